Background: an optimization exercise with open tools, aiming at small area, a short achievable clock period and few clock cycles. Do not read the settings as production practice. Where RTL was checked, it was by simulation tests only, not by an equivalence proof against the original. Runs are listed by start time; runs that overlapped did not see each other's results, and the first one shown may already differ from the original design. The series may have gaps, and a smaller design here may also do less where the tests do not look. No functional check of the RTL was part of runs 2 to 7, 9 to 11, 18, 21 to 24, 26, 27, 30, 31 and 36. No driver is modelled on the clock port, so clocking that relies on it looks cheaper here than on a real chip. Power is estimated from default activity; no workload was simulated.

==> design/flow/design.v <==
`default_nettype none
module alu (
    input  logic signed [11:0] a, b,
    input  logic [3:0] opcode,
    output logic [11:0] result,
    output logic zero_flag, positive_flag
);
    parameter [11:0] NOP = 12'b101100010001;  
    parameter [3:0] HALT   = 4'b0000;  
    parameter [3:0] LOAD   = 4'b0001;  
    parameter [3:0] STOREL = 4'b0110;  
    parameter [3:0] STOREU = 4'b0111;  
    parameter [3:0] ADD    = 4'b1000;  
    parameter [3:0] SUB    = 4'b1001;  
    parameter [3:0] AND    = 4'b1010;  
    parameter [3:0] OR     = 4'b1011;  
    parameter [3:0] XOR    = 4'b1100;  
    parameter [3:0] SL     = 4'b1101;  
    parameter [3:0] SRL    = 4'b1110;  
    parameter [3:0] SRA    = 4'b1111;  
    parameter [3:0] NOT    = 4'b0101;  
    parameter [3:0] LI     = 4'b0100;  
    parameter [3:0] JUMP   = 4'b0010;  
    parameter [3:0] BRANCH = 4'b0011;  
    always_comb begin
        case (opcode)
            4'b1000: result = a + b;  
            4'b1001: result = b - a;  
            4'b1010: result = a & b;  
            4'b1011: result = a | b;  
            4'b1100: result = a ^ b;  
            4'b1101: result = a << b;     
            4'b1110: result = a >> b;     
            4'b1111: result = a >>> b;    
            4'b0101: result = ~b;  
            4'b0011: result = a + b;  
            4'b0010: result = a + b;  
            default: result = 12'b0;   
        endcase
        zero_flag = (result == 12'b0);
        positive_flag = (result[11] == 1'b0) & ~zero_flag;  
    end
endmodule
`default_nettype wire
`default_nettype none
module branch_jump (
    input  logic [9:0] pc_plus_1, alu_result,
    input  logic branch_op, jump_op, prev_zero_flag, prev_positive_flag, 
    input logic branch_type,  
    output logic [9:0] next_pc, 
    output logic take_branch
);
    always_comb begin
        take_branch = 1'b0;
        next_pc = alu_result;
        if (branch_op) begin
            if (branch_type & prev_positive_flag) begin 
                take_branch = 1'b1;
            end else if (~branch_type & prev_zero_flag) begin 
                take_branch = 1'b1;
            end
        end else if (jump_op) begin 
            take_branch = 1'b1;
        end
    end
endmodule
`default_nettype wire
`default_nettype none
module control (
    input  logic [9:0] pc,
    input  logic [9:0] mem_address,
    input logic [5:0] mem_write_data,  
    input logic mem_store,  
    input logic mem_load,  
    input logic mem_store_commit,  
    input logic [11:0] instruction_ex_stage,
    input logic [11:0] instruction_c_stage,
    input logic [11:0] mem_result,  
    output logic pc_enable,
    output logic FE_reg_enable,
    output logic FE_reg_clear,
    output logic EC_reg_enable,
    output logic EC_reg_clear,
    output logic write_commit,  
    output logic mem_read_write,  
    output logic [9:0] mem_bus_out  
);
    parameter [3:0] HALT   = 4'b0000;  
    always_comb begin
        pc_enable = 1;
        FE_reg_enable = 0;
        FE_reg_clear = 0;
        EC_reg_enable = 0;
        EC_reg_clear = 0;
        write_commit = 0;
        mem_read_write = 1;  
        mem_bus_out = '0;
        if (mem_store_commit) begin
            mem_read_write = 0;
            mem_bus_out[5:0] = mem_write_data[5:0];
            if (instruction_c_stage[8] == 1) begin
                mem_bus_out[6] = 1;
            end
            write_commit = 1;
            pc_enable = 0;
            FE_reg_enable = 0;
            EC_reg_enable = 0;
            EC_reg_clear = 1;
        end
        else if (mem_store | mem_load) begin 
            mem_read_write = ~mem_store; 
            mem_bus_out = mem_address;
            write_commit = 0;
            pc_enable = 0;
            FE_reg_enable = 0;
            FE_reg_clear = 1; 
            EC_reg_enable = 1;
        end
        else if (instruction_ex_stage[11:9] == 3'b001) begin
            pc_enable = 0;
            FE_reg_enable = 0;
            write_commit = 0;
            FE_reg_clear = 1; 
            EC_reg_enable = 1;
        end
        else begin
            if (mem_result[11:8] == HALT) begin
                pc_enable = 0;
            end else begin
                pc_enable = 1;
            end
            FE_reg_enable = 1;
            EC_reg_enable = 1;
            mem_read_write = 1;
            mem_bus_out = pc;
        end
        if (instruction_c_stage[11:8] == HALT) begin
            mem_read_write = 1;
            write_commit = 1;
        end
    end
endmodule
`default_nettype wire
`default_nettype none
module decode (
    input  logic [11:0] instruction,
    output logic flag_write_enable,
    output logic jump_op,
    output logic branch_op,
    output logic load_imm,
    output logic reg_write_enable,
    output logic mem_load,
    output logic mem_store,
    output logic mem_store_upper
);
    parameter [11:0] NOP = 12'b101100010001;  
    parameter [3:0] HALT   = 4'b0000;  
    parameter [3:0] LOAD   = 4'b0001;  
    parameter [3:0] STOREL = 4'b0110;  
    parameter [3:0] STOREU = 4'b0111;  
    parameter [3:0] ADD    = 4'b1000;  
    parameter [3:0] SUB    = 4'b1001;  
    parameter [3:0] AND    = 4'b1010;  
    parameter [3:0] OR     = 4'b1011;  
    parameter [3:0] XOR    = 4'b1100;  
    parameter [3:0] SL     = 4'b1101;  
    parameter [3:0] SRL    = 4'b1110;  
    parameter [3:0] SRA    = 4'b1111;  
    parameter [3:0] NOT    = 4'b0101;  
    parameter [3:0] LI     = 4'b0100;  
    parameter [3:0] JUMP   = 4'b0010;  
    parameter [3:0] BRANCH = 4'b0011;  
    logic [3:0] opcode;
    assign opcode = instruction[11:8];
    assign flag_write_enable = (opcode[3] | opcode == NOT) & instruction != NOP;
    assign jump_op = opcode == JUMP;
    assign branch_op = opcode == BRANCH;
    assign load_imm = opcode == LI;
    assign reg_write_enable = (opcode == LOAD) | (opcode == LI) | opcode[3] | (opcode == NOT);
    assign mem_load = (opcode == LOAD);
    assign mem_store = (opcode == STOREL) | (opcode == STOREU);
    assign mem_store_upper = opcode[0];
endmodule
`default_nettype wire
`default_nettype none
module ec_pipe_reg (
    input  logic clk,
    input  logic rst,
    input  logic write_enable_EC,
    input  logic clear_EC,
    input  logic mem_store_EC_in,
    input  logic reg_write_en_EC_in,
    input  logic [3:0] reg_write_addr_EC_in,
    input  logic [11:0] execute_result_EC_in,
    input  logic [11:0] instruction_EC_in,
    input  logic [9:0] pc_plus_1_EC_in,
    output  logic mem_store_EC_out,
    output  logic reg_write_en_EC_out,
    output  logic [3:0] reg_write_addr_EC_out,
    output  logic [11:0] execute_result_EC_out,
    output  logic [11:0] instruction_EC_out,
    output  logic [9:0] pc_plus_1_EC_out
);
    parameter [11:0] NOP = 12'b101100010001;  
    logic [3:0] opcode_EC_in, opcode_EC_out;
    assign opcode_EC_in = instruction_EC_in[11:8];
    assign opcode_EC_out = instruction_EC_out[11:8];
    always_ff @(posedge clk or posedge rst) begin
        if (rst) begin
            mem_store_EC_out <= 1'b0;
            reg_write_en_EC_out <= 1'b0;
            reg_write_addr_EC_out <= 4'b0;
            execute_result_EC_out <= 12'b0;
            instruction_EC_out <= NOP;
            pc_plus_1_EC_out <= '0;
        end else begin 
            if (clear_EC) begin
                mem_store_EC_out <= 1'b0;
                reg_write_en_EC_out <= 1'b0;
                reg_write_addr_EC_out <= 4'b0;
                execute_result_EC_out <= 12'b0;
                instruction_EC_out <= NOP;
                pc_plus_1_EC_out <= '0;
            end else if (write_enable_EC) begin
                mem_store_EC_out <= mem_store_EC_in;
                reg_write_en_EC_out <= reg_write_en_EC_in;
                reg_write_addr_EC_out <= reg_write_addr_EC_in;
                execute_result_EC_out <= execute_result_EC_in;
                instruction_EC_out <= instruction_EC_in;
                pc_plus_1_EC_out <= pc_plus_1_EC_in;
            end
        end
    end
endmodule
`default_nettype wire
`default_nettype none
module execute (
    input  logic [11:0] instruction_FE_out,
    input  logic [9:0] pc_plus_1_FE_out,
    input logic [11:0] mem_result,
    input logic current_p_flag, current_z_flag,
    input logic reg_write_en,
    input logic [3:0] reg_write_addr,
    input logic [11:0] reg_write_data,
    input logic clk,
    input logic rst,
    output logic [11:0] execute_result,
    output logic [3:0] reg_write_addr_EC_in,
    output logic reg_write_en_EC_in,
    output logic [9:0] next_pc,
    output logic take_branch,
    output logic flag_write_enable,
    output logic new_p_flag, new_z_flag,
    output logic mem_store,
    output logic mem_load,
    output logic [9:0] Rs
);
    logic jump_op, branch_op, load_imm, mem_store_upper;
    decode decode_mod (
        .instruction(instruction_FE_out),
        .flag_write_enable(flag_write_enable),
        .jump_op(jump_op),
        .branch_op(branch_op),
        .load_imm(load_imm),
        .reg_write_enable(reg_write_en_EC_in),
        .mem_load(mem_load),
        .mem_store(mem_store), 
        .mem_store_upper(mem_store_upper)
    );
    logic [11:0] data_out_rs, data_out_rd;
    register_file i_reg_file(
        .clk(clk),
        .rst(rst),
        .rd_reg_addr(instruction_FE_out[7:4]),
        .rs_reg_addr(instruction_FE_out[3:0]),    
        .reg_write_addr(reg_write_addr),
        .reg_write_data(reg_write_data),   
        .reg_write_en(reg_write_en),
        .data_out_rs(data_out_rs),
        .data_out_rd(data_out_rd)
    );
    logic [11:0] alu_input_a, alu_input_b;
    assign alu_input_b = (jump_op | branch_op) ? {{2{pc_plus_1_FE_out[9]}}, pc_plus_1_FE_out} : data_out_rs;
    assign alu_input_a = (branch_op) ? {{5{instruction_FE_out[6]}}, instruction_FE_out[6:0]} : data_out_rd;
    logic [11:0] ALU_out;
    alu alu_mod (
        .a(alu_input_a),
        .b(alu_input_b),
        .opcode(instruction_FE_out[11:8]),
        .result(ALU_out),
        .zero_flag(new_z_flag),
        .positive_flag(new_p_flag)
    );
    branch_jump bj_logic (
        .pc_plus_1(pc_plus_1_FE_out), 
        .alu_result(ALU_out[9:0]),
        .branch_op(branch_op), 
        .jump_op(jump_op), 
        .prev_zero_flag(current_z_flag), 
        .prev_positive_flag(current_p_flag), 
        .branch_type(instruction_FE_out[7]),  
        .next_pc(next_pc), 
        .take_branch(take_branch)
    );
    logic [11:0] ex_res_1, ex_res_2, mem_store_data;
    assign mem_store_data = (mem_store_upper) ? {6'b0, data_out_rd[11:6]} : {6'b0, data_out_rd[5:0]};
    assign ex_res_1 = (mem_store) ? mem_store_data : ALU_out;
    assign ex_res_2 = (mem_load) ? mem_result : ex_res_1;
    assign execute_result = (load_imm) ? {8'b0, instruction_FE_out[3:0]} : ex_res_2;
    assign reg_write_addr_EC_in = instruction_FE_out[7:4];
    assign Rs = data_out_rs[9:0];
endmodule
`default_nettype wire
`default_nettype none
module fe_pipe_reg (
    input  logic clk,
    input  logic rst,
    input  logic write_enable_FE,
    input  logic clear_FE,
    input  logic [11:0] instruction_FE_in,
    input  logic [9:0] pc_plus_1_FE_in,
    output logic [11:0] instruction_FE_out,
    output logic [9:0] pc_plus_1_FE_out
);
    parameter [11:0] NOP = 12'b101100010001;  
    logic [3:0] opcode_FE_in, opcode_FE_out;
    assign opcode_FE_in = instruction_FE_in[11:8];
    assign opcode_FE_out = instruction_FE_out[11:8];
    always_ff @(posedge clk or posedge rst) begin
        if (rst) begin
            instruction_FE_out <= NOP;
            pc_plus_1_FE_out <= '0;
        end
        else begin 
            if (clear_FE) begin
                instruction_FE_out <= NOP;
                pc_plus_1_FE_out <= '0;
            end else if (write_enable_FE) begin
                instruction_FE_out <= instruction_FE_in;
                pc_plus_1_FE_out <= pc_plus_1_FE_in;
            end
        end
    end
endmodule
`default_nettype wire
`default_nettype none
module fetch (
    input  logic clk,
    input  logic rst,
    input  logic pc_enable,
    input  logic [9:0] next_pc,
    input  logic [11:0] instruction_from_mem,
    input logic take_branch,
    output logic [9:0] pc_out, pc_plus_1_out
);
    assign pc_plus_1_out = pc_out + 1'b1;
    logic [9:0] next_pc_internal;
    assign next_pc_internal = take_branch ? next_pc : (pc_enable ? pc_plus_1_out : pc_out);  
    always_ff @(posedge clk or posedge rst) begin
        if (rst) begin
            pc_out <= '0;
        end else  begin
            pc_out <= next_pc_internal;
        end
    end
endmodule
`default_nettype wire
`default_nettype none
module flags_register (
    input  logic clk,
    input  logic rst,
    input  logic z_in, p_in,
    input logic flag_write_enable,
    output logic z_out, p_out   
);
    logic z_reg, p_reg;
    always_ff @(posedge clk or posedge rst) begin
        if (rst) begin
            z_reg <= 1'b0;   
            p_reg <= 1'b0;   
        end else if (flag_write_enable) begin
            z_reg <= z_in;   
            p_reg <= p_in;   
        end
    end
    assign z_out = z_reg;
    assign p_out = p_reg;
endmodule
`default_nettype wire
`default_nettype none
module register_file (
    input  logic clk,
    input  logic rst,
    input  logic [3:0] rd_reg_addr, rs_reg_addr,     
    input  logic [3:0] reg_write_addr,
    input  logic [11:0] reg_write_data,   
    input  logic reg_write_en,
    output logic [11:0] data_out_rs,
    output logic [11:0] data_out_rd
);
    logic [11:0] registers [15:0];  
    always_comb begin
        if (reg_write_en && reg_write_addr == rs_reg_addr) begin
            data_out_rs = reg_write_data;
        end else begin
            data_out_rs = registers[rs_reg_addr];
        end
        if (reg_write_en && reg_write_addr == rd_reg_addr) begin
            data_out_rd = reg_write_data;
        end else begin
            data_out_rd = registers[rd_reg_addr];
        end
    end
    always_ff @(posedge clk or posedge rst) begin
        if (rst) begin
            for (int i = 0; i < 16; i++) begin
                registers[i] <= 12'b0;
            end
        end else if (reg_write_en) begin
            registers[reg_write_addr] <= reg_write_data;
        end
    end
endmodule
`default_nettype wire
`default_nettype none
module my_chip (
    input logic [11:0] io_in,  
    output logic [11:0] io_out,  
    input logic clock, 
    input logic reset  
);
    logic clk; 
    logic rst; 
    logic [11:0] mem_result;
    logic [9:0] addr_data;
    logic read_write;
    logic write_commit;
    assign clk = clock;
    assign rst = reset;
    assign mem_result = io_in;
    assign io_out = {read_write, write_commit, addr_data};
    logic pc_enable;
    logic FE_reg_enable;
    logic FE_reg_clear;
    logic EC_reg_enable;
    logic EC_reg_clear;
    control i_control (
        .pc(pc),
        .mem_address(Rs),
        .mem_write_data(execute_result_EC_out[5:0]),
        .mem_store(mem_store),
        .mem_load(mem_load),
        .mem_store_commit(mem_store_EC_out),
        .instruction_ex_stage(instruction_FE_out),
        .instruction_c_stage(instruction_EC_out),
        .mem_result(mem_result),
        .pc_enable(pc_enable),
        .FE_reg_enable(FE_reg_enable),
        .FE_reg_clear(FE_reg_clear),
        .EC_reg_enable(EC_reg_enable),
        .EC_reg_clear(EC_reg_clear),
        .write_commit(write_commit),
        .mem_read_write(read_write),
        .mem_bus_out(addr_data)
    );
    logic [9:0] pc, pc_plus_1_out;
    fetch i_fetch (
        .clk(clk),
        .rst(rst),
        .pc_enable(pc_enable),
        .next_pc(next_pc),  
        .instruction_from_mem(mem_result),
        .take_branch(take_branch),
        .pc_out(pc),
        .pc_plus_1_out(pc_plus_1_out)
    );
    logic [11:0] instruction_FE_out;
    logic [9:0] pc_plus_1_FE_out;
    fe_pipe_reg i_fe_pipe_reg (
        .clk(clk),
        .rst(rst),
        .write_enable_FE(FE_reg_enable),
        .clear_FE(FE_reg_clear),
        .instruction_FE_in(mem_result),
        .pc_plus_1_FE_in(pc_plus_1_out),
        .instruction_FE_out(instruction_FE_out),
        .pc_plus_1_FE_out(pc_plus_1_FE_out)
    );
    logic [11:0] execute_result;
    logic [3:0] reg_write_addr_EC_in;
    logic reg_write_en_EC_in;
    logic mem_store_EC_in;
    logic [9:0] next_pc;
    logic take_branch;
    logic flag_write_enable;
    logic new_p_flag, new_z_flag;
    logic mem_store;
    logic mem_load;
    logic [9:0] Rs;
    execute i_execute (
        .instruction_FE_out(instruction_FE_out),
        .pc_plus_1_FE_out(pc_plus_1_FE_out),
        .mem_result(mem_result),
        .current_p_flag(current_p_flag),
        .current_z_flag(current_z_flag),
        .reg_write_en(reg_write_en_EC_out),
        .reg_write_addr(reg_write_addr_EC_out),
        .reg_write_data(execute_result_EC_out),
        .clk(clk),
        .rst(rst),
        .execute_result(execute_result),
        .reg_write_addr_EC_in(reg_write_addr_EC_in),
        .reg_write_en_EC_in(reg_write_en_EC_in),
        .next_pc(next_pc),
        .take_branch(take_branch),
        .flag_write_enable(flag_write_enable),
        .new_p_flag(new_p_flag),
        .new_z_flag(new_z_flag),
        .mem_store(mem_store),
        .mem_load(mem_load),
        .Rs(Rs)
    );
    logic current_z_flag, current_p_flag;
    flags_register i_flags_register (
        .clk(clk),
        .rst(rst),
        .z_in(new_z_flag),
        .p_in(new_p_flag),
        .flag_write_enable(flag_write_enable),
        .z_out(current_z_flag),
        .p_out(current_p_flag)
    );
    logic mem_store_EC_out;
    logic reg_write_en_EC_out;
    logic [3:0] reg_write_addr_EC_out;
    logic [11:0] execute_result_EC_out;
    logic [11:0] instruction_EC_out;
    logic [9:0] pc_plus_1_EC_out;
    ec_pipe_reg i_ec_pipe_reg (
        .clk(clk),
        .rst(rst),
        .write_enable_EC(EC_reg_enable),
        .clear_EC(EC_reg_clear),
        .mem_store_EC_in(mem_store),
        .reg_write_en_EC_in(reg_write_en_EC_in),
        .reg_write_addr_EC_in(reg_write_addr_EC_in),
        .execute_result_EC_in(execute_result),
        .instruction_EC_in(instruction_FE_out),
        .pc_plus_1_EC_in(pc_plus_1_FE_out),
        .mem_store_EC_out(mem_store_EC_out),
        .reg_write_en_EC_out(reg_write_en_EC_out),
        .reg_write_addr_EC_out(reg_write_addr_EC_out),
        .execute_result_EC_out(execute_result_EC_out),
        .instruction_EC_out(instruction_EC_out),
        .pc_plus_1_EC_out(pc_plus_1_EC_out)
    );
endmodule
`default_nettype wire
==> design/flow/run.sh <==
#!/bin/bash
# synth_recipe.tcl (not shown) runs the flow's synth.tcl, then flattens the netlist and writes it again
# the make line also repeats each setting of config.mk as NAME=value (left out here)
make -C /OpenROAD-flow-scripts/flow DESIGN_CONFIG=/design/flow/config.mk WORK_HOME=/design/flow/orfs CLKGATE_MAP_FILE= SYNTH_SCRIPT=/design/flow/synth_recipe.tcl finish
==> design/flow/config.mk <==
export PLATFORM = sky130hd
export DESIGN_NAME = my_chip
export DESIGN_NICKNAME = my_chip
export VERILOG_FILES = /design/flow/design.v
export SDC_FILE = /design/flow/constraint.sdc
export NUM_CORES = 4
export LEC_CHECK = 0
export CAP_MARGIN = 20
export CORE_MARGIN = 2
export CORE_UTILIZATION = 40
export SLEW_MARGIN = 20
==> design/flow/constraint.sdc <==
create_clock -name core_clock -period 8.0 [get_ports {clock}]
set_input_delay 1.6000 -clock core_clock [delete_from_list [all_inputs] [get_ports {clock}]]
set_output_delay 1.6000 -clock core_clock [all_outputs]
set_load 0.01 [all_outputs]
==> impl_metrics.prom, run 1 <==
# TYPE chip_impl_metric gauge
chip_impl_info{name="status",value="timing/DRC/antenna clean"} 1
chip_impl_metric{name="grt.overflow.total",unit=""} 0
chip_impl_metric{name="async_flop_share",unit="%"} 100
chip_impl_metric{name="synth_edf_count",unit=""} 0
chip_impl_metric{name="drt_first_pass_iters",unit=""} 5
chip_impl_metric{name="setup_viol_count_final",unit=""} 0
chip_impl_metric{name="placement_rows",unit=""} 76
chip_impl_metric{name="floorplan.io_pins",unit=""} 26
chip_impl_metric{name="first_global_vias",unit=""} 15490
chip_impl_metric{name="clkSinkCount",unit=""} 248
chip_impl_metric{name="cts_buffers",unit=""} 26
chip_impl_metric{name="achievable-frequency",unit="MHz"} 140
chip_impl_info{name="crit_path_cell_trace",value="nor2b_1 > a22oi_1 > o221ai_1 > a211oi_1 > o31ai_2 > nor2_1 > a31oi_1 > xnor2_1 > ha_1 > or3_1 > a211oi_1 > o31a_1 > xnor2_1 > a22oi_1 > nand3_1 > a21o_1 > nor3b_1 > nor3b_1 > nand4_1 > nor4_2 > a21oi_1"} 1
chip_impl_metric{name="place.detailed.hpwl",unit="mm"} 54.1
chip_impl_metric{name="syn_area",unit="sq um"} 17500
chip_impl_info{name="cpMaxStageDelayCell",value="dfrtp_2"} 1
chip_impl_metric{name="core_area",unit="sq um"} 43100
chip_impl_metric{name="flow.area_growth_from_synthesis",unit="%"} 9.70
chip_impl_metric{name="initial_core_util",unit="%"} 40.6
chip_impl_metric{name="drtIter0Drc",unit=""} 2225
chip_impl_metric{name="route.detailed.wl_per_inst",unit="um"} 30.6
chip_impl_metric{name="holdPathStages",unit=""} 1
chip_impl_metric{name="cts_resized",unit=""} 0
chip_impl_metric{name="area_enclosed_by_the_die_boundary",unit="sq um"} 45400
chip_impl_metric{name="place.gp.congestion",unit=""} 1.04
chip_impl_metric{name="total_number_of_nets_in_the_final_design",unit=""} 1880
chip_impl_info{name="yosys_most_used_dff",value="dfrtp_1"} 1
chip_impl_metric{name="cts.htree.levels",unit=""} 1
chip_impl_info{name="end_kind",value="flip-flop"} 1
chip_impl_metric{name="via_count",unit=""} 16311
chip_impl_metric{name="worst_ep_required_time",unit="ps"} 8470
chip_impl_info{name="critPathKind",value="reg2reg"} 1
chip_impl_metric{name="post_drt_via_cell_ratio",unit=""} 6.70
chip_impl_metric{name="remaining_drc_errors",unit=""} 0
chip_impl_metric{name="critical-path-max-stage-delay",unit="ps"} 1010
chip_impl_metric{name="synth_warnings",unit=""} 9
chip_impl_metric{name="final_min_period_over_clock_period",unit="%"} 89.1
chip_impl_metric{name="timing_max_transition_violations_final",unit=""} 0
chip_impl_metric{name="slew_headroom",unit="%"} 19.6
chip_impl_metric{name="synthesis.instances",unit=""} 1877
chip_impl_info{name="clock_tree_from_tritoncts",value="done"} 1
chip_impl_metric{name="largest_register_ff_count",unit=""} 192
chip_impl_metric{name="timing.final.hold_violations",unit=""} 0
chip_impl_metric{name="part_of_the_yosys_area_used_for_sequential_elements",unit="%"} 35.6
chip_impl_metric{name="setup_fix_buffers_added_after_clock_tree_synthesis",unit=""} 0
chip_impl_metric{name="setup_total_negative_slack",unit="ps"} 0
chip_impl_metric{name="num_antenna_cells",unit=""} 0
chip_impl_metric{name="post_route_cells_drive_above_1_share",unit="%"} 20.8
chip_impl_metric{name="maximum_number_of_pins_on_one_net_before_global_route_repair",unit=""} 145
chip_impl_metric{name="timing.clock.skew",unit="ps"} 45.5
chip_impl_metric{name="worst-endpoint-arrival",unit="ps"} 7590
chip_impl_metric{name="antenna_found_initial",unit=""} 0
chip_impl_metric{name="die_w",unit="um"} 213
chip_impl_metric{name="drv_cap",unit=""} 0
chip_impl_metric{name="yosysUniqueCellTypes",unit=""} 92
chip_impl_metric{name="cts.hold.buffers_added",unit=""} 0
chip_impl_metric{name="whs",unit="ps"} 504
chip_impl_metric{name="synth.net_count",unit=""} 1928
chip_impl_info{name="hp-class",value="reg2reg"} 1
chip_impl_info{name="top_register",value="i_execute.i_reg_file.registers"} 1
chip_impl_metric{name="timing_worst_slew_pin_value",unit="ps"} 1210
chip_impl_metric{name="worstRegToRegCells",unit=""} 21
chip_impl_metric{name="post_synth.cell_area_avg",unit="sq um"} 9.31
chip_impl_metric{name="critPathMaxFanout",unit=""} 44
chip_impl_metric{name="global_route_usage_over_all_layers",unit="%"} 33.0
chip_impl_metric{name="cts.clk_slew.worst_paths",unit="ps"} 70
chip_impl_info{name="clockRootBuffer",value="clkbuf_16"} 1
chip_impl_metric{name="io_buffers",unit=""} 25
chip_impl_metric{name="synth-seq-cells",unit=""} 248
chip_impl_metric{name="global_route_wire_length_before_repair",unit="mm"} 109
chip_impl_info{name="start_kind",value="flip-flop"} 1
chip_impl_info{name="layout_top_registers",value="i_execute.i_reg_file.registers: 192 flops, i_ec_pipe_reg.execute_result_EC_out: 12 flops, i_fe_pipe_reg.instruction_FE_out: 12 flops"} 1
chip_impl_metric{name="cts-root-to-sink-buffers",unit=""} 3
chip_impl_metric{name="clk-insertion-delay-late",unit="ps"} 590
chip_impl_metric{name="chipHeight",unit="um"} 213
chip_impl_info{name="setup_repair_after_global_routing_missed_its_margin",value="false"} 1
chip_impl_metric{name="final_critical_delay_including_setup_and_external_delays",unit="ps"} 7120
chip_impl_metric{name="post_route_antenna_net_violation_count",unit=""} 0
chip_impl_metric{name="totalWireLength",unit="mm"} 74.5
[critical path: cells and delay by family (launching register included)]
kind | cells | cell delay [ps]
simple gates | 8 | 2650
compound gates | 10 | 2870
xor+xnor | 2 | 200
flops | 1 | 1010
fa+ha+maj | 1 | 220
[synth_stat cells (all sizes together) (25+ instances only)]
master	count	area (sq um)
buf	67	399
a21oi	111	556
mux2	202	2280
nor2	130	493
a22oi	47	353
ha	36	450
dfrtp	240	6010
a31oi	35	225
nor3	35	175
and3	31	194
nand2	127	477
a221oi	25	255
mux2i	81	811
inv	46	173
xnor2	27	236
nor2b	27	169
o21ai	87	435
clkbuf	94	353
o22ai	30	188
nand3	47	240
[final cells by class]
| type | instances | area [sq um] |
|---|---|---|
| clock inverter | 14 | 214 |
| multi-input combinational | 1417 | 10300 |
| clock buffer | 33 | 737 |
| inverter | 51 | 195 |
| fill | 4194 | 23900 |
| tap | 585 | 732 |
| sequential | 248 | 6220 |
| timing repair buffer | 85 | 726 |
[logic make-up after synthesis]
group | after synthesis | synth area share [%]
mux | 285 | 17.9
simple gates | 540 | 15.8
xor+xnor | 37 | 1.85
flops | 248 | 35.6
buf+inv | 212 | 5.40
compound gates | 518 | 20.7
fa+ha+maj | 37 | 2.69
[through the flow]
stage | instances | setup WS, ps | util (%) | area [sq um]
2_1_floorplan | 1877 | 2740 | - | 17500
3_3_place_gp | 2386 | 1360 | 42.2 | 18200
3_5_place_dp | 2386 | 1130 | 42.3 | 18200
4_1_cts | 2433 | 1100 | 44.5 | 19200
5_1_grt | 2433 | 421 | 44.5 | 19200
6_report | 2433 | 876 | 44.5 | 19200
[per-layer routing]
layer / part of all wire, % / track usage [%] / routed length [um] / up-vias
li1: - / - / - / 6910
met1: 43 / 48.4 / 32300 / 8071
met2: 40 / 45.9 / 30100 / 1144
met3: 12 / 9.77 / 9140 / 186
met4: 3.9 / 11.0 / 2880 / 0
met5: 0 / 0 / 0 / -
[path summary, 6_finish.rpt]
check | end | slack (ps) | from
max | i_flags_register.p_reg | 880 | i_fe_pipe_reg.instruction_FE_out[6]
max in group asynchronous | i_fe_pipe_reg.instruction_FE_out[1] | 4990 | reset
min in group asynchronous | i_execute.i_reg_file.registers[8][0] | 1510 | reset
min | i_flags_register.z_reg | 500 | i_flags_register.z_reg
min reg2reg | i_flags_register.z_reg | 500 | i_flags_register.z_reg
max reg2reg | i_flags_register.p_reg | 880 | i_fe_pipe_reg.instruction_FE_out[6]
[placed cells by master, fill, tap and decap left out, drive strengths merged, types with 13 or more instances in the layout]
cell type / n
a22oi: 47
ha: 36
o21ai: 87
and3: 31
and2: 13
o22ai: 30
nor3: 35
clkbuf: 33
nand4: 14
clkdlybuf4s50: 25
or2: 20
nor2: 130
a221oi: 25
a22o: 22
inv: 46
nand2b: 24
mux2: 202
nand3b: 21
mux2i: 81
buf: 60
xnor2: 27
dfrtp: 240
a211oi: 20
a31oi: 35
nand2: 127
nor2b: 27
nand3: 47
a21oi: 111
o221ai: 14
clkinv: 13
Testbench counts, summed over its fixed seeds: cycles 156,036.
Power of run 1 is not shown: default switching activity piles up to over one toggle a cycle in this logic, so the estimate is an artifact.
==> inputs of run 2 (changes only) <==
==> design/flow/design.v (replaced) <==
`default_nettype none
module my_chip (
    input  logic [11:0] io_in,
    output logic [11:0] io_out,
    input  logic clock,
    input  logic reset
);
    localparam [11:0] NOP = 12'hB11;
    logic [9:0]  pc;         
    logic [11:0] ir;         
    logic        st_ph;      
    logic        zf, pf;     
    logic [11:0] rf [0:15];  
    wire [3:0] op = ir[11:8];
    wire [3:0] rd = ir[7:4];
    wire [3:0] rs = ir[3:0];
    wire [11:0] a = rf[rd];
    wire [11:0] b = rf[rs];
    wire is_halt  = (op == 4'b0000);
    wire is_load  = (op == 4'b0001);
    wire is_jump  = (op == 4'b0010);
    wire is_br    = (op == 4'b0011);
    wire is_store = (op[3:1] == 3'b011);
    wire big = |b[11:4] | (b[3:0] >= 4'd12);
    logic [11:0] shl, shr;
    always_comb begin
        shl = a << b[3:0];
        shr = $signed({op[0] & a[11], a}) >>> b[3:0];
        if (big) begin
            shl = 12'b0;
            shr = {12{op[0] & a[11]}};
        end
    end
    logic [11:0] res;
    always_comb begin
        case (op)
            4'b1000: res = a + b;
            4'b1001: res = b - a;
            4'b1010: res = a & b;
            4'b1011: res = a | b;
            4'b1100: res = a ^ b;
            4'b1101: res = shl;
            4'b1110: res = shr;
            4'b1111: res = shr;
            4'b0101: res = ~b;
            default: res = {8'b0, rs};  
        endcase
    end
    wire rf_we = op[3] | (op[3:1] == 3'b010) | is_load;  
    wire [11:0] rf_wd = is_load ? io_in : res;
    wire fl_we = (op[3] | (op == 4'b0101)) & (ir != NOP);
    wire res_z = (res == 12'b0);
    wire br_taken = is_br & (ir[7] ? pf : zf);
    wire [9:0] br_tgt = pc + {{3{ir[6]}}, ir[6:0]};
    wire [9:0] jp_tgt = pc + a[9:0];
    wire [9:0] faddr = is_jump ? jp_tgt : (br_taken ? br_tgt : pc);
    always_comb begin
        if (is_halt)
            io_out = {2'b11, 10'b0};
        else if (is_load)
            io_out = {2'b10, b[9:0]};
        else if (is_store)
            io_out = st_ph ? {2'b01, 3'b0, op[0], (op[0] ? a[11:6] : a[5:0])}
                           : {2'b00, b[9:0]};
        else
            io_out = {2'b10, faddr};
    end
    wire fetching = ~(is_halt | is_load | is_store);
    always_ff @(posedge clock or posedge reset) begin
        if (reset) begin
            pc    <= 10'b0;
            ir    <= NOP;
            st_ph <= 1'b0;
            zf    <= 1'b0;
            pf    <= 1'b0;
        end else begin
            if (fl_we) begin
                zf <= res_z;
                pf <= ~res[11] & ~res_z;
            end
            if (fetching) begin
                ir <= io_in;
                pc <= faddr + 10'd1;
            end else if (is_load | (is_store & st_ph)) begin
                ir <= NOP;
            end
            if (is_store) st_ph <= ~st_ph;
        end
    end
    always_ff @(posedge clock or posedge reset) begin
        if (reset) begin
            for (int i = 0; i < 16; i++) rf[i] <= 12'b0;
        end else if (rf_we) begin
            rf[rd] <= rf_wd;
        end
    end
endmodule
`default_nettype wire
==> impl_metrics.prom, run 2 <==
# TYPE chip_impl_metric gauge
chip_impl_info{name="start_kind",value="flip-flop"} 1
chip_impl_info{name="hp-class",value="reg2reg"} 1
chip_impl_metric{name="largest_register_ff_count",unit=""} 192
chip_impl_metric{name="cts_buffers",unit=""} 26
chip_impl_metric{name="timing.clock.skew",unit="ps"} 23.1
chip_impl_metric{name="flow.area_growth_from_synthesis",unit="%"} 11.0
chip_impl_info{name="layout_top_registers",value="rf: 192 flops, ir: 12 flops, pc: 10 flops"} 1
chip_impl_info{name="r2r-start",value="ir[5]"} 1
chip_impl_metric{name="yosysUniqueCellTypes",unit=""} 91
chip_impl_info{name="critPathCapture",value="io_out[6]"} 1
chip_impl_info{name="first_element_of_the_critical_path",value="ir[4]"} 1
chip_impl_metric{name="regToRegSetupSlack",unit="ps"} 1290
chip_impl_metric{name="floorplan.io_pins",unit=""} 26
chip_impl_metric{name="syn_area",unit="sq um"} 15900
chip_impl_info{name="setup_repair_after_global_routing_missed_its_margin",value="false"} 1
chip_impl_metric{name="global_route_wire_length_before_repair",unit="mm"} 104
chip_impl_info{name="worst_r2r_endpoint",value="pf"} 1
chip_impl_metric{name="via_count",unit=""} 15911
chip_impl_metric{name="maximum_number_of_pins_on_one_net_before_global_route_repair",unit=""} 116
chip_impl_metric{name="drt_first_pass_iters",unit=""} 6
chip_impl_info{name="clockRootBuffer",value="clkbuf_16"} 1
chip_impl_metric{name="drv_cap",unit=""} 0
chip_impl_metric{name="synth_warnings",unit=""} 2
chip_impl_metric{name="core_area",unit="sq um"} 38900
chip_impl_metric{name="remaining_drc_errors",unit=""} 0
chip_impl_metric{name="total_number_of_nets_in_the_final_design",unit=""} 1958
chip_impl_metric{name="cts_resized",unit=""} 0
chip_impl_metric{name="worst_ep_required_time",unit="ps"} 6400
chip_impl_metric{name="worstRegToRegCells",unit=""} 20
chip_impl_metric{name="synth-seq-cells",unit=""} 217
chip_impl_metric{name="route.detailed.wl_per_inst",unit="um"} 28.8
chip_impl_info{name="end_kind",value="output port"} 1
chip_impl_metric{name="final_min_period_over_clock_period",unit="%"} 94.3
chip_impl_metric{name="part_of_the_yosys_area_used_for_sequential_elements",unit="%"} 34.2
chip_impl_metric{name="cts.hold.buffers_added",unit=""} 0
chip_impl_info{name="synth.area.top_cells",value="dfrtp_1, o21ai_0, nand2_1"} 1
chip_impl_metric{name="clk-insertion-delay-late",unit="ps"} 570
chip_impl_metric{name="async_flop_share",unit="%"} 100
chip_impl_metric{name="setup_fix_buffers_added_after_clock_tree_synthesis",unit=""} 0
chip_impl_metric{name="synthesis.instances",unit=""} 1916
chip_impl_metric{name="place.detailed.hpwl",unit="mm"} 51.3
chip_impl_metric{name="placement_rows",unit=""} 72
chip_impl_metric{name="post_route_antenna_net_violation_count",unit=""} 0
chip_impl_metric{name="antenna_found_initial",unit=""} 1
chip_impl_metric{name="layout.core_utilization",unit="%"} 45.3
chip_impl_metric{name="num_antenna_cells",unit=""} 0
chip_impl_metric{name="cts-root-to-sink-buffers",unit=""} 3
chip_impl_info{name="post-synth-top-count-cell",value="nand2_1"} 1
chip_impl_metric{name="chipHeight",unit="um"} 203
chip_impl_metric{name="critPathMaxFanout",unit=""} 32
chip_impl_metric{name="post_route_cells_drive_above_1_share",unit="%"} 10.5
chip_impl_metric{name="grt.overflow.total",unit=""} 0
chip_impl_info{name="critPathKind",value="reg2out"} 1
chip_impl_metric{name="final_critical_delay_including_setup_and_external_delays",unit="ps"} 7550
chip_impl_metric{name="synth.net_count",unit=""} 1988
chip_impl_metric{name="worst-endpoint-arrival",unit="ps"} 5950
chip_impl_metric{name="post-synth-top-area-fraction",unit="%"} 33.4
chip_impl_metric{name="timing_max_transition_violations_final",unit=""} 0
chip_impl_metric{name="cts.htree.levels",unit=""} 1
chip_impl_metric{name="timing.final.hold_violations",unit=""} 0
chip_impl_metric{name="setup_total_negative_slack",unit="ps"} 0
chip_impl_info{name="worstHoldStart",value="pc[9]"} 1
chip_impl_metric{name="place.gp.congestion",unit=""} 1.05
chip_impl_metric{name="achievable-frequency",unit="MHz"} 133
chip_impl_info{name="synth_commonest_cells",value="nand2_1, o21ai_0, dfrtp_1, nor2_1, clkbuf_1"} 1
chip_impl_metric{name="io_buffers",unit=""} 25
chip_impl_metric{name="clkSinkCount",unit=""} 217
chip_impl_info{name="mostFrequentLayoutCell",value="nand2_1"} 1
chip_impl_metric{name="setup_viol_count_final",unit=""} 0
chip_impl_metric{name="post_drt_via_cell_ratio",unit=""} 6.56
chip_impl_info{name="status",value="timing/DRC/antenna clean"} 1
chip_impl_info{name="yosys_most_used_dff",value="dfrtp_1"} 1
chip_impl_metric{name="cts.clk_slew.worst_paths",unit="ps"} 60
chip_impl_metric{name="timing_worst_slew_pin_value",unit="ps"} 1240
chip_impl_metric{name="global_route_usage_over_all_layers",unit="%"} 33.7
chip_impl_info{name="clock_tree_from_tritoncts",value="done"} 1
chip_impl_metric{name="totalWireLength",unit="mm"} 69.9
chip_impl_metric{name="drtIter0Drc",unit=""} 2066
chip_impl_metric{name="die_w",unit="um"} 203
chip_impl_metric{name="synth_edf_count",unit=""} 0
chip_impl_metric{name="initial_core_util",unit="%"} 40.8
chip_impl_metric{name="area_enclosed_by_the_die_boundary",unit="sq um"} 41300
chip_impl_metric{name="first_global_vias",unit=""} 15094
chip_impl_info{name="mostFrequentLayoutCells",value="nand2_1, o21ai_0, dfrtp_1"} 1
chip_impl_metric{name="post_synth.cell_area_avg",unit="sq um"} 8.29
chip_impl_info{name="synthDominantAreaCellType",value="dfrtp_1"} 1
chip_impl_info{name="top_register",value="rf"} 1
chip_impl_metric{name="slew_headroom",unit="%"} 17.1
[run 2: cells by family (layout without fill, tap and decap cells)]
family          count (synthesis)  in the layout  synth area share [%]
mux                            94             94                  6.13
simple gates                  647            647                  19.9
flops                         217            217                  34.2
compound gates                650            650                  26.8
xor+xnor                       44             44                  2.43
fa+ha+maj                      58             58                  4.71
buf+inv                       206            196                  5.80
[run 2: how the worst min path moves through the flow]
stage,slack (ps),endpoint,cells past startpoint
detailed placement,490,zf,2
finish,510,pc[9],2
floorplan,460,rf[4][11],2
global placement,480,zf,2
global route,530,zf,2
CTS,510,pc[9],2
[run 2: critical path: stages (launching register included)]
cell,delay (ps)
dfstp_2,900
buf_4,430
nand3b_1,170
a21oi_1,80
o32ai_1,350
a31oi_1,330
ha_1,320
fa_1,440
a21o_1,210
a21oi_1,230
o21bai_1,100
a21oi_1,260
xnor2_1,150
nor2_1,50
a21oi_1,360
nor2_1,110
a211oi_1,280
clkdlybuf4s50_1,610
[run 2: cell type report]
type	instances	area [sq um]
fillers	3911	21300
multi-input cells	1493	9540
flip-flops and latches	217	5440
repair buffers	100	813
clock buffers	31	701
well taps	518	648
clock inverters	17	283
inverters	48	188
[run 2: stage by stage]
stage / hold slack, ps / std cells / setup WS [ps] / cell area, sq um
2_1_floorplan: 456 / 1916 / 472 / 15900
3_3_place_gp: 478 / 2376 / 1180 / 16600
3_5_place_dp: 486 / 2376 / 1160 / 16600
4_1_cts: 512 / 2424 / 542 / 17600
5_1_grt: 529 / 2424 / 81.3 / 17600
6_report: 505 / 2424 / 454 / 17600
[run 2: routing by layer]
layer | vias up | part of all wire (%) | wire, um | track usage (%)
met5 | - | 0.090 | 63 | 0.833
met4 | 4 | 6.0 | 4180 | 16.3
met3 | 227 | 11 | 7470 | 7.94
met2 | 993 | 41 | 28900 | 49.1
met1 | 7716 | 42 | 29300 | 46.9
li1 | 6971 | - | - | -
Power of run 2 is left out for the same reason.
==> inputs of run 3 (changes only) <==
--- a/design/flow/design.v
+++ b/design/flow/design.v
@@ -55,3 +55,3 @@
     wire [9:0] jp_tgt = pc + a[9:0];
-    wire [9:0] faddr = is_jump ? jp_tgt : (br_taken ? br_tgt : pc);
+    wire [9:0] faddr = br_taken ? br_tgt : pc;
     always_comb begin
@@ -67,3 +67,3 @@
     end
-    wire fetching = ~(is_halt | is_load | is_store);
+    wire fetching = ~(is_halt | is_load | is_store | is_jump);
     always_ff @(posedge clock or posedge reset) begin
@@ -83,2 +83,5 @@
                 pc <= faddr + 10'd1;
+            end else if (is_jump) begin
+                ir <= NOP;
+                pc <= jp_tgt;
             end else if (is_load | (is_store & st_ph)) begin
--- a/design/flow/config.mk
+++ b/design/flow/config.mk
@@ -10,2 +10,3 @@
 export CORE_UTILIZATION = 40
+export SETUP_SLACK_MARGIN = 3
 export SLEW_MARGIN = 20
==> impl_metrics.prom, run 3 <==
# TYPE chip_impl_metric gauge
chip_impl_metric{name="setup_total_negative_slack",unit="ps"} 0
chip_impl_metric{name="clkSinkCount",unit=""} 217
chip_impl_metric{name="clk-insertion-delay-late",unit="ps"} 570
chip_impl_metric{name="grt_use_met2",unit="%"} 50.6
chip_impl_metric{name="cts-root-to-sink-buffers",unit=""} 3
chip_impl_metric{name="place_inst",unit=""} 2358
chip_impl_info{name="mostFrequentLayoutCells",value="nand2_1, o21ai_0, dfrtp_1"} 1
chip_impl_metric{name="post-synth-top-area-fraction",unit="%"} 33.4
chip_impl_metric{name="remaining_drc_errors",unit=""} 0
chip_impl_info{name="end_kind",value="flip-flop"} 1
chip_impl_metric{name="global_route_wire_length_before_repair",unit="mm"} 108
chip_impl_metric{name="timing_worst_slew_pin_value",unit="ps"} 1020
chip_impl_metric{name="slew_headroom",unit="%"} 31.7
chip_impl_metric{name="gr_util_met1",unit="%"} 48.2
chip_impl_metric{name="post_synth.cell_area_avg",unit="sq um"} 8.37
chip_impl_metric{name="timing_max_transition_violations_final",unit=""} 0
chip_impl_metric{name="part_of_the_yosys_area_used_for_sequential_elements",unit="%"} 34.2
chip_impl_info{name="hp-class",value="reg2reg"} 1
chip_impl_metric{name="synthesis.instances",unit=""} 1897
chip_impl_info{name="first_element_of_the_critical_path",value="ir[4]"} 1
chip_impl_info{name="critPathCapture",value="pf"} 1
chip_impl_info{name="synth_commonest_cells",value="nand2_1, o21ai_0, dfrtp_1, nor2_1, a21oi_1"} 1
chip_impl_metric{name="stdcell_area",unit="sq um"} 20000
chip_impl_metric{name="post_route_cells_drive_above_1_share",unit="%"} 23.8
chip_impl_info{name="yosys_most_used_dff",value="dfrtp_1"} 1
chip_impl_metric{name="async_flop_share",unit="%"} 100
chip_impl_metric{name="place.detailed.hpwl",unit="mm"} 49.3
chip_impl_metric{name="die_w",unit="um"} 203
chip_impl_info{name="synth.area.top_cells",value="dfrtp_1, o21ai_0, nand2_1"} 1
chip_impl_metric{name="final_critical_delay_including_setup_and_external_delays",unit="ps"} 5210
chip_impl_metric{name="grt.met3_usage",unit="%"} 11.2
chip_impl_info{name="synthDominantAreaCellType",value="dfrtp_1"} 1
chip_impl_metric{name="place.gp.congestion",unit=""} 0.997
chip_impl_metric{name="synth_warnings",unit=""} 2
chip_impl_metric{name="worst-endpoint-arrival",unit="ps"} 5630
chip_impl_metric{name="timing.final.hold_violations",unit=""} 0
chip_impl_metric{name="floorplan.io_pins",unit=""} 26
chip_impl_metric{name="post_route_antenna_net_violation_count",unit=""} 0
chip_impl_info{name="top_register",value="rf"} 1
chip_impl_info{name="layout_top_registers",value="rf: 192 flops, ir: 12 flops, pc: 10 flops"} 1
chip_impl_metric{name="route.detailed.wl_per_inst",unit="um"} 29.6
chip_impl_metric{name="cts.hold.buffers_added",unit=""} 0
chip_impl_info{name="start_kind",value="flip-flop"} 1
chip_impl_info{name="clockRootBuffer",value="clkbuf_16"} 1
chip_impl_metric{name="placement_rows",unit=""} 72
chip_impl_metric{name="fill_cells",unit=""} 3662
chip_impl_metric{name="cts_buffers",unit=""} 26
chip_impl_metric{name="cts.htree.levels",unit=""} 1
chip_impl_metric{name="flow.area_growth_from_synthesis",unit="%"} 25.6
chip_impl_metric{name="antenna_found_initial",unit=""} 1
chip_impl_metric{name="critPathMaxFanout",unit=""} 10
chip_impl_info{name="clock_tree_from_tritoncts",value="done"} 1
chip_impl_metric{name="cts.clk_slew.worst_paths",unit="ps"} 60
chip_impl_metric{name="total_number_of_nets_in_the_final_design",unit=""} 2076
chip_impl_metric{name="post_drt_via_cell_ratio",unit=""} 6.67
chip_impl_metric{name="drt_first_pass_iters",unit=""} 6
chip_impl_metric{name="yosysUniqueCellTypes",unit=""} 97
chip_impl_info{name="r2r-start",value="ir[4]"} 1
chip_impl_metric{name="regToRegSetupSlack",unit="ps"} 2790
chip_impl_info{name="worst_r2r_endpoint",value="pf"} 1
chip_impl_metric{name="totalWireLength",unit="mm"} 75.3
chip_impl_metric{name="timing.clock.skew",unit="ps"} 26.0
chip_impl_metric{name="placement.cell_area",unit="sq um"} 16700
chip_impl_info{name="critPathKind",value="reg2reg"} 1
chip_impl_info{name="setup_repair_after_global_routing_missed_its_margin",value="true"} 1
chip_impl_metric{name="finalNonFillerCells",unit=""} 2543
chip_impl_metric{name="synth_edf_count",unit=""} 0
chip_impl_metric{name="whs",unit="ps"} 487
chip_impl_metric{name="via_count",unit=""} 16969
chip_impl_metric{name="worst_ep_required_time",unit="ps"} 8420
chip_impl_metric{name="synth-seq-cells",unit=""} 217
chip_impl_info{name="grt_most_used_layer",value="met2"} 1
chip_impl_metric{name="grt.overflow.total",unit=""} 0
chip_impl_metric{name="area_enclosed_by_the_die_boundary",unit="sq um"} 41300
chip_impl_metric{name="drtIter0Drc",unit=""} 2570
chip_impl_metric{name="chipHeight",unit="um"} 203
chip_impl_metric{name="initial_core_util",unit="%"} 40.8
chip_impl_metric{name="achievable-frequency",unit="MHz"} 192
chip_impl_metric{name="syn_area",unit="sq um"} 15900
chip_impl_metric{name="setup_viol_count_final",unit=""} 0
chip_impl_info{name="post-synth-top-count-cell",value="nand2_1"} 1
chip_impl_metric{name="largest_register_ff_count",unit=""} 192
chip_impl_metric{name="io_buffers",unit=""} 25
chip_impl_metric{name="first_global_vias",unit=""} 16059
chip_impl_info{name="status",value="timing/DRC/antenna clean"} 1
chip_impl_metric{name="core_area",unit="sq um"} 38900
chip_impl_metric{name="worstRegToRegCells",unit=""} 23
chip_impl_metric{name="maximum_number_of_pins_on_one_net_before_global_route_repair",unit=""} 69
chip_impl_info{name="worstHoldStart",value="pf"} 1
chip_impl_metric{name="drv_cap",unit=""} 0
chip_impl_metric{name="final_min_period_over_clock_period",unit="%"} 65.2
chip_impl_metric{name="global_route_usage_over_all_layers",unit="%"} 35.2
chip_impl_info{name="mostFrequentLayoutCell",value="nand2_1"} 1
chip_impl_metric{name="synth.net_count",unit=""} 1969
-- run 3: cell types whose count changed in the layout (fill, tap and decap cells not counted), sizes merged, moves of 9 or more --
cell,previous run,this run
buf,75,202
a22oi,43,31
clkbuf,31,40
clkdlybuf4s50,25,15
a31oi,29,19
nand2,292,281
-- run 3: worst min-delay path by stage --
| stage | endpoint | cells after the start |
|---|---|---|
| global route | pf | 2 |
| CTS | pf | 2 |
| finish | pf | 2 |
| global placement | pf | 2 |
| floorplan | pf | 2 |
| detailed placement | pf | 2 |
-- run 3: critical path, stage by stage, from the launching register on --
cell and delay (ps):
dfstp_4 630, buf_12 140, buf_4 140, clkinv_4 130
a21o_1 180, a32o_2 270, nor3b_4 340, nor2_4 90
inv_2 120, ha_4 180, nor2_4 50, xnor2_2 170
ha_1 330, nor2b_4 140, o21ai_2 170, a21oi_2 90
o21ai_2 150, nor2b_4 170, xnor2_2 70, a221o_1 340
or4b_4 540, nor4_4 280, and3_4 240, o31ai_1 70
-- run 3: kinds of logic (layout without fill, tap and decap cells) --
| group | Yosys count | in the layout | share of synthesized area (%) |
|---|---|---|---|
| flip-flops | 217 | 217 | 34.2 |
| AND/OR/NAND/NOR | 650 | 650 | 20.0 |
| other | 0 | 1 | 0 |
| XOR/XNOR | 43 | 43 | 2.37 |
| adder cells (fa/ha/maj) | 58 | 58 | 4.71 |
| buffers and inverters | 198 | 324 | 5.40 |
| AO/OA/AOI/OAI | 623 | 624 | 25.5 |
| multiplexers | 108 | 108 | 7.74 |
-- run 3: cell type report --
class	count	area (sq um)	share of cell area (%)
clock buffer	35	776	3.89
clock inverter	13	165	0.828
inverter	49	220	1.10
multi-input combinational	1483	10500	52.4
tap	518	648	3.25
timing repair buffer	227	2210	11.1
sequential	217	5470	27.4
antenna	1	2.50	0.0125
-- run 3: timing repair --
item,4_1_cts,5_1_grt
setup buffers,63,61
setup endpoints to repair,205,151
pin swaps,31,76
gates resized for setup,178,145
cloned,6,6
-- run 3: through the flow --
| stage | utilization (%) | setup slack, ps |
|---|---|---|
| 6_report | 51.3 | 2790 |
| 5_1_grt | 51.3 | 2640 |
| 4_1_cts | 48.7 | 2760 |
| 3_5_place_dp | 42.9 | 1600 |
| 3_3_place_gp | 42.8 | 1820 |
| 2_1_floorplan | - | 3030 |
-- run 3: layer usage --
metal	vias to the layer above	routed length [um]
met5	-	14
met4	2	4140
met3	287	10200
met2	1247	31100
met1	8244	29900
li1	7189	-
Power of run 3 is left out for the same reason.
==> inputs of run 4 (changes only) <==
--- a/design/flow/config.mk
+++ b/design/flow/config.mk
@@ -10,3 +10,3 @@
 export CORE_UTILIZATION = 40
-export SETUP_SLACK_MARGIN = 3
+export SETUP_SLACK_MARGIN = 4.5
 export SLEW_MARGIN = 20
==> impl_metrics.prom, run 4 <==
# TYPE chip_impl_metric gauge
chip_impl_metric{name="flow.area_growth_from_synthesis",unit="%"} 40.1
chip_impl_metric{name="drv_cap",unit=""} 0
chip_impl_metric{name="worst_ep_required_time",unit="ps"} 8430
chip_impl_metric{name="slew_headroom",unit="%"} 18.4
chip_impl_metric{name="place.gp.congestion",unit=""} 1.05
chip_impl_metric{name="synth-seq-cells",unit=""} 217
chip_impl_metric{name="global_route_wire_length_before_repair",unit="mm"} 115
chip_impl_metric{name="area_enclosed_by_the_die_boundary",unit="sq um"} 41300
chip_impl_info{name="clockRootBuffer",value="clkbuf_16"} 1
chip_impl_metric{name="regToRegSetupSlack",unit="ps"} 2870
chip_impl_info{name="top_register",value="rf"} 1
chip_impl_metric{name="maximum_number_of_pins_on_one_net_before_global_route_repair",unit=""} 127
chip_impl_metric{name="clkSinkCount",unit=""} 217
chip_impl_metric{name="timing_worst_slew_pin_value",unit="ps"} 1220
chip_impl_metric{name="timing_max_transition_violations_final",unit=""} 0
chip_impl_metric{name="global_route_usage_over_all_layers",unit="%"} 37.6
chip_impl_info{name="yosys_most_used_dff",value="dfrtp_1"} 1
chip_impl_metric{name="cts.htree.levels",unit=""} 1
chip_impl_metric{name="cts-root-to-sink-buffers",unit=""} 3
chip_impl_metric{name="post_synth.cell_area_avg",unit="sq um"} 8.37
chip_impl_metric{name="worst-endpoint-arrival",unit="ps"} 5560
chip_impl_metric{name="part_of_the_yosys_area_used_for_sequential_elements",unit="%"} 34.2
chip_impl_metric{name="total_number_of_nets_in_the_final_design",unit=""} 2183
chip_impl_info{name="setup_repair_after_global_routing_missed_its_margin",value="true"} 1
chip_impl_metric{name="synth_edf_count",unit=""} 0
chip_impl_metric{name="final_critical_delay_including_setup_and_external_delays",unit="ps"} 5130
chip_impl_info{name="status",value="timing/DRC/antenna clean"} 1
chip_impl_metric{name="initial_core_util",unit="%"} 40.8
chip_impl_metric{name="core_area",unit="sq um"} 38900
chip_impl_info{name="clock_tree_from_tritoncts",value="done"} 1
chip_impl_metric{name="yosysUniqueCellTypes",unit=""} 97
chip_impl_metric{name="clk-insertion-delay-late",unit="ps"} 560
chip_impl_metric{name="setup_viol_count_final",unit=""} 0
chip_impl_info{name="synth_commonest_cells",value="nand2_1, o21ai_0, dfrtp_1, nor2_1, a21oi_1"} 1
chip_impl_metric{name="floorplan.io_pins",unit=""} 26
chip_impl_metric{name="post_drt_via_cell_ratio",unit=""} 6.76
chip_impl_info{name="mostFrequentLayoutCell",value="nand2_1"} 1
chip_impl_metric{name="antenna_found_initial",unit=""} 0
chip_impl_metric{name="timing.clock.skew",unit="ps"} 22.8
chip_impl_info{name="synthDominantAreaCellType",value="dfrtp_1"} 1
chip_impl_metric{name="timing.final.hold_violations",unit=""} 0
chip_impl_metric{name="first_global_vias",unit=""} 17014
chip_impl_metric{name="post-synth-top-area-fraction",unit="%"} 33.4
chip_impl_metric{name="grt.met3_usage",unit="%"} 12.9
chip_impl_metric{name="cts.clk_slew.worst_paths",unit="ps"} 60
chip_impl_metric{name="post_route_cells_drive_above_1_share",unit="%"} 35.6
chip_impl_metric{name="place.detailed.hpwl",unit="mm"} 49.4
chip_impl_metric{name="post-place-ws",unit="ps"} 1970
chip_impl_info{name="mostFrequentLayoutCells",value="nand2_1, dfrtp_1, buf_4"} 1
chip_impl_metric{name="grt_use_met2",unit="%"} 54.3
chip_impl_info{name="post-synth-top-count-cell",value="nand2_1"} 1
chip_impl_info{name="start_kind",value="flip-flop"} 1
chip_impl_info{name="cpMaxStageDelayCell",value="or4b_4"} 1
chip_impl_metric{name="largest_register_ff_count",unit=""} 192
chip_impl_info{name="crit_path_frequent_cell",value="buf_4"} 1
chip_impl_metric{name="grt.overflow.total",unit=""} 0
chip_impl_info{name="layout_top_registers",value="rf: 192 flops, ir: 12 flops, pc: 10 flops"} 1
chip_impl_info{name="hp-class",value="reg2reg"} 1
chip_impl_metric{name="via_count",unit=""} 17896
chip_impl_metric{name="post_route_antenna_net_violation_count",unit=""} 0
chip_impl_info{name="grt_most_used_layer",value="met2"} 1
chip_impl_metric{name="fill_cells",unit=""} 3426
chip_impl_metric{name="synth.net_count",unit=""} 1969
chip_impl_metric{name="syn_area",unit="sq um"} 15900
chip_impl_info{name="critPathKind",value="reg2reg"} 1
chip_impl_metric{name="placement_rows",unit=""} 72
chip_impl_info{name="synth.area.top_cells",value="dfrtp_1, o21ai_0, nand2_1"} 1
chip_impl_metric{name="critPathMaxFanout",unit=""} 9
chip_impl_metric{name="setup_total_negative_slack",unit="ps"} 0
chip_impl_metric{name="die_w",unit="um"} 203
chip_impl_metric{name="synthesis.instances",unit=""} 1897
chip_impl_metric{name="route.detailed.wl_per_inst",unit="um"} 30.1
chip_impl_metric{name="io_buffers",unit=""} 25
chip_impl_info{name="crit_path_cell_trace",value="buf_12 > buf_12 > buf_4 > or3_1 > a21oi_2 > nor4_4 > o21ai_4 > buf_4 > xnor2_1 > ha_1 > buf_4 > buf_4 > o21ai_2 > a21boi_2 > o21ai_2 > nor2b_4 > xnor2_1 > a221o_1 > or4b_4 > nor4_2 > and3_1 > o31ai_1"} 1
chip_impl_metric{name="remaining_drc_errors",unit=""} 0
chip_impl_metric{name="finalWorstSetupSlack",unit="ps"} 2870
chip_impl_metric{name="final_min_period_over_clock_period",unit="%"} 64.2
chip_impl_metric{name="gr_util_met1",unit="%"} 50.1
chip_impl_metric{name="totalWireLength",unit="mm"} 79.7
chip_impl_metric{name="synth_warnings",unit=""} 2
chip_impl_metric{name="async_flop_share",unit="%"} 100
chip_impl_metric{name="chipHeight",unit="um"} 203
chip_impl_metric{name="cts_buffers",unit=""} 26
chip_impl_metric{name="drtIter0Drc",unit=""} 2797
chip_impl_info{name="end_kind",value="flip-flop"} 1
chip_impl_metric{name="drt_first_pass_iters",unit=""} 8
chip_impl_metric{name="achievable-frequency",unit="MHz"} 195
chip_impl_metric{name="critical-path-max-stage-delay",unit="ps"} 510
run 4: worst max-delay path, delay by kind of cell (launching register included):
family                     cells  cell delay [ps]
xor gates and xnor gates       2              230
and+or+nand+nor                6             1650
adders and majority gates      1              270
buffers and inverters          6              930
DFF                            1              490
AOI/OAI and AO/OA              7             1400
run 4: area by class of cell:
type                            count  area [sq um]  area share (%)
Clock buffer                       35           766            3.44
Multi-Input combinational cell   1486         11600            52.0
Sequential cell                   217          5480            24.6
Antenna cell                        1          2.50          0.0112
Clock inverter                     10           138           0.619
Tap cell                          518           648            2.91
Timing Repair inverter              1          8.76          0.0394
Inverter                           49           248            1.11
Timing Repair Buffer              330          3400            15.3
run 4: metal layers:
metal | up-vias | share of wire [%]
li1 | 7438 | -
met1 | 8626 | 39
met2 | 1416 | 41
met3 | 416 | 14
met4 | 0 | 6.8
met5 | - | 0
run 4: path summary, 6_finish.rpt:
check,startpoint,to,depth (start not counted)
setup / recovery,ir[4],pf,22
hold / removal,rf[4][8],rf[4][8],2
setup reg to reg,ir[4],pf,22
hold reg to reg,rf[4][8],rf[4][8],2
max in group asynchronous,reset,ir[2],3
min in group asynchronous,reset,rf[14][10],2
run 4: metrics by stage:
step / util (%) / hold WS, ps / cells / instance area [sq um]
final: 57.2 / 513 / 2647 / 22200
after global routing: 57.2 / 532 / 2646 / 22200
after CTS: 55.0 / 510 / 2601 / 21400
after detailed placement: 43.6 / 496 / 2342 / 17000
after global placement: 43.5 / 479 / 2342 / 16900
after floorplan: - / 460 / 1897 / 16500
run 4: cells by family (layout without fill, tap and decap cells):
logic type               after synthesis  in the layout  synth area share, %
AND/OR/NAND/NOR                      650            650                 20.0
buffers and inverters                198            425                 5.40
adder cells (fa/ha/maj)               58             58                 4.71
multiplexers                         108            108                 7.74
flip-flops                           217            217                 34.2
XOR/XNOR                              43             43                 2.37
other                                  0              1                    0
AO/OA/AOI/OAI                        623            627                 25.5
run 4: repair_timing:
item                                    in CTS  in global routing
hold buffers                                 0                  0
setup buffers                              198                 43
cloned                                      16                  2
endpoints found under the setup margin     214                214
pin swaps                                  131                 96
gates resized for setup                    447                130
Power of run 4 is left out for the same reason.
==> inputs of run 5 (changes only) <==
==> design/flow/design.v (replaced) <==
`default_nettype none
module my_chip (
    input  logic [11:0] io_in,
    output logic [11:0] io_out,
    input  logic clock,
    input  logic reset
);
    localparam [11:0] BUBBLE = 12'h300;  
    logic [11:0] cmd;         
    logic [9:0]  npc;         
    logic [11:0] xi;          
    logic [11:0] xa, xb;      
    logic        zf, pf;      
    logic [11:0] rf [0:15];   
    assign io_out = cmd;
    wire [3:0] xop = xi[11:8];
    wire [3:0] xrd = xi[7:4];
    wire x_load  = (xop == 4'b0001);
    wire x_jump  = (xop == 4'b0010);
    wire x_store = (xop[3:1] == 3'b011);
    wire x_halt  = (xop == 4'b0000);
    wire x_we    = xop[3] | (xop[3:1] == 3'b010);           
    wire x_fwe   = (xop[3] | (xop == 4'b0101)) & (xi != 12'hB11);
    wire big = |xb[11:4] | (xb[3:0] >= 4'd12);
    logic [11:0] shl, shr;
    always_comb begin
        shl = xa << xb[3:0];
        shr = $signed({xop[0] & xa[11], xa}) >>> xb[3:0];
        if (big) begin
            shl = 12'b0;
            shr = {12{xop[0] & xa[11]}};
        end
    end
    logic [11:0] res;
    always_comb begin
        case (xop)
            4'b1000: res = xa + xb;
            4'b1001: res = xb - xa;
            4'b1010: res = xa & xb;
            4'b1011: res = xa | xb;
            4'b1100: res = xa ^ xb;
            4'b1101: res = shl;
            4'b1110: res = shr;
            4'b1111: res = shr;
            4'b0101: res = ~xb;
            default: res = {8'b0, xi[3:0]};  
        endcase
    end
    wire res_z = (res == 12'b0);
    wire res_p = ~res[11] & ~res_z;
    wire zn = x_fwe ? res_z : zf;
    wire pn = x_fwe ? res_p : pf;
    wire fetch = cmd[11] & ~cmd[10] & ~x_load & ~x_jump;
    wire [3:0] iop = io_in[11:8];
    wire [3:0] ird = io_in[7:4];
    wire [3:0] irs = io_in[3:0];
    wire i_load  = (iop == 4'b0001);
    wire i_store = (iop[3:1] == 3'b011);
    wire i_halt  = (iop == 4'b0000);
    wire i_jump  = (iop == 4'b0010);
    wire i_br    = (iop == 4'b0011);
    wire [11:0] ra = (x_we && xrd == ird) ? res : rf[ird];
    wire [11:0] rb = (x_we && xrd == irs) ? res : rf[irs];
    wire br_taken = i_br & (io_in[7] ? pn : zn);
    wire [9:0] off = {{3{io_in[6]}}, io_in[6:0]};
    wire [9:0] br_t  = npc + off;
    wire [9:0] br_t1 = npc + off + 10'd1;
    wire [9:0] jp_t  = npc + xa[9:0];
    wire [9:0] jp_t1 = npc + xa[9:0] + 10'd1;
    wire [9:0] npc1  = npc + 10'd1;
    logic [11:0] cmd_n;
    logic [9:0]  npc_n;
    logic [11:0] xi_n;
    always_comb begin
        cmd_n = cmd;
        npc_n = npc;
        xi_n  = BUBBLE;
        if (fetch) begin
            xi_n = io_in;
            if (i_load)       cmd_n = {2'b10, rb[9:0]};
            else if (i_store) cmd_n = {2'b00, rb[9:0]};
            else if (i_halt)  cmd_n = {2'b11, 10'b0};
            else if (i_jump)  cmd_n = {2'b10, npc};
            else if (br_taken) begin
                cmd_n = {2'b10, br_t};
                npc_n = br_t1;
            end else begin
                cmd_n = {2'b10, npc};
                npc_n = npc1;
            end
        end else if (x_halt) begin
            xi_n = xi;
        end else if (x_store & ~cmd[10]) begin
            cmd_n = {2'b01, 3'b000, xop[0], (xop[0] ? xa[11:6] : xa[5:0])};
        end else if (x_jump) begin
            cmd_n = {2'b10, jp_t};
            npc_n = jp_t1;
        end else begin  
            cmd_n = {2'b10, npc};
            npc_n = npc1;
        end
    end
    always_ff @(posedge clock or posedge reset) begin
        if (reset) begin
            cmd <= {2'b10, 10'd0};
            npc <= 10'd1;
            xi  <= BUBBLE;
            zf  <= 1'b0;
            pf  <= 1'b0;
        end else begin
            cmd <= cmd_n;
            npc <= npc_n;
            xi  <= xi_n;
            zf  <= zn;
            pf  <= pn;
        end
    end
    always_ff @(posedge clock) begin
        xa <= ra;
        xb <= rb;
    end
    wire rf_we = x_we | x_load;
    wire [11:0] rf_wd = x_load ? io_in : res;
    always_ff @(posedge clock or posedge reset) begin
        if (reset) begin
            for (int i = 0; i < 16; i++) rf[i] <= 12'b0;
        end else if (rf_we) begin
            rf[xrd] <= rf_wd;
        end
    end
endmodule
`default_nettype wire
--- a/design/flow/config.mk
+++ b/design/flow/config.mk
@@ -10,3 +10,3 @@
 export CORE_UTILIZATION = 40
-export SETUP_SLACK_MARGIN = 4.5
+export SETUP_SLACK_MARGIN = 3
 export SLEW_MARGIN = 20
==> impl_metrics.prom, run 5 <==
# TYPE chip_impl_metric gauge
chip_impl_metric{name="report.power.total",unit="mW"} 8.70
chip_impl_metric{name="power.switching",unit="mW"} 4.24
chip_impl_metric{name="slew_headroom",unit="%"} 20.9
chip_impl_metric{name="chipHeight",unit="um"} 208
chip_impl_info{name="status",value="timing/DRC/antenna clean"} 1
chip_impl_metric{name="finalWorstSetupSlack",unit="ps"} 3180
chip_impl_info{name="setup_repair_after_global_routing_missed_its_margin",value="false"} 1
chip_impl_metric{name="setup_viol_count_final",unit=""} 0
chip_impl_metric{name="static-leakage-power",unit="nW"} 7.59
chip_impl_metric{name="cts_buffers",unit=""} 28
chip_impl_metric{name="num_antenna_cells",unit=""} 0
chip_impl_metric{name="placement_rows",unit=""} 74
chip_impl_metric{name="synthMuxAreaShare",unit="%"} 5.21
chip_impl_metric{name="place.gp.congestion",unit=""} 0.952
chip_impl_metric{name="p_clk_share",unit="%"} 15.8
chip_impl_metric{name="post-synth-top-area-fraction",unit="%"} 33.8
chip_impl_metric{name="total_number_of_nets_in_the_final_design",unit=""} 1987
chip_impl_info{name="r2r-start",value="xa[4]"} 1
chip_impl_metric{name="initial_core_util",unit="%"} 40.6
chip_impl_metric{name="synth_edf_count",unit=""} 0
chip_impl_metric{name="global_route_wire_length_before_repair",unit="mm"} 98.6
chip_impl_metric{name="cts.htree.levels",unit=""} 1
chip_impl_metric{name="seq_power_share",unit="%"} 31.7
chip_impl_metric{name="timing.clock.skew",unit="ps"} 53.9
chip_impl_info{name="start_kind",value="flip-flop"} 1
chip_impl_metric{name="route.detailed.wl_per_inst",unit="um"} 26.8
chip_impl_info{name="top_register",value="rf"} 1
chip_impl_metric{name="async_flop_share",unit="%"} 90.5
chip_impl_metric{name="synth-seq-cells",unit=""} 252
chip_impl_metric{name="timing.final.hold_violations",unit=""} 0
chip_impl_metric{name="remaining_drc_errors",unit=""} 0
chip_impl_metric{name="final_min_period_over_clock_period",unit="%"} 60.2
chip_impl_metric{name="timing_max_transition_violations_final",unit=""} 0
chip_impl_metric{name="synth-adder-area-share",unit="%"} 4.66
chip_impl_metric{name="via_count",unit=""} 16418
chip_impl_info{name="synth.area.top_cells",value="dfrtp_1, o21ai_0, nand2_1"} 1
chip_impl_metric{name="grt.overflow.total",unit=""} 0
chip_impl_metric{name="floorplan.io_pins",unit=""} 26
chip_impl_metric{name="syn_area",unit="sq um"} 16600
chip_impl_metric{name="synthesis.instances",unit=""} 1953
chip_impl_info{name="worstHoldStart",value="zf"} 1
chip_impl_metric{name="drt_first_pass_iters",unit=""} 6
chip_impl_metric{name="place_inst",unit=""} 2406
chip_impl_info{name="critPathKind",value="reg2reg"} 1
chip_impl_metric{name="clkSinkCount",unit=""} 252
chip_impl_metric{name="synth_warnings",unit=""} 2
chip_impl_info{name="combinational_family_with_the_most_area_after_synthesis",value="compound AO/OA/AOI/OAI gates"} 1
chip_impl_metric{name="post_route_cells_drive_above_1_share",unit="%"} 10.9
chip_impl_info{name="mostFrequentLayoutCell",value="nand2_1"} 1
chip_impl_info{name="clockRootBuffer",value="clkbuf_16"} 1
chip_impl_metric{name="cts-root-to-sink-buffers",unit=""} 3
chip_impl_metric{name="worst-endpoint-arrival",unit="ps"} 5250
chip_impl_metric{name="ir_drop",unit="mV"} 0.201
chip_impl_metric{name="intPower",unit="mW"} 4.45
chip_impl_info{name="first_element_of_the_critical_path",value="xa[4]"} 1
chip_impl_metric{name="part_of_the_yosys_area_used_for_sequential_elements",unit="%"} 37.3
chip_impl_metric{name="drtIter0Drc",unit=""} 2182
chip_impl_metric{name="setup_total_negative_slack",unit="ps"} 0
chip_impl_metric{name="netSwitchingFraction",unit="%"} 48.8
chip_impl_metric{name="antenna_found_initial",unit=""} 0
chip_impl_metric{name="clk-insertion-delay-late",unit="ps"} 590
chip_impl_metric{name="worst_ep_required_time",unit="ps"} 8430
chip_impl_metric{name="place.detailed.hpwl",unit="mm"} 42.6
chip_impl_info{name="post-synth-top-count-cell",value="nand2_1"} 1
chip_impl_metric{name="core_area",unit="sq um"} 40900
chip_impl_metric{name="flow.area_growth_from_synthesis",unit="%"} 11.8
chip_impl_metric{name="yosysUniqueCellTypes",unit=""} 88
chip_impl_metric{name="post_drt_via_cell_ratio",unit=""} 6.66
chip_impl_metric{name="first_global_vias",unit=""} 15556
chip_impl_metric{name="timing_worst_slew_pin_value",unit="ps"} 1190
chip_impl_metric{name="cts.hold.buffers_added",unit=""} 0
chip_impl_metric{name="simple_gate_portion_of_the_synthesized_area",unit="%"} 17.7
chip_impl_metric{name="power_density",unit="nW/um^2"} 469
chip_impl_metric{name="synth-compound-area-share",unit="%"} 27.0
chip_impl_info{name="hp-class",value="reg2reg"} 1
chip_impl_metric{name="drv_cap",unit=""} 0
chip_impl_info{name="synth_commonest_cells",value="nand2_1, o21ai_0, dfrtp_1, a22oi_1, clkbuf_1"} 1
chip_impl_metric{name="post_route_antenna_net_violation_count",unit=""} 0
chip_impl_metric{name="p_comb_share",unit="%"} 52.6
chip_impl_metric{name="cts.clk_slew.worst_paths",unit="ps"} 60
chip_impl_metric{name="die_w",unit="um"} 208
chip_impl_metric{name="synth.net_count",unit=""} 2027
chip_impl_metric{name="totalWireLength",unit="mm"} 66.0
chip_impl_metric{name="fill_cells",unit=""} 3995
chip_impl_metric{name="synthXorXnorAreaFrac",unit="%"} 3.38
chip_impl_metric{name="final_critical_delay_including_setup_and_external_delays",unit="ps"} 4820
chip_impl_metric{name="post-place-ws",unit="ps"} 2340
chip_impl_metric{name="post_synth.cell_area_avg",unit="sq um"} 8.50
chip_impl_metric{name="largest_register_ff_count",unit=""} 192
chip_impl_metric{name="global_route_usage_over_all_layers",unit="%"} 29.5
chip_impl_info{name="end_kind",value="flip-flop"} 1
chip_impl_info{name="mostFrequentLayoutCells",value="nand2_1, o21ai_0, dfrtp_1"} 1
chip_impl_metric{name="critPathMaxFanout",unit=""} 17
chip_impl_metric{name="area_enclosed_by_the_die_boundary",unit="sq um"} 43200
chip_impl_info{name="yosys_most_used_dff",value="dfrtp_1"} 1
chip_impl_info{name="synthDominantAreaCellType",value="dfrtp_1"} 1
chip_impl_metric{name="io_buffers",unit=""} 25
chip_impl_metric{name="maximum_number_of_pins_on_one_net_before_global_route_repair",unit=""} 74
chip_impl_metric{name="finalNonFillerCells",unit=""} 2466
chip_impl_metric{name="achievable-frequency",unit="MHz"} 207
chip_impl_info{name="clock_tree_from_tritoncts",value="done"} 1
## run 5: cell types whose count changed after synthesis, moves of 20 or more
cell and delta:
a22oi_1 +113, buf_2 -42, clkbuf_1 +50, dfxtp_1 +24, mux2_2 -21, mux2i_1 -43, nand2_1 +27, nand4_1 +30
nor2b_1 -22, o21ai_1 -20, o22ai_1 +23
## run 5: layout make-up
type                            count  area, sq um  share of cell area, %
Multi-Input combinational cell   1507         9830                   53.0
Sequential cell                   252         6210                   33.4
Clock buffer                       39          792                   4.27
Timing Repair Buffer               83          716                   3.86
Tap cell                          532          666                   3.59
Clock inverter                     12          190                   1.02
Inverter                           41          158                  0.849
## run 5: worst max-delay path: stages, from the launching register on
cell and delay, ps:
dfxtp_1 570, inv_1 280, nand3_1 120, or3_1 380, o21ai_0 220, xnor2_1 170
ha_1 330, a41oi_1 200, o21ai_0 130, a221oi_1 360, xor2_1 220, o211ai_2 190
a2111oi_4 390, nand4_4 240, a31oi_4 390, a211oi_1 140, o32a_1 370
## run 5: layer usage
| metal | track usage [%] | up-vias | wire length (um) |
|---|---|---|---|
| met5 | 0.445 | - | 0 |
| met4 | 12.0 | 0 | 3070 |
| met3 | 7.23 | 233 | 7470 |
| met2 | 45.8 | 1082 | 29000 |
| met1 | 39.6 | 7956 | 26500 |
| li1 | - | 7147 | - |
## run 5: stage by stage
step / cell area, sq um / hold WS (ps) / utilization, %
after global routing: 18600 / 531 / 45.3
final: 18600 / 493 / 45.3
after detailed placement: 17400 / 469 / 42.5
after CTS: 18400 / 486 / 45.0
after global placement: 17400 / 464 / 42.4
after floorplan: 16600 / 450 / -
## run 5: power groups by stage
stage / combinational (mW) / sequential [mW] / clock, mW
2_1_floorplan: 3.33 / 2.33 / 0
3_3_place_gp: 4.31 / 2.71 / 0
3_5_place_dp: 4.39 / 2.73 / 0
4_1_cts: 4.42 / 2.72 / 1.38
5_1_grt: 4.99 / 2.81 / 1.44
6_report: 4.57 / 2.75 / 1.37
## run 5: path summary, 6_finish.rpt
path,to,slack [ps],cells after the start
max,npc[5],3180,16
min,zf,490,2
max reg2reg,npc[5],3180,16
min reg2reg,zf,490,2
max in group asynchronous,xi[10],5180,4
min in group asynchronous,rf[14][3],1590,3
## run 5: logic make-up after synthesis
| group | after synthesis |
|---|---|
| adder cells (fa/ha/maj) | 60 |
| AND/OR/NAND/NOR | 631 |
| XOR/XNOR | 64 |
| multiplexers | 57 |
| buffers and inverters | 196 |
| AO/OA/AOI/OAI | 693 |
| flip-flops | 252 |
## run 5: timing repair
item | in CTS | in global routing
setup endpoints to repair | 36 | 20
pin swaps | 0 | 3
resized for setup | 10 | 10
cloned | 0 | 2
setup buffers | 0 | 7
==> inputs of run 6 (changes only) <==
--- a/design/flow/design.v
+++ b/design/flow/design.v
@@ -9,3 +9,3 @@
     logic [11:0] cmd;         
-    logic [9:0]  npc;         
+    logic [9:0]  rpc;         
     logic [11:0] xi;          
@@ -15,2 +15,4 @@
     assign io_out = cmd;
+    logic x_add, x_sub, x_and, x_or, x_xor, x_shl, x_shr, x_not, x_li;
+    logic x_we, x_fwe;
     wire [3:0] xop = xi[11:8];
@@ -21,4 +23,2 @@
     wire x_halt  = (xop == 4'b0000);
-    wire x_we    = xop[3] | (xop[3:1] == 3'b010);           
-    wire x_fwe   = (xop[3] | (xop == 4'b0101)) & (xi != 12'hB11);
     wire big = |xb[11:4] | (xb[3:0] >= 4'd12);
@@ -33,18 +33,23 @@
     end
-    logic [11:0] res;
-    always_comb begin
-        case (xop)
-            4'b1000: res = xa + xb;
-            4'b1001: res = xb - xa;
-            4'b1010: res = xa & xb;
-            4'b1011: res = xa | xb;
-            4'b1100: res = xa ^ xb;
-            4'b1101: res = shl;
-            4'b1110: res = shr;
-            4'b1111: res = shr;
-            4'b0101: res = ~xb;
-            default: res = {8'b0, xi[3:0]};  
-        endcase
-    end
-    wire res_z = (res == 12'b0);
+    wire [11:0] sum  = xa + xb;
+    wire [11:0] diff = xb - xa;
+    wire [11:0] res = ({12{x_add}} & sum)
+                    | ({12{x_sub}} & diff)
+                    | ({12{x_and}} & (xa & xb))
+                    | ({12{x_or}}  & (xa | xb))
+                    | ({12{x_xor}} & (xa ^ xb))
+                    | ({12{x_shl}} & shl)
+                    | ({12{x_shr}} & shr)
+                    | ({12{x_not}} & ~xb)
+                    | ({12{x_li}}  & {8'b0, xi[3:0]});
+    wire [11:0] ab_x = xa ^ xb;
+    wire z_add = (ab_x == {xa[10:0] | xb[10:0], 1'b0});
+    wire z_eq  = (ab_x == 12'b0);               
+    wire z_and = ((xa & xb) == 12'b0);
+    wire z_or  = ((xa | xb) == 12'b0);
+    wire z_not = (xb == 12'hFFF);
+    wire z_shl = (shl == 12'b0);
+    wire z_shr = (shr == 12'b0);
+    wire res_z = (x_add & z_add) | ((x_sub | x_xor) & z_eq) | (x_and & z_and)
+               | (x_or & z_or) | (x_not & z_not) | (x_shl & z_shl) | (x_shr & z_shr);
     wire res_p = ~res[11] & ~res_z;
@@ -64,10 +69,13 @@
     wire br_taken = i_br & (io_in[7] ? pn : zn);
-    wire [9:0] off = {{3{io_in[6]}}, io_in[6:0]};
-    wire [9:0] br_t  = npc + off;
-    wire [9:0] br_t1 = npc + off + 10'd1;
-    wire [9:0] jp_t  = npc + xa[9:0];
-    wire [9:0] jp_t1 = npc + xa[9:0] + 10'd1;
-    wire [9:0] npc1  = npc + 10'd1;
+    wire [9:0] fa  = cmd[9:0];
+    wire [9:0] fa1 = fa + 10'd1;
+    wire [7:0] lo = {1'b0, fa[6:0]} + {1'b0, io_in[6:0]} + 8'd1;
+    wire [2:0] hi_p = fa[9:7] + 3'd1;
+    wire [2:0] hi_m = fa[9:7] - 3'd1;
+    wire [2:0] hi = lo[7] ? (io_in[6] ? fa[9:7] : hi_p)
+                          : (io_in[6] ? hi_m : fa[9:7]);
+    wire [9:0] br_t = {hi, lo[6:0]};
+    wire [9:0] jp_t = rpc + xa[9:0];
     logic [11:0] cmd_n;
-    logic [9:0]  npc_n;
+    logic [9:0]  rpc_n;
     logic [11:0] xi_n;
@@ -75,3 +83,3 @@
         cmd_n = cmd;
-        npc_n = npc;
+        rpc_n = rpc;
         xi_n  = BUBBLE;
@@ -79,2 +87,3 @@
             xi_n = io_in;
+            rpc_n = fa1;
             if (i_load)       cmd_n = {2'b10, rb[9:0]};
@@ -82,10 +91,5 @@
             else if (i_halt)  cmd_n = {2'b11, 10'b0};
-            else if (i_jump)  cmd_n = {2'b10, npc};
-            else if (br_taken) begin
-                cmd_n = {2'b10, br_t};
-                npc_n = br_t1;
-            end else begin
-                cmd_n = {2'b10, npc};
-                npc_n = npc1;
-            end
+            else if (i_jump)  cmd_n = {2'b10, fa1};
+            else if (br_taken) cmd_n = {2'b10, br_t};
+            else               cmd_n = {2'b10, fa1};
         end else if (x_halt) begin
@@ -96,6 +100,4 @@
             cmd_n = {2'b10, jp_t};
-            npc_n = jp_t1;
         end else begin  
-            cmd_n = {2'b10, npc};
-            npc_n = npc1;
+            cmd_n = {2'b10, rpc};
         end
@@ -105,3 +107,3 @@
             cmd <= {2'b10, 10'd0};
-            npc <= 10'd1;
+            rpc <= 10'd0;
             xi  <= BUBBLE;
@@ -111,3 +113,3 @@
             cmd <= cmd_n;
-            npc <= npc_n;
+            rpc <= rpc_n;
             xi  <= xi_n;
@@ -120,2 +122,20 @@
         xb <= rb;
+    end
+    wire [3:0] nop_ = xi_n[11:8];
+    always_ff @(posedge clock or posedge reset) begin
+        if (reset) begin
+            {x_add, x_sub, x_and, x_or, x_xor, x_shl, x_shr, x_not, x_li, x_we, x_fwe} <= '0;
+        end else begin
+            x_add <= (nop_ == 4'b1000);
+            x_sub <= (nop_ == 4'b1001);
+            x_and <= (nop_ == 4'b1010);
+            x_or  <= (nop_ == 4'b1011);
+            x_xor <= (nop_ == 4'b1100);
+            x_shl <= (nop_ == 4'b1101);
+            x_shr <= (nop_[3:1] == 3'b111);
+            x_not <= (nop_ == 4'b0101);
+            x_li  <= (nop_ == 4'b0100);
+            x_we  <= nop_[3] | (nop_[3:1] == 3'b010);
+            x_fwe <= (nop_[3] | (nop_ == 4'b0101)) & (xi_n != 12'hB11);
+        end
     end
--- a/design/flow/config.mk
+++ b/design/flow/config.mk
@@ -10,3 +10,3 @@
 export CORE_UTILIZATION = 40
-export SETUP_SLACK_MARGIN = 3
+export SETUP_SLACK_MARGIN = 3.5
 export SLEW_MARGIN = 20
==> impl_metrics.prom, run 6 <==
# TYPE chip_impl_metric gauge
chip_impl_info{name="status",value="timing/DRC/antenna clean"} 1
chip_impl_metric{name="yosysUniqueCellTypes",unit=""} 89
chip_impl_metric{name="post_route_antenna_net_violation_count",unit=""} 0
chip_impl_info{name="critical-path-top-delay-family",value="buffers and inverters"} 1
chip_impl_info{name="synth.area.top_cells",value="dfrtp_1, o21ai_0, nand2_1"} 1
chip_impl_metric{name="post_drt_via_cell_ratio",unit=""} 6.58
chip_impl_metric{name="place_inst",unit=""} 2418
chip_impl_metric{name="post-place-ws",unit="ps"} 2980
chip_impl_metric{name="drtIter0Drc",unit=""} 2121
chip_impl_info{name="crit_path_cell_trace",value="clkdlybuf4s50_1 > inv_1 > nor4b_2 > buf_4 > a22oi_1 > nand4_1 > o22ai_1 > mux2_2 > o31a_1 > o211a_1 > a221oi_2"} 1
chip_impl_info{name="clock_tree_from_tritoncts",value="done"} 1
chip_impl_metric{name="cts_buffers",unit=""} 30
chip_impl_metric{name="ir_drop",unit="mV"} 0.227
chip_impl_metric{name="area_enclosed_by_the_die_boundary",unit="sq um"} 43600
chip_impl_metric{name="clkSinkCount",unit=""} 263
chip_impl_metric{name="worst-path-buf-inv",unit=""} 3
chip_impl_metric{name="cts.hold.buffers_added",unit=""} 0
chip_impl_metric{name="place.gp.congestion",unit=""} 0.975
chip_impl_metric{name="flow.area_growth_from_synthesis",unit="%"} 12.3
chip_impl_metric{name="achievable-frequency",unit="MHz"} 227
chip_impl_info{name="yosys_most_used_dff",value="dfrtp_1"} 1
chip_impl_metric{name="synthesis.instances",unit=""} 1955
chip_impl_metric{name="setup_total_negative_slack",unit="ps"} 0
chip_impl_metric{name="gr_util_met1",unit="%"} 39.7
chip_impl_metric{name="chipHeight",unit="um"} 209
chip_impl_info{name="grt_most_used_layer",value="met2"} 1
chip_impl_metric{name="remaining_drc_errors",unit=""} 0
chip_impl_metric{name="drt_first_pass_iters",unit=""} 7
chip_impl_metric{name="place.detailed.hpwl",unit="mm"} 45.9
chip_impl_metric{name="finalNonFillerCells",unit=""} 2475
chip_impl_metric{name="worst_ep_required_time",unit="ps"} 8480
chip_impl_metric{name="clk-insertion-delay-late",unit="ps"} 600
chip_impl_info{name="start_kind",value="input port"} 1
chip_impl_info{name="setup_repair_after_global_routing_missed_its_margin",value="false"} 1
chip_impl_metric{name="cts.htree.levels",unit=""} 1
chip_impl_metric{name="report.power.total",unit="mW"} 8.27
chip_impl_metric{name="initial_core_util",unit="%"} 40.3
chip_impl_metric{name="cts-root-to-sink-buffers",unit=""} 3
chip_impl_metric{name="worst-endpoint-arrival",unit="ps"} 4890
chip_impl_metric{name="part_of_the_yosys_area_used_for_sequential_elements",unit="%"} 38.5
chip_impl_metric{name="async_flop_share",unit="%"} 90.9
chip_impl_metric{name="timing_max_transition_violations_final",unit=""} 0
chip_impl_metric{name="route.detailed.wl_per_inst",unit="um"} 27.2
chip_impl_metric{name="syn_area",unit="sq um"} 16800
chip_impl_metric{name="post-synth-top-area-fraction",unit="%"} 35.2
chip_impl_metric{name="core_area",unit="sq um"} 41700
chip_impl_metric{name="first_global_vias",unit=""} 15744
chip_impl_metric{name="synth.net_count",unit=""} 2026
chip_impl_metric{name="fill_cells",unit=""} 4127
chip_impl_info{name="end_kind",value="flip-flop"} 1
chip_impl_metric{name="post_route_cells_drive_above_1_share",unit="%"} 10.3
chip_impl_info{name="hp-class",value="reg2reg"} 1
chip_impl_metric{name="post_synth.cell_area_avg",unit="sq um"} 8.58
chip_impl_metric{name="finalWorstSetupSlack",unit="ps"} 3590
chip_impl_metric{name="timing.clock.skew",unit="ps"} 30.6
chip_impl_metric{name="synth_edf_count",unit=""} 0
chip_impl_info{name="top_register",value="rf"} 1
chip_impl_metric{name="grt.met3_usage",unit="%"} 5.97
chip_impl_metric{name="floorplan.io_pins",unit=""} 26
chip_impl_metric{name="grt_use_met2",unit="%"} 48.7
chip_impl_info{name="cpMaxStageDelayCell",value="clkdlybuf4s50_1"} 1
chip_impl_info{name="post-synth-top-count-cell",value="nand2_1"} 1
chip_impl_info{name="clockRootBuffer",value="clkbuf_16"} 1
chip_impl_metric{name="drv_cap",unit=""} 0
chip_impl_info{name="mostFrequentLayoutCells",value="nand2_1, o21ai_0, dfrtp_1"} 1
chip_impl_metric{name="grt.overflow.total",unit=""} 0
chip_impl_metric{name="setup_viol_count_final",unit=""} 0
chip_impl_metric{name="global_route_wire_length_before_repair",unit="mm"} 101
chip_impl_metric{name="power_density",unit="nW/um^2"} 439
chip_impl_metric{name="timing_worst_slew_pin_value",unit="ps"} 1280
chip_impl_metric{name="final_critical_delay_including_setup_and_external_delays",unit="ps"} 4410
chip_impl_metric{name="global_route_usage_over_all_layers",unit="%"} 30.6
chip_impl_metric{name="total_number_of_nets_in_the_final_design",unit=""} 1985
chip_impl_metric{name="via_count",unit=""} 16294
chip_impl_metric{name="totalWireLength",unit="mm"} 67.4
chip_impl_metric{name="die_w",unit="um"} 209
chip_impl_info{name="synthDominantAreaCellType",value="dfrtp_1"} 1
chip_impl_metric{name="slew_headroom",unit="%"} 13.8
chip_impl_metric{name="critPathMaxFanout",unit=""} 16
chip_impl_metric{name="cts.clk_slew.worst_paths",unit="ps"} 60
chip_impl_metric{name="io_buffers",unit=""} 25
chip_impl_info{name="synth_commonest_cells",value="nand2_1, o21ai_0, dfrtp_1, clkbuf_1, a22oi_1"} 1
chip_impl_metric{name="antenna_found_initial",unit=""} 0
chip_impl_metric{name="maximum_number_of_pins_on_one_net_before_global_route_repair",unit=""} 179
chip_impl_info{name="critPathKind",value="in2reg"} 1
chip_impl_metric{name="num_antenna_cells",unit=""} 0
chip_impl_metric{name="largest_register_ff_count",unit=""} 192
chip_impl_metric{name="final_min_period_over_clock_period",unit="%"} 55.1
chip_impl_metric{name="critical-path-max-stage-delay",unit="ps"} 910
chip_impl_info{name="mostFrequentLayoutCell",value="nand2_1"} 1
chip_impl_metric{name="layout.core_utilization",unit="%"} 45.2
chip_impl_metric{name="placement_rows",unit=""} 75
chip_impl_metric{name="synth_warnings",unit=""} 2
chip_impl_metric{name="timing.final.hold_violations",unit=""} 0
chip_impl_metric{name="synth-seq-cells",unit=""} 263
chip_impl_metric{name="static-leakage-power",unit="nW"} 7.76
run 6: cell count changes after synthesis, moves of 6 or more:
| cell | delta |
|---|---|
| a21oi_1 | -23 |
| a221oi_1 | +10 |
| a22oi_1 | -13 |
| a31oi_1 | -7 |
| and3_1 | -7 |
| dfrtp_1 | +12 |
| inv_1 | +22 |
| nand3_1 | -6 |
| nor2_1 | -27 |
| nor4_1 | +9 |
| o211ai_1 | +9 |
| o21a_1 | +6 |
| o21ai_0 | +16 |
| xor2_1 | -10 |
run 6: metal layers:
metal	vias to the layer above	wire length [um]
met2	958	30400
met3	280	6200
met5	-	0
met4	0	3940
li1	7182	-
met1	7874	26900
run 6: logic make-up (layout without fill, tap and decap cells):
logic type	after synthesis	after routing	share of synthesized area [%]
adders and majority gates	57	57	4.47
DFF	263	263	38.5
and+or+nand+nor	608	608	17.2
muxes	55	55	4.82
xor gates and xnor gates	49	49	2.56
buffers and inverters	219	200	5.10
AOI/OAI and AO/OA	704	704	27.3
run 6: final timing paths:
check | from | endpoint | slack, ps | depth (start not counted)
worst max-delay path | io_in[1] | cmd[4] | 3590 | 11
worst min-delay path | rf[4][9] | rf[4][9] | 510 | 2
worst max register to register | xb[3] | cmd[3] | 3760 | 12
worst min register to register | rf[4][9] | rf[4][9] | 510 | 2
max in group asynchronous | reset | rf[13][5] | 4940 | 5
min in group asynchronous | reset | rf[2][0] | 1610 | 3
run 6: report_power, final:
part	switching, mW	internal (mW)
sequential	0.821	1.94
clock	0.596	0.899
combinational	2.50	1.51
total	3.92	4.35
run 6: worst reg2reg max path, cell delays in order (launching register included):
cell      delay [ps]
dfxtp_1          310
buf_4            240
clkinv_1         350
ha_1             590
o21ai_0          230
o21ai_1          370
a311oi_1         150
a211oi_1         430
a41oi_1          220
and3_1           360
nor3_4           370
mux2_2           380
a21oi_1          160
run 6: what timing repair did:
action                     CTS  global route
cloned                       0             0
setup endpoints to repair    6             9
buffers inserted             0             1
resized for setup            3            15
hold endpoints to repair     0             0
run 6: cell type report:
class	count	area, sq um	area share [%]
Clock buffer	36	823	4.37
Clock inverter	18	267	1.41
Inverter	63	244	1.29
Multi-Input combinational cell	1473	9630	51.1
Sequential cell	263	6470	34.3
Tap cell	539	674	3.58
Timing Repair Buffer	83	737	3.91
run 6: stage by stage:
stage	area [sq um]	hold WS, ps
floorplan	16800	467
global placement	17600	491
detailed placement	17700	498
CTS	18700	514
global route	18800	535
finish	18800	512
==> inputs of run 7 (changes only) <==
--- a/design/flow/design.v
+++ b/design/flow/design.v
@@ -71,8 +71,33 @@
     wire [9:0] fa1 = fa + 10'd1;
-    wire [7:0] lo = {1'b0, fa[6:0]} + {1'b0, io_in[6:0]} + 8'd1;
-    wire [2:0] hi_p = fa[9:7] + 3'd1;
-    wire [2:0] hi_m = fa[9:7] - 3'd1;
-    wire [2:0] hi = lo[7] ? (io_in[6] ? fa[9:7] : hi_p)
-                          : (io_in[6] ? hi_m : fa[9:7]);
-    wire [9:0] br_t = {hi, lo[6:0]};
+    wire [6:0] bg = fa1[6:0] & io_in[6:0];
+    wire [6:0] bp = fa1[6:0] ^ io_in[6:0];
+    wire [6:0] g1, p1, g2, p2, g3;
+    genvar k;
+    generate
+        for (k = 0; k < 7; k++) begin : pfx
+            if (k % 2 == 1) begin
+                assign g1[k] = bg[k] | (bp[k] & bg[k-1]);
+                assign p1[k] = bp[k] & bp[k-1];
+            end else begin
+                assign g1[k] = bg[k];
+                assign p1[k] = bp[k];
+            end
+            if (k % 4 >= 2) begin
+                assign g2[k] = g1[k] | (p1[k] & g1[(k/4)*4+1]);
+                assign p2[k] = p1[k] & p1[(k/4)*4+1];
+            end else begin
+                assign g2[k] = g1[k];
+                assign p2[k] = p1[k];
+            end
+            if (k >= 4) assign g3[k] = g2[k] | (p2[k] & g2[3]);
+            else        assign g3[k] = g2[k];
+        end
+    endgenerate
+    wire [6:0] lo = bp ^ {g3[5:0], 1'b0};
+    wire c7 = g3[6];
+    wire [2:0] hi_p = fa1[9:7] + 3'd1;
+    wire [2:0] hi_m = fa1[9:7] - 3'd1;
+    wire [2:0] hi = c7 ? (io_in[6] ? fa1[9:7] : hi_p)
+                       : (io_in[6] ? hi_m : fa1[9:7]);
+    wire [9:0] br_t = {hi, lo};
     wire [9:0] jp_t = rpc + xa[9:0];
--- a/design/flow/config.mk
+++ b/design/flow/config.mk
@@ -10,3 +10,3 @@
 export CORE_UTILIZATION = 40
-export SETUP_SLACK_MARGIN = 3.5
+export SETUP_SLACK_MARGIN = 4.0
 export SLEW_MARGIN = 20
==> impl_metrics.prom, run 7 <==
# TYPE chip_impl_metric gauge
chip_impl_info{name="status",value="timing/DRC/antenna clean"} 1
chip_impl_metric{name="power_density",unit="nW/um^2"} 415
chip_impl_metric{name="post_drt_via_cell_ratio",unit=""} 6.51
chip_impl_metric{name="synth_warnings",unit=""} 2
chip_impl_metric{name="remaining_drc_errors",unit=""} 0
chip_impl_info{name="mostFrequentLayoutCells",value="nand2_1, o21ai_0, dfrtp_1"} 1
chip_impl_metric{name="timing_max_transition_violations_final",unit=""} 0
chip_impl_info{name="synth_commonest_cells",value="nand2_1, o21ai_0, dfrtp_1, a22oi_1, clkbuf_1"} 1
chip_impl_metric{name="async_flop_share",unit="%"} 90.9
chip_impl_metric{name="area_enclosed_by_the_die_boundary",unit="sq um"} 42800
chip_impl_info{name="synthDominantAreaCellType",value="dfrtp_1"} 1
chip_impl_info{name="first_element_of_the_critical_path",value="io_in[6]"} 1
chip_impl_metric{name="timing.clock.skew",unit="ps"} 29.9
chip_impl_metric{name="cts.htree.levels",unit=""} 1
chip_impl_metric{name="final_min_period_over_clock_period",unit="%"} 49.6
chip_impl_metric{name="setup_viol_count_final",unit=""} 0
chip_impl_metric{name="timing.final.hold_violations",unit=""} 0
chip_impl_metric{name="post_synth.cell_area_avg",unit="sq um"} 8.53
chip_impl_metric{name="part_of_the_yosys_area_used_for_sequential_elements",unit="%"} 39.3
chip_impl_info{name="r2r-start",value="xa[1]"} 1
chip_impl_metric{name="timing_worst_slew_pin_value",unit="ps"} 1130
chip_impl_info{name="post-synth-top-count-cell",value="nand2_1"} 1
chip_impl_metric{name="chipHeight",unit="um"} 207
chip_impl_metric{name="io_buffers",unit=""} 25
chip_impl_metric{name="antenna_found_initial",unit=""} 0
chip_impl_metric{name="setup_total_negative_slack",unit="ps"} 0
chip_impl_metric{name="num_antenna_cells",unit=""} 0
chip_impl_metric{name="whs",unit="ps"} 492
chip_impl_info{name="critical-path-top-delay-family",value="simple AND/OR/NAND/NOR gates"} 1
chip_impl_info{name="start_kind",value="input port"} 1
chip_impl_metric{name="critical-path-max-stage-delay",unit="ps"} 980
chip_impl_metric{name="syn_area",unit="sq um"} 16500
chip_impl_metric{name="cts_buffers",unit=""} 29
chip_impl_metric{name="worstRegToRegCells",unit=""} 12
chip_impl_info{name="worstHoldStart",value="pf"} 1
chip_impl_metric{name="critPathMaxFanout",unit=""} 15
chip_impl_metric{name="worst_ep_required_time",unit="ps"} 8460
chip_impl_metric{name="multiInputGateArea",unit="sq um"} 9390
chip_impl_metric{name="grt.overflow.total",unit=""} 0
chip_impl_info{name="mostFrequentLayoutCell",value="nand2_1"} 1
chip_impl_metric{name="slew_headroom",unit="%"} 24.4
chip_impl_info{name="clockRootBuffer",value="clkbuf_16"} 1
chip_impl_metric{name="worst-endpoint-arrival",unit="ps"} 4420
chip_impl_metric{name="die_w",unit="um"} 207
chip_impl_metric{name="global_route_wire_length_before_repair",unit="mm"} 97.8
chip_impl_metric{name="clk-insertion-delay-late",unit="ps"} 590
chip_impl_metric{name="flow.area_growth_from_synthesis",unit="%"} 12.6
chip_impl_metric{name="ir_drop",unit="mV"} 0.213
chip_impl_metric{name="first_global_vias",unit=""} 15432
chip_impl_metric{name="post_route_antenna_net_violation_count",unit=""} 0
chip_impl_info{name="setup_repair_after_global_routing_missed_its_margin",value="true"} 1
chip_impl_metric{name="core_area",unit="sq um"} 40700
chip_impl_metric{name="cts.hold.buffers_added",unit=""} 0
chip_impl_metric{name="total_number_of_nets_in_the_final_design",unit=""} 1975
chip_impl_metric{name="via_count",unit=""} 15993
chip_impl_metric{name="cts-root-to-sink-buffers",unit=""} 3
chip_impl_metric{name="final_critical_delay_including_setup_and_external_delays",unit="ps"} 3970
chip_impl_info{name="crit_path_cell_trace",value="clkdlybuf4s50_1 > nand2_1 > nor2_4 > a22o_1 > a221oi_1 > nand3_1 > o22ai_1 > mux2i_1"} 1
chip_impl_metric{name="report.power.total",unit="mW"} 7.70
chip_impl_metric{name="largest_register_ff_count",unit=""} 192
chip_impl_metric{name="worst-path-buf-inv",unit=""} 1
chip_impl_metric{name="yosysUniqueCellTypes",unit=""} 87
chip_impl_metric{name="global_route_usage_over_all_layers",unit="%"} 30.6
chip_impl_metric{name="totalWireLength",unit="mm"} 65.2
chip_impl_metric{name="maximum_number_of_pins_on_one_net_before_global_route_repair",unit=""} 79
chip_impl_info{name="cpMaxStageDelayCell",value="clkdlybuf4s50_1"} 1
chip_impl_metric{name="fill_cells",unit=""} 3968
chip_impl_metric{name="drv_cap",unit=""} 0
chip_impl_metric{name="drt_first_pass_iters",unit=""} 7
chip_impl_metric{name="place.detailed.hpwl",unit="mm"} 43.4
chip_impl_metric{name="synth.net_count",unit=""} 2003
chip_impl_metric{name="cts.clk_slew.worst_paths",unit="ps"} 60
chip_impl_metric{name="clkSinkCount",unit=""} 263
chip_impl_metric{name="post-synth-top-area-fraction",unit="%"} 35.9
chip_impl_metric{name="regToRegSetupSlack",unit="ps"} 4080
chip_impl_info{name="critPathKind",value="in2reg"} 1
chip_impl_info{name="yosys_most_used_dff",value="dfrtp_1"} 1
chip_impl_info{name="top_register",value="rf"} 1
chip_impl_metric{name="synth_edf_count",unit=""} 0
chip_impl_metric{name="floorplan.io_pins",unit=""} 26
chip_impl_info{name="end_kind",value="flip-flop"} 1
chip_impl_info{name="worst_r2r_endpoint",value="cmd[0]"} 1
chip_impl_info{name="synth.area.top_cells",value="dfrtp_1, o21ai_0, nand2_1"} 1
chip_impl_metric{name="synth-seq-cells",unit=""} 263
chip_impl_metric{name="achievable-frequency",unit="MHz"} 252
chip_impl_metric{name="post_route_cells_drive_above_1_share",unit="%"} 11.1
chip_impl_metric{name="initial_core_util",unit="%"} 40.4
chip_impl_metric{name="place.gp.congestion",unit=""} 1.02
chip_impl_metric{name="layout.core_utilization",unit="%"} 45.5
chip_impl_info{name="hp-class",value="reg2reg"} 1
chip_impl_info{name="clock_tree_from_tritoncts",value="done"} 1
chip_impl_metric{name="static-leakage-power",unit="nW"} 7.76
chip_impl_metric{name="holdPathStages",unit=""} 2
chip_impl_metric{name="synthesis.instances",unit=""} 1930
chip_impl_metric{name="placement_rows",unit=""} 74
chip_impl_metric{name="route.detailed.wl_per_inst",unit="um"} 26.5
chip_impl_metric{name="drtIter0Drc",unit=""} 2291
chip_impl_metric{name="area_taken_by_flip_flops_and_latches",unit="sq um"} 6480
chip_impl_info{name="min_to",value="pf"} 1
[run 7: repair_timing]
action | 4_1_cts | 5_1_grt
buffers inserted | 1 | 0
gates resized for setup | 29 | 31
pin swaps | 0 | 1
gates cloned | 0 | 1
endpoints found under the setup margin | 112 | 100
[run 7: report_power, final]
group / internal, mW / switching (mW) / leakage (nW)
Combinational: 1.36 / 2.20 / 4.14
Sequential: 1.94 / 0.782 / 3.13
Clock: 0.833 / 0.582 / 0.485
Total: 4.14 / 3.56 / 7.76
[run 7: routing by layer]
metal / track usage (%) / routed length, um / share of wire, % / vias to the layer above
met2: 48.7 / 28800 / 44 / 1011
li1: - / - / - / 7049
met4: 15.1 / 3930 / 6.0 / 0
met3: 5.84 / 6630 / 10 / 279
met1: 39.8 / 25800 / 40 / 7654
met5: 0 / 0 / 0 / -
[run 7: area by class of cell]
cell class | count | area share [%]
clock buffer | 43 | 4.75
tap | 532 | 3.59
multi-input combinational | 1455 | 50.7
sequential | 263 | 34.9
timing repair buffer | 81 | 3.75
inverter | 72 | 1.52
clock inverter | 11 | 0.749
[run 7: worst max path at each step]
stage,end,slack (ps),depth (start not counted)
6_report,xa[2],4030,8
5_1_grt,cmd[0],3970,12
4_1_cts,rf[12][6],3960,15
3_5_place_dp,cmd[8],2990,13
3_3_place_gp,cmd[5],3120,10
2_1_floorplan,cmd[0],3270,1
[run 7: through the flow]
| step | cells | setup slack, ps | area (sq um) |
|---|---|---|---|
| 6_report | 2457 | 4030 | 18500 |
| 5_1_grt | 2457 | 3970 | 18500 |
| 4_1_cts | 2455 | 3960 | 18400 |
| 3_5_place_dp | 2400 | 2990 | 17300 |
| 3_3_place_gp | 2400 | 3120 | 17300 |
| 2_1_floorplan | 1930 | 3270 | 16500 |
[run 7: cell families after synthesis]
logic type | share of synthesized area (%)
XOR/XNOR | 1.97
multiplexers | 5.10
AO/OA/AOI/OAI | 26.8
AND/OR/NAND/NOR | 17.0
buffers and inverters | 5.10
adder cells (fa/ha/maj) | 4.76
flip-flops | 39.3
[run 7: worst min-delay path, delay by kind of cell, from the launching register on]
family,cells,cell delay (ps)
and+or+nand+nor,1,60
AOI/OAI and AO/OA,1,70
DFF,1,320
==> inputs of run 8 (changes only) <==
--- a/design/flow/design.v
+++ b/design/flow/design.v
@@ -25,5 +25,6 @@
     logic [11:0] shl, shr;
+    wire [23:0] shr_w = {{12{xop[0] & xa[11]}}, xa} >> xb[3:0];
     always_comb begin
         shl = xa << xb[3:0];
-        shr = $signed({xop[0] & xa[11], xa}) >>> xb[3:0];
+        shr = shr_w[11:0];
         if (big) begin
@@ -71,33 +72,8 @@
     wire [9:0] fa1 = fa + 10'd1;
-    wire [6:0] bg = fa1[6:0] & io_in[6:0];
-    wire [6:0] bp = fa1[6:0] ^ io_in[6:0];
-    wire [6:0] g1, p1, g2, p2, g3;
-    genvar k;
-    generate
-        for (k = 0; k < 7; k++) begin : pfx
-            if (k % 2 == 1) begin
-                assign g1[k] = bg[k] | (bp[k] & bg[k-1]);
-                assign p1[k] = bp[k] & bp[k-1];
-            end else begin
-                assign g1[k] = bg[k];
-                assign p1[k] = bp[k];
-            end
-            if (k % 4 >= 2) begin
-                assign g2[k] = g1[k] | (p1[k] & g1[(k/4)*4+1]);
-                assign p2[k] = p1[k] & p1[(k/4)*4+1];
-            end else begin
-                assign g2[k] = g1[k];
-                assign p2[k] = p1[k];
-            end
-            if (k >= 4) assign g3[k] = g2[k] | (p2[k] & g2[3]);
-            else        assign g3[k] = g2[k];
-        end
-    endgenerate
-    wire [6:0] lo = bp ^ {g3[5:0], 1'b0};
-    wire c7 = g3[6];
-    wire [2:0] hi_p = fa1[9:7] + 3'd1;
-    wire [2:0] hi_m = fa1[9:7] - 3'd1;
-    wire [2:0] hi = c7 ? (io_in[6] ? fa1[9:7] : hi_p)
-                       : (io_in[6] ? hi_m : fa1[9:7]);
-    wire [9:0] br_t = {hi, lo};
+    wire [7:0] lo = {1'b0, fa[6:0]} + {1'b0, io_in[6:0]} + 8'd1;
+    wire [2:0] hi_p = fa[9:7] + 3'd1;
+    wire [2:0] hi_m = fa[9:7] - 3'd1;
+    wire [2:0] hi = lo[7] ? (io_in[6] ? fa[9:7] : hi_p)
+                          : (io_in[6] ? hi_m : fa[9:7]);
+    wire [9:0] br_t = {hi, lo[6:0]};
     wire [9:0] jp_t = rpc + xa[9:0];
--- a/design/flow/config.mk
+++ b/design/flow/config.mk
@@ -10,3 +10,3 @@
 export CORE_UTILIZATION = 40
-export SETUP_SLACK_MARGIN = 4.0
+export SETUP_SLACK_MARGIN = 3.5
 export SLEW_MARGIN = 20
==> impl_metrics.prom, run 8 <==
# TYPE chip_impl_metric gauge
chip_impl_info{name="status",value="timing/DRC/antenna clean"} 1
chip_impl_metric{name="synthMuxAreaShare",unit="%"} 5.97
chip_impl_info{name="end_kind",value="flip-flop"} 1
chip_impl_metric{name="timing.clock.skew",unit="ps"} 79.2
chip_impl_info{name="post-synth-top-count-cell",value="nand2_1"} 1
chip_impl_metric{name="synth.net_count",unit=""} 1995
chip_impl_metric{name="drt_first_pass_iters",unit=""} 6
chip_impl_info{name="combinational_family_with_the_most_area_after_synthesis",value="compound AO/OA/AOI/OAI gates"} 1
chip_impl_metric{name="total_number_of_nets_in_the_final_design",unit=""} 1960
chip_impl_metric{name="yosysUniqueCellTypes",unit=""} 80
chip_impl_info{name="mostFrequentLayoutCell",value="nand2_1"} 1
chip_impl_info{name="synth_commonest_cells",value="nand2_1, o21ai_0, dfrtp_1, clkbuf_1, a22oi_1"} 1
chip_impl_metric{name="ir_drop",unit="mV"} 0.238
chip_impl_metric{name="syn_area",unit="sq um"} 16600
chip_impl_metric{name="cts_buffers",unit=""} 28
chip_impl_metric{name="timing_max_transition_violations_final",unit=""} 0
chip_impl_info{name="yosys_most_used_dff",value="dfrtp_1"} 1
chip_impl_metric{name="setup_viol_count_final",unit=""} 0
chip_impl_metric{name="timing_worst_slew_pin_value",unit="ps"} 1220
chip_impl_metric{name="slew_headroom",unit="%"} 18.7
chip_impl_metric{name="placement.cell_area",unit="sq um"} 17500
chip_impl_metric{name="remaining_drc_errors",unit=""} 0
chip_impl_metric{name="worst_ep_required_time",unit="ps"} 8400
chip_impl_metric{name="post_synth.cell_area_avg",unit="sq um"} 8.61
chip_impl_metric{name="regToRegSetupSlack",unit="ps"} 3720
chip_impl_info{name="setup_repair_after_global_routing_missed_its_margin",value="true"} 1
chip_impl_metric{name="totalWireLength",unit="mm"} 63.6
chip_impl_metric{name="post_route_antenna_net_violation_count",unit=""} 0
chip_impl_info{name="cpMaxStageDelayCell",value="clkdlybuf4s50_1"} 1
chip_impl_metric{name="cts-root-to-sink-buffers",unit=""} 3
chip_impl_metric{name="post_route_cells_drive_above_1_share",unit="%"} 10.4
chip_impl_metric{name="drv_cap",unit=""} 0
chip_impl_info{name="top_register",value="rf"} 1
chip_impl_metric{name="initial_core_util",unit="%"} 40.6
chip_impl_metric{name="grt.overflow.total",unit=""} 0
chip_impl_metric{name="cts.clk_slew.worst_paths",unit="ps"} 60
chip_impl_info{name="start_kind",value="input port"} 1
chip_impl_metric{name="stdcell_area",unit="sq um"} 18500
chip_impl_metric{name="chipHeight",unit="um"} 208
chip_impl_metric{name="num_antenna_cells",unit=""} 0
chip_impl_metric{name="report.power.total",unit="mW"} 7.42
chip_impl_metric{name="post-place-ws",unit="ps"} 2690
chip_impl_metric{name="wl_met1",unit="mm"} 25.8
chip_impl_info{name="synth.area.top_cells",value="dfrtp_1, o21ai_0, nand2_1"} 1
chip_impl_metric{name="worstRegToRegCells",unit=""} 12
chip_impl_metric{name="floorplan.io_pins",unit=""} 26
chip_impl_info{name="critPathKind",value="in2reg"} 1
chip_impl_info{name="clockRootBuffer",value="clkbuf_16"} 1
chip_impl_metric{name="critical-path-max-stage-delay",unit="ps"} 690
chip_impl_info{name="highest_metal_used",value="met4"} 1
chip_impl_metric{name="post-synth-top-area-fraction",unit="%"} 35.6
chip_impl_metric{name="first_global_vias",unit=""} 15074
chip_impl_metric{name="layout.core_utilization",unit="%"} 45.3
chip_impl_metric{name="power_density",unit="nW/um^2"} 402
chip_impl_metric{name="synth_edf_count",unit=""} 0
chip_impl_metric{name="place.gp.congestion",unit=""} 0.959
chip_impl_info{name="r2r-start",value="xa[4]"} 1
chip_impl_metric{name="setup_total_negative_slack",unit="ps"} 0
chip_impl_metric{name="final_critical_delay_including_setup_and_external_delays",unit="ps"} 4280
chip_impl_metric{name="place.detailed.hpwl",unit="mm"} 42.2
chip_impl_metric{name="die_w",unit="um"} 208
chip_impl_info{name="clock_tree_from_tritoncts",value="done"} 1
chip_impl_info{name="worst_r2r_endpoint",value="cmd[8]"} 1
chip_impl_metric{name="area_enclosed_by_the_die_boundary",unit="sq um"} 43100
chip_impl_metric{name="critPathMaxFanout",unit=""} 11
chip_impl_metric{name="timing.final.hold_violations",unit=""} 0
chip_impl_metric{name="met3WireLength",unit="mm"} 6.47
chip_impl_info{name="first_element_of_the_critical_path",value="io_in[4]"} 1
chip_impl_metric{name="global_route_usage_over_all_layers",unit="%"} 28.9
chip_impl_metric{name="fill_cells",unit=""} 3966
chip_impl_info{name="crit_path_cell_trace",value="clkdlybuf4s50_1 > ha_1 > o21ai_0 > a21oi_1 > nor4_1 > nor3_1 > inv_1 > fa_1 > xnor2_1 > xnor2_1 > nor3_1 > a21oi_1 > a31oi_1"} 1
chip_impl_metric{name="clk-insertion-delay-late",unit="ps"} 610
chip_impl_metric{name="whs",unit="ps"} 494
chip_impl_metric{name="clkSinkCount",unit=""} 263
chip_impl_metric{name="io_buffers",unit=""} 25
chip_impl_metric{name="finalWorstSetupSlack",unit="ps"} 3720
chip_impl_metric{name="synth-seq-cells",unit=""} 263
chip_impl_metric{name="synthesis.instances",unit=""} 1924
chip_impl_metric{name="finalNonFillerCells",unit=""} 2442
chip_impl_metric{name="part_of_the_yosys_area_used_for_sequential_elements",unit="%"} 39.0
chip_impl_metric{name="via_count",unit=""} 15908
chip_impl_metric{name="global_route_wire_length_before_repair",unit="mm"} 96.1
chip_impl_info{name="mostFrequentLayoutCells",value="nand2_1, o21ai_0, dfrtp_1"} 1
chip_impl_metric{name="drtIter0Drc",unit=""} 2255
chip_impl_metric{name="cts.htree.levels",unit=""} 1
chip_impl_metric{name="cts.hold.buffers_added",unit=""} 0
chip_impl_metric{name="final_min_period_over_clock_period",unit="%"} 53.5
chip_impl_metric{name="place_inst",unit=""} 2384
chip_impl_info{name="hp-class",value="reg2reg"} 1
chip_impl_metric{name="maximum_number_of_pins_on_one_net_before_global_route_repair",unit=""} 186
chip_impl_metric{name="route.detailed.wl_per_inst",unit="um"} 26.1
chip_impl_metric{name="post_drt_via_cell_ratio",unit=""} 6.51
chip_impl_metric{name="synth-adder-area-share",unit="%"} 4.53
chip_impl_info{name="synthDominantAreaCellType",value="dfrtp_1"} 1
chip_impl_metric{name="synthXorXnorAreaFrac",unit="%"} 2.64
chip_impl_metric{name="simple_gate_portion_of_the_synthesized_area",unit="%"} 17.2
chip_impl_metric{name="worst-endpoint-arrival",unit="ps"} 4680
chip_impl_metric{name="placement_rows",unit=""} 74
chip_impl_metric{name="routed-wl-met2",unit="mm"} 27.8
chip_impl_metric{name="achievable-frequency",unit="MHz"} 234
chip_impl_metric{name="static-leakage-power",unit="nW"} 7.65
chip_impl_metric{name="core_area",unit="sq um"} 40800
chip_impl_info{name="critPathCapture",value="cmd[9]"} 1
chip_impl_metric{name="largest_register_ff_count",unit=""} 192
chip_impl_metric{name="antenna_found_initial",unit=""} 0
chip_impl_metric{name="synth-compound-area-share",unit="%"} 25.6
chip_impl_metric{name="flow.area_growth_from_synthesis",unit="%"} 11.5
chip_impl_metric{name="synth_warnings",unit=""} 2
chip_impl_metric{name="async_flop_share",unit="%"} 90.9
[run 8: worst min path at each step]
| stage | startpoint | end | slack (ps) | cells after the start |
|---|---|---|---|---|
| floorplan | zf | zf | 470 | 1 |
| global placement | zf | zf | 470 | 1 |
| detailed placement | zf | zf | 480 | 1 |
| CTS | zf | zf | 490 | 1 |
| global route | zf | zf | 520 | 1 |
| finish | zf | zf | 490 | 1 |
[run 8: layer usage]
layer,global-route usage (%),vias up
li1,-,7009
met2,44.3,987
met1,39.1,7660
met5,0,-
met3,6.02,252
met4,13.7,0
[run 8: where the power goes]
group	internal [mW]	switching, mW	total [mW]
Combinational	1.39	2.08	3.46
Clock	0.704	0.557	1.26
Sequential	1.93	0.770	2.70
Total	4.02	3.40	7.42
[run 8: layout make-up]
type                    instances  area (sq um)  area share (%)
clock buffers                  43           817            4.42
clock inverters                 8          70.1           0.379
inverters                      57           228            1.23
multi-input cells            1451          9450            51.1
flip-flops and latches        263          6470            35.0
well taps                     532           666            3.60
repair buffers                 88           786            4.25
[run 8: cell families (layout without fill, tap and decap cells)]
kind of cell,count (synthesis),count (layout)
AOI/OAI and AO/OA,654,654
adders and majority gates,57,57
xor gates and xnor gates,50,50
muxes,71,71
and+or+nand+nor,619,619
buffers and inverters,210,196
DFF,263,263
[run 8: repair_timing]
action | CTS | global route
buffers inserted | 5 | 0
pin swaps | 1 | 0
cloned | 0 | 0
endpoints found under the hold margin | 0 | 0
setup endpoints to repair | 10 | 10
gates resized for setup | 6 | 8
[run 8: critical path, delay by kind of cell]
| family | cells | cell delay [ps] |
|---|---|---|
| adder cells (fa/ha/maj) | 2 | 880 |
| AO/OA/AOI/OAI | 4 | 550 |
| XOR/XNOR | 2 | 310 |
| AND/OR/NAND/NOR | 3 | 540 |
| buffers and inverters | 2 | 790 |
Testbench counts for the RTL of run 8, summed over its fixed seeds: cycles 144,292.
==> inputs of run 9 (changes only) <==
--- a/design/flow/design.v
+++ b/design/flow/design.v
@@ -25,6 +25,5 @@
     logic [11:0] shl, shr;
-    wire [23:0] shr_w = {{12{xop[0] & xa[11]}}, xa} >> xb[3:0];
     always_comb begin
         shl = xa << xb[3:0];
-        shr = shr_w[11:0];
+        shr = $signed({xop[0] & xa[11], xa}) >>> xb[3:0];
         if (big) begin
@@ -72,8 +71,33 @@
     wire [9:0] fa1 = fa + 10'd1;
-    wire [7:0] lo = {1'b0, fa[6:0]} + {1'b0, io_in[6:0]} + 8'd1;
-    wire [2:0] hi_p = fa[9:7] + 3'd1;
-    wire [2:0] hi_m = fa[9:7] - 3'd1;
-    wire [2:0] hi = lo[7] ? (io_in[6] ? fa[9:7] : hi_p)
-                          : (io_in[6] ? hi_m : fa[9:7]);
-    wire [9:0] br_t = {hi, lo[6:0]};
+    wire [6:0] bg = fa1[6:0] & io_in[6:0];
+    wire [6:0] bp = fa1[6:0] ^ io_in[6:0];
+    wire [6:0] g1, p1, g2, p2, g3;
+    genvar k;
+    generate
+        for (k = 0; k < 7; k++) begin : pfx
+            if (k % 2 == 1) begin
+                assign g1[k] = bg[k] | (bp[k] & bg[k-1]);
+                assign p1[k] = bp[k] & bp[k-1];
+            end else begin
+                assign g1[k] = bg[k];
+                assign p1[k] = bp[k];
+            end
+            if (k % 4 >= 2) begin
+                assign g2[k] = g1[k] | (p1[k] & g1[(k/4)*4+1]);
+                assign p2[k] = p1[k] & p1[(k/4)*4+1];
+            end else begin
+                assign g2[k] = g1[k];
+                assign p2[k] = p1[k];
+            end
+            if (k >= 4) assign g3[k] = g2[k] | (p2[k] & g2[3]);
+            else        assign g3[k] = g2[k];
+        end
+    endgenerate
+    wire [6:0] lo = bp ^ {g3[5:0], 1'b0};
+    wire c7 = g3[6];
+    wire [2:0] hi_p = fa1[9:7] + 3'd1;
+    wire [2:0] hi_m = fa1[9:7] - 3'd1;
+    wire [2:0] hi = c7 ? (io_in[6] ? fa1[9:7] : hi_p)
+                       : (io_in[6] ? hi_m : fa1[9:7]);
+    wire [9:0] br_t = {hi, lo};
     wire [9:0] jp_t = rpc + xa[9:0];
--- a/design/flow/config.mk
+++ b/design/flow/config.mk
@@ -10,3 +10,3 @@
 export CORE_UTILIZATION = 40
-export SETUP_SLACK_MARGIN = 3.5
+export SETUP_SLACK_MARGIN = 4.5
 export SLEW_MARGIN = 20
==> impl_metrics.prom, run 9 <==
# TYPE chip_impl_metric gauge
chip_impl_metric{name="fill_cells",unit=""} 3908
chip_impl_metric{name="drv_cap",unit=""} 0
chip_impl_metric{name="drt_first_pass_iters",unit=""} 12
chip_impl_metric{name="layout.core_utilization",unit="%"} 48.1
chip_impl_metric{name="die_w",unit="um"} 207
chip_impl_metric{name="finalNonFillerCells",unit=""} 2526
chip_impl_metric{name="worst-path-buf-inv",unit=""} 1
chip_impl_metric{name="multiInputGateArea",unit="sq um"} 9700
chip_impl_metric{name="chipHeight",unit="um"} 207
chip_impl_metric{name="static-leakage-power",unit="nW"} 8.25
chip_impl_metric{name="timing_worst_slew_pin_value",unit="ps"} 1220
chip_impl_metric{name="synthesis.instances",unit=""} 1930
chip_impl_metric{name="flow.area_growth_from_synthesis",unit="%"} 19.2
chip_impl_metric{name="placement.cell_area",unit="sq um"} 17400
chip_impl_metric{name="timing_max_transition_violations_final",unit=""} 0
chip_impl_info{name="mostFrequentLayoutCells",value="nand2_1, o21ai_0, dfrtp_1"} 1
chip_impl_metric{name="global_route_wire_length_before_repair",unit="mm"} 103
chip_impl_metric{name="clkSinkCount",unit=""} 263
chip_impl_info{name="top_register",value="rf"} 1
chip_impl_metric{name="critical-path-max-stage-delay",unit="ps"} 950
chip_impl_metric{name="slew_headroom",unit="%"} 18.4
chip_impl_metric{name="global_route_usage_over_all_layers",unit="%"} 32.3
chip_impl_metric{name="floorplan.io_pins",unit=""} 26
chip_impl_info{name="synthDominantAreaCellType",value="dfrtp_1"} 1
chip_impl_metric{name="grt.overflow.total",unit=""} 0
chip_impl_info{name="mostFrequentLayoutCell",value="nand2_1"} 1
chip_impl_info{name="yosys_most_used_dff",value="dfrtp_1"} 1
chip_impl_metric{name="post_synth.cell_area_avg",unit="sq um"} 8.53
chip_impl_metric{name="post_drt_via_cell_ratio",unit=""} 6.53
chip_impl_metric{name="first_global_vias",unit=""} 15804
chip_impl_metric{name="area_taken_by_flip_flops_and_latches",unit="sq um"} 6510
chip_impl_metric{name="cts.hold.buffers_added",unit=""} 0
chip_impl_metric{name="setup_total_negative_slack",unit="ps"} 0
chip_impl_metric{name="via_count",unit=""} 16492
chip_impl_metric{name="initial_core_util",unit="%"} 40.4
chip_impl_metric{name="post-place-ws",unit="ps"} 3060
chip_impl_metric{name="synth.net_count",unit=""} 2003
chip_impl_info{name="worstHoldStart",value="pf"} 1
chip_impl_info{name="setup_repair_after_global_routing_missed_its_margin",value="true"} 1
chip_impl_metric{name="totalWireLength",unit="mm"} 68.9
chip_impl_metric{name="critPathMaxFanout",unit=""} 12
chip_impl_metric{name="drtIter0Drc",unit=""} 2510
chip_impl_metric{name="final_min_period_over_clock_period",unit="%"} 44.6
chip_impl_info{name="critical-path-top-delay-family",value="simple AND/OR/NAND/NOR gates"} 1
chip_impl_metric{name="async_flop_share",unit="%"} 90.9
chip_impl_metric{name="synth_warnings",unit=""} 2
chip_impl_info{name="synth_commonest_cells",value="nand2_1, o21ai_0, dfrtp_1, a22oi_1, clkbuf_1"} 1
chip_impl_metric{name="place.detailed.hpwl",unit="mm"} 44.4
chip_impl_metric{name="antenna_found_initial",unit=""} 3
chip_impl_metric{name="total_number_of_nets_in_the_final_design",unit=""} 2043
chip_impl_metric{name="largest_register_ff_count",unit=""} 192
chip_impl_metric{name="synth-seq-cells",unit=""} 263
chip_impl_metric{name="power_density",unit="nW/um^2"} 434
chip_impl_info{name="first_element_of_the_critical_path",value="io_in[3]"} 1
chip_impl_metric{name="synth_edf_count",unit=""} 0
chip_impl_metric{name="setup_viol_count_final",unit=""} 0
chip_impl_metric{name="core_area",unit="sq um"} 40700
chip_impl_metric{name="ir_drop",unit="mV"} 0.227
chip_impl_info{name="status",value="timing/DRC/antenna clean"} 1
chip_impl_metric{name="worst-endpoint-arrival",unit="ps"} 4020
chip_impl_metric{name="cts.htree.levels",unit=""} 1
chip_impl_metric{name="post_route_antenna_net_violation_count",unit=""} 0
chip_impl_metric{name="stdcell_area",unit="sq um"} 19600
chip_impl_info{name="start_kind",value="input port"} 1
chip_impl_metric{name="whs",unit="ps"} 503
chip_impl_info{name="r2r-start",value="xa[1]"} 1
chip_impl_metric{name="report.power.total",unit="mW"} 8.52
chip_impl_metric{name="post_route_cells_drive_above_1_share",unit="%"} 16.9
chip_impl_metric{name="placement_rows",unit=""} 74
chip_impl_info{name="synth.area.top_cells",value="dfrtp_1, o21ai_0, nand2_1"} 1
chip_impl_info{name="critPathKind",value="in2reg"} 1
chip_impl_info{name="clock_tree_from_tritoncts",value="done"} 1
chip_impl_metric{name="io_buffers",unit=""} 25
chip_impl_metric{name="clk-insertion-delay-late",unit="ps"} 590
chip_impl_metric{name="cts-root-to-sink-buffers",unit=""} 3
chip_impl_info{name="post-synth-top-count-cell",value="nand2_1"} 1
chip_impl_metric{name="yosysUniqueCellTypes",unit=""} 87
chip_impl_metric{name="route.detailed.wl_per_inst",unit="um"} 27.3
chip_impl_metric{name="timing.final.hold_violations",unit=""} 0
chip_impl_metric{name="place.gp.congestion",unit=""} 0.960
chip_impl_metric{name="area_enclosed_by_the_die_boundary",unit="sq um"} 42800
chip_impl_info{name="crit_path_cell_trace",value="clkdlybuf4s18_2 > or4_1 > o22a_1 > mux2_2 > a221oi_1 > o21ai_1"} 1
chip_impl_metric{name="maximum_number_of_pins_on_one_net_before_global_route_repair",unit=""} 174
chip_impl_metric{name="worst_ep_required_time",unit="ps"} 8440
chip_impl_metric{name="part_of_the_yosys_area_used_for_sequential_elements",unit="%"} 39.3
chip_impl_metric{name="syn_area",unit="sq um"} 16500
chip_impl_metric{name="cts.clk_slew.worst_paths",unit="ps"} 60
chip_impl_metric{name="remaining_drc_errors",unit=""} 0
chip_impl_metric{name="final_critical_delay_including_setup_and_external_delays",unit="ps"} 3570
chip_impl_metric{name="finalWorstSetupSlack",unit="ps"} 4430
chip_impl_info{name="cpMaxStageDelayCell",value="or4_1"} 1
chip_impl_metric{name="cts_buffers",unit=""} 29
chip_impl_metric{name="achievable-frequency",unit="MHz"} 280
chip_impl_metric{name="place_inst",unit=""} 2404
chip_impl_metric{name="post-synth-top-area-fraction",unit="%"} 35.9
chip_impl_info{name="hp-class",value="reg2reg"} 1
chip_impl_info{name="clockRootBuffer",value="clkbuf_16"} 1
chip_impl_info{name="end_kind",value="flip-flop"} 1
chip_impl_metric{name="timing.clock.skew",unit="ps"} 21.9
-- run 9: cell count changes after synthesis, sizes merged, moves of 13 or more --
cell,previous run,this run
a21oi,56,82
a221oi,43,30
a22o,38,23
a22oi,114,135
clkbuf,135,122
inv,55,70
nand2,323,301
-- run 9: cells by family after synthesis --
| logic type | share of synthesized area, % |
|---|---|
| muxes | 5.10 |
| and+or+nand+nor | 17.0 |
| adders and majority gates | 4.76 |
| xor gates and xnor gates | 1.97 |
| AOI/OAI and AO/OA | 26.8 |
| DFF | 39.3 |
| buffers and inverters | 5.10 |
-- run 9: layout make-up --
cell class,instances,area share [%]
clock inverters,14,1.23
multi-input cells,1455,49.5
repair buffers,149,7.07
well taps,532,3.39
diodes,1,0.0128
flip-flops and latches,263,33.2
inverters,72,1.59
clock buffers,40,4.06
-- run 9: metal layers --
layer	vias to the layer above	global-route usage, %	share of wire (%)
li1	7186	-	-
met4	4	17.5	6.9
met1	7870	41.0	39
met3	323	7.49	9.6
met2	1109	51.1	45
met5	-	0	0.048
-- run 9: timing repair --
action                                  in CTS  in global routing
setup buffers                               51                 11
endpoints found under the setup margin     196                128
gates resized for setup                    108                 62
pin swaps                                   14                 12
cloned                                       3                  2
-- run 9: worst reg2reg max path, delay by kind of cell (launching register included) --
| family | cells | cell delay [ps] |
|---|---|---|
| muxes | 1 | 120 |
| DFF | 1 | 360 |
| and+or+nand+nor | 4 | 1400 |
| AOI/OAI and AO/OA | 5 | 1010 |
| buffers and inverters | 2 | 210 |
| adders and majority gates | 1 | 280 |
-- run 9: worst paths after layout --
check,depth (start not counted),end,slack (ps)
min in group asynchronous,3,rf[6][2],1620
hold reg to reg,2,pf,500
setup reg to reg,13,cmd[2],4490
max in group asynchronous,4,rf[15][9],4960
setup / recovery,6,cmd[7],4430
hold / removal,2,pf,500
-- run 9: where the power goes --
part           internal, mW  switching (mW)  total, mW
Sequential             1.96           0.765       2.72
Clock                 0.894           0.570       1.46
Combinational          1.81            2.53       4.34
==> inputs of run 10 (changes only) <==
--- a/design/flow/design.v
+++ b/design/flow/design.v
@@ -14,4 +14,5 @@
     logic [11:0] rf [0:15];   
+    logic [15:0] rv;          
     assign io_out = cmd;
-    logic x_add, x_sub, x_and, x_or, x_xor, x_shl, x_shr, x_not, x_li;
+    logic x_add, x_sub, x_and, x_or, x_xor, x_shl, x_shr, x_sra, x_not, x_li;
     logic x_we, x_fwe;
@@ -23,16 +24,18 @@
     wire x_halt  = (xop == 4'b0000);
+    logic [11:0] xa_rev, sh_in, sh_out, sh_rev;
+    always_comb begin
+        for (int i = 0; i < 12; i++) xa_rev[i] = xa[11 - i];
+    end
+    assign sh_in = x_shl ? xa_rev : xa;
+    wire sh_fill = x_sra & xa[11];
     wire big = |xb[11:4] | (xb[3:0] >= 4'd12);
-    logic [11:0] shl, shr;
+    wire [23:0] sh_w = {{12{sh_fill}}, sh_in} >> xb[3:0];
     always_comb begin
-        shl = xa << xb[3:0];
-        shr = $signed({xop[0] & xa[11], xa}) >>> xb[3:0];
-        if (big) begin
-            shl = 12'b0;
-            shr = {12{xop[0] & xa[11]}};
-        end
+        sh_out = sh_w[11:0];
+        if (big) sh_out = {12{sh_fill}};
+        for (int i = 0; i < 12; i++) sh_rev[i] = sh_out[11 - i];
     end
-    wire [11:0] sum  = xa + xb;
-    wire [11:0] diff = xb - xa;
-    wire [11:0] res = ({12{x_add}} & sum)
-                    | ({12{x_sub}} & diff)
+    wire [11:0] add_a = xa ^ {12{x_sub}};
+    wire [11:0] sum = add_a + xb + {11'b0, x_sub};
+    wire [11:0] res = ({12{x_add | x_sub}} & sum)
                     | ({12{x_and}} & (xa & xb))
@@ -40,4 +43,4 @@
                     | ({12{x_xor}} & (xa ^ xb))
-                    | ({12{x_shl}} & shl)
-                    | ({12{x_shr}} & shr)
+                    | ({12{x_shl}} & sh_rev)
+                    | ({12{x_shr}} & sh_out)
                     | ({12{x_not}} & ~xb)
@@ -45,11 +48,10 @@
     wire [11:0] ab_x = xa ^ xb;
-    wire z_add = (ab_x == {xa[10:0] | xb[10:0], 1'b0});
-    wire z_eq  = (ab_x == 12'b0);               
+    wire z_as  = ((add_a ^ xb) == {add_a[10:0] | xb[10:0], x_sub});
     wire z_and = ((xa & xb) == 12'b0);
     wire z_or  = ((xa | xb) == 12'b0);
+    wire z_xor = (ab_x == 12'b0);
     wire z_not = (xb == 12'hFFF);
-    wire z_shl = (shl == 12'b0);
-    wire z_shr = (shr == 12'b0);
-    wire res_z = (x_add & z_add) | ((x_sub | x_xor) & z_eq) | (x_and & z_and)
-               | (x_or & z_or) | (x_not & z_not) | (x_shl & z_shl) | (x_shr & z_shr);
+    wire z_sh  = (sh_out == 12'b0);
+    wire res_z = ((x_add | x_sub) & z_as) | (x_xor & z_xor) | (x_and & z_and)
+               | (x_or & z_or) | (x_not & z_not) | ((x_shl | x_shr) & z_sh);
     wire res_p = ~res[11] & ~res_z;
@@ -66,4 +68,13 @@
     wire i_br    = (iop == 4'b0011);
-    wire [11:0] ra = (x_we && xrd == ird) ? res : rf[ird];
-    wire [11:0] rb = (x_we && xrd == irs) ? res : rf[irs];
+    logic [11:0] rf_a, rf_b;
+    always_comb begin
+        rf_a = 12'b0;
+        rf_b = 12'b0;
+        for (int i = 0; i < 16; i++) begin
+            rf_a = rf_a | (rf[i] & {12{rv[i] & (ird == i)}});
+            rf_b = rf_b | (rf[i] & {12{rv[i] & (irs == i)}});
+        end
+    end
+    wire [11:0] ra = (x_we && xrd == ird) ? res : rf_a;
+    wire [11:0] rb = (x_we && xrd == irs) ? res : rf_b;
     wire br_taken = i_br & (io_in[7] ? pn : zn);
@@ -151,3 +162,3 @@
         if (reset) begin
-            {x_add, x_sub, x_and, x_or, x_xor, x_shl, x_shr, x_not, x_li, x_we, x_fwe} <= '0;
+            {x_add, x_sub, x_and, x_or, x_xor, x_shl, x_shr, x_sra, x_not, x_li, x_we, x_fwe} <= '0;
         end else begin
@@ -160,2 +171,3 @@
             x_shr <= (nop_[3:1] == 3'b111);
+            x_sra <= (nop_ == 4'b1111);
             x_not <= (nop_ == 4'b0101);
@@ -168,8 +180,8 @@
     wire [11:0] rf_wd = x_load ? io_in : res;
+    always_ff @(posedge clock) begin
+        if (rf_we) rf[xrd] <= rf_wd;
+    end
     always_ff @(posedge clock or posedge reset) begin
-        if (reset) begin
-            for (int i = 0; i < 16; i++) rf[i] <= 12'b0;
-        end else if (rf_we) begin
-            rf[xrd] <= rf_wd;
-        end
+        if (reset) rv <= 16'b0;
+        else if (rf_we) rv[xrd] <= 1'b1;
     end
==> impl_metrics.prom, run 10 <==
# TYPE chip_impl_metric gauge
chip_impl_info{name="status",value="timing/DRC/antenna clean"} 1
chip_impl_metric{name="setup_viol_count_final",unit=""} 0
chip_impl_info{name="r2r-start",value="x_shl"} 1
chip_impl_metric{name="slew_headroom",unit="%"} 37.9
chip_impl_metric{name="floorplan.io_pins",unit=""} 26
chip_impl_metric{name="via_count",unit=""} 13530
chip_impl_metric{name="worstRegToRegCells",unit=""} 12
chip_impl_info{name="critPathCapture",value="cmd[8]"} 1
chip_impl_info{name="setup_repair_after_global_routing_missed_its_margin",value="true"} 1
chip_impl_metric{name="final_min_period_over_clock_period",unit="%"} 46.0
chip_impl_metric{name="post_synth.cell_area_avg",unit="sq um"} 10.8
chip_impl_info{name="top_register",value="rf"} 1
chip_impl_metric{name="cts.clk_slew.worst_paths",unit="ps"} 70
chip_impl_info{name="cpMaxStageDelayCell",value="mux4_2"} 1
chip_impl_metric{name="critical-path-max-stage-delay",unit="ps"} 530
chip_impl_metric{name="cts.hold.buffers_added",unit=""} 0
chip_impl_metric{name="post_drt_via_cell_ratio",unit=""} 6.65
chip_impl_metric{name="place.detailed.hpwl",unit="mm"} 39.3
chip_impl_metric{name="synth_edf_count",unit=""} 192
chip_impl_metric{name="critPathMaxFanout",unit=""} 6
chip_impl_metric{name="cts.htree.levels",unit=""} 1
chip_impl_metric{name="timing.clock.skew",unit="ps"} 11.9
chip_impl_metric{name="ir_drop",unit="mV"} 0.217
chip_impl_metric{name="drtIter0Drc",unit=""} 2344
chip_impl_metric{name="place.gp.congestion",unit=""} 0.965
chip_impl_info{name="clockRootBuffer",value="clkbuf_16"} 1
chip_impl_metric{name="num_antenna_cells",unit=""} 0
chip_impl_metric{name="clk-insertion-delay-late",unit="ps"} 570
chip_impl_metric{name="totalWireLength",unit="mm"} 60.3
chip_impl_metric{name="placement.cell_area",unit="sq um"} 16600
chip_impl_metric{name="setup_total_negative_slack",unit="ps"} 0
chip_impl_metric{name="core_area",unit="sq um"} 38700
chip_impl_info{name="start_kind",value="flip-flop"} 1
chip_impl_metric{name="total_number_of_nets_in_the_final_design",unit=""} 1580
chip_impl_metric{name="flow.area_growth_from_synthesis",unit="%"} 19.0
chip_impl_metric{name="static-leakage-power",unit="nW"} 6.92
chip_impl_info{name="clock_tree_from_tritoncts",value="done"} 1
chip_impl_metric{name="initial_core_util",unit="%"} 40.6
chip_impl_metric{name="part_of_the_yosys_area_used_for_sequential_elements",unit="%"} 49.9
chip_impl_metric{name="achievable-frequency",unit="MHz"} 272
chip_impl_metric{name="area_enclosed_by_the_die_boundary",unit="sq um"} 40900
chip_impl_metric{name="cts_buffers",unit=""} 29
chip_impl_metric{name="timing_max_transition_violations_final",unit=""} 0
chip_impl_metric{name="post-synth-top-area-fraction",unit="%"} 36.6
chip_impl_info{name="synth.area.top_cells",value="edfxtp_1, dfrtp_1, ha_1"} 1
chip_impl_info{name="synth_commonest_cells",value="edfxtp_1, a22oi_1, nand2_1, nor2_1, a21oi_1"} 1
chip_impl_metric{name="post_route_cells_drive_above_1_share",unit="%"} 20.1
chip_impl_metric{name="synthesis.instances",unit=""} 1452
chip_impl_metric{name="async_flop_share",unit="%"} 22.9
chip_impl_metric{name="timing.final.hold_violations",unit=""} 0
chip_impl_metric{name="clkSinkCount",unit=""} 280
chip_impl_metric{name="syn_area",unit="sq um"} 15700
chip_impl_metric{name="first_global_vias",unit=""} 13043
chip_impl_metric{name="maximum_number_of_pins_on_one_net_before_global_route_repair",unit=""} 65
chip_impl_info{name="crit_path_cell_trace",value="clkbuf_16 > mux4_2 > mux2i_4 > nand4_1 > or4_4 > o311ai_4 > a31oi_2 > or2_1 > a221o_2 > mux2i_2 > a211oi_2 > a211o_1"} 1
chip_impl_metric{name="synth-seq-cells",unit=""} 280
chip_impl_metric{name="cts-root-to-sink-buffers",unit=""} 3
chip_impl_metric{name="global_route_wire_length_before_repair",unit="mm"} 87.8
chip_impl_info{name="yosys_most_used_dff",value="edfxtp_1"} 1
chip_impl_metric{name="timing_worst_slew_pin_value",unit="ps"} 929
chip_impl_metric{name="yosysUniqueCellTypes",unit=""} 71
chip_impl_metric{name="remaining_drc_errors",unit=""} 0
chip_impl_metric{name="antenna_found_initial",unit=""} 0
chip_impl_info{name="hp-class",value="reg2reg"} 1
chip_impl_metric{name="global_route_usage_over_all_layers",unit="%"} 28.8
chip_impl_metric{name="fill_cells",unit=""} 3465
chip_impl_info{name="first_element_of_the_critical_path",value="x_shl"} 1
chip_impl_metric{name="whs",unit="ps"} 492
chip_impl_info{name="critPathKind",value="reg2reg"} 1
chip_impl_metric{name="regToRegSetupSlack",unit="ps"} 4320
chip_impl_metric{name="largest_register_ff_count",unit=""} 192
chip_impl_metric{name="route.detailed.wl_per_inst",unit="um"} 29.6
chip_impl_metric{name="placement_rows",unit=""} 72
chip_impl_metric{name="worst_ep_required_time",unit="ps"} 8460
chip_impl_metric{name="die_w",unit="um"} 202
chip_impl_metric{name="post_route_antenna_net_violation_count",unit=""} 0
chip_impl_metric{name="drt_first_pass_iters",unit=""} 10
chip_impl_metric{name="synth_warnings",unit=""} 1
chip_impl_metric{name="drv_cap",unit=""} 0
chip_impl_metric{name="stdcell_area",unit="sq um"} 18700
chip_impl_metric{name="synth.net_count",unit=""} 1538
chip_impl_metric{name="power_density",unit="nW/um^2"} 364
chip_impl_metric{name="chipHeight",unit="um"} 202
chip_impl_info{name="layout_top_registers",value="rf: 192 flops, rv: 16 flops"} 1
chip_impl_metric{name="final_critical_delay_including_setup_and_external_delays",unit="ps"} 3680
chip_impl_info{name="end_kind",value="flip-flop"} 1
chip_impl_metric{name="grt.overflow.total",unit=""} 0
chip_impl_info{name="worst_r2r_endpoint",value="cmd[8]"} 1
chip_impl_info{name="mostFrequentLayoutCell",value="edfxtp_1"} 1
chip_impl_info{name="synthDominantAreaCellType",value="edfxtp_1"} 1
chip_impl_info{name="mostFrequentLayoutCells",value="edfxtp_1, a22oi_1, nand2_1"} 1
chip_impl_info{name="post-synth-top-count-cell",value="edfxtp_1"} 1
chip_impl_metric{name="worst-endpoint-arrival",unit="ps"} 4140
chip_impl_metric{name="io_buffers",unit=""} 25
==> run 10: cell type report <==
type	count	area [sq um]	share of cell area [%]
clock buffers	36	783	4.18
clock inverters	18	213	1.14
inverters	70	267	1.42
multi-input cells	1021	8030	42.9
flip-flops and latches	280	7890	42.1
well taps	518	648	3.46
repair buffers	92	895	4.78
==> run 10: cells by family after synthesis <==
group,count (synthesis),share of synthesized area [%]
compound gates,445,20.5
simple gates,396,12.2
flops,280,49.9
buf+inv,152,3.83
fa+ha+maj,72,5.96
xor+xnor,63,3.51
mux,44,4.13
==> run 10: per-stage QoR <==
step	utilization, %	cells	setup WS, ps	power (mW)
2_1_floorplan	-	1452	4360	3.95
3_3_place_gp	42.9	1944	3300	4.86
3_5_place_dp	43.0	1945	3230	4.90
4_1_cts	47.6	2029	4380	6.64
5_1_grt	48.3	2035	4200	7.13
6_report	48.3	2035	4320	6.82
==> run 10: worst min path at each step <==
stage,slack (ps),start,cells after the start,endpoint
3_3_place_gp,460,pf,2,pf
5_1_grt,520,pf,2,pf
3_5_place_dp,470,pf,2,pf
2_1_floorplan,430,rv[5],1,rv[5]
4_1_cts,490,pf,2,pf
6_report,490,pf,2,pf
==> run 10: timing repair <==
item,in CTS,in global routing
gates resized for setup,156,58
gates cloned,3,1
setup endpoints to repair,279,218
pin swaps,21,8
setup buffers,27,5
endpoints found under the hold margin,0,0
==> run 10: worst max-delay path, delay by kind of cell (launching register included) <==
family	cells	cell delay, ps
muxes	3	970
buffers and inverters	1	160
DFF	1	420
AOI/OAI and AO/OA	5	1110
and+or+nand+nor	3	900
==> run 10: power by group <==
group	internal [mW]	switching [mW]	total (mW)	leakage (nW)
Sequential	2.02	0.447	2.47	2.76
Combinational	1.16	1.77	2.94	3.69
Clock	0.828	0.586	1.41	0.484
Total	4.01	2.81	6.82	6.92
==> run 10: per-layer routing <==
layer  share of wire, %  vias to the layer above  GRT usage [%]
met1                 39                     6553           38.8
met5                  0                        -          0.476
met4                5.7                        0           11.7
li1                   -                     5714              -
met2                 44                      987           45.2
met3                 11                      276           6.35
==> inputs of run 11 (changes only) <==
--- a/design/flow/config.mk
+++ b/design/flow/config.mk
@@ -7,2 +7,3 @@
 export LEC_CHECK = 0
+export ABC_AREA = 1
 export CAP_MARGIN = 20
==> impl_metrics.prom, run 11 <==
# TYPE chip_impl_metric gauge
chip_impl_metric{name="setup_viol_count_final",unit=""} 0
chip_impl_metric{name="synth_edf_count",unit=""} 192
chip_impl_info{name="end_kind",value="flip-flop"} 1
chip_impl_info{name="yosys_most_used_dff",value="edfxtp_1"} 1
chip_impl_metric{name="place.detailed.hpwl",unit="mm"} 48.0
chip_impl_metric{name="largest_register_ff_count",unit=""} 192
chip_impl_metric{name="setup_total_negative_slack",unit="ps"} 0
chip_impl_metric{name="simple_gate_portion_of_the_synthesized_area",unit="%"} 22.1
chip_impl_metric{name="synthMuxAreaShare",unit="%"} 0
chip_impl_metric{name="ir_drop",unit="mV"} 0.275
chip_impl_metric{name="grt.overflow.total",unit=""} 0
chip_impl_metric{name="worst-endpoint-arrival",unit="ps"} 3660
chip_impl_metric{name="wl_met1",unit="mm"} 26.1
chip_impl_metric{name="initial_core_util",unit="%"} 40.6
chip_impl_metric{name="whs",unit="ps"} 523
chip_impl_metric{name="async_flop_share",unit="%"} 22.9
chip_impl_metric{name="syn_area",unit="sq um"} 16200
chip_impl_metric{name="num_antenna_cells",unit=""} 0
chip_impl_metric{name="seq_power_share",unit="%"} 34.2
chip_impl_metric{name="regToRegSetupSlack",unit="ps"} 4490
chip_impl_metric{name="cts.htree.levels",unit=""} 2
chip_impl_info{name="clock_tree_from_tritoncts",value="done"} 1
chip_impl_metric{name="timing.final.hold_violations",unit=""} 0
chip_impl_metric{name="post-synth-top-area-fraction",unit="%"} 35.6
chip_impl_metric{name="final_critical_delay_including_setup_and_external_delays",unit="ps"} 3510
chip_impl_info{name="status",value="timing/DRC/antenna clean"} 1
chip_impl_metric{name="die_w",unit="um"} 205
chip_impl_metric{name="power.switching",unit="mW"} 2.92
chip_impl_metric{name="final_min_period_over_clock_period",unit="%"} 43.8
chip_impl_metric{name="power_density",unit="nW/um^2"} 346
chip_impl_info{name="clockRootBuffer",value="clkbuf_16"} 1
chip_impl_metric{name="yosysUniqueCellTypes",unit=""} 58
chip_impl_metric{name="post_drt_via_cell_ratio",unit=""} 5.94
chip_impl_metric{name="timing_worst_slew_pin_value",unit="ps"} 1270
chip_impl_metric{name="p_clk_share",unit="%"} 23.1
chip_impl_metric{name="synth-seq-cells",unit=""} 280
chip_impl_metric{name="worst_ep_required_time",unit="ps"} 8150
chip_impl_metric{name="clk-insertion-delay-late",unit="ps"} 560
chip_impl_metric{name="io_buffers",unit=""} 25
chip_impl_metric{name="post_route_cells_drive_above_1_share",unit="%"} 16.2
chip_impl_info{name="critPathKind",value="reg2reg"} 1
chip_impl_metric{name="placement.cell_area",unit="sq um"} 17300
chip_impl_info{name="highest_metal_used",value="met4"} 1
chip_impl_metric{name="post_synth.cell_area_avg",unit="sq um"} 8.66
chip_impl_metric{name="place.gp.congestion",unit=""} 1.02
chip_impl_metric{name="synthesis.instances",unit=""} 1873
chip_impl_metric{name="maximum_number_of_pins_on_one_net_before_global_route_repair",unit=""} 65
chip_impl_metric{name="drt_first_pass_iters",unit=""} 6
chip_impl_metric{name="netSwitchingFraction",unit="%"} 43.0
chip_impl_info{name="mostFrequentLayoutCell",value="nand2_1"} 1
chip_impl_metric{name="global_route_wire_length_before_repair",unit="mm"} 95.3
chip_impl_metric{name="routed-wl-met2",unit="mm"} 30.1
chip_impl_metric{name="synth-compound-area-share",unit="%"} 14.4
chip_impl_metric{name="synthXorXnorAreaFrac",unit="%"} 1.78
chip_impl_metric{name="stdcell_area",unit="sq um"} 19600
chip_impl_metric{name="fill_cells",unit=""} 3771
chip_impl_metric{name="core_area",unit="sq um"} 39900
chip_impl_info{name="start_kind",value="flip-flop"} 1
chip_impl_metric{name="floorplan.io_pins",unit=""} 26
chip_impl_metric{name="part_of_the_yosys_area_used_for_sequential_elements",unit="%"} 48.4
chip_impl_metric{name="chipHeight",unit="um"} 205
chip_impl_metric{name="cts.clk_slew.worst_paths",unit="ps"} 60
chip_impl_metric{name="timing_max_transition_violations_final",unit=""} 0
chip_impl_metric{name="achievable-frequency",unit="MHz"} 285
chip_impl_metric{name="static-leakage-power",unit="nW"} 8.02
chip_impl_metric{name="remaining_drc_errors",unit=""} 0
chip_impl_metric{name="cts-root-to-sink-buffers",unit=""} 3
chip_impl_info{name="hp-class",value="reg2reg"} 1
chip_impl_metric{name="synth.net_count",unit=""} 1959
chip_impl_metric{name="met3WireLength",unit="mm"} 5.41
chip_impl_info{name="synth.area.top_cells",value="edfxtp_1, nand2_1, dfrtp_1"} 1
chip_impl_metric{name="intPower",unit="mW"} 3.86
chip_impl_metric{name="placement_rows",unit=""} 73
chip_impl_info{name="post-synth-top-count-cell",value="nand2_1"} 1
chip_impl_info{name="combinational_family_with_the_most_area_after_synthesis",value="simple AND/OR/NAND/NOR gates"} 1
chip_impl_metric{name="first_global_vias",unit=""} 14590
chip_impl_metric{name="critPathMaxFanout",unit=""} 18
chip_impl_metric{name="p_comb_share",unit="%"} 42.7
chip_impl_metric{name="clkSinkCount",unit=""} 280
chip_impl_metric{name="synth-adder-area-share",unit="%"} 5.79
chip_impl_metric{name="drtIter0Drc",unit=""} 1811
chip_impl_metric{name="cts_buffers",unit=""} 34
chip_impl_info{name="mostFrequentLayoutCells",value="nand2_1, inv_1, edfxtp_1"} 1
chip_impl_metric{name="timing.clock.skew",unit="ps"} 36.4
chip_impl_info{name="synthDominantAreaCellType",value="edfxtp_1"} 1
chip_impl_info{name="top_register",value="rf"} 1
chip_impl_metric{name="area_enclosed_by_the_die_boundary",unit="sq um"} 42200
chip_impl_info{name="setup_repair_after_global_routing_missed_its_margin",value="true"} 1
chip_impl_metric{name="synth_warnings",unit=""} 1
chip_impl_metric{name="post_route_antenna_net_violation_count",unit=""} 0
chip_impl_metric{name="route.detailed.wl_per_inst",unit="um"} 25.9
chip_impl_metric{name="drv_cap",unit=""} 0
chip_impl_metric{name="antenna_found_initial",unit=""} 0
chip_impl_info{name="synth_commonest_cells",value="nand2_1, inv_1, edfxtp_1, nor2_1, nand3_1"} 1
chip_impl_metric{name="slew_headroom",unit="%"} 15.2
chip_impl_metric{name="global_route_usage_over_all_layers",unit="%"} 31.0
chip_impl_info{name="layout_top_registers",value="rf: 192 flops, rv: 16 flops"} 1
chip_impl_metric{name="totalWireLength",unit="mm"} 65.3
chip_impl_metric{name="flow.area_growth_from_synthesis",unit="%"} 20.7
chip_impl_metric{name="total_number_of_nets_in_the_final_design",unit=""} 2060
chip_impl_metric{name="via_count",unit=""} 14986
[run 11: logic make-up (layout without fill, tap and decap cells)]
group           Yosys count  count (layout)
simple gates            818             819
compound gates          361             363
xor+xnor                 33              33
fa+ha+maj                72              72
flops                   280             280
buf+inv                 309             431
[run 11: worst max-delay path: stages, from the launching register on]
cell and delay (ps):
dfstp_2 650, inv_1 140, nor3_1 290, buf_4 300, inv_1 520, o21ai_2 1190
[run 11: final timing paths]
kind | startpoint | end | cells past startpoint
setup reg to reg | xi[8] | rf[9][7] | 5
hold / removal | rv[14] | rv[14] | 2
max in group asynchronous | reset | x_sub | 3
setup / recovery | xi[8] | rf[9][7] | 5
hold reg to reg | rv[14] | rv[14] | 2
min in group asynchronous | reset | rv[7] | 3
[run 11: final cells by class]
cell class	count	area, sq um	area share [%]
Multi-Input combinational cell	1287	8000	40.9
Sequential cell	280	7880	40.3
Inverter	267	1040	5.29
Clock buffer	42	911	4.65
Timing Repair Buffer	104	875	4.47
Tap cell	525	657	3.36
Clock inverter	18	210	1.07
[run 11: timing repair]
action / in CTS / in global routing
endpoints found under the setup margin: 158 / 111
pin swaps: 17 / 25
resized for setup: 108 / 101
gates cloned: 1 / 2
hold buffers: 0 / 0
endpoints found under the hold margin: 0 / 0
buffers inserted: 27 / 10
[run 11: metrics by stage]
stage	power (mW)	instances	util (%)	setup WS [ps]
floorplan	3.81	1873	-	4450
global placement	4.82	2422	43.3	2860
detailed placement	4.84	2423	43.3	2840
CTS	6.53	2511	47.6	4480
global route	7.13	2523	49.0	4390
finish	6.77	2523	49.0	4490
[run 11: per-layer routing]
layer | vias to the layer above | global-route usage, %
met2 | 811 | 51.1
met3 | 204 | 5.00
li1 | 6720 | -
met1 | 7251 | 39.9
met4 | 0 | 14.7
met5 | - | 0
[run 11: power by group through the flow]
stage / clock network [mW] / registers, mW / logic, mW
global placement: 0 / 2.31 / 2.51
finish: 1.57 / 2.32 / 2.89
detailed placement: 0 / 2.31 / 2.53
global route: 1.65 / 2.33 / 3.16
floorplan: 0 / 2.16 / 1.65
CTS: 1.59 / 2.29 / 2.65
==> inputs of run 12 (changes only) <==
--- a/design/flow/design.v
+++ b/design/flow/design.v
@@ -14,3 +14,2 @@
     logic [11:0] rf [0:15];   
-    logic [15:0] rv;          
     assign io_out = cmd;
@@ -68,13 +67,4 @@
     wire i_br    = (iop == 4'b0011);
-    logic [11:0] rf_a, rf_b;
-    always_comb begin
-        rf_a = 12'b0;
-        rf_b = 12'b0;
-        for (int i = 0; i < 16; i++) begin
-            rf_a = rf_a | (rf[i] & {12{rv[i] & (ird == i)}});
-            rf_b = rf_b | (rf[i] & {12{rv[i] & (irs == i)}});
-        end
-    end
-    wire [11:0] ra = (x_we && xrd == ird) ? res : rf_a;
-    wire [11:0] rb = (x_we && xrd == irs) ? res : rf_b;
+    wire [11:0] ra = (x_we && xrd == ird) ? res : rf[ird];
+    wire [11:0] rb = (x_we && xrd == irs) ? res : rf[irs];
     wire br_taken = i_br & (io_in[7] ? pn : zn);
@@ -180,8 +170,8 @@
     wire [11:0] rf_wd = x_load ? io_in : res;
-    always_ff @(posedge clock) begin
-        if (rf_we) rf[xrd] <= rf_wd;
-    end
     always_ff @(posedge clock or posedge reset) begin
-        if (reset) rv <= 16'b0;
-        else if (rf_we) rv[xrd] <= 1'b1;
+        if (reset) begin
+            for (int i = 0; i < 16; i++) rf[i] <= 12'b0;
+        end else if (rf_we) begin
+            rf[xrd] <= rf_wd;
+        end
     end
==> impl_metrics.prom, run 12 <==
# TYPE chip_impl_metric gauge
chip_impl_metric{name="antenna_found_initial",unit=""} 1
chip_impl_metric{name="worst_ep_required_time",unit="ps"} 8410
chip_impl_metric{name="global_route_wire_length_before_repair",unit="mm"} 105
chip_impl_metric{name="finalWorstSetupSlack",unit="ps"} 4530
chip_impl_info{name="post-synth-top-count-cell",value="nand2_1"} 1
chip_impl_metric{name="first_global_vias",unit=""} 16106
chip_impl_metric{name="fill_cells",unit=""} 4158
chip_impl_metric{name="setup_total_negative_slack",unit="ps"} 0
chip_impl_info{name="cpMaxStageDelayCell",value="nand2_1"} 1
chip_impl_info{name="worstHoldStart",value="rf[15][10]"} 1
chip_impl_info{name="top_register",value="rf"} 1
chip_impl_metric{name="synth_warnings",unit=""} 2
chip_impl_metric{name="seq_power_share",unit="%"} 33.3
chip_impl_metric{name="area_enclosed_by_the_die_boundary",unit="sq um"} 42900
chip_impl_metric{name="via_count",unit=""} 16636
chip_impl_metric{name="route.detailed.wl_per_inst",unit="um"} 24.9
chip_impl_metric{name="timing.clock.skew",unit="ps"} 14.6
chip_impl_info{name="clockRootBuffer",value="clkbuf_16"} 1
chip_impl_metric{name="placement_rows",unit=""} 74
chip_impl_metric{name="p_comb_share",unit="%"} 48.0
chip_impl_info{name="start_kind",value="flip-flop"} 1
chip_impl_info{name="synth_commonest_cells",value="nand2_1, o21ai_0, inv_1, dfrtp_1, nor2_1"} 1
chip_impl_metric{name="flow.area_growth_from_synthesis",unit="%"} 16.3
chip_impl_metric{name="remaining_drc_errors",unit=""} 0
chip_impl_metric{name="async_flop_share",unit="%"} 90.9
chip_impl_info{name="clock_tree_from_tritoncts",value="done"} 1
chip_impl_metric{name="cts_buffers",unit=""} 31
chip_impl_metric{name="worstRegToRegCells",unit=""} 8
chip_impl_metric{name="drt_first_pass_iters",unit=""} 8
chip_impl_metric{name="drtIter0Drc",unit=""} 1829
chip_impl_metric{name="post_synth.cell_area_avg",unit="sq um"} 7.41
chip_impl_metric{name="initial_core_util",unit="%"} 40.5
chip_impl_metric{name="post_route_antenna_net_violation_count",unit=""} 0
chip_impl_metric{name="layout.core_utilization",unit="%"} 47.1
chip_impl_metric{name="placement.cell_area",unit="sq um"} 17300
chip_impl_info{name="hp-class",value="reg2reg"} 1
chip_impl_metric{name="largest_register_ff_count",unit=""} 192
chip_impl_metric{name="achievable-frequency",unit="MHz"} 289
chip_impl_metric{name="worst-path-buf-inv",unit=""} 2
chip_impl_metric{name="p_clk_share",unit="%"} 18.7
chip_impl_metric{name="regToRegSetupSlack",unit="ps"} 4530
chip_impl_metric{name="part_of_the_yosys_area_used_for_sequential_elements",unit="%"} 39.4
chip_impl_metric{name="place.detailed.hpwl",unit="mm"} 52.4
chip_impl_metric{name="worst-endpoint-arrival",unit="ps"} 3880
chip_impl_metric{name="place_inst",unit=""} 2721
chip_impl_metric{name="setup_viol_count_final",unit=""} 0
chip_impl_metric{name="global_route_usage_over_all_layers",unit="%"} 32.2
chip_impl_metric{name="cts.clk_slew.worst_paths",unit="ps"} 60
chip_impl_info{name="worst_r2r_endpoint",value="rf[14][11]"} 1
chip_impl_info{name="synthDominantAreaCellType",value="dfrtp_1"} 1
chip_impl_info{name="status",value="timing/DRC/antenna clean"} 1
chip_impl_metric{name="critical-path-max-stage-delay",unit="ps"} 790
chip_impl_metric{name="stdcell_area",unit="sq um"} 19200
chip_impl_metric{name="total_number_of_nets_in_the_final_design",unit=""} 2345
chip_impl_metric{name="maximum_number_of_pins_on_one_net_before_global_route_repair",unit=""} 131
chip_impl_metric{name="timing_max_transition_violations_final",unit=""} 0
chip_impl_metric{name="critPathMaxFanout",unit=""} 24
chip_impl_info{name="crit_path_frequent_cell",value="nand2_1"} 1
chip_impl_info{name="mostFrequentLayoutCell",value="nand2_1"} 1
chip_impl_metric{name="timing_worst_slew_pin_value",unit="ps"} 1080
chip_impl_metric{name="io_buffers",unit=""} 25
chip_impl_metric{name="cts-root-to-sink-buffers",unit=""} 3
chip_impl_metric{name="clk-insertion-delay-late",unit="ps"} 580
chip_impl_info{name="synth.area.top_cells",value="dfrtp_1, nand2_1, o21ai_0"} 1
chip_impl_info{name="min_to",value="rf[15][10]"} 1
chip_impl_metric{name="netSwitchingFraction",unit="%"} 48.6
chip_impl_metric{name="post_route_cells_drive_above_1_share",unit="%"} 12.5
chip_impl_metric{name="synthesis.instances",unit=""} 2225
chip_impl_metric{name="final_min_period_over_clock_period",unit="%"} 43.3
chip_impl_metric{name="finalNonFillerCells",unit=""} 2819
chip_impl_metric{name="static-leakage-power",unit="nW"} 8.92
chip_impl_metric{name="holdPathStages",unit=""} 2
chip_impl_metric{name="synth-seq-cells",unit=""} 264
chip_impl_metric{name="cts.htree.levels",unit=""} 1
chip_impl_metric{name="timing.final.hold_violations",unit=""} 0
chip_impl_info{name="yosys_most_used_dff",value="dfrtp_1"} 1
chip_impl_metric{name="place.gp.congestion",unit=""} 1.05
chip_impl_info{name="crit_path_cell_trace",value="inv_1 > nor3_2 > buf_4 > nor2_1 > nor3_1 > nand2_1 > nand2_1 > o21ai_0"} 1
chip_impl_info{name="setup_repair_after_global_routing_missed_its_margin",value="true"} 1
chip_impl_metric{name="power_density",unit="nW/um^2"} 431
chip_impl_info{name="end_kind",value="flip-flop"} 1
chip_impl_info{name="critPathKind",value="reg2reg"} 1
chip_impl_metric{name="core_area",unit="sq um"} 40700
chip_impl_metric{name="totalWireLength",unit="mm"} 70.2
chip_impl_info{name="r2r-start",value="xi[8]"} 1
chip_impl_metric{name="final_critical_delay_including_setup_and_external_delays",unit="ps"} 3470
chip_impl_metric{name="yosysUniqueCellTypes",unit=""} 62
chip_impl_metric{name="report.power.total",unit="mW"} 8.27
chip_impl_info{name="critical-path-top-delay-family",value="simple AND/OR/NAND/NOR gates"} 1
chip_impl_metric{name="power.switching",unit="mW"} 4.02
chip_impl_metric{name="synth.net_count",unit=""} 2307
chip_impl_metric{name="floorplan.io_pins",unit=""} 26
chip_impl_metric{name="post-place-ws",unit="ps"} 2690
chip_impl_metric{name="num_antenna_cells",unit=""} 0
chip_impl_metric{name="drv_cap",unit=""} 0
chip_impl_metric{name="syn_area",unit="sq um"} 16500
chip_impl_metric{name="grt.overflow.total",unit=""} 0
chip_impl_metric{name="clkSinkCount",unit=""} 264
chip_impl_metric{name="chipHeight",unit="um"} 207
chip_impl_metric{name="slew_headroom",unit="%"} 28.3
chip_impl_metric{name="synth_edf_count",unit=""} 0
chip_impl_info{name="mostFrequentLayoutCells",value="nand2_1, o21ai_0, dfrtp_1"} 1
chip_impl_metric{name="ir_drop",unit="mV"} 0.204
chip_impl_metric{name="post_drt_via_cell_ratio",unit=""} 5.90
chip_impl_metric{name="whs",unit="ps"} 486
chip_impl_metric{name="post-synth-top-area-fraction",unit="%"} 36.0
chip_impl_metric{name="intPower",unit="mW"} 4.25
chip_impl_metric{name="die_w",unit="um"} 207
## run 12: cell count changes in the layout (fill, tap and decap cells not counted), moves of 18 or more
cell | before | now
o21ai_0 | 90 | 247
nor2_1 | 150 | 115
nor2_4 | 2 | 21
edfxtp_1 | 192 | 0
nand2_1 | 406 | 572
o21ai_1 | 7 | 71
dfrtp_1 | 59 | 236
a221oi_1 | 28 | 46
o22ai_1 | 36 | 55
## run 12: logic make-up after synthesis
group                      count (synthesis)  synth area share [%]
xor gates and xnor gates                  35                  1.86
AOI/OAI and AO/OA                        572                  20.9
and+or+nand+nor                          935                  24.2
buffers and inverters                    351                  8.26
DFF                                      264                  39.4
adders and majority gates                 68                  5.39
## run 12: worst reg2reg max path, cell delays in order (launching register included)
cell and delay (ps):
dfstp_2 650, inv_1 150, nor3_2 210, buf_4 320, nor2_1 140, nor3_1 700, nand2_1 790, nand2_1 250
o21ai_0 110
## run 12: repair_timing
item / in CTS / in global routing
hold buffers: 0 / 0
setup endpoints to repair: 179 / 146
buffers inserted: 18 / 22
cloned: 0 / 1
gates resized for setup: 100 / 59
pin swaps: 7 / 12
## run 12: power by group through the flow
stage / clock network [mW] / registers [mW] / logic, mW
2_1_floorplan: 0 / 2.35 / 2.50
3_3_place_gp: 0 / 2.71 / 3.66
3_5_place_dp: 0 / 2.71 / 3.71
4_1_cts: 1.57 / 2.71 / 3.80
5_1_grt: 1.62 / 2.79 / 4.40
6_report: 1.54 / 2.76 / 3.97
## run 12: layer usage
metal	up-vias	part of all wire, %	global-route usage, %
li1	7628	-	-
met1	8032	41	41.4
met2	756	46	52.4
met3	218	6.4	4.67
met4	2	6.2	17.0
met5	-	0.024	0
## run 12: how the worst max path moves through the flow
stage | start | end | slack [ps] | cells after the start
2_1_floorplan | reset | cmd[0] | 3250 | 1
3_5_place_dp | io_in[0] | cmd[9] | 2690 | 11
3_3_place_gp | io_in[0] | cmd[9] | 2360 | 11
6_report | xi[8] | rf[14][11] | 4530 | 8
4_1_cts | io_in[7] | xa[0] | 4520 | 11
5_1_grt | xi[8] | rf[14][9] | 4350 | 7
## run 12: layout make-up
| class | count | area [sq um] | share of cell area, % |
|---|---|---|---|
| repair buffers | 93 | 821 | 4.28 |
| repair inverters | 1 | 5.00 | 0.0261 |
| inverters | 262 | 1010 | 5.28 |
| flip-flops and latches | 264 | 6500 | 33.9 |
| multi-input cells | 1610 | 9060 | 47.2 |
| clock inverters | 18 | 255 | 1.33 |
| clock buffers | 39 | 856 | 4.46 |
| well taps | 532 | 666 | 3.47 |
Testbench counts for the RTL of run 12, summed over its fixed seeds: cycles 144,292.
==> inputs of run 13 (changes only) <==
--- a/design/flow/config.mk
+++ b/design/flow/config.mk
@@ -11,2 +11,4 @@
 export CORE_UTILIZATION = 40
+export CTS_BUF_LIST = sky130_fd_sc_hd__clkbuf_4 sky130_fd_sc_hd__clkbuf_8
+export CTS_CLUSTER_SIZE = 25
 export SETUP_SLACK_MARGIN = 4.5
==> impl_metrics.prom, run 13 <==
# TYPE chip_impl_metric gauge
chip_impl_info{name="first_element_of_the_critical_path",value="xi[8]"} 1
chip_impl_info{name="hp-class",value="reg2reg"} 1
chip_impl_info{name="combinational_family_with_the_most_area_after_synthesis",value="simple AND/OR/NAND/NOR gates"} 1
chip_impl_metric{name="static-leakage-power",unit="nW"} 8.80
chip_impl_metric{name="part_of_the_yosys_area_used_for_sequential_elements",unit="%"} 39.4
chip_impl_metric{name="synth_warnings",unit=""} 2
chip_impl_metric{name="io_buffers",unit=""} 25
chip_impl_metric{name="antenna_found_initial",unit=""} 0
chip_impl_metric{name="cts_buffers",unit=""} 46
chip_impl_metric{name="power_density",unit="nW/um^2"} 427
chip_impl_metric{name="critPathMaxFanout",unit=""} 24
chip_impl_metric{name="cts-root-to-sink-buffers",unit=""} 3
chip_impl_metric{name="chipHeight",unit="um"} 207
chip_impl_metric{name="total_number_of_nets_in_the_final_design",unit=""} 2344
chip_impl_metric{name="post_drt_via_cell_ratio",unit=""} 5.90
chip_impl_metric{name="worst_ep_required_time",unit="ps"} 8470
chip_impl_metric{name="place.gp.congestion",unit=""} 1.05
chip_impl_metric{name="post_synth.cell_area_avg",unit="sq um"} 7.41
chip_impl_metric{name="clk-insertion-delay-late",unit="ps"} 650
chip_impl_info{name="mostFrequentLayoutCell",value="nand2_1"} 1
chip_impl_metric{name="post_route_antenna_net_violation_count",unit=""} 0
chip_impl_metric{name="totalWireLength",unit="mm"} 70.0
chip_impl_info{name="setup_repair_after_global_routing_missed_its_margin",value="true"} 1
chip_impl_info{name="r2r-start",value="xi[8]"} 1
chip_impl_metric{name="initial_core_util",unit="%"} 40.5
chip_impl_info{name="synth_commonest_cells",value="nand2_1, o21ai_0, inv_1, dfrtp_1, nor2_1"} 1
chip_impl_metric{name="route.detailed.wl_per_inst",unit="um"} 24.7
chip_impl_metric{name="setup_viol_count_final",unit=""} 0
chip_impl_metric{name="synthesis.instances",unit=""} 2225
chip_impl_metric{name="post_route_cells_drive_above_1_share",unit="%"} 12.2
chip_impl_metric{name="floorplan.io_pins",unit=""} 26
chip_impl_metric{name="drv_cap",unit=""} 0
chip_impl_metric{name="synthXorXnorAreaFrac",unit="%"} 1.86
chip_impl_metric{name="drtIter0Drc",unit=""} 1727
chip_impl_metric{name="maximum_number_of_pins_on_one_net_before_global_route_repair",unit=""} 131
chip_impl_metric{name="worst-endpoint-arrival",unit="ps"} 4020
chip_impl_info{name="worstHoldStart",value="rf[3][3]"} 1
chip_impl_metric{name="num_antenna_cells",unit=""} 0
chip_impl_metric{name="cts.htree.levels",unit=""} 2
chip_impl_metric{name="synth-seq-cells",unit=""} 264
chip_impl_metric{name="synth-compound-area-share",unit="%"} 20.9
chip_impl_metric{name="achievable-frequency",unit="MHz"} 282
chip_impl_metric{name="fill_cells",unit=""} 4228
chip_impl_metric{name="timing.clock.skew",unit="ps"} 53.5
chip_impl_metric{name="largest_register_ff_count",unit=""} 192
chip_impl_info{name="start_kind",value="flip-flop"} 1
chip_impl_info{name="clockRootBuffer",value="clkbuf_8"} 1
chip_impl_metric{name="global_route_usage_over_all_layers",unit="%"} 32.3
chip_impl_metric{name="timing.final.hold_violations",unit=""} 0
chip_impl_metric{name="synth.net_count",unit=""} 2307
chip_impl_metric{name="area_enclosed_by_the_die_boundary",unit="sq um"} 42900
chip_impl_metric{name="post-synth-top-area-fraction",unit="%"} 36.0
chip_impl_metric{name="remaining_drc_errors",unit=""} 0
chip_impl_info{name="clock_tree_from_tritoncts",value="done"} 1
chip_impl_info{name="synthDominantAreaCellType",value="dfrtp_1"} 1
chip_impl_info{name="yosys_most_used_dff",value="dfrtp_1"} 1
chip_impl_info{name="status",value="timing/DRC/antenna clean"} 1
chip_impl_metric{name="flow.area_growth_from_synthesis",unit="%"} 14.2
chip_impl_metric{name="core_area",unit="sq um"} 40700
chip_impl_metric{name="timing_worst_slew_pin_value",unit="ps"} 1060
chip_impl_metric{name="first_global_vias",unit=""} 16297
chip_impl_info{name="post-synth-top-count-cell",value="nand2_1"} 1
chip_impl_info{name="synth.area.top_cells",value="dfrtp_1, nand2_1, o21ai_0"} 1
chip_impl_metric{name="cts.clk_slew.worst_paths",unit="ps"} 60
chip_impl_metric{name="yosysUniqueCellTypes",unit=""} 62
chip_impl_metric{name="placement_rows",unit=""} 74
chip_impl_metric{name="timing_max_transition_violations_final",unit=""} 0
chip_impl_metric{name="drt_first_pass_iters",unit=""} 8
chip_impl_metric{name="final_critical_delay_including_setup_and_external_delays",unit="ps"} 3550
chip_impl_metric{name="synth_edf_count",unit=""} 0
chip_impl_metric{name="syn_area",unit="sq um"} 16500
chip_impl_metric{name="synthMuxAreaShare",unit="%"} 0
chip_impl_metric{name="synth-adder-area-share",unit="%"} 5.39
chip_impl_metric{name="ir_drop",unit="mV"} 0.174
chip_impl_metric{name="die_w",unit="um"} 207
chip_impl_info{name="end_kind",value="flip-flop"} 1
chip_impl_metric{name="slew_headroom",unit="%"} 29.6
chip_impl_metric{name="setup_total_negative_slack",unit="ps"} 0
chip_impl_metric{name="clkSinkCount",unit=""} 264
chip_impl_metric{name="async_flop_share",unit="%"} 90.9
chip_impl_metric{name="simple_gate_portion_of_the_synthesized_area",unit="%"} 24.2
chip_impl_metric{name="place.detailed.hpwl",unit="mm"} 52.4
chip_impl_metric{name="via_count",unit=""} 16711
chip_impl_info{name="mostFrequentLayoutCells",value="nand2_1, o21ai_0, dfrtp_1"} 1
chip_impl_metric{name="report.power.total",unit="mW"} 8.03
chip_impl_metric{name="global_route_wire_length_before_repair",unit="mm"} 105
chip_impl_metric{name="grt.overflow.total",unit=""} 0
chip_impl_info{name="top_register",value="rf"} 1
chip_impl_info{name="critPathKind",value="reg2reg"} 1
chip_impl_metric{name="final_min_period_over_clock_period",unit="%"} 44.4
[run 13: cell counts after synthesis]
Identical to the previous run, type by type.
[run 13: final cells by class]
class	instances	area, sq um	area share, %
Clock buffer	75	926	4.92
Clock inverter	10	67.6	0.359
Inverter	262	1010	5.37
Multi-Input combinational cell	1610	8960	47.6
Sequential cell	264	6500	34.5
Tap cell	532	666	3.53
Timing Repair Buffer	78	704	3.74
[run 13: kinds of logic after synthesis]
kind of cell / count (synthesis)
AND/OR/NAND/NOR: 935
adder cells (fa/ha/maj): 68
buffers and inverters: 351
XOR/XNOR: 35
AO/OA/AOI/OAI: 572
flip-flops: 264
[run 13: what timing repair did]
| action | CTS | global route |
|---|---|---|
| buffers inserted | 16 | 9 |
| endpoints found under the setup margin | 179 | 138 |
| hold endpoints to repair | 0 | 0 |
| pin swaps | 8 | 2 |
| gates resized for setup | 84 | 42 |
| hold buffers | 0 | 0 |
[run 13: stage by stage]
stage	utilization, %	hold WS [ps]	std cells	area [sq um]	setup WS, ps
finish	46.2	485	2831	18800	4450
global route	46.2	496	2831	18800	4360
CTS	45.8	490	2822	18600	4520
detailed placement	42.4	475	2721	17300	2690
global placement	42.4	470	2721	17300	2360
floorplan	-	453	2225	16500	3250
[run 13: path summary, 6_finish.rpt]
check	endpoint	slack, ps	cells past startpoint
setup / recovery	rf[6][9]	4450	8
hold reg to reg	rf[3][3]	490	2
max in group asynchronous	x_sub	4970	3
hold / removal	rf[3][3]	490	2
setup reg to reg	rf[6][9]	4450	8
min in group asynchronous	rf[8][10]	1510	2
[run 13: where the power goes]
group          internal (mW)  switching, mW
registers               1.96          0.789
clock network          0.738          0.600
logic                   1.33           2.62
[run 13: per-layer routing]
layer  GRT usage [%]  wire [um]  vias up
met5               0          0        -
li1                -          -     7633
met2            51.8      31700      768
met3            4.53       4720      246
met1            41.4      28700     8064
met4            19.9       4910        0
[run 13: worst max-delay path, cell delays in order (launching register included)]
cell     delay (ps)
dfstp_2         650
inv_1           150
nor3_2          210
buf_4           310
nor2_1          130
nor3_1          710
nand2_1         830
nand2_1         240
o21ai_0         110
==> inputs of run 14 (changes only) <==
==> design/flow/flow/run.sh (new file) <==
#!/bin/bash
set -euo pipefail
bash standard.sh synth > synth.log 2>&1
bash standard.sh BUFFER_PORTS_ARGS="-buffer_cell sky130_fd_sc_hd__buf_2" finish > layout.log 2>&1
==> design/flow/standard.sh (new file) <==
#!/bin/bash
# synth_recipe.tcl (not shown) runs the flow's synth.tcl, then flattens the netlist and writes it again
# the make line also repeats each setting of config.mk as NAME=value (left out here)
make -C /OpenROAD-flow-scripts/flow DESIGN_CONFIG=/design/flow/config.mk WORK_HOME=/design/flow/orfs CLKGATE_MAP_FILE= SYNTH_SCRIPT=/design/flow/synth_recipe.tcl "${@:-finish}"
--- a/design/flow/config.mk
+++ b/design/flow/config.mk
@@ -11,4 +11,2 @@
 export CORE_UTILIZATION = 40
-export CTS_BUF_LIST = sky130_fd_sc_hd__clkbuf_4 sky130_fd_sc_hd__clkbuf_8
-export CTS_CLUSTER_SIZE = 25
 export SETUP_SLACK_MARGIN = 4.5
removed: design/flow/run.sh
==> impl_metrics.prom, run 14 <==
# TYPE chip_impl_metric gauge
chip_impl_metric{name="largest_register_ff_count",unit=""} 192
chip_impl_metric{name="cts.hold.buffers_added",unit=""} 0
chip_impl_info{name="worstHoldStart",value="rf[1][1]"} 1
chip_impl_metric{name="worst_ep_required_time",unit="ps"} 8440
chip_impl_info{name="hp-class",value="reg2reg"} 1
chip_impl_info{name="r2r-start",value="xi[8]"} 1
chip_impl_metric{name="initial_core_util",unit="%"} 40.5
chip_impl_info{name="mostFrequentLayoutCells",value="nand2_1, o21ai_0, dfrtp_1"} 1
chip_impl_info{name="yosys_most_used_dff",value="dfrtp_1"} 1
chip_impl_metric{name="post_synth.cell_area_avg",unit="sq um"} 7.41
chip_impl_info{name="critical-path-top-delay-family",value="compound AO/OA/AOI/OAI gates"} 1
chip_impl_metric{name="syn_area",unit="sq um"} 16500
chip_impl_metric{name="clkSinkCount",unit=""} 264
chip_impl_metric{name="power.switching",unit="mW"} 3.99
chip_impl_metric{name="drtIter0Drc",unit=""} 1844
chip_impl_info{name="post-synth-top-count-cell",value="nand2_1"} 1
chip_impl_metric{name="placement_rows",unit=""} 74
chip_impl_info{name="synthDominantAreaCellType",value="dfrtp_1"} 1
chip_impl_metric{name="timing_worst_slew_pin_value",unit="ps"} 1070
chip_impl_metric{name="intPower",unit="mW"} 4.02
chip_impl_metric{name="via_count",unit=""} 16697
chip_impl_metric{name="whs",unit="ps"} 486
chip_impl_metric{name="core_area",unit="sq um"} 40700
chip_impl_metric{name="totalWireLength",unit="mm"} 70.7
chip_impl_info{name="crit_path_cell_trace",value="buf_2 > inv_1 > nor2_4 > nand2_1 > o22ai_1 > a221oi_1 > a31o_2 > o21ai_0 > o21ai_0 > inv_1 > nand2_1 > a21oi_2"} 1
chip_impl_metric{name="finalNonFillerCells",unit=""} 2810
chip_impl_metric{name="yosysUniqueCellTypes",unit=""} 62
chip_impl_metric{name="num_antenna_cells",unit=""} 0
chip_impl_metric{name="critical-path-max-stage-delay",unit="ps"} 400
chip_impl_metric{name="worst-endpoint-arrival",unit="ps"} 3930
chip_impl_info{name="setup_repair_after_global_routing_missed_its_margin",value="true"} 1
chip_impl_metric{name="synthesis.instances",unit=""} 2225
chip_impl_metric{name="critPathMaxFanout",unit=""} 8
chip_impl_metric{name="grt.overflow.total",unit=""} 0
chip_impl_metric{name="die_w",unit="um"} 207
chip_impl_metric{name="worst-path-buf-inv",unit=""} 3
chip_impl_metric{name="layout.core_utilization",unit="%"} 46.1
chip_impl_metric{name="cts-root-to-sink-buffers",unit=""} 3
chip_impl_metric{name="holdPathStages",unit=""} 2
chip_impl_metric{name="timing_max_transition_violations_final",unit=""} 0
chip_impl_metric{name="worstRegToRegCells",unit=""} 7
chip_impl_info{name="start_kind",value="input port"} 1
chip_impl_metric{name="drt_first_pass_iters",unit=""} 6
chip_impl_metric{name="setup_viol_count_final",unit=""} 0
chip_impl_metric{name="crit_cells",unit=""} 12
chip_impl_info{name="status",value="timing/DRC/antenna clean"} 1
chip_impl_metric{name="synth.net_count",unit=""} 2307
chip_impl_info{name="top_register",value="rf"} 1
chip_impl_metric{name="antenna_found_initial",unit=""} 1
chip_impl_metric{name="io_buffers",unit=""} 25
chip_impl_metric{name="power_density",unit="nW/um^2"} 426
chip_impl_metric{name="cts.clk_slew.worst_paths",unit="ps"} 60
chip_impl_metric{name="remaining_drc_errors",unit=""} 0
chip_impl_metric{name="post_route_cells_drive_above_1_share",unit="%"} 12.7
chip_impl_metric{name="timing.clock.skew",unit="ps"} 39.1
chip_impl_metric{name="static-leakage-power",unit="nW"} 8.79
chip_impl_metric{name="drv_cap",unit=""} 0
chip_impl_metric{name="global_route_wire_length_before_repair",unit="mm"} 104
chip_impl_metric{name="global_route_usage_over_all_layers",unit="%"} 32.0
chip_impl_metric{name="netSwitchingFraction",unit="%"} 49.8
chip_impl_metric{name="post_route_antenna_net_violation_count",unit=""} 0
chip_impl_metric{name="setup_total_negative_slack",unit="ps"} 0
chip_impl_metric{name="post-synth-top-area-fraction",unit="%"} 36.0
chip_impl_metric{name="slew_headroom",unit="%"} 27.8
chip_impl_metric{name="clk-insertion-delay-late",unit="ps"} 600
chip_impl_info{name="critPathKind",value="in2reg"} 1
chip_impl_metric{name="synth_warnings",unit=""} 2
chip_impl_metric{name="total_number_of_nets_in_the_final_design",unit=""} 2340
chip_impl_metric{name="place.gp.congestion",unit=""} 1.04
chip_impl_info{name="clock_tree_from_tritoncts",value="done"} 1
chip_impl_info{name="end_kind",value="flip-flop"} 1
chip_impl_metric{name="place.detailed.hpwl",unit="mm"} 52.2
chip_impl_info{name="synth.area.top_cells",value="dfrtp_1, nand2_1, o21ai_0"} 1
chip_impl_info{name="synth_commonest_cells",value="nand2_1, o21ai_0, inv_1, dfrtp_1, nor2_1"} 1
chip_impl_info{name="cpMaxStageDelayCell",value="a221oi_1"} 1
chip_impl_metric{name="route.detailed.wl_per_inst",unit="um"} 25.2
chip_impl_metric{name="place_inst",unit=""} 2724
chip_impl_metric{name="seq_power_share",unit="%"} 34.1
chip_impl_info{name="mostFrequentLayoutCell",value="nand2_1"} 1
chip_impl_metric{name="synth_edf_count",unit=""} 0
chip_impl_metric{name="final_critical_delay_including_setup_and_external_delays",unit="ps"} 3480
chip_impl_metric{name="post_drt_via_cell_ratio",unit=""} 5.94
chip_impl_metric{name="area_enclosed_by_the_die_boundary",unit="sq um"} 42900
chip_impl_metric{name="floorplan.io_pins",unit=""} 26
chip_impl_metric{name="p_clk_share",unit="%"} 17.0
chip_impl_info{name="first_element_of_the_critical_path",value="io_in[3]"} 1
chip_impl_metric{name="maximum_number_of_pins_on_one_net_before_global_route_repair",unit=""} 136
chip_impl_metric{name="synth-seq-cells",unit=""} 264
chip_impl_metric{name="cts_buffers",unit=""} 30
chip_impl_metric{name="cts.htree.levels",unit=""} 1
chip_impl_metric{name="flow.area_growth_from_synthesis",unit="%"} 14.0
chip_impl_metric{name="timing.final.hold_violations",unit=""} 0
chip_impl_metric{name="chipHeight",unit="um"} 207
chip_impl_metric{name="p_comb_share",unit="%"} 48.9
chip_impl_info{name="clockRootBuffer",value="clkbuf_16"} 1
chip_impl_metric{name="final_min_period_over_clock_period",unit="%"} 43.5
chip_impl_metric{name="ir_drop",unit="mV"} 0.214
chip_impl_metric{name="achievable-frequency",unit="MHz"} 287
chip_impl_metric{name="async_flop_share",unit="%"} 90.9
chip_impl_metric{name="report.power.total",unit="mW"} 8.01
chip_impl_metric{name="first_global_vias",unit=""} 16041
chip_impl_metric{name="part_of_the_yosys_area_used_for_sequential_elements",unit="%"} 39.4
==> run 14: cell counts after synthesis <==
No cell type changed its count.
==> run 14: what timing repair did <==
item	CTS	global route
resized for setup	36	85
cloned	0	1
endpoints found under the setup margin	134	187
setup buffers	7	26
pin swaps	4	7
==> run 14: final timing paths <==
| kind | slack (ps) | endpoint |
|---|---|---|
| min in group asynchronous | 1150 | rf[14][4] |
| max in group asynchronous | 5290 | x_shl |
| worst min register to register | 490 | rf[1][1] |
| worst max register to register | 4600 | rf[3][1] |
| worst min-delay path | 490 | rf[1][1] |
| worst max-delay path | 4520 | cmd[5] |
==> run 14: kinds of logic after synthesis <==
group / Yosys count / share of synthesized area (%)
xor gates and xnor gates: 35 / 1.86
DFF: 264 / 39.4
adders and majority gates: 68 / 5.39
buffers and inverters: 351 / 8.26
AOI/OAI and AO/OA: 572 / 20.9
and+or+nand+nor: 935 / 24.2
==> run 14: layer usage <==
metal  part of all wire [%]  track usage, %
met4                    6.9            19.3
met2                     45            51.0
met5                  0.023               0
met3                    6.7            4.64
met1                     41            41.2
==> run 14: cell type report <==
type	instances	area, sq um
clock inverter	13	125
clock buffer	39	835
timing repair buffer	89	649
sequential	264	6510
multi-input combinational	1611	8990
inverter	262	1020
fill	4169	21900
tap	532	666
==> run 14: tightest hold or removal path: stages, from the launching register on <==
cell     delay [ps]
dfrtp_1         340
nand2_1          50
o21ai_0          60
==> run 14: per-stage QoR <==
stage                     worst slack, ps  area, sq um
after CTS                            4400        18300
after global routing                 4290        18800
after floorplan                      3250        16500
after global placement               2840        17200
after detailed placement             3190        17200
final                                4520        18800
==> run 14: power groups by stage <==
stage / clock [mW] / combinational (mW) / sequential, mW
2_1_floorplan: 0 / 2.50 / 2.35
3_3_place_gp: 0 / 3.62 / 2.69
3_5_place_dp: 0 / 3.66 / 2.70
4_1_cts: 1.39 / 3.72 / 2.69
5_1_grt: 1.44 / 4.31 / 2.77
6_report: 1.36 / 3.91 / 2.73
==> inputs of run 15 (changes only) <==
--- a/design/flow/config.mk
+++ b/design/flow/config.mk
@@ -11,3 +11,5 @@
 export CORE_UTILIZATION = 40
-export SETUP_SLACK_MARGIN = 4.5
+export CTS_BUF_LIST = sky130_fd_sc_hd__clkbuf_4 sky130_fd_sc_hd__clkbuf_8
+export CTS_CLUSTER_SIZE = 25
+export SETUP_SLACK_MARGIN = 5.0
 export SLEW_MARGIN = 20
==> impl_metrics.prom, run 15 <==
# TYPE chip_impl_metric gauge
chip_impl_metric{name="timing_worst_slew_pin_value",unit="ps"} 933
chip_impl_metric{name="placement_rows",unit=""} 74
chip_impl_info{name="synthDominantAreaCellType",value="dfrtp_1"} 1
chip_impl_metric{name="grt.overflow.total",unit=""} 0
chip_impl_metric{name="static-leakage-power",unit="nW"} 9.64
chip_impl_metric{name="regToRegSetupSlack",unit="ps"} 4760
chip_impl_metric{name="synth.net_count",unit=""} 2307
chip_impl_metric{name="clkSinkCount",unit=""} 264
chip_impl_info{name="r2r-start",value="x_sub"} 1
chip_impl_info{name="end_kind",value="flip-flop"} 1
chip_impl_metric{name="maximum_number_of_pins_on_one_net_before_global_route_repair",unit=""} 111
chip_impl_metric{name="post_synth.cell_area_avg",unit="sq um"} 7.41
chip_impl_metric{name="remaining_drc_errors",unit=""} 0
chip_impl_metric{name="post_route_cells_drive_above_1_share",unit="%"} 24.6
chip_impl_metric{name="cts-root-to-sink-buffers",unit=""} 3
chip_impl_info{name="mostFrequentLayoutCells",value="nand2_1, dfrtp_1, inv_1"} 1
chip_impl_metric{name="totalWireLength",unit="mm"} 75.5
chip_impl_info{name="post-synth-top-count-cell",value="nand2_1"} 1
chip_impl_metric{name="global_route_wire_length_before_repair",unit="mm"} 110
chip_impl_metric{name="via_count",unit=""} 17467
chip_impl_metric{name="synthMuxAreaShare",unit="%"} 0
chip_impl_metric{name="timing_max_transition_violations_final",unit=""} 0
chip_impl_metric{name="synthesis.instances",unit=""} 2225
chip_impl_metric{name="synth-adder-area-share",unit="%"} 5.39
chip_impl_info{name="start_kind",value="flip-flop"} 1
chip_impl_metric{name="achievable-frequency",unit="MHz"} 309
chip_impl_metric{name="part_of_the_yosys_area_used_for_sequential_elements",unit="%"} 39.4
chip_impl_metric{name="num_antenna_cells",unit=""} 0
chip_impl_metric{name="floorplan.io_pins",unit=""} 26
chip_impl_metric{name="critPathMaxFanout",unit=""} 8
chip_impl_metric{name="timing.final.hold_violations",unit=""} 0
chip_impl_info{name="clock_tree_from_tritoncts",value="done"} 1
chip_impl_metric{name="place.detailed.hpwl",unit="mm"} 53.8
chip_impl_metric{name="syn_area",unit="sq um"} 16500
chip_impl_metric{name="synthXorXnorAreaFrac",unit="%"} 1.86
chip_impl_info{name="top_register",value="rf"} 1
chip_impl_metric{name="drtIter0Drc",unit=""} 1919
chip_impl_metric{name="synth_warnings",unit=""} 2
chip_impl_metric{name="whs",unit="ps"} 487
chip_impl_info{name="synth_commonest_cells",value="nand2_1, o21ai_0, inv_1, dfrtp_1, nor2_1"} 1
chip_impl_metric{name="final_min_period_over_clock_period",unit="%"} 40.5
chip_impl_metric{name="yosysUniqueCellTypes",unit=""} 62
chip_impl_info{name="critPathCapture",value="cmd[7]"} 1
chip_impl_metric{name="worst-endpoint-arrival",unit="ps"} 3740
chip_impl_info{name="setup_repair_after_global_routing_missed_its_margin",value="true"} 1
chip_impl_metric{name="worst_ep_required_time",unit="ps"} 8500
chip_impl_metric{name="core_area",unit="sq um"} 40700
chip_impl_metric{name="route.detailed.wl_per_inst",unit="um"} 25.8
chip_impl_metric{name="slew_headroom",unit="%"} 37.7
chip_impl_metric{name="place.gp.congestion",unit=""} 1.05
chip_impl_info{name="hp-class",value="reg2reg"} 1
chip_impl_metric{name="final_critical_delay_including_setup_and_external_delays",unit="ps"} 3240
chip_impl_metric{name="drt_first_pass_iters",unit=""} 6
chip_impl_metric{name="die_w",unit="um"} 207
chip_impl_metric{name="ir_drop",unit="mV"} 0.222
chip_impl_metric{name="post_drt_via_cell_ratio",unit=""} 5.96
chip_impl_metric{name="async_flop_share",unit="%"} 90.9
chip_impl_info{name="yosys_most_used_dff",value="dfrtp_1"} 1
chip_impl_metric{name="power_density",unit="nW/um^2"} 441
chip_impl_info{name="worst_r2r_endpoint",value="cmd[7]"} 1
chip_impl_info{name="combinational_family_with_the_most_area_after_synthesis",value="simple AND/OR/NAND/NOR gates"} 1
chip_impl_info{name="mostFrequentLayoutCell",value="nand2_1"} 1
chip_impl_metric{name="largest_register_ff_count",unit=""} 192
chip_impl_metric{name="cts_buffers",unit=""} 47
chip_impl_info{name="clockRootBuffer",value="clkbuf_8"} 1
chip_impl_metric{name="drv_cap",unit=""} 0
chip_impl_metric{name="global_route_usage_over_all_layers",unit="%"} 34.0
chip_impl_metric{name="synth_edf_count",unit=""} 0
chip_impl_metric{name="post-synth-top-area-fraction",unit="%"} 36.0
chip_impl_metric{name="area_enclosed_by_the_die_boundary",unit="sq um"} 42900
chip_impl_metric{name="simple_gate_portion_of_the_synthesized_area",unit="%"} 24.2
chip_impl_metric{name="total_number_of_nets_in_the_final_design",unit=""} 2442
chip_impl_metric{name="io_buffers",unit=""} 25
chip_impl_metric{name="first_global_vias",unit=""} 16815
chip_impl_metric{name="initial_core_util",unit="%"} 40.5
chip_impl_info{name="status",value="timing/DRC/antenna clean"} 1
chip_impl_metric{name="flow.area_growth_from_synthesis",unit="%"} 26.8
chip_impl_info{name="synth.area.top_cells",value="dfrtp_1, nand2_1, o21ai_0"} 1
chip_impl_metric{name="antenna_found_initial",unit=""} 1
chip_impl_metric{name="clk-insertion-delay-late",unit="ps"} 630
chip_impl_metric{name="timing.clock.skew",unit="ps"} 29.3
chip_impl_metric{name="chipHeight",unit="um"} 207
chip_impl_metric{name="post_route_antenna_net_violation_count",unit=""} 0
chip_impl_metric{name="worstRegToRegCells",unit=""} 20
chip_impl_metric{name="cts.clk_slew.worst_paths",unit="ps"} 60
chip_impl_metric{name="synth-seq-cells",unit=""} 264
chip_impl_metric{name="setup_viol_count_final",unit=""} 0
chip_impl_info{name="critPathKind",value="reg2reg"} 1
chip_impl_metric{name="synth-compound-area-share",unit="%"} 20.9
chip_impl_info{name="first_element_of_the_critical_path",value="x_sub"} 1
chip_impl_metric{name="cts.hold.buffers_added",unit=""} 0
chip_impl_metric{name="cts.htree.levels",unit=""} 2
chip_impl_metric{name="setup_total_negative_slack",unit="ps"} 0
## run 15: cell counts after synthesis
Identical to the previous run, type by type.
## run 15: layer usage
metal / routed length (um) / GRT usage, %
met5: 18 / 0
met4: 4790 / 19.1
met3: 5310 / 5.46
met2: 34700 / 54.7
met1: 30700 / 43.8
## run 15: worst min path at each step
stage | endpoint | from | slack (ps) | cells past startpoint
3_5_place_dp | rf[3][8] | rf[3][8] | 480 | 2
3_3_place_gp | rf[1][9] | rf[1][9] | 470 | 2
2_1_floorplan | rf[0][7] | rf[0][7] | 450 | 2
5_1_grt | rf[10][10] | rf[10][10] | 510 | 2
4_1_cts | rf[3][8] | rf[3][8] | 490 | 2
6_report | rf[13][8] | rf[13][8] | 490 | 2
## run 15: timing repair
item,4_1_cts,5_1_grt
resized for setup,264,165
setup buffers,83,29
endpoints found under the hold margin,0,0
pin swaps,66,52
cloned,5,3
endpoints found under the setup margin,240,195
## run 15: logic make-up after synthesis
logic type / after synthesis
and+or+nand+nor: 935
DFF: 264
buffers and inverters: 351
AOI/OAI and AO/OA: 572
xor gates and xnor gates: 35
adders and majority gates: 68
## run 15: area by class of cell
type / count / area, sq um
tap: 532 / 666
inverter: 262 / 1050
clock inverter: 8 / 71.3
fill: 3978 / 19800
sequential: 264 / 6510
timing repair buffer: 173 / 1670
clock buffer: 79 / 943
multi-input combinational: 1612 / 9990
## run 15: critical path, stage by stage, from the launching register on
cell      delay (ps)
dfrtp_4          500
buf_12           170
buf_12           140
xnor2_4          210
ha_4             250
a21oi_4          130
nor2_2            50
a211oi_2         170
and3_4           240
nand2_2           50
nand2_2           70
nor2_2            50
nor2_4           210
nand3_4          120
nand3_4          170
buf_4            160
nand4_1           80
nand3_1           90
nand2_1           80
nand2_1           90
a21oi_2           50
## run 15: power by group
group          internal [mW]  switching [mW]
logic                   1.94            3.13
clock network          0.775           0.588
registers               1.96           0.812
total                   4.68            4.53
## run 15: metrics by stage
stage	instances	util (%)	power [mW]	instance area (sq um)	setup slack [ps]
after floorplan	2225	-	4.89	16600	3250
after global placement	2723	42.4	6.43	17300	3170
after detailed placement	2723	42.4	6.48	17300	3250
after CTS	2898	49.3	8.63	20100	4890
after global routing	2930	51.3	9.70	20900	4660
final	2930	51.3	9.21	20900	4760
==> inputs of run 16 (changes only) <==
==> design/flow/run.sh (new file) <==
#!/bin/bash
# synth_recipe.tcl (not shown) runs the flow's synth.tcl, then flattens the netlist and writes it again
# the make line also repeats each setting of config.mk as NAME=value (left out here)
make -C /OpenROAD-flow-scripts/flow DESIGN_CONFIG=/design/flow/config.mk WORK_HOME=/design/flow/orfs CLKGATE_MAP_FILE= SYNTH_SCRIPT=/design/flow/synth_recipe.tcl finish
removed: design/flow/flow/run.sh
removed: design/flow/standard.sh
==> impl_metrics.prom, run 16 <==
# TYPE chip_impl_metric gauge
chip_impl_metric{name="finalNonFillerCells",unit=""} 2942
chip_impl_metric{name="p_comb_share",unit="%"} 57.7
chip_impl_metric{name="place.gp.congestion",unit=""} 1.06
chip_impl_metric{name="area_enclosed_by_the_die_boundary",unit="sq um"} 42900
chip_impl_info{name="hp-class",value="reg2reg"} 1
chip_impl_metric{name="clk-insertion-delay-late",unit="ps"} 640
chip_impl_info{name="synth_commonest_cells",value="nand2_1, o21ai_0, inv_1, dfrtp_1, nor2_1"} 1
chip_impl_info{name="synth.area.top_cells",value="dfrtp_1, nand2_1, o21ai_0"} 1
chip_impl_metric{name="power_density",unit="nW/um^2"} 448
chip_impl_metric{name="slew_headroom",unit="%"} 51.4
chip_impl_metric{name="timing_worst_slew_pin_value",unit="ps"} 725
chip_impl_metric{name="setup_viol_count_final",unit=""} 0
chip_impl_metric{name="async_flop_share",unit="%"} 90.9
chip_impl_metric{name="clkSinkCount",unit=""} 264
chip_impl_metric{name="part_of_the_yosys_area_used_for_sequential_elements",unit="%"} 39.4
chip_impl_metric{name="synth.net_count",unit=""} 2307
chip_impl_metric{name="final_min_period_over_clock_period",unit="%"} 41.6
chip_impl_metric{name="layout.core_utilization",unit="%"} 53.5
chip_impl_metric{name="placement_rows",unit=""} 74
chip_impl_metric{name="drtIter0Drc",unit=""} 1718
chip_impl_metric{name="synth_edf_count",unit=""} 0
chip_impl_info{name="status",value="timing/DRC/antenna clean"} 1
chip_impl_metric{name="global_route_wire_length_before_repair",unit="mm"} 110
chip_impl_metric{name="cts.hold.buffers_added",unit=""} 0
chip_impl_metric{name="cts_buffers",unit=""} 45
chip_impl_metric{name="total_number_of_nets_in_the_final_design",unit=""} 2456
chip_impl_metric{name="first_global_vias",unit=""} 16724
chip_impl_metric{name="netSwitchingFraction",unit="%"} 49.7
chip_impl_metric{name="maximum_number_of_pins_on_one_net_before_global_route_repair",unit=""} 129
chip_impl_metric{name="initial_core_util",unit="%"} 40.5
chip_impl_metric{name="num_antenna_cells",unit=""} 0
chip_impl_metric{name="post_synth.cell_area_avg",unit="sq um"} 7.41
chip_impl_metric{name="post_route_antenna_net_violation_count",unit=""} 0
chip_impl_metric{name="critPathMaxFanout",unit=""} 8
chip_impl_metric{name="timing.final.hold_violations",unit=""} 0
chip_impl_metric{name="totalWireLength",unit="mm"} 77.3
chip_impl_metric{name="achievable-frequency",unit="MHz"} 300
chip_impl_info{name="clockRootBuffer",value="clkbuf_8"} 1
chip_impl_metric{name="post-synth-top-area-fraction",unit="%"} 36.0
chip_impl_metric{name="intPower",unit="mW"} 4.92
chip_impl_info{name="start_kind",value="flip-flop"} 1
chip_impl_metric{name="power.switching",unit="mW"} 4.85
chip_impl_metric{name="cts-root-to-sink-buffers",unit=""} 3
chip_impl_metric{name="yosysUniqueCellTypes",unit=""} 62
chip_impl_metric{name="core_area",unit="sq um"} 40700
chip_impl_info{name="setup_repair_after_global_routing_missed_its_margin",value="true"} 1
chip_impl_info{name="r2r-start",value="x_sub"} 1
chip_impl_info{name="mostFrequentLayoutCell",value="nand2_1"} 1
chip_impl_info{name="top_register",value="rf"} 1
chip_impl_metric{name="synth-seq-cells",unit=""} 264
chip_impl_info{name="end_kind",value="flip-flop"} 1
chip_impl_metric{name="synthesis.instances",unit=""} 2225
chip_impl_metric{name="drt_first_pass_iters",unit=""} 6
chip_impl_metric{name="seq_power_share",unit="%"} 28.5
chip_impl_metric{name="setup_total_negative_slack",unit="ps"} 0
chip_impl_metric{name="via_count",unit=""} 17683
chip_impl_metric{name="worst-endpoint-arrival",unit="ps"} 3820
chip_impl_info{name="worstHoldStart",value="rf[8][6]"} 1
chip_impl_metric{name="io_buffers",unit=""} 25
chip_impl_metric{name="syn_area",unit="sq um"} 16500
chip_impl_info{name="first_element_of_the_critical_path",value="x_sub"} 1
chip_impl_metric{name="drv_cap",unit=""} 0
chip_impl_metric{name="synth_warnings",unit=""} 2
chip_impl_metric{name="floorplan.io_pins",unit=""} 26
chip_impl_metric{name="ir_drop",unit="mV"} 0.194
chip_impl_metric{name="timing.clock.skew",unit="ps"} 35.0
chip_impl_metric{name="grt.overflow.total",unit=""} 0
chip_impl_metric{name="post_drt_via_cell_ratio",unit=""} 6.01
chip_impl_info{name="yosys_most_used_dff",value="dfrtp_1"} 1
chip_impl_metric{name="flow.area_growth_from_synthesis",unit="%"} 32.2
chip_impl_metric{name="cts.clk_slew.worst_paths",unit="ps"} 60
chip_impl_metric{name="post_route_cells_drive_above_1_share",unit="%"} 28.8
chip_impl_metric{name="place.detailed.hpwl",unit="mm"} 53.1
chip_impl_metric{name="worst_ep_required_time",unit="ps"} 8490
chip_impl_info{name="clock_tree_from_tritoncts",value="done"} 1
chip_impl_metric{name="die_w",unit="um"} 207
chip_impl_metric{name="route.detailed.wl_per_inst",unit="um"} 26.3
chip_impl_metric{name="timing_max_transition_violations_final",unit=""} 0
chip_impl_metric{name="global_route_usage_over_all_layers",unit="%"} 33.9
chip_impl_metric{name="antenna_found_initial",unit=""} 0
chip_impl_info{name="mostFrequentLayoutCells",value="nand2_1, dfrtp_1, inv_1"} 1
chip_impl_metric{name="final_critical_delay_including_setup_and_external_delays",unit="ps"} 3330
chip_impl_info{name="critPathKind",value="reg2reg"} 1
chip_impl_metric{name="static-leakage-power",unit="nW"} 9.99
chip_impl_metric{name="p_clk_share",unit="%"} 13.8
chip_impl_metric{name="largest_register_ff_count",unit=""} 192
chip_impl_info{name="post-synth-top-count-cell",value="nand2_1"} 1
chip_impl_metric{name="place_inst",unit=""} 2718
chip_impl_metric{name="cts.htree.levels",unit=""} 2
chip_impl_metric{name="chipHeight",unit="um"} 207
chip_impl_info{name="synthDominantAreaCellType",value="dfrtp_1"} 1
chip_impl_metric{name="remaining_drc_errors",unit=""} 0
run 16: cell count changes in the layout (fill, tap and decap cells not counted), sizes merged:
cell           delta
buf               -8
bufinv            -1
clkbuf            +8
clkdlybuf4s15     +1
clkdlybuf4s50     +5
clkinv            -3
dlygate4sd2      +11
nor2              -1
run 16: through the flow:
stage               setup slack, ps  hold WS [ps]  power [mW]  instance area (sq um)
floorplan                      3250           453        4.89                  16600
global placement               2590           468        6.45                  17400
detailed placement             2620           473        6.49                  17400
CTS                            4750           486        8.67                  20400
global route                   4630           507        10.3                  21800
finish                         4670           481        9.77                  21800
run 16: area by class of cell:
cell class | instances | area, sq um
Clock inverter | 4 | 25.0
Sequential cell | 264 | 6520
Inverter | 262 | 1040
Tap cell | 532 | 666
Fill cell | 3826 | 18900
Clock buffer | 79 | 975
Timing Repair Buffer | 190 | 1950
Multi-Input combinational cell | 1611 | 10600
run 16: path summary, 6_finish.rpt:
| path | end | slack [ps] | cells past startpoint |
|---|---|---|---|
| max | rf[6][6] | 4670 | 16 |
| min | rf[8][6] | 480 | 2 |
| max reg2reg | rf[6][6] | 4670 | 16 |
| min reg2reg | rf[8][6] | 480 | 2 |
| max in group asynchronous | x_sub | 5450 | 4 |
| min in group asynchronous | rf[11][0] | 1300 | 2 |
run 16: routing by layer:
layer / global-route usage (%) / share of wire [%] / routed length [um] / up-vias
li1: - / - / - / 7909
met1: 44.2 / 40 / 31100 / 8562
met2: 54.0 / 45 / 34500 / 900
met3: 4.67 / 7.3 / 5630 / 312
met4: 19.6 / 7.8 / 6060 / 0
met5: 0 / 0 / 0 / -
run 16: worst max-delay path, cell delays in order, from the launching register on:
cell and delay (ps):
dfrtp_4 580, buf_12 170, xnor2_4 170, inv_2 80, fa_2 380, nand3_2 90
nand2_2 70, buf_6 120, buf_6 120, nand2_4 70, nand2_4 50, a21oi_4 170
xor2_2 250, o221ai_4 220, o21ai_4 320, clkbuf_16 250, o21ai_0 80
run 16: cells by family after synthesis:
| group | share of synthesized area [%] |
|---|---|
| DFF | 39.4 |
| xor gates and xnor gates | 1.86 |
| AOI/OAI and AO/OA | 20.9 |
| buffers and inverters | 8.26 |
| and+or+nand+nor | 24.2 |
| adders and majority gates | 5.39 |
run 16: repair_timing:
action                                  in CTS  in global routing
pin swaps                                  103                 63
resized for setup                          360                289
buffers inserted                            97                 32
endpoints found under the setup margin     313                221
gates cloned                                 3                  8
run 16: power groups by stage:
stage | Combinational (mW) | Clock [mW] | Sequential (mW)
3_3_place_gp | 3.72 | 0 | 2.72
5_1_grt | 6.01 | 1.43 | 2.82
2_1_floorplan | 2.54 | 0 | 2.35
6_report | 5.64 | 1.35 | 2.78
4_1_cts | 4.57 | 1.37 | 2.73
3_5_place_dp | 3.77 | 0 | 2.72
==> inputs of run 17 (changes only) <==
==> design/flow/flow/run.sh (new file) <==
#!/bin/bash
set -euo pipefail
bash standard.sh synth > synth.log 2>&1
bash standard.sh BUFFER_PORTS_ARGS="-buffer_cell sky130_fd_sc_hd__buf_2" finish > layout.log 2>&1
==> design/flow/standard.sh (new file) <==
#!/bin/bash
# synth_recipe.tcl (not shown) runs the flow's synth.tcl, then flattens the netlist and writes it again
# the make line also repeats each setting of config.mk as NAME=value (left out here)
make -C /OpenROAD-flow-scripts/flow DESIGN_CONFIG=/design/flow/config.mk WORK_HOME=/design/flow/orfs CLKGATE_MAP_FILE= SYNTH_SCRIPT=/design/flow/synth_recipe.tcl "${@:-finish}"
--- a/design/flow/config.mk
+++ b/design/flow/config.mk
@@ -15 +15,2 @@
 export SLEW_MARGIN = 20
+export TNS_END_PERCENT = 0
removed: design/flow/run.sh
==> impl_metrics.prom, run 17 <==
# TYPE chip_impl_metric gauge
chip_impl_info{name="status",value="timing/DRC/antenna clean"} 1
chip_impl_info{name="yosys_most_used_dff",value="dfrtp_1"} 1
chip_impl_info{name="setup_repair_after_global_routing_missed_its_margin",value="true"} 1
chip_impl_metric{name="intPower",unit="mW"} 4.30
chip_impl_metric{name="achievable-frequency",unit="MHz"} 306
chip_impl_info{name="post-synth-top-count-cell",value="nand2_1"} 1
chip_impl_metric{name="setup_total_negative_slack",unit="ps"} 0
chip_impl_metric{name="critPathMaxFanout",unit=""} 9
chip_impl_metric{name="floorplan.io_pins",unit=""} 26
chip_impl_metric{name="p_clk_share",unit="%"} 16.6
chip_impl_info{name="end_kind",value="flip-flop"} 1
chip_impl_metric{name="maximum_number_of_pins_on_one_net_before_global_route_repair",unit=""} 136
chip_impl_metric{name="remaining_drc_errors",unit=""} 0
chip_impl_metric{name="cts_buffers",unit=""} 48
chip_impl_metric{name="num_antenna_cells",unit=""} 0
chip_impl_metric{name="p_comb_share",unit="%"} 50.9
chip_impl_metric{name="grt_use_met2",unit="%"} 53.1
chip_impl_metric{name="grt.met3_usage",unit="%"} 5.29
chip_impl_metric{name="post_route_antenna_net_violation_count",unit=""} 0
chip_impl_metric{name="place.gp.congestion",unit=""} 1.04
chip_impl_info{name="cpMaxStageDelayCell",value="nor3_1"} 1
chip_impl_metric{name="synth_edf_count",unit=""} 0
chip_impl_metric{name="synthesis.instances",unit=""} 2225
chip_impl_metric{name="ir_drop",unit="mV"} 0.205
chip_impl_metric{name="post-synth-top-area-fraction",unit="%"} 36.0
chip_impl_info{name="synth_commonest_cells",value="nand2_1, o21ai_0, inv_1, dfrtp_1, nor2_1"} 1
chip_impl_metric{name="place.detailed.hpwl",unit="mm"} 52.2
chip_impl_metric{name="first_global_vias",unit=""} 16724
chip_impl_metric{name="critical-path-max-stage-delay",unit="ps"} 610
chip_impl_metric{name="clkSinkCount",unit=""} 264
chip_impl_metric{name="power.switching",unit="mW"} 4.19
chip_impl_metric{name="static-leakage-power",unit="nW"} 9.13
chip_impl_metric{name="flow.area_growth_from_synthesis",unit="%"} 19.3
chip_impl_info{name="worst_r2r_endpoint",value="rf[7][10]"} 1
chip_impl_metric{name="netSwitchingFraction",unit="%"} 49.3
chip_impl_metric{name="drt_first_pass_iters",unit=""} 7
chip_impl_metric{name="whs",unit="ps"} 487
chip_impl_metric{name="final_min_period_over_clock_period",unit="%"} 40.9
chip_impl_info{name="synthDominantAreaCellType",value="dfrtp_1"} 1
chip_impl_info{name="critical-path-top-delay-family",value="buffers and inverters"} 1
chip_impl_metric{name="area_enclosed_by_the_die_boundary",unit="sq um"} 42900
chip_impl_metric{name="report.power.total",unit="mW"} 8.49
chip_impl_metric{name="cts-root-to-sink-buffers",unit=""} 3
chip_impl_metric{name="seq_power_share",unit="%"} 32.4
chip_impl_metric{name="die_w",unit="um"} 207
chip_impl_metric{name="worst-endpoint-arrival",unit="ps"} 3690
chip_impl_info{name="crit_path_frequent_cell",value="inv_1"} 1
chip_impl_info{name="mostFrequentLayoutCell",value="nand2_1"} 1
chip_impl_metric{name="route.detailed.wl_per_inst",unit="um"} 25.2
chip_impl_info{name="critPathCapture",value="xa[6]"} 1
chip_impl_metric{name="global_route_wire_length_before_repair",unit="mm"} 108
chip_impl_metric{name="multiInputGateArea",unit="sq um"} 9460
chip_impl_metric{name="synth_warnings",unit=""} 2
chip_impl_metric{name="gr_util_met1",unit="%"} 41.8
chip_impl_metric{name="async_flop_share",unit="%"} 90.9
chip_impl_metric{name="place_inst",unit=""} 2724
chip_impl_info{name="synth.area.top_cells",value="dfrtp_1, nand2_1, o21ai_0"} 1
chip_impl_metric{name="drtIter0Drc",unit=""} 1749
chip_impl_metric{name="regToRegSetupSlack",unit="ps"} 4760
chip_impl_metric{name="cts.htree.levels",unit=""} 2
chip_impl_metric{name="synth-seq-cells",unit=""} 264
chip_impl_metric{name="total_number_of_nets_in_the_final_design",unit=""} 2385
chip_impl_metric{name="antenna_found_initial",unit=""} 2
chip_impl_metric{name="syn_area",unit="sq um"} 16500
chip_impl_metric{name="chipHeight",unit="um"} 207
chip_impl_metric{name="area_taken_by_flip_flops_and_latches",unit="sq um"} 6510
chip_impl_metric{name="timing.final.hold_violations",unit=""} 0
chip_impl_info{name="critPathKind",value="in2reg"} 1
chip_impl_info{name="clock_tree_from_tritoncts",value="done"} 1
chip_impl_info{name="start_kind",value="input port"} 1
chip_impl_metric{name="post_route_cells_drive_above_1_share",unit="%"} 18.3
chip_impl_info{name="top_register",value="rf"} 1
chip_impl_metric{name="synth.net_count",unit=""} 2307
chip_impl_metric{name="worst-path-buf-inv",unit=""} 4
chip_impl_metric{name="yosysUniqueCellTypes",unit=""} 62
chip_impl_metric{name="crit_cells",unit=""} 9
chip_impl_metric{name="fill_cells",unit=""} 4087
chip_impl_metric{name="worst_ep_required_time",unit="ps"} 8420
chip_impl_metric{name="finalNonFillerCells",unit=""} 2872
chip_impl_metric{name="post_synth.cell_area_avg",unit="sq um"} 7.41
chip_impl_metric{name="core_area",unit="sq um"} 40700
chip_impl_metric{name="drv_cap",unit=""} 0
chip_impl_metric{name="timing_max_transition_violations_final",unit=""} 0
chip_impl_metric{name="clk-insertion-delay-late",unit="ps"} 650
chip_impl_metric{name="cts.hold.buffers_added",unit=""} 0
chip_impl_metric{name="part_of_the_yosys_area_used_for_sequential_elements",unit="%"} 39.4
chip_impl_info{name="hp-class",value="reg2reg"} 1
chip_impl_metric{name="slew_headroom",unit="%"} 37.2
chip_impl_info{name="first_element_of_the_critical_path",value="io_in[6]"} 1
chip_impl_metric{name="placement_rows",unit=""} 74
chip_impl_info{name="mostFrequentLayoutCells",value="nand2_1, dfrtp_1, o21ai_0"} 1
chip_impl_metric{name="timing.clock.skew",unit="ps"} 69.0
chip_impl_metric{name="timing_worst_slew_pin_value",unit="ps"} 941
chip_impl_info{name="crit_path_cell_trace",value="buf_2 > clkinv_1 > nor2_1 > inv_1 > nor2_4 > inv_1 > o22ai_1 > nor3_1 > a41oi_1"} 1
chip_impl_metric{name="cts.clk_slew.worst_paths",unit="ps"} 60
chip_impl_metric{name="final_critical_delay_including_setup_and_external_delays",unit="ps"} 3270
chip_impl_metric{name="global_route_usage_over_all_layers",unit="%"} 33.3
chip_impl_info{name="r2r-start",value="x_sub"} 1
chip_impl_metric{name="via_count",unit=""} 17015
chip_impl_metric{name="grt.overflow.total",unit=""} 0
chip_impl_metric{name="largest_register_ff_count",unit=""} 192
chip_impl_metric{name="io_buffers",unit=""} 25
chip_impl_info{name="grt_most_used_layer",value="met2"} 1
chip_impl_metric{name="totalWireLength",unit="mm"} 72.5
chip_impl_metric{name="worstRegToRegCells",unit=""} 17
chip_impl_metric{name="setup_viol_count_final",unit=""} 0
chip_impl_metric{name="initial_core_util",unit="%"} 40.5
chip_impl_metric{name="post_drt_via_cell_ratio",unit=""} 5.92
chip_impl_info{name="clockRootBuffer",value="clkbuf_8"} 1
chip_impl_metric{name="power_density",unit="nW/um^2"} 432
==> run 17: how the worst min path moves through the flow <==
stage	to	cells after the start	from	slack [ps]
2_1_floorplan	rf[0][7]	2	rf[0][7]	450
3_3_place_gp	rf[5][3]	2	rf[5][3]	470
3_5_place_dp	rf[3][3]	2	rf[3][3]	480
4_1_cts	rf[3][3]	2	rf[3][3]	490
5_1_grt	rf[2][2]	2	rf[2][2]	510
6_report	rf[15][11]	2	rf[15][11]	490
==> run 17: tightest hold or removal path, stage by stage, from the launching register on <==
cell and delay (ps):
dfrtp_1 340, nand2_1 60, o21ai_0 60
==> run 17: final cells by class <==
type	count	area share, %
inverter	262	5.28
multi-input combinational	1614	48.1
clock inverter	15	0.731
timing repair buffer	113	4.78
clock buffer	72	4.66
tap	532	3.38
sequential	264	33.1
==> run 17: metal layers <==
metal,share of wire [%],up-vias
li1,-,7722
met1,40,8165
met2,45,842
met3,7.2,282
met4,7.7,4
met5,0.033,-
==> run 17: power by group through the flow <==
stage / sequential (mW) / clock (mW) / combinational [mW]
2_1_floorplan: 2.35 / 0 / 2.50
3_5_place_dp: 2.70 / 0 / 3.66
6_report: 2.76 / 1.41 / 4.32
3_3_place_gp: 2.69 / 0 / 3.62
4_1_cts: 2.71 / 1.44 / 4.15
5_1_grt: 2.79 / 1.50 / 4.73
==> run 17: cells by family after synthesis <==
| family | after synthesis | share of synthesized area (%) |
|---|---|---|
| fa+ha+maj | 68 | 5.39 |
| buf+inv | 351 | 8.26 |
| simple gates | 935 | 24.2 |
| xor+xnor | 35 | 1.86 |
| compound gates | 572 | 20.9 |
| flops | 264 | 39.4 |
==> run 17: stage by stage <==
stage               area (sq um)  setup WS (ps)  util, %
finish                     19700           4730     48.3
global route               19700           4640     48.3
CTS                        19500           4880     47.9
detailed placement         17200           3190     42.1
global placement           17200           2840     42.1
floorplan                  16500           3250        -
==> run 17: timing repair <==
action | CTS | global route
endpoints found under the setup margin | 238 | 226
gates resized for setup | 219 | 27
setup buffers | 52 | 4
cloned | 5 | 0
pin swaps | 45 | 15
==> inputs of run 18 (changes only) <==
--- a/design/flow/design.v
+++ b/design/flow/design.v
@@ -14,2 +14,3 @@
     logic [11:0] rf [0:15];   
+    logic [15:0] rv;          
     assign io_out = cmd;
@@ -67,4 +68,13 @@
     wire i_br    = (iop == 4'b0011);
-    wire [11:0] ra = (x_we && xrd == ird) ? res : rf[ird];
-    wire [11:0] rb = (x_we && xrd == irs) ? res : rf[irs];
+    logic [11:0] rf_a, rf_b;
+    always_comb begin
+        rf_a = 12'b0;
+        rf_b = 12'b0;
+        for (int i = 0; i < 16; i++) begin
+            rf_a = rf_a | (rf[i] & {12{rv[i] & (ird == i)}});
+            rf_b = rf_b | (rf[i] & {12{rv[i] & (irs == i)}});
+        end
+    end
+    wire [11:0] ra = (x_we && xrd == ird) ? res : rf_a;
+    wire [11:0] rb = (x_we && xrd == irs) ? res : rf_b;
     wire br_taken = i_br & (io_in[7] ? pn : zn);
@@ -170,8 +180,8 @@
     wire [11:0] rf_wd = x_load ? io_in : res;
+    always_ff @(posedge clock) begin
+        if (rf_we) rf[xrd] <= rf_wd;
+    end
     always_ff @(posedge clock or posedge reset) begin
-        if (reset) begin
-            for (int i = 0; i < 16; i++) rf[i] <= 12'b0;
-        end else if (rf_we) begin
-            rf[xrd] <= rf_wd;
-        end
+        if (reset) rv <= 16'b0;
+        else if (rf_we) rv[xrd] <= 1'b1;
     end
==> design/flow/run.sh (new file) <==
#!/bin/bash
# synth_recipe.tcl (not shown) runs the flow's synth.tcl, then flattens the netlist and writes it again
# the make line also repeats each setting of config.mk as NAME=value (left out here)
make -C /OpenROAD-flow-scripts/flow DESIGN_CONFIG=/design/flow/config.mk WORK_HOME=/design/flow/orfs CLKGATE_MAP_FILE= SYNTH_SCRIPT=/design/flow/synth_recipe.tcl finish
removed: design/flow/flow/run.sh
removed: design/flow/standard.sh
==> impl_metrics.prom, run 18 <==
# TYPE chip_impl_metric gauge
chip_impl_info{name="status",value="timing/DRC/antenna clean"} 1
chip_impl_metric{name="timing_worst_slew_pin_value",unit="ps"} 1090
chip_impl_metric{name="remaining_drc_errors",unit=""} 0
chip_impl_metric{name="setup_total_negative_slack",unit="ps"} 0
chip_impl_metric{name="part_of_the_yosys_area_used_for_sequential_elements",unit="%"} 48.4
chip_impl_metric{name="syn_area",unit="sq um"} 16200
chip_impl_metric{name="place.detailed.hpwl",unit="mm"} 50.2
chip_impl_info{name="start_kind",value="input port"} 1
chip_impl_info{name="critPathKind",value="in2reg"} 1
chip_impl_info{name="critical-path-top-delay-family",value="compound AO/OA/AOI/OAI gates"} 1
chip_impl_metric{name="async_flop_share",unit="%"} 22.9
chip_impl_metric{name="synth_edf_count",unit=""} 192
chip_impl_metric{name="final_min_period_over_clock_period",unit="%"} 42.8
chip_impl_metric{name="post_drt_via_cell_ratio",unit=""} 5.99
chip_impl_metric{name="regToRegSetupSlack",unit="ps"} 4600
chip_impl_metric{name="post_route_cells_drive_above_1_share",unit="%"} 17.3
chip_impl_metric{name="global_route_wire_length_before_repair",unit="mm"} 99.1
chip_impl_metric{name="timing.clock.skew",unit="ps"} 26.3
chip_impl_metric{name="power_density",unit="nW/um^2"} 349
chip_impl_metric{name="timing.final.hold_violations",unit=""} 0
chip_impl_info{name="mostFrequentLayoutCells",value="nand2_1, inv_1, edfxtp_1"} 1
chip_impl_metric{name="placement.cell_area",unit="sq um"} 17300
chip_impl_metric{name="achievable-frequency",unit="MHz"} 292
chip_impl_metric{name="synth-seq-cells",unit=""} 280
chip_impl_metric{name="post_route_antenna_net_violation_count",unit=""} 0
chip_impl_metric{name="cts-root-to-sink-buffers",unit=""} 3
chip_impl_metric{name="worst-endpoint-arrival",unit="ps"} 3900
chip_impl_metric{name="fill_cells",unit=""} 3851
chip_impl_info{name="layout_top_registers",value="rf: 192 flops, rv: 16 flops"} 1
chip_impl_metric{name="drtIter0Drc",unit=""} 2014
chip_impl_metric{name="setup_viol_count_final",unit=""} 0
chip_impl_info{name="top_register",value="rf"} 1
chip_impl_metric{name="placement_rows",unit=""} 73
chip_impl_metric{name="initial_core_util",unit="%"} 40.6
chip_impl_info{name="mostFrequentLayoutCell",value="nand2_1"} 1
chip_impl_metric{name="route.detailed.wl_per_inst",unit="um"} 26.7
chip_impl_metric{name="global_route_usage_over_all_layers",unit="%"} 32.6
chip_impl_metric{name="flow.area_growth_from_synthesis",unit="%"} 19.8
chip_impl_metric{name="worst-path-buf-inv",unit=""} 3
chip_impl_metric{name="ir_drop",unit="mV"} 0.161
chip_impl_metric{name="die_w",unit="um"} 205
chip_impl_metric{name="total_number_of_nets_in_the_final_design",unit=""} 2085
chip_impl_metric{name="slew_headroom",unit="%"} 27.6
chip_impl_metric{name="place.gp.congestion",unit=""} 1.05
chip_impl_metric{name="via_count",unit=""} 15349
chip_impl_metric{name="cts_buffers",unit=""} 48
chip_impl_metric{name="final_critical_delay_including_setup_and_external_delays",unit="ps"} 3420
chip_impl_metric{name="drv_cap",unit=""} 0
chip_impl_metric{name="first_global_vias",unit=""} 14685
chip_impl_metric{name="synthesis.instances",unit=""} 1873
chip_impl_info{name="clockRootBuffer",value="clkbuf_8"} 1
chip_impl_metric{name="maximum_number_of_pins_on_one_net_before_global_route_repair",unit=""} 65
chip_impl_info{name="crit_path_cell_trace",value="clkdlybuf4s15_1 > nand2_1 > nor3_1 > buf_4 > inv_1 > o22ai_1 > a211oi_1 > o2111ai_1 > o21ai_1 > o21ai_0"} 1
chip_impl_info{name="synthDominantAreaCellType",value="edfxtp_1"} 1
chip_impl_info{name="cpMaxStageDelayCell",value="a211oi_1"} 1
chip_impl_metric{name="totalWireLength",unit="mm"} 68.4
chip_impl_metric{name="area_enclosed_by_the_die_boundary",unit="sq um"} 42200
chip_impl_metric{name="clkSinkCount",unit=""} 280
chip_impl_info{name="hp-class",value="reg2reg"} 1
chip_impl_info{name="synth.area.top_cells",value="edfxtp_1, nand2_1, dfrtp_1"} 1
chip_impl_metric{name="whs",unit="ps"} 514
chip_impl_metric{name="synth_warnings",unit=""} 1
chip_impl_metric{name="synth.net_count",unit=""} 1959
chip_impl_metric{name="io_buffers",unit=""} 25
chip_impl_metric{name="clk-insertion-delay-late",unit="ps"} 640
chip_impl_metric{name="chipHeight",unit="um"} 205
chip_impl_metric{name="cts.hold.buffers_added",unit=""} 0
chip_impl_metric{name="cts.htree.levels",unit=""} 2
chip_impl_info{name="clock_tree_from_tritoncts",value="done"} 1
chip_impl_info{name="synth_commonest_cells",value="nand2_1, inv_1, edfxtp_1, nor2_1, nand3_1"} 1
chip_impl_metric{name="largest_register_ff_count",unit=""} 192
chip_impl_metric{name="antenna_found_initial",unit=""} 0
chip_impl_info{name="post-synth-top-count-cell",value="nand2_1"} 1
chip_impl_metric{name="critPathMaxFanout",unit=""} 9
chip_impl_metric{name="core_area",unit="sq um"} 39900
chip_impl_info{name="setup_repair_after_global_routing_missed_its_margin",value="true"} 1
chip_impl_metric{name="critical-path-max-stage-delay",unit="ps"} 400
chip_impl_metric{name="post_synth.cell_area_avg",unit="sq um"} 8.66
chip_impl_metric{name="drt_first_pass_iters",unit=""} 8
chip_impl_metric{name="cts.clk_slew.worst_paths",unit="ps"} 70
chip_impl_info{name="end_kind",value="flip-flop"} 1
chip_impl_metric{name="timing_max_transition_violations_final",unit=""} 0
chip_impl_metric{name="static-leakage-power",unit="nW"} 8.02
chip_impl_metric{name="stdcell_area",unit="sq um"} 19400
chip_impl_metric{name="yosysUniqueCellTypes",unit=""} 58
chip_impl_metric{name="floorplan.io_pins",unit=""} 26
chip_impl_metric{name="worst_ep_required_time",unit="ps"} 8480
chip_impl_info{name="yosys_most_used_dff",value="edfxtp_1"} 1
chip_impl_metric{name="grt.overflow.total",unit=""} 0
chip_impl_metric{name="post-synth-top-area-fraction",unit="%"} 35.6
## run 18: cell types whose count changed after synthesis, moves of 18 or more
| cell | delta |
|---|---|
| nand2_1 | -171 |
| dfrtp_1 | -176 |
| o21ai_1 | -67 |
| nor2_1 | +27 |
| nand3_1 | +19 |
| nor3_1 | +24 |
| a221oi_1 | -21 |
| edfxtp_1 | +192 |
| o22ai_1 | -18 |
| clkbuf_1 | -39 |
| o21ai_0 | -141 |
## run 18: per-stage QoR
stage	cells	utilization, %	worst slack (ps)	total power, mW
CTS	2542	47.8	4630	6.55
detailed placement	2422	43.3	2940	4.90
floorplan	1873	-	4520	3.82
finish	2563	48.7	4580	6.78
global route	2562	48.7	4490	7.11
global placement	2422	43.3	2650	4.89
## run 18: power by group
group,internal (mW),switching (mW)
Clock,0.844,0.606
Sequential,1.99,0.330
Combinational,0.980,2.03
## run 18: timing repair
| item | CTS | global route |
|---|---|---|
| pin swaps | 27 | 29 |
| buffers inserted | 30 | 18 |
| resized for setup | 127 | 46 |
| endpoints found under the setup margin | 324 | 321 |
| gates cloned | 2 | 1 |
## run 18: worst min-delay path: cells and delay by family (launching register included)
family	cells	cell delay, ps
flip-flops	1	320
AO/OA/AOI/OAI	1	80
buffers and inverters	1	70
## run 18: kinds of logic after synthesis
| logic type | Yosys count | synth area share [%] |
|---|---|---|
| adder cells (fa/ha/maj) | 72 | 5.79 |
| buffers and inverters | 309 | 7.51 |
| flip-flops | 280 | 48.4 |
| AND/OR/NAND/NOR | 818 | 22.1 |
| AO/OA/AOI/OAI | 361 | 14.4 |
| XOR/XNOR | 33 | 1.78 |
## run 18: per-layer routing
layer / wire (um) / track usage (%) / up-vias
met3: 5940 / 6.24 / 229
met1: 26600 / 40.7 / 7427
met5: 0 / 0 / -
li1: - / - / 6769
met4: 4440 / 18.0 / 0
met2: 31400 / 53.0 / 924
## run 18: cell type report
| cell class | instances | area, sq um | share of cell area (%) |
|---|---|---|---|
| diodes | 1 | 2.50 | 0.0129 |
| clock buffers | 76 | 902 | 4.64 |
| clock inverters | 12 | 163 | 0.837 |
| inverters | 267 | 1040 | 5.34 |
| multi-input cells | 1287 | 7830 | 40.3 |
| flip-flops and latches | 280 | 7880 | 40.6 |
| well taps | 525 | 657 | 3.38 |
| repair buffers | 115 | 956 | 4.92 |
## run 18: final timing paths
kind                              to  startpoint  cells after the start
max                           xa[11]    io_in[4]                     10
min                            rv[2]       rv[2]                      2
max reg2reg                rf[11][9]       x_sub                     15
min reg2reg                    rv[2]       rv[2]                      2
max in group asynchronous      x_shl       reset                      3
min in group asynchronous     rv[14]       reset                      3
==> inputs of run 19 (changes only) <==
--- a/design/flow/design.v
+++ b/design/flow/design.v
@@ -14,3 +14,2 @@
     logic [11:0] rf [0:15];   
-    logic [15:0] rv;          
     assign io_out = cmd;
@@ -68,13 +67,4 @@
     wire i_br    = (iop == 4'b0011);
-    logic [11:0] rf_a, rf_b;
-    always_comb begin
-        rf_a = 12'b0;
-        rf_b = 12'b0;
-        for (int i = 0; i < 16; i++) begin
-            rf_a = rf_a | (rf[i] & {12{rv[i] & (ird == i)}});
-            rf_b = rf_b | (rf[i] & {12{rv[i] & (irs == i)}});
-        end
-    end
-    wire [11:0] ra = (x_we && xrd == ird) ? res : rf_a;
-    wire [11:0] rb = (x_we && xrd == irs) ? res : rf_b;
+    wire [11:0] ra = (x_we && xrd == ird) ? res : rf[ird];
+    wire [11:0] rb = (x_we && xrd == irs) ? res : rf[irs];
     wire br_taken = i_br & (io_in[7] ? pn : zn);
@@ -180,8 +170,8 @@
     wire [11:0] rf_wd = x_load ? io_in : res;
-    always_ff @(posedge clock) begin
-        if (rf_we) rf[xrd] <= rf_wd;
-    end
     always_ff @(posedge clock or posedge reset) begin
-        if (reset) rv <= 16'b0;
-        else if (rf_we) rv[xrd] <= 1'b1;
+        if (reset) begin
+            for (int i = 0; i < 16; i++) rf[i] <= 12'b0;
+        end else if (rf_we) begin
+            rf[xrd] <= rf_wd;
+        end
     end
==> impl_metrics.prom, run 19 <==
# TYPE chip_impl_metric gauge
chip_impl_metric{name="cts-root-to-sink-buffers",unit=""} 3
chip_impl_metric{name="syn_area",unit="sq um"} 16500
chip_impl_metric{name="async_flop_share",unit="%"} 90.9
chip_impl_metric{name="post-place-ws",unit="ps"} 2690
chip_impl_metric{name="maximum_number_of_pins_on_one_net_before_global_route_repair",unit=""} 131
chip_impl_metric{name="yosysUniqueCellTypes",unit=""} 62
chip_impl_metric{name="power_density",unit="nW/um^2"} 427
chip_impl_metric{name="placement.cell_area",unit="sq um"} 17300
chip_impl_metric{name="global_route_usage_over_all_layers",unit="%"} 32.7
chip_impl_metric{name="cts.hold.buffers_added",unit=""} 0
chip_impl_metric{name="final_min_period_over_clock_period",unit="%"} 40.3
chip_impl_metric{name="drt_first_pass_iters",unit=""} 8
chip_impl_metric{name="fill_cells",unit=""} 4145
chip_impl_metric{name="cts.clk_slew.worst_paths",unit="ps"} 60
chip_impl_metric{name="finalWorstSetupSlack",unit="ps"} 4770
chip_impl_metric{name="timing.final.hold_violations",unit=""} 0
chip_impl_metric{name="part_of_the_yosys_area_used_for_sequential_elements",unit="%"} 39.4
chip_impl_info{name="end_kind",value="flip-flop"} 1
chip_impl_metric{name="global_route_wire_length_before_repair",unit="mm"} 106
chip_impl_metric{name="critical-path-max-stage-delay",unit="ps"} 460
chip_impl_metric{name="post-synth-top-area-fraction",unit="%"} 36.0
chip_impl_metric{name="whs",unit="ps"} 486
chip_impl_metric{name="drv_cap",unit=""} 0
chip_impl_metric{name="synth_edf_count",unit=""} 0
chip_impl_info{name="hp-class",value="reg2reg"} 1
chip_impl_metric{name="drtIter0Drc",unit=""} 1825
chip_impl_metric{name="floorplan.io_pins",unit=""} 26
chip_impl_metric{name="remaining_drc_errors",unit=""} 0
chip_impl_info{name="synthDominantAreaCellType",value="dfrtp_1"} 1
chip_impl_info{name="yosys_most_used_dff",value="dfrtp_1"} 1
chip_impl_metric{name="post_drt_via_cell_ratio",unit=""} 5.92
chip_impl_info{name="setup_repair_after_global_routing_missed_its_margin",value="true"} 1
chip_impl_metric{name="io_buffers",unit=""} 25
chip_impl_metric{name="first_global_vias",unit=""} 16504
chip_impl_metric{name="final_critical_delay_including_setup_and_external_delays",unit="ps"} 3230
chip_impl_metric{name="worstRegToRegCells",unit=""} 18
chip_impl_metric{name="static-leakage-power",unit="nW"} 9.09
chip_impl_metric{name="synth-seq-cells",unit=""} 264
chip_impl_metric{name="setup_viol_count_final",unit=""} 0
chip_impl_metric{name="antenna_found_initial",unit=""} 0
chip_impl_info{name="mostFrequentLayoutCells",value="nand2_1, o21ai_0, dfrtp_1"} 1
chip_impl_metric{name="holdPathStages",unit=""} 2
chip_impl_metric{name="worst_ep_required_time",unit="ps"} 8530
chip_impl_metric{name="achievable-frequency",unit="MHz"} 310
chip_impl_metric{name="clkSinkCount",unit=""} 264
chip_impl_info{name="clock_tree_from_tritoncts",value="done"} 1
chip_impl_metric{name="totalWireLength",unit="mm"} 71.8
chip_impl_info{name="cpMaxStageDelayCell",value="a2111oi_4"} 1
chip_impl_metric{name="route.detailed.wl_per_inst",unit="um"} 25.1
chip_impl_metric{name="placement_rows",unit=""} 74
chip_impl_metric{name="post_route_cells_drive_above_1_share",unit="%"} 17.5
chip_impl_metric{name="initial_core_util",unit="%"} 40.5
chip_impl_metric{name="ir_drop",unit="mV"} 0.175
chip_impl_metric{name="place.gp.congestion",unit=""} 1.05
chip_impl_info{name="start_kind",value="input port"} 1
chip_impl_info{name="status",value="timing/DRC/antenna clean"} 1
chip_impl_info{name="synth_commonest_cells",value="nand2_1, o21ai_0, inv_1, dfrtp_1, nor2_1"} 1
chip_impl_metric{name="flow.area_growth_from_synthesis",unit="%"} 19.3
chip_impl_metric{name="cts.htree.levels",unit=""} 2
chip_impl_metric{name="slew_headroom",unit="%"} 37.0
chip_impl_metric{name="post_route_antenna_net_violation_count",unit=""} 0
chip_impl_info{name="mostFrequentLayoutCell",value="nand2_1"} 1
chip_impl_metric{name="place.detailed.hpwl",unit="mm"} 52.4
chip_impl_metric{name="synthesis.instances",unit=""} 2225
chip_impl_metric{name="synth.net_count",unit=""} 2307
chip_impl_metric{name="clk-insertion-delay-late",unit="ps"} 650
chip_impl_info{name="crit_path_cell_trace",value="buf_4 > nand2_2 > nor2_4 > inv_2 > buf_4 > o21ai_0 > a2111oi_4 > nand3_1 > a21boi_2 > a21oi_1 > nand2_1 > a21oi_2"} 1
chip_impl_metric{name="timing_max_transition_violations_final",unit=""} 0
chip_impl_metric{name="die_w",unit="um"} 207
chip_impl_metric{name="critPathMaxFanout",unit=""} 7
chip_impl_metric{name="cts_buffers",unit=""} 46
chip_impl_info{name="clockRootBuffer",value="clkbuf_8"} 1
chip_impl_metric{name="chipHeight",unit="um"} 207
chip_impl_metric{name="largest_register_ff_count",unit=""} 192
chip_impl_info{name="crit_path_frequent_cell",value="buf_4"} 1
chip_impl_metric{name="grt.overflow.total",unit=""} 0
chip_impl_metric{name="via_count",unit=""} 16956
chip_impl_info{name="top_register",value="rf"} 1
chip_impl_metric{name="total_number_of_nets_in_the_final_design",unit=""} 2377
chip_impl_metric{name="area_enclosed_by_the_die_boundary",unit="sq um"} 42900
chip_impl_info{name="post-synth-top-count-cell",value="nand2_1"} 1
chip_impl_metric{name="report.power.total",unit="mW"} 8.40
chip_impl_metric{name="worst-endpoint-arrival",unit="ps"} 3750
chip_impl_metric{name="num_antenna_cells",unit=""} 0
chip_impl_info{name="synth.area.top_cells",value="dfrtp_1, nand2_1, o21ai_0"} 1
chip_impl_metric{name="post_synth.cell_area_avg",unit="sq um"} 7.41
chip_impl_metric{name="core_area",unit="sq um"} 40700
chip_impl_metric{name="synth_warnings",unit=""} 2
chip_impl_metric{name="timing_worst_slew_pin_value",unit="ps"} 943
chip_impl_info{name="critPathKind",value="in2reg"} 1
chip_impl_metric{name="stdcell_area",unit="sq um"} 19700
chip_impl_metric{name="timing.clock.skew",unit="ps"} 52.6
chip_impl_metric{name="setup_total_negative_slack",unit="ps"} 0
## run 19: changes by cell type after synthesis, moves of 13 or more
cell | before | now
o21ai_1 | 2 | 69
o21ai_0 | 110 | 251
a21oi_1 | 61 | 48
a221oi_1 | 32 | 53
nand2_1 | 413 | 584
nor3_1 | 43 | 19
edfxtp_1 | 192 | 0
a22oi_1 | 18 | 2
o22ai_1 | 39 | 57
nor2_1 | 160 | 133
nand3_1 | 125 | 106
clkbuf_1 | 26 | 65
dfrtp_1 | 61 | 237
## run 19: repair_timing
action                     in CTS  in global routing
gates cloned                    0                  2
setup endpoints to repair     307                335
setup buffers                  33                 23
resized for setup             166                124
pin swaps                      14                 23
## run 19: path summary, 6_finish.rpt
path / from / endpoint / slack (ps)
hold / removal: rf[3][3] / rf[3][3] / 490
max in group asynchronous: reset / rf[0][8] / 5250
setup reg to reg: x_sub / cmd[8] / 4800
setup / recovery: io_in[2] / cmd[9] / 4770
hold reg to reg: rf[3][3] / rf[3][3] / 490
min in group asynchronous: reset / rf[8][10] / 1510
## run 19: per-layer routing
layer / global-route usage [%] / wire (um) / up-vias
met1: 41.7 / 29000 / 8126
met5: 0 / 0 / -
li1: - / - / 7718
met2: 52.4 / 32700 / 848
met3: 4.78 / 4820 / 264
met4: 20.7 / 5290 / 0
## run 19: power breakdown
part	internal [mW]	switching, mW
clock network	0.738	0.602
registers	1.96	0.804
logic	1.51	2.78
## run 19: stage by stage
step / utilization [%] / std cells
floorplan: - / 2225
global placement: 42.4 / 2721
detailed placement: 42.4 / 2721
CTS: 46.6 / 2839
global route: 48.3 / 2864
finish: 48.3 / 2864
## run 19: area by class of cell
class	instances	area [sq um]	share of cell area, %
clock buffer	75	926	4.71
clock inverter	10	67.6	0.344
inverter	262	1030	5.23
multi-input combinational	1611	9470	48.1
sequential	264	6510	33.1
tap	532	666	3.38
timing repair buffer	110	1000	5.08
## run 19: kinds of logic (layout without fill, tap and decap cells)
| group | Yosys count | after routing | synth area share, % |
|---|---|---|---|
| adder cells (fa/ha/maj) | 68 | 68 | 5.39 |
| AND/OR/NAND/NOR | 935 | 936 | 24.2 |
| AO/OA/AOI/OAI | 572 | 572 | 20.9 |
| buffers and inverters | 351 | 457 | 8.26 |
| XOR/XNOR | 35 | 35 | 1.86 |
| flip-flops | 264 | 264 | 39.4 |
## run 19: critical path: cells and delay by family
family                 cells  cell delay (ps)
buffers and inverters      3              430
and+or+nand+nor            4              630
AOI/OAI and AO/OA          5             1080
Testbench counts for the RTL of run 19, summed over its fixed seeds: cycles 144,292.
==> inputs of run 20 (changes only) <==
--- a/design/flow/config.mk
+++ b/design/flow/config.mk
@@ -10,3 +10,3 @@
 export CORE_MARGIN = 2
-export CORE_UTILIZATION = 40
+export CORE_UTILIZATION = 60
 export CTS_BUF_LIST = sky130_fd_sc_hd__clkbuf_4 sky130_fd_sc_hd__clkbuf_8
==> impl_metrics.prom, run 20 <==
# TYPE chip_impl_metric gauge
chip_impl_metric{name="largest_register_ff_count",unit=""} 192
chip_impl_metric{name="layout.core_utilization",unit="%"} 72.5
chip_impl_info{name="mostFrequentLayoutCell",value="nand2_1"} 1
chip_impl_metric{name="post-synth-top-area-fraction",unit="%"} 36.0
chip_impl_metric{name="syn_area",unit="sq um"} 16500
chip_impl_metric{name="synth_warnings",unit=""} 2
chip_impl_metric{name="simple_gate_portion_of_the_synthesized_area",unit="%"} 24.2
chip_impl_metric{name="holdPathStages",unit=""} 2
chip_impl_metric{name="global_route_usage_over_all_layers",unit="%"} 46.6
chip_impl_info{name="synth_commonest_cells",value="nand2_1, o21ai_0, inv_1, dfrtp_1, nor2_1"} 1
chip_impl_info{name="post-synth-top-count-cell",value="nand2_1"} 1
chip_impl_info{name="hp-class",value="reg2reg"} 1
chip_impl_metric{name="place.gp.congestion",unit=""} 1.05
chip_impl_metric{name="drtIter0Drc",unit=""} 2412
chip_impl_metric{name="placement_rows",unit=""} 60
chip_impl_metric{name="slew_headroom",unit="%"} 29.6
chip_impl_metric{name="worst_ep_required_time",unit="ps"} 8450
chip_impl_metric{name="setup_viol_count_final",unit=""} 0
chip_impl_metric{name="part_of_the_yosys_area_used_for_sequential_elements",unit="%"} 39.4
chip_impl_metric{name="synth-seq-cells",unit=""} 264
chip_impl_metric{name="area_enclosed_by_the_die_boundary",unit="sq um"} 28800
chip_impl_metric{name="synth-adder-area-share",unit="%"} 5.39
chip_impl_metric{name="drt_first_pass_iters",unit=""} 9
chip_impl_metric{name="antenna_found_initial",unit=""} 0
chip_impl_metric{name="cts_buffers",unit=""} 44
chip_impl_metric{name="cts.clk_slew.worst_paths",unit="ps"} 70
chip_impl_info{name="status",value="timing/DRC/antenna clean"} 1
chip_impl_metric{name="synthesis.instances",unit=""} 2225
chip_impl_metric{name="route.detailed.wl_per_inst",unit="um"} 25.7
chip_impl_metric{name="io_buffers",unit=""} 25
chip_impl_info{name="mostFrequentLayoutCells",value="nand2_1, o21ai_0, dfrtp_1"} 1
chip_impl_metric{name="post_synth.cell_area_avg",unit="sq um"} 7.41
chip_impl_metric{name="die_w",unit="um"} 170
chip_impl_metric{name="synthMuxAreaShare",unit="%"} 0
chip_impl_metric{name="cts-root-to-sink-buffers",unit=""} 3
chip_impl_metric{name="total_number_of_nets_in_the_final_design",unit=""} 2380
chip_impl_metric{name="synth_edf_count",unit=""} 0
chip_impl_metric{name="cts.htree.levels",unit=""} 2
chip_impl_metric{name="timing.final.hold_violations",unit=""} 0
chip_impl_metric{name="final_critical_delay_including_setup_and_external_delays",unit="ps"} 3370
chip_impl_metric{name="cts.hold.buffers_added",unit=""} 0
chip_impl_metric{name="static-leakage-power",unit="nW"} 9.15
chip_impl_info{name="start_kind",value="flip-flop"} 1
chip_impl_metric{name="synth-compound-area-share",unit="%"} 20.9
chip_impl_info{name="top_register",value="rf"} 1
chip_impl_metric{name="first_global_vias",unit=""} 16670
chip_impl_metric{name="post_route_cells_drive_above_1_share",unit="%"} 17.9
chip_impl_metric{name="maximum_number_of_pins_on_one_net_before_global_route_repair",unit=""} 142
chip_impl_info{name="clock_tree_from_tritoncts",value="done"} 1
chip_impl_metric{name="synth.net_count",unit=""} 2307
chip_impl_info{name="end_kind",value="flip-flop"} 1
chip_impl_metric{name="worstRegToRegCells",unit=""} 8
chip_impl_metric{name="flow.area_growth_from_synthesis",unit="%"} 18.4
chip_impl_metric{name="synthXorXnorAreaFrac",unit="%"} 1.86
chip_impl_metric{name="timing_max_transition_violations_final",unit=""} 0
chip_impl_metric{name="num_antenna_cells",unit=""} 0
chip_impl_metric{name="drv_cap",unit=""} 0
chip_impl_metric{name="yosysUniqueCellTypes",unit=""} 62
chip_impl_metric{name="global_route_wire_length_before_repair",unit="mm"} 100
chip_impl_metric{name="totalWireLength",unit="mm"} 68.6
chip_impl_metric{name="achievable-frequency",unit="MHz"} 296
chip_impl_metric{name="critPathMaxFanout",unit=""} 24
chip_impl_metric{name="timing.clock.skew",unit="ps"} 62.4
chip_impl_metric{name="initial_core_util",unit="%"} 61.2
chip_impl_metric{name="clk-insertion-delay-late",unit="ps"} 630
chip_impl_info{name="setup_repair_after_global_routing_missed_its_margin",value="true"} 1
chip_impl_metric{name="place.detailed.hpwl",unit="mm"} 47.4
chip_impl_metric{name="floorplan.io_pins",unit=""} 26
chip_impl_metric{name="report.power.total",unit="mW"} 8.42
chip_impl_metric{name="worst-endpoint-arrival",unit="ps"} 3820
chip_impl_metric{name="chipHeight",unit="um"} 170
chip_impl_info{name="combinational_family_with_the_most_area_after_synthesis",value="simple AND/OR/NAND/NOR gates"} 1
chip_impl_metric{name="power_density",unit="nW/um^2"} 431
chip_impl_metric{name="async_flop_share",unit="%"} 90.9
chip_impl_metric{name="whs",unit="ps"} 487
chip_impl_metric{name="remaining_drc_errors",unit=""} 0
chip_impl_metric{name="setup_total_negative_slack",unit="ps"} 0
chip_impl_info{name="yosys_most_used_dff",value="dfrtp_1"} 1
chip_impl_metric{name="core_area",unit="sq um"} 27000
chip_impl_metric{name="post_drt_via_cell_ratio",unit=""} 6.74
chip_impl_metric{name="ir_drop",unit="mV"} 0.288
chip_impl_metric{name="post_route_antenna_net_violation_count",unit=""} 0
chip_impl_metric{name="via_count",unit=""} 18014
chip_impl_metric{name="clkSinkCount",unit=""} 264
chip_impl_info{name="synth.area.top_cells",value="dfrtp_1, nand2_1, o21ai_0"} 1
chip_impl_metric{name="grt.overflow.total",unit=""} 0
chip_impl_info{name="synthDominantAreaCellType",value="dfrtp_1"} 1
chip_impl_metric{name="final_min_period_over_clock_period",unit="%"} 42.2
chip_impl_info{name="critPathKind",value="reg2reg"} 1
chip_impl_info{name="clockRootBuffer",value="clkbuf_8"} 1
chip_impl_metric{name="timing_worst_slew_pin_value",unit="ps"} 1050
-- run 20: cell counts after synthesis --
Identical to the previous run, type by type.
-- run 20: worst max-delay path: stages (launching register included) --
cell and delay [ps]:
dfstp_2 650, inv_1 140, nor3_2 230, buf_6 270
nor2_1 170, nor3_2 820, nand2_2 630, nand2_1 170
o21ai_0 100
-- run 20: layer usage --
layer	track usage [%]	part of all wire (%)	vias up
li1	-	-	7708
met1	57.2	35	8377
met2	71.4	44	1469
met3	11.1	11	460
met4	35.1	9.9	0
met5	0.696	0	-
-- run 20: kinds of logic after synthesis --
logic type	count (synthesis)
simple gates	935
fa+ha+maj	68
compound gates	572
buf+inv	351
xor+xnor	35
flops	264
-- run 20: power breakdown --
part / leakage, nW / internal [mW] / total (mW) / switching [mW]
registers: 3.05 / 1.96 / 2.76 / 0.796
logic: 5.56 / 1.48 / 4.27 / 2.79
clock network: 0.535 / 0.788 / 1.39 / 0.603
-- run 20: path summary, 6_finish.rpt --
check	start	to	slack, ps
setup / recovery	xi[8]	rf[14][0]	4630
hold / removal	rf[3][4]	rf[3][4]	490
setup reg to reg	xi[8]	rf[14][0]	4630
hold reg to reg	rf[3][4]	rf[3][4]	490
max in group asynchronous	reset	cmd[5]	5180
min in group asynchronous	reset	rf[8][4]	1420
-- run 20: layout make-up --
class                      instances  area [sq um]
multi-input combinational       1612          9450
fill                            2031          7420
sequential                       264          6510
timing repair buffer             114          1100
inverter                         262          1020
clock buffer                      68           855
tap                              341           427
clock inverter                    13           166
-- run 20: metrics by stage --
step / cells / area [sq um] / setup WS (ps)
floorplan: 2225 / 16500 / 3250
finish: 2674 / 19500 / 4630
detailed placement: 2521 / 17000 / 2920
CTS: 2629 / 18700 / 4760
global placement: 2521 / 17000 / 2840
global route: 2674 / 19500 / 4430
-- run 20: what timing repair did --
item / 4_1_cts / 5_1_grt
buffers inserted: 27 / 43
endpoints found under the setup margin: 246 / 313
cloned: 0 / 2
pin swaps: 17 / 33
gates resized for setup: 183 / 109
==> inputs of run 21 (changes only) <==
--- a/design/flow/design.v
+++ b/design/flow/design.v
@@ -67,39 +67,26 @@
     wire i_br    = (iop == 4'b0011);
-    wire [11:0] ra = (x_we && xrd == ird) ? res : rf[ird];
-    wire [11:0] rb = (x_we && xrd == irs) ? res : rf[irs];
-    wire br_taken = i_br & (io_in[7] ? pn : zn);
+    wire byp_a = x_we & (xrd == ird);
+    wire byp_b = x_we & (xrd == irs);
+    logic [11:0] ra, rb;
+    always_comb begin
+        ra = res & {12{byp_a}};
+        rb = res & {12{byp_b}};
+        for (int i = 0; i < 16; i++) begin
+            ra = ra | (rf[i] & {12{~byp_a & (ird == i)}});
+            rb = rb | (rf[i] & {12{~byp_b & (irs == i)}});
+        end
+    end
+    wire cond = io_in[7] ? pn : zn;
     wire [9:0] fa  = cmd[9:0];
     wire [9:0] fa1 = fa + 10'd1;
-    wire [6:0] bg = fa1[6:0] & io_in[6:0];
-    wire [6:0] bp = fa1[6:0] ^ io_in[6:0];
-    wire [6:0] g1, p1, g2, p2, g3;
-    genvar k;
-    generate
-        for (k = 0; k < 7; k++) begin : pfx
-            if (k % 2 == 1) begin
-                assign g1[k] = bg[k] | (bp[k] & bg[k-1]);
-                assign p1[k] = bp[k] & bp[k-1];
-            end else begin
-                assign g1[k] = bg[k];
-                assign p1[k] = bp[k];
-            end
-            if (k % 4 >= 2) begin
-                assign g2[k] = g1[k] | (p1[k] & g1[(k/4)*4+1]);
-                assign p2[k] = p1[k] & p1[(k/4)*4+1];
-            end else begin
-                assign g2[k] = g1[k];
-                assign p2[k] = p1[k];
-            end
-            if (k >= 4) assign g3[k] = g2[k] | (p2[k] & g2[3]);
-            else        assign g3[k] = g2[k];
-        end
-    endgenerate
-    wire [6:0] lo = bp ^ {g3[5:0], 1'b0};
-    wire c7 = g3[6];
-    wire [2:0] hi_p = fa1[9:7] + 3'd1;
-    wire [2:0] hi_m = fa1[9:7] - 3'd1;
-    wire [2:0] hi = c7 ? (io_in[6] ? fa1[9:7] : hi_p)
-                       : (io_in[6] ? hi_m : fa1[9:7]);
-    wire [9:0] br_t = {hi, lo};
+    wire [9:0] br_t = fa1 + {{3{io_in[6]}}, io_in[6:0]};
     wire [9:0] jp_t = rpc + xa[9:0];
+    wire f_ldst  = fetch & (i_load | i_store);
+    wire f_br    = fetch & i_br;
+    wire f_seq   = fetch & ~i_load & ~i_store & ~i_halt & ~i_br;
+    wire n_hold  = ~fetch & x_halt;
+    wire n_sdata = ~fetch & x_store & ~cmd[10];
+    wire n_jump  = ~fetch & x_jump;
+    wire n_rpc   = ~fetch & ~x_halt & ~(x_store & ~cmd[10]) & ~x_jump;
+    wire [9:0] sdata = {3'b000, xop[0], (xop[0] ? xa[11:6] : xa[5:0])};
     logic [11:0] cmd_n;
@@ -108,23 +95,13 @@
     always_comb begin
-        cmd_n = cmd;
-        rpc_n = rpc;
-        xi_n  = BUBBLE;
-        if (fetch) begin
-            xi_n = io_in;
-            rpc_n = fa1;
-            if (i_load)       cmd_n = {2'b10, rb[9:0]};
-            else if (i_store) cmd_n = {2'b00, rb[9:0]};
-            else if (i_halt)  cmd_n = {2'b11, 10'b0};
-            else if (i_jump)  cmd_n = {2'b10, fa1};
-            else if (br_taken) cmd_n = {2'b10, br_t};
-            else               cmd_n = {2'b10, fa1};
-        end else if (x_halt) begin
-            xi_n = xi;
-        end else if (x_store & ~cmd[10]) begin
-            cmd_n = {2'b01, 3'b000, xop[0], (xop[0] ? xa[11:6] : xa[5:0])};
-        end else if (x_jump) begin
-            cmd_n = {2'b10, jp_t};
-        end else begin  
-            cmd_n = {2'b10, rpc};
-        end
+        cmd_n[9:0] = ({10{f_ldst}} & rb[9:0])
+                   | ({10{f_seq | (f_br & ~cond)}} & fa1)
+                   | ({10{f_br & cond}} & br_t)
+                   | ({10{n_hold}} & cmd[9:0])
+                   | ({10{n_sdata}} & sdata)
+                   | ({10{n_jump}} & jp_t)
+                   | ({10{n_rpc}} & rpc);
+        cmd_n[11] = (fetch & ~i_store) | (~fetch & ~n_sdata);
+        cmd_n[10] = (fetch & i_halt) | n_hold | n_sdata;
+        rpc_n = fetch ? fa1 : rpc;
+        xi_n  = fetch ? io_in : (x_halt ? xi : BUBBLE);
     end
--- a/design/flow/config.mk
+++ b/design/flow/config.mk
@@ -10,3 +10,3 @@
 export CORE_MARGIN = 2
-export CORE_UTILIZATION = 60
+export CORE_UTILIZATION = 40
 export CTS_BUF_LIST = sky130_fd_sc_hd__clkbuf_4 sky130_fd_sc_hd__clkbuf_8
==> impl_metrics.prom, run 21 <==
# TYPE chip_impl_metric gauge
chip_impl_info{name="setup_repair_after_global_routing_missed_its_margin",value="true"} 1
chip_impl_info{name="synth_commonest_cells",value="nand2_1, o21ai_0, dfrtp_1, inv_1, nor2_1"} 1
chip_impl_info{name="mostFrequentLayoutCells",value="nand2_1, o21ai_0, dfrtp_1"} 1
chip_impl_metric{name="static-leakage-power",unit="nW"} 9.67
chip_impl_metric{name="post-synth-top-area-fraction",unit="%"} 35.4
chip_impl_metric{name="post_route_cells_drive_above_1_share",unit="%"} 18.8
chip_impl_metric{name="grt.overflow.total",unit=""} 0
chip_impl_info{name="clockRootBuffer",value="clkbuf_8"} 1
chip_impl_info{name="status",value="timing/DRC/antenna clean"} 1
chip_impl_metric{name="fill_cells",unit=""} 4166
chip_impl_metric{name="synth_warnings",unit=""} 2
chip_impl_metric{name="ir_drop",unit="mV"} 0.211
chip_impl_metric{name="async_flop_share",unit="%"} 90.9
chip_impl_metric{name="holdPathStages",unit=""} 2
chip_impl_metric{name="setup_total_negative_slack",unit="ps"} 0
chip_impl_info{name="worst_r2r_endpoint",value="rf[7][10]"} 1
chip_impl_metric{name="area_enclosed_by_the_die_boundary",unit="sq um"} 43600
chip_impl_info{name="hp-class",value="reg2reg"} 1
chip_impl_metric{name="cts_buffers",unit=""} 48
chip_impl_metric{name="post_synth.cell_area_avg",unit="sq um"} 7.18
chip_impl_metric{name="synth_edf_count",unit=""} 0
chip_impl_metric{name="timing.clock.skew",unit="ps"} 37.7
chip_impl_metric{name="remaining_drc_errors",unit=""} 0
chip_impl_metric{name="timing_max_transition_violations_final",unit=""} 0
chip_impl_metric{name="syn_area",unit="sq um"} 16800
chip_impl_metric{name="slew_headroom",unit="%"} 40.4
chip_impl_info{name="worstHoldStart",value="rf[15][10]"} 1
chip_impl_metric{name="chipHeight",unit="um"} 209
chip_impl_metric{name="io_buffers",unit=""} 25
chip_impl_metric{name="regToRegSetupSlack",unit="ps"} 4790
chip_impl_info{name="synthDominantAreaCellType",value="dfrtp_1"} 1
chip_impl_metric{name="synth-seq-cells",unit=""} 264
chip_impl_metric{name="drt_first_pass_iters",unit=""} 8
chip_impl_metric{name="route.detailed.wl_per_inst",unit="um"} 27.2
chip_impl_metric{name="global_route_usage_over_all_layers",unit="%"} 36.9
chip_impl_metric{name="worstRegToRegCells",unit=""} 13
chip_impl_metric{name="critPathMaxFanout",unit=""} 7
chip_impl_metric{name="total_number_of_nets_in_the_final_design",unit=""} 2501
chip_impl_metric{name="area_taken_by_flip_flops_and_latches",unit="sq um"} 6520
chip_impl_metric{name="die_w",unit="um"} 209
chip_impl_metric{name="clk-insertion-delay-late",unit="ps"} 650
chip_impl_metric{name="multiInputGateArea",unit="sq um"} 10000
chip_impl_metric{name="finalWorstSetupSlack",unit="ps"} 4680
chip_impl_metric{name="drtIter0Drc",unit=""} 1773
chip_impl_metric{name="antenna_found_initial",unit=""} 2
chip_impl_info{name="end_kind",value="flip-flop"} 1
chip_impl_metric{name="post_drt_via_cell_ratio",unit=""} 5.93
chip_impl_metric{name="cts.hold.buffers_added",unit=""} 0
chip_impl_metric{name="synth.net_count",unit=""} 2416
chip_impl_metric{name="setup_viol_count_final",unit=""} 0
chip_impl_info{name="start_kind",value="input port"} 1
chip_impl_metric{name="cts.htree.levels",unit=""} 2
chip_impl_metric{name="worst-endpoint-arrival",unit="ps"} 3790
chip_impl_metric{name="timing_worst_slew_pin_value",unit="ps"} 892
chip_impl_metric{name="initial_core_util",unit="%"} 40.8
chip_impl_metric{name="layout.core_utilization",unit="%"} 50.1
chip_impl_metric{name="timing.final.hold_violations",unit=""} 0
chip_impl_metric{name="global_route_wire_length_before_repair",unit="mm"} 117
chip_impl_metric{name="maximum_number_of_pins_on_one_net_before_global_route_repair",unit=""} 105
chip_impl_metric{name="clkSinkCount",unit=""} 264
chip_impl_metric{name="synthesis.instances",unit=""} 2335
chip_impl_metric{name="core_area",unit="sq um"} 41100
chip_impl_metric{name="post-place-ws",unit="ps"} 2630
chip_impl_metric{name="floorplan.io_pins",unit=""} 26
chip_impl_metric{name="worst_ep_required_time",unit="ps"} 8470
chip_impl_info{name="min_to",value="rf[15][10]"} 1
chip_impl_metric{name="drv_cap",unit=""} 0
chip_impl_metric{name="place.gp.congestion",unit=""} 1.07
chip_impl_metric{name="stdcell_area",unit="sq um"} 20600
chip_impl_info{name="post-synth-top-count-cell",value="nand2_1"} 1
chip_impl_metric{name="via_count",unit=""} 17716
chip_impl_metric{name="totalWireLength",unit="mm"} 81.4
chip_impl_info{name="top_register",value="rf"} 1
chip_impl_metric{name="final_critical_delay_including_setup_and_external_delays",unit="ps"} 3320
chip_impl_metric{name="post_route_antenna_net_violation_count",unit=""} 0
chip_impl_metric{name="placement.cell_area",unit="sq um"} 17400
chip_impl_info{name="yosys_most_used_dff",value="dfrtp_1"} 1
chip_impl_info{name="critPathKind",value="in2reg"} 1
chip_impl_metric{name="flow.area_growth_from_synthesis",unit="%"} 22.8
chip_impl_metric{name="first_global_vias",unit=""} 17231
chip_impl_info{name="clock_tree_from_tritoncts",value="done"} 1
chip_impl_info{name="mostFrequentLayoutCell",value="nand2_1"} 1
chip_impl_metric{name="power_density",unit="nW/um^2"} 439
chip_impl_metric{name="part_of_the_yosys_area_used_for_sequential_elements",unit="%"} 38.7
chip_impl_metric{name="largest_register_ff_count",unit=""} 192
chip_impl_info{name="synth.area.top_cells",value="dfrtp_1, nand2_1, o21ai_0"} 1
chip_impl_metric{name="cts-root-to-sink-buffers",unit=""} 3
chip_impl_metric{name="achievable-frequency",unit="MHz"} 301
chip_impl_metric{name="final_min_period_over_clock_period",unit="%"} 41.6
chip_impl_info{name="r2r-start",value="x_sub"} 1
chip_impl_metric{name="num_antenna_cells",unit=""} 0
chip_impl_metric{name="cts.clk_slew.worst_paths",unit="ps"} 60
chip_impl_metric{name="yosysUniqueCellTypes",unit=""} 63
chip_impl_metric{name="place.detailed.hpwl",unit="mm"} 61.6
chip_impl_metric{name="placement_rows",unit=""} 74
## run 21: layout make-up
cell class,instances,share of cell area (%)
Clock buffer,72,4.48
Clock inverter,15,0.991
Inverter,258,5.26
Multi-Input combinational cell,1733,48.8
Sequential cell,264,31.7
Tap cell,532,3.23
Timing Repair Buffer,112,5.51
Timing Repair inverter,3,0.0790
## run 21: layer usage
metal	up-vias	GRT usage [%]	part of all wire (%)
met1	8587	45.1	39
met4	0	23.8	7.5
met2	882	61.1	47
met5	-	0	0
met3	280	5.34	6.7
li1	7967	-	-
## run 21: timing repair
| item | in CTS | in global routing |
|---|---|---|
| endpoints found under the setup margin | 255 | 247 |
| gates cloned | 4 | 2 |
| resized for setup | 284 | 107 |
| buffers inserted | 60 | 14 |
| pin swaps | 68 | 37 |
## run 21: cell families after synthesis
family	share of synthesized area [%]
adder cells (fa/ha/maj)	5.14
flip-flops	38.7
AO/OA/AOI/OAI	17.8
XOR/XNOR	1.88
buffers and inverters	8.15
AND/OR/NAND/NOR	28.3
## run 21: stage by stage
stage	power, mW	hold WS (ps)	instances
final	9.03	484	2989
after global routing	9.54	512	2989
after CTS	8.65	488	2973
after detailed placement	6.74	473	2822
after global placement	6.72	469	2822
after floorplan	4.97	445	2335
## run 21: worst max-delay path: stages
cell and delay, ps:
buf_4 140, inv_2 60, nor2_1 40, nor3_1 190, nand2_1 110, nor3_4 250, bufinv_8 280, nand2_8 100
clkinvlp_4 150, nand2_1 220, nand4_1 220, nor2_1 260, nand4_1 160
## run 21: power by group
group	switching (mW)	internal, mW
clock network	0.608	0.899
logic	3.13	1.55
registers	0.875	1.97
total	4.61	4.42
## run 21: worst max-delay path by stage
stage | from | to | slack [ps] | cells past startpoint
floorplan | reset | cmd[0] | 3250 | 1
global placement | io_in[6] | xa[9] | 2640 | 15
detailed placement | io_in[6] | xa[9] | 2630 | 15
CTS | cmd[7] | io_out[7] | 4740 | 1
global route | x_sub | cmd[4] | 4620 | 18
finish | io_in[4] | xa[5] | 4680 | 13
==> inputs of run 22 (changes only) <==
--- a/design/flow/design.v
+++ b/design/flow/design.v
@@ -67,26 +67,41 @@
     wire i_br    = (iop == 4'b0011);
-    wire byp_a = x_we & (xrd == ird);
-    wire byp_b = x_we & (xrd == irs);
-    logic [11:0] ra, rb;
-    always_comb begin
-        ra = res & {12{byp_a}};
-        rb = res & {12{byp_b}};
-        for (int i = 0; i < 16; i++) begin
-            ra = ra | (rf[i] & {12{~byp_a & (ird == i)}});
-            rb = rb | (rf[i] & {12{~byp_b & (irs == i)}});
-        end
-    end
-    wire cond = io_in[7] ? pn : zn;
+    wire [11:0] ra = (x_we && xrd == ird) ? res : rf[ird];
+    wire [11:0] rb = (x_we && xrd == irs) ? res : rf[irs];
+    wire br_taken = i_br & (io_in[7] ? pn : zn);
     wire [9:0] fa  = cmd[9:0];
     wire [9:0] fa1 = fa + 10'd1;
-    wire [9:0] br_t = fa1 + {{3{io_in[6]}}, io_in[6:0]};
+    wire [6:0] bg = fa1[6:0] & io_in[6:0];
+    wire [6:0] bp = fa1[6:0] ^ io_in[6:0];
+    wire [6:0] g1, p1, g2, p2, g3;
+    genvar k;
+    generate
+        for (k = 0; k < 7; k++) begin : pfx
+            if (k % 2 == 1) begin
+                assign g1[k] = bg[k] | (bp[k] & bg[k-1]);
+                assign p1[k] = bp[k] & bp[k-1];
+            end else begin
+                assign g1[k] = bg[k];
+                assign p1[k] = bp[k];
+            end
+            if (k % 4 >= 2) begin
+                assign g2[k] = g1[k] | (p1[k] & g1[(k/4)*4+1]);
+                assign p2[k] = p1[k] & p1[(k/4)*4+1];
+            end else begin
+                assign g2[k] = g1[k];
+                assign p2[k] = p1[k];
+            end
+            if (k >= 4) assign g3[k] = g2[k] | (p2[k] & g2[3]);
+            else        assign g3[k] = g2[k];
+        end
+    endgenerate
+    wire [6:0] lo = bp ^ {g3[5:0], 1'b0};
+    wire c7 = g3[6];
+    wire [2:0] hi_p = fa1[9:7] + 3'd1;
+    wire [2:0] hi_m = fa1[9:7] - 3'd1;
+    wire [2:0] hi = c7 ? (io_in[6] ? fa1[9:7] : hi_p)
+                       : (io_in[6] ? hi_m : fa1[9:7]);
+    wire [9:0] br_t = {hi, lo};
     wire [9:0] jp_t = rpc + xa[9:0];
-    wire f_ldst  = fetch & (i_load | i_store);
-    wire f_br    = fetch & i_br;
-    wire f_seq   = fetch & ~i_load & ~i_store & ~i_halt & ~i_br;
-    wire n_hold  = ~fetch & x_halt;
-    wire n_sdata = ~fetch & x_store & ~cmd[10];
-    wire n_jump  = ~fetch & x_jump;
-    wire n_rpc   = ~fetch & ~x_halt & ~(x_store & ~cmd[10]) & ~x_jump;
-    wire [9:0] sdata = {3'b000, xop[0], (xop[0] ? xa[11:6] : xa[5:0])};
+    wire [9:0] jp_li = fa1 + {6'b0, xi[3:0]};
+    wire jump_fwd = i_jump & x_li & (xrd == ird);
     logic [11:0] cmd_n;
@@ -95,13 +110,27 @@
     always_comb begin
-        cmd_n[9:0] = ({10{f_ldst}} & rb[9:0])
-                   | ({10{f_seq | (f_br & ~cond)}} & fa1)
-                   | ({10{f_br & cond}} & br_t)
-                   | ({10{n_hold}} & cmd[9:0])
-                   | ({10{n_sdata}} & sdata)
-                   | ({10{n_jump}} & jp_t)
-                   | ({10{n_rpc}} & rpc);
-        cmd_n[11] = (fetch & ~i_store) | (~fetch & ~n_sdata);
-        cmd_n[10] = (fetch & i_halt) | n_hold | n_sdata;
-        rpc_n = fetch ? fa1 : rpc;
-        xi_n  = fetch ? io_in : (x_halt ? xi : BUBBLE);
+        cmd_n = cmd;
+        rpc_n = rpc;
+        xi_n  = BUBBLE;
+        if (fetch) begin
+            xi_n = io_in;
+            rpc_n = fa1;
+            if (i_load)       cmd_n = {2'b10, rb[9:0]};
+            else if (i_store) cmd_n = {2'b00, rb[9:0]};
+            else if (i_halt)  cmd_n = {2'b11, 10'b0};
+            else if (jump_fwd) begin
+                cmd_n = {2'b10, jp_li};
+                xi_n  = BUBBLE;
+            end
+            else if (i_jump)  cmd_n = {2'b10, fa1};
+            else if (br_taken) cmd_n = {2'b10, br_t};
+            else               cmd_n = {2'b10, fa1};
+        end else if (x_halt) begin
+            xi_n = xi;
+        end else if (x_store & ~cmd[10]) begin
+            cmd_n = {2'b01, 3'b000, xop[0], (xop[0] ? xa[11:6] : xa[5:0])};
+        end else if (x_jump) begin
+            cmd_n = {2'b10, jp_t};
+        end else begin  
+            cmd_n = {2'b10, rpc};
+        end
     end
==> impl_metrics.prom, run 22 <==
# TYPE chip_impl_metric gauge
chip_impl_info{name="status",value="timing/DRC/antenna clean"} 1
chip_impl_metric{name="global_route_usage_over_all_layers",unit="%"} 31.2
chip_impl_metric{name="holdPathStages",unit=""} 2
chip_impl_info{name="post-synth-top-count-cell",value="nand2_1"} 1
chip_impl_metric{name="drtIter0Drc",unit=""} 2026
chip_impl_metric{name="power.switching",unit="mW"} 4.10
chip_impl_info{name="synth_commonest_cells",value="nand2_1, o21ai_0, inv_1, dfrtp_1, nor2_1"} 1
chip_impl_metric{name="power_density",unit="nW/um^2"} 434
chip_impl_metric{name="first_global_vias",unit=""} 16473
chip_impl_metric{name="achievable-frequency",unit="MHz"} 280
chip_impl_metric{name="intPower",unit="mW"} 4.28
chip_impl_metric{name="num_antenna_cells",unit=""} 0
chip_impl_metric{name="worst_ep_required_time",unit="ps"} 8500
chip_impl_metric{name="setup_total_negative_slack",unit="ps"} 0
chip_impl_info{name="critPathKind",value="in2reg"} 1
chip_impl_info{name="mostFrequentLayoutCells",value="nand2_1, o21ai_0, dfrtp_1"} 1
chip_impl_metric{name="multiInputGateArea",unit="sq um"} 9380
chip_impl_metric{name="timing.clock.skew",unit="ps"} 26.3
chip_impl_info{name="critical-path-top-delay-family",value="compound AO/OA/AOI/OAI gates"} 1
chip_impl_metric{name="global_route_wire_length_before_repair",unit="mm"} 103
chip_impl_metric{name="async_flop_share",unit="%"} 90.9
chip_impl_metric{name="final_min_period_over_clock_period",unit="%"} 44.6
chip_impl_metric{name="totalWireLength",unit="mm"} 68.3
chip_impl_info{name="hp-class",value="reg2reg"} 1
chip_impl_metric{name="setup_viol_count_final",unit=""} 0
chip_impl_metric{name="syn_area",unit="sq um"} 16600
chip_impl_info{name="clockRootBuffer",value="clkbuf_8"} 1
chip_impl_metric{name="place.detailed.hpwl",unit="mm"} 50.8
chip_impl_info{name="clock_tree_from_tritoncts",value="done"} 1
chip_impl_metric{name="p_comb_share",unit="%"} 49.3
chip_impl_metric{name="critPathMaxFanout",unit=""} 8
chip_impl_metric{name="drv_cap",unit=""} 0
chip_impl_metric{name="core_area",unit="sq um"} 40900
chip_impl_metric{name="final_critical_delay_including_setup_and_external_delays",unit="ps"} 3570
chip_impl_metric{name="p_clk_share",unit="%"} 17.8
chip_impl_metric{name="synth-seq-cells",unit=""} 264
chip_impl_metric{name="drt_first_pass_iters",unit=""} 6
chip_impl_metric{name="worstRegToRegCells",unit=""} 22
chip_impl_metric{name="post-synth-top-area-fraction",unit="%"} 35.7
chip_impl_metric{name="chipHeight",unit="um"} 208
chip_impl_metric{name="post_synth.cell_area_avg",unit="sq um"} 7.33
chip_impl_metric{name="post_route_antenna_net_violation_count",unit=""} 0
chip_impl_metric{name="total_number_of_nets_in_the_final_design",unit=""} 2383
chip_impl_info{name="end_kind",value="flip-flop"} 1
chip_impl_metric{name="static-leakage-power",unit="nW"} 9.07
chip_impl_info{name="cpMaxStageDelayCell",value="dlygate4sd2_1"} 1
chip_impl_metric{name="netSwitchingFraction",unit="%"} 48.9
chip_impl_metric{name="antenna_found_initial",unit=""} 1
chip_impl_metric{name="yosysUniqueCellTypes",unit=""} 61
chip_impl_metric{name="remaining_drc_errors",unit=""} 0
chip_impl_metric{name="synth_warnings",unit=""} 2
chip_impl_metric{name="clk-insertion-delay-late",unit="ps"} 630
chip_impl_metric{name="regToRegSetupSlack",unit="ps"} 4440
chip_impl_info{name="yosys_most_used_dff",value="dfrtp_1"} 1
chip_impl_metric{name="area_taken_by_flip_flops_and_latches",unit="sq um"} 6500
chip_impl_info{name="synthDominantAreaCellType",value="dfrtp_1"} 1
chip_impl_metric{name="initial_core_util",unit="%"} 40.6
chip_impl_info{name="r2r-start",value="x_sub"} 1
chip_impl_metric{name="fill_cells",unit=""} 4150
chip_impl_metric{name="place.gp.congestion",unit=""} 0.999
chip_impl_metric{name="post_drt_via_cell_ratio",unit=""} 5.87
chip_impl_info{name="crit_path_cell_trace",value="dlygate4sd2_1 > inv_1 > nor2_1 > inv_2 > nor2_1 > nand2_1 > nand2_1 > a221oi_1 > o2111ai_1 > a21oi_2 > nand3_2 > a21oi_1 > o21ai_0"} 1
chip_impl_metric{name="area_enclosed_by_the_die_boundary",unit="sq um"} 43200
chip_impl_metric{name="timing.final.hold_violations",unit=""} 0
chip_impl_metric{name="grt.overflow.total",unit=""} 0
chip_impl_metric{name="io_buffers",unit=""} 25
chip_impl_metric{name="cts.htree.levels",unit=""} 2
chip_impl_metric{name="post_route_cells_drive_above_1_share",unit="%"} 13.1
chip_impl_metric{name="route.detailed.wl_per_inst",unit="um"} 23.8
chip_impl_metric{name="report.power.total",unit="mW"} 8.39
chip_impl_info{name="mostFrequentLayoutCell",value="nand2_1"} 1
chip_impl_info{name="start_kind",value="input port"} 1
chip_impl_info{name="min_to",value="rf[12][1]"} 1
chip_impl_metric{name="cts_buffers",unit=""} 48
chip_impl_metric{name="maximum_number_of_pins_on_one_net_before_global_route_repair",unit=""} 131
chip_impl_info{name="worst_r2r_endpoint",value="rf[11][10]"} 1
chip_impl_metric{name="synth_edf_count",unit=""} 0
chip_impl_metric{name="worst-endpoint-arrival",unit="ps"} 4060
chip_impl_info{name="synth.area.top_cells",value="dfrtp_1, nand2_1, o21ai_0"} 1
chip_impl_metric{name="ir_drop",unit="mV"} 0.206
chip_impl_info{name="setup_repair_after_global_routing_missed_its_margin",value="true"} 1
chip_impl_metric{name="largest_register_ff_count",unit=""} 192
chip_impl_metric{name="slew_headroom",unit="%"} 20.9
chip_impl_info{name="worstHoldStart",value="rf[12][1]"} 1
chip_impl_metric{name="die_w",unit="um"} 208
chip_impl_metric{name="seq_power_share",unit="%"} 32.9
chip_impl_metric{name="flow.area_growth_from_synthesis",unit="%"} 16.2
chip_impl_metric{name="clkSinkCount",unit=""} 264
chip_impl_metric{name="cts.clk_slew.worst_paths",unit="ps"} 60
chip_impl_metric{name="timing_worst_slew_pin_value",unit="ps"} 1180
chip_impl_metric{name="critical-path-max-stage-delay",unit="ps"} 350
chip_impl_info{name="top_register",value="rf"} 1
chip_impl_metric{name="part_of_the_yosys_area_used_for_sequential_elements",unit="%"} 39.0
chip_impl_metric{name="worst-path-buf-inv",unit=""} 3
chip_impl_metric{name="timing_max_transition_violations_final",unit=""} 0
chip_impl_metric{name="floorplan.io_pins",unit=""} 26
chip_impl_metric{name="cts-root-to-sink-buffers",unit=""} 3
chip_impl_metric{name="via_count",unit=""} 16810
chip_impl_metric{name="placement_rows",unit=""} 74
chip_impl_metric{name="synth.net_count",unit=""} 2356
chip_impl_metric{name="synthesis.instances",unit=""} 2269
run 22: changes by cell type after synthesis, moves of 11 or more:
cell      previous run  this run
nand2_1            744       637
a221oi_1            27        48
clkbuf_1            48        73
inv_2               30         5
inv_1              224       247
buf_2               21        10
run 22: cell families after synthesis:
logic type / synth area share, %
buf+inv: 7.93
fa+ha+maj: 5.76
compound gates: 20.1
xor+xnor: 1.79
flops: 39.0
simple gates: 25.2
mux: 0.181
run 22: worst max path at each step:
stage	start	endpoint	cells past startpoint
detailed placement	io_in[0]	cmd[7]	13
global placement	io_in[0]	cmd[7]	13
CTS	x_sub	rf[0][10]	22
global route	x_sub	cmd[5]	19
finish	io_in[4]	xa[9]	13
floorplan	reset	cmd[0]	1
run 22: what timing repair did:
item                       in CTS  in global routing
hold buffers                    0                  0
pin swaps                      16                 10
cloned                          0                  1
hold endpoints to repair        0                  0
setup endpoints to repair     260                331
resized for setup             156                 34
buffers inserted               25                  3
run 22: layout make-up:
| type | instances | area share, % |
|---|---|---|
| multi-input combinational | 1663 | 48.5 |
| sequential | 264 | 33.7 |
| inverter | 252 | 5.02 |
| clock buffer | 73 | 4.78 |
| timing repair buffer | 67 | 3.48 |
| tap | 532 | 3.44 |
| clock inverter | 15 | 1.07 |
run 22: per-stage QoR:
| stage | setup slack, ps | cells | area (sq um) | hold WS, ps | utilization, % |
|---|---|---|---|---|---|
| floorplan | 3250 | 2269 | 16600 | 453 | - |
| global placement | 2770 | 2749 | 17300 | 468 | 42.3 |
| detailed placement | 2750 | 2749 | 17300 | 473 | 42.3 |
| CTS | 4590 | 2862 | 19200 | 489 | 46.8 |
| global route | 4280 | 2866 | 19300 | 512 | 47.2 |
| finish | 4430 | 2866 | 19300 | 485 | 47.2 |
run 22: power groups by stage:
stage          registers [mW]  logic (mW)  clock network [mW]
3_5_place_dp             2.72        3.73                   0
4_1_cts                  2.72        3.98                1.52
3_3_place_gp             2.72        3.68                   0
5_1_grt                  2.80        4.58                1.58
2_1_floorplan            2.35        2.56                   0
6_report                 2.76        4.13                1.50
run 22: worst reg2reg max path, stage by stage, from the launching register on:
cell and delay, ps:
dfrtp_4 560, xnor2_4 200, inv_2 70, fa_2 390, nand2_2 70, inv_2 40
o21ai_2 110, nand2_1 90, nand2_1 80, nand2_1 60, nand2_2 70, a21oi_2 60
or2_1 240, a21oi_2 160, or2_1 150, nand2_2 70, a21oi_2 130, nand2_1 70
nand3_2 90, nand4_1 210, nand2_4 240, clkbuf_16 190, o21ai_1 60
run 22: layer usage:
layer | share of wire, % | vias up | track usage [%]
met5 | 0 | - | 0
met4 | 5.7 | 0 | 15.8
met3 | 6.9 | 232 | 4.85
met2 | 46 | 766 | 50.5
met1 | 42 | 8063 | 40.5
li1 | - | 7749 | -
==> inputs of run 23 (changes only) <==
--- a/design/flow/config.mk
+++ b/design/flow/config.mk
@@ -13,3 +13,3 @@
 export CTS_CLUSTER_SIZE = 25
-export SETUP_SLACK_MARGIN = 5.0
+export SETUP_SLACK_MARGIN = 4.5
 export SLEW_MARGIN = 20
==> impl_metrics.prom, run 23 <==
# TYPE chip_impl_metric gauge
chip_impl_metric{name="ir_drop",unit="mV"} 0.207
chip_impl_metric{name="cts.htree.levels",unit=""} 2
chip_impl_metric{name="static-leakage-power",unit="nW"} 9.06
chip_impl_metric{name="regToRegSetupSlack",unit="ps"} 4490
chip_impl_metric{name="routed-wl-met2",unit="mm"} 31.2
chip_impl_info{name="post-synth-top-count-cell",value="nand2_1"} 1
chip_impl_info{name="mostFrequentLayoutCells",value="nand2_1, o21ai_0, dfrtp_1"} 1
chip_impl_metric{name="p_clk_share",unit="%"} 18.0
chip_impl_metric{name="timing_worst_slew_pin_value",unit="ps"} 1180
chip_impl_metric{name="post-place-ws",unit="ps"} 2750
chip_impl_metric{name="synth_warnings",unit=""} 2
chip_impl_info{name="synth.area.top_cells",value="dfrtp_1, nand2_1, o21ai_0"} 1
chip_impl_info{name="end_kind",value="flip-flop"} 1
chip_impl_metric{name="cts_buffers",unit=""} 48
chip_impl_info{name="status",value="timing/DRC/antenna clean"} 1
chip_impl_info{name="top_register",value="rf"} 1
chip_impl_metric{name="total_number_of_nets_in_the_final_design",unit=""} 2385
chip_impl_metric{name="post-synth-top-area-fraction",unit="%"} 35.7
chip_impl_metric{name="synth-seq-cells",unit=""} 264
chip_impl_metric{name="synthMuxAreaShare",unit="%"} 0.181
chip_impl_info{name="r2r-start",value="xi[8]"} 1
chip_impl_metric{name="part_of_the_yosys_area_used_for_sequential_elements",unit="%"} 39.0
chip_impl_metric{name="seq_power_share",unit="%"} 33.3
chip_impl_metric{name="synth.net_count",unit=""} 2356
chip_impl_metric{name="worstRegToRegCells",unit=""} 7
chip_impl_info{name="highest_metal_used",value="met4"} 1
chip_impl_metric{name="syn_area",unit="sq um"} 16600
chip_impl_info{name="worst_r2r_endpoint",value="rf[1][7]"} 1
chip_impl_metric{name="largest_register_ff_count",unit=""} 192
chip_impl_metric{name="holdPathStages",unit=""} 2
chip_impl_metric{name="slew_headroom",unit="%"} 20.9
chip_impl_metric{name="maximum_number_of_pins_on_one_net_before_global_route_repair",unit=""} 131
chip_impl_metric{name="totalWireLength",unit="mm"} 67.7
chip_impl_metric{name="final_min_period_over_clock_period",unit="%"} 45.9
chip_impl_metric{name="simple_gate_portion_of_the_synthesized_area",unit="%"} 25.2
chip_impl_metric{name="remaining_drc_errors",unit=""} 0
chip_impl_metric{name="async_flop_share",unit="%"} 90.9
chip_impl_info{name="clockRootBuffer",value="clkbuf_8"} 1
chip_impl_metric{name="clkSinkCount",unit=""} 264
chip_impl_metric{name="synth_edf_count",unit=""} 0
chip_impl_metric{name="drv_cap",unit=""} 0
chip_impl_metric{name="place.detailed.hpwl",unit="mm"} 50.8
chip_impl_metric{name="post_drt_via_cell_ratio",unit=""} 5.87
chip_impl_metric{name="power_density",unit="nW/um^2"} 431
chip_impl_metric{name="worst-endpoint-arrival",unit="ps"} 4160
chip_impl_metric{name="intPower",unit="mW"} 4.24
chip_impl_metric{name="synthXorXnorAreaFrac",unit="%"} 1.79
chip_impl_metric{name="report.power.total",unit="mW"} 8.28
chip_impl_metric{name="finalWorstSetupSlack",unit="ps"} 4330
chip_impl_info{name="hp-class",value="reg2reg"} 1
chip_impl_metric{name="die_w",unit="um"} 208
chip_impl_metric{name="num_antenna_cells",unit=""} 0
chip_impl_metric{name="timing.final.hold_violations",unit=""} 0
chip_impl_metric{name="met3WireLength",unit="mm"} 4.59
chip_impl_metric{name="post_route_cells_drive_above_1_share",unit="%"} 11.8
chip_impl_metric{name="via_count",unit=""} 16830
chip_impl_metric{name="power.switching",unit="mW"} 4.04
chip_impl_metric{name="wl_met1",unit="mm"} 28.2
chip_impl_metric{name="antenna_found_initial",unit=""} 1
chip_impl_info{name="synth_commonest_cells",value="nand2_1, o21ai_0, inv_1, dfrtp_1, nor2_1"} 1
chip_impl_metric{name="setup_viol_count_final",unit=""} 0
chip_impl_info{name="setup_repair_after_global_routing_missed_its_margin",value="true"} 1
chip_impl_info{name="combinational_family_with_the_most_area_after_synthesis",value="simple AND/OR/NAND/NOR gates"} 1
chip_impl_info{name="worstHoldStart",value="rf[2][10]"} 1
chip_impl_metric{name="drt_first_pass_iters",unit=""} 9
chip_impl_metric{name="placement_rows",unit=""} 74
chip_impl_metric{name="achievable-frequency",unit="MHz"} 272
chip_impl_info{name="mostFrequentLayoutCell",value="nand2_1"} 1
chip_impl_metric{name="synthesis.instances",unit=""} 2269
chip_impl_info{name="min_to",value="rf[2][10]"} 1
chip_impl_info{name="start_kind",value="input port"} 1
chip_impl_metric{name="initial_core_util",unit="%"} 40.6
chip_impl_metric{name="io_buffers",unit=""} 25
chip_impl_metric{name="synth-adder-area-share",unit="%"} 5.76
chip_impl_metric{name="post_route_antenna_net_violation_count",unit=""} 0
chip_impl_metric{name="worst_ep_required_time",unit="ps"} 8480
chip_impl_metric{name="floorplan.io_pins",unit=""} 26
chip_impl_metric{name="whs",unit="ps"} 485
chip_impl_metric{name="global_route_wire_length_before_repair",unit="mm"} 102
chip_impl_metric{name="drtIter0Drc",unit=""} 2052
chip_impl_metric{name="area_enclosed_by_the_die_boundary",unit="sq um"} 43200
chip_impl_info{name="clock_tree_from_tritoncts",value="done"} 1
chip_impl_metric{name="post_synth.cell_area_avg",unit="sq um"} 7.33
chip_impl_metric{name="netSwitchingFraction",unit="%"} 48.8
chip_impl_metric{name="place.gp.congestion",unit=""} 0.999
chip_impl_metric{name="first_global_vias",unit=""} 16340
chip_impl_metric{name="route.detailed.wl_per_inst",unit="um"} 23.6
chip_impl_metric{name="core_area",unit="sq um"} 40900
chip_impl_metric{name="layout.core_utilization",unit="%"} 46.9
chip_impl_metric{name="global_route_usage_over_all_layers",unit="%"} 31.0
chip_impl_metric{name="p_comb_share",unit="%"} 48.7
chip_impl_metric{name="timing_max_transition_violations_final",unit=""} 0
chip_impl_metric{name="clk-insertion-delay-late",unit="ps"} 620
chip_impl_metric{name="cts.clk_slew.worst_paths",unit="ps"} 60
chip_impl_metric{name="setup_total_negative_slack",unit="ps"} 0
chip_impl_info{name="critPathKind",value="in2reg"} 1
chip_impl_metric{name="final_critical_delay_including_setup_and_external_delays",unit="ps"} 3670
chip_impl_metric{name="timing.clock.skew",unit="ps"} 20.8
chip_impl_metric{name="synth-compound-area-share",unit="%"} 20.1
chip_impl_metric{name="cts-root-to-sink-buffers",unit=""} 3
chip_impl_metric{name="cts.hold.buffers_added",unit=""} 0
chip_impl_metric{name="critPathMaxFanout",unit=""} 8
chip_impl_info{name="synthDominantAreaCellType",value="dfrtp_1"} 1
chip_impl_metric{name="grt.overflow.total",unit=""} 0
chip_impl_metric{name="chipHeight",unit="um"} 208
chip_impl_metric{name="yosysUniqueCellTypes",unit=""} 61
chip_impl_metric{name="flow.area_growth_from_synthesis",unit="%"} 15.5
chip_impl_info{name="yosys_most_used_dff",value="dfrtp_1"} 1
[run 23: per-layer routing]
layer	vias to the layer above	global-route usage [%]
met1	8092	40.1
met4	0	16.2
li1	7745	-
met5	-	0
met2	775	49.8
met3	218	5.16
[run 23: how the worst max path moves through the flow]
stage	from	endpoint	slack [ps]
after global routing	x_sub	rf[0][10]	4250
after global placement	io_in[0]	cmd[7]	2770
after floorplan	reset	cmd[0]	3250
after CTS	xb[2]	rf[0][10]	4270
final	io_in[4]	xa[9]	4330
after detailed placement	io_in[0]	cmd[7]	2750
[run 23: through the flow]
step | instances | area [sq um]
2_1_floorplan | 2269 | 16600
3_3_place_gp | 2749 | 17300
3_5_place_dp | 2749 | 17300
4_1_cts | 2843 | 18800
5_1_grt | 2868 | 19200
6_report | 2868 | 19200
[run 23: critical path, stage by stage]
cell           delay [ps]
dlygate4sd2_1         340
inv_1                 180
nor2_1                 60
inv_1                 240
nor2_1                220
nand2_1               100
nand2_1                60
a221oi_1              290
o2111ai_1             270
a21oi_2               300
nand3_2               210
a21oi_1               190
o21ai_0                90
[run 23: layout make-up]
class / count / area (sq um)
tap: 532 / 666
inverter: 252 / 970
fill: 4147 / 21700
sequential: 264 / 6510
clock inverter: 15 / 206
multi-input combinational: 1663 / 9280
timing repair buffer: 69 / 648
clock buffer: 73 / 923
[run 23: cells by family (layout without fill, tap and decap cells)]
logic type	after synthesis	after routing
AOI/OAI and AO/OA	555	555
and+or+nand+nor	998	998
DFF	264	264
xor gates and xnor gates	34	34
adders and majority gates	73	73
muxes	3	3
buffers and inverters	342	409
[run 23: repair_timing]
action                     CTS  global route
resized for setup           90            57
setup endpoints to repair  231           226
pin swaps                    5            10
setup buffers                6            25
[run 23: power by group through the flow]
stage                     Clock [mW]  Sequential [mW]  Combinational, mW
after global placement             0             2.72               3.68
after detailed placement           0             2.72               3.73
after global routing            1.58             2.80               4.48
final                           1.49             2.75               4.03
after CTS                       1.52             2.71               3.86
after floorplan                    0             2.35               2.56
==> inputs of run 24 (changes only) <==
--- a/design/flow/config.mk
+++ b/design/flow/config.mk
@@ -13,4 +13,4 @@
 export CTS_CLUSTER_SIZE = 25
-export SETUP_SLACK_MARGIN = 4.5
+export SETUP_SLACK_MARGIN = 5.0
 export SLEW_MARGIN = 20
-export TNS_END_PERCENT = 0
+export TNS_END_PERCENT = 10
==> impl_metrics.prom, run 24 <==
# TYPE chip_impl_metric gauge
chip_impl_info{name="status",value="timing/DRC/antenna clean"} 1
chip_impl_metric{name="ir_drop",unit="mV"} 0.201
chip_impl_metric{name="post-place-ws",unit="ps"} 2750
chip_impl_metric{name="cts-root-to-sink-buffers",unit=""} 3
chip_impl_metric{name="cts.hold.buffers_added",unit=""} 0
chip_impl_info{name="start_kind",value="flip-flop"} 1
chip_impl_metric{name="synth_warnings",unit=""} 2
chip_impl_metric{name="part_of_the_yosys_area_used_for_sequential_elements",unit="%"} 39.0
chip_impl_metric{name="cts.htree.levels",unit=""} 2
chip_impl_metric{name="post_drt_via_cell_ratio",unit=""} 5.88
chip_impl_metric{name="regToRegSetupSlack",unit="ps"} 4500
chip_impl_metric{name="area_enclosed_by_the_die_boundary",unit="sq um"} 43200
chip_impl_info{name="hp-class",value="reg2reg"} 1
chip_impl_info{name="setup_repair_after_global_routing_missed_its_margin",value="true"} 1
chip_impl_metric{name="cts.clk_slew.worst_paths",unit="ps"} 60
chip_impl_info{name="top_register",value="rf"} 1
chip_impl_info{name="mostFrequentLayoutCells",value="nand2_1, o21ai_0, dfrtp_1"} 1
chip_impl_metric{name="report.power.total",unit="mW"} 8.68
chip_impl_info{name="post-synth-top-count-cell",value="nand2_1"} 1
chip_impl_metric{name="timing_worst_slew_pin_value",unit="ps"} 997
chip_impl_metric{name="post_synth.cell_area_avg",unit="sq um"} 7.33
chip_impl_info{name="r2r-start",value="x_sub"} 1
chip_impl_metric{name="post-synth-top-area-fraction",unit="%"} 35.7
chip_impl_metric{name="placement.cell_area",unit="sq um"} 17300
chip_impl_metric{name="final_critical_delay_including_setup_and_external_delays",unit="ps"} 3500
chip_impl_info{name="synthDominantAreaCellType",value="dfrtp_1"} 1
chip_impl_info{name="worst_r2r_endpoint",value="rf[9][10]"} 1
chip_impl_metric{name="grt.overflow.total",unit=""} 0
chip_impl_metric{name="static-leakage-power",unit="nW"} 9.34
chip_impl_metric{name="synthesis.instances",unit=""} 2269
chip_impl_metric{name="timing.clock.skew",unit="ps"} 19.4
chip_impl_metric{name="stdcell_area",unit="sq um"} 20000
chip_impl_metric{name="power.switching",unit="mW"} 4.22
chip_impl_metric{name="achievable-frequency",unit="MHz"} 286
chip_impl_metric{name="antenna_found_initial",unit=""} 1
chip_impl_metric{name="p_clk_share",unit="%"} 17.2
chip_impl_metric{name="drv_cap",unit=""} 0
chip_impl_metric{name="global_route_usage_over_all_layers",unit="%"} 31.4
chip_impl_metric{name="initial_core_util",unit="%"} 40.6
chip_impl_metric{name="remaining_drc_errors",unit=""} 0
chip_impl_metric{name="total_number_of_nets_in_the_final_design",unit=""} 2418
chip_impl_metric{name="critPathMaxFanout",unit=""} 6
chip_impl_metric{name="placement_rows",unit=""} 74
chip_impl_metric{name="holdPathStages",unit=""} 2
chip_impl_metric{name="async_flop_share",unit="%"} 90.9
chip_impl_metric{name="synth-seq-cells",unit=""} 264
chip_impl_info{name="worstHoldStart",value="rf[2][10]"} 1
chip_impl_metric{name="worstRegToRegCells",unit=""} 22
chip_impl_metric{name="place.gp.congestion",unit=""} 0.999
chip_impl_metric{name="yosysUniqueCellTypes",unit=""} 61
chip_impl_metric{name="syn_area",unit="sq um"} 16600
chip_impl_metric{name="p_comb_share",unit="%"} 50.9
chip_impl_info{name="synth_commonest_cells",value="nand2_1, o21ai_0, inv_1, dfrtp_1, nor2_1"} 1
chip_impl_metric{name="chipHeight",unit="um"} 208
chip_impl_info{name="min_to",value="rf[2][10]"} 1
chip_impl_metric{name="route.detailed.wl_per_inst",unit="um"} 23.7
chip_impl_info{name="end_kind",value="flip-flop"} 1
chip_impl_metric{name="setup_total_negative_slack",unit="ps"} 0
chip_impl_metric{name="largest_register_ff_count",unit=""} 192
chip_impl_metric{name="timing.final.hold_violations",unit=""} 0
chip_impl_metric{name="clkSinkCount",unit=""} 264
chip_impl_metric{name="global_route_wire_length_before_repair",unit="mm"} 104
chip_impl_info{name="synth.area.top_cells",value="dfrtp_1, nand2_1, o21ai_0"} 1
chip_impl_info{name="clockRootBuffer",value="clkbuf_8"} 1
chip_impl_metric{name="slew_headroom",unit="%"} 33.5
chip_impl_info{name="mostFrequentLayoutCell",value="nand2_1"} 1
chip_impl_metric{name="via_count",unit=""} 17067
chip_impl_metric{name="flow.area_growth_from_synthesis",unit="%"} 20.2
chip_impl_metric{name="intPower",unit="mW"} 4.46
chip_impl_metric{name="seq_power_share",unit="%"} 31.9
chip_impl_metric{name="io_buffers",unit=""} 25
chip_impl_metric{name="worst_ep_required_time",unit="ps"} 8480
chip_impl_metric{name="drt_first_pass_iters",unit=""} 8
chip_impl_metric{name="final_min_period_over_clock_period",unit="%"} 43.8
chip_impl_metric{name="post_route_antenna_net_violation_count",unit=""} 0
chip_impl_metric{name="finalWorstSetupSlack",unit="ps"} 4500
chip_impl_metric{name="synth.net_count",unit=""} 2356
chip_impl_metric{name="drtIter0Drc",unit=""} 1974
chip_impl_metric{name="num_antenna_cells",unit=""} 0
chip_impl_metric{name="post_route_cells_drive_above_1_share",unit="%"} 16.7
chip_impl_info{name="critPathKind",value="reg2reg"} 1
chip_impl_metric{name="cts_buffers",unit=""} 48
chip_impl_metric{name="totalWireLength",unit="mm"} 68.8
chip_impl_metric{name="place.detailed.hpwl",unit="mm"} 50.8
chip_impl_metric{name="worst-endpoint-arrival",unit="ps"} 3980
chip_impl_info{name="clock_tree_from_tritoncts",value="done"} 1
chip_impl_metric{name="power_density",unit="nW/um^2"} 435
chip_impl_metric{name="core_area",unit="sq um"} 40900
chip_impl_metric{name="first_global_vias",unit=""} 16744
chip_impl_info{name="yosys_most_used_dff",value="dfrtp_1"} 1
chip_impl_metric{name="netSwitchingFraction",unit="%"} 48.6
chip_impl_metric{name="setup_viol_count_final",unit=""} 0
chip_impl_metric{name="maximum_number_of_pins_on_one_net_before_global_route_repair",unit=""} 131
chip_impl_metric{name="timing_max_transition_violations_final",unit=""} 0
chip_impl_metric{name="floorplan.io_pins",unit=""} 26
chip_impl_metric{name="die_w",unit="um"} 208
chip_impl_metric{name="synth_edf_count",unit=""} 0
chip_impl_metric{name="clk-insertion-delay-late",unit="ps"} 620
-- run 24: cell counts after synthesis --
Identical to the previous run, type by type.
-- run 24: cells by family after synthesis --
family | synth area share (%)
AO/OA/AOI/OAI | 20.1
XOR/XNOR | 1.79
adder cells (fa/ha/maj) | 5.76
buffers and inverters | 7.93
flip-flops | 39.0
multiplexers | 0.181
AND/OR/NAND/NOR | 25.2
-- run 24: timing repair --
action / CTS / global route
resized for setup: 244 / 47
pin swaps: 49 / 14
gates cloned: 1 / 1
endpoints found under the hold margin: 0 / 0
buffers inserted: 55 / 7
endpoints found under the setup margin: 260 / 313
-- run 24: worst max-delay path, cell delays in order, from the launching register on --
cell and delay [ps]:
dfrtp_4 560, xnor2_4 200, inv_2 60, fa_2 370, nand2_2 70, inv_2 40
o21ai_2 110, nand2_1 80, nand2_1 80, nand2_1 70, nand2_2 70, a21oi_2 60
or2_1 250, a21oi_2 150, or2_1 150, nand2_2 70, a21oi_2 120, nand2_1 70
nand3_2 90, nand4_1 210, nand2_4 230, clkbuf_16 190, o21ai_2 50
-- run 24: how the worst max path moves through the flow --
stage	start	endpoint	slack, ps	cells past startpoint
3_5_place_dp	io_in[0]	cmd[7]	2750	13
5_1_grt	x_sub	rf[0][10]	4320	22
2_1_floorplan	reset	cmd[0]	3250	1
3_3_place_gp	io_in[0]	cmd[7]	2770	13
6_report	x_sub	rf[9][10]	4500	22
4_1_cts	cmd[2]	io_out[2]	4600	1
-- run 24: per-stage QoR --
step	instances	util, %	hold WS [ps]
floorplan	2269	-	453
global placement	2749	42.3	468
detailed placement	2749	42.3	473
CTS	2893	48.2	489
global route	2901	48.8	512
finish	2901	48.8	485
-- run 24: cell type report --
cell class / instances / area (sq um)
Clock buffer: 73 / 923
Sequential cell: 264 / 6510
Tap cell: 532 / 666
Multi-Input combinational cell: 1664 / 9720
Timing Repair Buffer: 101 / 970
Inverter: 252 / 982
Fill cell: 4079 / 20900
Clock inverter: 15 / 206
-- run 24: per-layer routing --
layer  global-route usage [%]  up-vias  wire length (um)
met2                     51.4      795             31600
li1                         -     7815                 -
met4                     15.8        0              3990
met3                     4.59      253              4900
met5                        0        -                 0
met1                     40.7     8204             28300
-- run 24: power by group through the flow --
stage,Clock [mW],Sequential [mW],Combinational [mW]
floorplan,0,2.35,2.56
global placement,0,2.72,3.68
detailed placement,0,2.72,3.73
CTS,1.52,2.73,4.21
global route,1.58,2.81,4.87
finish,1.49,2.77,4.42
==> inputs of run 25 (changes only) <==
--- a/design/flow/design.v
+++ b/design/flow/design.v
@@ -104,4 +104,2 @@
     wire [9:0] jp_t = rpc + xa[9:0];
-    wire [9:0] jp_li = fa1 + {6'b0, xi[3:0]};
-    wire jump_fwd = i_jump & x_li & (xrd == ird);
     logic [11:0] cmd_n;
@@ -119,6 +117,2 @@
             else if (i_halt)  cmd_n = {2'b11, 10'b0};
-            else if (jump_fwd) begin
-                cmd_n = {2'b10, jp_li};
-                xi_n  = BUBBLE;
-            end
             else if (i_jump)  cmd_n = {2'b10, fa1};
==> impl_metrics.prom, run 25 <==
# TYPE chip_impl_metric gauge
chip_impl_metric{name="ir_drop",unit="mV"} 0.175
chip_impl_metric{name="synthMuxAreaShare",unit="%"} 0
chip_impl_metric{name="maximum_number_of_pins_on_one_net_before_global_route_repair",unit=""} 131
chip_impl_metric{name="worst-endpoint-arrival",unit="ps"} 1620
chip_impl_metric{name="async_flop_share",unit="%"} 90.9
chip_impl_info{name="mostFrequentLayoutCells",value="nand2_1, dfrtp_1, o21ai_0"} 1
chip_impl_info{name="synthDominantAreaCellType",value="dfrtp_1"} 1
chip_impl_metric{name="place.detailed.hpwl",unit="mm"} 52.4
chip_impl_metric{name="area_enclosed_by_the_die_boundary",unit="sq um"} 42900
chip_impl_metric{name="p_clk_share",unit="%"} 15.0
chip_impl_metric{name="synth.net_count",unit=""} 2307
chip_impl_metric{name="post_drt_via_cell_ratio",unit=""} 5.95
chip_impl_metric{name="first_global_vias",unit=""} 16749
chip_impl_metric{name="timing_max_transition_violations_final",unit=""} 0
chip_impl_metric{name="finalNonFillerCells",unit=""} 2920
chip_impl_metric{name="power_density",unit="nW/um^2"} 436
chip_impl_info{name="r2r-start",value="x_sub"} 1
chip_impl_metric{name="cts.htree.levels",unit=""} 2
chip_impl_info{name="yosys_most_used_dff",value="dfrtp_1"} 1
chip_impl_metric{name="cts_buffers",unit=""} 46
chip_impl_metric{name="multiInputGateArea",unit="sq um"} 9760
chip_impl_info{name="critical-path-top-delay-family",value="buffers and inverters"} 1
chip_impl_metric{name="slew_headroom",unit="%"} 29.8
chip_impl_metric{name="placement_rows",unit=""} 74
chip_impl_info{name="mostFrequentLayoutCell",value="nand2_1"} 1
chip_impl_metric{name="timing_worst_slew_pin_value",unit="ps"} 1050
chip_impl_metric{name="intPower",unit="mW"} 4.54
chip_impl_metric{name="post-synth-top-area-fraction",unit="%"} 36.0
chip_impl_metric{name="global_route_wire_length_before_repair",unit="mm"} 108
chip_impl_metric{name="place_inst",unit=""} 2721
chip_impl_metric{name="area_taken_by_flip_flops_and_latches",unit="sq um"} 6520
chip_impl_metric{name="worst_ep_required_time",unit="ps"} 6400
chip_impl_info{name="worstHoldStart",value="rf[2][6]"} 1
chip_impl_metric{name="regToRegSetupSlack",unit="ps"} 4790
chip_impl_info{name="post-synth-top-count-cell",value="nand2_1"} 1
chip_impl_metric{name="critPathMaxFanout",unit=""} 3
chip_impl_metric{name="setup_viol_count_final",unit=""} 0
chip_impl_info{name="clock_tree_from_tritoncts",value="done"} 1
chip_impl_metric{name="antenna_found_initial",unit=""} 1
chip_impl_metric{name="fill_cells",unit=""} 4056
chip_impl_metric{name="syn_area",unit="sq um"} 16500
chip_impl_metric{name="report.power.total",unit="mW"} 8.96
chip_impl_metric{name="worstRegToRegCells",unit=""} 15
chip_impl_metric{name="largest_register_ff_count",unit=""} 192
chip_impl_info{name="setup_repair_after_global_routing_missed_its_margin",value="true"} 1
chip_impl_metric{name="p_comb_share",unit="%"} 54.1
chip_impl_info{name="clockRootBuffer",value="clkbuf_8"} 1
chip_impl_info{name="end_kind",value="output port"} 1
chip_impl_metric{name="setup_total_negative_slack",unit="ps"} 0
chip_impl_metric{name="totalWireLength",unit="mm"} 74.2
chip_impl_metric{name="initial_core_util",unit="%"} 40.5
chip_impl_info{name="hp-class",value="reg2reg"} 1
chip_impl_info{name="synth.area.top_cells",value="dfrtp_1, nand2_1, o21ai_0"} 1
chip_impl_metric{name="io_buffers",unit=""} 25
chip_impl_metric{name="post_synth.cell_area_avg",unit="sq um"} 7.41
chip_impl_metric{name="final_critical_delay_including_setup_and_external_delays",unit="ps"} 3220
chip_impl_metric{name="yosysUniqueCellTypes",unit=""} 62
chip_impl_metric{name="core_area",unit="sq um"} 40700
chip_impl_metric{name="route.detailed.wl_per_inst",unit="um"} 25.4
chip_impl_metric{name="post_route_cells_drive_above_1_share",unit="%"} 21.4
chip_impl_metric{name="die_w",unit="um"} 207
chip_impl_info{name="combinational_family_with_the_most_area_after_synthesis",value="simple AND/OR/NAND/NOR gates"} 1
chip_impl_info{name="status",value="timing/DRC/antenna clean"} 1
chip_impl_metric{name="cts-root-to-sink-buffers",unit=""} 3
chip_impl_info{name="critPathKind",value="reg2out"} 1
chip_impl_metric{name="seq_power_share",unit="%"} 30.9
chip_impl_metric{name="worst-path-buf-inv",unit=""} 1
chip_impl_metric{name="synthesis.instances",unit=""} 2225
chip_impl_metric{name="synthXorXnorAreaFrac",unit="%"} 1.86
chip_impl_info{name="synth_commonest_cells",value="nand2_1, o21ai_0, inv_1, dfrtp_1, nor2_1"} 1
chip_impl_metric{name="critical-path-max-stage-delay",unit="ps"} 570
chip_impl_metric{name="synth_edf_count",unit=""} 0
chip_impl_metric{name="total_number_of_nets_in_the_final_design",unit=""} 2432
chip_impl_info{name="top_register",value="rf"} 1
chip_impl_metric{name="clkSinkCount",unit=""} 264
chip_impl_metric{name="timing.clock.skew",unit="ps"} 51.5
chip_impl_metric{name="synth-adder-area-share",unit="%"} 5.39
chip_impl_metric{name="drv_cap",unit=""} 0
chip_impl_metric{name="simple_gate_portion_of_the_synthesized_area",unit="%"} 24.2
chip_impl_info{name="worst_r2r_endpoint",value="rf[9][6]"} 1
chip_impl_metric{name="timing.final.hold_violations",unit=""} 0
chip_impl_metric{name="placement.cell_area",unit="sq um"} 17300
chip_impl_metric{name="synth-seq-cells",unit=""} 264
chip_impl_metric{name="drt_first_pass_iters",unit=""} 6
chip_impl_metric{name="grt.overflow.total",unit=""} 0
chip_impl_metric{name="static-leakage-power",unit="nW"} 9.49
chip_impl_metric{name="post_route_antenna_net_violation_count",unit=""} 0
chip_impl_metric{name="netSwitchingFraction",unit="%"} 49.4
chip_impl_info{name="cpMaxStageDelayCell",value="clkdlybuf4s50_1"} 1
chip_impl_metric{name="power.switching",unit="mW"} 4.43
chip_impl_info{name="min_to",value="rf[2][6]"} 1
chip_impl_info{name="start_kind",value="flip-flop"} 1
chip_impl_metric{name="drtIter0Drc",unit=""} 1758
chip_impl_metric{name="achievable-frequency",unit="MHz"} 310
chip_impl_metric{name="global_route_usage_over_all_layers",unit="%"} 33.3
chip_impl_metric{name="place.gp.congestion",unit=""} 1.05
chip_impl_metric{name="synth-compound-area-share",unit="%"} 20.9
chip_impl_metric{name="stdcell_area",unit="sq um"} 20600
chip_impl_metric{name="chipHeight",unit="um"} 207
chip_impl_metric{name="via_count",unit=""} 17374
chip_impl_metric{name="cts.clk_slew.worst_paths",unit="ps"} 60
chip_impl_metric{name="synth_warnings",unit=""} 2
chip_impl_metric{name="clk-insertion-delay-late",unit="ps"} 650
chip_impl_metric{name="holdPathStages",unit=""} 2
chip_impl_info{name="crit_path_cell_trace",value="clkdlybuf4s50_1"} 1
chip_impl_metric{name="part_of_the_yosys_area_used_for_sequential_elements",unit="%"} 39.4
chip_impl_metric{name="flow.area_growth_from_synthesis",unit="%"} 24.6
chip_impl_metric{name="final_min_period_over_clock_period",unit="%"} 40.3
chip_impl_metric{name="remaining_drc_errors",unit=""} 0
chip_impl_metric{name="floorplan.io_pins",unit=""} 26
run 25: kinds of logic after synthesis:
kind of cell	after synthesis
AO/OA/AOI/OAI	572
XOR/XNOR	35
adder cells (fa/ha/maj)	68
buffers and inverters	351
flip-flops	264
AND/OR/NAND/NOR	935
run 25: cell type report:
| type | count | area share [%] |
|---|---|---|
| inverter | 262 | 5.07 |
| antenna | 1 | 0.0122 |
| clock inverter | 10 | 0.329 |
| multi-input combinational | 1613 | 47.5 |
| tap | 532 | 3.24 |
| timing repair buffer | 162 | 7.63 |
| timing repair inverter | 1 | 0.0244 |
| clock buffer | 75 | 4.51 |
| sequential | 264 | 31.7 |
run 25: worst max path at each step:
stage          cells past startpoint  slack (ps)         to     start
2_1_floorplan                      1        3250     cmd[0]     reset
3_3_place_gp                      11        2360     cmd[9]  io_in[0]
3_5_place_dp                      11        2690     cmd[9]  io_in[0]
4_1_cts                            8        4740      xa[5]  io_in[5]
5_1_grt                           14        4700     cmd[1]  io_in[3]
6_report                           1        4780  io_out[4]    cmd[4]
run 25: timing repair:
item	in CTS	in global routing
setup endpoints to repair	307	329
hold buffers	0	0
resized for setup	219	169
setup buffers	62	42
pin swaps	24	58
cloned	2	7
run 25: through the flow:
stage	hold WS [ps]	setup WS, ps	util (%)
after CTS	490	4740	47.8
after detailed placement	475	2690	42.4
after floorplan	453	3250	-
after global placement	470	2360	42.4
final	485	4780	50.4
after global routing	496	4700	50.4
run 25: power groups by stage:
stage / sequential [mW] / combinational [mW] / clock (mW)
2_1_floorplan: 2.35 / 2.50 / 0
3_3_place_gp: 2.71 / 3.66 / 0
3_5_place_dp: 2.71 / 3.71 / 0
4_1_cts: 2.71 / 4.21 / 1.36
5_1_grt: 2.80 / 5.26 / 1.43
6_report: 2.77 / 4.85 / 1.34
run 25: per-layer routing:
metal | part of all wire (%) | GRT usage [%] | routed length, um
met2 | 46 | 53.9 | 33900
met1 | 40 | 42.1 | 29700
met5 | 0 | 0 | 0
met3 | 7.1 | 4.75 | 5270
met4 | 7.2 | 20.3 | 5360
Testbench counts for the RTL of run 25, summed over its fixed seeds: cycles 144,292.
==> inputs of run 26 (changes only) <==
--- a/design/flow/design.v
+++ b/design/flow/design.v
@@ -20,3 +20,4 @@
     wire x_load  = (xop == 4'b0001);
-    wire x_jump  = (xop == 4'b0010);
+    logic x_jdone;            
+    wire x_jump  = (xop == 4'b0010) & ~x_jdone;
     wire x_store = (xop[3:1] == 3'b011);
@@ -104,2 +105,4 @@
     wire [9:0] jp_t = rpc + xa[9:0];
+    wire [9:0] jp_li = fa1 + {6'b0, xi[3:0]};
+    wire jump_fwd = i_jump & x_li & (xrd == ird);
     logic [11:0] cmd_n;
@@ -117,2 +120,3 @@
             else if (i_halt)  cmd_n = {2'b11, 10'b0};
+            else if (jump_fwd) cmd_n = {2'b10, jp_li};
             else if (i_jump)  cmd_n = {2'b10, fa1};
@@ -133,2 +137,3 @@
             cmd <= {2'b10, 10'd0};
+            x_jdone <= 1'b0;
             rpc <= 10'd0;
@@ -139,2 +144,3 @@
             cmd <= cmd_n;
+            x_jdone <= fetch & jump_fwd;
             rpc <= rpc_n;
--- a/design/flow/config.mk
+++ b/design/flow/config.mk
@@ -15,2 +15,2 @@
 export SLEW_MARGIN = 20
-export TNS_END_PERCENT = 10
+export TNS_END_PERCENT = 0
==> impl_metrics.prom, run 26 <==
# TYPE chip_impl_metric gauge
chip_impl_info{name="clockRootBuffer",value="clkbuf_8"} 1
chip_impl_metric{name="place_inst",unit=""} 2793
chip_impl_metric{name="multiInputGateArea",unit="sq um"} 9820
chip_impl_metric{name="finalNonFillerCells",unit=""} 2937
chip_impl_metric{name="syn_area",unit="sq um"} 16900
chip_impl_info{name="post-synth-top-count-cell",value="nand2_1"} 1
chip_impl_metric{name="post-synth-top-area-fraction",unit="%"} 35.2
chip_impl_metric{name="total_number_of_nets_in_the_final_design",unit=""} 2449
chip_impl_info{name="hp-class",value="reg2reg"} 1
chip_impl_metric{name="drtIter0Drc",unit=""} 1969
chip_impl_metric{name="whs",unit="ps"} 484
chip_impl_metric{name="chipHeight",unit="um"} 210
chip_impl_metric{name="grt_use_met2",unit="%"} 54.2
chip_impl_metric{name="cts.htree.levels",unit=""} 2
chip_impl_metric{name="remaining_drc_errors",unit=""} 0
chip_impl_metric{name="synthXorXnorAreaFrac",unit="%"} 1.97
chip_impl_metric{name="async_flop_share",unit="%"} 90.9
chip_impl_metric{name="area_taken_by_flip_flops_and_latches",unit="sq um"} 6550
chip_impl_info{name="top_register",value="rf"} 1
chip_impl_metric{name="post_route_cells_drive_above_1_share",unit="%"} 16.5
chip_impl_metric{name="num_antenna_cells",unit=""} 0
chip_impl_metric{name="stdcell_area",unit="sq um"} 20200
chip_impl_metric{name="initial_core_util",unit="%"} 40.4
chip_impl_metric{name="final_critical_delay_including_setup_and_external_delays",unit="ps"} 3320
chip_impl_metric{name="setup_total_negative_slack",unit="ps"} 0
chip_impl_metric{name="synth_edf_count",unit=""} 0
chip_impl_metric{name="post_route_antenna_net_violation_count",unit=""} 0
chip_impl_metric{name="simple_gate_portion_of_the_synthesized_area",unit="%"} 25.1
chip_impl_metric{name="timing.final.hold_violations",unit=""} 0
chip_impl_metric{name="synth-compound-area-share",unit="%"} 19.8
chip_impl_metric{name="flow.area_growth_from_synthesis",unit="%"} 19.2
chip_impl_info{name="clock_tree_from_tritoncts",value="done"} 1
chip_impl_metric{name="io_buffers",unit=""} 25
chip_impl_info{name="mostFrequentLayoutCells",value="nand2_1, o21ai_0, inv_1"} 1
chip_impl_metric{name="synth_warnings",unit=""} 2
chip_impl_metric{name="worst_ep_required_time",unit="ps"} 8490
chip_impl_info{name="synthDominantAreaCellType",value="dfrtp_1"} 1
chip_impl_info{name="synth_commonest_cells",value="nand2_1, inv_1, o21ai_0, dfrtp_1, nor2_1"} 1
chip_impl_metric{name="cts_buffers",unit=""} 47
chip_impl_info{name="grt_most_used_layer",value="met2"} 1
chip_impl_metric{name="layout.core_utilization",unit="%"} 48.2
chip_impl_metric{name="placement.cell_area",unit="sq um"} 17600
chip_impl_metric{name="core_area",unit="sq um"} 41900
chip_impl_metric{name="p_clk_share",unit="%"} 16.2
chip_impl_metric{name="drv_cap",unit=""} 0
chip_impl_metric{name="place.gp.congestion",unit=""} 1.01
chip_impl_metric{name="synth.net_count",unit=""} 2380
chip_impl_metric{name="route.detailed.wl_per_inst",unit="um"} 23.7
chip_impl_metric{name="synth-adder-area-share",unit="%"} 5.66
chip_impl_metric{name="part_of_the_yosys_area_used_for_sequential_elements",unit="%"} 38.5
chip_impl_metric{name="intPower",unit="mW"} 4.53
chip_impl_metric{name="first_global_vias",unit=""} 16665
chip_impl_metric{name="synth-seq-cells",unit=""} 265
chip_impl_metric{name="yosysUniqueCellTypes",unit=""} 61
chip_impl_metric{name="cts.hold.buffers_added",unit=""} 0
chip_impl_info{name="mostFrequentLayoutCell",value="nand2_1"} 1
chip_impl_metric{name="synthesis.instances",unit=""} 2293
chip_impl_metric{name="p_comb_share",unit="%"} 52.2
chip_impl_metric{name="fill_cells",unit=""} 4195
chip_impl_metric{name="placement_rows",unit=""} 75
chip_impl_metric{name="final_min_period_over_clock_period",unit="%"} 41.4
chip_impl_metric{name="area_enclosed_by_the_die_boundary",unit="sq um"} 44000
chip_impl_metric{name="clkSinkCount",unit=""} 265
chip_impl_info{name="critPathKind",value="in2reg"} 1
chip_impl_metric{name="totalWireLength",unit="mm"} 69.6
chip_impl_metric{name="clk-insertion-delay-late",unit="ps"} 640
chip_impl_metric{name="timing_worst_slew_pin_value",unit="ps"} 1040
chip_impl_metric{name="maximum_number_of_pins_on_one_net_before_global_route_repair",unit=""} 128
chip_impl_metric{name="worst-endpoint-arrival",unit="ps"} 3810
chip_impl_info{name="start_kind",value="input port"} 1
chip_impl_info{name="yosys_most_used_dff",value="dfrtp_1"} 1
chip_impl_metric{name="cts.clk_slew.worst_paths",unit="ps"} 60
chip_impl_metric{name="floorplan.io_pins",unit=""} 26
chip_impl_metric{name="synthMuxAreaShare",unit="%"} 0.237
chip_impl_metric{name="post_drt_via_cell_ratio",unit=""} 5.85
chip_impl_metric{name="slew_headroom",unit="%"} 30.8
chip_impl_info{name="setup_repair_after_global_routing_missed_its_margin",value="true"} 1
chip_impl_metric{name="grt.overflow.total",unit=""} 0
chip_impl_metric{name="gr_util_met1",unit="%"} 39.6
chip_impl_metric{name="ir_drop",unit="mV"} 0.218
chip_impl_metric{name="regToRegSetupSlack",unit="ps"} 4740
chip_impl_metric{name="setup_viol_count_final",unit=""} 0
chip_impl_info{name="status",value="timing/DRC/antenna clean"} 1
chip_impl_metric{name="antenna_found_initial",unit=""} 0
chip_impl_metric{name="drt_first_pass_iters",unit=""} 5
chip_impl_metric{name="timing_max_transition_violations_final",unit=""} 0
chip_impl_metric{name="power.switching",unit="mW"} 4.45
chip_impl_metric{name="netSwitchingFraction",unit="%"} 49.5
chip_impl_metric{name="seq_power_share",unit="%"} 31.5
chip_impl_metric{name="via_count",unit=""} 17172
chip_impl_info{name="synth.area.top_cells",value="dfrtp_1, nand2_1, o21ai_0"} 1
chip_impl_metric{name="static-leakage-power",unit="nW"} 9.24
chip_impl_metric{name="grt.met3_usage",unit="%"} 4.01
chip_impl_info{name="combinational_family_with_the_most_area_after_synthesis",value="simple AND/OR/NAND/NOR gates"} 1
chip_impl_metric{name="largest_register_ff_count",unit=""} 192
chip_impl_metric{name="global_route_wire_length_before_repair",unit="mm"} 105
chip_impl_metric{name="global_route_usage_over_all_layers",unit="%"} 31.6
chip_impl_metric{name="power_density",unit="nW/um^2"} 445
chip_impl_metric{name="timing.clock.skew",unit="ps"} 38.1
chip_impl_metric{name="critPathMaxFanout",unit=""} 10
chip_impl_metric{name="die_w",unit="um"} 210
chip_impl_metric{name="achievable-frequency",unit="MHz"} 302
chip_impl_metric{name="cts-root-to-sink-buffers",unit=""} 3
chip_impl_metric{name="place.detailed.hpwl",unit="mm"} 51.3
chip_impl_metric{name="post_synth.cell_area_avg",unit="sq um"} 7.38
chip_impl_info{name="end_kind",value="flip-flop"} 1
## run 26: cell count changes in the layout (fill, tap and decap cells not counted), sizes merged, moves of 11 or more
cell,before,now
o21ai,328,302
inv,246,274
nor2,146,159
o22ai,57,35
buf,139,85
clkbuf,81,68
a221oi,54,71
nand2,592,634
a21oi,59,70
## run 26: what timing repair did
action / in CTS / in global routing
gates resized for setup: 188 / 81
setup buffers: 35 / 21
cloned: 2 / 1
setup endpoints to repair: 315 / 322
pin swaps: 31 / 38
endpoints found under the hold margin: 0 / 0
## run 26: final timing paths
path / from / endpoint / cells past startpoint
worst min register to register: rf[11][0] / rf[11][0] / 2
worst min-delay path: rf[11][0] / rf[11][0] / 2
worst max register to register: xa[7] / cmd[4] / 19
min in group asynchronous: reset / rf[7][6] / 2
max in group asynchronous: reset / rf[2][7] / 3
worst max-delay path: io_in[4] / xa[1] / 12
## run 26: power groups by stage
stage          Sequential [mW]  Combinational (mW)  Clock (mW)
2_1_floorplan             2.38                2.75           0
3_3_place_gp              2.79                3.88           0
3_5_place_dp              2.78                3.93           0
4_1_cts                   2.78                4.38        1.48
5_1_grt                   2.87                5.13        1.54
6_report                  2.83                4.69        1.46
## run 26: critical path: stages
cell,delay [ps]
clkdlybuf4s15_2,280
inv_2,150
nor2_1,70
inv_1,190
nor2_1,70
buf_4,200
nand2_1,80
o21ai_0,70
a221oi_1,410
nand4_1,280
a21oi_1,260
o21ai_0,140
## run 26: stage by stage
stage,setup slack [ps],power (mW)
2_1_floorplan,3240,5.14
3_3_place_gp,2860,6.66
3_5_place_dp,2820,6.71
4_1_cts,4780,8.64
5_1_grt,4560,9.54
6_report,4680,8.97
## run 26: layer usage
| metal | up-vias | wire length (um) |
|---|---|---|
| li1 | 7900 | - |
| met5 | - | 0 |
| met1 | 8209 | 27800 |
| met2 | 844 | 33400 |
| met3 | 219 | 4620 |
| met4 | 0 | 3760 |
## run 26: cell type report
| type | count | area share [%] |
|---|---|---|
| Clock buffer | 68 | 4.27 |
| Timing Repair Buffer | 104 | 4.73 |
| Sequential cell | 265 | 32.5 |
| Multi-Input combinational cell | 1662 | 48.7 |
| Clock inverter | 17 | 1.10 |
| Inverter | 282 | 5.45 |
| Tap cell | 539 | 3.34 |
## run 26: cells by family after synthesis
logic type	Yosys count
compound gates	547
xor+xnor	38
fa+ha+maj	73
buf+inv	369
flops	265
mux	4
simple gates	997
==> inputs of run 27 (changes only) <==
==> design/flow/flow/run.sh (new file) <==
#!/bin/bash
set -euo pipefail
HERE=$(pwd)
bash standard.sh synth > synth.log 2>&1
bash standard.sh POST_CTS_TCL="$HERE/flow/post_cts.tcl" finish > layout.log 2>&1
==> design/flow/flow/post_cts.tcl (new file) <==
# Extra setup repair after CTS: the worst 20% of the violating endpoints,
# then the worst path alone, then legalize the placement again.
estimate_parasitics -placement
repair_timing -setup -setup_margin 5.0 -repair_tns 20 -verbose
repair_timing -setup -setup_margin 5.0 -repair_tns 0 -verbose
detailed_placement
check_placement -verbose
==> design/flow/standard.sh (new file) <==
#!/bin/bash
# synth_recipe.tcl (not shown) runs the flow's synth.tcl, then flattens the netlist and writes it again
# the make line also repeats each setting of config.mk as NAME=value (left out here)
make -C /OpenROAD-flow-scripts/flow DESIGN_CONFIG=/design/flow/config.mk WORK_HOME=/design/flow/orfs CLKGATE_MAP_FILE= SYNTH_SCRIPT=/design/flow/synth_recipe.tcl "${@:-finish}"
removed: design/flow/run.sh
==> impl_metrics.prom, run 27 <==
# TYPE chip_impl_metric gauge
chip_impl_metric{name="post_route_antenna_net_violation_count",unit=""} 0
chip_impl_metric{name="regToRegSetupSlack",unit="ps"} 4690
chip_impl_metric{name="yosysUniqueCellTypes",unit=""} 61
chip_impl_info{name="hp-class",value="reg2reg"} 1
chip_impl_info{name="start_kind",value="flip-flop"} 1
chip_impl_metric{name="post-synth-top-area-fraction",unit="%"} 35.2
chip_impl_metric{name="post_drt_via_cell_ratio",unit=""} 5.91
chip_impl_metric{name="largest_register_ff_count",unit=""} 192
chip_impl_metric{name="clkSinkCount",unit=""} 265
chip_impl_metric{name="totalWireLength",unit="mm"} 70.5
chip_impl_metric{name="area_enclosed_by_the_die_boundary",unit="sq um"} 44000
chip_impl_metric{name="syn_area",unit="sq um"} 16900
chip_impl_metric{name="power_density",unit="nW/um^2"} 451
chip_impl_metric{name="critPathMaxFanout",unit=""} 8
chip_impl_metric{name="clk-insertion-delay-late",unit="ps"} 640
chip_impl_info{name="synth_commonest_cells",value="nand2_1, inv_1, o21ai_0, dfrtp_1, nor2_1"} 1
chip_impl_metric{name="timing.final.hold_violations",unit=""} 0
chip_impl_metric{name="holdPathStages",unit=""} 2
chip_impl_metric{name="drt_first_pass_iters",unit=""} 6
chip_impl_info{name="synthDominantAreaCellType",value="dfrtp_1"} 1
chip_impl_metric{name="via_count",unit=""} 17439
chip_impl_metric{name="slew_headroom",unit="%"} 37.2
chip_impl_info{name="post-synth-top-count-cell",value="nand2_1"} 1
chip_impl_metric{name="floorplan.io_pins",unit=""} 26
chip_impl_metric{name="timing_max_transition_violations_final",unit=""} 0
chip_impl_metric{name="final_critical_delay_including_setup_and_external_delays",unit="ps"} 3310
chip_impl_info{name="yosys_most_used_dff",value="dfrtp_1"} 1
chip_impl_info{name="mostFrequentLayoutCells",value="nand2_1, o21ai_0, inv_1"} 1
chip_impl_metric{name="part_of_the_yosys_area_used_for_sequential_elements",unit="%"} 38.5
chip_impl_metric{name="first_global_vias",unit=""} 16999
chip_impl_metric{name="setup_viol_count_final",unit=""} 0
chip_impl_metric{name="grt.overflow.total",unit=""} 0
chip_impl_metric{name="remaining_drc_errors",unit=""} 0
chip_impl_metric{name="chipHeight",unit="um"} 210
chip_impl_info{name="clock_tree_from_tritoncts",value="done"} 1
chip_impl_info{name="critPathKind",value="reg2reg"} 1
chip_impl_metric{name="final_min_period_over_clock_period",unit="%"} 41.3
chip_impl_metric{name="post_synth.cell_area_avg",unit="sq um"} 7.38
chip_impl_info{name="status",value="timing/DRC/antenna clean"} 1
chip_impl_metric{name="global_route_usage_over_all_layers",unit="%"} 32.2
chip_impl_metric{name="static-leakage-power",unit="nW"} 9.39
chip_impl_metric{name="io_buffers",unit=""} 25
chip_impl_metric{name="die_w",unit="um"} 210
chip_impl_metric{name="flow.area_growth_from_synthesis",unit="%"} 20.9
chip_impl_info{name="worstHoldStart",value="rf[11][0]"} 1
chip_impl_metric{name="total_number_of_nets_in_the_final_design",unit=""} 2462
chip_impl_metric{name="initial_core_util",unit="%"} 40.4
chip_impl_info{name="r2r-start",value="x_sub"} 1
chip_impl_metric{name="synth-seq-cells",unit=""} 265
chip_impl_metric{name="drtIter0Drc",unit=""} 2118
chip_impl_metric{name="synthesis.instances",unit=""} 2293
chip_impl_info{name="synth.area.top_cells",value="dfrtp_1, nand2_1, o21ai_0"} 1
chip_impl_metric{name="finalWorstSetupSlack",unit="ps"} 4690
chip_impl_metric{name="place.detailed.hpwl",unit="mm"} 51.3
chip_impl_metric{name="route.detailed.wl_per_inst",unit="um"} 23.9
chip_impl_info{name="min_to",value="rf[11][0]"} 1
chip_impl_info{name="worst_r2r_endpoint",value="rf[15][2]"} 1
chip_impl_metric{name="achievable-frequency",unit="MHz"} 302
chip_impl_metric{name="worst_ep_required_time",unit="ps"} 8460
chip_impl_metric{name="maximum_number_of_pins_on_one_net_before_global_route_repair",unit=""} 128
chip_impl_metric{name="global_route_wire_length_before_repair",unit="mm"} 107
chip_impl_metric{name="synth_edf_count",unit=""} 0
chip_impl_info{name="mostFrequentLayoutCell",value="nand2_1"} 1
chip_impl_metric{name="timing_worst_slew_pin_value",unit="ps"} 940
chip_impl_metric{name="cts.clk_slew.worst_paths",unit="ps"} 60
chip_impl_metric{name="setup_total_negative_slack",unit="ps"} 0
chip_impl_metric{name="async_flop_share",unit="%"} 90.9
chip_impl_metric{name="ir_drop",unit="mV"} 0.215
chip_impl_metric{name="post_route_cells_drive_above_1_share",unit="%"} 17.8
chip_impl_info{name="top_register",value="rf"} 1
chip_impl_metric{name="core_area",unit="sq um"} 41900
chip_impl_info{name="end_kind",value="flip-flop"} 1
chip_impl_metric{name="antenna_found_initial",unit=""} 0
chip_impl_metric{name="drv_cap",unit=""} 0
chip_impl_metric{name="placement_rows",unit=""} 75
chip_impl_metric{name="worstRegToRegCells",unit=""} 12
chip_impl_metric{name="timing.clock.skew",unit="ps"} 37.3
chip_impl_metric{name="num_antenna_cells",unit=""} 0
chip_impl_info{name="setup_repair_after_global_routing_missed_its_margin",value="true"} 1
chip_impl_metric{name="synth_warnings",unit=""} 2
chip_impl_metric{name="place.gp.congestion",unit=""} 1.01
chip_impl_metric{name="post-place-ws",unit="ps"} 2820
chip_impl_metric{name="synth.net_count",unit=""} 2380
chip_impl_metric{name="worst-endpoint-arrival",unit="ps"} 3770
## run 27: cell counts after synthesis
No cell type changed its count.
## run 27: per-stage QoR
stage	cells	total power [mW]	area, sq um	utilization [%]	hold WS (ps)
detailed placement	2793	6.71	17600	42.1	474
finish	2950	9.22	20500	48.9	483
global route	2950	9.77	20500	48.9	504
floorplan	2293	5.14	16900	-	453
global placement	2793	6.66	17600	42.1	469
## run 27: power by group
part | leakage (nW) | switching (mW) | total [mW] | internal [mW]
Combinational | 5.69 | 3.08 | 4.92 | 1.83
Sequential | 3.13 | 0.861 | 2.84 | 1.98
Clock | 0.565 | 0.599 | 1.46 | 0.856
Total | 9.39 | 4.54 | 9.22 | 4.67
## run 27: area by class of cell
cell class,instances,area [sq um]
flip-flops and latches,265,6550
inverters,282,1100
clock inverters,17,221
repair buffers,117,1120
multi-input cells,1662,9930
clock buffers,68,861
fillers,4183,21400
well taps,539,674
## run 27: cells by family (layout without fill, tap and decap cells)
logic type	after synthesis	after routing	synth area share [%]
fa+ha+maj	73	73	5.66
simple gates	997	999	25.1
buf+inv	369	484	8.76
flops	265	265	38.5
xor+xnor	38	38	1.97
compound gates	547	548	19.8
mux	4	4	0.237
## run 27: worst max-delay path by stage
stage / startpoint / to / slack, ps / depth (start not counted)
6_report: x_sub / rf[15][2] / 4690 / 12
5_1_grt: x_sub / rf[3][10] / 4590 / 21
3_5_place_dp: io_in[0] / cmd[5] / 2820 / 15
3_3_place_gp: io_in[3] / cmd[5] / 2860 / 15
2_1_floorplan: reset / cmd[0] / 3240 / 1
## run 27: per-layer routing
metal | share of wire, % | global-route usage (%)
met1 | 40 | 40.3
met2 | 47 | 54.3
met3 | 6.4 | 4.14
met4 | 5.9 | 17.1
met5 | 0 | 0
## run 27: critical path, stage by stage, from the launching register on
cell	delay, ps
dfrtp_4	590
xnor2_4	200
inv_2	70
fa_2	420
buf_4	140
buf_4	120
o21ai_0	410
o2111ai_1	190
a21oi_1	190
o2111ai_2	260
o21ai_4	270
buf_4	200
o21ai_1	80
==> inputs of run 28 (changes only) <==
--- a/design/flow/design.v
+++ b/design/flow/design.v
@@ -20,4 +20,3 @@
     wire x_load  = (xop == 4'b0001);
-    logic x_jdone;            
-    wire x_jump  = (xop == 4'b0010) & ~x_jdone;
+    wire x_jump  = (xop == 4'b0010);
     wire x_store = (xop[3:1] == 3'b011);
@@ -105,4 +104,2 @@
     wire [9:0] jp_t = rpc + xa[9:0];
-    wire [9:0] jp_li = fa1 + {6'b0, xi[3:0]};
-    wire jump_fwd = i_jump & x_li & (xrd == ird);
     logic [11:0] cmd_n;
@@ -120,3 +117,2 @@
             else if (i_halt)  cmd_n = {2'b11, 10'b0};
-            else if (jump_fwd) cmd_n = {2'b10, jp_li};
             else if (i_jump)  cmd_n = {2'b10, fa1};
@@ -137,3 +133,2 @@
             cmd <= {2'b10, 10'd0};
-            x_jdone <= 1'b0;
             rpc <= 10'd0;
@@ -144,3 +139,2 @@
             cmd <= cmd_n;
-            x_jdone <= fetch & jump_fwd;
             rpc <= rpc_n;
==> design/flow/run.sh (new file) <==
#!/bin/bash
# synth_recipe.tcl (not shown) runs the flow's synth.tcl, then flattens the netlist and writes it again
# the make line also repeats each setting of config.mk as NAME=value (left out here)
make -C /OpenROAD-flow-scripts/flow DESIGN_CONFIG=/design/flow/config.mk WORK_HOME=/design/flow/orfs CLKGATE_MAP_FILE= SYNTH_SCRIPT=/design/flow/synth_recipe.tcl finish
--- a/design/flow/config.mk
+++ b/design/flow/config.mk
@@ -11,4 +11,4 @@
 export CORE_UTILIZATION = 40
-export CTS_BUF_LIST = sky130_fd_sc_hd__clkbuf_4 sky130_fd_sc_hd__clkbuf_8
-export CTS_CLUSTER_SIZE = 25
+export CTS_BUF_LIST = sky130_fd_sc_hd__clkbuf_4
+export CTS_CLUSTER_SIZE = 20
 export SETUP_SLACK_MARGIN = 5.0
removed: design/flow/flow/run.sh
removed: design/flow/flow/post_cts.tcl
removed: design/flow/standard.sh
==> impl_metrics.prom, run 28 <==
# TYPE chip_impl_metric gauge
chip_impl_metric{name="drv_cap",unit=""} 0
chip_impl_metric{name="final_critical_delay_including_setup_and_external_delays",unit="ps"} 3310
chip_impl_metric{name="whs",unit="ps"} 484
chip_impl_metric{name="finalNonFillerCells",unit=""} 2928
chip_impl_metric{name="chipHeight",unit="um"} 207
chip_impl_metric{name="critical-path-max-stage-delay",unit="ps"} 590
chip_impl_info{name="synth_commonest_cells",value="nand2_1, o21ai_0, inv_1, dfrtp_1, nor2_1"} 1
chip_impl_metric{name="power_density",unit="nW/um^2"} 430
chip_impl_metric{name="timing_max_transition_violations_final",unit=""} 0
chip_impl_metric{name="worst-endpoint-arrival",unit="ps"} 3940
chip_impl_metric{name="static-leakage-power",unit="nW"} 9.25
chip_impl_info{name="post-synth-top-count-cell",value="nand2_1"} 1
chip_impl_metric{name="synth-seq-cells",unit=""} 264
chip_impl_metric{name="cts.clk_slew.worst_paths",unit="ps"} 70
chip_impl_metric{name="die_w",unit="um"} 207
chip_impl_metric{name="place.detailed.hpwl",unit="mm"} 52.4
chip_impl_metric{name="cts_buffers",unit=""} 75
chip_impl_info{name="top_register",value="rf"} 1
chip_impl_info{name="critPathKind",value="reg2reg"} 1
chip_impl_metric{name="fill_cells",unit=""} 4141
chip_impl_metric{name="timing.final.hold_violations",unit=""} 0
chip_impl_metric{name="worst-path-buf-inv",unit=""} 2
chip_impl_info{name="start_kind",value="flip-flop"} 1
chip_impl_info{name="end_kind",value="flip-flop"} 1
chip_impl_metric{name="remaining_drc_errors",unit=""} 0
chip_impl_metric{name="global_route_usage_over_all_layers",unit="%"} 32.9
chip_impl_metric{name="worst_ep_required_time",unit="ps"} 8630
chip_impl_metric{name="report.power.total",unit="mW"} 8.54
chip_impl_metric{name="ir_drop",unit="mV"} 0.181
chip_impl_metric{name="synth_warnings",unit=""} 2
chip_impl_metric{name="totalWireLength",unit="mm"} 72.5
chip_impl_metric{name="setup_viol_count_final",unit=""} 0
chip_impl_info{name="crit_path_cell_trace",value="buf_12 > xnor2_4 > ha_4 > a21oi_2 > nand2_2 > nand4_1 > o211ai_1 > a21o_1 > a21oi_2 > nand2_1 > nand3_1 > nand4_1 > o21ai_4 > clkbuf_16 > o21ai_1"} 1
chip_impl_metric{name="core_area",unit="sq um"} 40700
chip_impl_info{name="synth.area.top_cells",value="dfrtp_1, nand2_1, o21ai_0"} 1
chip_impl_metric{name="post_synth.cell_area_avg",unit="sq um"} 7.41
chip_impl_metric{name="place_inst",unit=""} 2721
chip_impl_metric{name="achievable-frequency",unit="MHz"} 302
chip_impl_metric{name="antenna_found_initial",unit=""} 1
chip_impl_metric{name="setup_total_negative_slack",unit="ps"} 0
chip_impl_metric{name="regToRegSetupSlack",unit="ps"} 4690
chip_impl_metric{name="route.detailed.wl_per_inst",unit="um"} 24.8
chip_impl_metric{name="stdcell_area",unit="sq um"} 19800
chip_impl_info{name="critical-path-top-delay-family",value="compound AO/OA/AOI/OAI gates"} 1
chip_impl_metric{name="maximum_number_of_pins_on_one_net_before_global_route_repair",unit=""} 131
chip_impl_metric{name="place.gp.congestion",unit=""} 1.05
chip_impl_info{name="mostFrequentLayoutCell",value="nand2_1"} 1
chip_impl_metric{name="timing.clock.skew",unit="ps"} 91.3
chip_impl_metric{name="placement_rows",unit=""} 74
chip_impl_metric{name="synth_edf_count",unit=""} 0
chip_impl_metric{name="slew_headroom",unit="%"} 37.6
chip_impl_info{name="status",value="timing/DRC/antenna clean"} 1
chip_impl_info{name="clockRootBuffer",value="clkbuf_4"} 1
chip_impl_metric{name="total_number_of_nets_in_the_final_design",unit=""} 2423
chip_impl_metric{name="critPathMaxFanout",unit=""} 8
chip_impl_info{name="mostFrequentLayoutCells",value="nand2_1, dfrtp_1, o21ai_0"} 1
chip_impl_metric{name="synthesis.instances",unit=""} 2225
chip_impl_metric{name="drt_first_pass_iters",unit=""} 5
chip_impl_metric{name="io_buffers",unit=""} 25
chip_impl_metric{name="floorplan.io_pins",unit=""} 26
chip_impl_metric{name="post-place-ws",unit="ps"} 2690
chip_impl_metric{name="post_drt_via_cell_ratio",unit=""} 5.89
chip_impl_metric{name="yosysUniqueCellTypes",unit=""} 62
chip_impl_metric{name="first_global_vias",unit=""} 16791
chip_impl_metric{name="post_route_cells_drive_above_1_share",unit="%"} 19.0
chip_impl_metric{name="cts-root-to-sink-buffers",unit=""} 3
chip_impl_info{name="clock_tree_from_tritoncts",value="done"} 1
chip_impl_metric{name="timing_worst_slew_pin_value",unit="ps"} 935
chip_impl_metric{name="global_route_wire_length_before_repair",unit="mm"} 107
chip_impl_metric{name="part_of_the_yosys_area_used_for_sequential_elements",unit="%"} 39.4
chip_impl_metric{name="syn_area",unit="sq um"} 16500
chip_impl_metric{name="area_enclosed_by_the_die_boundary",unit="sq um"} 42900
chip_impl_metric{name="area_taken_by_flip_flops_and_latches",unit="sq um"} 6510
chip_impl_info{name="setup_repair_after_global_routing_missed_its_margin",value="true"} 1
chip_impl_metric{name="placement.cell_area",unit="sq um"} 17300
chip_impl_metric{name="grt.overflow.total",unit=""} 0
chip_impl_metric{name="clk-insertion-delay-late",unit="ps"} 800
chip_impl_metric{name="initial_core_util",unit="%"} 40.5
chip_impl_metric{name="final_min_period_over_clock_period",unit="%"} 41.3
chip_impl_info{name="cpMaxStageDelayCell",value="dfrtp_4"} 1
chip_impl_metric{name="via_count",unit=""} 17260
chip_impl_metric{name="multiInputGateArea",unit="sq um"} 9500
chip_impl_metric{name="finalWorstSetupSlack",unit="ps"} 4690
chip_impl_metric{name="cts.hold.buffers_added",unit=""} 0
chip_impl_metric{name="post-synth-top-area-fraction",unit="%"} 36.0
chip_impl_metric{name="synth.net_count",unit=""} 2307
chip_impl_info{name="synthDominantAreaCellType",value="dfrtp_1"} 1
chip_impl_metric{name="layout.core_utilization",unit="%"} 48.7
chip_impl_metric{name="flow.area_growth_from_synthesis",unit="%"} 20.4
chip_impl_info{name="hp-class",value="reg2reg"} 1
chip_impl_metric{name="clkSinkCount",unit=""} 264
chip_impl_metric{name="drtIter0Drc",unit=""} 1733
chip_impl_metric{name="async_flop_share",unit="%"} 90.9
chip_impl_metric{name="post_route_antenna_net_violation_count",unit=""} 0
chip_impl_info{name="yosys_most_used_dff",value="dfrtp_1"} 1
chip_impl_metric{name="cts.htree.levels",unit=""} 3
chip_impl_metric{name="largest_register_ff_count",unit=""} 192
run 28: logic make-up after synthesis:
kind of cell / share of synthesized area, %
adders and majority gates: 5.39
buffers and inverters: 8.26
and+or+nand+nor: 24.2
xor gates and xnor gates: 1.86
DFF: 39.4
AOI/OAI and AO/OA: 20.9
run 28: worst paths after layout:
| check | start | depth (start not counted) | to |
|---|---|---|---|
| worst min-delay path | rf[10][10] | 2 | rf[10][10] |
| min in group asynchronous | reset | 2 | rf[8][10] |
| worst max-delay path | x_sub | 15 | rf[5][10] |
| worst max register to register | x_sub | 15 | rf[5][10] |
| max in group asynchronous | reset | 3 | x_sub |
| worst min register to register | rf[10][10] | 2 | rf[10][10] |
run 28: report_power, final:
part           switching [mW]  internal (mW)  leakage (nW)  total [mW]
registers               0.798           1.96          3.04        2.76
clock network           0.619          0.689         0.579        1.31
logic                    2.84           1.63          5.62        4.47
total                    4.26           4.28          9.25        8.54
run 28: layer usage:
layer / share of wire [%] / GRT usage [%] / vias up / routed length [um]
li1: - / - / 7837 / -
met1: 40 / 41.3 / 8292 / 29300
met2: 46 / 53.4 / 858 / 33200
met3: 6.9 / 5.47 / 273 / 5000
met4: 6.9 / 19.9 / 0 / 5000
met5: 0 / 0 / - / 0
run 28: worst min-delay path, stage by stage (launching register included):
cell and delay (ps):
dfrtp_1 340, nand2_1 60, o21ai_2 50
run 28: area by class of cell:
| class | count | share of cell area, % |
|---|---|---|
| multi-input cells | 1610 | 47.9 |
| flip-flops and latches | 264 | 32.8 |
| repair buffers | 128 | 5.91 |
| inverters | 262 | 5.15 |
| clock buffers | 108 | 4.09 |
| well taps | 532 | 3.35 |
| clock inverters | 23 | 0.820 |
| diodes | 1 | 0.0126 |
run 28: timing repair:
item	CTS	global route
setup endpoints to repair	250	311
pin swaps	12	38
buffers inserted	42	31
resized for setup	144	162
cloned	0	2
Testbench counts for the RTL of run 28, summed over its fixed seeds: cycles 144,292.
==> inputs of run 29 (changes only) <==
--- a/design/flow/config.mk
+++ b/design/flow/config.mk
@@ -7,3 +7,2 @@
 export LEC_CHECK = 0
-export ABC_AREA = 1
 export CAP_MARGIN = 20
@@ -11,4 +10,4 @@
 export CORE_UTILIZATION = 40
-export CTS_BUF_LIST = sky130_fd_sc_hd__clkbuf_4
-export CTS_CLUSTER_SIZE = 20
+export CTS_BUF_LIST = sky130_fd_sc_hd__clkbuf_4 sky130_fd_sc_hd__clkbuf_8
+export CTS_CLUSTER_SIZE = 25
 export SETUP_SLACK_MARGIN = 5.0
==> impl_metrics.prom, run 29 <==
# TYPE chip_impl_metric gauge
chip_impl_info{name="status",value="timing/DRC/antenna clean"} 1
chip_impl_metric{name="achievable-frequency",unit="MHz"} 271
chip_impl_info{name="yosys_most_used_dff",value="dfrtp_1"} 1
chip_impl_metric{name="holdPathStages",unit=""} 2
chip_impl_metric{name="multiInputGateArea",unit="sq um"} 9510
chip_impl_metric{name="post_route_cells_drive_above_1_share",unit="%"} 15.0
chip_impl_info{name="min_to",value="rpc[9]"} 1
chip_impl_info{name="synth_commonest_cells",value="nand2_1, o21ai_0, dfrtp_1, a22oi_1, clkbuf_1"} 1
chip_impl_metric{name="netSwitchingFraction",unit="%"} 45.4
chip_impl_metric{name="antenna_found_initial",unit=""} 2
chip_impl_metric{name="global_route_wire_length_before_repair",unit="mm"} 95.8
chip_impl_info{name="end_kind",value="flip-flop"} 1
chip_impl_metric{name="place.detailed.hpwl",unit="mm"} 42.6
chip_impl_metric{name="critPathMaxFanout",unit=""} 19
chip_impl_metric{name="cts.htree.levels",unit=""} 2
chip_impl_metric{name="clk-insertion-delay-late",unit="ps"} 600
chip_impl_metric{name="report.power.total",unit="mW"} 7.27
chip_impl_metric{name="timing.final.hold_violations",unit=""} 0
chip_impl_metric{name="totalWireLength",unit="mm"} 64.2
chip_impl_metric{name="area_taken_by_flip_flops_and_latches",unit="sq um"} 6510
chip_impl_metric{name="power_density",unit="nW/um^2"} 387
chip_impl_info{name="worst_r2r_endpoint",value="cmd[2]"} 1
chip_impl_metric{name="synthesis.instances",unit=""} 1883
chip_impl_metric{name="total_number_of_nets_in_the_final_design",unit=""} 1974
chip_impl_metric{name="timing_max_transition_violations_final",unit=""} 0
chip_impl_info{name="critPathKind",value="in2reg"} 1
chip_impl_metric{name="floorplan.io_pins",unit=""} 26
chip_impl_metric{name="io_buffers",unit=""} 25
chip_impl_metric{name="drv_cap",unit=""} 0
chip_impl_metric{name="num_antenna_cells",unit=""} 0
chip_impl_metric{name="timing_worst_slew_pin_value",unit="ps"} 1150
chip_impl_metric{name="initial_core_util",unit="%"} 40.8
chip_impl_metric{name="timing.clock.skew",unit="ps"} 18.5
chip_impl_metric{name="area_enclosed_by_the_die_boundary",unit="sq um"} 42400
chip_impl_metric{name="post_drt_via_cell_ratio",unit=""} 6.36
chip_impl_metric{name="place.gp.congestion",unit=""} 0.958
chip_impl_metric{name="maximum_number_of_pins_on_one_net_before_global_route_repair",unit=""} 71
chip_impl_metric{name="drt_first_pass_iters",unit=""} 7
chip_impl_metric{name="post-synth-top-area-fraction",unit="%"} 36.4
chip_impl_metric{name="async_flop_share",unit="%"} 90.9
chip_impl_info{name="clockRootBuffer",value="clkbuf_8"} 1
chip_impl_info{name="worstHoldStart",value="rpc[9]"} 1
chip_impl_metric{name="cts-root-to-sink-buffers",unit=""} 3
chip_impl_info{name="synthDominantAreaCellType",value="dfrtp_1"} 1
chip_impl_metric{name="part_of_the_yosys_area_used_for_sequential_elements",unit="%"} 39.8
chip_impl_metric{name="synthXorXnorAreaFrac",unit="%"} 3.22
chip_impl_metric{name="synth_warnings",unit=""} 2
chip_impl_info{name="start_kind",value="input port"} 1
chip_impl_metric{name="worst-endpoint-arrival",unit="ps"} 4150
chip_impl_metric{name="placement_rows",unit=""} 73
chip_impl_metric{name="route.detailed.wl_per_inst",unit="um"} 26.2
chip_impl_metric{name="setup_viol_count_final",unit=""} 0
chip_impl_info{name="combinational_family_with_the_most_area_after_synthesis",value="compound AO/OA/AOI/OAI gates"} 1
chip_impl_metric{name="p_clk_share",unit="%"} 17.9
chip_impl_metric{name="clkSinkCount",unit=""} 264
chip_impl_info{name="r2r-start",value="xb[6]"} 1
chip_impl_info{name="cpMaxStageDelayCell",value="dlygate4sd2_1"} 1
chip_impl_metric{name="yosysUniqueCellTypes",unit=""} 90
chip_impl_metric{name="cts.hold.buffers_added",unit=""} 0
chip_impl_metric{name="via_count",unit=""} 15580
chip_impl_info{name="critical-path-top-delay-family",value="buffers and inverters"} 1
chip_impl_metric{name="die_w",unit="um"} 206
chip_impl_metric{name="core_area",unit="sq um"} 40000
chip_impl_metric{name="seq_power_share",unit="%"} 37.9
chip_impl_metric{name="synthMuxAreaShare",unit="%"} 3.94
chip_impl_metric{name="synth.net_count",unit=""} 1965
chip_impl_metric{name="post_route_antenna_net_violation_count",unit=""} 0
chip_impl_info{name="post-synth-top-count-cell",value="nand2_1"} 1
chip_impl_metric{name="worst-path-buf-inv",unit=""} 2
chip_impl_metric{name="post_synth.cell_area_avg",unit="sq um"} 8.66
chip_impl_metric{name="ir_drop",unit="mV"} 0.219
chip_impl_metric{name="cts_buffers",unit=""} 43
chip_impl_metric{name="intPower",unit="mW"} 3.97
chip_impl_info{name="hp-class",value="reg2reg"} 1
chip_impl_metric{name="final_critical_delay_including_setup_and_external_delays",unit="ps"} 3690
chip_impl_metric{name="setup_total_negative_slack",unit="ps"} 0
chip_impl_metric{name="first_global_vias",unit=""} 15044
chip_impl_info{name="mostFrequentLayoutCell",value="nand2_1"} 1
chip_impl_metric{name="power.switching",unit="mW"} 3.30
chip_impl_info{name="mostFrequentLayoutCells",value="nand2_1, o21ai_0, dfrtp_1"} 1
chip_impl_metric{name="simple_gate_portion_of_the_synthesized_area",unit="%"} 16.9
chip_impl_metric{name="synth_edf_count",unit=""} 0
chip_impl_metric{name="synth-adder-area-share",unit="%"} 5.45
chip_impl_metric{name="fill_cells",unit=""} 3844
chip_impl_metric{name="worst_ep_required_time",unit="ps"} 8460
chip_impl_metric{name="flow.area_growth_from_synthesis",unit="%"} 15.1
chip_impl_metric{name="static-leakage-power",unit="nW"} 7.97
chip_impl_metric{name="slew_headroom",unit="%"} 23.4
chip_impl_metric{name="p_comb_share",unit="%"} 44.2
chip_impl_metric{name="remaining_drc_errors",unit=""} 0
chip_impl_metric{name="grt.overflow.total",unit=""} 0
chip_impl_info{name="synth.area.top_cells",value="dfrtp_1, o21ai_0, nand2_1"} 1
chip_impl_info{name="clock_tree_from_tritoncts",value="done"} 1
chip_impl_metric{name="synth-compound-area-share",unit="%"} 25.5
chip_impl_metric{name="regToRegSetupSlack",unit="ps"} 4340
chip_impl_metric{name="syn_area",unit="sq um"} 16300
chip_impl_metric{name="synth-seq-cells",unit=""} 264
chip_impl_info{name="setup_repair_after_global_routing_missed_its_margin",value="true"} 1
chip_impl_metric{name="drtIter0Drc",unit=""} 2313
chip_impl_metric{name="cts.clk_slew.worst_paths",unit="ps"} 60
chip_impl_metric{name="largest_register_ff_count",unit=""} 192
chip_impl_metric{name="chipHeight",unit="um"} 206
chip_impl_metric{name="final_min_period_over_clock_period",unit="%"} 46.1
chip_impl_info{name="crit_path_cell_trace",value="dlygate4sd2_1 > nand2b_1 > nor2_1 > buf_4 > a22o_1 > a221oi_1 > nand3_1 > o22ai_1 > o21ai_0"} 1
chip_impl_metric{name="critical-path-max-stage-delay",unit="ps"} 820
chip_impl_metric{name="global_route_usage_over_all_layers",unit="%"} 30.3
chip_impl_info{name="top_register",value="rf"} 1
chip_impl_metric{name="worstRegToRegCells",unit=""} 11
==> run 29: worst max path at each step <==
stage | startpoint | end | slack [ps] | cells past startpoint
after floorplan | reset | cmd[0] | 3250 | 1
after global placement | io_in[0] | cmd[9] | 3010 | 14
after detailed placement | io_in[0] | cmd[9] | 2980 | 14
after CTS | x_sub | cmd[8] | 4390 | 14
after global routing | x_sub | cmd[8] | 4250 | 16
final | io_in[6] | xa[5] | 4310 | 9
==> run 29: final cells by class <==
type | count | area share (%)
Clock buffer | 68 | 4.65
Timing Repair Buffer | 105 | 4.75
Multi-Input combinational cell | 1411 | 50.6
Clock inverter | 8 | 0.400
Sequential cell | 264 | 34.7
Inverter | 67 | 1.38
Tap cell | 525 | 3.50
==> run 29: layer usage <==
layer	vias up	GRT usage (%)	wire (um)
met2	992	47.5	28300
met3	274	7.27	6320
li1	6915	-	-
met5	-	0	18
met4	2	16.4	4010
met1	7397	38.7	25500
==> run 29: through the flow <==
stage | cell area, sq um | util, % | hold WS, ps | setup WS [ps] | cells
finish | 18800 | 46.9 | 510 | 4310 | 2448
global route | 18800 | 46.9 | 530 | 4250 | 2448
CTS | 18600 | 46.4 | 511 | 4390 | 2439
detailed placement | 17200 | 42.9 | 496 | 2980 | 2348
global placement | 17100 | 42.8 | 487 | 3010 | 2348
floorplan | 16300 | - | 467 | 3250 | 1883
==> run 29: cell families after synthesis <==
kind of cell / count (synthesis)
DFF: 264
buffers and inverters: 208
and+or+nand+nor: 596
xor gates and xnor gates: 60
adders and majority gates: 68
muxes: 49
AOI/OAI and AO/OA: 638
==> run 29: tightest hold or removal path: cells and delay by family (launching register included) <==
kind | cells | cell delay [ps]
flops | 1 | 360
compound gates | 1 | 60
simple gates | 1 | 50
==> run 29: timing repair <==
action / CTS / global route
setup buffers: 14 / 8
pin swaps: 18 / 15
gates resized for setup: 96 / 32
cloned: 1 / 0
endpoints found under the hold margin: 0 / 0
endpoints found under the setup margin: 294 / 421
==> run 29: power groups by stage <==
| stage | Sequential, mW | Combinational, mW | Clock [mW] |
|---|---|---|---|
| finish | 2.75 | 3.21 | 1.30 |
| detailed placement | 2.71 | 2.88 | 0 |
| global route | 2.79 | 3.54 | 1.38 |
| floorplan | 2.33 | 2.13 | 0 |
| global placement | 2.71 | 2.82 | 0 |
| CTS | 2.70 | 3.08 | 1.32 |
==> inputs of run 30 (changes only) <==
--- a/design/flow/design.v
+++ b/design/flow/design.v
@@ -20,3 +20,4 @@
     wire x_load  = (xop == 4'b0001);
-    wire x_jump  = (xop == 4'b0010);
+    logic x_jdone;            
+    wire x_jump  = (xop == 4'b0010) & ~x_jdone;
     wire x_store = (xop[3:1] == 3'b011);
@@ -104,2 +105,4 @@
     wire [9:0] jp_t = rpc + xa[9:0];
+    wire [9:0] jp_li = fa1 + {6'b0, xi[3:0]};
+    wire jump_fwd = i_jump & x_li & (xrd == ird);
     logic [11:0] cmd_n;
@@ -117,2 +120,3 @@
             else if (i_halt)  cmd_n = {2'b11, 10'b0};
+            else if (jump_fwd) cmd_n = {2'b10, jp_li};
             else if (i_jump)  cmd_n = {2'b10, fa1};
@@ -133,2 +137,3 @@
             cmd <= {2'b10, 10'd0};
+            x_jdone <= 1'b0;
             rpc <= 10'd0;
@@ -139,2 +144,3 @@
             cmd <= cmd_n;
+            x_jdone <= fetch & jump_fwd;
             rpc <= rpc_n;
--- a/design/flow/config.mk
+++ b/design/flow/config.mk
@@ -7,2 +7,3 @@
 export LEC_CHECK = 0
+export ABC_AREA = 1
 export CAP_MARGIN = 20
@@ -12,2 +13,3 @@
 export CTS_CLUSTER_SIZE = 25
+export PLACE_DENSITY = 0.75
 export SETUP_SLACK_MARGIN = 5.0
==> impl_metrics.prom, run 30 <==
# TYPE chip_impl_metric gauge
chip_impl_info{name="status",value="timing/DRC/antenna clean"} 1
chip_impl_metric{name="timing_max_transition_violations_final",unit=""} 0
chip_impl_info{name="end_kind",value="flip-flop"} 1
chip_impl_metric{name="seq_power_share",unit="%"} 32.4
chip_impl_metric{name="area_enclosed_by_the_die_boundary",unit="sq um"} 44000
chip_impl_metric{name="power.switching",unit="mW"} 4.32
chip_impl_metric{name="placement.cell_area",unit="sq um"} 17600
chip_impl_info{name="synthDominantAreaCellType",value="dfrtp_1"} 1
chip_impl_metric{name="place.detailed.hpwl",unit="mm"} 50.4
chip_impl_metric{name="setup_total_negative_slack",unit="ps"} 0
chip_impl_metric{name="drt_first_pass_iters",unit=""} 5
chip_impl_metric{name="yosysUniqueCellTypes",unit=""} 61
chip_impl_metric{name="synth.net_count",unit=""} 2380
chip_impl_metric{name="clkSinkCount",unit=""} 265
chip_impl_info{name="synth_commonest_cells",value="nand2_1, inv_1, o21ai_0, dfrtp_1, nor2_1"} 1
chip_impl_metric{name="layout.core_utilization",unit="%"} 47.1
chip_impl_metric{name="worst-path-buf-inv",unit=""} 2
chip_impl_metric{name="first_global_vias",unit=""} 16914
chip_impl_info{name="setup_repair_after_global_routing_missed_its_margin",value="true"} 1
chip_impl_metric{name="slew_headroom",unit="%"} 34.0
chip_impl_metric{name="largest_register_ff_count",unit=""} 192
chip_impl_metric{name="critPathMaxFanout",unit=""} 8
chip_impl_info{name="clock_tree_from_tritoncts",value="done"} 1
chip_impl_metric{name="multiInputGateArea",unit="sq um"} 9570
chip_impl_metric{name="timing.clock.skew",unit="ps"} 42.6
chip_impl_metric{name="wl_met1",unit="mm"} 27.6
chip_impl_metric{name="antenna_found_initial",unit=""} 1
chip_impl_metric{name="worst-endpoint-arrival",unit="ps"} 3980
chip_impl_metric{name="worst_ep_required_time",unit="ps"} 8520
chip_impl_metric{name="via_count",unit=""} 17263
chip_impl_metric{name="synth_edf_count",unit=""} 0
chip_impl_info{name="top_register",value="rf"} 1
chip_impl_metric{name="routed-wl-met2",unit="mm"} 32.0
chip_impl_info{name="highest_metal_used",value="met4"} 1
chip_impl_metric{name="initial_core_util",unit="%"} 40.4
chip_impl_info{name="clockRootBuffer",value="clkbuf_8"} 1
chip_impl_metric{name="p_clk_share",unit="%"} 15.3
chip_impl_metric{name="intPower",unit="mW"} 4.34
chip_impl_metric{name="setup_viol_count_final",unit=""} 0
chip_impl_metric{name="part_of_the_yosys_area_used_for_sequential_elements",unit="%"} 38.5
chip_impl_info{name="mostFrequentLayoutCell",value="nand2_1"} 1
chip_impl_info{name="start_kind",value="input port"} 1
chip_impl_info{name="yosys_most_used_dff",value="dfrtp_1"} 1
chip_impl_metric{name="flow.area_growth_from_synthesis",unit="%"} 16.4
chip_impl_metric{name="post_route_antenna_net_violation_count",unit=""} 0
chip_impl_info{name="critical-path-top-delay-family",value="simple AND/OR/NAND/NOR gates"} 1
chip_impl_metric{name="p_comb_share",unit="%"} 52.3
chip_impl_metric{name="maximum_number_of_pins_on_one_net_before_global_route_repair",unit=""} 148
chip_impl_metric{name="achievable-frequency",unit="MHz"} 289
chip_impl_info{name="cpMaxStageDelayCell",value="dlygate4sd2_1"} 1
chip_impl_metric{name="syn_area",unit="sq um"} 16900
chip_impl_metric{name="placement_rows",unit=""} 75
chip_impl_info{name="crit_path_frequent_cell",value="o21ai_0"} 1
chip_impl_metric{name="num_antenna_cells",unit=""} 0
chip_impl_metric{name="cts.htree.levels",unit=""} 2
chip_impl_metric{name="cts_buffers",unit=""} 46
chip_impl_metric{name="totalWireLength",unit="mm"} 69.1
chip_impl_metric{name="power_density",unit="nW/um^2"} 440
chip_impl_metric{name="report.power.total",unit="mW"} 8.66
chip_impl_metric{name="post_synth.cell_area_avg",unit="sq um"} 7.38
chip_impl_metric{name="drtIter0Drc",unit=""} 1878
chip_impl_metric{name="core_area",unit="sq um"} 41900
chip_impl_metric{name="cts-root-to-sink-buffers",unit=""} 3
chip_impl_metric{name="stdcell_area",unit="sq um"} 19700
chip_impl_info{name="critPathKind",value="in2reg"} 1
chip_impl_metric{name="floorplan.io_pins",unit=""} 26
chip_impl_metric{name="async_flop_share",unit="%"} 90.9
chip_impl_metric{name="global_route_wire_length_before_repair",unit="mm"} 104
chip_impl_metric{name="area_taken_by_flip_flops_and_latches",unit="sq um"} 6540
chip_impl_metric{name="final_min_period_over_clock_period",unit="%"} 43.3
chip_impl_info{name="hp-class",value="reg2reg"} 1
chip_impl_info{name="synth.area.top_cells",value="dfrtp_1, nand2_1, o21ai_0"} 1
chip_impl_metric{name="static-leakage-power",unit="nW"} 9.05
chip_impl_metric{name="cts.clk_slew.worst_paths",unit="ps"} 70
chip_impl_metric{name="remaining_drc_errors",unit=""} 0
chip_impl_metric{name="met3WireLength",unit="mm"} 4.81
chip_impl_metric{name="drv_cap",unit=""} 0
chip_impl_metric{name="io_buffers",unit=""} 25
chip_impl_metric{name="post_route_cells_drive_above_1_share",unit="%"} 14.5
chip_impl_metric{name="timing.final.hold_violations",unit=""} 0
chip_impl_metric{name="synth_warnings",unit=""} 2
chip_impl_metric{name="timing_worst_slew_pin_value",unit="ps"} 989
chip_impl_metric{name="cts.hold.buffers_added",unit=""} 0
chip_impl_metric{name="global_route_usage_over_all_layers",unit="%"} 31.4
chip_impl_metric{name="synth-seq-cells",unit=""} 265
chip_impl_metric{name="clk-insertion-delay-late",unit="ps"} 630
chip_impl_metric{name="chipHeight",unit="um"} 210
chip_impl_info{name="crit_path_cell_trace",value="dlygate4sd2_1 > nand2_1 > nor2_2 > inv_1 > o2111ai_1 > a21oi_1 > nand3_1 > o21ai_0 > o21ai_0"} 1
chip_impl_metric{name="synthesis.instances",unit=""} 2293
chip_impl_metric{name="die_w",unit="um"} 210
chip_impl_info{name="post-synth-top-count-cell",value="nand2_1"} 1
chip_impl_metric{name="fill_cells",unit=""} 4144
chip_impl_metric{name="total_number_of_nets_in_the_final_design",unit=""} 2434
chip_impl_metric{name="final_critical_delay_including_setup_and_external_delays",unit="ps"} 3460
chip_impl_metric{name="critical-path-max-stage-delay",unit="ps"} 510
chip_impl_metric{name="netSwitchingFraction",unit="%"} 49.9
chip_impl_metric{name="grt.overflow.total",unit=""} 0
chip_impl_metric{name="whs",unit="ps"} 488
chip_impl_metric{name="post-synth-top-area-fraction",unit="%"} 35.2
chip_impl_metric{name="route.detailed.wl_per_inst",unit="um"} 23.7
chip_impl_metric{name="place.gp.congestion",unit=""} 1.01
chip_impl_metric{name="ir_drop",unit="mV"} 0.205
chip_impl_metric{name="post_drt_via_cell_ratio",unit=""} 5.92
chip_impl_info{name="mostFrequentLayoutCells",value="nand2_1, o21ai_0, inv_1"} 1
run 30: changes by cell type after synthesis, moves of 20 or more:
cell      before  now
o21ai_1        7   27
xor2_1        43   15
nor3_1        42   22
a221oi_1      25   71
nand3_1       36  101
nand2_1      307  623
a22oi_1      127    0
clkbuf_1     126   58
nor2_1        85  148
inv_1         67  268
mux2i_1       29    4
run 30: what timing repair did:
| item | 4_1_cts | 5_1_grt |
|---|---|---|
| endpoints found under the setup margin | 243 | 243 |
| cloned | 1 | 0 |
| pin swaps | 42 | 21 |
| gates resized for setup | 182 | 25 |
| setup buffers | 32 | 11 |
run 30: worst reg2reg max path, delay by kind of cell, from the launching register on:
family | cells | cell delay, ps
AO/OA/AOI/OAI | 5 | 1270
buffers and inverters | 4 | 760
flip-flops | 1 | 560
AND/OR/NAND/NOR | 2 | 670
run 30: area by class of cell:
cell class                      instances  area share [%]
Clock buffer                           72            4.62
Clock inverter                          6           0.337
Inverter                              282            5.55
Multi-Input combinational cell       1660            48.6
Sequential cell                       265            33.2
Tap cell                              539            3.42
Timing Repair Buffer                   92            4.27
run 30: final timing paths:
path                            slack, ps      from  depth (start not counted)        end
worst max-delay path                 4540  io_in[7]                          9      xa[9]
min in group asynchronous            1370     reset                          2  rf[11][7]
worst min-delay path                  490  rf[7][1]                          2   rf[7][1]
worst max register to register       4620     x_sub                         11  rf[14][0]
worst min register to register        490  rf[7][1]                          2   rf[7][1]
max in group asynchronous            5320     reset                          3   rf[6][3]
run 30: per-stage QoR:
step,std cells,setup WS [ps]
floorplan,2293,3240
global placement,2794,2930
detailed placement,2794,2840
CTS,2905,4700
global route,2916,4440
finish,2916,4540
run 30: power groups by stage:
| stage | clock [mW] | sequential [mW] | combinational, mW |
|---|---|---|---|
| floorplan | 0 | 2.38 | 2.75 |
| global placement | 0 | 2.75 | 3.81 |
| detailed placement | 0 | 2.75 | 3.90 |
| CTS | 1.35 | 2.76 | 4.33 |
| global route | 1.41 | 2.84 | 4.97 |
| finish | 1.33 | 2.80 | 4.53 |
run 30: cell families (layout without fill, tap and decap cells):
kind of cell               Yosys count  count (layout)  synth area share (%)
and+or+nand+nor                    997             997                  25.1
AOI/OAI and AO/OA                  547             548                  19.8
buffers and inverters              369             452                  8.76
DFF                                265             265                  38.5
adders and majority gates           73              73                  5.66
xor gates and xnor gates            38              38                  1.97
muxes                                4               4                 0.237
run 30: per-layer routing:
metal  vias up  GRT usage [%]
met3       248           5.19
met4         0           19.2
met1      8316           39.2
met5         -              0
li1       7841              -
met2       858           51.3
==> inputs of run 31 (changes only) <==
--- a/design/flow/design.v
+++ b/design/flow/design.v
@@ -20,4 +20,3 @@
     wire x_load  = (xop == 4'b0001);
-    logic x_jdone;            
-    wire x_jump  = (xop == 4'b0010) & ~x_jdone;
+    wire x_jump  = (xop == 4'b0010);
     wire x_store = (xop[3:1] == 3'b011);
@@ -105,31 +104,22 @@
     wire [9:0] jp_t = rpc + xa[9:0];
-    wire [9:0] jp_li = fa1 + {6'b0, xi[3:0]};
-    wire jump_fwd = i_jump & x_li & (xrd == ird);
-    logic [11:0] cmd_n;
-    logic [9:0]  rpc_n;
-    logic [11:0] xi_n;
+    wire f_ldst = fetch & (i_load | i_store);
+    wire f_brt  = fetch & br_taken;
+    logic [11:0] cmd_e;      
     always_comb begin
-        cmd_n = cmd;
-        rpc_n = rpc;
-        xi_n  = BUBBLE;
-        if (fetch) begin
-            xi_n = io_in;
-            rpc_n = fa1;
-            if (i_load)       cmd_n = {2'b10, rb[9:0]};
-            else if (i_store) cmd_n = {2'b00, rb[9:0]};
-            else if (i_halt)  cmd_n = {2'b11, 10'b0};
-            else if (jump_fwd) cmd_n = {2'b10, jp_li};
-            else if (i_jump)  cmd_n = {2'b10, fa1};
-            else if (br_taken) cmd_n = {2'b10, br_t};
-            else               cmd_n = {2'b10, fa1};
-        end else if (x_halt) begin
-            xi_n = xi;
-        end else if (x_store & ~cmd[10]) begin
-            cmd_n = {2'b01, 3'b000, xop[0], (xop[0] ? xa[11:6] : xa[5:0])};
-        end else if (x_jump) begin
-            cmd_n = {2'b10, jp_t};
-        end else begin  
-            cmd_n = {2'b10, rpc};
-        end
+        if (fetch)
+            cmd_e = i_halt ? {2'b11, 10'b0} : {2'b10, fa1};
+        else if (x_halt)
+            cmd_e = cmd;
+        else if (x_store & ~cmd[10])
+            cmd_e = {2'b01, 3'b000, xop[0], (xop[0] ? xa[11:6] : xa[5:0])};
+        else if (x_jump)
+            cmd_e = {2'b10, jp_t};
+        else  
+            cmd_e = {2'b10, rpc};
     end
+    wire [11:0] cmd_n = f_ldst ? {~i_store, 1'b0, rb[9:0]}
+                      : f_brt  ? {2'b10, br_t}
+                      : cmd_e;
+    wire [9:0]  rpc_n = fetch ? fa1 : rpc;
+    wire [11:0] xi_n  = fetch ? io_in : (x_halt ? xi : BUBBLE);
     always_ff @(posedge clock or posedge reset) begin
@@ -137,3 +127,2 @@
             cmd <= {2'b10, 10'd0};
-            x_jdone <= 1'b0;
             rpc <= 10'd0;
@@ -144,3 +133,2 @@
             cmd <= cmd_n;
-            x_jdone <= fetch & jump_fwd;
             rpc <= rpc_n;
--- a/design/flow/config.mk
+++ b/design/flow/config.mk
@@ -13,3 +13,2 @@
 export CTS_CLUSTER_SIZE = 25
-export PLACE_DENSITY = 0.75
 export SETUP_SLACK_MARGIN = 5.0
==> impl_metrics.prom, run 31 <==
# TYPE chip_impl_metric gauge
chip_impl_metric{name="part_of_the_yosys_area_used_for_sequential_elements",unit="%"} 39.7
chip_impl_metric{name="setup_total_negative_slack",unit="ps"} 0
chip_impl_metric{name="timing.final.hold_violations",unit=""} 0
chip_impl_metric{name="global_route_wire_length_before_repair",unit="mm"} 103
chip_impl_metric{name="synth-seq-cells",unit=""} 264
chip_impl_metric{name="post_route_cells_drive_above_1_share",unit="%"} 16.1
chip_impl_metric{name="first_global_vias",unit=""} 16222
chip_impl_info{name="synth_commonest_cells",value="nand2_1, o21ai_0, inv_1, dfrtp_1, nor2_1"} 1
chip_impl_metric{name="timing.clock.skew",unit="ps"} 25.6
chip_impl_info{name="critical-path-top-delay-family",value="simple AND/OR/NAND/NOR gates"} 1
chip_impl_metric{name="worst-path-buf-inv",unit=""} 3
chip_impl_metric{name="floorplan.io_pins",unit=""} 26
chip_impl_metric{name="cts_buffers",unit=""} 48
chip_impl_metric{name="drt_first_pass_iters",unit=""} 6
chip_impl_metric{name="syn_area",unit="sq um"} 16400
chip_impl_metric{name="cts.hold.buffers_added",unit=""} 0
chip_impl_metric{name="critPathMaxFanout",unit=""} 8
chip_impl_info{name="crit_path_cell_trace",value="buf_4 > inv_2 > nor2_2 > nand2_2 > inv_1 > nand2_1 > nand2_1 > nor2_1 > nand4_1 > o21ai_0 > o21ai_1 > a21oi_1 > a21oi_1"} 1
chip_impl_metric{name="slew_headroom",unit="%"} 36.6
chip_impl_metric{name="largest_register_ff_count",unit=""} 192
chip_impl_metric{name="clk-insertion-delay-late",unit="ps"} 630
chip_impl_metric{name="post_drt_via_cell_ratio",unit=""} 5.89
chip_impl_info{name="post-synth-top-count-cell",value="nand2_1"} 1
chip_impl_metric{name="setup_viol_count_final",unit=""} 0
chip_impl_info{name="status",value="timing/DRC/antenna clean"} 1
chip_impl_metric{name="multiInputGateArea",unit="sq um"} 9270
chip_impl_metric{name="layout.core_utilization",unit="%"} 47.9
chip_impl_info{name="hp-class",value="reg2reg"} 1
chip_impl_metric{name="area_taken_by_flip_flops_and_latches",unit="sq um"} 6530
chip_impl_metric{name="ir_drop",unit="mV"} 0.203
chip_impl_info{name="setup_repair_after_global_routing_missed_its_margin",value="true"} 1
chip_impl_metric{name="power_density",unit="nW/um^2"} 402
chip_impl_metric{name="antenna_found_initial",unit=""} 1
chip_impl_metric{name="placement_rows",unit=""} 74
chip_impl_metric{name="place.gp.congestion",unit=""} 1.11
chip_impl_metric{name="maximum_number_of_pins_on_one_net_before_global_route_repair",unit=""} 141
chip_impl_info{name="synth.area.top_cells",value="dfrtp_1, nand2_1, o21ai_0"} 1
chip_impl_metric{name="worst_ep_required_time",unit="ps"} 8540
chip_impl_metric{name="drtIter0Drc",unit=""} 1786
chip_impl_metric{name="grt.overflow.total",unit=""} 0
chip_impl_metric{name="static-leakage-power",unit="nW"} 9.24
chip_impl_info{name="yosys_most_used_dff",value="dfrtp_1"} 1
chip_impl_metric{name="route.detailed.wl_per_inst",unit="um"} 24.4
chip_impl_metric{name="place.detailed.hpwl",unit="mm"} 50.9
chip_impl_metric{name="flow.area_growth_from_synthesis",unit="%"} 19.0
chip_impl_info{name="cpMaxStageDelayCell",value="o21ai_1"} 1
chip_impl_metric{name="place_inst",unit=""} 2711
chip_impl_info{name="end_kind",value="flip-flop"} 1
chip_impl_info{name="top_register",value="rf"} 1
chip_impl_metric{name="finalNonFillerCells",unit=""} 2848
chip_impl_info{name="mostFrequentLayoutCells",value="nand2_1, o21ai_0, inv_1, dfrtp_1, nor2_1"} 1
chip_impl_metric{name="async_flop_share",unit="%"} 90.9
chip_impl_metric{name="critical-path-max-stage-delay",unit="ps"} 330
chip_impl_metric{name="remaining_drc_errors",unit=""} 0
chip_impl_metric{name="synth.net_count",unit=""} 2306
chip_impl_info{name="start_kind",value="input port"} 1
chip_impl_metric{name="synth_edf_count",unit=""} 0
chip_impl_metric{name="cts-root-to-sink-buffers",unit=""} 3
chip_impl_metric{name="post_synth.cell_area_avg",unit="sq um"} 7.36
chip_impl_info{name="synthDominantAreaCellType",value="dfrtp_1"} 1
chip_impl_metric{name="via_count",unit=""} 16775
chip_impl_metric{name="timing_max_transition_violations_final",unit=""} 0
chip_impl_metric{name="die_w",unit="um"} 206
chip_impl_metric{name="drv_cap",unit=""} 0
chip_impl_metric{name="post_route_antenna_net_violation_count",unit=""} 0
chip_impl_metric{name="io_buffers",unit=""} 25
chip_impl_metric{name="total_number_of_nets_in_the_final_design",unit=""} 2359
chip_impl_metric{name="achievable-frequency",unit="MHz"} 308
chip_impl_info{name="critPathKind",value="in2reg"} 1
chip_impl_metric{name="synth_warnings",unit=""} 2
chip_impl_metric{name="yosysUniqueCellTypes",unit=""} 53
chip_impl_metric{name="final_critical_delay_including_setup_and_external_delays",unit="ps"} 3250
chip_impl_metric{name="timing_worst_slew_pin_value",unit="ps"} 949
chip_impl_metric{name="area_enclosed_by_the_die_boundary",unit="sq um"} 42500
chip_impl_metric{name="cts.clk_slew.worst_paths",unit="ps"} 60
chip_impl_metric{name="num_antenna_cells",unit=""} 0
chip_impl_info{name="clock_tree_from_tritoncts",value="done"} 1
chip_impl_metric{name="fill_cells",unit=""} 4041
chip_impl_metric{name="initial_core_util",unit="%"} 40.3
chip_impl_metric{name="chipHeight",unit="um"} 206
chip_impl_metric{name="cts.htree.levels",unit=""} 2
chip_impl_metric{name="clkSinkCount",unit=""} 264
chip_impl_metric{name="final_min_period_over_clock_period",unit="%"} 40.6
chip_impl_info{name="mostFrequentLayoutCell",value="nand2_1"} 1
chip_impl_metric{name="post-synth-top-area-fraction",unit="%"} 36.2
chip_impl_metric{name="synthesis.instances",unit=""} 2224
chip_impl_metric{name="totalWireLength",unit="mm"} 69.6
chip_impl_metric{name="worst-endpoint-arrival",unit="ps"} 3790
chip_impl_info{name="clockRootBuffer",value="clkbuf_8"} 1
chip_impl_metric{name="core_area",unit="sq um"} 40600
chip_impl_metric{name="global_route_usage_over_all_layers",unit="%"} 32.9
-- run 31: cell types whose count changed in the layout (fill, tap and decap cells not counted), sizes merged, moves of 5 or more --
cell      change
o21ai        +10
clkinvlp      +5
o211ai        -9
clkbuf       +12
o22ai        +36
nand2        -33
o2111ai       -9
a221oi       -20
a31oi         +5
inv          -17
nor2         -31
-- run 31: metrics by stage --
step	hold WS (ps)	cell area (sq um)	power (mW)	setup WS [ps]
6_report	483	19500	7.82	4750
5_1_grt	502	19500	8.30	4670
4_1_cts	489	18900	7.57	4770
3_5_place_dp	474	17100	5.86	3030
3_3_place_gp	468	17000	5.84	2850
2_1_floorplan	453	16400	4.53	3250
-- run 31: worst reg2reg max path, stage by stage (launching register included) --
cell and delay (ps):
dfrtp_4 490, buf_4 200, xnor2_1 150, ha_1 310, xnor2_2 290, nor2_1 60, a2111oi_0 500, o211ai_1 470
o21ai_4 290, buf_12 180, o21ai_0 110
-- run 31: final cells by class --
cell class	count	share of cell area (%)
multi-input cells	1605	47.6
well taps	532	3.42
clock buffers	80	4.92
repair buffers	89	4.32
clock inverters	9	0.777
inverters	269	5.44
flip-flops and latches	264	33.5
-- run 31: report_power, final --
part	total (mW)	switching, mW	internal, mW
Combinational	3.72	2.45	1.27
Sequential	2.63	0.727	1.90
Clock	1.47	0.585	0.883
-- run 31: repair_timing --
action                                  CTS  global route
setup buffers                            20            28
gates resized for setup                 175            98
endpoints found under the setup margin  268           381
pin swaps                                19            18
-- run 31: layer usage --
| layer | up-vias | global-route usage (%) | routed length, um |
|---|---|---|---|
| li1 | 7658 | - | - |
| met1 | 8060 | 40.4 | 28100 |
| met2 | 795 | 53.8 | 32200 |
| met3 | 262 | 5.77 | 4620 |
| met4 | 0 | 20.3 | 4620 |
| met5 | - | 0 | 0 |
-- run 31: worst paths after layout --
kind	cells after the start	slack, ps	startpoint	end
worst max register to register	10	4810	x_sub	rf[12][0]
worst min-delay path	2	480	rf[2][9]	rf[2][9]
min in group asynchronous	2	1510	reset	rf[2][11]
worst max-delay path	13	4750	io_in[0]	cmd[0]
max in group asynchronous	3	5190	reset	xi[6]
worst min register to register	2	480	rf[2][9]	rf[2][9]
-- run 31: cell families (layout without fill, tap and decap cells) --
kind of cell	count (synthesis)	count (layout)	synth area share, %
simple gates	931	931	23.8
compound gates	569	569	20.6
buf+inv	355	447	8.49
flops	264	264	39.7
fa+ha+maj	68	68	5.43
xor+xnor	36	36	1.93
mux	1	1	0.0688
==> inputs of run 32 (changes only) <==
--- a/design/flow/design.v
+++ b/design/flow/design.v
@@ -20,3 +20,4 @@
     wire x_load  = (xop == 4'b0001);
-    wire x_jump  = (xop == 4'b0010);
+    logic x_jdone;            
+    wire x_jump  = (xop == 4'b0010) & ~x_jdone;
     wire x_store = (xop[3:1] == 3'b011);
@@ -104,2 +105,4 @@
     wire [9:0] jp_t = rpc + xa[9:0];
+    wire [9:0] jp_li = fa1 + {6'b0, xi[3:0]};
+    wire jump_fwd = i_jump & x_li & (xrd == ird);
     wire f_ldst = fetch & (i_load | i_store);
@@ -109,3 +112,3 @@
         if (fetch)
-            cmd_e = i_halt ? {2'b11, 10'b0} : {2'b10, fa1};
+            cmd_e = i_halt ? {2'b11, 10'b0} : {2'b10, (jump_fwd ? jp_li : fa1)};
         else if (x_halt)
@@ -127,2 +130,3 @@
             cmd <= {2'b10, 10'd0};
+            x_jdone <= 1'b0;
             rpc <= 10'd0;
@@ -133,2 +137,3 @@
             cmd <= cmd_n;
+            x_jdone <= fetch & jump_fwd;
             rpc <= rpc_n;
==> impl_metrics.prom, run 32 <==
# TYPE chip_impl_metric gauge
chip_impl_info{name="first_element_of_the_critical_path",value="x_sub"} 1
chip_impl_metric{name="place.detailed.hpwl",unit="mm"} 50.0
chip_impl_metric{name="part_of_the_yosys_area_used_for_sequential_elements",unit="%"} 38.5
chip_impl_metric{name="io_buffers",unit=""} 25
chip_impl_metric{name="initial_core_util",unit="%"} 40.5
chip_impl_info{name="worst_r2r_endpoint",value="cmd[6]"} 1
chip_impl_info{name="top_register",value="rf"} 1
chip_impl_info{name="clock_tree_from_tritoncts",value="done"} 1
chip_impl_info{name="mostFrequentLayoutCell",value="nand2_1"} 1
chip_impl_info{name="synth.area.top_cells",value="dfrtp_1, nand2_1, o21ai_0"} 1
chip_impl_metric{name="regToRegSetupSlack",unit="ps"} 4770
chip_impl_metric{name="global_route_wire_length_before_repair",unit="mm"} 103
chip_impl_metric{name="cts.clk_slew.worst_paths",unit="ps"} 60
chip_impl_metric{name="holdPathStages",unit=""} 2
chip_impl_metric{name="multiInputGateArea",unit="sq um"} 10100
chip_impl_metric{name="maximum_number_of_pins_on_one_net_before_global_route_repair",unit=""} 144
chip_impl_metric{name="post_route_antenna_net_violation_count",unit=""} 0
chip_impl_metric{name="route.detailed.wl_per_inst",unit="um"} 23.0
chip_impl_metric{name="grt.met3_usage",unit="%"} 4.91
chip_impl_metric{name="async_flop_share",unit="%"} 90.9
chip_impl_metric{name="cts_buffers",unit=""} 47
chip_impl_metric{name="worst-endpoint-arrival",unit="ps"} 3780
chip_impl_metric{name="via_count",unit=""} 17530
chip_impl_info{name="worstHoldStart",value="rf[6][2]"} 1
chip_impl_metric{name="cts-root-to-sink-buffers",unit=""} 3
chip_impl_metric{name="critPathMaxFanout",unit=""} 7
chip_impl_info{name="status",value="timing/DRC/antenna clean"} 1
chip_impl_metric{name="totalWireLength",unit="mm"} 69.5
chip_impl_metric{name="antenna_found_initial",unit=""} 1
chip_impl_metric{name="first_global_vias",unit=""} 16504
chip_impl_metric{name="chipHeight",unit="um"} 210
chip_impl_metric{name="synth-seq-cells",unit=""} 265
chip_impl_metric{name="synth_warnings",unit=""} 2
chip_impl_info{name="mostFrequentLayoutCells",value="nand2_1, o21ai_0, dfrtp_1"} 1
chip_impl_metric{name="timing.clock.skew",unit="ps"} 31.0
chip_impl_info{name="min_to",value="rf[6][2]"} 1
chip_impl_info{name="yosys_most_used_dff",value="dfrtp_1"} 1
chip_impl_info{name="synthDominantAreaCellType",value="dfrtp_1"} 1
chip_impl_metric{name="drv_cap",unit=""} 0
chip_impl_metric{name="floorplan.io_pins",unit=""} 26
chip_impl_metric{name="timing.final.hold_violations",unit=""} 0
chip_impl_info{name="hp-class",value="reg2reg"} 1
chip_impl_metric{name="global_route_usage_over_all_layers",unit="%"} 31.1
chip_impl_metric{name="synth.net_count",unit=""} 2456
chip_impl_metric{name="post_drt_via_cell_ratio",unit=""} 5.82
chip_impl_metric{name="worstRegToRegCells",unit=""} 15
chip_impl_metric{name="post_route_cells_drive_above_1_share",unit="%"} 16.5
chip_impl_info{name="clockRootBuffer",value="clkbuf_8"} 1
chip_impl_metric{name="power_density",unit="nW/um^2"} 406
chip_impl_metric{name="slew_headroom",unit="%"} 37.6
chip_impl_metric{name="grt_use_met2",unit="%"} 47.8
chip_impl_metric{name="placement.cell_area",unit="sq um"} 17600
chip_impl_info{name="end_kind",value="flip-flop"} 1
chip_impl_metric{name="area_taken_by_flip_flops_and_latches",unit="sq um"} 6560
chip_impl_metric{name="ir_drop",unit="mV"} 0.173
chip_impl_metric{name="drtIter0Drc",unit=""} 2012
chip_impl_metric{name="die_w",unit="um"} 210
chip_impl_info{name="synth_commonest_cells",value="nand2_1, o21ai_0, dfrtp_1, inv_1, nor2_1"} 1
chip_impl_metric{name="grt.overflow.total",unit=""} 0
chip_impl_metric{name="fill_cells",unit=""} 4199
chip_impl_metric{name="worst_ep_required_time",unit="ps"} 8550
chip_impl_metric{name="timing_max_transition_violations_final",unit=""} 0
chip_impl_metric{name="remaining_drc_errors",unit=""} 0
chip_impl_metric{name="area_enclosed_by_the_die_boundary",unit="sq um"} 44000
chip_impl_info{name="r2r-start",value="x_sub"} 1
chip_impl_metric{name="cts.hold.buffers_added",unit=""} 0
chip_impl_info{name="setup_repair_after_global_routing_missed_its_margin",value="true"} 1
chip_impl_info{name="start_kind",value="flip-flop"} 1
chip_impl_metric{name="cts.htree.levels",unit=""} 2
chip_impl_metric{name="gr_util_met1",unit="%"} 41.4
chip_impl_metric{name="static-leakage-power",unit="nW"} 9.40
chip_impl_info{name="critPathKind",value="reg2reg"} 1
chip_impl_metric{name="clk-insertion-delay-late",unit="ps"} 630
chip_impl_metric{name="setup_total_negative_slack",unit="ps"} 0
chip_impl_metric{name="largest_register_ff_count",unit=""} 192
chip_impl_metric{name="yosysUniqueCellTypes",unit=""} 62
chip_impl_metric{name="placement_rows",unit=""} 75
chip_impl_metric{name="setup_viol_count_final",unit=""} 0
chip_impl_metric{name="core_area",unit="sq um"} 41900
chip_impl_metric{name="clkSinkCount",unit=""} 265
chip_impl_metric{name="drt_first_pass_iters",unit=""} 7
chip_impl_metric{name="stdcell_area",unit="sq um"} 20400
chip_impl_metric{name="achievable-frequency",unit="MHz"} 310
chip_impl_metric{name="syn_area",unit="sq um"} 16900
chip_impl_metric{name="final_critical_delay_including_setup_and_external_delays",unit="ps"} 3230
chip_impl_metric{name="synthesis.instances",unit=""} 2369
chip_impl_metric{name="post-synth-top-area-fraction",unit="%"} 35.1
chip_impl_metric{name="place.gp.congestion",unit=""} 1.02
chip_impl_metric{name="post_synth.cell_area_avg",unit="sq um"} 7.15
chip_impl_metric{name="flow.area_growth_from_synthesis",unit="%"} 20.3
chip_impl_metric{name="final_min_period_over_clock_period",unit="%"} 40.3
chip_impl_metric{name="total_number_of_nets_in_the_final_design",unit=""} 2524
chip_impl_metric{name="timing_worst_slew_pin_value",unit="ps"} 933
chip_impl_metric{name="synth_edf_count",unit=""} 0
chip_impl_info{name="post-synth-top-count-cell",value="nand2_1"} 1
chip_impl_info{name="grt_most_used_layer",value="met2"} 1
==> run 32: cell count changes in the layout (fill, tap and decap cells not counted), sizes merged, moves of 9 or more <==
cell,change
nand4,+10
o211ai,+9
a221oi,-15
nand3,+41
nand2,+146
inv,-26
o22ai,-45
a21oi,-16
o21ai,-27
buf,+22
nor2,+43
==> run 32: power breakdown <==
part           leakage, nW  internal, mW  switching, mW
registers             3.04          1.93          0.763
logic                 5.83          1.48           2.74
clock network        0.537         0.759          0.595
==> run 32: how the worst max path moves through the flow <==
stage                        end  slack, ps
after floorplan           cmd[0]       3240
after global placement    cmd[2]       3230
after detailed placement  cmd[7]       3150
after CTS                 cmd[9]       4780
after global routing      cmd[6]       4660
final                     cmd[6]       4770
==> run 32: final cells by class <==
type                            instances  share of cell area, %
Antenna cell                            1                 0.0123
Clock buffer                           77                   4.71
Clock inverter                          9                  0.276
Inverter                              244                   4.85
Multi-Input combinational cell       1766                   49.6
Sequential cell                       265                   32.2
Tap cell                              539                   3.31
Timing Repair Buffer                  111                   5.01
Timing Repair inverter                  2                 0.0614
==> run 32: stage by stage <==
stage	utilization, %	setup WS (ps)	hold slack (ps)	instances	power, mW
2_1_floorplan	-	3240	453	2369	4.78
3_3_place_gp	42.0	3230	469	2848	6.15
3_5_place_dp	42.0	3150	474	2848	6.18
4_1_cts	46.2	4780	489	2964	7.85
5_1_grt	48.7	4660	517	3013	8.77
6_report	48.7	4770	487	3014	8.27
==> run 32: repair_timing <==
action	CTS	global route
buffers inserted	29	44
gates resized for setup	164	154
gates cloned	1	4
pin swaps	17	34
endpoints found under the setup margin	240	248
==> run 32: kinds of logic (layout without fill, tap and decap cells) <==
group           after synthesis  count (layout)  synth area share, %
compound gates              484             485                 17.1
simple gates               1167            1169                 28.9
fa+ha+maj                    73              73                 5.66
buf+inv                     341             443                 7.89
xor+xnor                     38              38                 1.96
flops                       265             265                 38.5
other cells                   0               1                    0
mux                           1               1               0.0665
==> run 32: per-layer routing <==
layer / routed length [um] / vias up
li1: - / 8072
met1: 28900 / 8382
met2: 30400 / 829
met3: 5330 / 247
met4: 4780 / 0
met5: 0 / -
==> run 32: critical path, stage by stage (launching register included) <==
cell      delay, ps
dfrtp_4         490
buf_12          160
buf_4           140
xnor2_1         140
ha_2            410
o211ai_1        130
nor4b_2         310
nand4_1         240
nor2b_4         210
nand2_1          80
nand2_2         110
nand2_4         160
nand3_4         120
nand2_1         100
nand3_1         190
a21oi_2         180
Testbench counts for the RTL of run 32, summed over its fixed seeds: cycles 139,326.
==> inputs of run 33 (changes only) <==
--- a/design/flow/design.v
+++ b/design/flow/design.v
@@ -48,3 +48,3 @@
     wire [11:0] ab_x = xa ^ xb;
-    wire z_as  = ((add_a ^ xb) == {add_a[10:0] | xb[10:0], x_sub});
+    wire z_add = (ab_x == {xa[10:0] | xb[10:0], 1'b0});  
     wire z_and = ((xa & xb) == 12'b0);
@@ -54,3 +54,3 @@
     wire z_sh  = (sh_out == 12'b0);
-    wire res_z = ((x_add | x_sub) & z_as) | (x_xor & z_xor) | (x_and & z_and)
+    wire res_z = (x_add & z_add) | ((x_sub | x_xor) & z_xor) | (x_and & z_and)
                | (x_or & z_or) | (x_not & z_not) | ((x_shl | x_shr) & z_sh);
==> impl_metrics.prom, run 33 <==
# TYPE chip_impl_metric gauge
chip_impl_info{name="clockRootBuffer",value="clkbuf_8"} 1
chip_impl_metric{name="antenna_found_initial",unit=""} 0
chip_impl_metric{name="timing.final.hold_violations",unit=""} 0
chip_impl_info{name="crit_path_cell_trace",value="buf_6 > inv_4 > nor2_1 > buf_6 > clkinvlp_4 > nor2_4 > buf_4 > a22o_1 > nor2_1 > nand4_1 > a211oi_2 > o21ai_2 > nor2_1 > nor2_1 > nand2_1 > nand2_1"} 1
chip_impl_metric{name="part_of_the_yosys_area_used_for_sequential_elements",unit="%"} 39.2
chip_impl_metric{name="whs",unit="ps"} 485
chip_impl_metric{name="synth_warnings",unit=""} 2
chip_impl_metric{name="core_area",unit="sq um"} 40900
chip_impl_metric{name="timing_worst_slew_pin_value",unit="ps"} 1110
chip_impl_info{name="crit_path_frequent_cell",value="nor2_1"} 1
chip_impl_metric{name="ir_drop",unit="mV"} 0.244
chip_impl_info{name="clock_tree_from_tritoncts",value="done"} 1
chip_impl_metric{name="place.gp.congestion",unit=""} 1.01
chip_impl_metric{name="critical-path-max-stage-delay",unit="ps"} 420
chip_impl_metric{name="slew_headroom",unit="%"} 25.9
chip_impl_info{name="critical-path-top-delay-family",value="simple AND/OR/NAND/NOR gates"} 1
chip_impl_metric{name="post_drt_via_cell_ratio",unit=""} 5.95
chip_impl_metric{name="place_inst",unit=""} 2717
chip_impl_metric{name="post_route_antenna_net_violation_count",unit=""} 0
chip_impl_metric{name="worst_ep_required_time",unit="ps"} 8520
chip_impl_metric{name="global_route_usage_over_all_layers",unit="%"} 31.8
chip_impl_metric{name="clkSinkCount",unit=""} 265
chip_impl_info{name="post-synth-top-count-cell",value="nand2_1"} 1
chip_impl_metric{name="floorplan.io_pins",unit=""} 26
chip_impl_metric{name="synth_edf_count",unit=""} 0
chip_impl_metric{name="flow.area_growth_from_synthesis",unit="%"} 17.6
chip_impl_info{name="mostFrequentLayoutCells",value="nand2_1, o21ai_0, dfrtp_1"} 1
chip_impl_metric{name="chipHeight",unit="um"} 208
chip_impl_metric{name="global_route_wire_length_before_repair",unit="mm"} 104
chip_impl_metric{name="setup_viol_count_final",unit=""} 0
chip_impl_metric{name="clk-insertion-delay-late",unit="ps"} 630
chip_impl_metric{name="finalNonFillerCells",unit=""} 2863
chip_impl_info{name="hp-class",value="reg2reg"} 1
chip_impl_metric{name="die_w",unit="um"} 208
chip_impl_metric{name="num_antenna_cells",unit=""} 0
chip_impl_metric{name="final_min_period_over_clock_period",unit="%"} 40.8
chip_impl_metric{name="timing.clock.skew",unit="ps"} 33.5
chip_impl_metric{name="initial_core_util",unit="%"} 40.6
chip_impl_info{name="cpMaxStageDelayCell",value="a211oi_2"} 1
chip_impl_metric{name="placement_rows",unit=""} 74
chip_impl_metric{name="power_density",unit="nW/um^2"} 414
chip_impl_info{name="critPathKind",value="in2reg"} 1
chip_impl_metric{name="io_buffers",unit=""} 25
chip_impl_metric{name="largest_register_ff_count",unit=""} 192
chip_impl_metric{name="drtIter0Drc",unit=""} 1942
chip_impl_metric{name="synthesis.instances",unit=""} 2245
chip_impl_metric{name="drt_first_pass_iters",unit=""} 6
chip_impl_metric{name="cts_buffers",unit=""} 46
chip_impl_metric{name="setup_total_negative_slack",unit="ps"} 0
chip_impl_metric{name="area_enclosed_by_the_die_boundary",unit="sq um"} 43200
chip_impl_metric{name="cts.hold.buffers_added",unit=""} 0
chip_impl_metric{name="post-synth-top-area-fraction",unit="%"} 35.8
chip_impl_metric{name="stdcell_area",unit="sq um"} 19500
chip_impl_metric{name="yosysUniqueCellTypes",unit=""} 67
chip_impl_metric{name="achievable-frequency",unit="MHz"} 307
chip_impl_metric{name="placement.cell_area",unit="sq um"} 17200
chip_impl_info{name="synth.area.top_cells",value="dfrtp_1, nand2_1, o21ai_0"} 1
chip_impl_metric{name="total_number_of_nets_in_the_final_design",unit=""} 2370
chip_impl_metric{name="worst-path-buf-inv",unit=""} 5
chip_impl_info{name="synthDominantAreaCellType",value="dfrtp_1"} 1
chip_impl_metric{name="synth.net_count",unit=""} 2321
chip_impl_metric{name="timing_max_transition_violations_final",unit=""} 0
chip_impl_metric{name="syn_area",unit="sq um"} 16600
chip_impl_metric{name="worst-endpoint-arrival",unit="ps"} 3780
chip_impl_metric{name="maximum_number_of_pins_on_one_net_before_global_route_repair",unit=""} 169
chip_impl_metric{name="first_global_vias",unit=""} 16395
chip_impl_info{name="end_kind",value="flip-flop"} 1
chip_impl_info{name="synth_commonest_cells",value="nand2_1, o21ai_0, dfrtp_1, inv_1, nor2_1"} 1
chip_impl_metric{name="drv_cap",unit=""} 0
chip_impl_metric{name="cts.clk_slew.worst_paths",unit="ps"} 70
chip_impl_metric{name="post_route_cells_drive_above_1_share",unit="%"} 16.7
chip_impl_metric{name="place.detailed.hpwl",unit="mm"} 51.0
chip_impl_metric{name="totalWireLength",unit="mm"} 70.6
chip_impl_info{name="status",value="timing/DRC/antenna clean"} 1
chip_impl_metric{name="async_flop_share",unit="%"} 90.9
chip_impl_metric{name="critPathMaxFanout",unit=""} 7
chip_impl_info{name="setup_repair_after_global_routing_missed_its_margin",value="true"} 1
chip_impl_metric{name="post_synth.cell_area_avg",unit="sq um"} 7.40
chip_impl_metric{name="static-leakage-power",unit="nW"} 8.98
chip_impl_info{name="yosys_most_used_dff",value="dfrtp_1"} 1
chip_impl_metric{name="synth-seq-cells",unit=""} 265
chip_impl_info{name="top_register",value="rf"} 1
chip_impl_info{name="mostFrequentLayoutCell",value="nand2_1"} 1
chip_impl_metric{name="remaining_drc_errors",unit=""} 0
chip_impl_metric{name="regToRegSetupSlack",unit="ps"} 4800
chip_impl_metric{name="cts.htree.levels",unit=""} 2
chip_impl_metric{name="via_count",unit=""} 17041
chip_impl_info{name="start_kind",value="input port"} 1
chip_impl_metric{name="route.detailed.wl_per_inst",unit="um"} 24.7
chip_impl_metric{name="final_critical_delay_including_setup_and_external_delays",unit="ps"} 3260
chip_impl_metric{name="grt.overflow.total",unit=""} 0
chip_impl_metric{name="cts-root-to-sink-buffers",unit=""} 3
-- run 33: changes by cell type after synthesis, moves of 6 or more --
| cell | delta |
|---|---|
| nand3_1 | -29 |
| inv_1 | -28 |
| nor2_1 | -28 |
| o21ai_0 | +18 |
| o2111ai_1 | -6 |
| a21oi_1 | +15 |
| nor4_1 | -7 |
| a221oi_1 | +13 |
| a22o_1 | +9 |
| ha_1 | -11 |
| xnor2_1 | -7 |
| nand2_1 | -89 |
| o21ai_2 | +14 |
-- run 33: final timing paths --
path	from	cells after the start	to
setup / recovery	io_in[0]	16	cmd[0]
hold / removal	rf[6][1]	2	rf[6][1]
setup reg to reg	x_sub	13	rf[1][10]
hold reg to reg	rf[6][1]	2	rf[6][1]
max in group asynchronous	reset	4	rf[5][3]
min in group asynchronous	reset	3	rf[2][2]
-- run 33: final cells by class --
cell class                      instances  area, sq um
Fill cell                            4115        21400
Multi-Input combinational cell       1675         9550
Sequential cell                       265         6550
Clock buffer                           78          955
Timing Repair Buffer                   97          901
Inverter                              208          828
Tap cell                              532          666
Clock inverter                          7         87.6
Timing Repair inverter                  1         5.00
-- run 33: per-stage QoR --
step                utilization, %  worst slack, ps  total power [mW]
detailed placement            42.1             2810              6.13
CTS                           46.6             4730              7.77
global placement              42.1             2770              6.09
global route                  47.7             4700              8.56
floorplan                        -             3240              4.73
finish                        47.7             4740              8.08
-- run 33: where the power goes --
group,switching [mW],total (mW),internal [mW]
clock network,0.598,1.41,0.814
logic,2.62,3.97,1.35
registers,0.778,2.70,1.92
total,3.99,8.08,4.09
-- run 33: logic make-up after synthesis --
kind of cell / share of synthesized area [%]
multiplexers: 0.128
AND/OR/NAND/NOR: 26.1
XOR/XNOR: 1.84
flip-flops: 39.2
adder cells (fa/ha/maj): 4.94
buffers and inverters: 7.27
AO/OA/AOI/OAI: 20.5
-- run 33: repair_timing --
item / CTS / global route
gates cloned: 1 / 2
gates resized for setup: 183 / 85
endpoints found under the setup margin: 327 / 313
pin swaps: 19 / 27
buffers inserted: 35 / 23
-- run 33: layer usage --
metal / wire length (um) / share of wire, % / track usage [%]
met1: 29300 / 41 / 41.9
met2: 31900 / 45 / 50.6
met3: 5080 / 7.2 / 5.05
met4: 4330 / 6.1 / 16.3
met5: 0 / 0 / 0
-- run 33: tightest hold or removal path, delay by kind of cell, from the launching register on --
family,cells,cell delay [ps]
DFF,1,340
AOI/OAI and AO/OA,1,60
and+or+nand+nor,1,50
Testbench counts for the RTL of run 33, summed over its fixed seeds: cycles 139,326.
==> inputs of run 34 (changes only) <==
--- a/design/flow/config.mk
+++ b/design/flow/config.mk
@@ -13,2 +13,3 @@
 export CTS_CLUSTER_SIZE = 25
+export GPL_ROUTABILITY_DRIVEN = 0
 export SETUP_SLACK_MARGIN = 5.0
==> impl_metrics.prom, run 34 <==
# TYPE chip_impl_metric gauge
chip_impl_metric{name="placement_rows",unit=""} 74
chip_impl_metric{name="synth_warnings",unit=""} 2
chip_impl_info{name="r2r-start",value="x_sub"} 1
chip_impl_metric{name="maximum_number_of_pins_on_one_net_before_global_route_repair",unit=""} 151
chip_impl_info{name="top_register",value="rf"} 1
chip_impl_info{name="mostFrequentLayoutCells",value="nand2_1, o21ai_0, dfrtp_1"} 1
chip_impl_info{name="clock_tree_from_tritoncts",value="done"} 1
chip_impl_metric{name="synth_edf_count",unit=""} 0
chip_impl_metric{name="static-leakage-power",unit="nW"} 9.08
chip_impl_metric{name="post_route_cells_drive_above_1_share",unit="%"} 17.4
chip_impl_metric{name="largest_register_ff_count",unit=""} 192
chip_impl_info{name="synth_commonest_cells",value="nand2_1, o21ai_0, dfrtp_1, inv_1, nor2_1"} 1
chip_impl_info{name="yosys_most_used_dff",value="dfrtp_1"} 1
chip_impl_metric{name="post_synth.cell_area_avg",unit="sq um"} 7.40
chip_impl_metric{name="total_number_of_nets_in_the_final_design",unit=""} 2374
chip_impl_metric{name="finalNonFillerCells",unit=""} 2864
chip_impl_metric{name="final_min_period_over_clock_period",unit="%"} 40.6
chip_impl_metric{name="setup_total_negative_slack",unit="ps"} 0
chip_impl_info{name="synthDominantAreaCellType",value="dfrtp_1"} 1
chip_impl_metric{name="timing_max_transition_violations_final",unit=""} 0
chip_impl_info{name="post-synth-top-count-cell",value="nand2_1"} 1
chip_impl_info{name="hp-class",value="reg2reg"} 1
chip_impl_metric{name="io_buffers",unit=""} 25
chip_impl_metric{name="area_enclosed_by_the_die_boundary",unit="sq um"} 43200
chip_impl_metric{name="remaining_drc_errors",unit=""} 0
chip_impl_metric{name="global_route_usage_over_all_layers",unit="%"} 29.7
chip_impl_metric{name="timing.final.hold_violations",unit=""} 0
chip_impl_metric{name="part_of_the_yosys_area_used_for_sequential_elements",unit="%"} 39.2
chip_impl_metric{name="drtIter0Drc",unit=""} 2640
chip_impl_metric{name="first_global_vias",unit=""} 16228
chip_impl_metric{name="async_flop_share",unit="%"} 90.9
chip_impl_metric{name="post_route_antenna_net_violation_count",unit=""} 0
chip_impl_metric{name="timing_worst_slew_pin_value",unit="ps"} 1080
chip_impl_metric{name="totalWireLength",unit="mm"} 66.4
chip_impl_metric{name="clk-insertion-delay-late",unit="ps"} 650
chip_impl_metric{name="route.detailed.wl_per_inst",unit="um"} 23.2
chip_impl_metric{name="syn_area",unit="sq um"} 16600
chip_impl_metric{name="setup_viol_count_final",unit=""} 0
chip_impl_metric{name="worst-endpoint-arrival",unit="ps"} 3760
chip_impl_metric{name="place.detailed.hpwl",unit="mm"} 46.4
chip_impl_metric{name="fill_cells",unit=""} 4052
chip_impl_metric{name="worst_ep_required_time",unit="ps"} 8510
chip_impl_info{name="setup_repair_after_global_routing_missed_its_margin",value="true"} 1
chip_impl_metric{name="timing.clock.skew",unit="ps"} 38.0
chip_impl_metric{name="regToRegSetupSlack",unit="ps"} 4820
chip_impl_metric{name="worstRegToRegCells",unit=""} 10
chip_impl_metric{name="synth.net_count",unit=""} 2321
chip_impl_metric{name="place_inst",unit=""} 2710
chip_impl_metric{name="cts.htree.levels",unit=""} 2
chip_impl_metric{name="floorplan.io_pins",unit=""} 26
chip_impl_metric{name="global_route_wire_length_before_repair",unit="mm"} 99.7
chip_impl_metric{name="critPathMaxFanout",unit=""} 7
chip_impl_metric{name="cts.hold.buffers_added",unit=""} 0
chip_impl_metric{name="core_area",unit="sq um"} 40900
chip_impl_metric{name="synth-seq-cells",unit=""} 265
chip_impl_info{name="status",value="timing/DRC/antenna clean"} 1
chip_impl_metric{name="cts-root-to-sink-buffers",unit=""} 3
chip_impl_metric{name="clkSinkCount",unit=""} 265
chip_impl_metric{name="synthesis.instances",unit=""} 2245
chip_impl_metric{name="achievable-frequency",unit="MHz"} 308
chip_impl_info{name="critPathCapture",value="cmd[6]"} 1
chip_impl_metric{name="yosysUniqueCellTypes",unit=""} 67
chip_impl_metric{name="chipHeight",unit="um"} 208
chip_impl_metric{name="die_w",unit="um"} 208
chip_impl_info{name="critPathKind",value="in2reg"} 1
chip_impl_metric{name="drt_first_pass_iters",unit=""} 9
chip_impl_metric{name="post-synth-top-area-fraction",unit="%"} 35.8
chip_impl_metric{name="ir_drop",unit="mV"} 0.181
chip_impl_info{name="clockRootBuffer",value="clkbuf_8"} 1
chip_impl_metric{name="cts_buffers",unit=""} 46
chip_impl_metric{name="slew_headroom",unit="%"} 28.2
chip_impl_metric{name="power_density",unit="nW/um^2"} 417
chip_impl_info{name="end_kind",value="flip-flop"} 1
chip_impl_metric{name="grt.overflow.total",unit=""} 0
chip_impl_metric{name="cts.clk_slew.worst_paths",unit="ps"} 60
chip_impl_metric{name="flow.area_growth_from_synthesis",unit="%"} 19.0
chip_impl_info{name="worst_r2r_endpoint",value="rf[0][1]"} 1
chip_impl_metric{name="post_drt_via_cell_ratio",unit=""} 6.08
chip_impl_info{name="synth.area.top_cells",value="dfrtp_1, nand2_1, o21ai_0"} 1
chip_impl_metric{name="drv_cap",unit=""} 0
chip_impl_info{name="start_kind",value="input port"} 1
chip_impl_metric{name="final_critical_delay_including_setup_and_external_delays",unit="ps"} 3250
chip_impl_metric{name="initial_core_util",unit="%"} 40.6
chip_impl_metric{name="via_count",unit=""} 17425
chip_impl_info{name="first_element_of_the_critical_path",value="io_in[1]"} 1
chip_impl_metric{name="antenna_found_initial",unit=""} 1
chip_impl_info{name="mostFrequentLayoutCell",value="nand2_1"} 1
## run 34: cell counts after synthesis
Identical to the previous run, type by type.
## run 34: final cells by class
class	count	area (sq um)	share of cell area (%)
Tap cell	532	666	3.37
Sequential cell	265	6550	33.1
Antenna cell	1	2.50	0.0127
Clock buffer	71	877	4.44
Clock inverter	10	201	1.02
Inverter	208	825	4.17
Multi-Input combinational cell	1675	9680	48.9
Timing Repair Buffer	102	980	4.95
## run 34: critical path: stages
cell,delay (ps)
buf_2,180
nand2_4,120
inv_1,90
nand2_1,120
clkinvlp_4,200
nand2_1,120
nand4_1,140
a221oi_2,270
nand4_1,240
o21bai_1,280
o21ai_1,150
nand2_1,80
nand2_1,50
inv_1,50
a21oi_1,50
## run 34: report_power, final
group          internal (mW)  leakage (nW)  total, mW  switching (mW)
registers               1.92          3.04       2.70           0.775
clock network          0.863         0.565       1.48           0.616
logic                   1.45          5.48       4.08            2.63
total                   4.24          9.08       8.25            4.02
## run 34: worst min path at each step
| stage | from | to | slack [ps] | cells past startpoint |
|---|---|---|---|---|
| after CTS | rf[13][10] | rf[13][10] | 490 | 2 |
| final | rf[13][10] | rf[13][10] | 480 | 2 |
| after floorplan | rf[13][7] | rf[13][7] | 450 | 2 |
| after global routing | rf[2][2] | rf[2][2] | 510 | 2 |
| after detailed placement | rf[13][10] | rf[13][10] | 470 | 2 |
| after global placement | rf[1][9] | rf[1][9] | 470 | 2 |
## run 34: cells by family (layout without fill, tap and decap cells)
logic type	after synthesis	count (layout)	synth area share (%)
xor gates and xnor gates	35	35	1.84
adders and majority gates	62	62	4.94
muxes	2	2	0.128
other	0	1	0
buffers and inverters	306	391	7.27
AOI/OAI and AO/OA	555	555	20.5
and+or+nand+nor	1020	1021	26.1
DFF	265	265	39.2
## run 34: what timing repair did
action,4_1_cts,5_1_grt
gates cloned,0,2
pin swaps,20,30
resized for setup,157,131
setup endpoints to repair,254,248
buffers inserted,31,39
## run 34: stage by stage
| stage | util [%] | hold slack [ps] | total power [mW] | setup slack [ps] | area [sq um] |
|---|---|---|---|---|---|
| finish | 48.3 | 481 | 8.25 | 4750 | 19800 |
| global route | 48.3 | 505 | 8.72 | 4750 | 19800 |
| CTS | 46.2 | 489 | 7.72 | 4740 | 18900 |
| detailed placement | 41.9 | 474 | 6.04 | 2960 | 17200 |
| global placement | 41.9 | 470 | 5.98 | 3030 | 17200 |
| floorplan | - | 453 | 4.73 | 3240 | 16600 |
## run 34: routing by layer
layer | vias to the layer above | GRT usage, % | part of all wire, %
li1 | 7773 | - | -
met1 | 8157 | 39.1 | 40
met2 | 1158 | 44.9 | 43
met3 | 337 | 7.64 | 10
met4 | 0 | 15.7 | 6.6
met5 | - | 0 | 0
==> inputs of run 35 (changes only) <==
--- a/design/flow/config.mk
+++ b/design/flow/config.mk
@@ -13,4 +13,3 @@
 export CTS_CLUSTER_SIZE = 25
-export GPL_ROUTABILITY_DRIVEN = 0
-export SETUP_SLACK_MARGIN = 5.0
+export SETUP_SLACK_MARGIN = 4.8
 export SLEW_MARGIN = 20
==> impl_metrics.prom, run 35 <==
# TYPE chip_impl_metric gauge
chip_impl_metric{name="final_critical_delay_including_setup_and_external_delays",unit="ps"} 3540
chip_impl_info{name="status",value="timing/DRC/antenna clean"} 1
chip_impl_metric{name="clkSinkCount",unit=""} 265
chip_impl_metric{name="flow.area_growth_from_synthesis",unit="%"} 15.2
chip_impl_metric{name="power.switching",unit="mW"} 3.90
chip_impl_metric{name="post_synth.cell_area_avg",unit="sq um"} 7.40
chip_impl_metric{name="drv_cap",unit=""} 0
chip_impl_metric{name="placement_rows",unit=""} 74
chip_impl_metric{name="intPower",unit="mW"} 4.00
chip_impl_metric{name="global_route_usage_over_all_layers",unit="%"} 31.7
chip_impl_metric{name="timing.final.hold_violations",unit=""} 0
chip_impl_metric{name="area_taken_by_flip_flops_and_latches",unit="sq um"} 6530
chip_impl_metric{name="floorplan.io_pins",unit=""} 26
chip_impl_metric{name="place.gp.congestion",unit=""} 1.01
chip_impl_metric{name="remaining_drc_errors",unit=""} 0
chip_impl_info{name="synth_commonest_cells",value="nand2_1, o21ai_0, dfrtp_1, inv_1, nor2_1"} 1
chip_impl_metric{name="synth_warnings",unit=""} 2
chip_impl_metric{name="global_route_wire_length_before_repair",unit="mm"} 104
chip_impl_metric{name="synth_edf_count",unit=""} 0
chip_impl_metric{name="p_clk_share",unit="%"} 17.8
chip_impl_info{name="post-synth-top-count-cell",value="nand2_1"} 1
chip_impl_info{name="start_kind",value="input port"} 1
chip_impl_metric{name="yosysUniqueCellTypes",unit=""} 67
chip_impl_info{name="mostFrequentLayoutCell",value="nand2_1"} 1
chip_impl_info{name="crit_path_frequent_cell",value="nor2_1"} 1
chip_impl_metric{name="timing.clock.skew",unit="ps"} 37.4
chip_impl_info{name="synth.area.top_cells",value="dfrtp_1, nand2_1, o21ai_0"} 1
chip_impl_metric{name="seq_power_share",unit="%"} 34.2
chip_impl_metric{name="setup_total_negative_slack",unit="ps"} 0
chip_impl_metric{name="part_of_the_yosys_area_used_for_sequential_elements",unit="%"} 39.2
chip_impl_metric{name="cts.hold.buffers_added",unit=""} 0
chip_impl_metric{name="place.detailed.hpwl",unit="mm"} 51.0
chip_impl_metric{name="place_inst",unit=""} 2717
chip_impl_metric{name="cts-root-to-sink-buffers",unit=""} 3
chip_impl_metric{name="slew_headroom",unit="%"} 30.4
chip_impl_info{name="crit_path_cell_trace",value="buf_4 > inv_2 > nor2_1 > buf_6 > clkinvlp_4 > nor2_4 > buf_4 > a22o_1 > nor2_1 > nand4_1 > a211oi_2 > o21ai_2 > nor2_1 > nor2_1 > nand2_1 > nand2_1"} 1
chip_impl_metric{name="maximum_number_of_pins_on_one_net_before_global_route_repair",unit=""} 169
chip_impl_metric{name="timing_worst_slew_pin_value",unit="ps"} 1040
chip_impl_metric{name="multiInputGateArea",unit="sq um"} 9380
chip_impl_info{name="clockRootBuffer",value="clkbuf_8"} 1
chip_impl_metric{name="setup_viol_count_final",unit=""} 0
chip_impl_metric{name="achievable-frequency",unit="MHz"} 283
chip_impl_metric{name="post_route_cells_drive_above_1_share",unit="%"} 14.0
chip_impl_metric{name="via_count",unit=""} 16836
chip_impl_info{name="clock_tree_from_tritoncts",value="done"} 1
chip_impl_metric{name="async_flop_share",unit="%"} 90.9
chip_impl_metric{name="worst_ep_required_time",unit="ps"} 8520
chip_impl_metric{name="route.detailed.wl_per_inst",unit="um"} 24.5
chip_impl_metric{name="first_global_vias",unit=""} 16253
chip_impl_metric{name="worst-path-buf-inv",unit=""} 5
chip_impl_metric{name="post_drt_via_cell_ratio",unit=""} 5.93
chip_impl_metric{name="critPathMaxFanout",unit=""} 11
chip_impl_metric{name="total_number_of_nets_in_the_final_design",unit=""} 2346
chip_impl_info{name="hp-class",value="reg2reg"} 1
chip_impl_metric{name="finalNonFillerCells",unit=""} 2839
chip_impl_metric{name="drt_first_pass_iters",unit=""} 6
chip_impl_metric{name="chipHeight",unit="um"} 208
chip_impl_metric{name="synth.net_count",unit=""} 2321
chip_impl_metric{name="critical-path-max-stage-delay",unit="ps"} 480
chip_impl_metric{name="largest_register_ff_count",unit=""} 192
chip_impl_metric{name="cts.clk_slew.worst_paths",unit="ps"} 70
chip_impl_metric{name="drtIter0Drc",unit=""} 2003
chip_impl_metric{name="io_buffers",unit=""} 25
chip_impl_metric{name="timing_max_transition_violations_final",unit=""} 0
chip_impl_info{name="top_register",value="rf"} 1
chip_impl_metric{name="report.power.total",unit="mW"} 7.90
chip_impl_metric{name="cts_buffers",unit=""} 46
chip_impl_metric{name="num_antenna_cells",unit=""} 0
chip_impl_info{name="cpMaxStageDelayCell",value="a211oi_2"} 1
chip_impl_metric{name="p_comb_share",unit="%"} 48.0
chip_impl_info{name="mostFrequentLayoutCells",value="nand2_1, o21ai_0, dfrtp_1"} 1
chip_impl_metric{name="post-synth-top-area-fraction",unit="%"} 35.8
chip_impl_metric{name="initial_core_util",unit="%"} 40.6
chip_impl_metric{name="netSwitchingFraction",unit="%"} 49.4
chip_impl_metric{name="antenna_found_initial",unit=""} 0
chip_impl_metric{name="ir_drop",unit="mV"} 0.240
chip_impl_info{name="end_kind",value="flip-flop"} 1
chip_impl_metric{name="final_min_period_over_clock_period",unit="%"} 44.2
chip_impl_metric{name="synth-seq-cells",unit=""} 265
chip_impl_metric{name="power_density",unit="nW/um^2"} 413
chip_impl_info{name="synthDominantAreaCellType",value="dfrtp_1"} 1
chip_impl_info{name="critPathKind",value="in2reg"} 1
chip_impl_metric{name="grt.overflow.total",unit=""} 0
chip_impl_metric{name="die_w",unit="um"} 208
chip_impl_metric{name="area_enclosed_by_the_die_boundary",unit="sq um"} 43200
chip_impl_metric{name="layout.core_utilization",unit="%"} 46.8
chip_impl_info{name="critical-path-top-delay-family",value="compound AO/OA/AOI/OAI gates"} 1
chip_impl_metric{name="fill_cells",unit=""} 4164
chip_impl_metric{name="core_area",unit="sq um"} 40900
chip_impl_metric{name="clk-insertion-delay-late",unit="ps"} 630
chip_impl_metric{name="static-leakage-power",unit="nW"} 8.81
chip_impl_info{name="setup_repair_after_global_routing_missed_its_margin",value="true"} 1
chip_impl_info{name="yosys_most_used_dff",value="dfrtp_1"} 1
chip_impl_metric{name="syn_area",unit="sq um"} 16600
chip_impl_metric{name="cts.htree.levels",unit=""} 2
chip_impl_metric{name="synthesis.instances",unit=""} 2245
chip_impl_metric{name="totalWireLength",unit="mm"} 69.5
chip_impl_metric{name="post_route_antenna_net_violation_count",unit=""} 0
chip_impl_metric{name="worst-endpoint-arrival",unit="ps"} 4060
## run 35: cell counts after synthesis
No cell type changed its count.
## run 35: metal layers
layer | global-route usage, % | wire length [um]
met1 | 42.0 | 29200
met3 | 4.84 | 4650
met2 | 50.4 | 31600
met4 | 16.1 | 4080
met5 | 0 | 0
## run 35: area by class of cell
| cell class | instances | share of cell area (%) |
|---|---|---|
| multi-input combinational | 1675 | 49.0 |
| sequential | 265 | 34.1 |
| clock buffer | 78 | 4.99 |
| inverter | 208 | 4.24 |
| timing repair buffer | 74 | 3.72 |
| tap | 532 | 3.48 |
| clock inverter | 7 | 0.458 |
## run 35: stage by stage
stage | instance area [sq um] | setup WS [ps] | hold slack (ps)
global route | 19100 | 4460 | 506
finish | 19100 | 4460 | 485
detailed placement | 17200 | 2810 | 473
CTS | 18900 | 4660 | 488
floorplan | 16600 | 3240 | 453
global placement | 17200 | 2770 | 469
## run 35: power groups by stage
stage	logic (mW)	registers (mW)	clock network [mW]
2_1_floorplan	2.43	2.30	0
3_3_place_gp	3.42	2.67	0
3_5_place_dp	3.47	2.66	0
4_1_cts	3.63	2.66	1.43
5_1_grt	4.17	2.73	1.49
6_report	3.79	2.70	1.41
## run 35: cell families after synthesis
group,share of synthesized area (%)
simple gates,26.1
compound gates,20.5
buf+inv,7.27
flops,39.2
fa+ha+maj,4.94
xor+xnor,1.84
mux,0.128
## run 35: timing repair
item / 4_1_cts / 5_1_grt
setup buffers: 23 / 13
setup endpoints to repair: 317 / 299
cloned: 1 / 0
pin swaps: 13 / 16
gates resized for setup: 152 / 34
## run 35: path summary, 6_finish.rpt
path,start,end,slack [ps],cells past startpoint
worst max-delay path,io_in[0],cmd[0],4460,16
max in group asynchronous,reset,rf[5][3],5210,4
min in group asynchronous,reset,rf[2][2],1610,3
worst min-delay path,rf[6][1],rf[6][1],490,2
worst min register to register,rf[6][1],rf[6][1],490,2
worst max register to register,xi[8],rf[14][3],4670,6
## run 35: tightest hold or removal path, delay by kind of cell, from the launching register on
family	cells	cell delay, ps
flip-flops	1	340
AO/OA/AOI/OAI	1	60
AND/OR/NAND/NOR	1	50
==> inputs of run 36 (changes only) <==
--- a/design/flow/design.v
+++ b/design/flow/design.v
@@ -68,4 +68,13 @@
     wire i_br    = (iop == 4'b0011);
-    wire [11:0] ra = (x_we && xrd == ird) ? res : rf[ird];
-    wire [11:0] rb = (x_we && xrd == irs) ? res : rf[irs];
+    logic [11:0] rf_a, rf_b;
+    always_comb begin
+        rf_a = 12'b0;
+        rf_b = 12'b0;
+        for (int i = 0; i < 16; i++) begin
+            rf_a = rf_a | (rf[i] & {12{ird == i}});
+            rf_b = rf_b | (rf[i] & {12{irs == i}});
+        end
+    end
+    wire [11:0] ra = (x_we && xrd == ird) ? res : rf_a;
+    wire [11:0] rb = (x_we && xrd == irs) ? res : rf_b;
     wire br_taken = i_br & (io_in[7] ? pn : zn);
--- a/design/flow/config.mk
+++ b/design/flow/config.mk
@@ -13,3 +13,3 @@
 export CTS_CLUSTER_SIZE = 25
-export SETUP_SLACK_MARGIN = 4.8
+export SETUP_SLACK_MARGIN = 5.0
 export SLEW_MARGIN = 20
==> impl_metrics.prom, run 36 <==
# TYPE chip_impl_metric gauge
chip_impl_metric{name="antenna_found_initial",unit=""} 0
chip_impl_info{name="yosys_most_used_dff",value="dfrtp_1"} 1
chip_impl_metric{name="wl_met1",unit="mm"} 31.0
chip_impl_metric{name="placement_rows",unit=""} 74
chip_impl_info{name="status",value="timing/DRC/antenna clean"} 1
chip_impl_metric{name="part_of_the_yosys_area_used_for_sequential_elements",unit="%"} 39.4
chip_impl_metric{name="floorplan.io_pins",unit=""} 26
chip_impl_info{name="cpMaxStageDelayCell",value="a211oi_4"} 1
chip_impl_info{name="top_register",value="rf"} 1
chip_impl_info{name="critical-path-top-delay-family",value="simple AND/OR/NAND/NOR gates"} 1
chip_impl_metric{name="area_enclosed_by_the_die_boundary",unit="sq um"} 43000
chip_impl_info{name="synthDominantAreaCellType",value="dfrtp_1"} 1
chip_impl_metric{name="post_route_antenna_net_violation_count",unit=""} 0
chip_impl_metric{name="synthesis.instances",unit=""} 2280
chip_impl_metric{name="io_buffers",unit=""} 25
chip_impl_metric{name="cts.htree.levels",unit=""} 2
chip_impl_metric{name="yosysUniqueCellTypes",unit=""} 59
chip_impl_metric{name="timing_worst_slew_pin_value",unit="ps"} 1060
chip_impl_metric{name="initial_core_util",unit="%"} 40.5
chip_impl_metric{name="total_number_of_nets_in_the_final_design",unit=""} 2460
chip_impl_metric{name="post_drt_via_cell_ratio",unit=""} 5.91
chip_impl_metric{name="setup_viol_count_final",unit=""} 0
chip_impl_info{name="mostFrequentLayoutCells",value="nand2_1, inv_1, o21ai_0"} 1
chip_impl_metric{name="post_route_cells_drive_above_1_share",unit="%"} 17.0
chip_impl_metric{name="post-synth-top-area-fraction",unit="%"} 36.0
chip_impl_info{name="synth_commonest_cells",value="nand2_1, inv_1, o21ai_0, dfrtp_1, nor2_1"} 1
chip_impl_info{name="crit_path_cell_trace",value="clkdlybuf4s18_2 > inv_4 > nor2_1 > inv_2 > nor2_1 > buf_4 > nand2_1 > nand4_1 > a211oi_4 > nand4_1 > nand2_1 > o21ai_0"} 1
chip_impl_metric{name="drtIter0Drc",unit=""} 1893
chip_impl_metric{name="static-leakage-power",unit="nW"} 9.37
chip_impl_metric{name="syn_area",unit="sq um"} 16500
chip_impl_metric{name="route.detailed.wl_per_inst",unit="um"} 25.2
chip_impl_metric{name="slew_headroom",unit="%"} 29.2
chip_impl_metric{name="totalWireLength",unit="mm"} 74.5
chip_impl_metric{name="global_route_wire_length_before_repair",unit="mm"} 108
chip_impl_metric{name="global_route_usage_over_all_layers",unit="%"} 33.4
chip_impl_metric{name="largest_register_ff_count",unit=""} 192
chip_impl_metric{name="grt.overflow.total",unit=""} 0
chip_impl_metric{name="final_min_period_over_clock_period",unit="%"} 40.6
chip_impl_info{name="clock_tree_from_tritoncts",value="done"} 1
chip_impl_metric{name="routed-wl-met2",unit="mm"} 33.6
chip_impl_info{name="setup_repair_after_global_routing_missed_its_margin",value="true"} 1
chip_impl_metric{name="drv_cap",unit=""} 0
chip_impl_metric{name="flow.area_growth_from_synthesis",unit="%"} 21.4
chip_impl_metric{name="clkSinkCount",unit=""} 265
chip_impl_metric{name="chipHeight",unit="um"} 207
chip_impl_info{name="clockRootBuffer",value="clkbuf_8"} 1
chip_impl_metric{name="drt_first_pass_iters",unit=""} 6
chip_impl_metric{name="met3WireLength",unit="mm"} 5.12
chip_impl_metric{name="place.gp.congestion",unit=""} 1.08
chip_impl_metric{name="critical-path-max-stage-delay",unit="ps"} 370
chip_impl_metric{name="remaining_drc_errors",unit=""} 0
chip_impl_metric{name="timing.clock.skew",unit="ps"} 38.4
chip_impl_info{name="end_kind",value="flip-flop"} 1
chip_impl_metric{name="report.power.total",unit="mW"} 8.23
chip_impl_metric{name="ir_drop",unit="mV"} 0.182
chip_impl_metric{name="async_flop_share",unit="%"} 90.9
chip_impl_metric{name="critPathMaxFanout",unit=""} 9
chip_impl_metric{name="cts_buffers",unit=""} 48
chip_impl_metric{name="core_area",unit="sq um"} 40800
chip_impl_metric{name="worst-path-buf-inv",unit=""} 4
chip_impl_metric{name="achievable-frequency",unit="MHz"} 308
chip_impl_metric{name="cts.clk_slew.worst_paths",unit="ps"} 60
chip_impl_metric{name="via_count",unit=""} 17459
chip_impl_metric{name="synth_warnings",unit=""} 2
chip_impl_metric{name="timing_max_transition_violations_final",unit=""} 0
chip_impl_metric{name="synth_edf_count",unit=""} 0
chip_impl_info{name="hp-class",value="reg2reg"} 1
chip_impl_metric{name="place.detailed.hpwl",unit="mm"} 53.7
chip_impl_metric{name="layout.core_utilization",unit="%"} 49.2
chip_impl_metric{name="synth.net_count",unit=""} 2356
chip_impl_metric{name="clk-insertion-delay-late",unit="ps"} 660
chip_impl_metric{name="cts-root-to-sink-buffers",unit=""} 3
chip_impl_metric{name="timing.final.hold_violations",unit=""} 0
chip_impl_metric{name="worst_ep_required_time",unit="ps"} 8500
chip_impl_metric{name="final_critical_delay_including_setup_and_external_delays",unit="ps"} 3250
chip_impl_metric{name="worst-endpoint-arrival",unit="ps"} 3750
chip_impl_info{name="start_kind",value="input port"} 1
chip_impl_metric{name="power_density",unit="nW/um^2"} 410
chip_impl_metric{name="num_antenna_cells",unit=""} 0
chip_impl_metric{name="first_global_vias",unit=""} 16578
chip_impl_info{name="critPathKind",value="in2reg"} 1
chip_impl_metric{name="regToRegSetupSlack",unit="ps"} 4850
chip_impl_metric{name="setup_total_negative_slack",unit="ps"} 0
chip_impl_info{name="post-synth-top-count-cell",value="nand2_1"} 1
chip_impl_info{name="synth.area.top_cells",value="dfrtp_1, nand2_1, o21ai_0"} 1
chip_impl_metric{name="synth-seq-cells",unit=""} 265
chip_impl_info{name="highest_metal_used",value="met4"} 1
chip_impl_metric{name="maximum_number_of_pins_on_one_net_before_global_route_repair",unit=""} 155
chip_impl_metric{name="cts.hold.buffers_added",unit=""} 0
chip_impl_metric{name="die_w",unit="um"} 207
chip_impl_info{name="mostFrequentLayoutCell",value="nand2_1"} 1
chip_impl_metric{name="post_synth.cell_area_avg",unit="sq um"} 7.25
-- run 36: tightest hold or removal path, delay by kind of cell (launching register included) --
kind | cells | cell delay (ps)
AOI/OAI and AO/OA | 1 | 60
DFF | 1 | 340
and+or+nand+nor | 1 | 50
-- run 36: report_power, final --
group          switching (mW)  internal (mW)
Sequential              0.791           1.95
Clock                   0.623          0.879
Combinational            2.59           1.41
-- run 36: final cells by class --
type / instances / area [sq um]
clock buffers: 77 / 941
clock inverters: 12 / 179
fillers: 4076 / 20800
inverters: 276 / 1070
multi-input cells: 1658 / 9430
flip-flops and latches: 265 / 6540
well taps: 532 / 666
repair buffers: 134 / 1230
repair inverters: 1 / 5.00
-- run 36: layer usage --
layer,vias to the layer above,global-route usage (%)
li1,7911,-
met1,8472,44.3
met2,848,52.9
met3,228,4.21
met4,0,18.8
met5,-,0
-- run 36: kinds of logic after synthesis --
group,Yosys count,synth area share (%)
xor gates and xnor gates,38,2.01
buffers and inverters,360,8.41
AOI/OAI and AO/OA,547,20.1
DFF,265,39.4
and+or+nand+nor,1007,25.0
adders and majority gates,62,4.97
muxes,1,0.0681
-- run 36: repair_timing --
action                     in CTS  in global routing
setup endpoints to repair     245                240
buffers inserted               25                 58
pin swaps                      13                 43
gates resized for setup       166                119
cloned                          0                  5
-- run 36: stage by stage --
step                std cells  hold WS [ps]  instance area, sq um  setup WS (ps)
finish                   2955           487                 20100           4750
global route             2955           511                 20100           4730
CTS                      2892           488                 19100           4760
detailed placement       2778           462                 17300           2810
global placement         2778           460                 17300           2780
floorplan                2280           445                 16500           3240
-- run 36: worst paths after layout --
path                             to     start  depth (start not counted)
max                           xa[4]  io_in[7]                         12
min                        rf[6][3]  rf[6][3]                          2
max reg2reg                rf[3][4]     x_sub                         13
min reg2reg                rf[6][3]  rf[6][3]                          2
max in group asynchronous     x_sub     reset                          3
min in group asynchronous  rf[7][3]     reset                          2

[port drivers added, routing unchanged]
No port has a modelled driver above. Below, the same layouts with a new extraction and two added sets of constraints. Step 1 (the two cells are an assumption about what drives the block):
set clk [get_ports {clock}]
set_driving_cell -lib_cell sky130_fd_sc_hd__clkbuf_16 $clk
set_driving_cell -lib_cell sky130_fd_sc_hd__buf_2 [delete_from_list [all_inputs] $clk]
Step 2 times the ports against the registers' clock, not the clock port: input delays grow and output delays shrink by t, the midpoint of the rising clock arrivals with the driver on. Slacks: ideal / step 1 / step 2; pairs: ideal / step 1.
run	shift t [ns]	setup slack, ns	latest minus earliest clock arrival (ns)	worst data-port slew with drivers (ns)
run 1	0.611	0.876 / 0.876 / 0.876	0.049 / 0.049	0.03
run 2	0.609	0.454 / 0.401 / 1.009	0.023 / 0.023	0.03
run 3	0.610	2.788 / 2.788 / 2.788	0.026 / 0.026	0.04
run 4	0.607	2.865 / 2.865 / 2.865	0.023 / 0.023	0.05
run 5	0.610	3.180 / 3.180 / 2.669	0.054 / 0.054	0.04
run 6	0.635	3.588 / 3.620 / 2.985	0.031 / 0.031	0.04
run 7	0.622	4.032 / 4.058 / 3.436	0.030 / 0.030	0.04
run 8	0.627	3.717 / 3.720 / 3.122	0.079 / 0.079	0.07
run 9	0.627	4.429 / 4.461 / 3.835	0.023 / 0.023	0.03
run 10	0.617	4.322 / 4.322 / 3.785	0.013 / 0.013	0.03
run 11	0.597	4.493 / 4.493 / 3.976	0.038 / 0.038	0.04
run 12	0.630	4.534 / 4.534 / 3.945	0.015 / 0.014	0.04
run 13	0.675	4.449 / 4.449 / 3.922	0.054 / 0.054	0.04
run 14	0.644	4.516 / 4.541 / 3.897	0.039 / 0.040	0.04
run 15	0.673	4.760 / 4.760 / 4.149	0.029 / 0.030	0.08
run 16	0.670	4.669 / 4.669 / 4.152	0.035 / 0.035	0.04
run 17	0.666	4.730 / 4.763 / 4.096	0.069 / 0.069	0.05
run 18	0.676	4.578 / 4.604 / 3.929	0.026 / 0.027	0.04
run 19	0.671	4.772 / 4.727 / 4.114	0.053 / 0.052	0.05
run 20	0.651	4.627 / 4.627 / 4.099	0.063 / 0.063	0.05
run 21	0.685	4.675 / 4.707 / 4.022	0.038 / 0.038	0.09
run 22	0.661	4.433 / 4.438 / 3.777	0.029 / 0.029	0.10
run 23	0.663	4.328 / 4.358 / 3.696	0.023 / 0.023	0.10
run 24	0.661	4.498 / 4.498 / 3.856	0.020 / 0.021	0.11
run 25	0.677	4.775 / 4.726 / 4.167	0.051 / 0.051	0.05
run 26	0.668	4.685 / 4.712 / 4.044	0.039 / 0.040	0.05
run 27	0.669	4.692 / 4.692 / 4.055	0.039 / 0.039	0.06
run 28	0.805	4.692 / 4.692 / 4.023	0.093 / 0.092	0.05
run 29	0.635	4.309 / 4.316 / 3.681	0.029 / 0.029	0.04
run 30	0.663	4.539 / 4.567 / 3.904	0.043 / 0.043	0.04
run 31	0.667	4.751 / 4.727 / 4.110	0.030 / 0.030	0.04
run 32	0.665	4.775 / 4.775 / 4.172	0.035 / 0.035	0.05
run 33	0.661	4.739 / 4.705 / 4.096	0.033 / 0.033	0.04
run 34	0.691	4.750 / 4.717 / 4.095	0.040 / 0.040	0.04
run 35	0.657	4.463 / 4.488 / 3.831	0.037 / 0.038	0.03
run 36	0.693	4.754 / 4.741 / 4.090	0.039 / 0.039	0.04
After both steps setup and hold are still met in every run listed. The setup slack of run 28, which loses most, moves by 0.000 ns with the drivers and by -0.669 ns with both steps.
